What follows belongs to an exercise in optimizing a design on an open flow for small area, a short achievable clock period and few clock cycles per item; a production flow would make more cautious choices. Where RTL was checked, it was by simulation tests only, not by an equivalence proof against the original. Runs are listed by start time; runs that overlapped did not see each other's results, and the first one shown may already differ from the original design. Not every run is shown, and edits may drop behaviour that the tests do not exercise. Only the layout flow was run in runs 2 to 4, 7 to 11, 14, 18, 33, 44 and 59; the RTL was not checked for function there. No driver is modelled on the clock port, so clocking that relies on it looks cheaper here than on a real chip. Power is estimated from default activity; no workload was simulated.

==> flow/design.v <==
module adler32(
    input clock,
    input rst_n,
    input size_valid,
    input [31:0] size,
    input data_start,
    input [7:0] data,
    output checksum_valid,
    output [31:0] checksum
);
    wire last;     
    reg sumValid;
    adler32_acc acc1(
        .clk( clock ),
        .rst_n( rst_n ),
        .data ( data ),
        .checksum( checksum ),
        .checksum_valid( checksum_valid ),
        .data_start( data_start )
    );
    size_count cnt1(
        .rst_n( rst_n ),
        .clock ( clock ),
        .size_valid( size_valid ),
        .data_start( data_start ),
        .size ( size ),
        .last ( last )    
    );
  always @( posedge clock )begin
      sumValid <= last;
  end
  assign checksum_valid = sumValid;
endmodule
module adler32_acc(
    input clk,
    input rst_n,
    input [7:0] data,
    input checksum_valid,
    input data_start,
    output [31:0] checksum
);
    reg [16:0] A;
    reg [16:0] B;
    always @( posedge clk )begin
      if( !rst_n || checksum_valid || data_start ) begin
        A <= 16'h0001;
        B <= 16'h0000;
      end
      else begin
          A = A + data;
          if(A >= 16'hFFF1)
            A = A - 16'hFFF1;
          else begin
           A = A;
	end
          B = B + A;
          if(B >= 16'hFFF1)
             B = B - 16'hFFF1;
            else 
              B = B;
    end
  end
assign checksum = {B[15:0],A[15:0]};
endmodule
module size_count(
    input rst_n,
    input clock,
    input size_valid,
    input data_start,
    input [31:0] size,
    output  last
);
wire [31:0] v_size;
wire  valid;
reg [31:0] vr_size;
reg once;
wire done;
size_set U1(
    .rst_n( rst_n ),
    .clock( clock ),
    .size_valid( size_valid ),
    .size( size ),
    .v_size( v_size )
);
valid_set U2(
    .rst_n( rst_n ),
    .clock( clock ),
    .data_start( data_start ),
    .done ( done ),
    .valid( valid )
);
always @( posedge clock )begin
      if( !rst_n )begin
        once <= 0;
	vr_size <=0;
	end
      else begin
        if( valid )begin
          if(once==0)begin
            vr_size <= v_size-1;
            once <= 1;	
          end
          if( vr_size >= 1)
          vr_size <= vr_size - 1;
        end
        else begin
          vr_size <= vr_size;
	 once <= 0;
	end
      end
end
assign last = ( vr_size  ==  1 );
assign done = last;
endmodule
module size_set(
    input rst_n,
    input clock,
    input size_valid,
    input [31:0] size,
    output reg [31:0] v_size
);
always @( posedge clock )begin
    if( !rst_n )
      v_size <= 0;
    else begin
      if( size_valid )
        v_size <= size;
      else
        v_size <= v_size;
    end
end
endmodule
module valid_set(
    input rst_n,
    input clock,
    input data_start,
    input done,
    output reg valid
);
always @( posedge clock )begin
    if( !rst_n )
      valid <= 0;
    else begin
      if( data_start )
        valid <= 1;
      else begin
      if( done )
	valid <=0;
      else
	valid <= valid;
	end
    end
end
endmodule
==> flow/run.sh <==
#!/bin/bash
# synth_recipe.tcl (not shown) runs the flow's synth.tcl, then flattens the netlist and writes it again
# the make line also repeats each setting of config.mk as NAME=value (left out here)
make -C /OpenROAD-flow-scripts/flow DESIGN_CONFIG=/design/flow/config.mk WORK_HOME=/design/flow/orfs CLKGATE_MAP_FILE= SYNTH_SCRIPT=/design/flow/synth_recipe.tcl finish
==> flow/config.mk <==
export PLATFORM = sky130hd
export DESIGN_NAME = adler32
export DESIGN_NICKNAME = adler32
export VERILOG_FILES = /design/flow/design.v
export SDC_FILE = /design/flow/constraint.sdc
export NUM_CORES = 4
export LEC_CHECK = 0
export CAP_MARGIN = 20
export CORE_MARGIN = 2
export CORE_UTILIZATION = 40
export SLEW_MARGIN = 20
==> flow/constraint.sdc <==
create_clock -name core_clock -period 7.5 [get_ports {clock}]
set_input_delay 1.5000 -clock core_clock [delete_from_list [all_inputs] [get_ports {clock}]]
set_output_delay 1.5000 -clock core_clock [all_outputs]
set_load 0.01 [all_outputs]
==> metrics.md, run 1 <==
| Metric | Value |
|---|---|
| Worst Path Required | `7.80 ns` |
| CTS Sinks | `101` |
| Worst R2R Path Depth | `23` |
| Clock-pin slew on the worst setup and hold paths | `0.08 ns` |
| Post-route ant nets | `0` |
| Root buffer cell | `clkbuf_16` |
| Worst Path Max Fanout | `5` |
| Hold Path Stages | `2` |
| Synthesis-to-layout area growth | `28.2%` |
| Multi-input logic area | `0.00503 mm^2` |
| Total number of yosys warnings | `5` |
| Antenna diode count | `0` |
| Switching pwr | `1.15 mW` |
| Internal power | `1.54 mW` |
| Slew margin rel. | `36.3%` |
| First-pass GRT wire length | `32.3 mm` |
| Fill count | `1720` |
| Setup crit start kind | `input pin` |
| Synth unique cells | `89` |
| Max frequency | `136 MHz` |
| Post-synth top area share | `27.6%` |
| Clock power frac | `17.8%` |
| FF/Latch Area | `0.00202 mm^2` |
| Sw Share | `42.7%` |
| First-pass detailed-route iteration total | `5` |
| Syn Std Cell Area | `0.00734 mm^2` |
| Io pins | `77` |
| P_leak | `3.80 nW` |
| Peak VDD IR | `196 uV` |
| Cell with the most instances after synthesis | `dfxtp_1` |
| Crit end category | `flip-flop` |
| Met2 Resource Use GR | `29.4%` |
| Worst Tran Pin Value | `0.956 ns` |
| Max cap viols | `0` |
| Final wirelength | `19.3 mm` |
| Flop pwr share | `26.1%` |
| Final setup violation count | `0` |
| Synth top cells by count | `dfxtp_1 (101), nand2_1 (69), a21oi_1 (63), nor2_1 (58), nor2b_1 (48)` |
| CP Class | `in -> reg` |
| Global placement routability congestion | `0.888` |
| Crit path DAT | `7.67 ns` |
| Biggest area consumer among synthesized cells | `dfxtp_1` |
| Hold/Removal Path Class | `reg -> reg` |
| EDFF count, synth | `0` |
| Antenna violations before repair | `0` |
| Total track usage | `19.9%` |
| Asr flop ratio synth | `0%` |
| Starting DRC count in detailed routing | `550` |
| Die span in y | `139 um` |
| CTS tree | `done` |
| CTS buffer count | `9` |
| Clock Path Buffers | `2` |
| H-tree depth | `3` |
| Status | `complete, no violations` |
| GRT met3 Usage | `2.58%` |
| Clock latency on the worst-skew pair | `0.36 ns` |
| Average instance area after synthesis | `8.09 um^2` |
| Vias in the first global route | `6471` |
| Part of the power in combinational logic | `56.1%` |
| Detailed-route wire length per cell | `15.1 um` |
| # rows | `49` |
| Fin. max-slew vios | `0` |
| Post-place instance area | `0.00884 mm^2` |
| Primary FF master, synth | `dfxtp_1` |
| Clk_skew | `0.0130 ns` |
| Die X | `139 um` |
| # port buffers | `76` |
| Vias per inst | `5.43` |
| Drt drc | `0` |
| Fin. Hold Viols | `0` |
| GRT busiest layer | `met1` |
| Grt met1 use | `29.8%` |
| Syn Inst Count | `907` |
| Tcrit/Tclk final | `98.2%` |
| DPL Wire Length | `14.3 mm` |
| Vias | `6940` |
| Largest net degree at the start of global routing | `69` |
| Count of nets after finishing | `1122` |
| Largest cells by area after synthesis | `dfxtp_1 (28%), ha_1 (5.3%), mux2i_1 (4.9%)` |
| Fraction of layout cells with a size suffix above 1 | `20.1%` |
| Sequential element share of the synthesized area | `27.6%` |
| Minimum clock period | `7.36 ns` |
| Full die area | `0.0194 mm^2` |
| Finished Cell Area | `0.00941 mm^2` |
| Core Area | `0.0180 mm^2` |
| Total grt overflow | `0` |
| Initial Utilization | `40.8%` |
| Pwr/cell area | `286 mW/mm^2` |
| Synth Register Bits | `101` |
| Total power | `2.69 mW` |
## worst paths after layout
check	slack, ns	startpoint	endpoint
worst max-delay path	0.14	data[2]	acc1.B[13]$_SDFF_PP0_
worst max register to register	1.39	acc1.A[2]$_SDFF_PP0_	acc1.B[13]$_SDFF_PP0_
worst min register to register	0.47	cnt1.vr_size[19]$_SDFFE_PN0P_	cnt1.vr_size[19]$_SDFFE_PN0P_
worst min-delay path	0.47	cnt1.vr_size[19]$_SDFFE_PN0P_	cnt1.vr_size[19]$_SDFFE_PN0P_
## worst max-delay path: stages
cell and delay, ns:
clkdlybuf4s50_1 0.47, ha_2 0.29, nor2b_2 0.16, o31a_2 0.39
o21a_1 0.19, or4b_4 0.54, nor4_4 0.30, o31ai_4 0.15
o31a_2 0.34, buf_4 0.15, nor2_2 0.10, xor2_1 0.22
ha_1 0.30, o211ai_1 0.17, o21ai_2 0.27, buf_6 0.15
o2111ai_4 0.16, a31o_4 0.27, a21oi_2 0.15, xor2_1 0.10
or4_4 0.54, and3_4 0.20, or4_1 0.47, nand2_1 0.07
## power by group through the flow
stage / registers [mW] / logic, mW / clock network, mW
6_report: 0.703 / 1.51 / 0.479
5_1_grt: 0.716 / 1.67 / 0.515
4_1_cts: 0.702 / 1.43 / 0.492
3_5_place_dp: 0.714 / 1.42 / 0
3_3_place_gp: 0.714 / 1.41 / 0
2_1_floorplan: 0.685 / 0.975 / 0
## area by class of cell
type | instances | area share [%]
Clock buffer | 9 | 2.39
Clock inverter | 7 | 0.825
Inverter | 29 | 1.16
Multi-Input combinational cell | 711 | 53.5
Sequential cell | 101 | 21.5
Tap cell | 229 | 3.05
Timing Repair Buffer | 193 | 17.6
## placed cells by master, fill, tap and decap left out, types with 6 or more instances in the layout
cell,instances
buf_4,113
dfxtp_1,101
clkdlybuf4s50_1,74
nand2_1,68
a21oi_1,59
nor2_1,55
nor2b_1,47
o21ai_0,38
xnor2_1,37
mux2i_1,36
nor3_1,31
inv_1,28
nand3_1,28
ha_1,28
xor2_1,26
and2_1,20
or3_1,13
a21o_1,12
nor4_1,12
o211ai_1,11
or4_1,9
clkbuf_16,9
o21a_1,8
a211oi_1,8
nand2b_1,7
or2_2,7
a21boi_0,7
a22oi_1,7
and3_1,6
## per-stage QoR
| step | hold slack [ns] | utilization [%] | setup WS [ns] | cells | setup TNS, ns |
|---|---|---|---|---|---|
| final | 0.474 | 52.4 | 0.137 | 1279 | 0 |
| after global routing | 0.498 | 52.4 | -0.0689 | 1279 | -0.560 |
| after CTS | 0.476 | 50.9 | 0.0216 | 1268 | 0 |
| after detailed placement | 0.463 | 49.2 | -0.372 | 1252 | -4.96 |
| after global placement | 0.457 | 49.2 | -0.289 | 1252 | -2.70 |
| after floorplan | 0.437 | - | 0.00217 | 907 | 0 |
## logic make-up after synthesis
kind of cell | share of synthesized area (%)
compound gates | 20.4
xor+xnor | 7.76
fa+ha+maj | 5.83
buf+inv | 6.74
flops | 27.6
mux | 5.22
simple gates | 26.5
## per-layer routing
layer	vias to the layer above	share of wire [%]
met4	0	1.8
met1	3228	51
met3	20	4.2
li1	3534	-
met2	158	43
met5	-	0
## state kept, by name (all words and copies together), names as in the netlist
name / flops
cnt1.once: 1
sumValid: 1
cnt1.U2.valid: 1
acc1.B: 17
cnt1.vr_size: 32
acc1.A: 17
cnt1.U1.v_size: 32
## timing repair
item | CTS | global route
endpoints found under the hold margin | 0 | 0
setup buffers | 0 | 11
gates resized for setup | 1 | 44
endpoints found under the setup margin | 6 | 17
pin swaps | 0 | 24
hold buffers | 0 | 0
cloned | 0 | 0
Testbench counts, summed over its fixed seeds: cycles 572,106, bytes 568,898.
==> inputs of run 2 (changes only) <==
==> flow/design.v (replaced) <==
module adler32(
    input clock,
    input rst_n,
    input size_valid,
    input [31:0] size,
    input data_start,
    input [7:0] data,
    output checksum_valid,
    output [31:0] checksum
);
    reg  [7:0]  d_q;       
    reg         ds_q;      
    reg         fa;        
    reg         fb;        
    reg  [31:0] held;      
    reg         held_ok;   
    reg  [31:0] cnt;       
    reg         active;    
    reg         f2;        
    reg  [15:0] A, B;
    reg         vld;
    wire f1 = active & (cnt == 32'd1);    
    wire [15:0] a_in = fa ? 16'd0 : A;
    wire [16:0] sa = a_in + d_q + fa;
    wire        ga = sa[16] | (&sa[15:4] & |sa[3:0]);    
    wire [7:0]  la = sa[7:0] + 8'd15;
    wire [15:0] b_in = fb ? 16'd0 : B;
    wire [16:0] xb = b_in + A;
    wire [16:0] yb = b_in + A + 17'd15;
    always @(posedge clock) begin
        d_q  <= f1 ? 8'd0 : data;
        ds_q <= data_start & rst_n;
        fa   <= ds_q;
        fb   <= fa;
        if (size_valid)
            held <= size;
        if (!rst_n) begin
            held_ok <= 1'b0;
            active  <= 1'b0;
            f2      <= 1'b0;
            vld     <= 1'b0;
        end else begin
            if (size_valid)
                held_ok <= 1'b1;
            if (ds_q)
                active <= held_ok;
            else if (f1)
                active <= 1'b0;
            f2  <= f1;
            vld <= f2;
        end
        cnt <= ds_q ? held : cnt - 32'd1;
        A <= ga ? {8'd0, la} : sa[15:0];
        B <= yb[16] ? yb[15:0] : xb[15:0];
    end
    assign checksum_valid = vld;
    assign checksum = {B, A};
endmodule
==> metrics.md, run 2 <==
| Metric | Value |
|---|---|
| Status | `complete, no violations` |
| Biggest area consumer among synthesized cells | `dfxtp_1` |
| EDFF count, synth | `32 (+32)` |
| Io pins | `77 (unchanged)` |
| Total track usage | `16.5% (-3.4 points)` |
| H-tree depth | `3 (unchanged)` |
| Final worst setup slack | `3.28 ns (+3.14 ns)` |
| # rows | `44 (-10%)` |
| Starting DRC count in detailed routing | `288 (-48%)` |
| Clock Path Buffers | `2 (unchanged)` |
| Syn Std Cell Area | `0.00599 mm^2 (-18%)` |
| First-pass GRT wire length | `21.2 mm (-34%)` |
| CTS Sinks | `111 (+9.9%)` |
| TNS Setup | `0 ns (unchanged)` |
| Die X | `126 um (-9.3%)` |
| Worst Path Buf+Inv | `1 (-2)` |
| Drt drc | `0 (unchanged)` |
| Most frequent cells in the layout | `dfxtp_1 (78), clkdlybuf4s50_1 (76), nand2_1 (65)` |
| Tcrit/Tclk final | `56.2% (-42 points)` |
| CTS buffer count | `9 (unchanged)` |
| FF/Latch Area | `0.00255 mm^2 (+26%)` |
| Total number of yosys warnings | `1 (-4)` |
| Synth top cells by count | `dfxtp_1 (79), nand2_1 (65), xnor2_1 (48), nor2_1 (41), o21ai_0 (38)` |
| Clock latency on the worst-skew pair | `0.35 ns (about the same)` |
| P_leak | `2.67 nW (-30%)` |
| Clock-pin slew on the worst setup and hold paths | `0.08 ns (about the same)` |
| Met3 wire length | `620 um (-24%)` |
| M1 WL | `5.97 mm (-40%)` |
| Asr flop ratio synth | `0% (unchanged)` |
| Total grt overflow | `0 (unchanged)` |
| Max cap viols | `0 (unchanged)` |
| Fin. max-slew vios | `0 (unchanged)` |
| Primary FF master, synth | `dfxtp_1` |
| Minimum clock period | `4.22 ns (-3.14 ns)` |
| Most common cell after layout, fill and taps aside | `dfxtp_1` |
| Post-place instance area | `0.00690 mm^2 (-22%)` |
| CTS tree | `done` |
| Pwr/cell area | `387 mW/mm^2 (+35%)` |
| Pre-CTS WS | `3.34 ns (+3.71 ns)` |
| Final setup violation count | `0 (unchanged)` |
| Global placement routability congestion | `0.842 (-5.1%)` |
| Detailed-route wire length per cell | `14.9 um (-1.2%)` |
| Die span in y | `126 um (-9.3%)` |
| Fin. Hold Viols | `0 (unchanged)` |
| Worst Path Max Fanout | `13 (+8)` |
| Met2 Resource Use GR | `28.5% (-0.91 points)` |
| Worst Tran Pin Value | `0.793 ns (-0.162 ns)` |
| Worst hold margin | `0.447 ns (-0.0271 ns)` |
| Placed cell count | `860 (-31%)` |
| Critical path's slowest cell | `o41ai_4` |
| Syn Inst Count | `616 (-32%)` |
| GRT met3 Usage | `4.01% (+1.4 points)` |
| Setup crit start kind | `flip-flop` |
| CP Class | `reg -> reg` |
| Fill count | `1369 (-20%)` |
| Vias in the first global route | `4353 (-33%)` |
| Final wirelength | `13.1 mm (-32%)` |
| Fraction of layout cells with a size suffix above 1 | `6.79% (-13 points)` |
| Synth unique cells | `72 (-19%)` |
| Crit path max-delay family | `simple AND/OR/NAND/NOR gates` |
| Routed length on met2 | `6.31 mm (-23%)` |
| Max frequency | `237 MHz (+75%)` |
| Synth Register Bits | `111 (+9.9%)` |
| Vias per inst | `5.19 (-4.4%)` |
| Hold-fix buffers, CTS | `0 (unchanged)` |
| Biggest regs | `cnt: 32 flops, held: 32 flops` |
| Finished Cell Area | `0.00719 mm^2 (-24%)` |
| Core Area | `0.0146 mm^2 (-19%)` |
| # port buffers | `76 (unchanged)` |
| Post-CTS sizing | `0 (-1)` |
| Crit-path max cell delay | `0.79 ns (+0.25 ns)` |
-- run 2: cell count changes after synthesis, sizes merged, moves of 13 or more --
| cell | change |
|---|---|
| nor2 | -18 |
| a21oi | -38 |
| dfxtp | -22 |
| mux2i | -33 |
| nor2b | -20 |
| nor3 | -16 |
| nand3 | -13 |
| clkbuf | -17 |
| edfxtp | +32 |
| buf | -32 |
-- run 2: report_power, final --
part           total (mW)  internal (mW)  switching [mW]  leakage [nW]
Sequential          0.881          0.755           0.126         0.974
Clock               0.473          0.234           0.238         0.139
Combinational        1.43          0.659           0.774          1.56
Total                2.79           1.65            1.14          2.67
-- run 2: worst paths after layout --
kind / from / end / slack, ns / cells past startpoint
worst max-delay path: fa$_DFF_P_ / A[3]$_DFF_P_ / 3.28 / 12
worst min-delay path: f2$_SDFF_PN0_ / vld$_SDFF_PN0_ / 0.45 / 1
worst max register to register: fa$_DFF_P_ / A[3]$_DFF_P_ / 3.28 / 12
worst min register to register: f2$_SDFF_PN0_ / vld$_SDFF_PN0_ / 0.45 / 1
-- run 2: area by class of cell --
| type | count | share of cell area, % |
|---|---|---|
| clock inverter | 7 | 0.905 |
| timing repair buffer | 77 | 10.7 |
| multi-input combinational | 471 | 45.8 |
| inverter | 17 | 0.887 |
| tap | 184 | 3.20 |
| clock buffer | 9 | 3.13 |
| sequential | 111 | 35.4 |
-- run 2: worst reg2reg max path: cells and delay by family, from the launching register on --
family | cells | cell delay (ns)
adder cells (fa/ha/maj) | 2 | 0.91
flip-flops | 1 | 0.61
AO/OA/AOI/OAI | 3 | 1.14
XOR/XNOR | 1 | 0.14
buffers and inverters | 1 | 0.22
AND/OR/NAND/NOR | 5 | 1.14
-- run 2: kinds of logic after synthesis --
group	count (synthesis)	share of synthesized area, %
xor+xnor	70	10.4
flops	111	42.4
fa+ha+maj	31	6.85
simple gates	240	21.9
buf+inv	34	2.61
compound gates	126	15.2
mux	4	0.689
==> inputs of run 3 (changes only) <==
--- a/flow/config.mk
+++ b/flow/config.mk
@@ -5,7 +5,9 @@
 export SDC_FILE = /design/flow/constraint.sdc
 export NUM_CORES = 4
 export LEC_CHECK = 0
+export ABC_CLOCK_PERIOD_IN_PS = 2500
 export CAP_MARGIN = 20
 export CORE_MARGIN = 2
 export CORE_UTILIZATION = 40
+export SETUP_SLACK_MARGIN = 4.8
 export SLEW_MARGIN = 20
==> metrics.md, run 3 <==
| Metric | Value |
|---|---|
| Syn Std Cell Area | `0.00599 mm^2 (unchanged)` |
| FF/Latch Area | `0.00259 mm^2 (+1.6%)` |
| Primary FF master, synth | `dfxtp_1` |
| Total grt overflow | `0 (unchanged)` |
| Asr flop ratio synth | `0% (unchanged)` |
| Fin. Hold Viols | `0 (unchanged)` |
| Worst R2R Path Depth | `13 (+1)` |
| Worst Path Buf+Inv | `2 (+1)` |
| P_leak | `3.18 nW (+19%)` |
| Reg2Reg Setup Slack | `4.24 ns (+0.96 ns)` |
| Worst Tran Pin Value | `0.689 ns (-0.104 ns)` |
| Total track usage | `17.6% (+1.1 points)` |
| Fill count | `1233 (-9.9%)` |
| Synth Register Bits | `111 (unchanged)` |
| Synth top cells by count | `dfxtp_1 (79), nand2_1 (65), xnor2_1 (48), nor2_1 (41), o21ai_0 (38)` |
| H-tree depth | `3 (unchanged)` |
| Minimum clock period | `3.26 ns (-0.955 ns)` |
| Post-place instance area | `0.00696 mm^2 (+0.92%)` |
| CTS buffer count | `9 (unchanged)` |
| Synthesis-to-layout area growth | `39.5%` |
| Starting DRC count in detailed routing | `250 (-13%)` |
| Fin. max-slew vios | `0 (unchanged)` |
| Core Area | `0.0146 mm^2 (unchanged)` |
| Final setup violation count | `0 (unchanged)` |
| CP Class | `reg -> reg` |
| Global placement routability congestion | `0.926 (+10%)` |
| TNS Setup | `0 ns (unchanged)` |
| Max cap viols | `0 (unchanged)` |
| Synth unique cells | `72 (unchanged)` |
| Min-delay src | `f2$_SDFF_PN0_` |
| Status | `complete, no violations` |
| First-pass GRT wire length | `22.8 mm (+7.5%)` |
| Detailed-route wire length per cell | `15.8 um (+5.7%)` |
| Mux contribution to synthesized area | `0.689% (unchanged)` |
| Hold Path End | `vld$_SDFF_PN0_` |
| Worst R2R End | `A[3]$_DFF_P_` |
| Simple-gate portion of the synthesized area | `21.9% (unchanged)` |
| Worst Path Max Fanout | `8 (-5)` |
| Post-Synth XOR/XNOR Area | `10.4% (unchanged)` |
| Clock latency on the worst-skew pair | `0.36 ns (about the same)` |
| Hold-fix buffers, CTS | `0 (unchanged)` |
| Biggest regs | `cnt: 32 flops, held: 32 flops` |
| Worst R2R Start | `fa$_DFF_P_` |
| Syn Inst Count | `616 (unchanged)` |
| Pwr/cell area | `398 mW/mm^2 (+2.9%)` |
| Most common cell after layout, fill and taps aside | `dfxtp_1` |
| Largest family of logic cells by synthesized area | `simple AND/OR/NAND/NOR gates` |
| Pre-CTS WS | `3.69 ns (+0.354 ns)` |
| CTS Sinks | `111 (unchanged)` |
| CTS tree | `done` |
| Die X | `126 um (unchanged)` |
| Die span in y | `126 um (unchanged)` |
| Most frequent cells in the layout | `dfxtp_1 (61), nand2_1 (60), clkdlybuf4s50_1 (43)` |
| Critical path's slowest cell | `or4_4` |
| Crit path max-delay family | `compound AO/OA/AOI/OAI gates` |
| Fraction of layout cells with a size suffix above 1 | `27.4% (+21 points)` |
| Clock Path Buffers | `2 (unchanged)` |
| Drt drc | `0 (unchanged)` |
| Io pins | `77 (unchanged)` |
| Finished Cell Area | `0.00836 mm^2 (+16%)` |
| Vias per inst | `5.23 (+0.87%)` |
| Slew margin rel. | `53.6%` |
| Compound-Gate Fraction of Synth Area | `15.2% (unchanged)` |
| Crit-path max cell delay | `0.53 ns (-0.26 ns)` |
| # rows | `44 (unchanged)` |
| Setup crit start kind | `flip-flop` |
| Biggest area consumer among synthesized cells | `dfxtp_1` |
| Clock-pin slew on the worst setup and hold paths | `0.08 ns (about the same)` |
| Hold Path Stages | `1 (unchanged)` |
| Adder-cell area share of the yosys netlist | `6.85% (unchanged)` |
| Final worst setup slack | `4.24 ns (+0.955 ns)` |
[run 3: routing by layer]
metal / wire (um) / vias up / global-route usage (%)
met5: 0 / - / 0
li1: - / 2440 / -
met4: 277 / 0 / 4.91
met2: 7240 / 113 / 30.2
met1: 6510 / 2273 / 22.0
met3: 585 / 18 / 4.34
[run 3: what timing repair did]
| item | in CTS | in global routing |
|---|---|---|
| cloned | 0 | 1 |
| resized for setup | 124 | 58 |
| setup buffers | 39 | 10 |
| endpoints found under the setup margin | 69 | 36 |
| pin swaps | 27 | 25 |
[run 3: how the worst max path moves through the flow]
stage / start / end / slack [ns] / cells past startpoint
after CTS: fa$_DFF_P_ / A[3]$_DFF_P_ / 4.30 / 13
after floorplan: fb$_DFF_P_ / B[3]$_DFF_P_ / 4.32 / 13
final: fa$_DFF_P_ / A[3]$_DFF_P_ / 4.24 / 13
after global placement: fa$_DFF_P_ / A[3]$_DFF_P_ / 3.81 / 12
after detailed placement: fa$_DFF_P_ / A[3]$_DFF_P_ / 3.69 / 12
after global routing: fa$_DFF_P_ / A[3]$_DFF_P_ / 4.11 / 13
[run 3: kinds of logic (layout without fill, tap and decap cells)]
group,Yosys count,in the layout
AND/OR/NAND/NOR,240,240
adder cells (fa/ha/maj),31,31
flip-flops,111,111
multiplexers,4,4
buffers and inverters,34,160
XOR/XNOR,70,70
AO/OA/AOI/OAI,126,126
[run 3: final cells by class]
class,count,share of cell area (%)
multi-input cells,471,47.5
flip-flops and latches,111,31.0
repair buffers,127,13.9
clock buffers,10,2.99
well taps,184,2.75
clock inverters,6,0.988
inverters,17,0.853
[run 3: power by group]
part | switching (mW) | internal, mW | total, mW
sequential | 0.133 | 0.764 | 0.897
combinational | 0.986 | 0.922 | 1.91
clock | 0.238 | 0.287 | 0.525
total | 1.36 | 1.97 | 3.33
==> inputs of run 4 (changes only) <==
--- a/flow/design.v
+++ b/flow/design.v
@@ -19,14 +19,24 @@
     reg         f2;        
     reg  [15:0] A, B;
     reg         vld;
-    wire f1 = active & (cnt == 32'd1);    
+    wire [31:0] zp;        
+    pfx_and #(.W(32)) u_zp(.x(~cnt), .y(zp));
+    wire [31:0] cnt_dec = cnt ^ zp;
+    wire        f1 = active & cnt[0] & ~|cnt[31:1];    
     wire [15:0] a_in = fa ? 16'd0 : A;
-    wire [16:0] sa = a_in + d_q + fa;
+    wire [16:0] sa;
+    pfx_add #(.W(16)) u_sa(.a(a_in), .b({8'd0, d_q}), .ci(fa), .s(sa));
     wire        ga = sa[16] | (&sa[15:4] & |sa[3:0]);    
     wire [7:0]  la = sa[7:0] + 8'd15;
     wire [15:0] b_in = fb ? 16'd0 : B;
-    wire [16:0] xb = b_in + A;
-    wire [16:0] yb = b_in + A + 17'd15;
+    wire [16:0] xb, yb;
+    pfx_add #(.W(16)) u_xb(.a(b_in), .b(A), .ci(1'b0), .s(xb));
+    wire [15:0] ys = {b_in[15:4] ^ A[15:4], ~(b_in[3:0] ^ A[3:0])};
+    wire [15:0] yc = {b_in[14:4] & A[14:4], b_in[3:0] | A[3:0], 1'b0};
+    wire        y16c = b_in[15] & A[15];
+    wire [16:0] ysum;
+    pfx_add #(.W(16)) u_yb(.a(ys), .b(yc), .ci(1'b0), .s(ysum));
+    wire        gb = ysum[16] | y16c;
     always @(posedge clock) begin
         d_q  <= f1 ? 8'd0 : data;
         ds_q <= data_start & rst_n;
@@ -49,10 +59,58 @@
             f2  <= f1;
             vld <= f2;
         end
-        cnt <= ds_q ? held : cnt - 32'd1;
+        cnt <= ds_q ? held : cnt_dec;
         A <= ga ? {8'd0, la} : sa[15:0];
-        B <= yb[16] ? yb[15:0] : xb[15:0];
+        B <= gb ? ysum[15:0] : xb[15:0];
     end
     assign checksum_valid = vld;
     assign checksum = {B, A};
 endmodule
+module pfx_and #(parameter W = 32) (
+    input  [W-1:0] x,
+    output [W-1:0] y
+);
+    localparam L = $clog2(W);
+    wire [W-1:0] t [0:L];
+    assign t[0] = x;
+    genvar l, i;
+    generate
+        for (l = 0; l < L; l = l + 1) begin : lv
+            for (i = 0; i < W; i = i + 1) begin : bt
+                if ((i >> l) & 1)
+                    assign t[l+1][i] = t[l][i] & t[l][((i >> l) << l) - 1];
+                else
+                    assign t[l+1][i] = t[l][i];
+            end
+        end
+    endgenerate
+    assign y = {t[L][W-2:0], 1'b1};
+endmodule
+module pfx_add #(parameter W = 16) (
+    input  [W-1:0] a,
+    input  [W-1:0] b,
+    input          ci,
+    output [W:0]   s
+);
+    localparam L = $clog2(W + 1);
+    wire [W:0] p0 = {a ^ b, 1'b0};
+    wire [W:0] g [0:L];
+    wire [W:0] p [0:L];
+    assign g[0] = {a & b, ci};
+    assign p[0] = p0;
+    genvar l, i;
+    generate
+        for (l = 0; l < L; l = l + 1) begin : lv
+            for (i = 0; i <= W; i = i + 1) begin : bt
+                if ((i >> l) & 1) begin
+                    assign g[l+1][i] = g[l][i] | (p[l][i] & g[l][((i >> l) << l) - 1]);
+                    assign p[l+1][i] = p[l][i] & p[l][((i >> l) << l) - 1];
+                end else begin
+                    assign g[l+1][i] = g[l][i];
+                    assign p[l+1][i] = p[l][i];
+                end
+            end
+        end
+    endgenerate
+    assign s = {g[L][W], p0[W:1] ^ g[L][W-1:0]};
+endmodule
==> metrics.md, run 4 <==
| Metric | Value |
|---|---|
| Asr flop ratio synth | `0% (unchanged)` |
| Most frequent cells in the layout | `dfxtp_1 (64), nand2_1 (56), inv_1 (43), clkdlybuf4s50_1 (43), ha_1 (40)` |
| Syn Inst Count | `609 (-1.1%)` |
| Total grt overflow | `0 (unchanged)` |
| Min-delay src | `f2$_SDFF_PN0_` |
| CTS Sinks | `111 (unchanged)` |
| CTS tree | `done` |
| Core Area | `0.0146 mm^2 (unchanged)` |
| Clock latency on the worst-skew pair | `0.36 ns (about the same)` |
| TNS Setup | `0 ns (unchanged)` |
| Adder-cell area share of the yosys netlist | `15.4% (+8.5 points)` |
| CTS buffer count | `9 (unchanged)` |
| Synth Register Bits | `111 (unchanged)` |
| Starting DRC count in detailed routing | `197 (-21%)` |
| Slew margin rel. | `34.7% (-19 points)` |
| Hold Path End | `vld$_SDFF_PN0_` |
| Largest cells by area after synthesis | `dfxtp_1 (26%), edfxtp_1 (16%), ha_1 (10%)` |
| First-pass GRT wire length | `22.0 mm (-3.6%)` |
| Die X | `126 um (about the same)` |
| Pre-CTS WS | `3.25 ns (-0.441 ns)` |
| Drt drc | `0 (unchanged)` |
| Final setup violation count | `0 (unchanged)` |
| Worst R2R End | `B[9]$_DFF_P_` |
| Clk_skew | `0.00750 ns` |
| Hold-fix buffers, CTS | `0 (unchanged)` |
| Primary FF master, synth | `dfxtp_1` |
| Post-place instance area | `0.00703 mm^2 (+0.95%)` |
| Synth unique cells | `55 (-24%)` |
| Status | `complete, no violations` |
| Worst setup path startpoint | `fb$_DFF_P_` |
| Worst Path Max Fanout | `6 (-2)` |
| Clock-pin slew on the worst setup and hold paths | `0.08 ns (about the same)` |
| Cell with the most instances after synthesis | `dfxtp_1` |
| Global placement routability congestion | `0.880 (-4.9%)` |
| Syn Std Cell Area | `0.00599 mm^2 (-0.10%)` |
| Final worst setup slack | `4.03 ns (-0.203 ns)` |
| P_leak | `3.41 nW (+7.5%)` |
| Biggest area consumer among synthesized cells | `dfxtp_1` |
| Fraction of layout cells with a size suffix above 1 | `21.6% (-5.8 points)` |
| Detailed-route wire length per cell | `14.2 um (-10%)` |
| Setup crit start kind | `flip-flop` |
| Synth top cells by count | `dfxtp_1 (79), nand2_1 (63), ha_1 (48), inv_1 (46), o21ai_0 (43)` |
| DPL Wire Length | `8.94 mm` |
| Tcrit/Tclk final | `46.2%` |
| Pwr/cell area | `377 mW/mm^2 (-5.4%)` |
| Minimum clock period | `3.47 ns (+0.203 ns)` |
| Reg2Reg Setup Slack | `4.03 ns (-0.20 ns)` |
| Finished Cell Area | `0.00809 mm^2 (-3.2%)` |
| Fin. Hold Viols | `0 (unchanged)` |
| Worst R2R Start | `fb$_DFF_P_` |
| Io pins | `77 (unchanged)` |
| Crit path to | `B[9]$_DFF_P_` |
| CP Class | `reg -> reg` |
| H-tree depth | `3 (unchanged)` |
| Synthesis-to-layout area growth | `35.1%` |
| Fin. max-slew vios | `0 (unchanged)` |
| Max cap viols | `0 (unchanged)` |
| Mux contribution to synthesized area | `1.50% (+0.82 points)` |
| Worst Tran Pin Value | `0.979 ns (+0.290 ns)` |
| Worst R2R Path Depth | `16 (+3)` |
| Vias per inst | `4.92 (-6.0%)` |
| Fill count | `1299 (+5.4%)` |
| Total track usage | `17.1% (-0.53 points)` |
| Hold Path Stages | `1 (unchanged)` |
| Die span in y | `126 um (about the same)` |
| # rows | `44 (unchanged)` |
| Largest family of logic cells by synthesized area | `simple AND/OR/NAND/NOR gates` |
| Most common cell after layout, fill and taps aside | `dfxtp_1` |
| Compound-Gate Fraction of Synth Area | `11.0% (-4.2 points)` |
| Post-Synth XOR/XNOR Area | `8.19% (-2.2 points)` |
| Simple-gate portion of the synthesized area | `17.6% (-4.3 points)` |
run 4: timing repair:
item	4_1_cts	5_1_grt
buffers inserted	32	11
cloned	2	0
endpoints found under the hold margin	0	0
pin swaps	30	18
setup endpoints to repair	65	32
gates resized for setup	95	44
run 4: layout make-up:
cell class	count	area (um^2)	share of cell area [%]
inverter	46	173	2.13
clock inverter	7	98.8	1.22
tap	184	230	2.85
clock buffer	9	225	2.78
timing repair buffer	120	1110	13.7
sequential	111	2580	31.8
multi-input combinational	439	3680	45.5
run 4: metal layers:
layer | track usage [%] | wire length [um] | part of all wire (%) | vias to the layer above
li1 | - | - | - | 2311
met5 | 0 | 0 | 0 | -
met3 | 4.34 | 525 | 4.0 | 20
met4 | 5.04 | 288 | 2.2 | 0
met1 | 20.2 | 5660 | 44 | 2073
met2 | 30.4 | 6510 | 50 | 99
run 4: stage by stage:
step	util, %	std cells	hold slack (ns)
after global placement	48.2	855	0.424
after detailed placement	48.2	855	0.426
after floorplan	-	609	0.327
after CTS	53.5	905	0.447
after global routing	55.4	916	0.461
final	55.4	916	0.442
run 4: critical path: stages (launching register included):
cell	delay [ns]
dfxtp_4	0.37
nand2b_4	0.16
ha_4	0.28
inv_2	0.04
ha_4	0.15
fa_2	0.37
a211oi_4	0.25
o21ba_4	0.19
a211o_1	0.15
nand3b_1	0.12
o31ai_2	0.26
inv_1	0.08
a21oi_2	0.16
fa_2	0.27
nor2b_4	0.19
buf_6	0.17
mux2i_1	0.19
run 4: cell families after synthesis:
group,after synthesis
mux,9
xor+xnor,56
flops,111
buf+inv,61
simple gates,204
fa+ha+maj,64
compound gates,104
run 4: power breakdown:
group / internal [mW] / switching [mW] / total, mW
combinational: 0.823 / 0.841 / 1.66
clock: 0.248 / 0.265 / 0.512
sequential: 0.759 / 0.114 / 0.873
==> inputs of run 5 (changes only) <==
==> flow/design.v (replaced) <==
module adler32(
    input clock,
    input rst_n,
    input size_valid,
    input [31:0] size,
    input data_start,
    input [7:0] data,
    output checksum_valid,
    output [31:0] checksum
);
    reg  [7:0]  d_q;       
    reg         ds_q;      
    reg         fa;        
    reg  [31:0] held;      
    reg         held_ok;   
    reg  [31:0] cnt;       
    reg         active;    
    reg         f2;        
    reg  [15:0] A, B;
    reg         vld;
    wire f1 = active & (cnt == 32'd1);    
    wire [15:0] a_in = fa ? 16'd0 : A;
    wire [8:0]  sl = a_in[7:0] + d_q + fa;
    wire [7:0]  ah1 = a_in[15:8] + 8'd1;
    wire        hff = &a_in[15:8];
    wire        hfe = (a_in[15:8] == 8'hFE);
    wire        lge = &sl[7:4] & |sl[3:0];                   
    wire        ga = sl[8] ? (hff | (hfe & lge)) : (hff & lge);   
    wire [7:0]  la = sl[7:0] + 8'd15;
    wire [15:0] a_nx = ga ? {8'd0, la} : {sl[8] ? ah1 : a_in[15:8], sl[7:0]};
    wire [16:0] xb = B + A;
    wire [16:0] yb = B + A + 17'd15;
    wire [15:0] b_nx = yb[16] ? yb[15:0] : xb[15:0];
    always @(posedge clock) begin
        d_q  <= f1 ? 8'd0 : data;
        ds_q <= data_start & rst_n;
        fa   <= ds_q;
        if (size_valid)
            held <= size;
        if (!rst_n) begin
            held_ok <= 1'b0;
            active  <= 1'b0;
            f2      <= 1'b0;
            vld     <= 1'b0;
        end else begin
            if (size_valid)
                held_ok <= 1'b1;
            if (ds_q)
                active <= held_ok;
            else if (f1)
                active <= 1'b0;
            f2  <= f1;
            vld <= f2;
        end
        cnt <= ds_q ? held : cnt - 32'd1;
        A <= a_nx;
        B <= fa ? 16'd0 : b_nx;
    end
    assign checksum_valid = vld;
    assign checksum = {B, A};
endmodule
==> metrics.md, run 5 <==
| Metric | Value |
|---|---|
| Fill count | `1217 (-6.3%)` |
| Starting DRC count in detailed routing | `273 (+39%)` |
| CTS buffer count | `9 (unchanged)` |
| Critical Path Stages | `13 (-3)` |
| Minimum clock period | `3.27 ns (-0.193 ns)` |
| Tcrit/Tclk final | `43.6% (-2.6 points)` |
| Worst Path Buf+Inv | `1 (-2)` |
| # rows | `43 (-2.3%)` |
| Syn Inst Count | `571 (-6.2%)` |
| Clk_skew | `0.00762 ns (+0.000127 ns)` |
| Asr flop ratio synth | `0% (unchanged)` |
| Sequence of cells on the critical path | `nor2b_4 > fa_2 > fa_2 > a21o_1 > a21o_1 > a211oi_2 > o211ai_1 > a2111oi_4 > nand3_2 > a211oi_4 > buf_6 > nand4_1 > xor2_1` |
| Count of nets after finishing | `784` |
| Max cap viols | `0 (unchanged)` |
| Die X | `122 um (-3.2%)` |
| Fraction of layout cells with a size suffix above 1 | `30.1% (+8.5 points)` |
| Final setup violation count | `0 (unchanged)` |
| Hold/Removal Path Class | `reg -> reg` |
| Reg2Reg Setup Slack | `4.23 ns (+0.19 ns)` |
| Syn Std Cell Area | `0.00559 mm^2 (-6.6%)` |
| Critical path's slowest cell | `dfxtp_4` |
| Core Area | `0.0138 mm^2 (-5.6%)` |
| Max frequency | `305 MHz` |
| CP Class | `reg -> reg` |
| Die span in y | `122 um (-3.2%)` |
| Largest cells by area after synthesis | `dfxtp_1 (28%), edfxtp_1 (17%), ha_1 (6.7%)` |
| Total grt overflow | `0 (unchanged)` |
| Worst R2R Path Depth | `13 (-3)` |
| Vias in the first global route | `4759` |
| Crit end category | `flip-flop` |
| CTS Sinks | `110 (-0.90%)` |
| Global placement routability congestion | `0.849 (-3.6%)` |
| Setup crit start kind | `flip-flop` |
| FF/Latch Area | `0.00256 mm^2 (-0.68%)` |
| # port buffers | `76` |
| Fin. Hold Viols | `0 (unchanged)` |
| Antenna violations before repair | `0` |
| Crit-path max cell delay | `0.35 ns (-0.02 ns)` |
| Clock-pin slew on the worst setup and hold paths | `0.07 ns (about the same)` |
| Total track usage | `19.1% (+2.0 points)` |
| Hold-fix buffers, CTS | `0 (unchanged)` |
| Crit path max-delay family | `compound AO/OA/AOI/OAI gates` |
| Slew margin rel. | `34.2% (-0.49 points)` |
| TNS Setup | `0 ns (unchanged)` |
| P_leak | `3.04 nW (-11%)` |
| Hold Path Stages | `1 (unchanged)` |
| Pwr/cell area | `417 mW/mm^2 (+11%)` |
| Biggest area consumer among synthesized cells | `dfxtp_1` |
| Fin. max-slew vios | `0 (unchanged)` |
| Worst Tran Pin Value | `0.987 ns (+0.00740 ns)` |
| Most frequent cells in the layout | `nand2_1 (57), dfxtp_1 (55), buf_4 (46)` |
| H-tree depth | `3 (unchanged)` |
| CTS tree | `done` |
| Primary FF master, synth | `dfxtp_1` |
| Core Util, Final | `57.3% (+1.8 points)` |
| Synth unique cells | `64 (+16%)` |
| Synthesis-to-layout area growth | `41.1%` |
| Cell with the most instances after synthesis | `dfxtp_1` |
| Status | `complete, no violations` |
| Drt drc | `0 (unchanged)` |
| Vias per inst | `5.18 (+5.3%)` |
| Most common cell after layout, fill and taps aside | `nand2_1` |
| Clock latency on the worst-skew pair | `0.35 ns (about the same)` |
| Synth Register Bits | `110 (-0.90%)` |
| Worst Path Max Fanout | `7 (+1)` |
| Synth top cells by count | `dfxtp_1 (78), nand2_1 (58), a21oi_1 (38), xnor2_1 (38), o21ai_0 (37)` |
| First-pass GRT wire length | `22.4 mm (+1.6%)` |
| Multi-input logic area | `0.00349 mm^2 (-5.2%)` |
| DPL Wire Length | `9.27 mm (+3.6%)` |
| Detailed-route wire length per cell | `15.5 um (+9.2%)` |
| Io pins | `77 (unchanged)` |
run 5: final timing paths:
kind | startpoint | to
max | A[0]$_DFF_P_ | A[6]$_DFF_P_
min | f2$_SDFF_PN0_ | vld$_SDFF_PN0_
max reg2reg | A[0]$_DFF_P_ | A[6]$_DFF_P_
min reg2reg | f2$_SDFF_PN0_ | vld$_SDFF_PN0_
run 5: through the flow:
stage	instances	hold WS, ns	setup WS [ns]	instance area (um^2)
finish	892	0.445	4.23	7890
global route	892	0.470	4.08	7890
CTS	873	0.446	4.24	7570
detailed placement	812	0.426	3.17	6620
global placement	812	0.426	3.32	6620
floorplan	571	0.329	4.18	5740
run 5: report_power, final:
group / internal, mW / total (mW) / switching (mW)
clock: 0.230 / 0.461 / 0.231
combinational: 0.923 / 1.94 / 1.02
sequential: 0.755 / 0.885 / 0.130
total: 1.91 / 3.29 / 1.38
run 5: layout make-up:
type	instances	share of cell area, %
clock buffers	9	2.85
clock inverters	7	0.698
inverters	16	0.761
multi-input cells	431	44.2
flip-flops and latches	110	32.4
well taps	180	2.85
repair buffers	139	16.2
run 5: logic make-up after synthesis:
family          share of synthesized area (%)
simple gates                             18.8
buf+inv                                  2.53
flops                                    45.1
mux                                     0.380
xor+xnor                                 9.69
compound gates                           15.7
fa+ha+maj                                7.79
run 5: repair_timing:
action                                  CTS  global route
cloned                                    1             1
setup buffers                            44            18
resized for setup                       120            42
pin swaps                                48            26
endpoints found under the setup margin   75            45
run 5: per-layer routing:
metal	GRT usage, %	routed length, um	vias up
met2	35.4	7300	97
met5	0	0	-
met1	21.5	5740	2180
met4	7.47	294	0
met3	3.53	487	19
li1	-	-	2321
Testbench counts for the RTL of run 5, summed over its fixed seeds: cycles 572,122, bytes 568,898.
==> inputs of run 6 (changes only) <==
==> flow/flow/run.sh (new file) <==
#!/bin/bash
# Standard layout, with plain buffers on the ports.
export BUFFER_PORTS_ARGS="-buffer_cell sky130_fd_sc_hd__buf_2"
bash standard.sh > standard.log 2>&1
==> flow/standard.sh (new file) <==
#!/bin/bash
# synth_recipe.tcl (not shown) runs the flow's synth.tcl, then flattens the netlist and writes it again
# the make line also repeats each setting of config.mk as NAME=value (left out here)
make -C /OpenROAD-flow-scripts/flow DESIGN_CONFIG=/design/flow/config.mk WORK_HOME=/design/flow/orfs CLKGATE_MAP_FILE= SYNTH_SCRIPT=/design/flow/synth_recipe.tcl "${@:-finish}"
removed: flow/run.sh
==> metrics.md, run 6 <==
| Metric | Value |
|---|---|
| Min-delay src | `held[22]$_DFFE_PP_` |
| Clock Power | `0.495 mW (+7.4%)` |
| Met2 Resource Use GR | `33.2% (-2.2 points)` |
| Worst Tran Pin Value | `1.02 ns (+0.0310 ns)` |
| Die span in y | `122 um (unchanged)` |
| Synthesis-to-layout area growth | `33.2%` |
| Count of nets after finishing | `771 (-1.7%)` |
| Minimum clock period | `3.24 ns (-0.0296 ns)` |
| Switching pwr | `1.36 mW (-1.5%)` |
| Synth top cells by count | `dfxtp_1 (78), nand2_1 (58), a21oi_1 (38), xnor2_1 (38), o21ai_0 (37)` |
| Vias in the first global route | `4469 (-6.1%)` |
| Worst R2R End | `A[6]$_DFF_P_` |
| Pre-CTS WS | `3.24 ns (+0.0728 ns)` |
| Part of the power in combinational logic | `57.5% (-1.6 points)` |
| TNS Setup | `0 ns (unchanged)` |
| Fin. max-slew vios | `0 (unchanged)` |
| Pwr/cell area | `433 mW/mm^2 (+3.8%)` |
| Clock power frac | `15.4% (+1.4 points)` |
| Placed cell count | `811 (-0.12%)` |
| CTS buffer count | `9 (unchanged)` |
| Tcrit/Tclk final | `43.3% (-0.39 points)` |
| Grt met1 use | `20.9% (-0.64 points)` |
| Syn Std Cell Area | `0.00559 mm^2 (unchanged)` |
| Drt drc | `0 (unchanged)` |
| # rows | `43 (unchanged)` |
| Io pins | `77 (unchanged)` |
| Crit end category | `flip-flop` |
| Total grt overflow | `0 (unchanged)` |
| Worst R2R Start | `A[0]$_DFF_P_` |
| Seq pwr | `0.874 mW (-1%)` |
| Flop pwr share | `27.1% (+0.2 points)` |
| Reg2Reg Setup Slack | `4.26 ns (+0.03 ns)` |
| Post-place instance area | `0.00623 mm^2 (-5.9%)` |
| Fin. Hold Viols | `0 (unchanged)` |
| # port buffers | `76 (unchanged)` |
| Cell with the most instances after synthesis | `dfxtp_1` |
| Most common cell after layout, fill and taps aside | `buf_2` |
| Total track usage | `18.1% (-1.0 points)` |
| GRT met3 Usage | `3.72% (+0.19 points)` |
| Fraction of layout cells with a size suffix above 1 | `36.8% (+6.7 points)` |
| Most frequent cells in the layout | `buf_2 (76), dfxtp_1 (72), nand2_1 (57)` |
| Vias per inst | `5.18 (about the same)` |
| Synth unique cells | `64 (unchanged)` |
| Total combinational power | `1.85 mW (-5%)` |
| Max cap viols | `0 (unchanged)` |
| Sw Share | `42.2% (+0.23 points)` |
| CTS Sinks | `110 (unchanged)` |
| Largest cells by area after synthesis | `dfxtp_1 (28%), edfxtp_1 (17%), ha_1 (6.7%)` |
| Cell Count, Final, Fillers Out | `879 (-1.5%)` |
| Worst Path Max Fanout | `7 (unchanged)` |
| Status | `complete, no violations` |
| Starting DRC count in detailed routing | `227 (-17%)` |
| CP Class | `reg -> reg` |
| Synth Register Bits | `110 (unchanged)` |
| Primary FF master, synth | `dfxtp_1` |
| Heaviest power group | `combinational cells` |
| Clk_skew | `0.00981 ns (+0.00218 ns)` |
| Final setup violation count | `0 (unchanged)` |
| P_leak | `2.91 nW (-4.3%)` |
| Worst hold margin | `0.448 ns (+0.00260 ns)` |
| Clock-pin slew on the worst setup and hold paths | `0.07 ns (about the same)` |
| Global placement routability congestion | `0.837 (-1.4%)` |
| Hold/Removal Path Class | `reg -> reg` |
| Biggest area consumer among synthesized cells | `dfxtp_1` |
| Clock latency on the worst-skew pair | `0.35 ns (about the same)` |
| H-tree depth | `3 (unchanged)` |
| Asr flop ratio synth | `0% (unchanged)` |
| GRT busiest layer | `met2` |
| Antenna violations before repair | `0 (unchanged)` |
| Syn Inst Count | `571 (unchanged)` |
| Detailed-route wire length per cell | `15.0 um (-3.4%)` |
## run 6: cell counts after synthesis
No cell type changed its count.
## run 6: area by class of cell
cell class,count,area [um^2]
tap,180,225
multi-input combinational,430,3480
fill,1252,6320
inverter,16,60.1
clock buffer,10,229
timing repair buffer,127,835
clock inverter,6,78.8
sequential,110,2540
## run 6: how the worst max path moves through the flow
stage                             from      endpoint  slack [ns]  depth (start not counted)
final                     A[0]$_DFF_P_  A[6]$_DFF_P_        4.26                         13
after global routing      A[0]$_DFF_P_  A[1]$_DFF_P_        4.10                         14
after CTS                 A[0]$_DFF_P_  A[6]$_DFF_P_        4.27                         13
after detailed placement    fa$_DFF_P_  A[6]$_DFF_P_        3.24                         12
after global placement      fa$_DFF_P_  A[6]$_DFF_P_        3.31                         12
after floorplan             fa$_DFF_P_  A[5]$_DFF_P_        4.18                         14
## run 6: timing repair
action	in CTS	in global routing
setup buffers	38	13
gates resized for setup	65	53
pin swaps	46	37
cloned	1	0
endpoints found under the hold margin	0	0
setup endpoints to repair	43	43
## run 6: worst max-delay path, stage by stage (launching register included)
cell	delay, ns
dfxtp_4	0.36
nor2b_4	0.12
fa_2	0.35
fa_2	0.35
a21o_1	0.16
a21o_1	0.20
a211oi_2	0.23
o211ai_1	0.18
a2111oi_4	0.30
nand3_2	0.16
a211oi_4	0.27
buf_6	0.17
nand4_1	0.11
xor2_1	0.16
## run 6: logic make-up (layout without fill, tap and decap cells)
family	Yosys count	in the layout	synth area share, %
AO/OA/AOI/OAI	133	133	15.7
AND/OR/NAND/NOR	200	201	18.8
flip-flops	110	110	45.1
buffers and inverters	32	159	2.53
adder cells (fa/ha/maj)	33	33	7.79
multiplexers	2	2	0.380
XOR/XNOR	61	61	9.69
## run 6: layer usage
layer / up-vias / wire length [um]
met1: 2136 / 5500
met2: 88 / 6950
li1: 2308 / -
met5: - / 0
met4: 0 / 264
met3: 22 / 434
==> inputs of run 7 (changes only) <==
--- a/flow/design.v
+++ b/flow/design.v
@@ -21,13 +21,12 @@
     wire f1 = active & (cnt == 32'd1);    
     wire [15:0] a_in = fa ? 16'd0 : A;
     wire [8:0]  sl = a_in[7:0] + d_q + fa;
+    wire [9:0]  tl = a_in[7:0] + d_q + 10'd15;
     wire [7:0]  ah1 = a_in[15:8] + 8'd1;
     wire        hff = &a_in[15:8];
     wire        hfe = (a_in[15:8] == 8'hFE);
-    wire        lge = &sl[7:4] & |sl[3:0];                   
-    wire        ga = sl[8] ? (hff | (hfe & lge)) : (hff & lge);   
-    wire [7:0]  la = sl[7:0] + 8'd15;
-    wire [15:0] a_nx = ga ? {8'd0, la} : {sl[8] ? ah1 : a_in[15:8], sl[7:0]};
+    wire        ga = (hff & (tl[8] | tl[9])) | (hfe & tl[9]);   
+    wire [15:0] a_nx = ga ? {8'd0, tl[7:0]} : {sl[8] ? ah1 : a_in[15:8], sl[7:0]};
     wire [16:0] xb = B + A;
     wire [16:0] yb = B + A + 17'd15;
     wire [15:0] b_nx = yb[16] ? yb[15:0] : xb[15:0];
==> flow/config.mk (replaced) <==
export PLATFORM = sky130hd
export DESIGN_NAME = adler32
export DESIGN_NICKNAME = adler32
export VERILOG_FILES = /design/flow/design.v
export SDC_FILE = /design/flow/constraint.sdc
export NUM_CORES = 4
export LEC_CHECK = 0
export CAP_MARGIN = 20
export CORE_MARGIN = 2
export CORE_UTILIZATION = 40
export SETUP_SLACK_MARGIN = 5
export SLEW_MARGIN = 20
export TNS_END_PERCENT = 100
==> metrics.md, run 7 <==
| Metric | Value |
|---|---|
| Status | `complete, no violations` |
| H-tree depth | `3 (unchanged)` |
| Simple-gate portion of the synthesized area | `17.8% (-0.98 points)` |
| RSZ-0062 raised after global routing | `yes` |
| Crit end category | `flip-flop` |
| Global placement routability congestion | `0.832 (-0.66%)` |
| Clock latency on the worst-skew pair | `0.36 ns (about the same)` |
| Post-Synth XOR/XNOR Area | `8.47% (-1.2 points)` |
| Worst hold margin | `0.437 ns (-0.0102 ns)` |
| Flop pwr share | `24.6% (-2.5 points)` |
| Synth unique cells | `74 (+16%)` |
| Clk_skew | `0.0108 ns (+0.000998 ns)` |
| Largest cells by area after synthesis | `dfxtp_1 (26%), edfxtp_1 (16%), ha_1 (8.0%)` |
| TNS Setup | `0 ns (unchanged)` |
| Sequence of cells on the critical path | `ha_4 > fa_2 > a211oi_4 > o21bai_2 > a21oi_1 > xor2_2 > buf_4 > nor4_4 > nand2_1 > or4_1 > a21oi_2` |
| Heaviest power group | `combinational cells` |
| Mux contribution to synthesized area | `2.06% (+1.7 points)` |
| P_leak | `3.42 nW (+18%)` |
| Total track usage | `18.3% (+0.24 points)` |
| CTS buffer count | `9 (unchanged)` |
| Part of the power in combinational logic | `61.1% (+3.6 points)` |
| Synth top cells by count | `dfxtp_1 (78), nand2_1 (55), xnor2_1 (40), ha_1 (39), inv_1 (35)` |
| First-pass GRT wire length | `23.7 mm` |
| # port buffers | `76 (unchanged)` |
| Critical path's slowest cell | `or4_1` |
| Vias | `5017` |
| Worst Tran Pin Value | `1.02 ns (-0.00103 ns)` |
| Synth Register Bits | `110 (unchanged)` |
| Syn Std Cell Area | `0.00607 mm^2 (+8.5%)` |
| Crit path max-delay family | `simple AND/OR/NAND/NOR gates` |
| Vias in the first global route | `4982 (+11%)` |
| CTS Sinks | `110 (unchanged)` |
| Syn Inst Count | `615 (+7.7%)` |
| Worst Path Buf+Inv | `1 (unchanged)` |
| Crit-path max cell delay | `0.55 ns (+0.19 ns)` |
| Largest family of logic cells by synthesized area | `simple AND/OR/NAND/NOR gates` |
| Cell with the most instances after synthesis | `dfxtp_1` |
| Most frequent cells in the layout | `buf_2 (75), dfxtp_1 (63), buf_4 (58)` |
| Starting DRC count in detailed routing | `338 (+49%)` |
| Most common cell after layout, fill and taps aside | `buf_2` |
| Fraction of layout cells with a size suffix above 1 | `40.0% (+3.3 points)` |
| Die span in y | `127 um (+4.0%)` |
| Detailed-route wire length per cell | `15.5 um (+3.5%)` |
| Fin. max-slew vios | `0 (unchanged)` |
| Synthesis-to-layout area growth | `36.2%` |
| Minimum clock period | `3.17 ns (-0.0713 ns)` |
| Io pins | `77 (unchanged)` |
| Peak VDD IR | `184 uV` |
| Count of nets after finishing | `852 (+11%)` |
| Clock Power | `0.515 mW (+4.0%)` |
| Tcrit/Tclk final | `42.3% (-0.95 points)` |
| Switching pwr | `1.49 mW (+9.4%)` |
| Primary FF master, synth | `dfxtp_1` |
| Clock power frac | `14.3% (-1.1 points)` |
| Hold/Removal Path Class | `reg -> reg` |
| Sw Share | `41.4% (-0.80 points)` |
| Compound-Gate Fraction of Synth Area | `15.4% (-0.35 points)` |
| Pwr/cell area | `435 mW/mm^2 (+0.53%)` |
| EDFF count, synth | `32` |
| Cell Count, Final, Fillers Out | `955 (+8.6%)` |
| Fin. Hold Viols | `0 (unchanged)` |
| Asr flop ratio synth | `0% (unchanged)` |
| Max cap viols | `0 (unchanged)` |
| Drt drc | `0 (unchanged)` |
| Clock-pin slew on the worst setup and hold paths | `0.07 ns (about the same)` |
| Critical Path Stages | `11 (-2)` |
| Post-route ant nets | `0` |
| Biggest area consumer among synthesized cells | `dfxtp_1` |
| Total combinational power | `2.20 mW (+19%)` |
| Placed cell count | `858 (+5.8%)` |
| Vias per inst | `5.25 (+1.4%)` |
[run 7: per-layer routing]
metal / GRT usage (%) / wire length, um / vias up
li1: - / - / 2507
met1: 21.7 / 6390 / 2371
met2: 32.4 / 7610 / 115
met3: 2.81 / 425 / 24
met4: 9.37 / 361 / 0
met5: 0 / 0 / -
[run 7: cell type report]
type	count	area [um^2]
clock inverters	6	92.6
well taps	188	235
clock buffers	10	229
fillers	1283	6770
inverters	35	144
repair buffers	156	1090
multi-input cells	450	3930
flip-flops and latches	110	2550
[run 7: cell families after synthesis]
family / Yosys count
DFF: 110
muxes: 12
adders and majority gates: 46
and+or+nand+nor: 198
buffers and inverters: 56
AOI/OAI and AO/OA: 136
xor gates and xnor gates: 57
[run 7: what timing repair did]
action,in CTS,in global routing
endpoints found under the setup margin,54,47
gates resized for setup,76,47
gates cloned,2,1
pin swaps,50,37
setup buffers,52,26
[run 7: worst register-to-register path: stages, from the launching register on]
cell and delay [ns]:
dfxtp_4 0.35, ha_4 0.16, fa_2 0.38, a211oi_4 0.26
o21bai_2 0.13, a21oi_1 0.27, xor2_2 0.17, buf_4 0.18
nor4_4 0.38, nand2_1 0.14, or4_1 0.55, a21oi_2 0.14
[run 7: final timing paths]
kind,slack [ns],endpoint,startpoint
hold reg to reg,0.44,vld$_SDFF_PN0_,f2$_SDFF_PN0_
hold / removal,0.44,vld$_SDFF_PN0_,f2$_SDFF_PN0_
setup / recovery,4.33,B[9]$_SDFF_PP0_,A[0]$_DFF_P_
setup reg to reg,4.33,B[9]$_SDFF_PP0_,A[0]$_DFF_P_
[run 7: through the flow]
| stage | util, % | power [mW] | area, um^2 |
|---|---|---|---|
| after detailed placement | 45.0 | 2.46 | 6760 |
| after global placement | 45.0 | 2.42 | 6760 |
| after floorplan | - | 2.11 | 6320 |
| final | 55.0 | 3.59 | 8260 |
| after global routing | 55.0 | 3.84 | 8260 |
| after CTS | 52.1 | 3.35 | 7830 |
==> inputs of run 8 (changes only) <==
--- a/flow/config.mk
+++ b/flow/config.mk
@@ -5,9 +5,9 @@
 export SDC_FILE = /design/flow/constraint.sdc
 export NUM_CORES = 4
 export LEC_CHECK = 0
+export ABC_CLOCK_PERIOD_IN_PS = 2500
 export CAP_MARGIN = 20
 export CORE_MARGIN = 2
 export CORE_UTILIZATION = 40
-export SETUP_SLACK_MARGIN = 5
+export SETUP_SLACK_MARGIN = 4.8
 export SLEW_MARGIN = 20
-export TNS_END_PERCENT = 100
==> metrics.md, run 8 <==
| Metric | Value |
|---|---|
| Clk_skew | `0.00901 ns (-0.00179 ns)` |
| Primary FF master, synth | `dfxtp_1` |
| Clock-pin slew on the worst setup and hold paths | `0.07 ns (about the same)` |
| Fill count | `1329 (+3.6%)` |
| Pwr/cell area | `426 mW/mm^2 (-2.1%)` |
| Biggest area consumer among synthesized cells | `dfxtp_1` |
| H-tree depth | `3 (unchanged)` |
| Syn Std Cell Area | `0.00607 mm^2 (unchanged)` |
| RSZ-0062 raised after global routing | `yes` |
| Post-place instance area | `0.00675 mm^2 (-0.15%)` |
| P_leak | `3.26 nW (-4.8%)` |
| Crit end category | `flip-flop` |
| Tcrit/Tclk final | `42.2% (-0.12 points)` |
| Fraction of layout cells with a size suffix above 1 | `36.2% (-3.9 points)` |
| First-pass GRT wire length | `21.6 mm (-8.8%)` |
| Final setup violation count | `0` |
| FF/Latch Area | `0.00254 mm^2 (-0.25%)` |
| Drt drc | `0 (unchanged)` |
| Critical path's slowest cell | `or4_1` |
| Biggest regs | `cnt: 32 flops, held: 32 flops` |
| Vias per inst | `5.22 (-0.60%)` |
| Post-route ant nets | `0 (unchanged)` |
| Status | `complete, no violations` |
| Total track usage | `16.6% (-1.7 points)` |
| Asr flop ratio synth | `0% (unchanged)` |
| Clock latency on the worst-skew pair | `0.36 ns (about the same)` |
| TNS Setup | `0 ns (unchanged)` |
| CTS Sinks | `110 (unchanged)` |
| Largest cells by area after synthesis | `dfxtp_1 (26%), edfxtp_1 (16%), ha_1 (8.0%)` |
| Most common cell after layout, fill and taps aside | `buf_2` |
| Worst Tran Pin Value | `0.993 ns (-0.0240 ns)` |
| Pre-CTS WS | `3.74 ns` |
| Core Util, Final | `52.9% (-2.1 points)` |
| Syn Inst Count | `615 (unchanged)` |
| Cell with the most instances after synthesis | `dfxtp_1` |
| Minimum clock period | `3.16 ns (-0.00914 ns)` |
| Root buffer cell | `clkbuf_16` |
| Setup crit start kind | `flip-flop` |
| Finished Cell Area | `0.00795 mm^2 (-3.8%)` |
| Sequence of cells on the critical path | `ha_4 > fa_2 > a21o_2 > a21oi_2 > xor2_2 > a311o_1 > nor3_4 > and2_4 > a31oi_4 > or4_1 > a21oi_2` |
| Global placement routability congestion | `0.891 (+7.1%)` |
| Die span in y | `127 um (unchanged)` |
| Peak VDD IR | `242 uV (+32%)` |
| Cell Count, Final, Fillers Out | `932 (-2.4%)` |
| EDFF count, synth | `32 (unchanged)` |
| Hold/Removal Path Class | `reg -> reg` |
| Vias | `4867 (-3.0%)` |
| Starting DRC count in detailed routing | `298 (-12%)` |
| Crit-path max cell delay | `0.55 ns (about the same)` |
| # port buffers | `76 (unchanged)` |
| Synth top cells by count | `dfxtp_1 (78), nand2_1 (55), xnor2_1 (40), ha_1 (39), inv_1 (35)` |
| Placed cell count | `858 (unchanged)` |
| Max cap viols | `0 (unchanged)` |
| Crit path max-delay family | `compound AO/OA/AOI/OAI gates` |
| Synth Register Bits | `110 (unchanged)` |
| Io pins | `77 (unchanged)` |
| Most frequent cells in the layout | `buf_2 (77), dfxtp_1 (66), nand2_1 (52)` |
| Total power | `3.39 mW (-5.8%)` |
| Detailed-route wire length per cell | `14.7 um (-5.4%)` |
| Worst hold margin | `0.447 ns (+0.00918 ns)` |
| Vias in the first global route | `4634 (-7.0%)` |
| CTS tree | `done` |
| Count of nets after finishing | `829 (-2.7%)` |
| Synth unique cells | `74 (unchanged)` |
| Multi-input logic area | `0.00381 mm^2 (-2.8%)` |
| Fin. max-slew vios | `0 (unchanged)` |
| CTS buffer count | `9 (unchanged)` |
| Worst Path Buf+Inv | `0 (-1)` |
| # rows | `45` |
| Fin. Hold Viols | `0 (unchanged)` |
| Synthesis-to-layout area growth | `31.0%` |
## run 8: cell types whose count changed in the layout (fill, tap and decap cells not counted), sizes merged
| cell | before | now |
|---|---|---|
| a31o | 5 | 4 |
| buf | 156 | 134 |
| bufinv | 2 | 1 |
| clkbuf | 10 | 9 |
| clkinv | 0 | 2 |
| clkinvlp | 2 | 1 |
| inv | 37 | 38 |
## run 8: area by class of cell
cell class,count,area share [%]
clock inverter,7,0.976
sequential,110,32.0
timing repair buffer,134,11.5
tap,188,2.96
inverter,35,1.78
multi-input combinational,449,48.0
clock buffer,9,2.83
## run 8: power by group
part	total [mW]	switching [mW]	internal, mW
clock network	0.486	0.223	0.263
registers	0.875	0.124	0.752
logic	2.02	1.07	0.951
total	3.39	1.42	1.97
## run 8: layer usage
layer / part of all wire (%) / vias to the layer above / GRT usage (%)
li1: - / 2455 / -
met1: 43 / 2275 / 20.4
met2: 50 / 111 / 28.8
met3: 4.0 / 26 / 2.68
met4: 2.7 / 0 / 7.76
met5: 0 / - / 0
## run 8: path summary, 6_finish.rpt
kind | start | to | slack, ns | cells after the start
worst max-delay path | A[0]$_DFF_P_ | B[15]$_SDFF_PP0_ | 4.34 | 11
worst min-delay path | held[20]$_DFFE_PP_ | cnt[20]$_DFF_P_ | 0.45 | 2
worst max register to register | A[0]$_DFF_P_ | B[15]$_SDFF_PP0_ | 4.34 | 11
worst min register to register | held[20]$_DFFE_PP_ | cnt[20]$_DFF_P_ | 0.45 | 2
## run 8: logic make-up after synthesis
| family | after synthesis | synth area share (%) |
|---|---|---|
| buffers and inverters | 56 | 4.35 |
| AO/OA/AOI/OAI | 136 | 15.4 |
| adder cells (fa/ha/maj) | 46 | 10.4 |
| XOR/XNOR | 57 | 8.47 |
| multiplexers | 12 | 2.06 |
| flip-flops | 110 | 41.6 |
| AND/OR/NAND/NOR | 198 | 17.8 |
## run 8: timing repair
action	CTS	global route
cloned	0	1
pin swaps	32	46
setup endpoints to repair	41	39
buffers inserted	29	28
gates resized for setup	39	58
==> inputs of run 9 (changes only) <==
==> flow/design.v: back to that of run 4 <==
--- a/flow/config.mk
+++ b/flow/config.mk
@@ -5,9 +5,10 @@
 export SDC_FILE = /design/flow/constraint.sdc
 export NUM_CORES = 4
 export LEC_CHECK = 0
-export ABC_CLOCK_PERIOD_IN_PS = 2500
 export CAP_MARGIN = 20
 export CORE_MARGIN = 2
 export CORE_UTILIZATION = 40
 export SETUP_SLACK_MARGIN = 4.8
 export SLEW_MARGIN = 20
+export SYNTH_HIERARCHICAL = 1
+export SYNTH_MINIMUM_KEEP_SIZE = 0
==> metrics.md, run 9 <==
| Metric | Value |
|---|---|
| TNS Setup | `0 ns (unchanged)` |
| P_leak | `4.05 nW (+24%)` |
| H-tree depth | `3 (unchanged)` |
| Root buffer cell | `clkbuf_16` |
| # port buffers | `76 (unchanged)` |
| Most frequent cells in the layout | `inv_1 (90), buf_2 (76), dfxtp_1 (73)` |
| Hold-fix buffers, CTS | `0` |
| Max frequency | `307 MHz` |
| M1 WL | `6.61 mm (+12%)` |
| Drt drc | `0 (unchanged)` |
| Die span in y | `135 um (+6.2%)` |
| Most common cell after layout, fill and taps aside | `inv_1` |
| Initial Utilization | `41.1%` |
| CTS Sinks | `111 (+0.91%)` |
| Fill count | `1460 (+9.9%)` |
| Fin. max-slew vios | `0 (unchanged)` |
| Sw Share | `40.4% (-1.5 points)` |
| Worst Path Buf+Inv | `2 (+2)` |
| Total track usage | `17.6% (+0.95 points)` |
| Die X | `135 um` |
| RSZ-0062 raised after global routing | `yes` |
| Io pins | `77 (unchanged)` |
| Final worst setup slack | `4.24 ns` |
| CTS buffer count | `9 (unchanged)` |
| Worst Tran Pin Value | `0.991 ns (-0.00175 ns)` |
| Core Util, Final | `54.5% (+1.6 points)` |
| Clock latency on the worst-skew pair | `0.36 ns (about the same)` |
| Total power | `4.61 mW (+36%)` |
| Antenna violations before repair | `0` |
| Crit path DAT | `3.55 ns` |
| Minimum clock period | `3.26 ns (+0.0947 ns)` |
| Total grt overflow | `0` |
| Crit path max-delay family | `compound AO/OA/AOI/OAI gates` |
| Critical Path Stages | `15 (+4)` |
| Global placement routability congestion | `0.815 (-8.5%)` |
| Cell Count, Final, Fillers Out | `1078 (+16%)` |
| Vias | `5319 (+9.3%)` |
| Average instance area after synthesis | `9.59 um^2` |
| Final setup violation count | `0 (unchanged)` |
| Clock-pin slew on the worst setup and hold paths | `0.07 ns (about the same)` |
| Internal power | `2.75 mW (+40%)` |
| Crit-path max cell delay | `0.52 ns (-0.03 ns)` |
| Status | `complete, no violations` |
| Peak VDD IR | `245 uV (+1.0%)` |
| Hold/Removal Path Class | `reg -> reg` |
| Pre-CTS WS | `4.01 ns (+0.275 ns)` |
| Max cap viols | `0 (unchanged)` |
| Worst R2R Start | `fa$_DFF_P_` |
| Syn Std Cell Area | `0.00687 mm^2 (+13%)` |
| Post-route ant nets | `0 (unchanged)` |
| Max Used Layer | `met4` |
| Count of nets after finishing | `972 (+17%)` |
| Min-delay src | `held[23]$_DFFE_PP_` |
| CP Class | `reg -> reg` |
| Worst Path Required | `7.79 ns` |
| First-pass detailed-route iteration total | `4` |
| Starting DRC count in detailed routing | `146 (-51%)` |
| Worst hold margin | `0.445 ns (-0.00147 ns)` |
| Flop pwr share | `20.5% (-5.4 points)` |
| Syn Inst Count | `716 (+16%)` |
| Full die area | `0.0182 mm^2` |
| Worst R2R Path Depth | `15 (+4)` |
| Routed length on met2 | `7.80 mm (+14%)` |
| Tcrit/Tclk final | `43.4% (+1.3 points)` |
| Pwr/cell area | `507 mW/mm^2 (+19%)` |
| # rows | `47 (+4.4%)` |
| Part of the power in combinational logic | `68.2% (+8.4 points)` |
| Met3 wire length | `523 um (-3.3%)` |
| Vias per inst | `4.93 (-5.5%)` |
| Slew margin rel. | `33.9%` |
| Fraction of layout cells with a size suffix above 1 | `34.7% (-1.4 points)` |
| Sequence of cells on the critical path | `buf_4 > nor2_4 > ha_4 > o211ai_1 > a21o_1 > nand2_2 > a21o_1 > a21o_2 > fa_1 > nand4_1 > nor4_4 > buf_4 > a21oi_4 > a211oi_2 > xor2_1` |
| Fin. Hold Viols | `0 (unchanged)` |
| Synthesis-to-layout area growth | `32.6%` |
| Vias in the first global route | `5412 (+17%)` |
| Setup crit start kind | `flip-flop` |
| CTS tree | `done` |
| Placed cell count | `1007 (+17%)` |
| DPL Wire Length | `11.1 mm` |
| Total number of yosys warnings | `9` |
| Worst setup path startpoint | `fa$_DFF_P_` |
| Largest net degree at the start of global routing | `68` |
| Hold Path Stages | `2 (unchanged)` |
| Biggest regs | `cnt: 32 flops, held: 32 flops` |
| Post-place instance area | `0.00794 mm^2 (+18%)` |
| Crit end category | `flip-flop` |
| First-pass GRT wire length | `25.4 mm (+17%)` |
| Switching pwr | `1.86 mW (+31%)` |
| Critical path's slowest cell | `fa_1` |
| Worst Path Max Fanout | `6` |
| Core Area | `0.0167 mm^2` |
| Clock power frac | `11.4% (-2.9 points)` |
| Detailed-route wire length per cell | `14.1 um (-4.1%)` |
| Clock Path Buffers | `2` |
| Antenna diode count | `0` |
| Finished Cell Area | `0.00910 mm^2 (+15%)` |
| Clk_skew | `0.00805 ns (-0.000960 ns)` |
| Final wirelength | `15.2 mm` |
[run 9: layout make-up]
type | count | area, um^2 | share of cell area (%)
clock inverter | 6 | 100 | 1.10
sequential | 111 | 2550 | 28.1
timing repair buffer | 130 | 880 | 9.66
tap | 220 | 275 | 3.02
clock buffer | 10 | 229 | 2.51
multi-input combinational | 506 | 4710 | 51.7
inverter | 95 | 359 | 3.94
[run 9: worst paths after layout]
check | slack (ns) | endpoint
max reg2reg | 4.24 | A[6]$_DFF_P_
max | 4.24 | A[6]$_DFF_P_
min | 0.45 | cnt[23]$_DFF_P_
min reg2reg | 0.45 | cnt[23]$_DFF_P_
[run 9: repair_timing]
item | in CTS | in global routing
buffers inserted | 45 | 8
gates resized for setup | 54 | 23
setup endpoints to repair | 32 | 32
gates cloned | 2 | 0
pin swaps | 33 | 13
[run 9: power groups by stage]
stage	Clock (mW)	Sequential, mW	Combinational, mW
4_1_cts	0.541	0.943	3.03
3_5_place_dp	0	0.952	2.66
5_1_grt	0.562	0.966	3.46
3_3_place_gp	0	0.947	2.58
2_1_floorplan	0	0.952	2.13
6_report	0.525	0.944	3.14
[run 9: per-layer routing]
layer	up-vias	track usage, %
li1	2701	-
met1	2489	20.7
met2	110	32.5
met3	19	3.49
met4	0	4.69
met5	-	0
[run 9: tightest hold or removal path, cell delays in order (launching register included)]
cell      delay (ns)
edfxtp_1        0.32
nand2_1         0.04
o21ai_0         0.05
==> inputs of run 10 (changes only) <==
==> flow/design.v (replaced) <==
module adler32(
    input clock,
    input rst_n,
    input size_valid,
    input [31:0] size,
    input data_start,
    input [7:0] data,
    output checksum_valid,
    output [31:0] checksum
);
    reg  [7:0]  d_q;       
    reg         ds_q;      
    reg         fa;        
    reg  [31:0] held;      
    reg         held_ok;   
    reg  [31:0] cnt;       
    reg         active;    
    reg         f2;        
    reg  [15:0] A, B;
    reg         vld;
    wire f1 = active & (cnt == 32'd1);    
    wire [15:0] a_in = fa ? 16'd0 : A;
    wire [8:0]  sl = a_in[7:0] + d_q + fa;
    wire [9:0]  tl = a_in[7:0] + d_q + 10'd15;
    wire [7:0]  ah1 = a_in[15:8] + 8'd1;
    wire        hff = &a_in[15:8];
    wire        hfe = (a_in[15:8] == 8'hFE);
    wire        ga = (hff & (tl[8] | tl[9])) | (hfe & tl[9]);   
    wire [15:0] a_nx = ga ? {8'd0, tl[7:0]} : {sl[8] ? ah1 : a_in[15:8], sl[7:0]};
    wire [16:0] xb = B + A;
    wire [16:0] yb = B + A + 17'd15;
    wire [15:0] b_nx = yb[16] ? yb[15:0] : xb[15:0];
    always @(posedge clock) begin
        d_q  <= f1 ? 8'd0 : data;
        ds_q <= data_start & rst_n;
        fa   <= ds_q;
        if (size_valid)
            held <= size;
        if (!rst_n) begin
            held_ok <= 1'b0;
            active  <= 1'b0;
            f2      <= 1'b0;
            vld     <= 1'b0;
        end else begin
            if (size_valid)
                held_ok <= 1'b1;
            if (ds_q)
                active <= held_ok;
            else if (f1)
                active <= 1'b0;
            f2  <= f1;
            vld <= f2;
        end
        cnt <= ds_q ? held : cnt - 32'd1;
        A <= a_nx;
        B <= fa ? 16'd0 : b_nx;
    end
    assign checksum_valid = vld;
    assign checksum = {B, A};
endmodule
==> flow/config.mk (replaced) <==
export PLATFORM = sky130hd
export DESIGN_NAME = adler32
export DESIGN_NICKNAME = adler32
export VERILOG_FILES = /design/flow/design.v
export SDC_FILE = /design/flow/constraint.sdc
export NUM_CORES = 4
export LEC_CHECK = 0
export ABC_AREA = 1
export CAP_MARGIN = 20
export CORE_MARGIN = 2
export CORE_UTILIZATION = 40
export SETUP_SLACK_MARGIN = 4.8
export SLEW_MARGIN = 20
==> metrics.md, run 10 <==
| Metric | Value |
|---|---|
| Hold-fix buffers, CTS | `0 (unchanged)` |
| Final worst setup slack | `4.83 ns (+0.592 ns)` |
| First-pass GRT wire length | `25.4 mm (-0.13%)` |
| Vias | `5760 (+8.3%)` |
| Peak VDD IR | `169 uV (-31%)` |
| H-tree depth | `3 (unchanged)` |
| Max frequency | `375 MHz (+22%)` |
| Worst R2R Path Depth | `15 (unchanged)` |
| CP Class | `reg -> reg` |
| Crit path max-delay family | `adder cells` |
| Average instance area after synthesis | `7.38 um^2 (-23%)` |
| Clock latency on the worst-skew pair | `0.36 ns (about the same)` |
| Crit end category | `flip-flop` |
| Crit path to | `A[0]$_DFF_P_` |
| Fin. max-slew vios | `0 (unchanged)` |
| Status | `complete, no violations` |
| Total track usage | `17.7% (+0.14 points)` |
| Antenna diode count | `0 (unchanged)` |
| RSZ-0062 raised after global routing | `yes` |
| Synthesis-to-layout area growth | `21.0%` |
| Total grt overflow | `0 (unchanged)` |
| Total power | `3.08 mW (-33%)` |
| Finished Cell Area | `0.00801 mm^2 (-12%)` |
| Worst Path Buf+Inv | `3 (+1)` |
| Worst setup path startpoint | `fa$_DFF_P_` |
| Detailed-route wire length per cell | `12.7 um (-9.6%)` |
| Crit path DAT | `2.89 ns (-0.66 ns)` |
| Largest net degree at the start of global routing | `43 (-37%)` |
| Io pins | `77 (unchanged)` |
| CTS buffer count | `9 (unchanged)` |
| Vias in the first global route | `5500 (+1.6%)` |
| Initial Utilization | `40.5% (-0.65 points)` |
| Slew margin rel. | `51.2% (+17 points)` |
| Final wirelength | `15.5 mm (+2.4%)` |
| Worst hold margin | `0.423 ns (-0.0225 ns)` |
| Fill count | `1639 (+12%)` |
| Most common cell after layout, fill and taps aside | `nand2_1` |
| CTS Sinks | `110 (-0.90%)` |
| Most frequent cells in the layout | `nand2_1 (215), inv_1 (121), nor2_1 (99)` |
| Antenna violations before repair | `0 (unchanged)` |
| Max cap viols | `0 (unchanged)` |
| Critical path's slowest cell | `dfxtp_4` |
| Count of nets after finishing | `1086 (+12%)` |
| Reg2Reg Setup Slack | `4.83 ns (+0.59 ns)` |
| Total number of yosys warnings | `1 (-8)` |
| Global placement routability congestion | `0.859 (+5.5%)` |
| Biggest regs | `cnt: 32 flops, held: 32 flops` |
| Placed cell count | `1180 (+17%)` |
| Post-place instance area | `0.00722 mm^2 (-9.0%)` |
| Sequence of cells on the critical path | `clkinvlp_4 > buf_4 > nand2_1 > ha_1 > inv_1 > ha_2 > fa_2 > nand3_2 > nand2_4 > a41oi_4 > nand2_2 > nand2_4 > o21ai_4 > nand2_1 > o21ai_0` |
| Drt drc | `0 (unchanged)` |
| Starting DRC count in detailed routing | `258 (+77%)` |
| Crit-path max cell delay | `0.38 ns (-0.14 ns)` |
| Die span in y | `133 um (-1.8%)` |
| Setup crit start kind | `flip-flop` |
| Worst Tran Pin Value | `0.727 ns (-0.264 ns)` |
| Critical Path Stages | `15 (unchanged)` |
| Core Area | `0.0163 mm^2 (-2.1%)` |
| Min-delay src | `f2$_SDFF_PN0_` |
| Final setup violation count | `0 (unchanged)` |
| Worst R2R Start | `fa$_DFF_P_` |
| Fin. Hold Viols | `0 (unchanged)` |
| DPL Wire Length | `11.4 mm (+2.3%)` |
| # rows | `47 (unchanged)` |
| TNS Setup | `0 ns (unchanged)` |
| Full die area | `0.0176 mm^2 (-3.6%)` |
| P_leak | `3.76 nW (-7.3%)` |
| Minimum clock period | `2.67 ns (-0.592 ns)` |
| Post-route ant nets | `0 (unchanged)` |
| First-pass detailed-route iteration total | `4 (unchanged)` |
| Cell Count, Final, Fillers Out | `1221 (+13%)` |
## run 10: changes by cell type in the layout (fill, tap and decap cells not counted), moves of 13 or more
cell,delta
a21oi_1,+32
xnor2_1,-30
nor2_1,+76
nand2_1,+159
nand3_1,+43
nor2b_1,-17
nor4_1,-13
ha_4,-23
mux2_4,-16
buf_4,-20
nand2_2,+14
inv_1,+31
## run 10: final cells by class
class,instances,area [um^2],share of cell area (%)
Timing Repair Buffer,97,554,6.92
Clock buffer,9,225,2.81
Tap cell,220,275,3.44
Sequential cell,110,2530,31.6
Multi-Input combinational cell,644,3830,47.9
Inverter,134,507,6.33
Clock inverter,7,81.3,1.02
## run 10: routing by layer
layer  up-vias  share of wire, %  GRT usage, %  wire length [um]
met5         -                 0             0                 0
met4         0              0.97          5.97               151
met3         8               3.1          2.07               476
met2        99                50          32.0              7720
met1      2584                46          21.9              7160
li1       3069                 -             -                 -
## run 10: how the worst min path moves through the flow
stage,slack [ns],end,depth (start not counted)
after floorplan,0.39,fa$_DFF_P_,0
after global placement,0.41,vld$_SDFF_PN0_,2
after detailed placement,0.40,vld$_SDFF_PN0_,2
after CTS,0.43,vld$_SDFF_PN0_,2
after global routing,0.45,vld$_SDFF_PN0_,2
final,0.42,vld$_SDFF_PN0_,2
## run 10: cells by family (layout without fill, tap and decap cells)
| family | Yosys count | after routing | share of synthesized area [%] |
|---|---|---|---|
| flip-flops | 110 | 110 | 38.1 |
| XOR/XNOR | 39 | 39 | 5.16 |
| adder cells (fa/ha/maj) | 46 | 46 | 9.49 |
| buffers and inverters | 148 | 247 | 8.64 |
| AO/OA/AOI/OAI | 96 | 99 | 7.68 |
| AND/OR/NAND/NOR | 458 | 460 | 30.9 |
## run 10: timing repair
item,in CTS,in global routing
hold endpoints to repair,0,0
buffers inserted,14,6
setup endpoints to repair,32,32
cloned,3,2
pin swaps,8,19
gates resized for setup,24,46
## run 10: report_power, final
part	internal (mW)	switching (mW)
clock network	0.239	0.240
logic	0.671	1.09
registers	0.737	0.106
==> inputs of run 11 (changes only) <==
--- a/flow/config.mk
+++ b/flow/config.mk
@@ -9,5 +9,5 @@
 export CAP_MARGIN = 20
 export CORE_MARGIN = 2
 export CORE_UTILIZATION = 40
-export SETUP_SLACK_MARGIN = 4.8
+export SETUP_SLACK_MARGIN = 5
 export SLEW_MARGIN = 20
==> metrics.md, run 11 <==
| Metric | Value |
|---|---|
| Status | `complete, no violations` |
| Fin. Hold Viols | `0 (unchanged)` |
| Min-delay src | `f2$_SDFF_PN0_` |
| Clock latency on the worst-skew pair | `0.35 ns (about the same)` |
| M1 WL | `7.37 mm (+2.9%)` |
| Vias | `6079 (+5.5%)` |
| Initial Utilization | `40.5% (unchanged)` |
| Full die area | `0.0176 mm^2 (unchanged)` |
| Detailed-route wire length per cell | `13.5 um (+6.2%)` |
| Grt met1 use | `22.6% (+0.64 points)` |
| Hold-fix buffers, CTS | `0 (unchanged)` |
| Final wirelength | `16.8 mm (+8.5%)` |
| Routed length on met2 | `8.49 mm (+10%)` |
| Peak VDD IR | `206 uV (+22%)` |
| Part of the power in combinational logic | `61.5% (+4.4 points)` |
| Worst Tran Pin Value | `0.748 ns (+0.0214 ns)` |
| Drt drc | `0 (unchanged)` |
| CTS Sinks | `110 (unchanged)` |
| Average instance area after synthesis | `7.38 um^2 (unchanged)` |
| Max Used Layer | `met4` |
| Post-place instance area | `0.00725 mm^2 (+0.42%)` |
| Clock power frac | `14.1% (-1.4 points)` |
| Largest net degree at the start of global routing | `43 (unchanged)` |
| H-tree depth | `3 (unchanged)` |
| RSZ-0062 raised after global routing | `yes` |
| Hold Path Stages | `2 (unchanged)` |
| Met3 wire length | `478 um (+0.42%)` |
| Total power | `3.55 mW (+15%)` |
| Reg2Reg Setup Slack | `4.80 ns (-0.04 ns)` |
| Final setup violation count | `0 (unchanged)` |
| Crit end category | `flip-flop` |
| Biggest regs | `cnt: 32 flops, held: 32 flops` |
| Io pins | `77 (unchanged)` |
| Setup crit start kind | `flip-flop` |
| Flop pwr share | `24.4% (-2.9 points)` |
| Total number of yosys warnings | `1 (unchanged)` |
| Finished Cell Area | `0.00871 mm^2 (+8.8%)` |
| DPL Wire Length | `11.6 mm (+1.7%)` |
| Worst hold margin | `0.439 ns (+0.0166 ns)` |
| Vias in the first global route | `5724 (+4.1%)` |
| Count of nets after finishing | `1112 (+2.4%)` |
| Switching pwr | `1.62 mW (+13%)` |
| Cell Count, Final, Fillers Out | `1247 (+2.1%)` |
| Hold Path End | `vld$_SDFF_PN0_` |
| Postcts setup bufs | `21 (+7)` |
| Worst R2R Start | `fa$_DFF_P_` |
| Max frequency | `370 MHz (-1.4%)` |
| Core Area | `0.0163 mm^2 (unchanged)` |
| Total grt overflow | `0 (unchanged)` |
| First-pass detailed-route iteration total | `4 (unchanged)` |
| Sequential element share of the synthesized area | `38.1%` |
| Most frequent cells in the layout | `nand2_1 (191), inv_1 (116), nor2_1 (99)` |
| GRT met3 Usage | `2.61% (+0.54 points)` |
| Final worst setup slack | `4.80 ns (-0.0371 ns)` |
| Post-route ant nets | `0 (unchanged)` |
| TNS Setup | `0 ns (unchanged)` |
| Fin. max-slew vios | `0 (unchanged)` |
| Max cap viols | `0 (unchanged)` |
| Root buffer cell | `clkbuf_16` |
| GRT busiest layer | `met2` |
| CTS buffer count | `9 (unchanged)` |
| Met2 Resource Use GR | `33.0% (+1.1 points)` |
| Placed cell count | `1180 (unchanged)` |
| Sw Share | `45.8% (-0.77 points)` |
| Crit path DAT | `2.98 ns (+0.09 ns)` |
| Global placement routability congestion | `0.840 (-2.3%)` |
| P_leak | `4.01 nW (+6.8%)` |
| # rows | `47 (unchanged)` |
| Antenna diode count | `0 (unchanged)` |
| CP Class | `reg -> reg` |
| Post-CTS sizing | `55 (+130%)` |
[run 11: cell counts after synthesis]
No cell type changed its count.
[run 11: area by class of cell]
type	instances	area [um^2]
inverters	134	509
repair buffers	122	773
flip-flops and latches	110	2540
fillers	1549	7640
clock buffers	9	225
well taps	220	275
clock inverters	7	88.8
multi-input cells	645	4300
[run 11: how the worst max path moves through the flow]
| stage | from | slack, ns | end |
|---|---|---|---|
| 2_1_floorplan | fa$_DFF_P_ | 4.93 | A[3]$_DFF_P_ |
| 3_3_place_gp | fa$_DFF_P_ | 4.13 | A[1]$_DFF_P_ |
| 3_5_place_dp | fa$_DFF_P_ | 4.01 | A[2]$_DFF_P_ |
| 4_1_cts | fa$_DFF_P_ | 4.91 | A[0]$_DFF_P_ |
| 5_1_grt | fa$_DFF_P_ | 4.68 | A[6]$_DFF_P_ |
| 6_report | fa$_DFF_P_ | 4.80 | A[6]$_DFF_P_ |
[run 11: cell families (layout without fill, tap and decap cells)]
| group | after synthesis | count (layout) | share of synthesized area (%) |
|---|---|---|---|
| AND/OR/NAND/NOR | 458 | 461 | 30.9 |
| buffers and inverters | 148 | 272 | 8.64 |
| adder cells (fa/ha/maj) | 46 | 46 | 9.49 |
| AO/OA/AOI/OAI | 96 | 99 | 7.68 |
| flip-flops | 110 | 110 | 38.1 |
| XOR/XNOR | 39 | 39 | 5.16 |
[run 11: worst max-delay path, cell delays in order, from the launching register on]
cell and delay [ns]:
dfxtp_4 0.38, clkinvlp_4 0.17, buf_6 0.15, nand2_4 0.05
ha_4 0.27, inv_4 0.04, ha_4 0.16, fa_2 0.41
nand3_2 0.09, nand2_4 0.07, a41oi_4 0.27, nand2_2 0.11
nand2_4 0.13, o21ai_2 0.14, o21ai_1 0.18
[run 11: power groups by stage]
stage	Combinational [mW]	Sequential, mW	Clock, mW
3_5_place_dp	1.61	0.847	0
4_1_cts	1.75	0.837	0.512
5_1_grt	2.41	0.882	0.535
3_3_place_gp	1.59	0.848	0
2_1_floorplan	1.23	0.846	0
6_report	2.18	0.867	0.500
==> inputs of run 12 (changes only) <==
--- a/flow/design.v
+++ b/flow/design.v
@@ -21,12 +21,13 @@
     wire f1 = active & (cnt == 32'd1);    
     wire [15:0] a_in = fa ? 16'd0 : A;
     wire [8:0]  sl = a_in[7:0] + d_q + fa;
-    wire [9:0]  tl = a_in[7:0] + d_q + 10'd15;
     wire [7:0]  ah1 = a_in[15:8] + 8'd1;
     wire        hff = &a_in[15:8];
     wire        hfe = (a_in[15:8] == 8'hFE);
-    wire        ga = (hff & (tl[8] | tl[9])) | (hfe & tl[9]);   
-    wire [15:0] a_nx = ga ? {8'd0, tl[7:0]} : {sl[8] ? ah1 : a_in[15:8], sl[7:0]};
+    wire        lge = &sl[7:4] & |sl[3:0];                   
+    wire        ga = sl[8] ? (hff | (hfe & lge)) : (hff & lge);   
+    wire [7:0]  la = sl[7:0] + 8'd15;
+    wire [15:0] a_nx = ga ? {8'd0, la} : {sl[8] ? ah1 : a_in[15:8], sl[7:0]};
     wire [16:0] xb = B + A;
     wire [16:0] yb = B + A + 17'd15;
     wire [15:0] b_nx = yb[16] ? yb[15:0] : xb[15:0];
--- a/flow/config.mk
+++ b/flow/config.mk
@@ -9,5 +9,5 @@
 export CAP_MARGIN = 20
 export CORE_MARGIN = 2
 export CORE_UTILIZATION = 40
-export SETUP_SLACK_MARGIN = 5
+export SETUP_SLACK_MARGIN = 4.8
 export SLEW_MARGIN = 20
==> metrics.md, run 12 <==
| Metric | Value |
|---|---|
| Biggest regs | `cnt: 32 flops, held: 32 flops` |
| Tcrit/Tclk final | `35.4%` |
| Clock latency on the worst-skew pair | `0.36 ns (about the same)` |
| Clock-pin slew on the worst setup and hold paths | `0.08 ns` |
| Hold Path Stages | `2 (unchanged)` |
| FF/Latch Area | `0.00254 mm^2 (-0.20%)` |
| Largest net degree at the start of global routing | `44 (+2.3%)` |
| Vias | `5708 (-6.1%)` |
| M1 WL | `7.20 mm (-2.3%)` |
| Post-CTS sizing | `14 (-75%)` |
| Asr flop ratio synth | `0%` |
| Antenna diode count | `0 (unchanged)` |
| Fin. Hold Viols | `0 (unchanged)` |
| Most frequent cells in the layout | `nand2_1 (190), inv_1 (132), nor2_1 (111)` |
| Hold/Removal Path Class | `reg -> reg` |
| CTS Sinks | `110 (unchanged)` |
| Most common cell after layout, fill and taps aside | `nand2_1` |
| Worst R2R Path Depth | `20` |
| Vias in the first global route | `5213 (-8.9%)` |
| Max frequency | `376 MHz (+1.8%)` |
| Post-route ant nets | `0 (unchanged)` |
| Placed cell count | `1165 (-1.3%)` |
| DPL Wire Length | `11.3 mm (-2.3%)` |
| Max cap viols | `0 (unchanged)` |
| Core Area | `0.0159 mm^2 (-2.5%)` |
| Worst R2R End | `A[13]$_SDFF_PP0_` |
| Worst R2R Start | `A[0]$_DFF_P_` |
| Multi-input logic area | `0.00371 mm^2 (-14%)` |
| Worst Tran Pin Value | `0.763 ns (+0.0148 ns)` |
| Postcts setup bufs | `11 (-48%)` |
| P_leak | `3.78 nW (-5.7%)` |
| Final wirelength | `15.5 mm (-8.1%)` |
| Setup crit start kind | `flip-flop` |
| Sequential element share of the synthesized area | `38.6% (+0.53 points)` |
| Syn Std Cell Area | `0.00653 mm^2` |
| Crit path DAT | `2.91 ns (-0.07 ns)` |
| Full die area | `0.0174 mm^2 (-1.3%)` |
| Global placement routability congestion | `0.870 (+3.5%)` |
| Max Used Layer | `met4` |
| Detailed-route wire length per cell | `12.9 um (-4.8%)` |
| Met3 wire length | `789 um (+65%)` |
| RSZ-0062 raised after global routing | `yes` |
| GRT met3 Usage | `4.15% (+1.5 points)` |
| First-pass detailed-route iteration total | `9 (+5)` |
| Reg2Reg Setup Slack | `4.84 ns (+0.05 ns)` |
| Final setup violation count | `0 (unchanged)` |
| Fill count | `1608 (+3.8%)` |
| Hold Path End | `vld$_SDFF_PN0_` |
| Io pins | `77 (unchanged)` |
| Fin. max-slew vios | `0 (unchanged)` |
| Cell Count, Final, Fillers Out | `1203 (-3.5%)` |
| CP Class | `reg -> reg` |
| Clock Path Buffers | `2` |
| Total number of yosys warnings | `1 (unchanged)` |
| Drt drc | `0 (unchanged)` |
| TNS Setup | `0 ns (unchanged)` |
| Hold-fix buffers, CTS | `0 (unchanged)` |
| Min-delay src | `f2$_SDFF_PN0_` |
| Total grt overflow | `0 (unchanged)` |
| CTS buffer count | `9 (unchanged)` |
| Root buffer cell | `clkbuf_16` |
| # rows | `46 (-2.1%)` |
| Met2 Resource Use GR | `30.2% (-2.8 points)` |
| Cell with the most instances after synthesis | `nand2_1` |
| GRT busiest layer | `met2` |
| Count of nets after finishing | `1059 (-4.8%)` |
| Status | `complete, no violations` |
| H-tree depth | `3 (unchanged)` |
| Average instance area after synthesis | `7.37 um^2 (-0.14%)` |
| Peak VDD IR | `225 uV (+9.1%)` |
| Initial Utilization | `40.9% (+0.46 points)` |
## run 12: worst max path at each step
stage	start	end	slack (ns)
6_report	A[0]$_DFF_P_	A[13]$_SDFF_PP0_	4.84
2_1_floorplan	fa$_DFF_P_	A[12]$_SDFF_PP0_	4.80
4_1_cts	A[0]$_DFF_P_	A[13]$_SDFF_PP0_	4.80
5_1_grt	A[0]$_DFF_P_	A[4]$_DFF_P_	4.69
3_3_place_gp	fa$_DFF_P_	A[9]$_SDFF_PP0_	4.34
3_5_place_dp	fa$_DFF_P_	A[13]$_SDFF_PP0_	4.28
## run 12: report_power, final
group / switching (mW) / internal [mW]
Combinational: 1.10 / 0.683
Sequential: 0.104 / 0.737
Clock: 0.247 / 0.271
## run 12: kinds of logic after synthesis
logic type	synth area share, %
buf+inv	9.60
fa+ha+maj	6.67
compound gates	7.30
flops	38.6
xor+xnor	5.37
simple gates	32.4
## run 12: layout make-up
type	instances	share of cell area, %
clock buffers	9	2.84
clock inverters	7	1.28
inverters	144	6.94
multi-input cells	622	46.7
flip-flops and latches	110	32.0
well taps	216	3.40
repair buffers	95	6.87
## run 12: worst max-delay path, stage by stage, from the launching register on
cell and delay, ns:
dfxtp_4 0.37, inv_4 0.06, nor2_4 0.03, fa_2 0.38, fa_2 0.42, nand2_2 0.07, nand2_2 0.05, nand2_2 0.06
nand2_2 0.06, nand2_2 0.07, nand2_2 0.06, nand2_2 0.07, nand2_2 0.06, nand2_2 0.06, nand2_2 0.08, a21oi_2 0.12
nand3_2 0.10, o21ai_4 0.14, nand2_4 0.14, inv_4 0.11, nor2_1 0.04
## run 12: per-stage QoR
step | cell area [um^2] | setup WS, ns | utilization, % | power [mW] | hold WS (ns)
global route | 7940 | 4.69 | 49.8 | 3.41 | 0.449
floorplan | 6580 | 4.80 | - | 2.09 | 0.387
finish | 7940 | 4.84 | 49.8 | 3.14 | 0.426
CTS | 7630 | 4.80 | 47.8 | 2.99 | 0.432
detailed placement | 7120 | 4.28 | 44.6 | 2.43 | 0.414
global placement | 7120 | 4.34 | 44.6 | 2.43 | 0.412
Testbench counts for the RTL of run 12, summed over its fixed seeds: cycles 572,122, bytes 568,898.
==> inputs of run 13 (changes only) <==
--- a/flow/design.v
+++ b/flow/design.v
@@ -29,8 +29,10 @@
     wire [7:0]  la = sl[7:0] + 8'd15;
     wire [15:0] a_nx = ga ? {8'd0, la} : {sl[8] ? ah1 : a_in[15:8], sl[7:0]};
     wire [16:0] xb = B + A;
-    wire [16:0] yb = B + A + 17'd15;
-    wire [15:0] b_nx = yb[16] ? yb[15:0] : xb[15:0];
+    wire        nz = |xb[3:0];
+    wire        gb = xb[16] | (&xb[15:4] & nz);
+    wire [15:0] yb = {xb[15:4] + {11'd0, nz}, xb[3:0] - 4'd1};
+    wire [15:0] b_nx = gb ? yb : xb[15:0];
     always @(posedge clock) begin
         d_q  <= f1 ? 8'd0 : data;
         ds_q <= data_start & rst_n;
==> metrics.md, run 13 <==
| Metric | Value |
|---|---|
| # rows | `45 (-2.2%)` |
| Switching pwr | `1.47 mW (+0.83%)` |
| Part of the power in combinational logic | `57.9% (+1.1 points)` |
| Met2 Resource Use GR | `32.8% (+2.6 points)` |
| Final setup violation count | `0 (unchanged)` |
| Vias in the first global route | `5265 (+1.0%)` |
| Most frequent cells in the layout | `nand2_1 (228), nor2_1 (122), inv_1 (111)` |
| DPL Wire Length | `11.1 mm (-1.5%)` |
| Core Area | `0.0153 mm^2 (-3.9%)` |
| Full die area | `0.0168 mm^2 (-3.4%)` |
| Clock latency on the worst-skew pair | `0.36 ns (about the same)` |
| Heaviest power group | `combinational cells` |
| Vias | `5580 (-2.2%)` |
| Largest family of logic cells by synthesized area | `simple AND/OR/NAND/NOR gates` |
| First-pass detailed-route iteration total | `4 (-5)` |
| Simple-gate portion of the synthesized area | `32.4% (about the same)` |
| Internal power | `1.75 mW (+3.5%)` |
| Cell Count, Final, Fillers Out | `1187 (-1.3%)` |
| Most common cell after layout, fill and taps aside | `nand2_1` |
| Compound-Gate Fraction of Synth Area | `6.66% (-0.65 points)` |
| Initial Utilization | `41.1% (+0.18 points)` |
| GRT met3 Usage | `2.39% (-1.8 points)` |
| Fill count | `1545 (-3.9%)` |
| Crit path max-delay family | `flip-flops` |
| CTS Sinks | `110 (unchanged)` |
| Worst Path Buf+Inv | `1 (-1)` |
| Clock-pin slew on the worst setup and hold paths | `0.07 ns (about the same)` |
| Core Util, Final | `49.8% (about the same)` |
| Tcrit/Tclk final | `34.2% (-1.2 points)` |
| Max frequency | `390 MHz (+3.6%)` |
| Status | `complete, no violations` |
| Total combinational power | `1.86 mW (+4%)` |
| Io pins | `77 (unchanged)` |
| Clock Power | `0.497 mW (-4.1%)` |
| Detailed-route wire length per cell | `12.5 um (-2.6%)` |
| Sequential element share of the synthesized area | `40.1% (+1.4 points)` |
| GRT busiest layer | `met2` |
| Placed cell count | `1152 (-1.1%)` |
| H-tree depth | `3 (unchanged)` |
| Hold/Removal Path Class | `reg -> reg` |
| Worst Tran Pin Value | `0.719 ns (-0.0445 ns)` |
| Total number of yosys warnings | `1 (unchanged)` |
| Global placement routability congestion | `0.875 (+0.55%)` |
| Finished Cell Area | `0.00763 mm^2 (-3.8%)` |
| Hold-fix buffers, CTS | `0 (unchanged)` |
| Peak VDD IR | `184 uV (-18%)` |
| Fin. max-slew vios | `0 (unchanged)` |
| Mux contribution to synthesized area | `0% (unchanged)` |
| CP Class | `reg -> out` |
| Total grt overflow | `0 (unchanged)` |
| Post-route ant nets | `0 (unchanged)` |
| Post-place instance area | `0.00689 mm^2 (-3.1%)` |
| Post-Synth XOR/XNOR Area | `5.13% (-0.24 points)` |
| Final worst setup slack | `4.94 ns (+0.0928 ns)` |
| TNS Setup | `0 ns (unchanged)` |
| Asr flop ratio synth | `0% (unchanged)` |
| Crit-path max cell delay | `0.50 ns (+0.08 ns)` |
| Pre-CTS WS | `4.17 ns (-0.107 ns)` |
| Critical path's slowest cell | `dfxtp_1` |
| Die X | `129 um` |
| Average instance area after synthesis | `7.19 um^2 (-2.4%)` |
| Syn Std Cell Area | `0.00630 mm^2 (-3.5%)` |
| Setup crit start kind | `flip-flop` |
| P_leak | `3.67 nW (-3.1%)` |
| Biggest regs | `cnt: 32 flops, held: 32 flops` |
| Adder-cell area share of the yosys netlist | `7.31% (+0.64 points)` |
| Flop pwr share | `26.6% (about the same)` |
| CTS buffer count | `9 (unchanged)` |
| RSZ-0062 raised after global routing | `yes` |
| Cell with the most instances after synthesis | `nand2_1` |
| Biggest area consumer among synthesized cells | `dfxtp_1` |
[run 13: changes by cell type after synthesis, sizes merged, moves of 2 or more]
cell    previous run  this run
nor4               0         6
nand4             18        14
a21oi             32        29
nand3             66        68
a31oi              7        10
clkbuf             9         6
buf                5         7
nand2            240       243
inv              143       122
nor2             124       133
or2                3         5
ha                30        32
xor2              29        24
[run 13: area by class of cell]
type | instances | area [um^2] | area share [%]
multi-input cells | 630 | 3500 | 45.8
inverters | 124 | 470 | 6.16
repair buffers | 96 | 543 | 7.11
flip-flops and latches | 110 | 2540 | 33.3
clock inverters | 5 | 42.5 | 0.557
clock buffers | 11 | 275 | 3.61
well taps | 211 | 264 | 3.46
[run 13: repair_timing]
action | in CTS | in global routing
gates resized for setup | 26 | 41
setup endpoints to repair | 32 | 32
buffers inserted | 7 | 11
pin swaps | 6 | 21
cloned | 0 | 1
[run 13: worst reg2reg max path, delay by kind of cell, from the launching register on]
family	cells	cell delay, ns
fa+ha+maj	5	1.19
compound gates	1	0.12
simple gates	9	0.75
buf+inv	2	0.09
flops	1	0.37
[run 13: worst paths after layout]
check                                         to  slack, ns  depth (start not counted)           from
worst max-delay path                 checksum[7]       4.94                          1   A[7]$_DFF_P_
worst min-delay path              vld$_SDFF_PN0_       0.41                          2  f2$_SDFF_PN0_
worst max register to register  B[10]$_SDFF_PP0_       4.94                         17   A[0]$_DFF_P_
worst min register to register    vld$_SDFF_PN0_       0.41                          2  f2$_SDFF_PN0_
[run 13: per-stage QoR]
step / hold WS, ns / total power [mW]
after floorplan: 0.390 / 2.00
after global placement: 0.406 / 2.37
after detailed placement: 0.402 / 2.38
after CTS: 0.420 / 3.00
after global routing: 0.424 / 3.52
final: 0.413 / 3.22
[run 13: per-layer routing]
metal	vias to the layer above	wire [um]
met1	2484	6830
met2	95	7240
met4	0	351
li1	2981	-
met3	20	439
met5	-	0
[run 13: cells by family after synthesis]
kind of cell / count (synthesis)
AOI/OAI and AO/OA: 73
xor gates and xnor gates: 36
adders and majority gates: 35
buffers and inverters: 137
DFF: 110
and+or+nand+nor: 485
Testbench counts for the RTL of run 13, summed over its fixed seeds: cycles 572,122, bytes 568,898.
==> inputs of run 14 (changes only) <==
--- a/flow/design.v
+++ b/flow/design.v
@@ -18,7 +18,8 @@
     reg         f2;        
     reg  [15:0] A, B;
     reg         vld;
-    wire f1 = active & (cnt == 32'd1);    
+    wire [31:0] cnt_m = ds_q ? held : cnt;
+    wire        f1 = active & (cnt_m == 32'd0);    
     wire [15:0] a_in = fa ? 16'd0 : A;
     wire [8:0]  sl = a_in[7:0] + d_q + fa;
     wire [7:0]  ah1 = a_in[15:8] + 8'd1;
@@ -54,7 +55,7 @@
             f2  <= f1;
             vld <= f2;
         end
-        cnt <= ds_q ? held : cnt - 32'd1;
+        cnt <= cnt_m - 32'd1;
         A <= a_nx;
         B <= fa ? 16'd0 : b_nx;
     end
==> metrics.md, run 14 <==
| Metric | Value |
|---|---|
| Worst Path Buf+Inv | `2 (+1)` |
| Synthesis-to-layout area growth | `21.7%` |
| Pwr/cell area | `385 mW/mm^2` |
| Worst Tran Pin Value | `0.726 ns (+0.00752 ns)` |
| Crit-path max cell delay | `0.42 ns (-0.08 ns)` |
| CTS Sinks | `110 (unchanged)` |
| FF/Latch Area | `0.00254 mm^2 (unchanged)` |
| Syn Std Cell Area | `0.00650 mm^2 (+3.2%)` |
| Fill count | `1595 (+3.2%)` |
| Detailed-route wire length per cell | `12.7 um (+1.6%)` |
| Max Used Layer | `met4` |
| CTS buffer count | `9 (unchanged)` |
| RSZ-0062 raised after global routing | `yes` |
| M1 WL | `6.98 mm (+2.2%)` |
| Clock-pin slew on the worst setup and hold paths | `0.08 ns (about the same)` |
| Status | `complete, no violations` |
| Clock latency on the worst-skew pair | `0.35 ns (about the same)` |
| H-tree depth | `3 (unchanged)` |
| Post-route ant nets | `0 (unchanged)` |
| Flop pwr share | `27.1% (+0.5 points)` |
| Total number of yosys warnings | `1 (unchanged)` |
| Most common cell after layout, fill and taps aside | `nand2_1` |
| Slew margin rel. | `51.6%` |
| Die X | `131 um (+1.5%)` |
| Asr flop ratio synth | `0% (unchanged)` |
| DPL Wire Length | `11.3 mm (+1.0%)` |
| Worst R2R Path Depth | `16 (-1)` |
| Cell with the most instances after synthesis | `nand2_1` |
| Fin. max-slew vios | `0 (unchanged)` |
| Sequential element share of the synthesized area | `38.8% (-1.2 points)` |
| Global placement routability congestion | `0.868 (-0.71%)` |
| Part of the power in combinational logic | `57.8% (about the same)` |
| Core Util, Final | `49.8% (-0.073 points)` |
| Max frequency | `375 MHz (-3.9%)` |
| Worst hold margin | `0.443 ns (+0.0305 ns)` |
| Reg2Reg Setup Slack | `4.83 ns (-0.10 ns)` |
| Met2 Resource Use GR | `30.7% (-2.1 points)` |
| Critical path's slowest cell | `fa_2` |
| Tcrit/Tclk final | `35.6% (+1.4 points)` |
| Initial Utilization | `40.9% (-0.22 points)` |
| Pre-CTS WS | `4.27 ns (+0.0954 ns)` |
| Vias | `5636 (+1.0%)` |
| Peak VDD IR | `191 uV (+4.0%)` |
| CP Class | `reg -> reg` |
| Met3 wire length | `538 um (+23%)` |
| Worst R2R End | `A[1]$_DFF_P_` |
| Internal power | `1.65 mW (-5.7%)` |
| Setup crit start kind | `flip-flop` |
| GRT busiest layer | `met2` |
| Worst R2R Start | `fa$_DFF_P_` |
| Io pins | `77 (unchanged)` |
| # rows | `46 (+2.2%)` |
| First-pass GRT wire length | `24.7 mm` |
| Hold/Removal Path Class | `reg -> reg` |
| Multi-input logic area | `0.00367 mm^2 (+5.0%)` |
| Routed length on met2 | `7.51 mm (+3.8%)` |
| Hold Path Stages | `2 (unchanged)` |
| Hold Path End | `vld$_SDFF_PN0_` |
| Average instance area after synthesis | `7.38 um^2 (+2.7%)` |
| Total power | `3.05 mW (-5.3%)` |
| Final setup violation count | `0 (unchanged)` |
| Vias in the first global route | `5269 (+0.076%)` |
| TNS Setup | `0 ns (unchanged)` |
| Biggest area consumer among synthesized cells | `dfxtp_1` |
| Crit path max-delay family | `simple AND/OR/NAND/NOR gates` |
| First-pass detailed-route iteration total | `5 (+1)` |
| Switching pwr | `1.40 mW (-4.8%)` |
| GRT met3 Usage | `2.85% (+0.46 points)` |
| P_leak | `3.83 nW (+4.5%)` |
| Biggest regs | `cnt: 32 flops, held: 32 flops` |
| Full die area | `0.0173 mm^2 (+3.1%)` |
==> run 14: worst min-delay path: cells and delay by family, from the launching register on <==
family	cells	cell delay, ns
and+or+nand+nor	1	0.06
DFF	1	0.31
buffers and inverters	1	0.03
==> run 14: cell type report <==
type                            count  area share, %
Clock inverter                      7          0.712
Multi-Input combinational cell    621           46.5
Sequential cell                   110           32.1
Clock buffer                        9           2.85
Inverter                          138           6.62
Timing Repair Buffer              101           7.80
Tap cell                          216           3.42
==> run 14: worst max-delay path by stage <==
stage / start / end / depth (start not counted)
after global routing: fa$_DFF_P_ / A[7]$_DFF_P_ / 16
after detailed placement: fa$_DFF_P_ / A[14]$_SDFF_PP0_ / 16
after floorplan: A[0]$_DFF_P_ / B[14]$_SDFF_PP0_ / 18
after CTS: A[0]$_DFF_P_ / B[15]$_SDFF_PP0_ / 17
final: fa$_DFF_P_ / A[1]$_DFF_P_ / 16
after global placement: A[0]$_DFF_P_ / B[4]$_SDFF_PP0_ / 17
==> run 14: logic make-up (layout without fill, tap and decap cells) <==
group	Yosys count	after routing	share of synthesized area [%]
muxes	2	2	0.308
adders and majority gates	34	34	6.90
DFF	110	110	38.8
AOI/OAI and AO/OA	58	58	5.30
buffers and inverters	150	255	9.28
and+or+nand+nor	480	481	33.2
xor gates and xnor gates	46	46	6.20
==> run 14: stage by stage <==
step                instances  instance area (um^2)
finish                   1202                  7910
global route             1202                  7910
CTS                      1191                  7600
detailed placement       1162                  7090
global placement         1162                  7090
floorplan                 880                  6530
==> run 14: power by group through the flow <==
stage	Sequential, mW	Combinational [mW]	Clock [mW]
finish	0.824	1.76	0.460
global route	0.840	2.00	0.495
CTS	0.822	1.56	0.474
detailed placement	0.833	1.46	0
global placement	0.831	1.45	0
floorplan	0.829	1.10	0
==> run 14: what timing repair did <==
item,4_1_cts,5_1_grt
buffers inserted,13,10
resized for setup,28,50
cloned,0,1
pin swaps,8,28
endpoints found under the setup margin,60,52
hold buffers,0,0
==> inputs of run 15 (changes only) <==
--- a/flow/design.v
+++ b/flow/design.v
@@ -18,8 +18,7 @@
     reg         f2;        
     reg  [15:0] A, B;
     reg         vld;
-    wire [31:0] cnt_m = ds_q ? held : cnt;
-    wire        f1 = active & (cnt_m == 32'd0);    
+    wire f1 = active & (cnt == 32'd1);    
     wire [15:0] a_in = fa ? 16'd0 : A;
     wire [8:0]  sl = a_in[7:0] + d_q + fa;
     wire [7:0]  ah1 = a_in[15:8] + 8'd1;
@@ -55,7 +54,7 @@
             f2  <= f1;
             vld <= f2;
         end
-        cnt <= cnt_m - 32'd1;
+        cnt <= ds_q ? held : cnt - 32'd1;
         A <= a_nx;
         B <= fa ? 16'd0 : b_nx;
     end
--- a/flow/config.mk
+++ b/flow/config.mk
@@ -5,9 +5,9 @@
 export SDC_FILE = /design/flow/constraint.sdc
 export NUM_CORES = 4
 export LEC_CHECK = 0
-export ABC_AREA = 1
 export CAP_MARGIN = 20
 export CORE_MARGIN = 2
 export CORE_UTILIZATION = 40
+export CTS_BUF_LIST = sky130_fd_sc_hd__clkbuf_4 sky130_fd_sc_hd__clkbuf_8
 export SETUP_SLACK_MARGIN = 4.8
 export SLEW_MARGIN = 20
==> metrics.md, run 15 <==
| Metric | Value |
|---|---|
| Status | `complete, no violations` |
| First-pass detailed-route iteration total | `4 (-1)` |
| Clock latency on the worst-skew pair | `0.39 ns (+0.04 ns)` |
| Part of the power in combinational logic | `62.6% (+4.8 points)` |
| Vias in the first global route | `5024 (-4.6%)` |
| Worst R2R Start | `A[0]$_DFF_P_` |
| Die X | `126 um (-4.5%)` |
| CTS buffer count | `9 (unchanged)` |
| Largest net degree at the start of global routing | `66` |
| Worst Path Buf+Inv | `3 (+1)` |
| Hold-fix buffers, CTS | `0 (unchanged)` |
| Pre-CTS WS | `3.76 ns (-0.509 ns)` |
| Total combinational power | `2.11 mW (+20%)` |
| Placed cell count | `868 (-25%)` |
| Initial Utilization | `40.8% (-0.072 points)` |
| Vias | `4974 (-12%)` |
| Total number of yosys warnings | `1 (unchanged)` |
| Syn Std Cell Area | `0.00591 mm^2 (-9.0%)` |
| RSZ-0062 raised after global routing | `yes` |
| # rows | `44 (-4.3%)` |
| Critical path's slowest cell | `or3_4` |
| Sequential element share of the synthesized area | `42.7% (+3.8 points)` |
| Hold Path Stages | `1 (-1)` |
| Clock Power | `0.401 mW (-13%)` |
| Final setup violation count | `0 (unchanged)` |
| Cell with the most instances after synthesis | `dfxtp_1` |
| CP Class | `reg -> reg` |
| First-pass GRT wire length | `23.2 mm (-6.2%)` |
| Average instance area after synthesis | `9.40 um^2 (+27%)` |
| Internal power | `1.94 mW (+17%)` |
| Worst R2R Path Depth | `13 (-3)` |
| Heaviest power group | `combinational cells` |
| Reg2Reg Setup Slack | `4.46 ns (-0.37 ns)` |
| H-tree depth | `3 (unchanged)` |
| Biggest regs | `cnt: 32 flops, held: 32 flops` |
| Drt drc | `0` |
| Synthesis-to-layout area growth | `27.8%` |
| Biggest area consumer among synthesized cells | `dfxtp_1` |
| Crit path max-delay family | `simple AND/OR/NAND/NOR gates` |
| TNS Setup | `0 ns (unchanged)` |
| Fin. max-slew vios | `0 (unchanged)` |
| Cell Count, Final, Fillers Out | `930 (-23%)` |
| Count of nets after finishing | `820` |
| Hold/Removal Path Class | `reg -> reg` |
| Full die area | `0.0158 mm^2 (-8.7%)` |
| Hold Path End | `vld$_SDFF_PN0_` |
| DPL Wire Length | `9.64 mm (-14%)` |
| Pwr/cell area | `447 mW/mm^2 (+16%)` |
| Worst hold margin | `0.446 ns (+0.00232 ns)` |
| Io pins | `77 (unchanged)` |
| Crit-path max cell delay | `0.41 ns (about the same)` |
| Seq pwr | `0.862 mW (+4.6%)` |
| Asr flop ratio synth | `0% (unchanged)` |
| Post-route ant nets | `0 (unchanged)` |
| Clock-pin slew on the worst setup and hold paths | `0.09 ns (about the same)` |
| Most common cell after layout, fill and taps aside | `buf_2` |
| Max frequency | `329 MHz (-12%)` |
| Core Util, Final | `52.2% (+2.4 points)` |
| Minimum clock period | `3.04 ns` |
| CTS Sinks | `110 (unchanged)` |
| Tcrit/Tclk final | `40.6% (+5.0 points)` |
| Switching pwr | `1.44 mW (+3.1%)` |
| Slew margin rel. | `33.9% (-18 points)` |
| Flop pwr share | `25.5% (-1.6 points)` |
| Worst R2R End | `B[0]$_SDFF_PP0_` |
| Peak VDD IR | `184 uV (-3.8%)` |
| Setup crit start kind | `flip-flop` |
| Worst Tran Pin Value | `0.992 ns (+0.266 ns)` |
| Detailed-route wire length per cell | `14.8 um (+17%)` |
| CTS tree | `done` |
| Global placement routability congestion | `0.862 (-0.76%)` |
## run 15: repair_timing
item / 4_1_cts / 5_1_grt
pin swaps: 33 / 19
setup endpoints to repair: 32 / 41
setup buffers: 36 / 9
resized for setup: 66 / 32
cloned: 1 / 0
## run 15: cell type report
cell class,count,area [um^2]
Fill cell,1319,6930
Multi-Input combinational cell,480,3720
Sequential cell,110,2540
Timing Repair Buffer,121,764
Tap cell,184,230
Clock buffer,10,131
Clock inverter,6,93.8
Inverter,19,71.3
## run 15: how the worst max path moves through the flow
stage,from,slack [ns],endpoint,cells after the start
global route,A[0]$_DFF_P_,4.34,B[0]$_SDFF_PP0_,13
floorplan,fa$_DFF_P_,4.34,A[6]$_DFF_P_,14
detailed placement,fa$_DFF_P_,3.76,A[7]$_DFF_P_,11
global placement,fa$_DFF_P_,3.88,A[7]$_DFF_P_,11
CTS,A[0]$_DFF_P_,4.51,B[0]$_SDFF_PP0_,13
finish,A[0]$_DFF_P_,4.46,B[0]$_SDFF_PP0_,13
## run 15: per-layer routing
metal / vias to the layer above / GRT usage (%) / routed length (um)
met5: - / 0 / 0
met4: 0 / 9.61 / 452
met3: 36 / 2.74 / 620
met2: 125 / 31.6 / 6880
met1: 2342 / 20.9 / 5830
li1: 2471 / - / -
## run 15: kinds of logic (layout without fill, tap and decap cells)
family	after synthesis	after routing	share of synthesized area, %
AO/OA/AOI/OAI	133	134	15.0
adder cells (fa/ha/maj)	35	35	7.79
AND/OR/NAND/NOR	242	242	21.2
buffers and inverters	40	156	2.90
multiplexers	8	8	1.42
flip-flops	110	110	42.7
XOR/XNOR	61	61	9.04
## run 15: metrics by stage
stage / power [mW] / instance area, um^2
final: 3.38 / 7550
after global routing: 3.65 / 7550
after CTS: 3.19 / 7320
after detailed placement: 2.46 / 6500
after global placement: 2.42 / 6500
after floorplan: 2.10 / 6020
Testbench counts for the RTL of run 15, summed over its fixed seeds: cycles 572,122, bytes 568,898.
==> inputs of run 16 (changes only) <==
==> flow/flow/run.sh (replaced) <==
#!/bin/bash
# Standard layout with plain buffers on the ports; synthesis is the standard
# one except that ABC maps the logic with the script in flow/abc.script.
set -o pipefail
export BUFFER_PORTS_ARGS="-buffer_cell sky130_fd_sc_hd__buf_2"
W=$PWD
cp flow/abc.script $W/abc_custom.script
{
  echo "proc abc {args} {"
  echo "  set i [lsearch -exact \$args -script]"
  echo "  if {\$i >= 0} { lset args [expr {\$i + 1}] $W/abc_custom.script }"
  echo "  yosys abc {*}\$args"
  echo "}"
  cat synth_recipe.tcl
} > $W/custom_synth.tcl
sed "s#SYNTH_SCRIPT=[^ ]*#SYNTH_SCRIPT=$W/custom_synth.tcl#" standard.sh > $W/custom_standard.sh
bash $W/custom_standard.sh > standard.log 2>&1
==> flow/flow/abc.script (new file) <==
strash
&get -n
&fraig -x
&put
scorr
dc2
strash
&get -n
&dch -f
&nf
&put
topo
stime -c
buffer -c
upsize -c
dnsize -c
==> metrics.md, run 16 <==
| Metric | Value |
|---|---|
| Crit path max-delay family | `compound AO/OA/AOI/OAI gates` |
| Critical path's slowest cell | `dfxtp_4` |
| Hold Path Stages | `1 (unchanged)` |
| Finished Cell Area | `0.00681 mm^2 (-9.9%)` |
| CTS tree | `done` |
| CTS Sinks | `110 (unchanged)` |
| RSZ-0062 raised after global routing | `yes` |
| Reg2Reg Setup Slack | `3.85 ns (-0.61 ns)` |
| Hold/Removal Path Class | `reg -> reg` |
| Crit-path max cell delay | `0.38 ns (-0.03 ns)` |
| Peak VDD IR | `156 uV (-15%)` |
| Largest net degree at the start of global routing | `58 (-12%)` |
| Status | `complete, no violations` |
| First-pass detailed-route iteration total | `7 (+3)` |
| Post-place instance area | `0.00600 mm^2 (-7.7%)` |
| Asr flop ratio synth | `0% (unchanged)` |
| Worst R2R End | `B[10]$_SDFF_PP0_` |
| Final setup violation count | `0 (unchanged)` |
| Most common cell after layout, fill and taps aside | `buf_2` |
| Worst Tran Pin Value | `0.920 ns (-0.0722 ns)` |
| Switching pwr | `1.06 mW (-27%)` |
| Flop pwr share | `33.7% (+8.2 points)` |
| TNS Setup | `0 ns (unchanged)` |
| Global placement routability congestion | `0.813 (-5.7%)` |
| Worst R2R Path Depth | `23 (+10)` |
| Placed cell count | `782 (-9.9%)` |
| Die span in y | `120 um` |
| Largest cells by area after synthesis | `dfxtp_1 (29%), edfxtp_1 (18%), ha_1 (7.5%)` |
| Vias in the first global route | `3998 (-20%)` |
| Detailed-route wire length per cell | `13.1 um (-12%)` |
| CTS buffer count | `9 (unchanged)` |
| Full die area | `0.0143 mm^2 (-9.2%)` |
| Part of the power in combinational logic | `51.8% (-11 points)` |
| Vias | `3996 (-20%)` |
| Average instance area after synthesis | `9.87 um^2 (+5.0%)` |
| Die X | `120 um (-4.7%)` |
| Worst Path Buf+Inv | `2 (-1)` |
| Fill count | `1193 (-9.6%)` |
| # rows | `42 (-4.5%)` |
| Initial Utilization | `40.7% (-0.099 points)` |
| Total power | `2.58 mW (-24%)` |
| Worst hold margin | `0.443 ns (-0.00209 ns)` |
| Clock-pin slew on the worst setup and hold paths | `0.11 ns (+0.02 ns)` |
| FF/Latch Area | `0.00254 mm^2 (-0.15%)` |
| Biggest regs | `cnt: 32 flops, held: 32 flops` |
| Fin. max-slew vios | `0 (unchanged)` |
| Multi-input logic area | `0.00304 mm^2 (-18%)` |
| Sequential element share of the synthesized area | `47.1% (+4.5 points)` |
| Hold-fix buffers, CTS | `0 (unchanged)` |
| DPL Wire Length | `7.65 mm (-21%)` |
| Slew margin rel. | `38.7% (+4.8 points)` |
| Core Util, Final | `51.8% (-0.35 points)` |
| Tcrit/Tclk final | `48.7% (+8.1 points)` |
| Worst R2R Start | `A[0]$_DFF_P_` |
| Synthesis-to-layout area growth | `27.2%` |
| Max frequency | `274 MHz (-17%)` |
| Pwr/cell area | `379 mW/mm^2 (-15%)` |
| Minimum clock period | `3.65 ns (+0.609 ns)` |
| Post-route ant nets | `0 (unchanged)` |
| Biggest area consumer among synthesized cells | `dfxtp_1` |
| Count of nets after finishing | `733 (-11%)` |
| Clock latency on the worst-skew pair | `0.39 ns (about the same)` |
| Io pins | `77 (unchanged)` |
| Internal power | `1.52 mW (-21%)` |
| Setup crit start kind | `flip-flop` |
| Cell Count, Final, Fillers Out | `835 (-10%)` |
| Pre-CTS WS | `3.54 ns (-0.213 ns)` |
| Syn Std Cell Area | `0.00535 mm^2 (-9.5%)` |
| Drt drc | `0 (unchanged)` |
| H-tree depth | `3 (unchanged)` |
| First-pass GRT wire length | `18.4 mm (-20%)` |
==> run 16: power by group through the flow <==
stage | Combinational (mW) | Sequential, mW | Clock (mW)
finish | 1.34 | 0.869 | 0.373
global route | 1.50 | 0.887 | 0.411
CTS | 1.26 | 0.863 | 0.386
detailed placement | 1.13 | 0.864 | 0
global placement | 1.09 | 0.858 | 0
floorplan | 0.860 | 0.863 | 0
==> run 16: worst max-delay path by stage <==
stage	slack (ns)	from	cells after the start	endpoint
2_1_floorplan	4.14	A[0]$_DFF_P_	23	B[11]$_SDFF_PP0_
3_3_place_gp	3.67	A[1]$_DFF_P_	19	B[14]$_SDFF_PP0_
3_5_place_dp	3.54	A[1]$_DFF_P_	20	B[13]$_SDFF_PP0_
4_1_cts	3.84	B[1]$_SDFF_PP0_	20	B[13]$_SDFF_PP0_
5_1_grt	3.62	A[0]$_DFF_P_	22	B[13]$_SDFF_PP0_
6_report	3.85	A[0]$_DFF_P_	23	B[10]$_SDFF_PP0_
==> run 16: per-layer routing <==
metal | track usage (%) | wire, um
met5 | 0 | 0
met4 | 6.84 | 232
met3 | 3.18 | 435
met2 | 26.5 | 5240
met1 | 20.6 | 5000
==> run 16: logic make-up (layout without fill, tap and decap cells) <==
logic type / Yosys count / count (layout) / synth area share, %
xor+xnor: 52 / 52 / 8.51
simple gates: 194 / 194 / 18.6
fa+ha+maj: 35 / 35 / 8.61
buf+inv: 45 / 161 / 3.44
flops: 110 / 110 / 47.1
mux: 5 / 5 / 1.01
compound gates: 101 / 102 / 12.7
==> run 16: final cells by class <==
type                            count  share of cell area, %
Clock buffer                        9                   1.82
Clock inverter                      7                   1.14
Inverter                           33                   1.93
Multi-Input combinational cell    388                   44.7
Sequential cell                   110                   37.3
Tap cell                          176                   3.24
Timing Repair Buffer              112                   9.94
==> run 16: what timing repair did <==
item	in CTS	in global routing
buffers inserted	23	13
cloned	1	0
gates resized for setup	33	37
setup endpoints to repair	39	36
pin swaps	40	28
==> inputs of run 17 (changes only) <==
==> flow/flow/abc.script (replaced) <==
strash
dch -f
amap
topo
stime -c
buffer -c
upsize -c
dnsize -c
==> metrics.md, run 17 <==
| Metric | Value |
|---|---|
| Status | `complete, no violations` |
| Die span in y | `122 um (+1.9%)` |
| Tcrit/Tclk final | `44.7% (-4.0 points)` |
| H-tree depth | `3 (unchanged)` |
| Initial Utilization | `40.5% (-0.18 points)` |
| Primary FF master, synth | `dfxtp_1` |
| CTS Sinks | `110 (unchanged)` |
| Fin. max-slew vios | `0 (unchanged)` |
| Vias in the first global route | `5178 (+30%)` |
| Hold/Removal Path Class | `reg -> reg` |
| GRT met3 Usage | `5.15% (+2.0 points)` |
| Worst R2R Path Depth | `17 (-26%)` |
| Hold-fix buffers, CTS | `0 (unchanged)` |
| Grt met1 use | `22.1% (+1.5 points)` |
| Largest net degree at the start of global routing | `49 (-16%)` |
| Full die area | `0.0149 mm^2 (+3.8%)` |
| # rows | `43 (+2.4%)` |
| Biggest regs | `cnt: 32 flops, held: 32 flops` |
| CTS buffer count | `9 (unchanged)` |
| Minimum clock period | `3.35 ns (-0.301 ns)` |
| Synthesis-to-layout area growth | `48.1%` |
| Vias | `5315 (+33%)` |
| M1 WL | `6.33 mm (+27%)` |
| Reg2Reg Setup Slack | `4.15 ns (+0.30 ns)` |
| Fill count | `1138 (-4.6%)` |
| Final setup violation count | `0 (unchanged)` |
| Syn Std Cell Area | `0.00556 mm^2 (+4.0%)` |
| Max Used Layer | `met4` |
| Routed length on met2 | `8.59 mm (+64%)` |
| Worst R2R End | `B[2]$_SDFF_PP0_` |
| First-pass detailed-route iteration total | `4 (-3)` |
| Average instance area after synthesis | `8.86 um^2 (-10%)` |
| Pwr/cell area | `338 mW/mm^2 (-11%)` |
| Worst Path Buf+Inv | `4 (+2)` |
| Pre-CTS WS | `3.97 ns (+0.432 ns)` |
| Total grt overflow | `0` |
| Critical path's slowest cell | `or3_4` |
| First-pass GRT wire length | `23.4 mm (+27%)` |
| Clk_skew | `0.0158 ns` |
| Die X | `122 um (+1.9%)` |
| EDFF count, synth | `32` |
| Crit-path max cell delay | `0.39 ns (about the same)` |
| Max cap viols | `0` |
| Detailed-route wire length per cell | `16.1 um (+23%)` |
| CTS tree | `done` |
| Io pins | `77 (unchanged)` |
| Clock-pin slew on the worst setup and hold paths | `0.12 ns (about the same)` |
| Most common cell after layout, fill and taps aside | `buf_2` |
| Slew margin rel. | `50.8% (+12 points)` |
| Drt drc | `0 (unchanged)` |
| Biggest area consumer among synthesized cells | `dfxtp_1` |
| Hold Path Stages | `1 (unchanged)` |
| Global placement routability congestion | `0.880 (+8.2%)` |
| RSZ-0062 raised after global routing | `yes` |
| Met3 wire length | `711 um (+63%)` |
| Setup crit start kind | `flip-flop` |
| GRT busiest layer | `met2` |
| Worst R2R Start | `B[0]$_SDFF_PP0_` |
| Asr flop ratio synth | `0% (unchanged)` |
| TNS Setup | `0 ns (unchanged)` |
| Final wirelength | `16.2 mm` |
| Peak VDD IR | `179 uV (+15%)` |
| DPL Wire Length | `9.01 mm (+18%)` |
| Sequential element share of the synthesized area | `45.3% (-1.8 points)` |
| Count of nets after finishing | `904 (+23%)` |
| Clock latency on the worst-skew pair | `0.41 ns (+0.02 ns)` |
| Worst Tran Pin Value | `0.733 ns (-0.187 ns)` |
| Max frequency | `299 MHz (+9.0%)` |
| Met2 Resource Use GR | `35.9% (+9.4 points)` |
| Cell with the most instances after synthesis | `dfxtp_1` |
| Largest cells by area after synthesis | `dfxtp_1 (28%), edfxtp_1 (17%), ha_1 (7.2%)` |
==> run 17: per-stage QoR <==
stage	cell area, um^2	util (%)	total power [mW]	std cells	hold WS [ns]
after global routing	8240	60.0	2.98	1010	0.478
final	8240	60.0	2.78	1010	0.451
after global placement	6280	45.8	1.87	874	0.432
after floorplan	5720	-	1.63	628	0.339
after detailed placement	6280	45.8	1.90	874	0.433
after CTS	7520	54.8	2.48	986	0.456
==> run 17: cells by family (layout without fill, tap and decap cells) <==
kind of cell,Yosys count,in the layout,synth area share (%)
xor gates and xnor gates,1,1,0.157
adders and majority gates,35,35,8.28
DFF,110,110,45.3
buffers and inverters,94,296,6.41
and+or+nand+nor,220,220,20.2
AOI/OAI and AO/OA,168,168,19.7
==> run 17: final cells by class <==
cell class / count / area (um^2) / share of cell area (%)
clock inverter: 5 / 48.8 / 0.592
inverter: 82 / 328 / 3.98
timing repair inverter: 1 / 16.3 / 0.197
timing repair buffer: 197 / 1580 / 19.1
sequential: 110 / 2540 / 30.9
clock buffer: 11 / 139 / 1.69
multi-input combinational: 424 / 3360 / 40.8
tap: 180 / 225 / 2.73
==> run 17: worst max path at each step <==
stage / start / end / cells past startpoint
after global placement: A[0]$_DFF_P_ / B[15]$_SDFF_PP0_ / 17
final: B[0]$_SDFF_PP0_ / B[2]$_SDFF_PP0_ / 17
after detailed placement: A[0]$_DFF_P_ / B[1]$_SDFF_PP0_ / 17
after CTS: B[0]$_SDFF_PP0_ / B[6]$_SDFF_PP0_ / 17
after floorplan: B[0]$_SDFF_PP0_ / B[8]$_SDFF_PP0_ / 16
after global routing: B[0]$_SDFF_PP0_ / B[2]$_SDFF_PP0_ / 17
==> run 17: power breakdown <==
group          switching (mW)  internal, mW  leakage, nW
registers               0.109         0.736        0.967
clock network           0.223         0.136       0.0992
logic                   0.865         0.715         2.52
total                    1.20          1.59         3.58
==> run 17: repair_timing <==
item,in CTS,in global routing
endpoints found under the hold margin,0,0
buffers inserted,94,24
pin swaps,21,32
resized for setup,64,135
endpoints found under the setup margin,44,51
gates cloned,2,0
==> inputs of run 18 (changes only) <==
--- a/flow/design.v
+++ b/flow/design.v
@@ -20,7 +20,8 @@
     reg         vld;
     wire f1 = active & (cnt == 32'd1);    
     wire [15:0] a_in = fa ? 16'd0 : A;
-    wire [8:0]  sl = a_in[7:0] + d_q + fa;
+    wire [8:0]  sl;
+    pfx_add #(.W(8)) u_sl(.a(a_in[7:0]), .b(d_q), .ci(fa), .s(sl));
     wire [7:0]  ah1 = a_in[15:8] + 8'd1;
     wire        hff = &a_in[15:8];
     wire        hfe = (a_in[15:8] == 8'hFE);
@@ -28,7 +29,8 @@
     wire        ga = sl[8] ? (hff | (hfe & lge)) : (hff & lge);   
     wire [7:0]  la = sl[7:0] + 8'd15;
     wire [15:0] a_nx = ga ? {8'd0, la} : {sl[8] ? ah1 : a_in[15:8], sl[7:0]};
-    wire [16:0] xb = B + A;
+    wire [16:0] xb;
+    pfx_add #(.W(16)) u_xb(.a(B), .b(A), .ci(1'b0), .s(xb));
     wire        nz = |xb[3:0];
     wire        gb = xb[16] | (&xb[15:4] & nz);
     wire [15:0] yb = {xb[15:4] + {11'd0, nz}, xb[3:0] - 4'd1};
@@ -61,3 +63,31 @@
     assign checksum_valid = vld;
     assign checksum = {B, A};
 endmodule
+module pfx_add #(parameter W = 16) (
+    input  [W-1:0] a,
+    input  [W-1:0] b,
+    input          ci,
+    output [W:0]   s
+);
+    localparam L = $clog2(W + 1);
+    wire [W:0] p0 = {a ^ b, 1'b0};
+    wire [W:0] g [0:L];
+    wire [W:0] p [0:L];
+    assign g[0] = {a & b, ci};
+    assign p[0] = p0;
+    genvar l, i;
+    generate
+        for (l = 0; l < L; l = l + 1) begin : lv
+            for (i = 0; i <= W; i = i + 1) begin : bt
+                if ((i >> l) & 1) begin
+                    assign g[l+1][i] = g[l][i] | (p[l][i] & g[l][((i >> l) << l) - 1]);
+                    assign p[l+1][i] = p[l][i] & p[l][((i >> l) << l) - 1];
+                end else begin
+                    assign g[l+1][i] = g[l][i];
+                    assign p[l+1][i] = p[l][i];
+                end
+            end
+        end
+    endgenerate
+    assign s = {g[L][W], p0[W:1] ^ g[L][W-1:0]};
+endmodule
==> flow/flow/run.sh (replaced) <==
#!/bin/bash
# Standard layout, with plain buffers on the ports.
export BUFFER_PORTS_ARGS="-buffer_cell sky130_fd_sc_hd__buf_2"
bash standard.sh > standard.log 2>&1
--- a/flow/config.mk
+++ b/flow/config.mk
@@ -5,6 +5,7 @@
 export SDC_FILE = /design/flow/constraint.sdc
 export NUM_CORES = 4
 export LEC_CHECK = 0
+export ABC_AREA = 1
 export CAP_MARGIN = 20
 export CORE_MARGIN = 2
 export CORE_UTILIZATION = 40
removed: flow/flow/abc.script
==> metrics.md, run 18 <==
| Metric | Value |
|---|---|
| Detailed-route wire length per cell | `13.4 um (-17%)` |
| Sequential element share of the synthesized area | `41.9% (-3.5 points)` |
| H-tree depth | `3 (unchanged)` |
| Io pins | `77 (unchanged)` |
| Hold-fix buffers, CTS | `0 (unchanged)` |
| Clock-pin slew on the worst setup and hold paths | `0.11 ns (about the same)` |
| Setup crit start kind | `flip-flop` |
| Met2 Resource Use GR | `32.1% (-3.8 points)` |
| Primary FF master, synth | `dfxtp_1` |
| Syn Std Cell Area | `0.00603 mm^2 (+8.3%)` |
| Slew margin rel. | `48.3% (-2.4 points)` |
| Part of the power in combinational logic | `61.5% (+4.7 points)` |
| Clk_skew | `0.0117 ns (-0.00406 ns)` |
| Max cap viols | `0 (unchanged)` |
| Die span in y | `127 um (+4.0%)` |
| Fill count | `1364 (+20%)` |
| Core Util, Final | `52.4% (-7.7 points)` |
| Routed length on met2 | `7.15 mm (-17%)` |
| Finished Cell Area | `0.00767 mm^2 (-6.9%)` |
| Flop pwr share | `27.4% (-2.9 points)` |
| Vias | `5054 (-4.9%)` |
| Largest family of logic cells by synthesized area | `simple AND/OR/NAND/NOR gates` |
| Status | `complete, no violations` |
| Largest net degree at the start of global routing | `42 (-14%)` |
| Full die area | `0.0161 mm^2 (+8.1%)` |
| Hold Path Stages | `2 (+1)` |
| GRT busiest layer | `met2` |
| M1 WL | `6.43 mm (+1.7%)` |
| Met3 wire length | `463 um (-35%)` |
| First-pass GRT wire length | `23.4 mm (+0.18%)` |
| Minimum clock period | `2.91 ns (-0.441 ns)` |
| RSZ-0062 raised after global routing | `yes` |
| Most common cell after layout, fill and taps aside | `nand2_1` |
| Average instance area after synthesis | `7.91 um^2 (-11%)` |
| Biggest area consumer among synthesized cells | `dfxtp_1` |
| Global placement routability congestion | `0.859 (-2.4%)` |
| Tcrit/Tclk final | `38.8% (-5.9 points)` |
| CTS Sinks | `110 (unchanged)` |
| Largest cells by area after synthesis | `dfxtp_1 (26%), edfxtp_1 (16%), nand2_1 (11%)` |
| GRT met3 Usage | `4.30% (-0.85 points)` |
| Total grt overflow | `0 (unchanged)` |
| TNS Setup | `0 ns (unchanged)` |
| Critical path's slowest cell | `fa_1` |
| Hold/Removal Path Class | `reg -> reg` |
| Mux contribution to synthesized area | `0% (unchanged)` |
| First-pass detailed-route iteration total | `4 (unchanged)` |
| Synthesis-to-layout area growth | `27.2%` |
| Vias in the first global route | `4977 (-3.9%)` |
| Post-Synth XOR/XNOR Area | `5.09% (+4.9 points)` |
| Die X | `127 um (+4.0%)` |
| Max Used Layer | `met4` |
| Simple-gate portion of the synthesized area | `30.0% (+9.9 points)` |
| Worst R2R Path Depth | `19 (+2)` |
| Post-place instance area | `0.00675 mm^2 (+7.5%)` |
| Asr flop ratio synth | `0% (unchanged)` |
| Worst R2R Start | `A[4]$_DFF_P_` |
| Final wirelength | `14.2 mm (-12%)` |
| Switching pwr | `1.48 mW (+23%)` |
| Sw Share | `45.8% (+2.9 points)` |
| Crit-path max cell delay | `0.46 ns (+0.07 ns)` |
| Count of nets after finishing | `959 (+6.1%)` |
| Placed cell count | `1010 (+16%)` |
| Drt drc | `0 (unchanged)` |
| Worst setup path startpoint | `A[4]$_DFF_P_` |
| Max frequency | `344 MHz (+15%)` |
| CTS tree | `done` |
| Clock power frac | `11.2% (-1.7 points)` |
| Biggest regs | `cnt: 32 flops, held: 32 flops` |
| CTS buffer count | `9 (unchanged)` |
| Total power | `3.22 mW (+16%)` |
| Cell Count, Final, Fillers Out | `1066 (+5.5%)` |
[run 18: changes by cell type after synthesis, moves of 14 or more]
| cell | before | now |
|---|---|---|
| a21oi_1 | 50 | 26 |
| inv_1 | 72 | 96 |
| nand2_1 | 61 | 169 |
| nand3_1 | 4 | 45 |
| nor2_1 | 67 | 111 |
| nor2b_1 | 20 | 0 |
| nor3_1 | 18 | 4 |
| o21ai_0 | 46 | 28 |
| o22ai_1 | 16 | 0 |
| xnor2_1 | 0 | 14 |
| xor2_1 | 1 | 21 |
[run 18: timing repair]
item / in CTS / in global routing
gates cloned: 1 / 1
endpoints found under the setup margin: 32 / 32
buffers inserted: 30 / 8
gates resized for setup: 86 / 35
pin swaps: 52 / 12
[run 18: power groups by stage]
stage          clock network (mW)  registers [mW]  logic [mW]
2_1_floorplan                   0           0.883        1.18
3_3_place_gp                    0           0.875        1.55
3_5_place_dp                    0           0.881        1.54
4_1_cts                     0.372           0.880        1.86
5_1_grt                     0.394           0.897        2.21
6_report                    0.360           0.882        1.98
[run 18: cell type report]
class / instances / area [um^2] / area share (%)
clock inverters: 6 / 67.6 / 0.881
repair buffers: 115 / 704 / 9.19
well taps: 184 / 230 / 3.00
flip-flops and latches: 110 / 2580 / 33.6
clock buffers: 10 / 131 / 1.71
multi-input cells: 535 / 3520 / 46.0
repair inverters: 1 / 16.3 / 0.212
inverters: 105 / 414 / 5.40
[run 18: critical path: cells and delay by family, from the launching register on]
| family | cells | cell delay (ns) |
|---|---|---|
| AND/OR/NAND/NOR | 11 | 0.87 |
| adder cells (fa/ha/maj) | 2 | 0.71 |
| AO/OA/AOI/OAI | 4 | 0.67 |
| flip-flops | 1 | 0.38 |
| buffers and inverters | 2 | 0.21 |
[run 18: through the flow]
step / worst slack (ns) / hold WS (ns)
finish: 4.59 / 0.438
global route: 4.39 / 0.452
CTS: 4.65 / 0.442
detailed placement: 4.28 / 0.416
global placement: 4.27 / 0.420
floorplan: 4.69 / 0.368
==> inputs of run 19 (changes only) <==
--- a/flow/design.v
+++ b/flow/design.v
@@ -20,8 +20,7 @@
     reg         vld;
     wire f1 = active & (cnt == 32'd1);    
     wire [15:0] a_in = fa ? 16'd0 : A;
-    wire [8:0]  sl;
-    pfx_add #(.W(8)) u_sl(.a(a_in[7:0]), .b(d_q), .ci(fa), .s(sl));
+    wire [8:0]  sl = a_in[7:0] + d_q + fa;
     wire [7:0]  ah1 = a_in[15:8] + 8'd1;
     wire        hff = &a_in[15:8];
     wire        hfe = (a_in[15:8] == 8'hFE);
@@ -29,8 +28,7 @@
     wire        ga = sl[8] ? (hff | (hfe & lge)) : (hff & lge);   
     wire [7:0]  la = sl[7:0] + 8'd15;
     wire [15:0] a_nx = ga ? {8'd0, la} : {sl[8] ? ah1 : a_in[15:8], sl[7:0]};
-    wire [16:0] xb;
-    pfx_add #(.W(16)) u_xb(.a(B), .b(A), .ci(1'b0), .s(xb));
+    wire [16:0] xb = B + A;
     wire        nz = |xb[3:0];
     wire        gb = xb[16] | (&xb[15:4] & nz);
     wire [15:0] yb = {xb[15:4] + {11'd0, nz}, xb[3:0] - 4'd1};
@@ -63,31 +61,3 @@
     assign checksum_valid = vld;
     assign checksum = {B, A};
 endmodule
-module pfx_add #(parameter W = 16) (
-    input  [W-1:0] a,
-    input  [W-1:0] b,
-    input          ci,
-    output [W:0]   s
-);
-    localparam L = $clog2(W + 1);
-    wire [W:0] p0 = {a ^ b, 1'b0};
-    wire [W:0] g [0:L];
-    wire [W:0] p [0:L];
-    assign g[0] = {a & b, ci};
-    assign p[0] = p0;
-    genvar l, i;
-    generate
-        for (l = 0; l < L; l = l + 1) begin : lv
-            for (i = 0; i <= W; i = i + 1) begin : bt
-                if ((i >> l) & 1) begin
-                    assign g[l+1][i] = g[l][i] | (p[l][i] & g[l][((i >> l) << l) - 1]);
-                    assign p[l+1][i] = p[l][i] & p[l][((i >> l) << l) - 1];
-                end else begin
-                    assign g[l+1][i] = g[l][i];
-                    assign p[l+1][i] = p[l][i];
-                end
-            end
-        end
-    endgenerate
-    assign s = {g[L][W], p0[W:1] ^ g[L][W-1:0]};
-endmodule
==> metrics.md, run 19 <==
| Metric | Value |
|---|---|
| Vias in the first global route | `5223 (+4.9%)` |
| Setup crit start kind | `flip-flop` |
| Die span in y | `129 um (+2.1%)` |
| Part of the power in combinational logic | `59.9% (-1.6 points)` |
| Worst hold margin | `0.418 ns (-0.0195 ns)` |
| Placed cell count | `1152 (+14%)` |
| Crit end category | `output port` |
| Critical path's slowest cell | `dfxtp_1` |
| Hold/Removal Path Class | `reg -> reg` |
| Root buffer cell | `clkbuf_8` |
| Worst Path Buf+Inv | `1 (-1)` |
| Most common cell after layout, fill and taps aside | `nand2_1` |
| CTS buffer count | `9 (unchanged)` |
| Fin. Hold Viols | `0` |
| Largest net degree at the start of global routing | `44 (+4.8%)` |
| Max frequency | `385 MHz (+12%)` |
| Clock-pin slew on the worst setup and hold paths | `0.11 ns (about the same)` |
| Max cap viols | `0 (unchanged)` |
| Minimum clock period | `2.60 ns (-0.314 ns)` |
| Status | `complete, no violations` |
| Global placement routability congestion | `0.875 (+1.8%)` |
| Vias | `5576 (+10%)` |
| RSZ-0062 raised after global routing | `no` |
| Sequential element share of the synthesized area | `40.1% (-1.8 points)` |
| Primary FF master, synth | `dfxtp_1` |
| Core Area | `0.0153 mm^2` |
| Seq pwr | `0.855 mW (-3.1%)` |
| Hold-fix buffers, CTS | `0 (unchanged)` |
| Clk_skew | `0.0101 ns (-0.00163 ns)` |
| Detailed-route wire length per cell | `12.5 um (-6.8%)` |
| Clock Power | `0.405 mW (+12%)` |
| Syn Std Cell Area | `0.00630 mm^2 (+4.5%)` |
| Finished Cell Area | `0.00757 mm^2 (-1.3%)` |
| Biggest area consumer among synthesized cells | `dfxtp_1` |
| Average instance area after synthesis | `7.19 um^2 (-9.1%)` |
| First-pass detailed-route iteration total | `4 (unchanged)` |
| Tcrit/Tclk final | `34.6% (-4.2 points)` |
| Syn Inst Count | `876` |
| Sw Share | `46.4% (+0.57 points)` |
| Worst setup path startpoint | `A[7]$_DFF_P_` |
| Final worst setup slack | `4.90 ns (+0.314 ns)` |
| Flop pwr share | `27.2% (-0.2 points)` |
| Cell Count, Final, Fillers Out | `1187 (+11%)` |
| Count of nets after finishing | `1050 (+9.5%)` |
| Final wirelength | `14.8 mm (+3.8%)` |
| Post-place instance area | `0.00689 mm^2 (+2.1%)` |
| Biggest regs | `cnt: 32 flops, held: 32 flops` |
| Clock power frac | `12.9% (+1.7 points)` |
| First-pass GRT wire length | `24.3 mm (+3.7%)` |
| Io pins | `77 (unchanged)` |
| Worst R2R Start | `A[0]$_DFF_P_` |
| Slew margin rel. | `51.6% (+3.3 points)` |
| CTS tree | `done` |
| CTS Sinks | `110 (unchanged)` |
| Total combinational power | `1.89 mW (-5%)` |
| Full die area | `0.0168 mm^2 (+4.3%)` |
| Total power | `3.15 mW (-2.4%)` |
| TNS Setup | `0 ns (unchanged)` |
| Synthesis-to-layout area growth | `20.2%` |
| Asr flop ratio synth | `0% (unchanged)` |
| Total grt overflow | `0 (unchanged)` |
| Crit-path max cell delay | `0.51 ns (+0.05 ns)` |
| H-tree depth | `3 (unchanged)` |
| Heaviest power group | `combinational cells` |
| Largest cells by area after synthesis | `dfxtp_1 (25%), edfxtp_1 (15%), nand2_1 (14%)` |
| Drt drc | `0 (unchanged)` |
| Core Util, Final | `49.4% (-2.9 points)` |
| Crit path max-delay family | `flip-flops` |
| Die X | `129 um (+2.1%)` |
| Switching pwr | `1.46 mW (-1.2%)` |
| Vias per inst | `4.70` |
-- run 19: changes by cell type in the layout (fill, tap and decap cells not counted), moves of 8 or more --
| cell | delta |
|---|---|
| nand2_2 | -15 |
| nand3_2 | -12 |
| nand4_1 | +8 |
| dfxtp_1 | +15 |
| a21oi_1 | +10 |
| inv_1 | +20 |
| dfxtp_4 | -8 |
| buf_4 | -14 |
| nand3_1 | +22 |
| nand2_1 | +82 |
| nor2_1 | +25 |
-- run 19: repair_timing --
| item | 4_1_cts | 5_1_grt |
|---|---|---|
| hold endpoints to repair | 0 | 0 |
| setup buffers | 7 | 11 |
| pin swaps | 6 | 21 |
| setup endpoints to repair | 32 | 32 |
| gates resized for setup | 26 | 48 |
| cloned | 0 | 1 |
-- run 19: cell type report --
cell class / instances / area, um^2
sequential: 110 / 2540
multi-input combinational: 630 / 3520
inverter: 124 / 474
clock inverter: 7 / 103
clock buffer: 9 / 124
tap: 211 / 264
fill: 1543 / 7740
timing repair buffer: 96 / 543
-- run 19: layer usage --
layer | vias to the layer above | track usage, % | routed length, um
li1 | 2977 | - | -
met1 | 2489 | 22.6 | 6820
met2 | 90 | 32.6 | 7140
met3 | 20 | 2.31 | 487
met4 | 0 | 7.65 | 338
met5 | - | 0 | 0
-- run 19: kinds of logic (layout without fill, tap and decap cells) --
group / after synthesis / in the layout / share of synthesized area (%)
DFF: 110 / 110 / 40.1
and+or+nand+nor: 485 / 486 / 32.4
buffers and inverters: 137 / 236 / 8.46
AOI/OAI and AO/OA: 73 / 73 / 6.66
xor gates and xnor gates: 36 / 36 / 5.13
adders and majority gates: 35 / 35 / 7.31
-- run 19: final timing paths --
kind                            slack [ns]          endpoint  depth (start not counted)
worst max-delay path                  4.90       checksum[7]                          1
worst min-delay path                  0.42    vld$_SDFF_PN0_                          2
worst max register to register        4.92  B[10]$_SDFF_PP0_                         17
worst min register to register        0.42    vld$_SDFF_PN0_                          2
Testbench counts for the RTL of run 19, summed over its fixed seeds: cycles 572,122, bytes 568,898.
==> inputs of run 20 (changes only) <==
--- a/flow/config.mk
+++ b/flow/config.mk
@@ -10,5 +10,5 @@
 export CORE_MARGIN = 2
 export CORE_UTILIZATION = 40
 export CTS_BUF_LIST = sky130_fd_sc_hd__clkbuf_4 sky130_fd_sc_hd__clkbuf_8
-export SETUP_SLACK_MARGIN = 4.8
+export SETUP_SLACK_MARGIN = 4.9
 export SLEW_MARGIN = 20
==> metrics.md, run 20 <==
| Metric | Value |
|---|---|
| Count of nets after finishing | `1059 (+0.86%)` |
| Total grt overflow | `0 (unchanged)` |
| Setup crit start kind | `flip-flop` |
| Biggest regs | `cnt: 32 flops, held: 32 flops` |
| Clock Power | `0.356 mW (-12%)` |
| Clock-pin slew on the worst setup and hold paths | `0.12 ns (about the same)` |
| Die span in y | `129 um (unchanged)` |
| Total number of yosys warnings | `1` |
| First-pass detailed-route iteration total | `4 (unchanged)` |
| Drt drc | `0 (unchanged)` |
| Flop pwr share | `26.7% (-0.5 points)` |
| Multi-input logic area | `0.00362 mm^2 (+2.7%)` |
| Clk_skew | `0.0171 ns (+0.00703 ns)` |
| Tcrit/Tclk final | `34.5% (-0.14 points)` |
| Part of the power in combinational logic | `62.2% (+2.3 points)` |
| First-pass GRT wire length | `23.5 mm (-3.3%)` |
| Vias per inst | `4.69 (-0.17%)` |
| Biggest area consumer among synthesized cells | `dfxtp_1` |
| Syn Inst Count | `876 (unchanged)` |
| Core Util, Final | `50.2% (+0.74 points)` |
| Cell Count, Final, Fillers Out | `1196 (+0.76%)` |
| Sequential element share of the synthesized area | `40.1% (unchanged)` |
| Fill count | `1573 (+1.9%)` |
| Crit-path max cell delay | `0.49 ns (-0.02 ns)` |
| P_leak | `3.68 nW` |
| Minimum clock period | `2.58 ns (-0.0108 ns)` |
| Sw Share | `47.0% (+0.62 points)` |
| Vias | `5609 (+0.59%)` |
| Worst Path Buf+Inv | `1 (unchanged)` |
| Core Area | `0.0153 mm^2 (unchanged)` |
| CTS Sinks | `110 (unchanged)` |
| Fin. Hold Viols | `0 (unchanged)` |
| Root buffer cell | `clkbuf_8` |
| RSZ-0062 raised after global routing | `yes` |
| FF/Latch Area | `0.00254 mm^2 (about the same)` |
| CTS tree | `done` |
| Full die area | `0.0168 mm^2 (unchanged)` |
| Critical path's slowest cell | `dfxtp_1` |
| Status | `complete, no violations` |
| Asr flop ratio synth | `0% (unchanged)` |
| Vias in the first global route | `5114 (-2.1%)` |
| Worst hold margin | `0.432 ns (+0.0141 ns)` |
| Synth unique cells | `38` |
| Heaviest power group | `combinational cells` |
| TNS Setup | `0 ns (unchanged)` |
| Most common cell after layout, fill and taps aside | `nand2_1` |
| Synthesis-to-layout area growth | `22.0%` |
| Detailed-route wire length per cell | `12.5 um (+0.61%)` |
| Total combinational power | `2.00 mW (+6%)` |
| Crit path max-delay family | `flip-flops` |
| Average instance area after synthesis | `7.19 um^2 (unchanged)` |
| Global placement routability congestion | `0.831 (-5.0%)` |
| Hold-fix buffers, CTS | `0 (unchanged)` |
| Max frequency | `387 MHz (+0.42%)` |
| H-tree depth | `3 (unchanged)` |
| Slew margin rel. | `52.9% (+1.3 points)` |
| Seq pwr | `0.857 mW (about the same)` |
| Syn Std Cell Area | `0.00630 mm^2 (unchanged)` |
| Final wirelength | `15.0 mm (+1.4%)` |
| CP Class | `reg -> out` |
| CTS buffer count | `9 (unchanged)` |
| Io pins | `77 (unchanged)` |
| Post-place instance area | `0.00693 mm^2 (+0.51%)` |
| Primary FF master, synth | `dfxtp_1` |
| Hold/Removal Path Class | `reg -> reg` |
| # rows | `45` |
| Final worst setup slack | `4.92 ns (+0.0108 ns)` |
| Largest cells by area after synthesis | `dfxtp_1 (25%), edfxtp_1 (15%), nand2_1 (14%)` |
| Placed cell count | `1151 (-0.087%)` |
| Switching pwr | `1.51 mW (+3.5%)` |
| Finished Cell Area | `0.00768 mm^2 (+1.5%)` |
-- run 20: cell count changes in the layout (fill, tap and decap cells not counted), sizes merged --
| cell | change |
|---|---|
| nand2 | +1 |
| bufinv | -2 |
| buf | +7 |
| inv | +1 |
| clkinv | +3 |
| clkinvlp | -1 |
-- run 20: area by class of cell --
class                   instances  share of cell area (%)
multi-input cells             631                    47.1
flip-flops and latches        110                    33.1
repair buffers                103                    7.64
inverters                     124                    6.20
well taps                     211                    3.44
clock buffers                   9                    1.61
clock inverters                 7                   0.879
repair inverters                1                  0.0651
-- run 20: path summary, 6_finish.rpt --
check / cells past startpoint / slack (ns) / end / from
max: 1 / 4.92 / checksum[3] / A[3]$_DFF_P_
min: 2 / 0.43 / vld$_SDFF_PN0_ / f2$_SDFF_PN0_
max reg2reg: 19 / 4.94 / B[14]$_SDFF_PP0_ / A[0]$_DFF_P_
min reg2reg: 2 / 0.43 / vld$_SDFF_PN0_ / f2$_SDFF_PN0_
-- run 20: routing by layer --
layer	track usage [%]	vias up	part of all wire [%]
li1	-	3004	-
met1	22.0	2505	47
met2	30.8	81	49
met3	3.55	19	3.3
met4	5.95	0	1.6
met5	0	-	0
-- run 20: tightest hold or removal path, delay by kind of cell (launching register included) --
kind                   cells  cell delay, ns
flip-flops                 1            0.31
AND/OR/NAND/NOR            1            0.05
buffers and inverters      1            0.04
-- run 20: timing repair --
item | CTS | global route
cloned | 0 | 3
endpoints found under the hold margin | 0 | 0
setup buffers | 11 | 15
resized for setup | 26 | 56
pin swaps | 8 | 31
endpoints found under the setup margin | 32 | 33
-- run 20: cells by family after synthesis --
kind of cell | count (synthesis) | share of synthesized area, %
buf+inv | 137 | 8.46
fa+ha+maj | 35 | 7.31
flops | 110 | 40.1
compound gates | 73 | 6.66
xor+xnor | 36 | 5.13
simple gates | 485 | 32.4
==> inputs of run 21 (changes only) <==
--- a/flow/config.mk
+++ b/flow/config.mk
@@ -10,5 +10,5 @@
 export CORE_MARGIN = 2
 export CORE_UTILIZATION = 40
 export CTS_BUF_LIST = sky130_fd_sc_hd__clkbuf_4 sky130_fd_sc_hd__clkbuf_8
-export SETUP_SLACK_MARGIN = 4.9
+export SETUP_SLACK_MARGIN = 4.95
 export SLEW_MARGIN = 20
==> metrics.md, run 21 <==
| Metric | Value |
|---|---|
| Clk_skew | `0.0144 ns (-0.00271 ns)` |
| Part of the power in combinational logic | `64.9% (+2.7 points)` |
| TNS Setup | `0 ns (unchanged)` |
| Biggest regs | `cnt: 32 flops, held: 32 flops` |
| Status | `complete, no violations` |
| Worst hold margin | `0.421 ns (-0.0115 ns)` |
| CTS Sinks | `110 (unchanged)` |
| Switching pwr | `1.65 mW (+9.0%)` |
| First-pass GRT wire length | `25.1 mm (+6.7%)` |
| Tcrit/Tclk final | `34.4% (-0.081 points)` |
| Synthesis-to-layout area growth | `28.9%` |
| Root buffer cell | `clkbuf_8` |
| Flop pwr share | `24.1% (-2.6 points)` |
| Post-place instance area | `0.00694 mm^2 (+0.13%)` |
| Global placement routability congestion | `0.857 (+3.2%)` |
| Die span in y | `129 um (unchanged)` |
| Worst Path Required | `7.79 ns` |
| Max frequency | `388 MHz (+0.24%)` |
| Post-synth top area share | `24.8%` |
| Vias per inst | `4.81 (+2.7%)` |
| Worst Path Buf+Inv | `2 (+1)` |
| CTS tree | `done` |
| Crit end category | `flip-flop` |
| Placed cell count | `1151 (unchanged)` |
| Minimum clock period | `2.58 ns (-0.00611 ns)` |
| Crit path max-delay family | `simple AND/OR/NAND/NOR gates` |
| Sequential element share of the synthesized area | `40.1% (unchanged)` |
| Clock-pin slew on the worst setup and hold paths | `0.11 ns (about the same)` |
| P_leak | `3.85 nW (+4.6%)` |
| Seq pwr | `0.841 mW (-2%)` |
| Sw Share | `47.2% (+0.18 points)` |
| Synth unique cells | `38 (unchanged)` |
| CP Class | `reg -> reg` |
| First-pass detailed-route iteration total | `4 (unchanged)` |
| Clock Path Buffers | `2` |
| Most common cell after layout, fill and taps aside | `nand2_1` |
| Crit-path max cell delay | `0.38 ns (-0.11 ns)` |
| Core Area | `0.0153 mm^2 (unchanged)` |
| Finished Cell Area | `0.00812 mm^2 (+5.7%)` |
| Full die area | `0.0168 mm^2 (unchanged)` |
| RSZ-0062 raised after global routing | `yes` |
| Asr flop ratio synth | `0% (unchanged)` |
| Count of nets after finishing | `1069 (+0.94%)` |
| Heaviest power group | `combinational cells` |
| H-tree depth | `3 (unchanged)` |
| Average instance area after synthesis | `7.19 um^2 (unchanged)` |
| Slew margin rel. | `51.8% (-1.1 points)` |
| Drt drc | `0 (unchanged)` |
| Final wirelength | `16.1 mm (+7.4%)` |
| Total combinational power | `2.26 mW (+13%)` |
| Final worst setup slack | `4.92 ns (+0.00611 ns)` |
| Core Util, Final | `53.0% (+2.8 points)` |
| Vias in the first global route | `5420 (+6.0%)` |
| Setup crit start kind | `flip-flop` |
| Largest cells by area after synthesis | `dfxtp_1 (25%), edfxtp_1 (15%), nand2_1 (14%)` |
| Detailed-route wire length per cell | `13.3 um (+6.5%)` |
| Io pins | `77 (unchanged)` |
| Clock Power | `0.383 mW (+7.6%)` |
| CTS buffer count | `9 (unchanged)` |
| Total number of yosys warnings | `1 (unchanged)` |
| Fin. Hold Viols | `0 (unchanged)` |
| Hold/Removal Path Class | `reg -> reg` |
| Critical path's slowest cell | `dfxtp_4` |
| Primary FF master, synth | `dfxtp_1` |
| # rows | `45 (unchanged)` |
| Syn Std Cell Area | `0.00630 mm^2 (unchanged)` |
| Total grt overflow | `0 (unchanged)` |
| Cell Count, Final, Fillers Out | `1206 (+0.84%)` |
| Syn Inst Count | `876 (unchanged)` |
| Biggest area consumer among synthesized cells | `dfxtp_1` |
| Vias | `5806 (+3.5%)` |
run 21: cell counts after synthesis:
No cell type changed its count.
run 21: repair_timing:
| action | CTS | global route |
|---|---|---|
| hold buffers | 0 | 0 |
| resized for setup | 43 | 109 |
| buffers inserted | 21 | 14 |
| endpoints found under the setup margin | 32 | 33 |
| cloned | 1 | 3 |
| pin swaps | 22 | 34 |
run 21: metal layers:
metal  wire length, um  vias to the layer above  global-route usage, %
met5                 0                        -                      0
met4               311                        0                   5.82
met3               687                       23                   3.22
met2              7970                      141                   33.4
met1              7130                     2624                   23.6
li1                  -                     3018                      -
run 21: cell families after synthesis:
family | synth area share (%)
adder cells (fa/ha/maj) | 7.31
buffers and inverters | 8.46
XOR/XNOR | 5.13
AND/OR/NAND/NOR | 32.4
flip-flops | 40.1
AO/OA/AOI/OAI | 6.66
run 21: worst paths after layout:
path / from / endpoint / slack (ns) / depth (start not counted)
max: A[0]$_DFF_P_ / B[14]$_SDFF_PP0_ / 4.92 / 19
min reg2reg: f2$_SDFF_PN0_ / vld$_SDFF_PN0_ / 0.42 / 2
max reg2reg: A[0]$_DFF_P_ / B[14]$_SDFF_PP0_ / 4.92 / 19
min: f2$_SDFF_PN0_ / vld$_SDFF_PN0_ / 0.42 / 2
run 21: cell type report:
| class | instances | area [um^2] | share of cell area (%) |
|---|---|---|---|
| Timing Repair Buffer | 112 | 731 | 9.00 |
| Clock inverter | 7 | 87.6 | 1.08 |
| Multi-Input combinational cell | 632 | 3870 | 47.7 |
| Sequential cell | 110 | 2540 | 31.3 |
| Timing Repair inverter | 1 | 16.3 | 0.200 |
| Tap cell | 211 | 264 | 3.25 |
| Inverter | 124 | 485 | 5.98 |
| Clock buffer | 9 | 124 | 1.53 |
==> inputs of run 22 (changes only) <==
--- a/flow/config.mk
+++ b/flow/config.mk
@@ -10,5 +10,5 @@
 export CORE_MARGIN = 2
 export CORE_UTILIZATION = 40
 export CTS_BUF_LIST = sky130_fd_sc_hd__clkbuf_4 sky130_fd_sc_hd__clkbuf_8
-export SETUP_SLACK_MARGIN = 4.95
+export SETUP_SLACK_MARGIN = 5
 export SLEW_MARGIN = 20
==> metrics.md, run 22 <==
| Metric | Value |
|---|---|
| Status | `complete, no violations` |
| Met2 Resource Use GR | `33.7% (+0.28 points)` |
| CTS Sinks | `110 (unchanged)` |
| Hold Path End | `cnt[29]$_DFF_P_` |
| Synthesis-to-layout area growth | `24.6%` |
| Core Area | `0.0153 mm^2 (unchanged)` |
| Average instance area after synthesis | `7.19 um^2 (unchanged)` |
| Total number of yosys warnings | `1 (unchanged)` |
| Total grt overflow | `0 (unchanged)` |
| Hold Path Stages | `2 (unchanged)` |
| Final worst setup slack | `4.95 ns (+0.0267 ns)` |
| Min-delay src | `held[29]$_DFFE_PP_` |
| Detailed-route wire length per cell | `12.7 um (-4.9%)` |
| Worst R2R Path Depth | `15 (-4)` |
| CP Class | `reg -> reg` |
| Minimum clock period | `2.55 ns (-0.0267 ns)` |
| Final wirelength | `15.2 mm (-5.6%)` |
| Die span in y | `129 um (unchanged)` |
| M1 WL | `6.79 mm (-4.8%)` |
| Hold/Removal Path Class | `reg -> reg` |
| Placed cell count | `1152 (+0.087%)` |
| GRT busiest layer | `met2` |
| Worst Path Required | `7.83 ns (+0.04 ns)` |
| Drt drc | `0 (unchanged)` |
| Setup crit start kind | `flip-flop` |
| Global placement routability congestion | `0.878 (+2.4%)` |
| Syn Inst Count | `876 (unchanged)` |
| Asr flop ratio synth | `0% (unchanged)` |
| # rows | `45 (unchanged)` |
| Slew margin rel. | `53.0% (+1.2 points)` |
| Antenna diode count | `0` |
| Finished Cell Area | `0.00785 mm^2 (-3.3%)` |
| Cell Count, Final, Fillers Out | `1197 (-0.75%)` |
| Routed length on met2 | `7.56 mm (-5.1%)` |
| Reg2Reg Setup Slack | `4.95 ns (+0.03 ns)` |
| H-tree depth | `3 (unchanged)` |
| Max frequency | `392 MHz (+1.0%)` |
| Tcrit/Tclk final | `34.0% (-0.36 points)` |
| CTS buffer count | `9 (unchanged)` |
| Worst hold margin | `0.449 ns (+0.0287 ns)` |
| Root buffer cell | `clkbuf_8` |
| Part of the power in combinational logic | `60.6% (-4.3 points)` |
| Worst R2R End | `B[8]$_SDFF_PP0_` |
| GRT met3 Usage | `4.38% (+1.2 points)` |
| TNS Setup | `0 ns (unchanged)` |
| EDFF count, synth | `32` |
| Post-place instance area | `0.00698 mm^2 (+0.63%)` |
| Grt met1 use | `22.3% (-1.3 points)` |
| Biggest area consumer among synthesized cells | `dfxtp_1` |
| Clk_skew | `0.0140 ns (-0.000410 ns)` |
| First-pass GRT wire length | `24.6 mm (-1.7%)` |
| Crit-path max cell delay | `0.59 ns (+0.21 ns)` |
| Syn Std Cell Area | `0.00630 mm^2 (unchanged)` |
| Clock-pin slew on the worst setup and hold paths | `0.11 ns (about the same)` |
| Met3 wire length | `666 um (-3.1%)` |
| Biggest regs | `cnt: 32 flops, held: 32 flops` |
| P_leak | `3.75 nW (-2.6%)` |
| Worst R2R Start | `A[0]$_DFF_P_` |
| Clock Path Buffers | `2 (unchanged)` |
| Sequential element share of the synthesized area | `40.1% (unchanged)` |
| Max Used Layer | `met4` |
| First-pass detailed-route iteration total | `5 (+1)` |
| Sw Share | `46.2% (-0.99 points)` |
| Worst Path Buf+Inv | `3 (+1)` |
| CTS tree | `done` |
| Critical path's slowest cell | `fa_2` |
| Io pins | `77 (unchanged)` |
| Flop pwr share | `26.4% (+2.3 points)` |
| Fin. Hold Viols | `0 (unchanged)` |
| Count of nets after finishing | `1060 (-0.84%)` |
| RSZ-0062 raised after global routing | `yes` |
==> run 22: cell counts after synthesis <==
Identical to the previous run, type by type.
==> run 22: power groups by stage <==
stage          registers, mW  logic, mW  clock network, mW
2_1_floorplan          0.851       1.23                  0
3_3_place_gp           0.862       1.58                  0
3_5_place_dp           0.862       1.59                  0
4_1_cts                0.851       1.76              0.437
5_1_grt                0.866       2.20              0.457
6_report               0.853       1.96              0.421
==> run 22: worst max path at each step <==
stage	start	endpoint	cells after the start	slack [ns]
floorplan	fa$_DFF_P_	A[2]$_DFF_P_	14	4.96
global placement	fa$_DFF_P_	A[7]$_DFF_P_	12	4.64
detailed placement	fa$_DFF_P_	A[3]$_DFF_P_	12	4.54
CTS	A[0]$_DFF_P_	B[10]$_SDFF_PP0_	17	4.93
global route	B[8]$_SDFF_PP0_	B[14]$_SDFF_PP0_	14	4.74
finish	A[0]$_DFF_P_	B[8]$_SDFF_PP0_	15	4.95
==> run 22: cell families after synthesis <==
kind of cell	after synthesis	share of synthesized area, %
AND/OR/NAND/NOR	485	32.4
buffers and inverters	137	8.46
flip-flops	110	40.1
AO/OA/AOI/OAI	73	6.66
XOR/XNOR	36	5.13
adder cells (fa/ha/maj)	35	7.31
==> run 22: tightest hold or removal path: stages (launching register included) <==
cell and delay, ns:
edfxtp_1 0.33, nand2_1 0.05, nand2_1 0.05
==> run 22: timing repair <==
action | 4_1_cts | 5_1_grt
gates resized for setup | 36 | 71
gates cloned | 2 | 2
hold endpoints to repair | 0 | 0
pin swaps | 17 | 28
buffers inserted | 13 | 12
setup endpoints to repair | 41 | 37
hold buffers | 0 | 0
==> run 22: cell type report <==
class | instances | area [um^2] | area share [%]
inverter | 124 | 484 | 6.17
tap | 211 | 264 | 3.36
clock buffer | 10 | 131 | 1.67
multi-input combinational | 632 | 3680 | 46.9
sequential | 110 | 2550 | 32.5
timing repair inverter | 1 | 11.3 | 0.143
timing repair buffer | 103 | 618 | 7.88
clock inverter | 6 | 104 | 1.32
==> inputs of run 23 (changes only) <==
==> flow/flow/run.sh (replaced) <==
#!/bin/bash
# Standard layout, with plain buffers on the ports.
export BUFFER_PORTS_ARGS="-buffer_cell sky130_fd_sc_hd__buf_4"
bash standard.sh > standard.log 2>&1
--- a/flow/config.mk
+++ b/flow/config.mk
@@ -10,5 +10,5 @@
 export CORE_MARGIN = 2
 export CORE_UTILIZATION = 40
 export CTS_BUF_LIST = sky130_fd_sc_hd__clkbuf_4 sky130_fd_sc_hd__clkbuf_8
-export SETUP_SLACK_MARGIN = 5
+export SETUP_SLACK_MARGIN = 4.8
 export SLEW_MARGIN = 20
==> metrics.md, run 23 <==
| Metric | Value |
|---|---|
| Vias | `5637` |
| Synthesis-to-layout area growth | `22.1%` |
| FF/Latch Area | `0.00254 mm^2 (-0.39%)` |
| RSZ-0062 raised after global routing | `yes` |
| Root buffer cell | `clkbuf_8` |
| Critical path's slowest cell | `fa_2` |
| Detailed-route wire length per cell | `12.7 um (-0.23%)` |
| CTS buffer count | `9 (unchanged)` |
| Setup crit start kind | `flip-flop` |
| Syn Std Cell Area | `0.00630 mm^2 (unchanged)` |
| Worst setup path startpoint | `A[0]$_DFF_P_` |
| First-pass GRT wire length | `24.6 mm (about the same)` |
| CTS Sinks | `110 (unchanged)` |
| Clock Path Buffers | `2 (unchanged)` |
| Sw Share | `47.1% (+0.91 points)` |
| Finished Cell Area | `0.00769 mm^2 (-2.1%)` |
| Worst Tran Pin Value | `0.632 ns` |
| Slew margin rel. | `57.4% (+4.4 points)` |
| Io pins | `77 (unchanged)` |
| Status | `complete, no violations` |
| TNS Setup | `0 ns (unchanged)` |
| Worst R2R Start | `A[0]$_DFF_P_` |
| CP Class | `reg -> reg` |
| Crit path to | `A[9]$_SDFF_PP0_` |
| # rows | `45 (unchanged)` |
| Worst Path Required | `7.77 ns (-0.06 ns)` |
| Min-delay src | `f2$_SDFF_PN0_` |
| Vias per inst | `4.76` |
| Hold/Removal Path Class | `reg -> reg` |
| Post-place instance area | `0.00708 mm^2 (+1.5%)` |
| Multi-input logic area | `0.00353 mm^2 (-4.2%)` |
| Biggest area consumer among synthesized cells | `dfxtp_1` |
| Sequential element share of the synthesized area | `40.1% (unchanged)` |
| Worst R2R Path Depth | `13 (-2)` |
| Count of nets after finishing | `1047 (-1.2%)` |
| Initial Utilization | `41.1%` |
| Part of the power in combinational logic | `61.3% (+0.7 points)` |
| Syn Inst Count | `876 (unchanged)` |
| Internal power | `1.64 mW` |
| Fin. Hold Viols | `0 (unchanged)` |
| Tcrit/Tclk final | `34.5% (+0.50 points)` |
| Clock latency on the worst-skew pair | `0.39 ns` |
| First-pass detailed-route iteration total | `4 (-1)` |
| H-tree depth | `3 (unchanged)` |
| Hold Path Stages | `2 (unchanged)` |
| Biggest regs | `cnt: 32 flops, held: 32 flops` |
| Clk_skew | `0.0181 ns (+0.00408 ns)` |
| Global placement routability congestion | `0.858 (-2.2%)` |
| Hold-fix buffers, CTS | `0 (unchanged)` |
| Die span in y | `129 um (unchanged)` |
| Crit-path max cell delay | `0.44 ns (-0.15 ns)` |
| Crit path DAT | `2.86 ns` |
| Average instance area after synthesis | `7.19 um^2 (unchanged)` |
| Asr flop ratio synth | `0% (unchanged)` |
| Reg2Reg Setup Slack | `4.91 ns (-0.04 ns)` |
| Final wirelength | `15.0 mm (-1.3%)` |
| Hold Path End | `vld$_SDFF_PN0_` |
| Antenna diode count | `0 (unchanged)` |
| Flop pwr share | `27.8% (+1.4 points)` |
| Worst R2R End | `A[9]$_SDFF_PP0_` |
| Max frequency | `386 MHz (-1.5%)` |
| Drt drc | `0 (unchanged)` |
| EDFF count, synth | `32 (unchanged)` |
| Clock-pin slew on the worst setup and hold paths | `0.11 ns (about the same)` |
| Core Area | `0.0153 mm^2 (unchanged)` |
| Total number of yosys warnings | `1 (unchanged)` |
| Total grt overflow | `0 (unchanged)` |
| CTS tree | `done` |
| Minimum clock period | `2.59 ns (+0.0379 ns)` |
| P_leak | `3.64 nW (-3.0%)` |
| Synth Register Bits | `110` |
[run 23: changes by cell type in the layout (fill, tap and decap cells not counted), sizes merged]
cell,previous run,this run
buf,103,93
bufinv,2,0
clkinv,2,5
clkinvlp,2,1
inv,125,124
nand2,246,244
[run 23: cell type report]
class	instances	share of cell area (%)
clock inverter	6	0.602
timing repair buffer	93	9.08
multi-input combinational	630	45.9
tap	211	3.43
clock buffer	10	1.71
sequential	110	33.1
inverter	124	6.20
[run 23: critical path, delay by kind of cell (launching register included)]
family | cells | cell delay, ns
simple gates | 5 | 0.56
fa+ha+maj | 2 | 0.80
compound gates | 2 | 0.28
buf+inv | 3 | 0.28
xor+xnor | 1 | 0.16
flops | 1 | 0.38
[run 23: per-layer routing]
metal  wire, um  track usage, %  vias to the layer above
met1       6860            23.6                     2552
met2       7390            32.4                       90
met5          0               0                        -
met3        535            2.93                       17
met4        200            5.82                        0
li1           -               -                     2978
[run 23: repair_timing]
action                     in CTS  in global routing
pin swaps                       8                 21
cloned                          0                  1
setup endpoints to repair      32                 32
resized for setup              31                 46
buffers inserted                9                  6
[run 23: cells by family after synthesis]
| family | Yosys count | share of synthesized area [%] |
|---|---|---|
| buffers and inverters | 137 | 8.46 |
| AO/OA/AOI/OAI | 73 | 6.66 |
| adder cells (fa/ha/maj) | 35 | 7.31 |
| flip-flops | 110 | 40.1 |
| XOR/XNOR | 36 | 5.13 |
| AND/OR/NAND/NOR | 485 | 32.4 |
[run 23: stage by stage]
stage                     worst slack, ns  std cells  hold WS (ns)
after floorplan                      4.80        876         0.390
after global placement               4.24       1152         0.404
after detailed placement             4.21       1152         0.410
after CTS                            4.80       1177         0.431
after global routing                 4.77       1184         0.444
final                                4.91       1184         0.425
[run 23: power groups by stage]
stage | clock, mW | combinational [mW] | sequential, mW
after floorplan | 0 | 1.16 | 0.845
after global placement | 0 | 1.55 | 0.862
after detailed placement | 0 | 1.56 | 0.860
after CTS | 0.348 | 1.68 | 0.850
after global routing | 0.377 | 2.14 | 0.877
final | 0.338 | 1.90 | 0.860
==> inputs of run 24 (changes only) <==
==> flow/flow/run.sh (replaced) <==
#!/bin/bash
# Standard layout, with plain buffers on the ports.
export BUFFER_PORTS_ARGS="-buffer_cell sky130_fd_sc_hd__buf_2"
bash standard.sh > standard.log 2>&1
--- a/flow/config.mk
+++ b/flow/config.mk
@@ -6,9 +6,9 @@
 export NUM_CORES = 4
 export LEC_CHECK = 0
 export ABC_AREA = 1
-export CAP_MARGIN = 20
+export CAP_MARGIN = 0
 export CORE_MARGIN = 2
 export CORE_UTILIZATION = 40
 export CTS_BUF_LIST = sky130_fd_sc_hd__clkbuf_4 sky130_fd_sc_hd__clkbuf_8
 export SETUP_SLACK_MARGIN = 4.8
-export SLEW_MARGIN = 20
+export SLEW_MARGIN = 0
==> metrics.md, run 24 <==
| Metric | Value |
|---|---|
| Clock latency on the worst-skew pair | `0.39 ns (about the same)` |
| CP Class | `reg -> out` |
| Final worst setup slack | `4.90 ns (-0.00574 ns)` |
| CTS Sinks | `110 (unchanged)` |
| Met2 Resource Use GR | `32.6% (+0.22 points)` |
| Io pins | `77 (unchanged)` |
| Asr flop ratio synth | `0% (unchanged)` |
| Worst Path Required | `6.00 ns (-1.77 ns)` |
| Die span in y | `129 um (unchanged)` |
| Vias | `5576 (-1.1%)` |
| Flop pwr share | `27.2% (-0.6 points)` |
| Synth Register Bits | `110 (unchanged)` |
| Max cap viols | `0` |
| Part of the power in combinational logic | `59.9% (-1.4 points)` |
| Synthesis-to-layout area growth | `20.2%` |
| Crit path DAT | `1.10 ns (-1.76 ns)` |
| Final wirelength | `14.8 mm (-1.3%)` |
| Grt met1 use | `22.6% (-1.0 points)` |
| Antenna diode count | `0 (unchanged)` |
| Max Used Layer | `met4` |
| Total combinational power | `1.89 mW (about the same)` |
| Heaviest power group | `combinational cells` |
| Syn Inst Count | `876 (unchanged)` |
| Cell Count, Final, Fillers Out | `1187 (+0.25%)` |
| Worst Path Buf+Inv | `1 (-2)` |
| Clock Path Buffers | `2 (unchanged)` |
| Clk_skew | `0.0101 ns (-0.00800 ns)` |
| Biggest area consumer among synthesized cells | `dfxtp_1` |
| CTS buffer count | `9 (unchanged)` |
| Total number of yosys warnings | `1 (unchanged)` |
| Count of nets after finishing | `1050 (+0.29%)` |
| Starting DRC count in detailed routing | `217` |
| First-pass GRT wire length | `24.3 mm (-1.4%)` |
| Root buffer cell | `clkbuf_8` |
| Sw Share | `46.4% (-0.73 points)` |
| Clock Power | `0.405 mW (+20%)` |
| Crit path max-delay family | `flip-flops` |
| Vias per inst | `4.70 (-1.3%)` |
| RSZ-0062 raised after global routing | `no` |
| Met3 wire length | `487 um (-9.0%)` |
| Drt drc | `0 (unchanged)` |
| Biggest regs | `cnt: 32 flops, held: 32 flops` |
| Max frequency | `385 MHz (-0.22%)` |
| Critical path's slowest cell | `dfxtp_1` |
| TNS Setup | `0 ns (unchanged)` |
| First-pass detailed-route iteration total | `4 (unchanged)` |
| Initial Utilization | `41.1% (unchanged)` |
| Core Area | `0.0153 mm^2 (unchanged)` |
| # rows | `45 (unchanged)` |
| Sequential element share of the synthesized area | `40.1% (unchanged)` |
| Slew margin rel. | `51.6% (-5.9 points)` |
| Average instance area after synthesis | `7.19 um^2 (unchanged)` |
| Crit-path max cell delay | `0.51 ns (+0.07 ns)` |
| Routed length on met2 | `7.14 mm (-3.4%)` |
| GRT busiest layer | `met2` |
| Clock-pin slew on the worst setup and hold paths | `0.11 ns (about the same)` |
| GRT met3 Usage | `2.31% (-0.62 points)` |
| Total grt overflow | `0 (unchanged)` |
| Status | `complete, no violations` |
| Detailed-route wire length per cell | `12.5 um (-1.6%)` |
| EDFF count, synth | `32 (unchanged)` |
| H-tree depth | `3 (unchanged)` |
| Internal power | `1.69 mW (+2.9%)` |
| Syn Std Cell Area | `0.00630 mm^2 (unchanged)` |
| Tcrit/Tclk final | `34.6% (+0.077 points)` |
| P_leak | `3.63 nW (-0.48%)` |
| Global placement routability congestion | `0.875 (+1.9%)` |
| Hold/Removal Path Class | `reg -> reg` |
| M1 WL | `6.82 mm (-0.60%)` |
| CTS tree | `done` |
| Seq pwr | `0.855 mW (-0.6%)` |
[run 24: cell types whose count changed in the layout (fill, tap and decap cells not counted), moves of 3 or more]
cell / previous run / this run
dfxtp_1: 67 / 70
buf_4: 93 / 19
buf_2: 0 / 76
dfxtp_2: 9 / 5
nand3_2: 4 / 1
inv_6: 1 / 4
[run 24: area by class of cell]
| type | instances | area (um^2) |
|---|---|---|
| repair buffers | 96 | 543 |
| clock buffers | 9 | 124 |
| flip-flops and latches | 110 | 2540 |
| fillers | 1543 | 7740 |
| clock inverters | 7 | 103 |
| multi-input cells | 630 | 3520 |
| inverters | 124 | 474 |
| well taps | 211 | 264 |
[run 24: worst register-to-register path, stage by stage (launching register included)]
cell and delay, ns:
dfxtp_4 0.38, ha_4 0.16, inv_2 0.05, fa_2 0.47, ha_4 0.18, inv_1 0.05
nor2_1 0.04, nand3_1 0.10, ha_2 0.23, ha_4 0.16, nand3_4 0.07, nor2_4 0.11
nand2_2 0.08, nor2_4 0.11, nand3_1 0.08, nand2_1 0.08, nand2_1 0.07, a21oi_2 0.12
[run 24: final timing paths]
kind | start | slack [ns] | end | cells after the start
setup / recovery | A[7]$_DFF_P_ | 4.90 | checksum[7] | 1
hold / removal | f2$_SDFF_PN0_ | 0.42 | vld$_SDFF_PN0_ | 2
setup reg to reg | A[0]$_DFF_P_ | 4.92 | B[10]$_SDFF_PP0_ | 17
hold reg to reg | f2$_SDFF_PN0_ | 0.42 | vld$_SDFF_PN0_ | 2
[run 24: logic make-up after synthesis]
group,share of synthesized area [%]
simple gates,32.4
buf+inv,8.46
fa+ha+maj,7.31
xor+xnor,5.13
compound gates,6.66
flops,40.1
[run 24: stage by stage]
stage | hold WS, ns | instance area, um^2
final | 0.418 | 7570
after global routing | 0.434 | 7570
after CTS | 0.427 | 7270
after detailed placement | 0.402 | 6890
after global placement | 0.406 | 6890
after floorplan | 0.390 | 6310
[run 24: what timing repair did]
item                       CTS  global route
hold buffers                 0             0
setup endpoints to repair   32            32
gates resized for setup     26            48
cloned                       0             1
pin swaps                    6            21
setup buffers                7            11
==> inputs of run 25 (changes only) <==
--- a/flow/config.mk
+++ b/flow/config.mk
@@ -6,9 +6,9 @@
 export NUM_CORES = 4
 export LEC_CHECK = 0
 export ABC_AREA = 1
-export CAP_MARGIN = 0
+export CAP_MARGIN = 20
 export CORE_MARGIN = 2
-export CORE_UTILIZATION = 40
+export CORE_UTILIZATION = 50
 export CTS_BUF_LIST = sky130_fd_sc_hd__clkbuf_4 sky130_fd_sc_hd__clkbuf_8
 export SETUP_SLACK_MARGIN = 4.8
-export SLEW_MARGIN = 0
+export SLEW_MARGIN = 20
==> metrics.md, run 25 <==
| Metric | Value |
|---|---|
| Post-place instance area | `0.00683 mm^2 (-0.89%)` |
| RSZ-0062 raised after global routing | `yes` |
| Tcrit/Tclk final | `34.6% (-0.053 points)` |
| First-pass detailed-route iteration total | `5 (+1)` |
| Clk_skew | `0.0188 ns (+0.00877 ns)` |
| Reg2Reg Setup Slack | `4.92 ns (about the same)` |
| Biggest regs | `cnt: 32 flops, held: 32 flops` |
| CP Class | `reg -> out` |
| CTS Sinks | `110 (unchanged)` |
| Clock-pin slew on the worst setup and hold paths | `0.10 ns (about the same)` |
| Synthesis-to-layout area growth | `17.8%` |
| Hold-fix buffers, CTS | `0 (unchanged)` |
| Final wirelength | `14.6 mm (-1.1%)` |
| Worst R2R Path Depth | `15 (-2)` |
| TNS Setup | `0 ns (unchanged)` |
| Minimum clock period | `2.59 ns` |
| Worst Path Buf+Inv | `1 (unchanged)` |
| Total track usage | `23.0%` |
| Average instance area after synthesis | `7.19 um^2 (unchanged)` |
| Critical path's slowest cell | `dfxtp_1` |
| First-pass GRT wire length | `24.3 mm (+0.11%)` |
| Max frequency | `386 MHz (+0.15%)` |
| Crit path to | `checksum[8]` |
| Global placement routability congestion | `0.932 (+6.6%)` |
| Drt drc | `0 (unchanged)` |
| Syn Inst Count | `876 (unchanged)` |
| Initial Utilization | `51.8% (+11 points)` |
| Io pins | `77 (unchanged)` |
| Die span in y | `116 um (-10%)` |
| Crit-path max cell delay | `0.51 ns (about the same)` |
| Worst Path Required | `6.00 ns (about the same)` |
| Biggest area consumer among synthesized cells | `dfxtp_1` |
| Critical Path Stages | `1 (unchanged)` |
| Synth Register Bits | `110 (unchanged)` |
| Final worst setup slack | `4.91 ns (+0.00398 ns)` |
| Clock Path Buffers | `2 (unchanged)` |
| Asr flop ratio synth | `0% (unchanged)` |
| Finished Cell Area | `0.00742 mm^2 (-2.0%)` |
| Vias per inst | `4.94 (+5.1%)` |
| Detailed-route wire length per cell | `12.8 um (+2.7%)` |
| Cell Count, Final, Fillers Out | `1143 (-3.7%)` |
| Core Area | `0.0122 mm^2 (-21%)` |
| H-tree depth | `3 (unchanged)` |
| Crit path max-delay family | `flip-flops` |
| CTS tree | `done` |
| Hold/Removal Path Class | `reg -> reg` |
| Starting DRC count in detailed routing | `248 (+14%)` |
| Worst setup path startpoint | `A[8]$_SDFF_PP0_` |
| Worst R2R Start | `A[0]$_DFF_P_` |
| Status | `complete, no violations` |
| Worst R2R End | `B[8]$_SDFF_PP0_` |
| Max cap viols | `0 (unchanged)` |
| EDFF count, synth | `32 (unchanged)` |
| Pwr/cell area | `419 mW/mm^2` |
| Worst hold margin | `0.420 ns (+0.00157 ns)` |
| Count of nets after finishing | `1049 (-0.095%)` |
| Total grt overflow | `0 (unchanged)` |
| Vias | `5644 (+1.2%)` |
| Total number of yosys warnings | `1 (unchanged)` |
| CTS buffer count | `9 (unchanged)` |
| Syn Std Cell Area | `0.00630 mm^2 (unchanged)` |
| # rows | `40 (-11%)` |
| Largest net degree at the start of global routing | `44` |
| Pre-CTS WS | `4.14 ns` |
| Slew margin rel. | `53.5% (+1.9 points)` |
| Worst Path Max Fanout | `3` |
| Root buffer cell | `clkbuf_8` |
| Antenna diode count | `0 (unchanged)` |
| Crit path DAT | `1.09 ns (about the same)` |
| Sequential element share of the synthesized area | `40.1% (unchanged)` |
| P_leak | `3.60 nW (-0.59%)` |
## run 25: logic make-up after synthesis
logic type	synth area share, %
buf+inv	8.46
fa+ha+maj	7.31
simple gates	32.4
xor+xnor	5.13
flops	40.1
compound gates	6.66
## run 25: cell type report
class	instances	area, um^2
fillers	1155	4740
multi-input cells	629	3500
flip-flops and latches	110	2530
repair buffers	96	534
inverters	124	468
well taps	168	210
clock buffers	10	131
clock inverters	6	45.0
## run 25: timing repair
item                                    in CTS  in global routing
pin swaps                                   11                 23
endpoints found under the hold margin        0                  0
endpoints found under the setup margin      32                 32
resized for setup                           23                 46
setup buffers                               12                  7
## run 25: metal layers
layer | GRT usage [%] | share of wire, %
met1 | 28.4 | 45
met2 | 40.5 | 49
met3 | 3.17 | 3.2
met4 | 9.29 | 2.2
met5 | 0 | 0
## run 25: worst min-delay path by stage
stage | start | end | slack (ns) | depth (start not counted)
after floorplan | f2$_SDFF_PN0_ | vld$_SDFF_PN0_ | 0.39 | 2
after global placement | f2$_SDFF_PN0_ | vld$_SDFF_PN0_ | 0.40 | 2
after detailed placement | f2$_SDFF_PN0_ | vld$_SDFF_PN0_ | 0.40 | 2
after CTS | f2$_SDFF_PN0_ | vld$_SDFF_PN0_ | 0.42 | 2
after global routing | f2$_SDFF_PN0_ | vld$_SDFF_PN0_ | 0.46 | 2
final | f2$_SDFF_PN0_ | vld$_SDFF_PN0_ | 0.42 | 2
## run 25: power breakdown
part	total (mW)	internal, mW	switching (mW)
registers	0.845	0.739	0.106
clock network	0.338	0.129	0.210
logic	1.92	0.784	1.14
total	3.11	1.65	1.45
==> inputs of run 26 (changes only) <==
--- a/flow/config.mk
+++ b/flow/config.mk
@@ -8,7 +8,7 @@
 export ABC_AREA = 1
 export CAP_MARGIN = 20
 export CORE_MARGIN = 2
-export CORE_UTILIZATION = 50
+export CORE_UTILIZATION = 60
 export CTS_BUF_LIST = sky130_fd_sc_hd__clkbuf_4 sky130_fd_sc_hd__clkbuf_8
 export SETUP_SLACK_MARGIN = 4.8
 export SLEW_MARGIN = 20
==> metrics.md, run 26 <==
| Metric | Value |
|---|---|
| Part of the power in combinational logic | `61.8% (about the same)` |
| Adder-cell area share of the yosys netlist | `7.31% (unchanged)` |
| Multi-input logic area | `0.00352 mm^2 (+0.68%)` |
| CTS tree | `done` |
| Io pins | `77 (unchanged)` |
| Clock Path Buffers | `2 (unchanged)` |
| Worst R2R End | `B[12]$_SDFF_PP0_` |
| Total combinational power | `1.94 mW (about the same)` |
| Min-delay src | `f2$_SDFF_PN0_` |
| Worst setup path startpoint | `A[6]$_DFF_P_` |
| CTS buffer count | `9 (unchanged)` |
| Largest family of logic cells by synthesized area | `simple AND/OR/NAND/NOR gates` |
| Syn Std Cell Area | `0.00630 mm^2 (unchanged)` |
| Largest net degree at the start of global routing | `44 (unchanged)` |
| Pre-CTS WS | `4.17 ns (+0.0308 ns)` |
| Worst Path Max Fanout | `6 (+3)` |
| Worst Path Required | `7.82 ns (+1.82 ns)` |
| Pwr/cell area | `423 mW/mm^2 (+0.96%)` |
| Post-Synth XOR/XNOR Area | `5.13% (unchanged)` |
| Clock Power | `0.351 mW (+4%)` |
| Antenna diode count | `0 (unchanged)` |
| FF/Latch Area | `0.00253 mm^2 (-0.15%)` |
| Root buffer cell | `clkbuf_8` |
| Max frequency | `383 MHz (-0.71%)` |
| Die span in y | `106 um (-8.4%)` |
| Cell Count, Final, Fillers Out | `1110 (-2.9%)` |
| CTS Sinks | `110 (unchanged)` |
| Internal power | `1.64 mW (-0.54%)` |
| Sw Share | `47.6% (+0.74 points)` |
| Worst hold margin | `0.420 ns (+0.000740 ns)` |
| Average instance area after synthesis | `7.19 um^2 (unchanged)` |
| Global placement routability congestion | `0.934 (+0.27%)` |
| Post-place instance area | `0.00679 mm^2 (-0.59%)` |
| TNS Setup | `0 ns (unchanged)` |
| Reg2Reg Setup Slack | `4.89 ns (-0.03 ns)` |
| Clock-pin slew on the worst setup and hold paths | `0.11 ns (about the same)` |
| Hold/Removal Path Class | `reg -> reg` |
| H-tree depth | `3 (unchanged)` |
| Worst R2R Start | `A[6]$_DFF_P_` |
| Synthesis-to-layout area growth | `17.7%` |
| CP Class | `reg -> reg` |
| Final worst setup slack | `4.89 ns (-0.0185 ns)` |
| Tcrit/Tclk final | `34.8% (+0.25 points)` |
| Clock power frac | `11.2% (+0.3 points)` |
| Detailed-route wire length per cell | `13.4 um (+4.7%)` |
| Total number of yosys warnings | `1 (unchanged)` |
| First-pass detailed-route iteration total | `8 (+3)` |
| RSZ-0062 raised after global routing | `yes` |
| Core Area | `0.0103 mm^2 (-15%)` |
| Asr flop ratio synth | `0% (unchanged)` |
| Simple-gate portion of the synthesized area | `32.4% (unchanged)` |
| Worst R2R Path Depth | `15 (unchanged)` |
| Switching pwr | `1.49 mW (+2.5%)` |
| Crit path DAT | `2.93 ns (+1.84 ns)` |
| Vias per inst | `5.24 (+6.1%)` |
| Final wirelength | `14.9 mm (+1.6%)` |
| Clk_skew | `0.00809 ns (-0.0108 ns)` |
| Status | `complete, no violations` |
| Sequential element share of the synthesized area | `40.1% (unchanged)` |
| Max cap viols | `0 (unchanged)` |
| Hold Path Stages | `2 (unchanged)` |
| Minimum clock period | `2.61 ns (+0.0185 ns)` |
| Fill count | `859 (-26%)` |
| Initial Utilization | `61.3% (+9.5 points)` |
| Starting DRC count in detailed routing | `294 (+19%)` |
| Synth Register Bits | `110 (unchanged)` |
| Drt drc | `0 (unchanged)` |
| Compound-Gate Fraction of Synth Area | `6.66% (unchanged)` |
| P_leak | `3.61 nW (+0.24%)` |
| First-pass GRT wire length | `23.2 mm (-4.5%)` |
| Total track usage | `25.7% (+2.7 points)` |
run 26: cell counts after synthesis:
Identical to the previous run, type by type.
run 26: how the worst max path moves through the flow:
stage	endpoint	slack [ns]	cells after the start
floorplan	A[2]$_DFF_P_	4.80	14
global placement	A[7]$_DFF_P_	4.32	12
detailed placement	A[8]$_SDFF_PP0_	4.17	11
CTS	B[14]$_SDFF_PP0_	4.80	19
global route	B[1]$_SDFF_PP0_	4.76	17
finish	B[12]$_SDFF_PP0_	4.89	15
run 26: layout make-up:
cell class | count | area share [%]
Multi-Input combinational cell | 630 | 47.5
Tap cell | 136 | 2.30
Timing Repair Buffer | 94 | 6.95
Inverter | 124 | 6.43
Sequential cell | 110 | 34.1
Clock inverter | 6 | 0.912
Clock buffer | 10 | 1.77
run 26: kinds of logic (layout without fill, tap and decap cells):
| logic type | Yosys count | in the layout |
|---|---|---|
| fa+ha+maj | 35 | 35 |
| flops | 110 | 110 |
| buf+inv | 137 | 234 |
| simple gates | 485 | 486 |
| xor+xnor | 36 | 36 |
| compound gates | 73 | 73 |
run 26: what timing repair did:
action | in CTS | in global routing
buffers inserted | 8 | 9
gates resized for setup | 21 | 43
setup endpoints to repair | 32 | 32
cloned | 0 | 1
endpoints found under the hold margin | 0 | 0
pin swaps | 8 | 17
run 26: worst max-delay path, stage by stage, from the launching register on:
cell and delay [ns]:
dfxtp_1 0.43, ha_2 0.34, nand2_1 0.15, inv_1 0.07, a21oi_1 0.22, nand2_1 0.12
nand2_1 0.10, nand2_2 0.12, nor2_2 0.17, nand2_1 0.10, nor2_2 0.14, nand3_4 0.15
buf_4 0.19, nand3_1 0.06, nand2_1 0.05, nor2_1 0.14
run 26: metal layers:
metal	up-vias	wire length (um)	GRT usage, %
li1	2973	-	-
met1	2643	6100	30.0
met2	174	7540	46.5
met3	26	786	4.17
met4	0	439	10.7
met5	-	0	0
==> inputs of run 27 (changes only) <==
--- a/flow/config.mk
+++ b/flow/config.mk
@@ -8,7 +8,7 @@
 export ABC_AREA = 1
 export CAP_MARGIN = 20
 export CORE_MARGIN = 2
-export CORE_UTILIZATION = 60
+export CORE_UTILIZATION = 55
 export CTS_BUF_LIST = sky130_fd_sc_hd__clkbuf_4 sky130_fd_sc_hd__clkbuf_8
 export SETUP_SLACK_MARGIN = 4.8
 export SLEW_MARGIN = 20
==> metrics.md, run 27 <==
| Metric | Value |
|---|---|
| Largest net degree at the start of global routing | `44 (unchanged)` |
| First-pass GRT wire length | `24.4 mm (+5.0%)` |
| Routed length on met2 | `7.36 mm (-2.5%)` |
| Minimum clock period | `2.61 ns (+0.000160 ns)` |
| Total number of yosys warnings | `1 (unchanged)` |
| H-tree depth | `3 (unchanged)` |
| Worst Path Max Fanout | `3 (-3)` |
| Worst R2R Path Depth | `16 (+1)` |
| Seq/total area | `34.4% (+0.25 points)` |
| Simple-gate portion of the synthesized area | `32.4% (unchanged)` |
| Status | `complete, no violations` |
| Max cap viols | `0 (unchanged)` |
| Post-place instance area | `0.00680 mm^2 (+0.13%)` |
| Pwr/cell area | `417 mW/mm^2 (-1.4%)` |
| Syn Inst Count | `876` |
| Sequential element share of the synthesized area | `40.1% (unchanged)` |
| FF/Latch Area | `0.00254 mm^2 (+0.25%)` |
| CTS tree | `done` |
| Compound-Gate Fraction of Synth Area | `6.66% (unchanged)` |
| M1 WL | `6.22 mm (+2.0%)` |
| GRT met3 Usage | `4.59% (+0.42 points)` |
| Worst Path Required | `7.78 ns (-0.04 ns)` |
| Post-Synth XOR/XNOR Area | `5.13% (unchanged)` |
| Die span in y | `111 um (+4.3%)` |
| Final wirelength | `14.6 mm (-2.0%)` |
| Multi-input logic area | `0.00347 mm^2 (-1.5%)` |
| FFs & Latches | `110 (unchanged)` |
| Met2 Resource Use GR | `43.8% (-2.7 points)` |
| Multi-In Gates | `629 (-0.16%)` |
| Non-clk buf share | `7.40% (+0.44 points)` |
| Antenna diode count | `0 (unchanged)` |
| Hold Path Stages | `2 (unchanged)` |
| Starting DRC count in detailed routing | `282 (-4.1%)` |
| Crit path DAT | `2.89 ns (-0.04 ns)` |
| Vias per inst | `5.14 (-1.9%)` |
| Clock-pin slew on the worst setup and hold paths | `0.10 ns (about the same)` |
| Final worst setup slack | `4.89 ns (-0.000160 ns)` |
| Global placement routability congestion | `0.915 (-2.1%)` |
| P_leak | `3.62 nW (+0.27%)` |
| CP Class | `reg -> reg` |
| Met3 wire length | `598 um (-24%)` |
| Root buffer cell | `clkbuf_8` |
| Fraction of area in multi-input gates | `47.0% (-0.48 points)` |
| Io pins | `77 (unchanged)` |
| GRT busiest layer | `met2` |
| Most frequent cells in the layout | `nand2_1 (226), nor2_1 (122), inv_1 (110)` |
| Synth Register Bits | `110 (unchanged)` |
| Initial Utilization | `55.9% (-5.4 points)` |
| TNS Setup | `0 ns (unchanged)` |
| RSZ-0062 raised after global routing | `yes` |
| CTS Sinks | `110 (unchanged)` |
| EDFF count, synth | `32` |
| Fin. Hold Viols | `0` |
| Clock Path Buffers | `2 (unchanged)` |
| CTS buffer count | `9 (unchanged)` |
| Adder-cell area share of the yosys netlist | `7.31% (unchanged)` |
| Clock-cell share | `2.39% (-0.29 points)` |
| Tcrit/Tclk final | `34.8% (about the same)` |
| First-pass detailed-route iteration total | `5 (-3)` |
| Peak VDD IR | `292 uV` |
| Layout clock buffers | `11 (+1)` |
| Asr flop ratio synth | `0% (unchanged)` |
| Syn Std Cell Area | `0.00630 mm^2 (unchanged)` |
| Fill count | `1028 (+20%)` |
| Area-dominant class | `multi-input combinational cells` |
| Total track usage | `24.1% (-1.6 points)` |
| Max Used Layer | `met4` |
| Max frequency | `383 MHz (about the same)` |
| Clk_skew | `0.0131 ns (+0.00500 ns)` |
| Grt met1 use | `28.6% (-1.4 points)` |
| Average instance area after synthesis | `7.19 um^2 (unchanged)` |
==> run 27: cell count changes in the layout (fill, tap and decap cells not counted), moves of 3 or more <==
cell,before,now
inv_1,113,110
inv_2,7,12
ha_4,7,3
ha_1,23,26
nand2_2,10,15
dfxtp_1,73,70
nand2_1,231,226
==> run 27: what timing repair did <==
item / CTS / global route
pin swaps: 9 / 25
buffers inserted: 7 / 13
resized for setup: 25 / 44
setup endpoints to repair: 32 / 32
==> run 27: worst max-delay path, cell delays in order (launching register included) <==
cell and delay, ns:
dfxtp_4 0.37, ha_4 0.16, inv_2 0.05, fa_2 0.47, ha_4 0.19, inv_2 0.04, nor2_1 0.03, nand3_1 0.09
ha_2 0.23, ha_4 0.16, nand3_4 0.07, nor2_4 0.11, nand2_2 0.09, o21ai_0 0.20, nand2_1 0.08, nand2_1 0.11
a21oi_2 0.06
==> run 27: through the flow <==
stage	utilization [%]	hold WS [ns]
after floorplan	-	0.390
after CTS	63.3	0.419
after global placement	60.3	0.398
after global routing	65.4	0.451
final	65.4	0.417
after detailed placement	60.3	0.397
==> run 27: path summary, 6_finish.rpt <==
path	slack [ns]	endpoint	from
min reg2reg	0.42	vld$_SDFF_PN0_	f2$_SDFF_PN0_
max	4.89	B[10]$_SDFF_PP0_	A[0]$_DFF_P_
min	0.42	vld$_SDFF_PN0_	f2$_SDFF_PN0_
max reg2reg	4.89	B[10]$_SDFF_PP0_	A[0]$_DFF_P_
==> run 27: logic make-up after synthesis <==
logic type,Yosys count
simple gates,485
xor+xnor,36
fa+ha+maj,35
buf+inv,137
compound gates,73
flops,110
==> run 27: power breakdown <==
| part | switching (mW) | total (mW) | internal [mW] |
|---|---|---|---|
| sequential | 0.0983 | 0.839 | 0.741 |
| clock | 0.201 | 0.336 | 0.134 |
| combinational | 1.15 | 1.90 | 0.750 |
==> inputs of run 28 (changes only) <==
--- a/flow/config.mk
+++ b/flow/config.mk
@@ -8,7 +8,8 @@
 export ABC_AREA = 1
 export CAP_MARGIN = 20
 export CORE_MARGIN = 2
-export CORE_UTILIZATION = 55
+export CORE_UTILIZATION = 50
 export CTS_BUF_LIST = sky130_fd_sc_hd__clkbuf_4 sky130_fd_sc_hd__clkbuf_8
+export GPL_ROUTABILITY_DRIVEN = 0
 export SETUP_SLACK_MARGIN = 4.8
 export SLEW_MARGIN = 20
==> metrics.md, run 28 <==
| Metric | Value |
|---|---|
| Status | `complete, no violations` |
| Crit path to | `B[8]$_SDFF_PP0_` |
| P_leak | `3.61 nW (-0.43%)` |
| Antenna violations before repair | `0` |
| Sequence of cells on the critical path | `ha_4 > inv_2 > fa_2 > ha_4 > inv_2 > nor2_2 > nand3_1 > ha_2 > ha_4 > nand3_4 > nor2_4 > buf_6 > xor2_1 > nand2_1 > a21oi_2` |
| Worst R2R Start | `A[0]$_DFF_P_` |
| Detailed-route wire length per cell | `12.9 um` |
| Fill count | `1131 (+10%)` |
| Final wirelength | `14.8 mm (+1.3%)` |
| CTS Sinks | `110 (unchanged)` |
| Multi-input logic area | `0.00349 mm^2 (+0.79%)` |
| CP Class | `reg -> reg` |
| Worst Path Buf+Inv | `3 (+1)` |
| Internal power | `1.62 mW (-0.39%)` |
| RSZ-0062 raised after global routing | `yes` |
| Part of the power in combinational logic | `62.0% (+0.2 points)` |
| Average instance area after synthesis | `7.19 um^2 (unchanged)` |
| Critical Path Stages | `15 (-1)` |
| Final worst setup slack | `4.90 ns (+0.00622 ns)` |
| Root buffer cell | `clkbuf_8` |
| Crit path max-delay family | `adder cells` |
| Most frequent cells in the layout | `nand2_1 (225), nor2_1 (120), inv_1 (111)` |
| Minimum clock period | `2.60 ns (-0.00622 ns)` |
| Worst Path Max Fanout | `3 (unchanged)` |
| Sequential element share of the synthesized area | `40.1% (unchanged)` |
| Adder-cell area share of the yosys netlist | `7.31% (unchanged)` |
| Max cap viols | `0 (unchanged)` |
| Compound-Gate Fraction of Synth Area | `6.66% (unchanged)` |
| Critical path's slowest cell | `fa_2` |
| First-pass GRT wire length | `24.0 mm (-1.5%)` |
| TNS Setup | `0 ns (unchanged)` |
| First-pass detailed-route iteration total | `4 (-1)` |
| Hold Path Stages | `2 (unchanged)` |
| Crit path DAT | `2.93 ns (+0.04 ns)` |
| Hold Path End | `vld$_SDFF_PN0_` |
| Post-place instance area | `0.00683 mm^2 (+0.46%)` |
| Core Util, Final | `61.3% (-4.2 points)` |
| Switching pwr | `1.46 mW (+0.76%)` |
| Fin. Hold Viols | `0 (unchanged)` |
| Syn Std Cell Area | `0.00630 mm^2 (unchanged)` |
| Worst hold margin | `0.416 ns (-0.00137 ns)` |
| Cell with the most instances after synthesis | `nand2_1` |
| Total number of yosys warnings | `1 (unchanged)` |
| Die span in y | `116 um (+4.7%)` |
| Worst setup path startpoint | `A[0]$_DFF_P_` |
| Clk_skew | `0.0107 ns (-0.00240 ns)` |
| Clock-pin slew on the worst setup and hold paths | `0.11 ns (about the same)` |
| Sw Share | `47.4% (+0.28 points)` |
| Reg2Reg Setup Slack | `4.90 ns (about the same)` |
| Starting DRC count in detailed routing | `263 (-6.7%)` |
| Pwr/cell area | `413 mW/mm^2 (-0.84%)` |
| Total track usage | `22.6% (-1.5 points)` |
| Post-Synth XOR/XNOR Area | `5.13% (unchanged)` |
| Clock Path Buffers | `2 (unchanged)` |
| Peak VDD IR | `195 uV (-33%)` |
| EDFF count, synth | `32 (unchanged)` |
| Most common cell on crit path | `ha_4` |
| Min-delay src | `f2$_SDFF_PN0_` |
| Largest net degree at the start of global routing | `44 (unchanged)` |
| Worst R2R Path Depth | `15 (-1)` |
| Worst R2R End | `B[8]$_SDFF_PP0_` |
| H-tree depth | `3 (unchanged)` |
| Initial Utilization | `51.8% (-4.1 points)` |
| Worst Path Required | `7.82 ns (+0.04 ns)` |
| Antenna diode count | `0 (unchanged)` |
| Clock power frac | `10.7% (-0.2 points)` |
| Max frequency | `384 MHz (+0.24%)` |
| Flop pwr share | `27.3% (about the same)` |
| Tcrit/Tclk final | `34.7% (-0.083 points)` |
| Syn Inst Count | `876 (unchanged)` |
| CTS tree | `done` |
-- run 28: cells by family after synthesis --
logic type | after synthesis
and+or+nand+nor | 485
adders and majority gates | 35
AOI/OAI and AO/OA | 73
DFF | 110
xor gates and xnor gates | 36
buffers and inverters | 137
-- run 28: layer usage --
layer | global-route usage (%) | up-vias | part of all wire [%]
met5 | 0 | - | 0
met4 | 8.89 | 0 | 1.7
met3 | 3.43 | 20 | 3.5
met2 | 40.8 | 119 | 50
met1 | 27.0 | 2547 | 45
li1 | - | 2980 | -
-- run 28: repair_timing --
item	4_1_cts	5_1_grt
setup endpoints to repair	32	32
cloned	0	1
setup buffers	9	10
hold endpoints to repair	0	0
gates resized for setup	27	49
hold buffers	0	0
pin swaps	7	25
-- run 28: power groups by stage --
| stage | Clock, mW | Combinational (mW) | Sequential, mW |
|---|---|---|---|
| 6_report | 0.331 | 1.91 | 0.840 |
| 5_1_grt | 0.364 | 2.14 | 0.854 |
| 4_1_cts | 0.345 | 1.68 | 0.838 |
| 3_5_place_dp | 0 | 1.53 | 0.848 |
| 3_3_place_gp | 0 | 1.52 | 0.845 |
| 2_1_floorplan | 0 | 1.16 | 0.845 |
-- run 28: final cells by class --
| cell class | count | share of cell area (%) |
|---|---|---|
| clock buffer | 9 | 1.66 |
| sequential | 110 | 34.0 |
| multi-input combinational | 630 | 46.9 |
| tap | 168 | 2.82 |
| clock inverter | 7 | 0.621 |
| timing repair buffer | 96 | 7.61 |
| inverter | 124 | 6.35 |
-- run 28: worst reg2reg max path, stage by stage, from the launching register on --
cell	delay, ns
dfxtp_2	0.37
ha_4	0.14
inv_2	0.04
fa_2	0.59
ha_4	0.16
inv_2	0.03
nor2_2	0.06
nand3_1	0.11
ha_2	0.24
ha_4	0.18
nand3_4	0.08
nor2_4	0.04
buf_6	0.12
xor2_1	0.13
nand2_1	0.07
a21oi_2	0.16
==> inputs of run 29 (changes only) <==
==> flow/flow/run.sh (replaced) <==
#!/bin/bash
# Standard layout, with plain buffers on the ports and without the full and
# half adder cells, so that adders are mapped to plain gates that timing
# repair can restructure and size.
export BUFFER_PORTS_ARGS="-buffer_cell sky130_fd_sc_hd__buf_2"
export DONT_USE_CELLS="sky130_fd_sc_hd__fa_1 sky130_fd_sc_hd__fa_2 sky130_fd_sc_hd__fa_4 sky130_fd_sc_hd__ha_1 sky130_fd_sc_hd__ha_2 sky130_fd_sc_hd__ha_4"
bash standard.sh > standard.log 2>&1
--- a/flow/config.mk
+++ b/flow/config.mk
@@ -10,6 +10,5 @@
 export CORE_MARGIN = 2
 export CORE_UTILIZATION = 50
 export CTS_BUF_LIST = sky130_fd_sc_hd__clkbuf_4 sky130_fd_sc_hd__clkbuf_8
-export GPL_ROUTABILITY_DRIVEN = 0
 export SETUP_SLACK_MARGIN = 4.8
 export SLEW_MARGIN = 20
==> metrics.md, run 29 <==
| Metric | Value |
|---|---|
| Sequence of cells on the critical path | `buf_2` |
| Total number of yosys warnings | `1 (unchanged)` |
| Reg2Reg Setup Slack | `4.92 ns (+0.02 ns)` |
| First-pass detailed-route iteration total | `5 (+1)` |
| Die span in y | `116 um (unchanged)` |
| Fraction of area in multi-input gates | `47.1% (+0.21 points)` |
| Non-clk bufs | `96 (unchanged)` |
| Worst Path Required | `6.00 ns (-1.82 ns)` |
| EDFF count, synth | `32 (unchanged)` |
| Pwr/cell area | `419 mW/mm^2 (+1.3%)` |
| Multi-input logic area | `0.00350 mm^2 (about the same)` |
| Routed length on met2 | `7.21 mm (-2.8%)` |
| Met3 wire length | `467 um (-9.5%)` |
| Post-synth top area share | `24.8%` |
| Worst R2R Start | `A[0]$_DFF_P_` |
| CTS tree | `done` |
| Average instance area after synthesis | `7.19 um^2 (unchanged)` |
| P_leak | `3.60 nW (about the same)` |
| Nonclk inv count | `124 (unchanged)` |
| Max Used Layer | `met4` |
| Tap Count | `168 (unchanged)` |
| GRT busiest layer | `met2` |
| Clock Path Buffers | `2 (unchanged)` |
| GRT met3 Usage | `3.17% (-0.26 points)` |
| Antenna diode count | `0 (unchanged)` |
| Syn Std Cell Area | `0.00630 mm^2 (unchanged)` |
| Worst Path Buf+Inv | `1 (-2)` |
| M1 WL | `6.63 mm (+0.73%)` |
| Initial Utilization | `51.8% (unchanged)` |
| Worst setup path startpoint | `A[8]$_SDFF_PP0_` |
| Worst hold margin | `0.420 ns (+0.00371 ns)` |
| Starting DRC count in detailed routing | `248 (-5.7%)` |
| Fin. Hold Viols | `0 (unchanged)` |
| Critical path's slowest cell | `dfxtp_1` |
| CTS Sinks | `110 (unchanged)` |
| Synth unique cells | `38` |
| Final wirelength | `14.6 mm (-0.90%)` |
| Clk_skew | `0.0188 ns (+0.00815 ns)` |
| Clock-pin slew on the worst setup and hold paths | `0.10 ns (about the same)` |
| Status | `complete, no violations` |
| Seq/total area | `34.2% (+0.14 points)` |
| Fill count | `1155 (+2.1%)` |
| Max cap viols | `0 (unchanged)` |
| Peak VDD IR | `228 uV (+17%)` |
| Clock-cell share | `2.38% (+0.094 points)` |
| Met2 Resource Use GR | `40.5% (-0.27 points)` |
| Worst R2R End | `B[8]$_SDFF_PP0_` |
| Non-clk buf share | `7.20% (-0.41 points)` |
| Hold-fix buffers, CTS | `0 (unchanged)` |
| Max frequency | `386 MHz (+0.48%)` |
| Minimum clock period | `2.59 ns (-0.0124 ns)` |
| RSZ-0062 raised after global routing | `yes` |
| Worst Path Max Fanout | `3 (unchanged)` |
| Crit path DAT | `1.09 ns (-1.84 ns)` |
| Final worst setup slack | `4.91 ns (+0.0124 ns)` |
| Crit path to | `checksum[8]` |
| Multi-In Gates | `629 (-0.16%)` |
| Area-dominant class | `multi-input combinational cells` |
| Total track usage | `23.0% (+0.38 points)` |
| Root buffer cell | `clkbuf_8` |
| Grt met1 use | `28.4% (+1.3 points)` |
| TNS Setup | `0 ns (unchanged)` |
| Critical Path Stages | `1 (-14)` |
| Largest net degree at the start of global routing | `44 (unchanged)` |
| Layout clock buffers | `10 (+1)` |
| Tcrit/Tclk final | `34.6% (-0.17 points)` |
| Cell with the most instances after synthesis | `nand2_1` |
| Worst R2R Path Depth | `15 (unchanged)` |
| CP Class | `reg -> out` |
| H-tree depth | `3 (unchanged)` |
| Sequential element share of the synthesized area | `40.1% (unchanged)` |
==> run 29: cell types whose count changed in the layout (fill, tap and decap cells not counted), moves of 3 or more <==
cell,delta
clkinv_1,-3
nor2_2,+3
nand2_2,-5
nand2_1,+4
inv_2,+3
dfxtp_2,-3
buf_4,+4
==> run 29: what timing repair did <==
| action | in CTS | in global routing |
|---|---|---|
| pin swaps | 11 | 23 |
| endpoints found under the setup margin | 32 | 32 |
| hold endpoints to repair | 0 | 0 |
| buffers inserted | 12 | 7 |
| gates resized for setup | 23 | 46 |
==> run 29: how the worst min path moves through the flow <==
| stage | depth (start not counted) | slack [ns] | endpoint | startpoint |
|---|---|---|---|---|
| 2_1_floorplan | 2 | 0.39 | vld$_SDFF_PN0_ | f2$_SDFF_PN0_ |
| 3_3_place_gp | 2 | 0.40 | vld$_SDFF_PN0_ | f2$_SDFF_PN0_ |
| 3_5_place_dp | 2 | 0.40 | vld$_SDFF_PN0_ | f2$_SDFF_PN0_ |
| 4_1_cts | 2 | 0.42 | vld$_SDFF_PN0_ | f2$_SDFF_PN0_ |
| 5_1_grt | 2 | 0.46 | vld$_SDFF_PN0_ | f2$_SDFF_PN0_ |
| 6_report | 2 | 0.42 | vld$_SDFF_PN0_ | f2$_SDFF_PN0_ |
==> run 29: power by group <==
group	internal, mW	switching [mW]	leakage [nW]
Sequential	0.739	0.106	0.966
Combinational	0.784	1.14	2.54
Clock	0.129	0.210	0.0967
==> run 29: per-stage QoR <==
step                util (%)  cell area [um^2]
finish                  61.0              7420
global route            61.0              7420
floorplan                  -              6310
detailed placement      56.2              6830
CTS                     59.2              7200
global placement        56.2              6830
==> run 29: cell families after synthesis <==
family | Yosys count | share of synthesized area (%)
buf+inv | 137 | 8.46
compound gates | 73 | 6.66
flops | 110 | 40.1
simple gates | 485 | 32.4
xor+xnor | 36 | 5.13
fa+ha+maj | 35 | 7.31
==> inputs of run 30 (changes only) <==
--- a/flow/config.mk
+++ b/flow/config.mk
@@ -10,5 +10,5 @@
 export CORE_MARGIN = 2
 export CORE_UTILIZATION = 50
 export CTS_BUF_LIST = sky130_fd_sc_hd__clkbuf_4 sky130_fd_sc_hd__clkbuf_8
-export SETUP_SLACK_MARGIN = 4.8
+export SETUP_SLACK_MARGIN = 5
 export SLEW_MARGIN = 20
==> metrics.md, run 30 <==
| Metric | Value |
|---|---|
| CTS Sinks | `110 (unchanged)` |
| Root buffer cell | `clkbuf_8` |
| Fraction of layout cells with a size suffix above 1 | `25.4%` |
| Area-dominant class | `multi-input combinational cells` |
| Minimum clock period | `2.63 ns (+0.0359 ns)` |
| Fill count | `1079 (-6.6%)` |
| Multi-input logic area | `0.00377 mm^2 (+7.7%)` |
| CP Class | `reg -> reg` |
| Clock-pin slew on the worst setup and hold paths | `0.10 ns (about the same)` |
| Worst setup path startpoint | `B[0]$_SDFF_PP0_` |
| CTS buffer count | `9` |
| Worst Path Required | `7.79 ns (+1.79 ns)` |
| Fin. Hold Viols | `0 (unchanged)` |
| P_leak | `3.76 nW (+4.4%)` |
| # port buffers | `76` |
| Clock Path Buffers | `2 (unchanged)` |
| Synth unique cells | `38 (unchanged)` |
| Worst hold margin | `0.420 ns (+0.000359 ns)` |
| Initial Utilization | `51.8% (unchanged)` |
| Vias in the first global route | `5469` |
| CTS tree | `done` |
| Antenna diode count | `0 (unchanged)` |
| Largest net degree at the start of global routing | `44 (unchanged)` |
| Tcrit/Tclk final | `35.0% (+0.48 points)` |
| Total number of yosys warnings | `1 (unchanged)` |
| Clk_skew | `0.0126 ns (-0.00628 ns)` |
| DPL Wire Length | `11.8 mm` |
| Hold-fix buffers, CTS | `0 (unchanged)` |
| Sequential element share of the synthesized area | `40.1% (unchanged)` |
| Final wirelength | `16.3 mm (+11%)` |
| Syn Std Cell Area | `0.00630 mm^2 (unchanged)` |
| Post-place instance area | `0.00692 mm^2 (+1.3%)` |
| Die span in y | `116 um (unchanged)` |
| Max frequency | `381 MHz (-1.4%)` |
| Post-synth top area share | `24.8% (unchanged)` |
| Clock-cell share | `2.46% (+0.085 points)` |
| Layout clock buffers | `11 (+1)` |
| EDFF count, synth | `32 (unchanged)` |
| Worst Tran Pin Value | `0.735 ns` |
| FFs & Latches | `110` |
| Detailed-route wire length per cell | `14.0 um` |
| Average instance area after synthesis | `7.19 um^2 (unchanged)` |
| Max cap viols | `0 (unchanged)` |
| Setup crit start kind | `flip-flop` |
| Cell with the most instances after synthesis | `nand2_1` |
| Min-delay src | `f2$_SDFF_PN0_` |
| Fraction of area in multi-input gates | `47.5% (+0.40 points)` |
| Starting DRC count in detailed routing | `365 (+47%)` |
| Worst R2R Start | `B[0]$_SDFF_PP0_` |
| RSZ-0062 raised after global routing | `yes` |
| Pwr/cell area | `430 mW/mm^2 (+2.6%)` |
| Seq/total area | `32.1% (-2.0 points)` |
| Multi-In Gates | `632 (+0.48%)` |
| Pre-CTS WS | `4.47 ns` |
| Non-clk buf share | `9.03% (+1.8 points)` |
| Non-clk bufs | `111 (+16%)` |
| # rows | `40` |
| Total track usage | `23.8% (+0.79 points)` |
| Worst Path Max Fanout | `8 (+5)` |
| Status | `complete, no violations` |
| H-tree depth | `3 (unchanged)` |
| Core Util, Final | `65.2% (+4.2 points)` |
| Tap Count | `168 (unchanged)` |
| Peak VDD IR | `204 uV (-10%)` |
| Biggest regs | `cnt: 32 flops, held: 32 flops` |
| TNS Setup | `0 ns (unchanged)` |
| Crit path DAT | `2.91 ns (+1.82 ns)` |
| First-pass detailed-route iteration total | `5 (unchanged)` |
| Nonclk inv count | `125 (+0.81%)` |
| Finished Cell Area | `0.00793 mm^2 (+6.8%)` |
| Final worst setup slack | `4.87 ns (-0.0359 ns)` |
-- run 30: path summary, 6_finish.rpt --
check / slack [ns] / depth (start not counted) / to
worst max-delay path: 4.87 / 18 / B[5]$_SDFF_PP0_
worst min-delay path: 0.42 / 2 / vld$_SDFF_PN0_
worst max register to register: 4.87 / 18 / B[5]$_SDFF_PP0_
worst min register to register: 0.42 / 2 / vld$_SDFF_PN0_
-- run 30: routing by layer --
| layer | GRT usage, % | vias up | wire length [um] |
|---|---|---|---|
| met5 | 0 | - | 0 |
| met4 | 11.5 | 0 | 626 |
| met3 | 3.43 | 32 | 720 |
| met2 | 41.4 | 170 | 8010 |
| met1 | 28.9 | 2687 | 6920 |
| li1 | - | 3013 | - |
-- run 30: logic make-up (layout without fill, tap and decap cells) --
| family | count (synthesis) | count (layout) | synth area share (%) |
|---|---|---|---|
| flops | 110 | 110 | 40.1 |
| fa+ha+maj | 35 | 35 | 7.31 |
| simple gates | 485 | 488 | 32.4 |
| compound gates | 73 | 73 | 6.66 |
| xor+xnor | 36 | 36 | 5.13 |
| buf+inv | 137 | 252 | 8.46 |
-- run 30: timing repair --
action | CTS | global route
pin swaps | 21 | 38
buffers inserted | 18 | 16
gates resized for setup | 41 | 72
setup endpoints to repair | 37 | 33
cloned | 2 | 2
-- run 30: worst max-delay path, stage by stage, from the launching register on --
cell and delay (ns):
dfxtp_4 0.38, ha_4 0.13, inv_2 0.04, fa_2 0.36
inv_2 0.07, nand2_2 0.07, nand2_4 0.09, nand2_4 0.06
xor2_4 0.17, buf_4 0.15, nand2_1 0.05, nor2_1 0.10
nand2_1 0.08, nor2_2 0.15, nand3_4 0.20, nand2_8 0.14
inv_4 0.06, nor2_1 0.16, nor2_1 0.07
-- run 30: where the power goes --
group          internal [mW]  switching, mW  leakage [nW]
sequential             0.742          0.103         0.970
clock                  0.163          0.200         0.103
combinational          0.901           1.30          2.69
total                   1.81           1.60          3.76
==> inputs of run 31 (changes only) <==
==> flow/flow/run.sh (replaced) <==
#!/bin/bash
# Standard layout, with two changes to how it is made:
#  - plain buffers (buf_2) on the ports;
#  - the full and half adder cells are added to the don't-use list, so that
#    synthesis maps adders to plain gates (faster after timing repair).
set -o pipefail
export BUFFER_PORTS_ARGS="-buffer_cell sky130_fd_sc_hd__buf_2"
BASE=$(make -s -C "$FLOW_HOME" DESIGN_CONFIG="$PWD/config.mk" WORK_HOME="$PWD/orfs" print-DONT_USE_CELLS 2>/dev/null | sed -n 's/^DONT_USE_CELLS: //p')
DU="$BASE sky130_fd_sc_hd__fa_1 sky130_fd_sc_hd__fa_2 sky130_fd_sc_hd__fa_4 sky130_fd_sc_hd__ha_1 sky130_fd_sc_hd__ha_2 sky130_fd_sc_hd__ha_4"
bash standard.sh "DONT_USE_CELLS=$DU" finish > standard.log 2>&1
--- a/flow/config.mk
+++ b/flow/config.mk
@@ -10,5 +10,5 @@
 export CORE_MARGIN = 2
 export CORE_UTILIZATION = 50
 export CTS_BUF_LIST = sky130_fd_sc_hd__clkbuf_4 sky130_fd_sc_hd__clkbuf_8
-export SETUP_SLACK_MARGIN = 5
+export SETUP_SLACK_MARGIN = 4.8
 export SLEW_MARGIN = 20
==> metrics.md, run 31 <==
| Metric | Value |
|---|---|
| Total grt overflow | `0` |
| Crit path DAT | `1.07 ns (-1.84 ns)` |
| Worst R2R Path Depth | `17 (-1)` |
| Worst Tran Pin Value | `0.813 ns (+0.0773 ns)` |
| Root buffer cell | `clkbuf_8` |
| Finished Cell Area | `0.00705 mm^2 (-11%)` |
| Synth unique cells | `40 (+5.3%)` |
| Pwr/cell area | `384 mW/mm^2 (-11%)` |
| Fin. Hold Viols | `0 (unchanged)` |
| Worst hold margin | `0.456 ns (+0.0361 ns)` |
| Min-delay src | `f2$_SDFF_PN0_` |
| Final wirelength | `15.7 mm (-3.4%)` |
| Worst Path Required | `6.00 ns (-1.79 ns)` |
| EDFF count, synth | `32 (unchanged)` |
| DPL Wire Length | `12.5 mm (+5.9%)` |
| Starting DRC count in detailed routing | `385 (+5.5%)` |
| Fill count | `1184 (+9.7%)` |
| Post-synth top area share | `25.0% (+0.17 points)` |
| CTS Sinks | `110 (unchanged)` |
| Die span in y | `116 um (-0.33%)` |
| CTS tree | `done` |
| Hold Path Stages | `2 (unchanged)` |
| Peak VDD IR | `163 uV (-20%)` |
| Cell with the most instances after synthesis | `nand2_1` |
| Post-place instance area | `0.00678 mm^2 (-2.0%)` |
| Total track usage | `24.4% (+0.62 points)` |
| Total number of yosys warnings | `1 (unchanged)` |
| P_leak | `3.51 nW (-6.7%)` |
| # port buffers | `76 (unchanged)` |
| Syn Std Cell Area | `0.00625 mm^2 (-0.68%)` |
| Pre-CTS WS | `4.42 ns (-0.0533 ns)` |
| Antenna diode count | `0 (unchanged)` |
| Hold/Removal Path Class | `reg -> reg` |
| Fraction of layout cells with a size suffix above 1 | `16.6% (-8.8 points)` |
| TNS Setup | `0 ns (unchanged)` |
| Setup crit start kind | `flip-flop` |
| Max frequency | `389 MHz (+2.2%)` |
| CTS buffer count | `9 (unchanged)` |
| Clock-pin slew on the worst setup and hold paths | `0.10 ns (about the same)` |
| Initial Utilization | `51.6% (-0.14 points)` |
| Critical Path Stages | `1 (-17)` |
| Tcrit/Tclk final | `34.3% (-0.74 points)` |
| Final worst setup slack | `4.93 ns (+0.0557 ns)` |
| # rows | `40 (unchanged)` |
| First-pass GRT wire length | `25.8 mm` |
| Hold Path End | `vld$_SDFF_PN0_` |
| Detailed-route wire length per cell | `13.3 um (-5.3%)` |
| Drt drc | `0` |
| RSZ-0062 raised after global routing | `no` |
| Vias in the first global route | `5694 (+4.1%)` |
| Minimum clock period | `2.57 ns (-0.0557 ns)` |
| Worst R2R Start | `A[5]$_DFF_P_` |
| Critical path's slowest cell | `dfxtp_1` |
| Max cap viols | `0 (unchanged)` |
| Worst Path Buf+Inv | `1 (-3)` |
| Biggest regs | `cnt: 32 flops, held: 32 flops` |
| H-tree depth | `3 (unchanged)` |
| Worst Path Max Fanout | `6 (-2)` |
| Sequential element share of the synthesized area | `40.3% (+0.27 points)` |
| Clk_skew | `0.0115 ns (-0.00102 ns)` |
| First-pass detailed-route iteration total | `5 (unchanged)` |
| Average instance area after synthesis | `6.71 um^2 (-6.6%)` |
| Largest net degree at the start of global routing | `54 (+23%)` |
| Status | `complete, no violations` |
| Worst R2R End | `B[8]$_SDFF_PP0_` |
| Worst setup path startpoint | `A[2]$_DFF_P_` |
| Clock Path Buffers | `2 (unchanged)` |
| Crit path to | `checksum[2]` |
| Reg2Reg Setup Slack | `5.00 ns (+0.13 ns)` |
| Crit path max-delay family | `flip-flops` |
| Crit-path max cell delay | `0.52 ns (+0.14 ns)` |
[run 31: cell count changes after synthesis, moves of 10 or more]
cell,before,now
ha_1,32,0
nand2_1,239,257
nor2_1,129,157
nand2_2,4,19
xor2_1,23,10
nor2_2,3,13
a31oi_1,10,24
[run 31: layer usage]
metal / track usage [%] / part of all wire [%]
met1: 29.1 / 42
met2: 43.7 / 50
met3: 3.29 / 4.6
met4: 11.1 / 3.9
met5: 0 / 0
[run 31: stage by stage]
stage	utilization (%)	power (mW)	std cells
after floorplan	-	1.99	932
after global placement	56.0	2.34	1164
after detailed placement	56.0	2.37	1164
after CTS	57.5	2.71	1180
after global routing	58.2	2.97	1186
final	58.2	2.71	1186
[run 31: report_power, final]
group          internal [mW]  switching (mW)  total [mW]
registers              0.733           0.131       0.863
clock network          0.137           0.193       0.331
logic                  0.505            1.01        1.52
total                   1.38            1.34        2.71
[run 31: layout make-up]
type / instances / area [um^2] / share of cell area (%)
multi-input cells: 680 / 3210 / 45.6
flip-flops and latches: 110 / 2530 / 35.8
inverters: 130 / 490 / 6.95
repair buffers: 82 / 438 / 6.21
well taps: 168 / 210 / 2.98
clock buffers: 13 / 154 / 2.18
clock inverters: 3 / 20.0 / 0.284
[run 31: logic make-up (layout without fill, tap and decap cells)]
| kind of cell | after synthesis | after routing | share of synthesized area [%] |
|---|---|---|---|
| simple gates | 567 | 567 | 39.5 |
| flops | 110 | 110 | 40.3 |
| xor+xnor | 16 | 16 | 2.24 |
| compound gates | 97 | 97 | 9.04 |
| buf+inv | 142 | 228 | 8.84 |
[run 31: repair_timing]
action                     in CTS  in global routing
setup endpoints to repair      19                 33
hold buffers                    0                  0
pin swaps                       0                  2
buffers inserted                0                  6
cloned                          0                  0
resized for setup               4                  8
==> inputs of run 32 (changes only) <==
--- a/flow/config.mk
+++ b/flow/config.mk
@@ -10,5 +10,5 @@
 export CORE_MARGIN = 2
 export CORE_UTILIZATION = 50
 export CTS_BUF_LIST = sky130_fd_sc_hd__clkbuf_4 sky130_fd_sc_hd__clkbuf_8
-export SETUP_SLACK_MARGIN = 4.8
+export SETUP_SLACK_MARGIN = 5
 export SLEW_MARGIN = 20
==> metrics.md, run 32 <==
| Metric | Value |
|---|---|
| Synth top cells by count | `nand2_1 (257), nor2_1 (157), inv_1 (117), dfxtp_1 (78), nand3_1 (73)` |
| CTS Sinks | `110 (unchanged)` |
| Clk_skew | `0.0117 ns (+0.000195 ns)` |
| Crit path max-delay family | `flip-flops` |
| Final worst setup slack | `5.05 ns (+0.123 ns)` |
| Die span in y | `116 um (unchanged)` |
| Total grt overflow | `0 (unchanged)` |
| Total power | `2.84 mW (+4.9%)` |
| Status | `complete, no violations` |
| Pre-CTS WS | `4.42 ns (unchanged)` |
| Final wirelength | `16.1 mm (+2.4%)` |
| Internal power | `1.44 mW (+4.4%)` |
| Syn Std Cell Area | `0.00625 mm^2 (unchanged)` |
| Total number of yosys warnings | `1 (unchanged)` |
| Initial Utilization | `51.6% (unchanged)` |
| Count of nets after finishing | `1061` |
| Vias per inst | `5.14` |
| Part of the power in combinational logic | `57.1% (+1.1 points)` |
| Biggest regs | `cnt: 32 flops, held: 32 flops` |
| Worst Path Max Fanout | `6 (unchanged)` |
| Crit-path max cell delay | `0.42 ns (-0.10 ns)` |
| First-pass detailed-route iteration total | `5 (unchanged)` |
| Starting DRC count in detailed routing | `321 (-17%)` |
| # port buffers | `76 (unchanged)` |
| Worst Path Buf+Inv | `1 (unchanged)` |
| Fin. Hold Viols | `0 (unchanged)` |
| Worst Path Required | `6.00 ns (about the same)` |
| EDFF count, synth | `32 (unchanged)` |
| Average instance area after synthesis | `6.71 um^2 (unchanged)` |
| Core Util, Final | `60.2% (+2.0 points)` |
| Antenna diode count | `0 (unchanged)` |
| Finished Cell Area | `0.00729 mm^2 (+3.4%)` |
| Switching pwr | `1.41 mW (+5.4%)` |
| Max cap viols | `0 (unchanged)` |
| Fin. max-slew vios | `0` |
| Total track usage | `24.6% (+0.18 points)` |
| Post-place instance area | `0.00678 mm^2 (unchanged)` |
| Detailed-route wire length per cell | `13.5 um (+2.0%)` |
| Max frequency | `408 MHz (+5.0%)` |
| Hold/Removal Path Class | `reg -> reg` |
| Crit path DAT | `0.95 ns (-0.12 ns)` |
| Cell with the most instances after synthesis | `nand2_1` |
| Tcrit/Tclk final | `32.6% (-1.6 points)` |
| Minimum clock period | `2.45 ns (-0.123 ns)` |
| Root buffer cell | `clkbuf_8` |
| Placed cell count | `1164 (unchanged)` |
| Post-synth top area share | `25.0% (unchanged)` |
| Clock-pin slew on the worst setup and hold paths | `0.10 ns (about the same)` |
| CTS buffer count | `9 (unchanged)` |
| DPL Wire Length | `12.5 mm (unchanged)` |
| Setup crit start kind | `flip-flop` |
| Cell Count, Final, Fillers Out | `1190 (+0.34%)` |
| Synth unique cells | `40 (unchanged)` |
| Io pins | `77` |
| Sequential element share of the synthesized area | `40.3% (unchanged)` |
| Clock power frac | `11.6% (-0.6 points)` |
| Peak VDD IR | `164 uV (+0.68%)` |
| P_leak | `3.56 nW (+1.4%)` |
| Clock latency on the worst-skew pair | `0.37 ns` |
| Pwr/cell area | `390 mW/mm^2 (+1.5%)` |
| Clock Path Buffers | `2 (unchanged)` |
| Critical path's slowest cell | `dfxtp_2` |
| Worst hold margin | `0.461 ns (+0.00459 ns)` |
| CTS tree | `done` |
| Vias in the first global route | `5709 (+0.26%)` |
| Drt drc | `0 (unchanged)` |
| Largest net degree at the start of global routing | `54 (unchanged)` |
| Fraction of layout cells with a size suffix above 1 | `22.1% (+5.5 points)` |
| Fill count | `1167 (-1.4%)` |
| First-pass GRT wire length | `26.0 mm (+0.56%)` |
| Sw Share | `49.5% (+0.22 points)` |
[run 32: changes by cell type in the layout (fill, tap and decap cells not counted), moves of 2 or more]
cell     before  now
inv_1       117  115
dfxtp_2       1   19
nor2_1      156  147
nor2_4        6   15
nand2_2      20   35
dfxtp_1      76   54
dfxtp_4       1    5
nand2_1     256  240
buf_4         5    8
[run 32: final cells by class]
cell class,instances,area [um^2],area share (%)
timing repair buffer,86,480,6.59
tap,168,210,2.88
sequential,110,2560,35.2
inverter,130,499,6.85
clock buffer,13,154,2.11
multi-input combinational,680,3360,46.1
clock inverter,3,20.0,0.274
[run 32: power by group through the flow]
stage	clock network, mW	logic (mW)	registers, mW
6_report	0.330	1.62	0.889
5_1_grt	0.362	1.84	0.904
4_1_cts	0.340	1.51	0.866
3_5_place_dp	0	1.49	0.875
3_3_place_gp	0	1.46	0.874
2_1_floorplan	0	1.12	0.863
[run 32: cell families (layout without fill, tap and decap cells)]
family | count (synthesis) | in the layout | synth area share, %
xor gates and xnor gates | 16 | 16 | 2.24
and+or+nand+nor | 567 | 567 | 39.5
buffers and inverters | 142 | 232 | 8.84
DFF | 110 | 110 | 40.3
AOI/OAI and AO/OA | 97 | 97 | 9.04
[run 32: what timing repair did]
item,4_1_cts,5_1_grt
gates resized for setup,18,64
endpoints found under the setup margin,42,44
hold buffers,0,0
gates cloned,0,0
pin swaps,2,4
buffers inserted,5,5
[run 32: final timing paths]
check	slack, ns	end	startpoint	cells past startpoint
worst min-delay path	0.46	vld$_SDFF_PN0_	f2$_SDFF_PN0_	2
worst max-delay path	5.05	checksum[14]	A[14]$_SDFF_PP0_	1
worst min register to register	0.46	vld$_SDFF_PN0_	f2$_SDFF_PN0_	2
worst max register to register	5.14	B[0]$_SDFF_PP0_	A[5]$_DFF_P_	17
[run 32: metal layers]
metal | up-vias | GRT usage [%] | wire length (um)
li1 | 3143 | - | -
met1 | 2756 | 29.2 | 6670
met2 | 185 | 44.1 | 8150
met3 | 34 | 3.24 | 744
met4 | 0 | 11.4 | 532
met5 | - | 0 | 0
==> inputs of run 33 (changes only) <==
--- a/flow/design.v
+++ b/flow/design.v
@@ -18,7 +18,25 @@
     reg         f2;        
     reg  [15:0] A, B;
     reg         vld;
-    wire f1 = active & (cnt == 32'd1);    
+    wire [31:0] cnt_nx;
+    wire [7:0]  zb;        
+    wire [7:0]  wz;        
+    assign wz[0] = 1'b1;
+    assign wz[1] = zb[0];
+    assign wz[2] = &zb[1:0];
+    assign wz[3] = &zb[2:0];
+    assign wz[4] = &zb[3:0];
+    assign wz[5] = wz[4] & zb[4];
+    assign wz[6] = wz[4] & (&zb[5:4]);
+    assign wz[7] = wz[4] & (&zb[6:4]);
+    genvar k;
+    generate
+        for (k = 0; k < 8; k = k + 1) begin : cb
+            cnt_blk u_b(.c(cnt[4*k+3:4*k]), .h(held[4*k+3:4*k]), .ld(ds_q),
+                        .w(wz[k]), .n(cnt_nx[4*k+3:4*k]), .z(zb[k]));
+        end
+    endgenerate
+    wire f1 = active & (cnt == 32'd1);
     wire [15:0] a_in = fa ? 16'd0 : A;
     wire [8:0]  sl = a_in[7:0] + d_q + fa;
     wire [7:0]  ah1 = a_in[15:8] + 8'd1;
@@ -54,10 +72,22 @@
             f2  <= f1;
             vld <= f2;
         end
-        cnt <= ds_q ? held : cnt - 32'd1;
+        cnt <= cnt_nx;
         A <= a_nx;
         B <= fa ? 16'd0 : b_nx;
     end
     assign checksum_valid = vld;
     assign checksum = {B, A};
 endmodule
+module cnt_blk(
+    input  [3:0] c,
+    input  [3:0] h,
+    input        ld,
+    input        w,
+    output [3:0] n,
+    output       z
+);
+    wire [3:0] t = {w & ~|c[2:0], w & ~|c[1:0], w & ~c[0], w};
+    assign n = ld ? h : c ^ t;
+    assign z = ~|c;
+endmodule
==> metrics.md, run 33 <==
| Metric | Value |
|---|---|
| Worst Path Max Fanout | `5 (-1)` |
| Count of nets after finishing | `1026 (-3.3%)` |
| Antenna diode count | `0 (unchanged)` |
| Sequential element share of the synthesized area | `41.8% (+1.4 points)` |
| Worst hold margin | `0.423 ns (-0.0379 ns)` |
| Synth top cells by count | `nand2_1 (262), nor2_1 (144), inv_1 (117), dfxtp_1 (78), nand3_1 (59)` |
| Total track usage | `23.1% (-1.5 points)` |
| Drt drc | `0 (unchanged)` |
| Core Util, Final | `59.8% (-0.42 points)` |
| Fin. Hold Viols | `0 (unchanged)` |
| # port buffers | `76 (unchanged)` |
| Root buffer cell | `clkbuf_8` |
| CTS buffer count | `9 (unchanged)` |
| Synthesis-to-layout area growth | `17.9%` |
| Die X | `114 um` |
| Io pins | `77 (unchanged)` |
| Detailed-route wire length per cell | `13.1 um (-3.1%)` |
| Biggest area consumer among synthesized cells | `dfxtp_1` |
| First-pass detailed-route iteration total | `5 (unchanged)` |
| Syn Std Cell Area | `0.00604 mm^2 (-3.4%)` |
| CTS tree | `done` |
| Starting DRC count in detailed routing | `453 (+41%)` |
| # rows | `40` |
| First-pass GRT wire length | `24.0 mm (-7.5%)` |
| Placed cell count | `1103 (-5.2%)` |
| Setup crit start kind | `flip-flop` |
| Final worst setup slack | `5.06 ns (+0.00413 ns)` |
| Status | `complete, no violations` |
| Initial Utilization | `50.7% (-0.94 points)` |
| Biggest regs | `cnt: 32 flops, held: 32 flops` |
| Vias | `5855` |
| P_leak | `3.62 nW (+1.8%)` |
| CTS Sinks | `110 (unchanged)` |
| Cell Count, Final, Fillers Out | `1134 (-4.7%)` |
| Synth unique cells | `41 (+2.5%)` |
| Total power | `2.82 mW (-0.69%)` |
| Crit path DAT | `0.94 ns (about the same)` |
| Max cap viols | `0 (unchanged)` |
| Final wirelength | `14.9 mm (-7.6%)` |
| Clock Path Buffers | `2 (unchanged)` |
| Hold/Removal Path Class | `reg -> reg` |
| DPL Wire Length | `11.2 mm (-11%)` |
| Max frequency | `409 MHz (+0.17%)` |
| Worst Tran Pin Value | `0.690 ns` |
| Crit-path max cell delay | `0.42 ns (about the same)` |
| Finished Cell Area | `0.00712 mm^2 (-2.3%)` |
| Cell with the most instances after synthesis | `nand2_1` |
| Peak VDD IR | `163 uV (-0.42%)` |
| Post-synth top area share | `25.9% (+0.89 points)` |
| EDFF count, synth | `32 (unchanged)` |
| Minimum clock period | `2.44 ns (-0.00413 ns)` |
| Tcrit/Tclk final | `32.6% (-0.055 points)` |
| Pre-CTS WS | `4.83 ns (+0.418 ns)` |
| Pwr/cell area | `396 mW/mm^2 (+1.7%)` |
| Fraction of layout cells with a size suffix above 1 | `22.3% (+0.18 points)` |
| Vias per inst | `5.16 (+0.43%)` |
| Total grt overflow | `0 (unchanged)` |
| Worst Path Required | `6.00 ns (about the same)` |
| Crit path max-delay family | `flip-flops` |
| Fin. max-slew vios | `0 (unchanged)` |
| Critical path's slowest cell | `dfxtp_2` |
| Clock-pin slew on the worst setup and hold paths | `0.10 ns (about the same)` |
| Worst Path Buf+Inv | `1 (unchanged)` |
| Die span in y | `114 um (-1.7%)` |
| Total number of yosys warnings | `1 (unchanged)` |
| Clock latency on the worst-skew pair | `0.36 ns (about the same)` |
| Largest net degree at the start of global routing | `62 (+15%)` |
| Vias in the first global route | `5265 (-7.8%)` |
| Clk_skew | `0.00966 ns (-0.00207 ns)` |
| Post-place instance area | `0.00656 mm^2 (-3.2%)` |
| Average instance area after synthesis | `6.79 um^2 (+1.2%)` |
==> run 33: final timing paths <==
path / from / to / slack, ns / cells after the start
worst max-delay path: A[2]$_DFF_P_ / checksum[2] / 5.06 / 1
worst min-delay path: f2$_SDFF_PN0_ / vld$_SDFF_PN0_ / 0.42 / 2
worst max register to register: fa$_DFF_P_ / A[7]$_DFF_P_ / 5.10 / 17
worst min register to register: f2$_SDFF_PN0_ / vld$_SDFF_PN0_ / 0.42 / 2
==> run 33: metal layers <==
layer | global-route usage, % | vias up | part of all wire [%]
met1 | 28.7 | 2643 | 43
met2 | 40.9 | 171 | 50
li1 | - | 3008 | -
met5 | 0 | - | 0
met3 | 2.92 | 33 | 4.5
met4 | 8.86 | 0 | 2.9
==> run 33: cells by family after synthesis <==
family	count (synthesis)	share of synthesized area, %
compound gates	84	8.27
flops	110	41.8
buf+inv	139	8.93
simple gates	540	38.7
xor+xnor	16	2.32
==> run 33: final cells by class <==
| cell class | count | area (um^2) |
|---|---|---|
| Clock inverter | 4 | 47.5 |
| Multi-Input combinational cell | 641 | 3150 |
| Clock buffer | 12 | 153 |
| Sequential cell | 110 | 2550 |
| Timing Repair Buffer | 93 | 551 |
| Tap cell | 147 | 184 |
| Fill cell | 1132 | 4790 |
| Inverter | 127 | 489 |
==> run 33: timing repair <==
item / CTS / global route
pin swaps: 0 / 13
gates resized for setup: 15 / 66
endpoints found under the setup margin: 41 / 41
hold buffers: 0 / 0
buffers inserted: 1 / 12
cloned: 0 / 2
==> run 33: power by group <==
| group | leakage (nW) | switching [mW] | internal (mW) |
|---|---|---|---|
| clock | 0.105 | 0.192 | 0.170 |
| combinational | 2.55 | 1.05 | 0.554 |
| sequential | 0.970 | 0.118 | 0.742 |
| total | 3.62 | 1.36 | 1.47 |
==> inputs of run 34 (changes only) <==
--- a/flow/design.v
+++ b/flow/design.v
@@ -36,7 +36,7 @@
                         .w(wz[k]), .n(cnt_nx[4*k+3:4*k]), .z(zb[k]));
         end
     endgenerate
-    wire f1 = active & (cnt == 32'd1);
+    wire f1 = active & cnt[0] & ~|cnt[3:1] & (&zb[7:1]);    
     wire [15:0] a_in = fa ? 16'd0 : A;
     wire [8:0]  sl = a_in[7:0] + d_q + fa;
     wire [7:0]  ah1 = a_in[15:8] + 8'd1;
==> flow/flow/run.sh (replaced) <==
#!/bin/bash
# Standard layout, with these changes to how it is made:
#  - plain buffers (buf_2) on the ports;
#  - the full and half adder cells are added to the don't-use list, so that
#    synthesis maps adders to plain gates (faster after timing repair);
#  - after clock tree synthesis, one more setup repair pass aims at a tighter
#    slack margin (flow/post_cts.tcl).
set -o pipefail
export BUFFER_PORTS_ARGS="-buffer_cell sky130_fd_sc_hd__buf_2"
BASE=$(make -s -C "$FLOW_HOME" DESIGN_CONFIG="$PWD/config.mk" WORK_HOME="$PWD/orfs" print-DONT_USE_CELLS 2>/dev/null | sed -n 's/^DONT_USE_CELLS: //p')
DU="$BASE sky130_fd_sc_hd__fa_1 sky130_fd_sc_hd__fa_2 sky130_fd_sc_hd__fa_4 sky130_fd_sc_hd__ha_1 sky130_fd_sc_hd__ha_2 sky130_fd_sc_hd__ha_4"
bash standard.sh "DONT_USE_CELLS=$DU" "POST_CTS_TCL=$PWD/flow/post_cts.tcl" finish > standard.log 2>&1
==> flow/flow/post_cts.tcl (new file) <==
# Extra setup repair after clock tree synthesis, aiming past the flow's margin.
repair_timing -setup -setup_margin 5.3 -repair_tns 100 -verbose
detailed_placement
check_placement -verbose
==> metrics.md, run 34 <==
| Metric | Value |
|---|---|
| Fraction of layout cells with a size suffix above 1 | `31.8% (+9.5 points)` |
| First-pass GRT wire length | `26.6 mm (+11%)` |
| Worst R2R Path Depth | `19 (+2)` |
| Fin. max-slew vios | `0 (unchanged)` |
| Tcrit/Tclk final | `31.9% (-0.72 points)` |
| Worst R2R End | `B[1]$_SDFF_PP0_` |
| Die span in y | `115 um (+1.1%)` |
| Antenna diode count | `0 (unchanged)` |
| Vias | `6181 (+5.6%)` |
| Minimum clock period | `2.39 ns (-0.0537 ns)` |
| Crit path max-delay family | `flip-flops` |
| Final setup violation count | `0` |
| Min-delay src | `f2$_SDFF_PN0_` |
| Syn Std Cell Area | `0.00618 mm^2 (+2.3%)` |
| Placed cell count | `1140 (+3.4%)` |
| Part of the power in combinational logic | `62.6% (+5.9 points)` |
| Reg2Reg Setup Slack | `5.22 ns (+0.12 ns)` |
| Starting DRC count in detailed routing | `313 (-31%)` |
| Post-synth top area share | `25.3% (-0.59 points)` |
| EDFF count, synth | `32 (unchanged)` |
| RSZ-0062 raised after global routing | `no` |
| Total grt overflow | `0 (unchanged)` |
| Fin. Hold Viols | `0 (unchanged)` |
| Internal power | `1.80 mW (+22%)` |
| Hold Path End | `vld$_SDFF_PN0_` |
| CTS Sinks | `110 (unchanged)` |
| Largest net degree at the start of global routing | `43 (-31%)` |
| Sequential element share of the synthesized area | `40.8% (-0.96 points)` |
| Peak VDD IR | `183 uV (+12%)` |
| Crit-path max cell delay | `0.38 ns (-0.04 ns)` |
| Biggest area consumer among synthesized cells | `dfxtp_1` |
| Cell Count, Final, Fillers Out | `1229 (+8.4%)` |
| # port buffers | `76 (unchanged)` |
| Total track usage | `25.6% (+2.5 points)` |
| Biggest regs | `cnt: 32 flops, held: 32 flops` |
| Clock latency on the worst-skew pair | `0.39 ns (+0.03 ns)` |
| Worst Path Max Fanout | `2 (-3)` |
| Fill count | `1028 (-9.2%)` |
| Clock power frac | `11.3% (-1.5 points)` |
| Status | `complete, no violations` |
| Hold Path Stages | `2 (unchanged)` |
| Clk_skew | `0.00943 ns (-0.000231 ns)` |
| CTS tree | `done` |
| Synthesis-to-layout area growth | `32.3%` |
| Pwr/cell area | `408 mW/mm^2 (+2.8%)` |
| Sw Share | `46.1% (-2.0 points)` |
| DPL Wire Length | `11.6 mm (+3.6%)` |
| Cell with the most instances after synthesis | `nand2_1` |
| First-pass detailed-route iteration total | `9 (+4)` |
| Synth unique cells | `41 (unchanged)` |
| Total number of yosys warnings | `1 (unchanged)` |
| Setup crit start kind | `flip-flop` |
| Vias in the first global route | `5804 (+10%)` |
| Crit path DAT | `0.89 ns (-0.05 ns)` |
| Total power | `3.33 mW (+18%)` |
| Vias per inst | `5.03 (-2.6%)` |
| Clock-pin slew on the worst setup and hold paths | `0.10 ns (about the same)` |
| Final wirelength | `16.4 mm (+10%)` |
| Switching pwr | `1.54 mW (+13%)` |
| Max frequency | `418 MHz (+2.2%)` |
| Drt drc | `0 (unchanged)` |
| P_leak | `4.09 nW (+13%)` |
| Max cap viols | `0 (unchanged)` |
| Die X | `115 um (+1.1%)` |
| Hold/Removal Path Class | `reg -> reg` |
| Count of nets after finishing | `1100 (+7.2%)` |
| Critical path's slowest cell | `dfxtp_4` |
| Detailed-route wire length per cell | `13.4 um (+1.8%)` |
| Flop pwr share | `26.0% (-4.5 points)` |
| Average instance area after synthesis | `6.78 um^2 (-0.13%)` |
| Synth top cells by count | `nand2_1 (274), nor2_1 (132), inv_1 (123), dfxtp_1 (78), nand3_1 (65)` |
## run 34: power by group through the flow
stage | combinational [mW] | clock, mW | sequential [mW]
2_1_floorplan | 1.11 | 0 | 0.857
3_3_place_gp | 1.43 | 0 | 0.868
3_5_place_dp | 1.45 | 0 | 0.871
5_1_grt | 2.29 | 0.411 | 0.884
6_report | 2.09 | 0.377 | 0.868
## run 34: layout make-up
type	count	area (um^2)	share of cell area, %
clock buffers	10	131	1.61
flip-flops and latches	110	2610	32.0
multi-input cells	656	3450	42.2
inverters	130	507	6.20
clock inverters	6	77.6	0.949
repair buffers	149	1190	14.6
well taps	168	210	2.57
## run 34: worst max path at each step
| stage | start | end | slack [ns] | cells past startpoint |
|---|---|---|---|---|
| 6_report | A[15]$_SDFF_PP0_ | checksum[15] | 5.11 | 1 |
| 2_1_floorplan | A[1]$_DFF_P_ | B[2]$_SDFF_PP0_ | 5.50 | 16 |
| 3_3_place_gp | fa$_DFF_P_ | A[3]$_DFF_P_ | 4.50 | 15 |
| 3_5_place_dp | fa$_DFF_P_ | A[3]$_DFF_P_ | 4.42 | 15 |
| 5_1_grt | fa$_DFF_P_ | A[3]$_DFF_P_ | 5.01 | 17 |
## run 34: per-stage QoR
step                area (um^2)  util, %  worst slack [ns]  hold WS (ns)
detailed placement         6680     55.4              4.42         0.405
finish                     8180     67.8              5.11         0.424
floorplan                  6180        -              5.50         0.349
global placement           6680     55.4              4.50         0.413
global route               8180     67.8              5.01         0.439
## run 34: kinds of logic after synthesis
kind of cell	after synthesis	synth area share, %
DFF	110	40.8
buffers and inverters	146	9.47
and+or+nand+nor	549	39.0
AOI/OAI and AO/OA	92	8.75
xor gates and xnor gates	14	1.98
## run 34: routing by layer
layer,GRT usage (%),share of wire [%],up-vias
li1,-,-,3190
met1,28.1,40,2808
met2,47.6,51,150
met3,5.17,5.1,33
met4,11.2,3.1,0
met5,0,0,-
Testbench counts for the RTL of run 34, summed over its fixed seeds: cycles 572,122, bytes 568,898.
==> inputs of run 35 (changes only) <==
==> flow/flow/run.sh (replaced) <==
#!/bin/bash
# Standard layout, with two changes to how it is made:
#  - plain buffers (buf_2) on the ports;
#  - the full and half adder cells are added to the don't-use list, so that
#    synthesis maps adders to plain gates (faster after timing repair).
set -o pipefail
export BUFFER_PORTS_ARGS="-buffer_cell sky130_fd_sc_hd__buf_2"
BASE=$(make -s -C "$FLOW_HOME" DESIGN_CONFIG="$PWD/config.mk" WORK_HOME="$PWD/orfs" print-DONT_USE_CELLS 2>/dev/null | sed -n 's/^DONT_USE_CELLS: //p')
DU="$BASE sky130_fd_sc_hd__fa_1 sky130_fd_sc_hd__fa_2 sky130_fd_sc_hd__fa_4 sky130_fd_sc_hd__ha_1 sky130_fd_sc_hd__ha_2 sky130_fd_sc_hd__ha_4"
bash standard.sh "DONT_USE_CELLS=$DU" finish > standard.log 2>&1
removed: flow/flow/post_cts.tcl
==> metrics.md, run 35 <==
| Metric | Value |
|---|---|
| Pre-CTS WS | `4.42 ns (unchanged)` |
| Die X | `115 um (unchanged)` |
| Drt drc | `0 (unchanged)` |
| RSZ-0062 raised after global routing | `yes` |
| Antenna diode count | `0 (unchanged)` |
| Pwr/cell area | `385 mW/mm^2 (-5.5%)` |
| Vias | `5788 (-6.4%)` |
| Worst Tran Pin Value | `0.725 ns` |
| Critical path's slowest cell | `dfxtp_1` |
| Final wirelength | `14.8 mm (-9.7%)` |
| Crit-path max cell delay | `0.41 ns (+0.03 ns)` |
| Vias in the first global route | `5233 (-9.8%)` |
| Detailed-route wire length per cell | `12.7 um (-4.9%)` |
| Io pins | `77` |
| Setup crit start kind | `flip-flop` |
| Biggest regs | `cnt: 32 flops, held: 32 flops` |
| Worst Path Buf+Inv | `1` |
| Total grt overflow | `0 (unchanged)` |
| Tcrit/Tclk final | `32.8% (+0.90 points)` |
| Most frequent cells in the layout | `nand2_1 (269), nor2_1 (125), inv_1 (121)` |
| Final setup violation count | `0 (unchanged)` |
| Fin. Hold Viols | `0 (unchanged)` |
| Status | `complete, no violations` |
| Starting DRC count in detailed routing | `265 (-15%)` |
| Finished Cell Area | `0.00712 mm^2 (-13%)` |
| Post-place instance area | `0.00668 mm^2 (unchanged)` |
| EDFF count, synth | `32 (unchanged)` |
| First-pass GRT wire length | `24.2 mm (-9.3%)` |
| Post-synth top area share | `25.3% (unchanged)` |
| Hold/Removal Path Class | `reg -> reg` |
| Syn Std Cell Area | `0.00618 mm^2 (unchanged)` |
| Biggest area consumer among synthesized cells | `dfxtp_1` |
| Primary FF master, synth | `dfxtp_1` |
| Total number of yosys warnings | `1 (unchanged)` |
| Synthesis-to-layout area growth | `15.3%` |
| Peak VDD IR | `181 uV (-1.2%)` |
| Max frequency | `407 MHz (-2.7%)` |
| CTS Sinks | `110 (unchanged)` |
| Minimum clock period | `2.46 ns (+0.0673 ns)` |
| Final worst setup slack | `5.04 ns (-0.0673 ns)` |
| Sequential element share of the synthesized area | `40.8% (unchanged)` |
| Largest net degree at the start of global routing | `43 (unchanged)` |
| Clk_skew | `0.00988 ns (+0.000451 ns)` |
| P_leak | `3.65 nW (-11%)` |
| Cell Count, Final, Fillers Out | `1167 (-5.0%)` |
| Worst Path Max Fanout | `3 (+1)` |
| Clock-pin slew on the worst setup and hold paths | `0.11 ns (about the same)` |
| Average instance area after synthesis | `6.78 um^2 (unchanged)` |
| CTS tree | `done` |
| Fin. max-slew vios | `0 (unchanged)` |
| GRT busiest layer | `met2` |
| Die span in y | `115 um (unchanged)` |
| GRT met3 Usage | `5.11% (-0.053 points)` |
| Synth top cells by count | `nand2_1 (274), nor2_1 (132), inv_1 (123), dfxtp_1 (78), nand3_1 (65)` |
| Total track usage | `23.2% (-2.4 points)` |
| DPL Wire Length | `11.6 mm (unchanged)` |
| Initial Utilization | `51.2%` |
| Max cap viols | `0 (unchanged)` |
| Crit path max-delay family | `flip-flops` |
| Met2 Resource Use GR | `42.2% (-5.4 points)` |
| Placed cell count | `1140 (unchanged)` |
| Fill count | `1158 (+13%)` |
| Count of nets after finishing | `1038 (-5.6%)` |
| Grt met1 use | `26.4% (-1.7 points)` |
| Core Util, Final | `59.1% (-8.7 points)` |
| Cell with the most instances after synthesis | `nand2_1` |
| First-pass detailed-route iteration total | `5 (-4)` |
| Crit path DAT | `0.96 ns (+0.07 ns)` |
| Fraction of layout cells with a size suffix above 1 | `19.5% (-12 points)` |
| Vias per inst | `4.96 (-1.4%)` |
| # port buffers | `76 (unchanged)` |
-- run 35: cell counts after synthesis --
No cell type changed its count.
-- run 35: through the flow --
step           hold slack (ns)  power, mW
3_3_place_gp             0.413       2.30
4_1_cts                  0.427       2.72
3_5_place_dp             0.405       2.32
6_report                 0.423       2.74
5_1_grt                  0.439       2.99
2_1_floorplan            0.349       1.96
-- run 35: final cells by class --
type / instances / area (um^2) / area share [%]
Sequential cell: 110 / 2570 / 36.1
Tap cell: 168 / 210 / 2.95
Clock inverter: 6 / 77.6 / 1.09
Timing Repair Buffer: 88 / 474 / 6.66
Inverter: 130 / 504 / 7.08
Clock buffer: 10 / 131 / 1.84
Multi-Input combinational cell: 655 / 3150 / 44.3
-- run 35: final timing paths --
path,from,cells after the start,to,slack [ns]
setup / recovery,B[12]$_SDFF_PP0_,1,checksum[28],5.04
hold / removal,f2$_SDFF_PN0_,2,vld$_SDFF_PN0_,0.42
setup reg to reg,cnt[0]$_DFF_P_,17,cnt[21]$_DFF_P_,5.18
hold reg to reg,f2$_SDFF_PN0_,2,vld$_SDFF_PN0_,0.42
-- run 35: repair_timing --
action | in CTS | in global routing
gates resized for setup | 23 | 37
setup endpoints to repair | 34 | 55
hold endpoints to repair | 0 | 0
pin swaps | 1 | 5
setup buffers | 2 | 9
-- run 35: metal layers --
layer / up-vias / wire length, um
met5: - / 0
met4: 0 / 347
met3: 24 / 624
met2: 110 / 7470
met1: 2593 / 6380
li1: 3061 / -
-- run 35: power breakdown --
| part | internal [mW] | switching (mW) |
|---|---|---|
| sequential | 0.745 | 0.126 |
| combinational | 0.513 | 0.983 |
| clock | 0.165 | 0.212 |
| total | 1.42 | 1.32 |
-- run 35: logic make-up (layout without fill, tap and decap cells) --
logic type                Yosys count  in the layout  synth area share [%]
AOI/OAI and AO/OA                  92             92                  8.75
buffers and inverters             146            234                  9.47
and+or+nand+nor                   549            549                  39.0
xor gates and xnor gates           14             14                  1.98
DFF                               110            110                  40.8
==> inputs of run 36 (changes only) <==
==> flow/flow/run.sh (replaced) <==
#!/bin/bash
# Standard layout, with these changes to how it is made:
#  - plain buffers (buf_2) on the ports;
#  - the full and half adder cells are added to the don't-use list, so that
#    synthesis maps adders to plain gates;
#  - ABC maps the logic with flow/abc.script (a delay-targeted map with area
#    recovery) instead of the flow's area script. The rest of synthesis is
#    synth_recipe.tcl unchanged.
set -o pipefail
W=$PWD
export BUFFER_PORTS_ARGS="-buffer_cell sky130_fd_sc_hd__buf_2"
BASE=$(make -s -C "$FLOW_HOME" DESIGN_CONFIG="$W/config.mk" WORK_HOME="$W/orfs" print-DONT_USE_CELLS 2>/dev/null | sed -n 's/^DONT_USE_CELLS: //p')
DU="$BASE sky130_fd_sc_hd__fa_1 sky130_fd_sc_hd__fa_2 sky130_fd_sc_hd__fa_4 sky130_fd_sc_hd__ha_1 sky130_fd_sc_hd__ha_2 sky130_fd_sc_hd__ha_4"
cp flow/abc.script "$W/abc_custom.script"
{
  echo "proc abc {args} {"
  echo "  set i [lsearch -exact \$args -script]"
  echo "  if {\$i >= 0} { lset args [expr {\$i + 1}] $W/abc_custom.script }"
  echo "  yosys abc {*}\$args"
  echo "}"
  cat synth_recipe.tcl
} > "$W/custom_synth.tcl"
sed "s#SYNTH_SCRIPT=[^ ]*#SYNTH_SCRIPT=$W/custom_synth.tcl#" standard.sh > "$W/custom_standard.sh"
bash "$W/custom_standard.sh" "DONT_USE_CELLS=$DU" finish > standard.log 2>&1
==> flow/flow/abc.script (new file) <==
strash
dch
map -D 1800
topo
stime -c
buffer -c
upsize -c
dnsize -c
==> metrics.md, run 36 <==
| Metric | Value |
|---|---|
| Pre-CTS WS | `4.08 ns (-0.336 ns)` |
| Crit path DAT | `3.08 ns (+2.12 ns)` |
| Minimum clock period | `2.79 ns (+0.332 ns)` |
| First-pass detailed-route iteration total | `5 (unchanged)` |
| Status | `complete, no violations` |
| Post-synth top area share | `28.8% (+3.5 points)` |
| Clk_skew | `0.0122 ns (+0.00231 ns)` |
| DPL Wire Length | `9.21 mm (-21%)` |
| Fraction of layout cells with a size suffix above 1 | `45.4% (+26 points)` |
| Fin. Hold Viols | `0 (unchanged)` |
| Reg2Reg Setup Slack | `4.71 ns (-0.47 ns)` |
| Critical path's slowest cell | `dfxtp_2` |
| Clock power frac | `11.9% (-1.8 points)` |
| Max cap viols | `0 (unchanged)` |
| Part of the power in combinational logic | `61.7% (+7.2 points)` |
| Antenna diode count | `0 (unchanged)` |
| CTS Sinks | `110 (unchanged)` |
| Vias | `5291 (-8.6%)` |
| P_leak | `3.44 nW (-5.6%)` |
| Total number of yosys warnings | `1 (unchanged)` |
| Final wirelength | `15.6 mm (+5.3%)` |
| Total grt overflow | `0 (unchanged)` |
| Worst Tran Pin Value | `0.707 ns (-0.0183 ns)` |
| Total combinational power | `2.05 mW (+37%)` |
| Biggest area consumer among synthesized cells | `dfxtp_1` |
| Sw Share | `44.2% (-4.0 points)` |
| Syn Std Cell Area | `0.00542 mm^2 (-12%)` |
| Synthesis-to-layout area growth | `43.7%` |
| Detailed-route wire length per cell | `16.0 um (+26%)` |
| Die span in y | `108 um (-6.1%)` |
| Cell Count, Final, Fillers Out | `973 (-17%)` |
| Switching pwr | `1.47 mW (+11%)` |
| EDFF count, synth | `32 (unchanged)` |
| Vias in the first global route | `5052 (-3.5%)` |
| Average instance area after synthesis | `8.02 um^2 (+18%)` |
| # port buffers | `76 (unchanged)` |
| Starting DRC count in detailed routing | `321 (+21%)` |
| Crit path to | `B[2]$_SDFF_PP0_` |
| Io pins | `77 (unchanged)` |
| Primary FF master, synth | `dfxtp_1` |
| Hold/Removal Path Class | `reg -> reg` |
| Fin. max-slew vios | `0 (unchanged)` |
| Seq pwr | `0.880 mW (+1%)` |
| Final worst setup slack | `4.71 ns (-0.332 ns)` |
| Final setup violation count | `0 (unchanged)` |
| Total power | `3.33 mW (+21%)` |
| Worst setup path startpoint | `A[4]$_DFF_P_` |
| Clock-pin slew on the worst setup and hold paths | `0.10 ns (about the same)` |
| Crit-path max cell delay | `0.35 ns (-0.06 ns)` |
| Placed cell count | `881 (-23%)` |
| Synth top cells by count | `nor2_1 (128), nand2_1 (95), dfxtp_1 (78), inv_1 (73), a21oi_1 (49)` |
| Cell with the most instances after synthesis | `nor2_1` |
| Internal power | `1.86 mW (+31%)` |
| H-tree depth | `3` |
| First-pass GRT wire length | `22.8 mm (-5.5%)` |
| Setup crit start kind | `flip-flop` |
| Biggest regs | `cnt: 32 flops, held: 32 flops` |
| Largest net degree at the start of global routing | `44 (+2.3%)` |
| Total track usage | `24.7% (+1.5 points)` |
| Clock Power | `0.395 mW (+5%)` |
| Vias per inst | `5.44 (+9.6%)` |
| Max frequency | `358 MHz (-12%)` |
| Drt drc | `0 (unchanged)` |
| CTS tree | `done` |
| Sequential element share of the synthesized area | `46.5% (+5.7 points)` |
| Min-delay src | `f2$_SDFF_PN0_` |
| Worst R2R End | `B[2]$_SDFF_PP0_` |
| Most frequent cells in the layout | `nor2_1 (99), nand2_1 (77), buf_2 (72)` |
| Die X | `108 um (-6.1%)` |
| Tcrit/Tclk final | `37.2% (+4.4 points)` |
| Crit end category | `flip-flop` |
-- run 36: final cells by class --
type,instances,area [um^2]
clock inverter,4,72.6
fill,780,2910
multi-input combinational,479,3430
tap,140,175
clock buffer,12,153
sequential,110,2560
inverter,76,307
timing repair buffer,151,1090
timing repair inverter,1,5.00
-- run 36: stage by stage --
stage          util [%]  hold WS (ns)  area [um^2]
2_1_floorplan         -         0.329         5420
3_5_place_dp       55.4         0.422         5930
3_3_place_gp       55.4         0.427         5930
6_report           72.8         0.450         7790
5_1_grt            72.8         0.463         7790
4_1_cts            66.8         0.445         7150
-- run 36: critical path: cells and delay by family, from the launching register on --
family	cells	cell delay (ns)
simple gates	6	1.10
flops	1	0.35
compound gates	4	0.46
buf+inv	4	0.58
xor+xnor	1	0.22
-- run 36: layer usage --
layer	track usage, %	vias up	wire, um
li1	-	2555	-
met3	3.32	51	752
met5	0	-	0
met2	46.7	189	8070
met4	10.9	0	541
met1	27.5	2496	6250
-- run 36: cells by family (layout without fill, tap and decap cells) --
kind of cell | count (synthesis) | in the layout | synth area share, %
simple gates | 316 | 317 | 26.8
mux | 1 | 1 | 0.185
flops | 110 | 110 | 46.5
xor+xnor | 36 | 36 | 6.23
buf+inv | 89 | 244 | 6.46
compound gates | 124 | 125 | 13.8
-- run 36: timing repair --
action,4_1_cts,5_1_grt
resized for setup,136,120
gates cloned,3,1
setup endpoints to repair,40,43
hold buffers,0,0
pin swaps,31,37
setup buffers,51,21
endpoints found under the hold margin,0,0
-- run 36: worst min path at each step --
stage / end / slack (ns) / cells after the start
floorplan: fa$_DFF_P_ / 0.33 / 0
global placement: vld$_SDFF_PN0_ / 0.43 / 2
detailed placement: vld$_SDFF_PN0_ / 0.42 / 2
CTS: vld$_SDFF_PN0_ / 0.45 / 2
global route: vld$_SDFF_PN0_ / 0.46 / 2
finish: vld$_SDFF_PN0_ / 0.45 / 2
==> inputs of run 37 (changes only) <==
==> flow/flow/abc.script (replaced) <==
strash
dch
map -D 1500
topo
stime -c
buffer -c
upsize -c
dnsize -c
==> metrics.md, run 37 <==
| Metric | Value |
|---|---|
| Switching pwr | `1.66 mW (+13%)` |
| Fraction of layout cells with a size suffix above 1 | `34.2% (-11 points)` |
| Vias in the first global route | `5244 (+3.8%)` |
| Crit end category | `flip-flop` |
| Clock power frac | `9.5% (-2.4 points)` |
| Worst Tran Pin Value | `0.887 ns (+0.180 ns)` |
| Total power | `3.49 mW (+4.7%)` |
| Fin. Hold Viols | `0 (unchanged)` |
| CTS tree | `done` |
| Detailed-route wire length per cell | `14.9 um (-7.3%)` |
| Critical path's slowest cell | `dfxtp_4` |
| Flop pwr share | `25.8%` |
| Max cap viols | `0 (unchanged)` |
| Crit-path max cell delay | `0.38 ns (+0.03 ns)` |
| Total number of yosys warnings | `1 (unchanged)` |
| Primary FF master, synth | `dfxtp_1` |
| Vias per inst | `5.41 (-0.49%)` |
| Drt drc | `0 (unchanged)` |
| # port buffers | `76 (unchanged)` |
| Internal power | `1.83 mW (-1.7%)` |
| Sequential element share of the synthesized area | `42.6% (-3.9 points)` |
| Placed cell count | `950 (+7.8%)` |
| Synth top cells by count | `nor2_1 (132), nand2_1 (116), inv_1 (88), dfxtp_1 (78), a21oi_1 (36)` |
| Worst Path Buf+Inv | `3 (-1)` |
| Average instance area after synthesis | `7.96 um^2 (-0.79%)` |
| Antenna diode count | `0 (unchanged)` |
| Max Used Layer | `met4` |
| Biggest regs | `cnt: 32 flops, held: 32 flops` |
| Total track usage | `22.9% (-1.8 points)` |
| Tcrit/Tclk final | `34.4% (-2.8 points)` |
| Fill count | `945 (+21%)` |
| Status | `complete, no violations` |
| Fin. max-slew vios | `0 (unchanged)` |
| Met3 wire length | `451 um (-40%)` |
| Total combinational power | `2.26 mW (+10%)` |
| Final worst setup slack | `4.92 ns (+0.206 ns)` |
| Crit path max-delay family | `compound AO/OA/AOI/OAI gates` |
| Cell with the most instances after synthesis | `nor2_1` |
| Die span in y | `113 um (+4.3%)` |
| Post-synth top area share | `26.4% (-2.4 points)` |
| Worst Path Required | `7.77 ns` |
| Io pins | `77 (unchanged)` |
| Final wirelength | `15.2 mm (-2.7%)` |
| Biggest area consumer among synthesized cells | `dfxtp_1` |
| Clock-pin slew on the worst setup and hold paths | `0.10 ns (about the same)` |
| P_leak | `3.42 nW (-0.78%)` |
| Total grt overflow | `0 (unchanged)` |
| Cell Count, Final, Fillers Out | `1022 (+5.0%)` |
| Sw Share | `47.6% (+3.4 points)` |
| Synth Register Bits | `110` |
| Routed length on met2 | `7.94 mm (-1.6%)` |
| M1 WL | `6.30 mm (+0.69%)` |
| Minimum clock period | `2.58 ns (-0.206 ns)` |
| H-tree depth | `3 (unchanged)` |
| Clock Path Buffers | `2` |
| Seq pwr | `0.899 mW (+2%)` |
| Hold/Removal Path Class | `reg -> reg` |
| Vias | `5530 (+4.5%)` |
| Clk_skew | `0.0151 ns (+0.00286 ns)` |
| Synthesis-to-layout area growth | `29.5%` |
| Syn Std Cell Area | `0.00592 mm^2 (+9.2%)` |
| Max frequency | `387 MHz (+8.0%)` |
| Largest net degree at the start of global routing | `57 (+30%)` |
| Pre-CTS WS | `4.03 ns (-0.0551 ns)` |
| First-pass detailed-route iteration total | `5 (unchanged)` |
| Setup crit start kind | `flip-flop` |
| Final setup violation count | `0 (unchanged)` |
| DPL Wire Length | `10.2 mm (+10%)` |
| First-pass GRT wire length | `23.7 mm (+3.6%)` |
| CTS Sinks | `110 (unchanged)` |
| Crit path DAT | `2.86 ns (-0.22 ns)` |
## run 37: kinds of logic (layout without fill, tap and decap cells)
logic type	count (synthesis)	count (layout)	synth area share, %
AND/OR/NAND/NOR	349	350	27.5
AO/OA/AOI/OAI	142	143	16.0
flip-flops	110	110	42.6
XOR/XNOR	33	33	6.47
buffers and inverters	110	243	7.42
## run 37: worst paths after layout
path,startpoint,to,slack (ns),depth (start not counted)
worst max-delay path,A[2]$_DFF_P_,B[5]$_SDFF_PP0_,4.92,14
worst min-delay path,f2$_SDFF_PN0_,vld$_SDFF_PN0_,0.42,2
worst max register to register,A[2]$_DFF_P_,B[5]$_SDFF_PP0_,4.92,14
worst min register to register,f2$_SDFF_PN0_,vld$_SDFF_PN0_,0.42,2
## run 37: tightest hold or removal path, delay by kind of cell, from the launching register on
family | cells | cell delay, ns
flip-flops | 1 | 0.31
buffers and inverters | 1 | 0.04
AND/OR/NAND/NOR | 1 | 0.04
## run 37: timing repair
action                                 in CTS  in global routing
cloned                                      1                  3
gates resized for setup                    78                 72
buffers inserted                           26                 26
setup endpoints to repair                  48                 39
pin swaps                                  22                 31
hold buffers                                0                  0
endpoints found under the hold margin       0                  0
## run 37: cell type report
cell class,count,area [um^2],share of cell area (%)
clock buffer,9,124,1.62
clock inverter,7,48.8,0.637
inverter,96,375,4.90
multi-input combinational,526,3500,45.7
sequential,110,2570,33.6
tap,143,179,2.33
timing repair buffer,130,857,11.2
timing repair inverter,1,8.76,0.114
## run 37: stage by stage
step,instance area [um^2],util [%]
finish,7670,66.9
global route,7670,66.9
CTS,7140,62.3
detailed placement,6410,55.9
global placement,6410,55.9
floorplan,5920,-
## run 37: metal layers
| layer | up-vias | GRT usage [%] |
|---|---|---|
| li1 | 2740 | - |
| met1 | 2619 | 27.4 |
| met4 | 0 | 11.2 |
| met3 | 35 | 2.14 |
| met2 | 136 | 41.3 |
| met5 | - | 0 |
==> inputs of run 38 (changes only) <==
==> flow/flow/run.sh (replaced) <==
#!/bin/bash
# Standard layout, with two changes to how it is made:
#  - plain buffers (buf_2) on the ports;
#  - the full and half adder cells are added to the don't-use list, so that
#    synthesis maps adders to plain gates (faster after timing repair).
set -o pipefail
export BUFFER_PORTS_ARGS="-buffer_cell sky130_fd_sc_hd__buf_2"
BASE=$(make -s -C "$FLOW_HOME" DESIGN_CONFIG="$PWD/config.mk" WORK_HOME="$PWD/orfs" print-DONT_USE_CELLS 2>/dev/null | sed -n 's/^DONT_USE_CELLS: //p')
DU="$BASE sky130_fd_sc_hd__fa_1 sky130_fd_sc_hd__fa_2 sky130_fd_sc_hd__fa_4 sky130_fd_sc_hd__ha_1 sky130_fd_sc_hd__ha_2 sky130_fd_sc_hd__ha_4"
bash standard.sh "DONT_USE_CELLS=$DU" finish > standard.log 2>&1
--- a/flow/config.mk
+++ b/flow/config.mk
@@ -10,5 +10,5 @@
 export CORE_MARGIN = 2
 export CORE_UTILIZATION = 50
 export CTS_BUF_LIST = sky130_fd_sc_hd__clkbuf_4 sky130_fd_sc_hd__clkbuf_8
-export SETUP_SLACK_MARGIN = 5
+export SETUP_SLACK_MARGIN = 4.9
 export SLEW_MARGIN = 20
removed: flow/flow/abc.script
==> metrics.md, run 38 <==
| Metric | Value |
|---|---|
| Clk_skew | `0.00782 ns (-0.00723 ns)` |
| Primary FF master, synth | `dfxtp_1` |
| Crit path DAT | `1.05 ns (-1.81 ns)` |
| Worst R2R Start | `B[7]$_SDFF_PP0_` |
| Clock-pin slew on the worst setup and hold paths | `0.10 ns (about the same)` |
| Total grt overflow | `0 (unchanged)` |
| Final wirelength | `14.8 mm (-2.9%)` |
| Antenna violations before repair | `0` |
| Total number of yosys warnings | `1 (unchanged)` |
| Min-delay src | `f2$_SDFF_PN0_` |
| Worst R2R Path Depth | `15 (+1)` |
| Antenna diode count | `0 (unchanged)` |
| Hold/Removal Path Class | `reg -> reg` |
| H-tree depth | `3 (unchanged)` |
| Minimum clock period | `2.55 ns (-0.0384 ns)` |
| Critical Path Stages | `1 (-13)` |
| Total track usage | `23.2% (+0.24 points)` |
| Post-CTS sizing | `6 (-92%)` |
| First-pass GRT wire length | `24.1 mm (+2.0%)` |
| Vias per inst | `4.96 (-8.3%)` |
| FF/Latch Area | `0.00254 mm^2 (-1.3%)` |
| DPL Wire Length | `11.6 mm (+14%)` |
| Synth top cells by count | `nand2_1 (274), nor2_1 (132), inv_1 (123), dfxtp_1 (78), nand3_1 (65)` |
| Reg2Reg Setup Slack | `5.07 ns (+0.15 ns)` |
| First-pass detailed-route iteration total | `5 (unchanged)` |
| Biggest regs | `cnt: 32 flops, held: 32 flops` |
| Crit-path max cell delay | `0.47 ns (+0.09 ns)` |
| Clock Path Buffers | `2 (unchanged)` |
| Total power | `2.72 mW (-22%)` |
| Crit path max-delay family | `flip-flops` |
| Placed cell count | `1140 (+20%)` |
| Worst Path Buf+Inv | `1 (-2)` |
| Vias in the first global route | `5224 (-0.38%)` |
| Synthesis-to-layout area growth | `13.1%` |
| Drt drc | `0 (unchanged)` |
| Cell Count, Final, Fillers Out | `1162 (+14%)` |
| Largest net degree at the start of global routing | `43 (-25%)` |
| Average instance area after synthesis | `6.78 um^2 (-15%)` |
| Die span in y | `115 um (+2.1%)` |
| Worst Tran Pin Value | `0.709 ns (-0.178 ns)` |
| Fin. max-slew vios | `0 (unchanged)` |
| Sequential element share of the synthesized area | `40.8% (-1.8 points)` |
| Tcrit/Tclk final | `33.9% (-0.51 points)` |
| Critical path's slowest cell | `dfxtp_1` |
| Worst Path Required | `6.00 ns (-1.77 ns)` |
| Cell with the most instances after synthesis | `nand2_1` |
| Biggest area consumer among synthesized cells | `dfxtp_1` |
| Hold Path Stages | `2 (unchanged)` |
| Worst R2R End | `B[4]$_SDFF_PP0_` |
| Detailed-route wire length per cell | `12.7 um (-15%)` |
| P_leak | `3.61 nW (+5.8%)` |
| # port buffers | `76 (unchanged)` |
| Fraction of layout cells with a size suffix above 1 | `17.2% (-17 points)` |
| Hold-fix buffers, CTS | `0 (unchanged)` |
| Status | `complete, no violations` |
| Fill count | `1177 (+25%)` |
| Max frequency | `393 MHz (+1.5%)` |
| CTS tree | `done` |
| Vias | `5765 (+4.2%)` |
| Io pins | `77 (unchanged)` |
| Syn Std Cell Area | `0.00618 mm^2 (+4.4%)` |
| Fin. Hold Viols | `0 (unchanged)` |
| Final setup violation count | `0 (unchanged)` |
| Synth Register Bits | `110 (unchanged)` |
| Multi-input logic area | `0.00311 mm^2 (-11%)` |
| Hold Path End | `vld$_SDFF_PN0_` |
| Max cap viols | `0 (unchanged)` |
| CTS Sinks | `110 (unchanged)` |
| Postcts setup bufs | `0 (-100%)` |
| Post-synth top area share | `25.3% (-1.1 points)` |
| Setup crit start kind | `flip-flop` |
==> run 38: cell count changes after synthesis, moves of 7 or more <==
cell	before	now
xor2_1	16	8
o21ai_1	12	4
nand3_1	35	65
nand2_1	116	274
a31oi_1	34	24
inv_1	88	123
nor3_1	5	12
nand2_2	5	13
o21ai_0	24	15
==> run 38: metrics by stage <==
step,utilization [%],area (um^2),setup WS (ns)
after global routing,58.0,6990,4.89
after global placement,55.4,6680,4.50
after CTS,57.3,6910,4.90
after floorplan,-,6180,5.50
final,58.0,6990,4.95
after detailed placement,55.4,6680,4.42
==> run 38: logic make-up after synthesis <==
| family | count (synthesis) | share of synthesized area, % |
|---|---|---|
| compound gates | 92 | 8.75 |
| flops | 110 | 40.8 |
| simple gates | 549 | 39.0 |
| xor+xnor | 14 | 1.98 |
| buf+inv | 146 | 9.47 |
==> run 38: worst min-delay path: stages, from the launching register on <==
cell and delay, ns:
dfxtp_1 0.31, nand2_1 0.05, inv_1 0.03
==> run 38: worst max path at each step <==
stage                                start               to  slack [ns]
after floorplan               A[1]$_DFF_P_  B[2]$_SDFF_PP0_        5.50
after global placement          fa$_DFF_P_     A[3]$_DFF_P_        4.50
after detailed placement        fa$_DFF_P_     A[3]$_DFF_P_        4.42
after CTS                 A[15]$_SDFF_PP0_     checksum[15]        4.90
after global routing        cnt[0]$_DFF_P_  cnt[21]$_DFF_P_        4.89
final                         A[5]$_DFF_P_      checksum[5]        4.95
==> run 38: final cells by class <==
cell class	count	share of cell area [%]
clock buffers	10	1.88
clock inverters	6	1.11
inverters	130	7.05
multi-input cells	655	44.5
flip-flops and latches	110	36.3
well taps	168	3.01
repair buffers	83	6.19
==> run 38: layer usage <==
layer / wire length [um] / global-route usage [%] / vias to the layer above
met2: 7370 / 42.1 / 120
met3: 674 / 5.11 / 24
li1: - / - / 3044
met5: 0 / 0 / -
met4: 359 / 9.00 / 0
met1: 6360 / 26.4 / 2577
==> run 38: report_power, final <==
group	internal, mW	switching (mW)
Combinational	0.504	0.976
Sequential	0.735	0.125
Clock	0.165	0.214
==> inputs of run 39 (changes only) <==
--- a/flow/config.mk
+++ b/flow/config.mk
@@ -8,7 +8,7 @@
 export ABC_AREA = 1
 export CAP_MARGIN = 20
 export CORE_MARGIN = 2
-export CORE_UTILIZATION = 50
+export CORE_UTILIZATION = 45
 export CTS_BUF_LIST = sky130_fd_sc_hd__clkbuf_4 sky130_fd_sc_hd__clkbuf_8
-export SETUP_SLACK_MARGIN = 4.9
+export SETUP_SLACK_MARGIN = 5
 export SLEW_MARGIN = 20
==> metrics.md, run 39 <==
| Metric | Value |
|---|---|
| Status | `complete, no violations` |
| Fin. max-slew vios | `0 (unchanged)` |
| Minimum clock period | `2.47 ns (-0.0747 ns)` |
| Synth Register Bits | `110 (unchanged)` |
| Synth unique cells | `41` |
| Post-place instance area | `0.00669 mm^2 (+0.15%)` |
| Crit path DAT | `0.97 ns (-0.08 ns)` |
| M1 WL | `6.61 mm (+3.9%)` |
| Worst Path Required | `6.00 ns (about the same)` |
| Finished Cell Area | `0.00723 mm^2 (+3.4%)` |
| Hold/Removal Path Class | `reg -> reg` |
| Total track usage | `20.8% (-2.4 points)` |
| Clk_skew | `0.0109 ns (+0.00309 ns)` |
| Final setup violation count | `0 (unchanged)` |
| Hold-fix buffers, CTS | `0 (unchanged)` |
| Biggest area consumer among synthesized cells | `dfxtp_1` |
| Max frequency | `405 MHz (+3.0%)` |
| Vias per inst | `4.92 (-0.83%)` |
| First-pass detailed-route iteration total | `5 (unchanged)` |
| Pre-CTS WS | `4.48 ns (+0.0634 ns)` |
| Crit path max-delay family | `flip-flops` |
| Total grt overflow | `0 (unchanged)` |
| Synthesis-to-layout area growth | `16.9%` |
| Largest net degree at the start of global routing | `57 (+33%)` |
| DPL Wire Length | `11.4 mm (-1.8%)` |
| Post-synth top area share | `25.3% (unchanged)` |
| Primary FF master, synth | `dfxtp_1` |
| Fraction of layout cells with a size suffix above 1 | `21.5% (+4.3 points)` |
| First-pass GRT wire length | `24.1 mm (-0.20%)` |
| # port buffers | `76 (unchanged)` |
| Setup crit start kind | `flip-flop` |
| Worst R2R Start | `A[10]$_SDFF_PP0_` |
| Final worst setup slack | `5.03 ns (+0.0747 ns)` |
| Worst R2R Path Depth | `16 (+1)` |
| CTS Sinks | `110 (unchanged)` |
| Min-delay src | `f2$_SDFF_PN0_` |
| Sequential element share of the synthesized area | `40.8% (unchanged)` |
| Worst Tran Pin Value | `0.689 ns (-0.0199 ns)` |
| Io pins | `77 (unchanged)` |
| Met3 wire length | `764 um (+13%)` |
| Detailed-route wire length per cell | `12.6 um (-0.67%)` |
| Die span in y | `121 um (+5.2%)` |
| P_leak | `3.67 nW (+1.7%)` |
| Max Used Layer | `met4` |
| Max cap viols | `0 (unchanged)` |
| H-tree depth | `3 (unchanged)` |
| Most common cell after layout, fill and taps aside | `nand2_1` |
| Total number of yosys warnings | `1 (unchanged)` |
| Critical path's slowest cell | `dfxtp_1` |
| Tcrit/Tclk final | `32.9% (-1.0 points)` |
| CTS tree | `done` |
| Synth top cells by count | `nand2_1 (274), nor2_1 (132), inv_1 (123), dfxtp_1 (78), nand3_1 (65)` |
| Final wirelength | `14.8 mm (+0.61%)` |
| CP Class | `reg -> out` |
| Core Util, Final | `54.1% (-3.8 points)` |
| Fin. Hold Viols | `0 (unchanged)` |
| Average instance area after synthesis | `6.78 um^2 (unchanged)` |
| Clock-pin slew on the worst setup and hold paths | `0.11 ns (about the same)` |
| Hold Path Stages | `2 (unchanged)` |
| Drt drc | `0 (unchanged)` |
| Reg2Reg Setup Slack | `5.16 ns (+0.09 ns)` |
| Worst R2R End | `B[3]$_SDFF_PP0_` |
| Worst Path Buf+Inv | `1 (unchanged)` |
| Vias | `5791 (+0.45%)` |
| Antenna violations before repair | `0 (unchanged)` |
| Vias in the first global route | `5162 (-1.2%)` |
| Crit-path max cell delay | `0.42 ns (-0.05 ns)` |
| Biggest regs | `cnt: 32 flops, held: 32 flops` |
| Clock Path Buffers | `2 (unchanged)` |
| Most frequent cells in the layout | `nand2_1 (259), inv_1 (120), nor2_1 (117)` |
| Cell with the most instances after synthesis | `nand2_1` |
## run 39: cells by family after synthesis
group,synth area share (%)
xor+xnor,1.98
flops,40.8
simple gates,39.0
buf+inv,9.47
compound gates,8.75
## run 39: worst max path at each step
stage | slack, ns | depth (start not counted) | to | from
global placement | 4.54 | 15 | A[3]$_DFF_P_ | fa$_DFF_P_
finish | 5.03 | 1 | checksum[22] | B[6]$_SDFF_PP0_
floorplan | 5.50 | 16 | B[2]$_SDFF_PP0_ | A[1]$_DFF_P_
global route | 4.95 | 18 | A[3]$_DFF_P_ | fa$_DFF_P_
CTS | 4.99 | 15 | A[3]$_DFF_P_ | fa$_DFF_P_
detailed placement | 4.48 | 15 | A[3]$_DFF_P_ | fa$_DFF_P_
## run 39: area by class of cell
| class | instances | area (um^2) |
|---|---|---|
| fill | 1422 | 6120 |
| clock inverter | 7 | 72.6 |
| timing repair buffer | 89 | 507 |
| clock buffer | 9 | 124 |
| tap | 176 | 220 |
| inverter | 130 | 499 |
| multi-input combinational | 656 | 3230 |
| sequential | 110 | 2570 |
## run 39: where the power goes
group | internal [mW] | total [mW] | switching (mW)
Sequential | 0.746 | 0.874 | 0.128
Clock | 0.131 | 0.354 | 0.224
Combinational | 0.542 | 1.55 | 1.01
## run 39: stage by stage
stage          total power, mW  cells
2_1_floorplan             1.96    911
3_3_place_gp              2.30   1148
3_5_place_dp              2.31   1148
4_1_cts                   2.68   1164
5_1_grt                   3.04   1177
6_report                  2.78   1177
## run 39: per-layer routing
layer,vias up,track usage (%)
met5,-,0
met4,0,6.54
met3,25,5.12
met2,131,36.7
met1,2574,24.8
li1,3061,-
## run 39: what timing repair did
item / in CTS / in global routing
buffers inserted: 0 / 12
cloned: 0 / 1
pin swaps: 0 / 7
resized for setup: 23 / 58
endpoints found under the setup margin: 36 / 52
==> inputs of run 40 (changes only) <==
==> flow/flow/run.sh (replaced) <==
#!/bin/bash
# Standard layout, with these changes to how it is made:
#  - plain buffers (buf_2) on the ports;
#  - the full and half adder cells are added to the don't-use list, so that
#    synthesis maps adders to plain gates;
#  - ABC maps the logic with flow/abc.script (a delay-targeted map with area
#    recovery) instead of the flow's area script. The rest of synthesis is
#    synth_recipe.tcl unchanged.
set -o pipefail
W=$PWD
export BUFFER_PORTS_ARGS="-buffer_cell sky130_fd_sc_hd__buf_2"
BASE=$(make -s -C "$FLOW_HOME" DESIGN_CONFIG="$W/config.mk" WORK_HOME="$W/orfs" print-DONT_USE_CELLS 2>/dev/null | sed -n 's/^DONT_USE_CELLS: //p')
DU="$BASE sky130_fd_sc_hd__fa_1 sky130_fd_sc_hd__fa_2 sky130_fd_sc_hd__fa_4 sky130_fd_sc_hd__ha_1 sky130_fd_sc_hd__ha_2 sky130_fd_sc_hd__ha_4"
cp flow/abc.script "$W/abc_custom.script"
{
  echo "proc abc {args} {"
  echo "  set i [lsearch -exact \$args -script]"
  echo "  if {\$i >= 0} { lset args [expr {\$i + 1}] $W/abc_custom.script }"
  echo "  yosys abc {*}\$args"
  echo "}"
  cat synth_recipe.tcl
} > "$W/custom_synth.tcl"
sed "s#SYNTH_SCRIPT=[^ ]*#SYNTH_SCRIPT=$W/custom_synth.tcl#" standard.sh > "$W/custom_standard.sh"
bash "$W/custom_standard.sh" "DONT_USE_CELLS=$DU" finish > standard.log 2>&1
==> flow/flow/abc.script (new file) <==
strash
&get -n
&dch -f
&put
dch
map -B 0.9
topo
stime -c
buffer -c
upsize -c
dnsize -c
--- a/flow/config.mk
+++ b/flow/config.mk
@@ -8,7 +8,7 @@
 export ABC_AREA = 1
 export CAP_MARGIN = 20
 export CORE_MARGIN = 2
-export CORE_UTILIZATION = 45
+export CORE_UTILIZATION = 50
 export CTS_BUF_LIST = sky130_fd_sc_hd__clkbuf_4 sky130_fd_sc_hd__clkbuf_8
 export SETUP_SLACK_MARGIN = 5
 export SLEW_MARGIN = 20
==> metrics.md, run 40 <==
| Metric | Value |
|---|---|
| First-pass detailed-route iteration total | `5 (unchanged)` |
| Worst R2R End | `B[2]$_SDFF_PP0_` |
| First-pass GRT wire length | `20.9 mm (-13%)` |
| Status | `complete, no violations` |
| Largest net degree at the start of global routing | `59 (+3.5%)` |
| Detailed-route wire length per cell | `12.1 um (-4.4%)` |
| CTS buffer count | `9` |
| Internal power | `1.34 mW (-5.4%)` |
| Minimum clock period | `2.43 ns (-0.0416 ns)` |
| Vias | `5231 (-9.7%)` |
| Synth top cells by count | `nand2_1 (203), nor2_1 (138), inv_1 (104), dfxtp_1 (78), nand3_1 (38)` |
| Flop pwr share | `35.5% (+4.0 points)` |
| Biggest area consumer among synthesized cells | `dfxtp_1` |
| Worst R2R Start | `A[7]$_DFF_P_` |
| Cell Count, Final, Fillers Out | `1045 (-11%)` |
| Core Util, Final | `60.2% (+6.1 points)` |
| Synthesis-to-layout area growth | `18.1%` |
| Reg2Reg Setup Slack | `5.13 ns (-0.03 ns)` |
| Crit path DAT | `0.93 ns (-0.04 ns)` |
| Cell with the most instances after synthesis | `nand2_1` |
| Switching pwr | `1.14 mW (-16%)` |
| Biggest regs | `cnt: 32 flops, held: 32 flops` |
| DPL Wire Length | `9.47 mm (-17%)` |
| Crit path max-delay family | `flip-flops` |
| Final wirelength | `12.6 mm (-15%)` |
| Fin. max-slew vios | `0 (unchanged)` |
| Total grt overflow | `0 (unchanged)` |
| Post-synth top area share | `26.9% (+1.7 points)` |
| Total number of yosys warnings | `1 (unchanged)` |
| Fraction of layout cells with a size suffix above 1 | `26.4% (+4.9 points)` |
| Average instance area after synthesis | `7.19 um^2 (+6.0%)` |
| # port buffers | `76 (unchanged)` |
| Critical Path Stages | `1 (unchanged)` |
| CTS tree | `done` |
| Die span in y | `112 um (-7.9%)` |
| Min-delay src | `f2$_SDFF_PN0_` |
| Primary FF master, synth | `dfxtp_1` |
| Post-place instance area | `0.00627 mm^2 (-6.2%)` |
| Total power | `2.49 mW (-11%)` |
| Worst Path Required | `6.00 ns (about the same)` |
| Sw Share | `46.0% (-2.9 points)` |
| CP Class | `reg -> out` |
| Tcrit/Tclk final | `32.4% (-0.55 points)` |
| Final worst setup slack | `5.07 ns (+0.0416 ns)` |
| Critical path's slowest cell | `dfxtp_4` |
| Clock power frac | `13.1% (+0.4 points)` |
| Sequential element share of the synthesized area | `43.5% (+2.7 points)` |
| Part of the power in combinational logic | `51.4% (-4.4 points)` |
| Synth unique cells | `45 (+9.8%)` |
| Worst setup path startpoint | `A[9]$_SDFF_PP0_` |
| Die X | `112 um` |
| Synth Register Bits | `110 (unchanged)` |
| P_leak | `3.40 nW (-7.4%)` |
| Clk_skew | `0.0113 ns (+0.000354 ns)` |
| Crit path to | `checksum[9]` |
| Hold Path Stages | `2 (unchanged)` |
| Finished Cell Area | `0.00685 mm^2 (-5.3%)` |
| Antenna violations before repair | `0 (unchanged)` |
| Worst Tran Pin Value | `0.719 ns (+0.0300 ns)` |
| Fin. Hold Viols | `0 (unchanged)` |
| Worst R2R Path Depth | `18 (+2)` |
| Max cap viols | `0 (unchanged)` |
| Slew margin rel. | `52.1%` |
| Io pins | `77 (unchanged)` |
| Total track usage | `20.2% (-0.59 points)` |
| Clock Path Buffers | `2 (unchanged)` |
| Most common cell after layout, fill and taps aside | `nand2_1` |
| Worst Path Buf+Inv | `1 (unchanged)` |
| Setup crit start kind | `flip-flop` |
| Vias in the first global route | `4862 (-5.8%)` |
| Drt drc | `0 (unchanged)` |
==> run 40: changes by cell type in the layout (fill, tap and decap cells not counted), moves of 4 or more <==
| cell | change |
|---|---|
| nand2_1 | -70 |
| nand3_1 | -27 |
| inv_1 | -18 |
| a21oi_1 | -9 |
| o21ai_1 | +7 |
| inv_2 | +5 |
| nor2_4 | +5 |
| a21o_1 | +4 |
| nand3_2 | +4 |
==> run 40: layer usage <==
| metal | share of wire, % | vias to the layer above | global-route usage [%] |
|---|---|---|---|
| li1 | - | 2743 | - |
| met1 | 45 | 2370 | 24.6 |
| met2 | 50 | 95 | 36.2 |
| met3 | 3.0 | 23 | 2.89 |
| met4 | 2.2 | 0 | 7.41 |
| met5 | 0 | - | 0 |
==> run 40: power by group through the flow <==
stage | Sequential (mW) | Clock [mW] | Combinational (mW)
floorplan | 0.864 | 0 | 0.884
global placement | 0.861 | 0 | 1.14
detailed placement | 0.864 | 0 | 1.16
CTS | 0.856 | 0.339 | 1.17
global route | 0.901 | 0.361 | 1.44
finish | 0.882 | 0.325 | 1.28
==> run 40: logic make-up (layout without fill, tap and decap cells) <==
kind of cell / Yosys count / in the layout / synth area share (%)
DFF: 110 / 110 / 43.5
and+or+nand+nor: 459 / 461 / 35.6
AOI/OAI and AO/OA: 91 / 91 / 9.18
xor gates and xnor gates: 14 / 14 / 2.50
buffers and inverters: 132 / 226 / 9.22
==> run 40: cell type report <==
class	instances	area, um^2
fillers	1037	4520
multi-input cells	566	2940
flip-flops and latches	110	2570
repair buffers	90	503
inverters	119	465
well taps	143	179
clock buffers	11	139
clock inverters	5	36.3
repair inverters	1	8.76
==> run 40: timing repair <==
action                     CTS  global route
gates resized for setup     16            73
hold buffers                 0             0
gates cloned                 1             2
buffers inserted             0            13
pin swaps                    1            12
setup endpoints to repair   39            39
==> inputs of run 41 (changes only) <==
==> flow/flow/abc.script (replaced) <==
strash
dc2
dch
map -B 0.9
topo
stime -c
buffer -c
upsize -c
dnsize -c
==> metrics.md, run 41 <==
| Metric | Value |
|---|---|
| Status | `complete, no violations` |
| Part of the power in combinational logic | `53.6% (+2.2 points)` |
| Max cap viols | `0 (unchanged)` |
| Worst R2R End | `B[4]$_SDFF_PP0_` |
| Fraction of layout cells with a size suffix above 1 | `42.2% (+16 points)` |
| Seq pwr | `0.867 mW (-2%)` |
| Biggest area consumer among synthesized cells | `dfxtp_1` |
| Total combinational power | `1.42 mW (+11%)` |
| CP Class | `reg -> reg` |
| Clock Path Buffers | `2 (unchanged)` |
| Drt drc | `0 (unchanged)` |
| Sequential element share of the synthesized area | `49.1% (+5.6 points)` |
| Worst R2R Path Depth | `22 (+4)` |
| Minimum clock period | `2.99 ns (+0.561 ns)` |
| Worst Path Max Fanout | `8` |
| Hold Path Stages | `2 (unchanged)` |
| Fin. Hold Viols | `0 (unchanged)` |
| GRT met3 Usage | `4.51% (+1.6 points)` |
| Fin. max-slew vios | `0 (unchanged)` |
| Worst Path Required | `7.77 ns (+1.77 ns)` |
| Crit path DAT | `3.26 ns (+2.33 ns)` |
| Final wirelength | `13.5 mm (+7.0%)` |
| Setup crit start kind | `flip-flop` |
| First-pass detailed-route iteration total | `9 (+4)` |
| Cell with the most instances after synthesis | `nand2_1` |
| Sw Share | `43.8% (-2.3 points)` |
| First-pass GRT wire length | `20.3 mm (-2.8%)` |
| Total power | `2.64 mW (+6.4%)` |
| Total grt overflow | `0 (unchanged)` |
| Worst R2R Start | `A[0]$_DFF_P_` |
| Switching pwr | `1.16 mW (+1.2%)` |
| Synthesis-to-layout area growth | `42.8%` |
| Average instance area after synthesis | `7.55 um^2 (+5.0%)` |
| Vias in the first global route | `4617 (-5.0%)` |
| Final worst setup slack | `4.51 ns (-0.561 ns)` |
| DPL Wire Length | `7.72 mm (-18%)` |
| Primary FF master, synth | `dfxtp_1` |
| Worst Tran Pin Value | `0.931 ns (+0.212 ns)` |
| Initial Utilization | `52.1%` |
| Synth Register Bits | `110 (unchanged)` |
| P_leak | `3.79 nW (+11%)` |
| Synth unique cells | `36 (-20%)` |
| Pre-CTS WS | `4.31 ns` |
| Heaviest power group | `combinational cells` |
| Finished Cell Area | `0.00733 mm^2 (+7.1%)` |
| Clock power frac | `13.6% (+0.5 points)` |
| Flop pwr share | `32.8% (-2.7 points)` |
| Total track usage | `22.4% (+2.3 points)` |
| Postcts setup bufs | `55 (+55)` |
| Post-place instance area | `0.00573 mm^2 (-8.7%)` |
| CTS buffer count | `9 (unchanged)` |
| Detailed-route wire length per cell | `13.8 um (+14%)` |
| Antenna violations before repair | `0 (unchanged)` |
| Hold-fix buffers, CTS | `0 (unchanged)` |
| Io pins | `77 (unchanged)` |
| Grt met1 use | `26.5% (+1.8 points)` |
| Clock Power | `0.361 mW (+11%)` |
| Synth top cells by count | `nand2_1 (195), inv_1 (95), nor2_1 (89), dfxtp_1 (78), nand3_1 (43)` |
| Clk_skew | `0.0120 ns (+0.000713 ns)` |
| Vias | `4984 (-4.7%)` |
| Tcrit/Tclk final | `39.9% (+7.5 points)` |
| Met2 Resource Use GR | `40.7% (+4.5 points)` |
| Slew margin rel. | `37.8% (-14 points)` |
| Post-synth top area share | `30.4% (+3.5 points)` |
| CTS tree | `done` |
| Internal power | `1.49 mW (+11%)` |
| Cell Count, Final, Fillers Out | `978 (-6.4%)` |
| Most common cell after layout, fill and taps aside | `nand2_1` |
| Die span in y | `105 um (-5.7%)` |
| Reg2Reg Setup Slack | `4.51 ns (-0.62 ns)` |
| Biggest regs | `cnt: 32 flops, held: 32 flops` |
run 41: how the worst min path moves through the flow:
stage	startpoint	end	slack (ns)
3_5_place_dp	held[28]$_DFFE_PP_	cnt[28]$_DFF_P_	0.43
2_1_floorplan	ds_q$_DFF_P_	fa$_DFF_P_	0.38
5_1_grt	held[28]$_DFFE_PP_	cnt[28]$_DFF_P_	0.45
3_3_place_gp	held[9]$_DFFE_PP_	cnt[9]$_DFF_P_	0.43
6_report	held[28]$_DFFE_PP_	cnt[28]$_DFF_P_	0.43
4_1_cts	held[28]$_DFFE_PP_	cnt[28]$_DFF_P_	0.44
run 41: worst max-delay path: stages (launching register included):
cell and delay (ns):
dfxtp_4 0.38, nand2_4 0.05, o21ai_2 0.15, buf_4 0.14
xor2_2 0.23, nor2_2 0.10, nand2_1 0.14, nand3_2 0.13
nor2_4 0.15, nand3_4 0.10, nor2_4 0.12, nand2_2 0.07
nor2_2 0.14, nand2_1 0.08, nor2_2 0.11, nand2_1 0.07
nor2_2 0.14, nand2_4 0.10, buf_12 0.14, nand2_8 0.12
nand3_4 0.09, nand2_2 0.07, nor2_1 0.04
run 41: cells by family (layout without fill, tap and decap cells):
| group | count (synthesis) | in the layout | share of synthesized area (%) |
|---|---|---|---|
| buffers and inverters | 109 | 273 | 8.16 |
| AOI/OAI and AO/OA | 73 | 73 | 8.58 |
| DFF | 110 | 110 | 49.1 |
| xor gates and xnor gates | 11 | 11 | 1.88 |
| and+or+nand+nor | 377 | 378 | 32.3 |
run 41: final cells by class:
cell class / instances / area, um^2
multi-input cells: 462 / 2930
flip-flops and latches: 110 / 2560
fillers: 701 / 2530
repair buffers: 158 / 1080
inverters: 98 / 380
well taps: 133 / 166
clock buffers: 12 / 146
clock inverters: 4 / 47.5
repair inverters: 1 / 8.76
run 41: metal layers:
| metal | vias to the layer above | part of all wire [%] |
|---|---|---|
| met5 | - | 0 |
| met4 | 0 | 2.7 |
| met3 | 31 | 4.4 |
| met2 | 137 | 53 |
| met1 | 2327 | 40 |
| li1 | 2489 | - |
==> inputs of run 42 (changes only) <==
==> flow/design.v (replaced) <==
module adler32(
    input clock,
    input rst_n,
    input size_valid,
    input [31:0] size,
    input data_start,
    input [7:0] data,
    output checksum_valid,
    output [31:0] checksum
);
    reg  [7:0]  d_q;       
    reg         ds_q;      
    reg         fa;        
    reg  [31:0] held;      
    reg         held_ok;   
    reg  [31:0] cnt;       
    reg         active;    
    reg         f2;        
    reg  [15:0] A, B;
    reg         vld;
    wire f1 = active & (cnt == 32'd1);    
    wire [15:0] a_in = fa ? 16'd0 : A;
    wire [8:0]  sl = a_in[7:0] + d_q + fa;
    wire [7:0]  ah1 = a_in[15:8] + 8'd1;
    wire        hff = &a_in[15:8];
    wire        hfe = (a_in[15:8] == 8'hFE);
    wire        lge = &sl[7:4] & |sl[3:0];                   
    wire        ga = sl[8] ? (hff | (hfe & lge)) : (hff & lge);   
    wire [7:0]  la = sl[7:0] + 8'd15;
    wire [15:0] a_nx = ga ? {8'd0, la} : {sl[8] ? ah1 : a_in[15:8], sl[7:0]};
    wire [16:0] xb = B + A;
    wire [16:0] yb = B + A + 17'd15;
    wire [15:0] b_nx = yb[16] ? yb[15:0] : xb[15:0];
    always @(posedge clock) begin
        d_q  <= f1 ? 8'd0 : data;
        ds_q <= data_start & rst_n;
        fa   <= ds_q;
        if (size_valid)
            held <= size;
        if (!rst_n) begin
            held_ok <= 1'b0;
            active  <= 1'b0;
            f2      <= 1'b0;
            vld     <= 1'b0;
        end else begin
            if (size_valid)
                held_ok <= 1'b1;
            if (ds_q)
                active <= held_ok;
            else if (f1)
                active <= 1'b0;
            f2  <= f1;
            vld <= f2;
        end
        cnt <= ds_q ? held : cnt - 32'd1;
        A <= a_nx;
        B <= fa ? 16'd0 : b_nx;
    end
    assign checksum_valid = vld;
    assign checksum = {B, A};
endmodule
==> flow/flow/abc.script (replaced) <==
strash
&get -n
&dch
&put
dch
map -B 0.9
topo
stime -c
buffer -c
upsize -c
dnsize -c
==> metrics.md, run 42 <==
| Metric | Value |
|---|---|
| CP Class | `reg -> out` |
| Most common cell after layout, fill and taps aside | `nand2_1` |
| Fill count | `1016 (+45%)` |
| Final wirelength | `13.1 mm (-3.1%)` |
| Fin. max-slew vios | `0 (unchanged)` |
| Adder-cell area share of the yosys netlist | `0% (unchanged)` |
| Slew margin rel. | `46.0% (+8.1 points)` |
| Post-synth top area share | `27.9% (-2.5 points)` |
| Die span in y | `110 um (+4.2%)` |
| Vias | `5199 (+4.3%)` |
| Critical Path Stages | `1 (-95%)` |
| Crit-path max cell delay | `0.43 ns (+0.05 ns)` |
| Sequence of cells on the critical path | `buf_2` |
| Status | `complete, no violations` |
| Total combinational power | `1.24 mW (-13%)` |
| Average instance area after synthesis | `7.01 um^2 (-7.1%)` |
| Synth Register Bits | `110 (unchanged)` |
| Worst Path Buf+Inv | `1 (-1)` |
| Fin. Hold Viols | `0 (unchanged)` |
| Primary FF master, synth | `dfxtp_1` |
| Postcts setup bufs | `3 (-95%)` |
| Vias in the first global route | `4650 (+0.71%)` |
| Hold Path Stages | `2 (unchanged)` |
| Heaviest power group | `combinational cells` |
| Drt drc | `0 (unchanged)` |
| First-pass GRT wire length | `20.4 mm (+0.61%)` |
| Critical path's slowest cell | `dfxtp_2` |
| Clock power frac | `14.6% (+1.0 points)` |
| Clock Path Buffers | `2 (unchanged)` |
| Worst setup path startpoint | `A[11]$_SDFF_PP0_` |
| Fraction of layout cells with a size suffix above 1 | `23.3% (-19 points)` |
| Part of the power in combinational logic | `50.7% (-2.9 points)` |
| Worst Tran Pin Value | `0.809 ns (-0.122 ns)` |
| DPL Wire Length | `9.65 mm (+25%)` |
| Mux contribution to synthesized area | `0% (unchanged)` |
| First-pass detailed-route iteration total | `5 (-4)` |
| Simple-gate portion of the synthesized area | `32.5% (+0.24 points)` |
| Max cap viols | `0 (unchanged)` |
| Internal power | `1.34 mW (-10%)` |
| CTS Sinks | `110` |
| Full die area | `0.0120 mm^2` |
| Largest family of logic cells by synthesized area | `simple AND/OR/NAND/NOR gates` |
| Total grt overflow | `0 (unchanged)` |
| Biggest area consumer among synthesized cells | `dfxtp_1` |
| Hold-fix buffers, CTS | `0 (unchanged)` |
| Clock Power | `0.358 mW (about the same)` |
| Synth unique cells | `36 (unchanged)` |
| CTS buffer count | `9 (unchanged)` |
| Tcrit/Tclk final | `32.8% (-7.1 points)` |
| Sw Share | `45.5% (+1.8 points)` |
| Clk_skew | `0.00857 ns (-0.00341 ns)` |
| Antenna violations before repair | `0 (unchanged)` |
| Seq pwr | `0.850 mW (-2%)` |
| Crit path DAT | `0.96 ns (-2.30 ns)` |
| Worst R2R Path Depth | `18 (-18%)` |
| Synth top cells by count | `nand2_1 (218), inv_1 (122), nor2_1 (118), dfxtp_1 (78), nand3_1 (50)` |
| Sequential element share of the synthesized area | `45.1% (-4.0 points)` |
| Asr flop ratio synth | `0%` |
| Total track usage | `21.7% (-0.71 points)` |
| Worst Path Required | `6.00 ns (-1.77 ns)` |
| Post-Synth XOR/XNOR Area | `2.33% (+0.45 points)` |
| Initial Utilization | `51.3% (-0.72 points)` |
| Detailed-route wire length per cell | `12.7 um (-8.1%)` |
| Synthesis-to-layout area growth | `19.9%` |
| Flop pwr share | `34.7% (+1.9 points)` |
| Worst Path Max Fanout | `7 (-1)` |
| P_leak | `3.42 nW (-9.7%)` |
| Setup crit start kind | `flip-flop` |
| Compound-Gate Fraction of Synth Area | `10.3% (+1.7 points)` |
| Worst R2R End | `B[7]$_SDFF_PP0_` |
| CTS tree | `done` |
==> run 42: cell types whose count changed after synthesis, sizes merged, moves of 5 or more <==
cell    before  now
nor2        99  123
xor2         8   14
o21ai       10   35
a21o         7    1
o21bai       0    5
nand2      204  222
a21oi       19   39
inv         98  130
a31oi       28   20
nand3       45   54
==> run 42: cells by family after synthesis <==
kind of cell           count (synthesis)
AND/OR/NAND/NOR                      427
AO/OA/AOI/OAI                        104
buffers and inverters                142
flip-flops                           110
XOR/XNOR                              14
==> run 42: final cells by class <==
type	instances	area (um^2)	area share (%)
inverters	130	498	7.43
well taps	140	175	2.61
clock inverters	6	60.1	0.897
flip-flops and latches	110	2560	38.2
multi-input cells	546	2790	41.7
clock buffers	10	138	2.05
repair buffers	89	478	7.13
==> run 42: how the worst min path moves through the flow <==
stage	endpoint	start	slack (ns)
global route	vld$_SDFF_PN0_	f2$_SDFF_PN0_	0.44
detailed placement	vld$_SDFF_PN0_	f2$_SDFF_PN0_	0.40
finish	vld$_SDFF_PN0_	f2$_SDFF_PN0_	0.41
global placement	vld$_SDFF_PN0_	f2$_SDFF_PN0_	0.40
floorplan	fa$_DFF_P_	ds_q$_DFF_P_	0.37
CTS	vld$_SDFF_PN0_	f2$_SDFF_PN0_	0.41
==> run 42: per-layer routing <==
metal	wire length (um)	part of all wire (%)	up-vias	GRT usage, %
met3	380	2.9	22	3.14
met2	6680	51	115	40.2
li1	-	-	2707	-
met5	0	0	-	0
met4	273	2.1	0	7.32
met1	5740	44	2355	25.6
==> run 42: through the flow <==
stage               instance area (um^2)  utilization (%)  worst slack [ns]  power (mW)  instances
floorplan                           5590                -              5.29        1.64        797
global placement                    6090             55.9              4.40        1.91       1001
detailed placement                  6090             55.9              4.34        1.93       1001
CTS                                 6380             58.6              5.00        2.31       1021
global route                        6700             61.5              4.96        2.63       1031
finish                              6700             61.5              5.04        2.45       1031
==> run 42: worst min-delay path: cells and delay by family, from the launching register on <==
kind	cells	cell delay, ns
simple gates	1	0.05
buf+inv	1	0.03
flops	1	0.31
Testbench counts for the RTL of run 42, summed over its fixed seeds: cycles 572,122, bytes 568,898.
==> inputs of run 43 (changes only) <==
--- a/flow/design.v
+++ b/flow/design.v
@@ -18,7 +18,25 @@
     reg         f2;        
     reg  [15:0] A, B;
     reg         vld;
-    wire f1 = active & (cnt == 32'd1);    
+    wire [31:0] cnt_nx;
+    wire [7:0]  zb;        
+    wire [7:0]  wz;        
+    assign wz[0] = 1'b1;
+    assign wz[1] = zb[0];
+    assign wz[2] = &zb[1:0];
+    assign wz[3] = &zb[2:0];
+    assign wz[4] = &zb[3:0];
+    assign wz[5] = wz[4] & zb[4];
+    assign wz[6] = wz[4] & (&zb[5:4]);
+    assign wz[7] = wz[4] & (&zb[6:4]);
+    genvar k;
+    generate
+        for (k = 0; k < 8; k = k + 1) begin : cb
+            cnt_blk u_b(.c(cnt[4*k+3:4*k]), .h(held[4*k+3:4*k]), .ld(ds_q),
+                        .w(wz[k]), .n(cnt_nx[4*k+3:4*k]), .z(zb[k]));
+        end
+    endgenerate
+    wire f1 = active & cnt[0] & ~|cnt[3:1] & (&zb[7:1]);    
     wire [15:0] a_in = fa ? 16'd0 : A;
     wire [8:0]  sl = a_in[7:0] + d_q + fa;
     wire [7:0]  ah1 = a_in[15:8] + 8'd1;
@@ -29,8 +47,10 @@
     wire [7:0]  la = sl[7:0] + 8'd15;
     wire [15:0] a_nx = ga ? {8'd0, la} : {sl[8] ? ah1 : a_in[15:8], sl[7:0]};
     wire [16:0] xb = B + A;
-    wire [16:0] yb = B + A + 17'd15;
-    wire [15:0] b_nx = yb[16] ? yb[15:0] : xb[15:0];
+    wire        nz = |xb[3:0];
+    wire        gb = xb[16] | (&xb[15:4] & nz);
+    wire [15:0] yb = {xb[15:4] + {11'd0, nz}, xb[3:0] - 4'd1};
+    wire [15:0] b_nx = gb ? yb : xb[15:0];
     always @(posedge clock) begin
         d_q  <= f1 ? 8'd0 : data;
         ds_q <= data_start & rst_n;
@@ -52,10 +72,22 @@
             f2  <= f1;
             vld <= f2;
         end
-        cnt <= ds_q ? held : cnt - 32'd1;
+        cnt <= cnt_nx;
         A <= a_nx;
         B <= fa ? 16'd0 : b_nx;
     end
     assign checksum_valid = vld;
     assign checksum = {B, A};
 endmodule
+module cnt_blk(
+    input  [3:0] c,
+    input  [3:0] h,
+    input        ld,
+    input        w,
+    output [3:0] n,
+    output       z
+);
+    wire [3:0] t = {w & ~|c[2:0], w & ~|c[1:0], w & ~c[0], w};
+    assign n = ld ? h : c ^ t;
+    assign z = ~|c;
+endmodule
==> metrics.md, run 43 <==
| Metric | Value |
|---|---|
| Crit path max-delay family | `flip-flops` |
| Total power | `2.47 mW (+0.71%)` |
| Max frequency | `408 MHz` |
| Most frequent cells in the layout | `nand2_1 (227), nor2_1 (137), inv_1 (112)` |
| Die span in y | `111 um (+0.71%)` |
| Biggest regs | `cnt: 32 flops, held: 32 flops` |
| Slew margin rel. | `42.6% (-3.4 points)` |
| Asr flop ratio synth | `0% (unchanged)` |
| Post-route ant nets | `0` |
| P_leak | `3.46 nW (+1.1%)` |
| Full die area | `0.0122 mm^2 (+1.4%)` |
| Synth Register Bits | `110 (unchanged)` |
| Synthesis-to-layout area growth | `18.7%` |
| Final wirelength | `12.7 mm (-2.8%)` |
| Clock Path Buffers | `2 (unchanged)` |
| Final worst setup slack | `5.05 ns (+0.00862 ns)` |
| Setup crit start kind | `flip-flop` |
| Minimum clock period | `2.45 ns` |
| Final setup violation count | `0` |
| Worst Path Required | `6.00 ns (about the same)` |
| Drt drc | `0 (unchanged)` |
| Antenna violations before repair | `0 (unchanged)` |
| EDFF count, synth | `32` |
| CTS buffer count | `9 (unchanged)` |
| Root buffer cell | `clkbuf_8` |
| Post-place instance area | `0.00614 mm^2 (+0.92%)` |
| Hold Path Stages | `2 (unchanged)` |
| Largest net degree at the start of global routing | `56` |
| # rows | `38` |
| Post-synth top area share | `27.5% (-0.41 points)` |
| Worst R2R Path Depth | `17 (-1)` |
| Worst Path Max Fanout | `4 (-3)` |
| Cell Count, Final, Fillers Out | `1060 (+2.8%)` |
| Status | `complete, no violations` |
| Largest cells by area after synthesis | `dfxtp_1 (28%), edfxtp_1 (17%), nand2_1 (16%)` |
| Clock latency on the worst-skew pair | `0.37 ns` |
| TNS Setup | `0 ns` |
| Core Util, Final | `61.6% (about the same)` |
| Peak VDD IR | `289 uV` |
| Detailed-route wire length per cell | `12.0 um (-5.4%)` |
| Sequential element share of the synthesized area | `44.5% (-0.66 points)` |
| Initial Utilization | `51.9% (+0.53 points)` |
| First-pass detailed-route iteration total | `5 (unchanged)` |
| FF/Latch Area | `0.00255 mm^2 (about the same)` |
| Count of nets after finishing | `959` |
| Worst Path Buf+Inv | `1 (unchanged)` |
| Crit end category | `output port` |
| Clk_skew | `0.0138 ns (+0.00525 ns)` |
| Worst hold margin | `0.419 ns` |
| Max cap viols | `0 (unchanged)` |
| Fraction of layout cells with a size suffix above 1 | `20.7% (-2.7 points)` |
| Die X | `111 um` |
| DPL Wire Length | `9.33 mm (-3.3%)` |
| CP Class | `reg -> out` |
| Io pins | `77` |
| Vias per inst | `5.03` |
| Fin. Hold Viols | `0 (unchanged)` |
| Cell with the most instances after synthesis | `nand2_1` |
| CTS Sinks | `110 (unchanged)` |
| Critical path's slowest cell | `dfxtp_1` |
| Hold/Removal Path Class | `reg -> reg` |
| Vias | `5328 (+2.5%)` |
| Finished Cell Area | `0.00673 mm^2 (+0.50%)` |
| Total track usage | `19.9% (-1.9 points)` |
| Primary FF master, synth | `dfxtp_1` |
| Starting DRC count in detailed routing | `274` |
| Vias in the first global route | `4883 (+5.0%)` |
| Pwr/cell area | `367 mW/mm^2` |
| Core Area | `0.0109 mm^2` |
| Syn Inst Count | `827` |
| Global placement routability congestion | `0.877` |
| CTS tree | `done` |
| # port buffers | `76` |
| Pre-CTS WS | `4.63 ns (+0.287 ns)` |
| Synth unique cells | `39 (+8.3%)` |
| Critical Path Stages | `1 (unchanged)` |
| Most common cell after layout, fill and taps aside | `nand2_1` |
| H-tree depth | `3` |
| Placed cell count | `1030 (+2.9%)` |
| Clock-pin slew on the worst setup and hold paths | `0.09 ns` |
| Crit path DAT | `0.95 ns (about the same)` |
| Fin. max-slew vios | `0 (unchanged)` |
| Multi-input logic area | `0.00283 mm^2 (+1.4%)` |
| Antenna diode count | `0` |
| Biggest area consumer among synthesized cells | `dfxtp_1` |
| First-pass GRT wire length | `20.4 mm (+0.24%)` |
| Worst Tran Pin Value | `0.860 ns (+0.0506 ns)` |
| Sequence of cells on the critical path | `buf_2` |
| Tcrit/Tclk final | `32.7% (-0.11 points)` |
| Syn Std Cell Area | `0.00567 mm^2` |
| Synth top cells by count | `nand2_1 (242), nor2_1 (150), inv_1 (113), dfxtp_1 (78), nand3_1 (40)` |
| Total number of yosys warnings | `1` |
| Fill count | `1010 (-0.59%)` |
| RSZ-0062 raised after global routing | `yes` |
| Total grt overflow | `0 (unchanged)` |
| Crit-path max cell delay | `0.42 ns (about the same)` |
| Average instance area after synthesis | `6.86 um^2 (-2.2%)` |
-- run 43: cell families after synthesis --
| kind of cell | share of synthesized area [%] |
|---|---|
| AND/OR/NAND/NOR | 34.9 |
| flip-flops | 44.5 |
| buffers and inverters | 9.60 |
| XOR/XNOR | 1.24 |
| AO/OA/AOI/OAI | 9.77 |
-- run 43: layout make-up --
class                   count  share of cell area, %
clock buffers              13                   2.47
clock inverters             3                  0.650
inverters                 123                   7.08
multi-input cells         583                   42.1
flip-flops and latches    110                   37.9
well taps                 140                   2.60
repair buffers             87                   7.06
repair inverters            1                  0.130
-- run 43: power by group --
part           switching [mW]  internal, mW
Clock                   0.195         0.181
Combinational           0.785         0.452
Sequential              0.113         0.742
Total                    1.09          1.38
-- run 43: path summary, 6_finish.rpt --
check / start / to / slack, ns
worst max-delay path: A[15]$_SDFF_PP0_ / checksum[15] / 5.05
worst min-delay path: f2$_SDFF_PN0_ / vld$_SDFF_PN0_ / 0.42
worst max register to register: A[2]$_DFF_P_ / B[2]$_SDFF_PP0_ / 5.14
worst min register to register: f2$_SDFF_PN0_ / vld$_SDFF_PN0_ / 0.42
-- run 43: repair_timing --
item	in CTS	in global routing
pin swaps	0	15
endpoints found under the setup margin	44	43
hold buffers	0	0
gates resized for setup	18	58
buffers inserted	0	11
gates cloned	0	3
-- run 43: layer usage --
metal | track usage (%) | up-vias | part of all wire, %
met5 | 0 | - | 0
met4 | 7.33 | 0 | 1.8
met3 | 3.13 | 20 | 3.6
met2 | 35.3 | 111 | 50
met1 | 24.3 | 2390 | 45
li1 | - | 2807 | -
Testbench counts for the RTL of run 43, summed over its fixed seeds: cycles 572,122, bytes 568,898.
==> inputs of run 44 (changes only) <==
--- a/flow/design.v
+++ b/flow/design.v
@@ -47,10 +47,8 @@
     wire [7:0]  la = sl[7:0] + 8'd15;
     wire [15:0] a_nx = ga ? {8'd0, la} : {sl[8] ? ah1 : a_in[15:8], sl[7:0]};
     wire [16:0] xb = B + A;
-    wire        nz = |xb[3:0];
-    wire        gb = xb[16] | (&xb[15:4] & nz);
-    wire [15:0] yb = {xb[15:4] + {11'd0, nz}, xb[3:0] - 4'd1};
-    wire [15:0] b_nx = gb ? yb : xb[15:0];
+    wire [16:0] yb = B + A + 17'd15;
+    wire [15:0] b_nx = yb[16] ? yb[15:0] : xb[15:0];
     always @(posedge clock) begin
         d_q  <= f1 ? 8'd0 : data;
         ds_q <= data_start & rst_n;
==> metrics.md, run 44 <==
| Metric | Value |
|---|---|
| Status | `complete, no violations` |
| Total grt overflow | `0 (unchanged)` |
| First-pass detailed-route iteration total | `7 (+2)` |
| Tcrit/Tclk final | `33.1% (+0.44 points)` |
| Flop pwr share | `33.9% (-0.8 points)` |
| Worst R2R End | `B[1]$_SDFF_PP0_` |
| Clock latency on the worst-skew pair | `0.39 ns (+0.02 ns)` |
| CP Class | `reg -> out` |
| Sequence of cells on the critical path | `buf_2` |
| Count of nets after finishing | `946 (-1.4%)` |
| Starting DRC count in detailed routing | `350 (+28%)` |
| Most frequent cells in the layout | `nand2_1 (192), inv_1 (122), nor2_1 (117)` |
| Crit path max-delay family | `flip-flops` |
| # rows | `38 (unchanged)` |
| Worst Path Max Fanout | `6 (+2)` |
| Multi-In Gates | `555 (-4.8%)` |
| Worst setup path startpoint | `A[13]$_SDFF_PP0_` |
| Tap Count | `140 (unchanged)` |
| Core Area | `0.0109 mm^2 (-0.44%)` |
| Biggest regs | `cnt: 32 flops, held: 32 flops` |
| TNS Setup | `0 ns (unchanged)` |
| Fin. max-slew vios | `0 (unchanged)` |
| CTS buffer count | `9 (unchanged)` |
| Largest cells by area after synthesis | `dfxtp_1 (28%), edfxtp_1 (17%), nand2_1 (15%)` |
| Drt drc | `0 (unchanged)` |
| FFs & Latches | `110 (unchanged)` |
| Clock-cell share | `3.33% (+0.21 points)` |
| Reg2Reg Setup Slack | `5.11 ns (-0.03 ns)` |
| Biggest area consumer among synthesized cells | `dfxtp_1` |
| Synth Register Bits | `110 (unchanged)` |
| # port buffers | `76 (unchanged)` |
| DPL Wire Length | `9.68 mm (+3.7%)` |
| Worst Tran Pin Value | `0.702 ns (-0.158 ns)` |
| RSZ-0062 raised after global routing | `no` |
| Cell with the most instances after synthesis | `nand2_1` |
| Part of the power in combinational logic | `49.8% (-0.3 points)` |
| Pre-CTS WS | `4.58 ns (-0.0444 ns)` |
| Post-place instance area | `0.00611 mm^2 (-0.53%)` |
| Post-route ant nets | `0 (unchanged)` |
| Multi-input logic area | `0.00294 mm^2 (+3.9%)` |
| Sw Share | `45.8% (+1.5 points)` |
| Area-dominant class | `multi-input combinational cells` |
| Clock Path Buffers | `2 (unchanged)` |
| Fin. Hold Viols | `0 (unchanged)` |
| Layout clock buffers | `10 (-3)` |
| FF/Latch Area | `0.00256 mm^2 (+0.25%)` |
| Die span in y | `110 um (-0.44%)` |
| Crit path DAT | `0.98 ns (+0.03 ns)` |
| Full die area | `0.0121 mm^2 (-0.88%)` |
| Cell Count, Final, Fillers Out | `1047 (-1.2%)` |
| Root buffer cell | `clkbuf_8` |
| CTS Sinks | `110 (unchanged)` |
| Syn Std Cell Area | `0.00562 mm^2 (-0.90%)` |
| Finished Cell Area | `0.00695 mm^2 (+3.3%)` |
| Post-synth top area share | `27.8% (+0.25 points)` |
| Die X | `110 um (-0.44%)` |
| Peak VDD IR | `277 uV (-4.2%)` |
| Hold/Removal Path Class | `reg -> reg` |
| Global placement routability congestion | `0.836 (-4.7%)` |
| Largest net degree at the start of global routing | `59 (+5.4%)` |
| Clk_skew | `0.0136 ns (-0.000189 ns)` |
| Worst Path Required | `6.00 ns (about the same)` |
| Critical path's slowest cell | `dfxtp_2` |
| Fill count | `985 (-2.5%)` |
| Fraction of layout cells with a size suffix above 1 | `25.2% (+4.6 points)` |
| Primary FF master, synth | `dfxtp_1` |
| Worst hold margin | `0.429 ns (+0.00996 ns)` |
| Placed cell count | `1007 (-2.2%)` |
| Io pins | `77 (unchanged)` |
| Synth top cells by count | `nand2_1 (220), nor2_1 (132), inv_1 (125), dfxtp_1 (78), nand3_1 (37)` |
| Seq/total area | `36.8% (-1.1 points)` |
## run 44: cell count changes after synthesis, moves of 4 or more
cell	change
inv_1	+12
inv_2	-8
nand2_1	-22
nor2_1	-18
nor2_2	+5
o21ai_0	+10
o21ai_1	-11
xnor2_1	-4
xor2_1	+6
## run 44: repair_timing
action                                  in CTS  in global routing
resized for setup                           21                102
pin swaps                                    1                 27
setup buffers                                0                 21
hold buffers                                 0                  0
gates cloned                                 2                  1
hold endpoints to repair                     0                  0
endpoints found under the setup margin      43                 46
## run 44: power groups by stage
| stage | clock network (mW) | registers [mW] | logic, mW |
|---|---|---|---|
| 2_1_floorplan | 0 | 0.847 | 0.747 |
| 3_3_place_gp | 0 | 0.845 | 1.02 |
| 3_5_place_dp | 0 | 0.847 | 1.04 |
| 4_1_cts | 0.417 | 0.839 | 1.05 |
| 5_1_grt | 0.438 | 0.867 | 1.41 |
| 6_report | 0.410 | 0.852 | 1.25 |
## run 44: worst min-delay path by stage
stage,startpoint,endpoint,cells past startpoint
2_1_floorplan,ds_q$_DFF_P_,fa$_DFF_P_,0
3_3_place_gp,f2$_SDFF_PN0_,vld$_SDFF_PN0_,2
3_5_place_dp,f2$_SDFF_PN0_,vld$_SDFF_PN0_,2
4_1_cts,f2$_SDFF_PN0_,vld$_SDFF_PN0_,2
5_1_grt,f2$_SDFF_PN0_,vld$_SDFF_PN0_,2
6_report,f2$_SDFF_PN0_,vld$_SDFF_PN0_,2
## run 44: kinds of logic after synthesis
| logic type | count (synthesis) | share of synthesized area, % |
|---|---|---|
| AND/OR/NAND/NOR | 446 | 33.7 |
| buffers and inverters | 140 | 9.75 |
| flip-flops | 110 | 44.9 |
| AO/OA/AOI/OAI | 95 | 9.51 |
| XOR/XNOR | 12 | 2.14 |
## run 44: metal layers
metal | track usage [%] | routed length, um | up-vias
met1 | 26.4 | 5650 | 2376
met2 | 41.1 | 7050 | 147
met4 | 8.41 | 243 | 0
met5 | 0 | 0 | -
li1 | - | - | 2735
met3 | 3.82 | 710 | 18
==> inputs of run 45 (changes only) <==
--- a/flow/design.v
+++ b/flow/design.v
@@ -47,8 +47,10 @@
     wire [7:0]  la = sl[7:0] + 8'd15;
     wire [15:0] a_nx = ga ? {8'd0, la} : {sl[8] ? ah1 : a_in[15:8], sl[7:0]};
     wire [16:0] xb = B + A;
-    wire [16:0] yb = B + A + 17'd15;
-    wire [15:0] b_nx = yb[16] ? yb[15:0] : xb[15:0];
+    wire        nz = |xb[3:0];
+    wire        gb = xb[16] | (&xb[15:4] & nz);
+    wire [15:0] yb = {xb[15:4] + {11'd0, nz}, xb[3:0] - 4'd1};
+    wire [15:0] b_nx = gb ? yb : xb[15:0];
     always @(posedge clock) begin
         d_q  <= f1 ? 8'd0 : data;
         ds_q <= data_start & rst_n;
==> flow/flow/abc.script (replaced) <==
strash
&get -n
&dch
&put
dch
map -B 0.9
topo
stime -c
==> metrics.md, run 45 <==
| Metric | Value |
|---|---|
| Status | `complete, no violations` |
| Worst hold margin | `0.455 ns (+0.0258 ns)` |
| Clk_skew | `0.0138 ns (+0.000130 ns)` |
| Core Area | `0.0108 mm^2 (-0.87%)` |
| FF/Latch Area | `0.00256 mm^2 (about the same)` |
| Die span in y | `109 um (-0.90%)` |
| Minimum clock period | `2.48 ns` |
| TNS Setup | `0 ns (unchanged)` |
| Flop pwr share | `34.4% (+0.5 points)` |
| Clock Path Buffers | `2 (unchanged)` |
| Worst Path Max Fanout | `3 (-3)` |
| Total combinational power | `1.25 mW (about the same)` |
| Sw Share | `44.7% (-1.1 points)` |
| Largest family of logic cells by synthesized area | `simple AND/OR/NAND/NOR gates` |
| Fin. max-slew vios | `0 (unchanged)` |
| Fraction of layout cells with a size suffix above 1 | `24.0% (-1.2 points)` |
| Drt drc | `0 (unchanged)` |
| RSZ-0062 raised after global routing | `yes` |
| Post-Synth XOR/XNOR Area | `1.27% (-0.87 points)` |
| CP Class | `reg -> out` |
| Crit path DAT | `0.98 ns (about the same)` |
| Crit path max-delay family | `flip-flops` |
| Root buffer cell | `clkbuf_8` |
| DPL Wire Length | `9.24 mm (-4.5%)` |
| Hold/Removal Path Class | `reg -> reg` |
| Full die area | `0.0119 mm^2 (-1.8%)` |
| Peak VDD IR | `287 uV (+3.4%)` |
| Largest net degree at the start of global routing | `56 (-5.1%)` |
| Synth Register Bits | `110 (unchanged)` |
| Most frequent cells in the layout | `nand2_1 (221), nor2_1 (132), clkinv_1 (111)` |
| Fin. Hold Viols | `0 (unchanged)` |
| Critical path's slowest cell | `dfxtp_2` |
| Clock latency on the worst-skew pair | `0.39 ns (about the same)` |
| Heaviest power group | `combinational cells` |
| CTS Sinks | `110 (unchanged)` |
| Syn Std Cell Area | `0.00552 mm^2 (-1.9%)` |
| Pre-CTS WS | `4.40 ns (-0.182 ns)` |
| Starting DRC count in detailed routing | `209 (-40%)` |
| # port buffers | `76 (unchanged)` |
| Global placement routability congestion | `0.812 (-2.9%)` |
| Compound-Gate Fraction of Synth Area | `9.96% (+0.45 points)` |
| Pwr/cell area | `363 mW/mm^2` |
| Post-synth top area share | `28.3% (+0.53 points)` |
| Part of the power in combinational logic | `50.4% (+0.6 points)` |
| Io pins | `77 (unchanged)` |
| Post-route ant nets | `0 (unchanged)` |
| Biggest regs | `cnt: 32 flops, held: 32 flops` |
| CTS buffer count | `9 (unchanged)` |
| Multi-input logic area | `0.00281 mm^2 (-4.5%)` |
| Seq pwr | `0.855 mW (about the same)` |
| Synth top cells by count | `nand2_1 (247), nor2_1 (155), clkinv_1 (123), dfxtp_1 (78), nand3_1 (41)` |
| Mux contribution to synthesized area | `0% (unchanged)` |
| Antenna diode count | `0` |
| Total grt overflow | `0 (unchanged)` |
| Vias in the first global route | `4900` |
| Worst Path Required | `6.00 ns (about the same)` |
| Adder-cell area share of the yosys netlist | `0% (unchanged)` |
| Primary FF master, synth | `dfxtp_1` |
| Tcrit/Tclk final | `33.1% (about the same)` |
| Worst Tran Pin Value | `0.693 ns (-0.00834 ns)` |
| Count of nets after finishing | `976 (+3.2%)` |
| Cell Count, Final, Fillers Out | `1077 (+2.9%)` |
| Post-place instance area | `0.00609 mm^2 (-0.33%)` |
| Simple-gate portion of the synthesized area | `34.7% (+0.94 points)` |
| Cell with the most instances after synthesis | `nand2_1` |
| Finished Cell Area | `0.00685 mm^2 (-1.4%)` |
| Biggest area consumer among synthesized cells | `dfxtp_1` |
| # rows | `38 (unchanged)` |
| EDFF count, synth | `32` |
| First-pass detailed-route iteration total | `4 (-3)` |
| Fill count | `972 (-1.3%)` |
-- run 45: cell count changes after synthesis, sizes merged, moves of 4 or more --
| cell | previous run | this run |
|---|---|---|
| buf | 6 | 0 |
| clkbuf | 7 | 0 |
| clkinv | 0 | 123 |
| inv | 127 | 0 |
| nand2 | 227 | 247 |
| nor2 | 142 | 155 |
| xnor2 | 0 | 4 |
| xor2 | 12 | 4 |
-- run 45: logic make-up after synthesis --
group / Yosys count
AO/OA/AOI/OAI: 97
XOR/XNOR: 8
buffers and inverters: 123
flip-flops: 110
AND/OR/NAND/NOR: 476
-- run 45: area by class of cell --
class	instances	share of cell area (%)
timing repair inverter	1	0.128
sequential	110	37.3
multi-input combinational	582	41.0
tap	140	2.56
inverter	123	6.96
clock buffer	10	1.92
timing repair buffer	105	8.91
clock inverter	6	1.17
-- run 45: repair_timing --
action / 4_1_cts / 5_1_grt
hold buffers: 0 / 0
pin swaps: 5 / 33
gates cloned: 1 / 1
setup buffers: 8 / 20
endpoints found under the setup margin: 46 / 44
gates resized for setup: 30 / 85
-- run 45: worst paths after layout --
| path | from | end | slack [ns] | depth (start not counted) |
|---|---|---|---|---|
| max | A[3]$_DFF_P_ | checksum[3] | 5.02 | 2 |
| min | f2$_SDFF_PN0_ | vld$_SDFF_PN0_ | 0.46 | 2 |
| max reg2reg | A[1]$_DFF_P_ | B[9]$_SDFF_PP0_ | 5.12 | 17 |
| min reg2reg | f2$_SDFF_PN0_ | vld$_SDFF_PN0_ | 0.46 | 2 |
-- run 45: layer usage --
metal  global-route usage [%]  up-vias  part of all wire, %
met1                     25.3     2448                   43
met2                     40.0      121                   51
met5                        0        -                    0
li1                         -     2847                    -
met3                     5.02       20                  4.7
met4                     8.24        0                  1.9
Testbench counts for the RTL of run 45, summed over its fixed seeds: cycles 572,122, bytes 568,898.
==> inputs of run 46 (changes only) <==
==> flow/flow/abc.script (replaced) <==
strash
&get -n
&dc2
&dch
&put
dch
map -B 0.9
topo
stime -c
buffer -c
upsize -c
dnsize -c
==> metrics.md, run 46 <==
| Metric | Value |
|---|---|
| Hold-fix buffers, CTS | `0 (unchanged)` |
| Count of nets after finishing | `899 (-7.9%)` |
| Cell with the most instances after synthesis | `nand2_1` |
| Total power | `2.36 mW` |
| Worst R2R End | `B[14]$_SDFF_PP0_` |
| Hold Path End | `vld$_SDFF_PN0_` |
| Crit path DAT | `0.97 ns (about the same)` |
| Post-synth top area share | `28.5% (+0.21 points)` |
| CP Class | `reg -> out` |
| Worst R2R Start | `A[0]$_DFF_P_` |
| TNS Setup | `0 ns (unchanged)` |
| Fraction of layout cells with a size suffix above 1 | `24.3% (+0.29 points)` |
| Largest net degree at the start of global routing | `45 (-20%)` |
| # rows | `38 (unchanged)` |
| Reg2Reg Setup Slack | `5.13 ns (about the same)` |
| CTS tree | `done` |
| # port buffers | `76 (unchanged)` |
| Post-place instance area | `0.00596 mm^2 (-2.2%)` |
| Root buffer cell | `clkbuf_8` |
| Min-delay src | `f2$_SDFF_PN0_` |
| Biggest area consumer among synthesized cells | `dfxtp_1` |
| Total grt overflow | `0 (unchanged)` |
| Global placement routability congestion | `0.824 (+1.5%)` |
| Antenna diode count | `0 (unchanged)` |
| Hold/Removal Path Class | `reg -> reg` |
| DPL Wire Length | `8.51 mm (-7.9%)` |
| Critical Path Stages | `1 (-1)` |
| Post-route ant nets | `0 (unchanged)` |
| Worst setup path startpoint | `A[13]$_SDFF_PP0_` |
| Worst Tran Pin Value | `0.698 ns (+0.00495 ns)` |
| Drt drc | `0 (unchanged)` |
| Worst Path Max Fanout | `6 (+3)` |
| Core Area | `0.0107 mm^2 (-0.44%)` |
| Clock latency on the worst-skew pair | `0.39 ns (about the same)` |
| Clk_skew | `0.0170 ns (+0.00327 ns)` |
| Clock Path Buffers | `2 (unchanged)` |
| CTS buffer count | `9 (unchanged)` |
| CTS Sinks | `110 (unchanged)` |
| First-pass detailed-route iteration total | `4 (unchanged)` |
| Pwr/cell area | `356 mW/mm^2 (-1.7%)` |
| Crit path to | `checksum[13]` |
| Full die area | `0.0118 mm^2 (-0.72%)` |
| Primary FF master, synth | `dfxtp_1` |
| Fin. Hold Viols | `0 (unchanged)` |
| Worst Path Required | `6.00 ns (about the same)` |
| Slew margin rel. | `53.4%` |
| Biggest regs | `cnt: 32 flops, held: 32 flops` |
| Synth Register Bits | `110 (unchanged)` |
| Tcrit/Tclk final | `33.0% (-0.11 points)` |
| Pre-CTS WS | `4.53 ns (+0.128 ns)` |
| Max cap viols | `0` |
| Fin. max-slew vios | `0 (unchanged)` |
| Critical path's slowest cell | `dfxtp_2` |
| EDFF count, synth | `32 (unchanged)` |
| Finished Cell Area | `0.00661 mm^2 (-3.5%)` |
| Synth top cells by count | `nand2_1 (199), nor2_1 (124), inv_1 (104), dfxtp_1 (78), nand3_1 (39)` |
| Worst R2R Path Depth | `16 (-1)` |
| Status | `complete, no violations` |
| Die span in y | `109 um (-0.36%)` |
| Starting DRC count in detailed routing | `365 (+75%)` |
| Fill count | `998 (+2.7%)` |
| RSZ-0062 raised after global routing | `yes` |
| Io pins | `77 (unchanged)` |
| Crit path max-delay family | `flip-flops` |
| Hold Path Stages | `2 (unchanged)` |
| Total number of yosys warnings | `1` |
| Most frequent cells in the layout | `nand2_1 (184), nor2_1 (110), inv_1 (103)` |
| Vias in the first global route | `4314 (-12%)` |
| Minimum clock period | `2.47 ns (-0.00849 ns)` |
| Peak VDD IR | `240 uV (-16%)` |
| Syn Std Cell Area | `0.00547 mm^2 (-0.75%)` |
==> run 46: cell count changes in the layout (fill, tap and decap cells not counted), moves of 5 or more <==
| cell | previous run | this run |
|---|---|---|
| a21oi_1 | 26 | 35 |
| buf_4 | 28 | 18 |
| clkinv_1 | 111 | 0 |
| dfxtp_2 | 19 | 14 |
| inv_1 | 0 | 103 |
| inv_2 | 9 | 1 |
| nand2_1 | 221 | 184 |
| nand4_1 | 13 | 8 |
| nor2_1 | 132 | 110 |
| o21ai_0 | 30 | 22 |
==> run 46: area by class of cell <==
class / instances / area [um^2] / area share (%)
timing repair buffer: 96 / 526 / 7.95
tap: 140 / 175 / 2.65
multi-input combinational: 532 / 2700 / 40.9
sequential: 110 / 2570 / 38.8
clock inverter: 6 / 93.8 / 1.42
clock buffer: 10 / 131 / 1.99
inverter: 105 / 407 / 6.15
timing repair inverter: 1 / 8.76 / 0.133
==> run 46: cell families after synthesis <==
group           after synthesis  synth area share (%)
compound gates               94                  9.78
xor+xnor                      8                  1.28
buf+inv                     119                  8.66
flops                       110                  46.1
simple gates                427                  34.2
==> run 46: report_power, final <==
group,internal (mW),leakage [nW],switching (mW)
sequential,0.748,0.972,0.113
clock,0.194,0.110,0.209
combinational,0.404,2.25,0.688
==> run 46: layer usage <==
metal / wire length [um] / part of all wire [%] / track usage (%) / vias up
li1: - / - / - / 2635
met1: 5510 / 45 / 24.7 / 2257
met2: 6210 / 50 / 35.3 / 85
met3: 345 / 2.8 / 2.99 / 21
met4: 252 / 2.0 / 8.88 / 0
met5: 0 / 0 / 0 / -
==> run 46: through the flow <==
stage	instances	hold slack, ns	util (%)
2_1_floorplan	758	0.349	-
3_3_place_gp	961	0.398	55.4
3_5_place_dp	961	0.404	55.4
4_1_cts	979	0.403	58.1
5_1_grt	1000	0.426	61.5
6_report	1000	0.401	61.5
==> run 46: what timing repair did <==
item / 4_1_cts / 5_1_grt
resized for setup: 17 / 69
setup buffers: 1 / 18
endpoints found under the setup margin: 42 / 43
pin swaps: 2 / 26
gates cloned: 1 / 3
==> inputs of run 47 (changes only) <==
==> flow/design.v (replaced) <==
module adler32(
    input clock,
    input rst_n,
    input size_valid,
    input [31:0] size,
    input data_start,
    input [7:0] data,
    output checksum_valid,
    output [31:0] checksum
);
    reg  [7:0]  d_q;       
    reg         ds_q;      
    reg         fa;        
    reg  [31:0] held;      
    reg         held_ok;   
    reg  [31:0] cnt;       
    reg         active;    
    reg         f2;        
    reg  [15:0] A, B;
    reg         vld;
    wire f1 = active & (cnt == 32'd1);    
    wire [15:0] a_in = fa ? 16'd0 : A;
    wire [8:0]  sl = a_in[7:0] + d_q + fa;
    wire [7:0]  ah1 = a_in[15:8] + 8'd1;
    wire        hff = &a_in[15:8];
    wire        hfe = (a_in[15:8] == 8'hFE);
    wire        lge = &sl[7:4] & |sl[3:0];                   
    wire        ga = sl[8] ? (hff | (hfe & lge)) : (hff & lge);   
    wire [7:0]  la = sl[7:0] + 8'd15;
    wire [15:0] a_nx = ga ? {8'd0, la} : {sl[8] ? ah1 : a_in[15:8], sl[7:0]};
    wire [16:0] xb = B + A;
    wire [16:0] yb = B + A + 17'd15;
    wire [15:0] b_nx = yb[16] ? yb[15:0] : xb[15:0];
    always @(posedge clock) begin
        d_q  <= f1 ? 8'd0 : data;
        ds_q <= data_start & rst_n;
        fa   <= ds_q;
        if (size_valid)
            held <= size;
        if (!rst_n) begin
            held_ok <= 1'b0;
            active  <= 1'b0;
            f2      <= 1'b0;
            vld     <= 1'b0;
        end else begin
            if (size_valid)
                held_ok <= 1'b1;
            if (ds_q)
                active <= held_ok;
            else if (f1)
                active <= 1'b0;
            f2  <= f1;
            vld <= f2;
        end
        cnt <= ds_q ? held : cnt - 32'd1;
        A <= a_nx;
        B <= fa ? 16'd0 : b_nx;
    end
    assign checksum_valid = vld;
    assign checksum = {B, A};
endmodule
==> metrics.md, run 47 <==
| Metric | Value |
|---|---|
| Synthesis-to-layout area growth | `27.2%` |
| Finished Cell Area | `0.00738 mm^2 (+12%)` |
| Post-synth top area share | `26.9% (-1.6 points)` |
| Clock latency on the worst-skew pair | `0.37 ns (-0.02 ns)` |
| Cell Count, Final, Fillers Out | `1076 (+7.6%)` |
| Crit path DAT | `1.01 ns (+0.04 ns)` |
| Synth top cells by count | `nand2_1 (197), nor2_1 (121), inv_1 (106), dfxtp_1 (78), nand3_1 (49)` |
| Fin. Hold Viols | `0 (unchanged)` |
| Synth Register Bits | `110 (unchanged)` |
| Clk_skew | `0.0108 ns (-0.00621 ns)` |
| EDFF count, synth | `32 (unchanged)` |
| Min-delay src | `held[1]$_DFFE_PP_` |
| Crit path max-delay family | `flip-flops` |
| Die span in y | `112 um (+2.9%)` |
| Slew margin rel. | `40.1% (-13 points)` |
| Core Area | `0.0114 mm^2 (+5.8%)` |
| Status | `complete, no violations` |
| Largest net degree at the start of global routing | `60 (+33%)` |
| Biggest regs | `cnt: 32 flops, held: 32 flops` |
| Critical path's slowest cell | `dfxtp_4` |
| Worst Path Max Fanout | `3 (-3)` |
| Cell with the most instances after synthesis | `nand2_1` |
| Drt drc | `0 (unchanged)` |
| Total number of yosys warnings | `1 (unchanged)` |
| Most frequent cells in the layout | `nand2_1 (164), inv_1 (102), nor2_1 (101)` |
| Crit end category | `output port` |
| Biggest area consumer among synthesized cells | `dfxtp_1` |
| Worst R2R Path Depth | `19 (+3)` |
| Hold Path End | `cnt[1]$_DFF_P_` |
| CP Class | `reg -> out` |
| TNS Setup | `0 ns (unchanged)` |
| Fill count | `1016 (+1.8%)` |
| # port buffers | `76 (unchanged)` |
| Worst Tran Pin Value | `0.897 ns (+0.199 ns)` |
| CTS Sinks | `110 (unchanged)` |
| RSZ-0062 raised after global routing | `yes` |
| Count of nets after finishing | `972 (+8.1%)` |
| Peak VDD IR | `310 uV (+29%)` |
| Full die area | `0.0125 mm^2 (+5.8%)` |
| Hold-fix buffers, CTS | `0 (unchanged)` |
| Vias in the first global route | `4991 (+16%)` |
| Worst R2R Start | `A[1]$_DFF_P_` |
| CTS buffer count | `9 (unchanged)` |
| Post-place instance area | `0.00629 mm^2 (+5.7%)` |
| CTS tree | `done` |
| Global placement routability congestion | `0.854 (+3.7%)` |
| Primary FF master, synth | `dfxtp_1` |
| Io pins | `77 (unchanged)` |
| Post-route ant nets | `0 (unchanged)` |
| # rows | `39 (+2.6%)` |
| Worst Path Required | `6.00 ns (about the same)` |
| Clock Path Buffers | `2 (unchanged)` |
| DPL Wire Length | `9.56 mm (+12%)` |
| Minimum clock period | `2.51 ns (+0.0355 ns)` |
| Most common cell after layout, fill and taps aside | `nand2_1` |
| Pre-CTS WS | `4.48 ns (-0.0461 ns)` |
| Max cap viols | `0 (unchanged)` |
| Die X | `112 um` |
| Syn Std Cell Area | `0.00580 mm^2 (+6.0%)` |
| Pwr/cell area | `381 mW/mm^2 (+7.0%)` |
| Antenna diode count | `0 (unchanged)` |
| Placed cell count | `1015 (+5.6%)` |
| Starting DRC count in detailed routing | `281 (-23%)` |
| Worst R2R End | `B[6]$_SDFF_PP0_` |
| Core Util, Final | `64.9% (+3.4 points)` |
| Total grt overflow | `0 (unchanged)` |
| Hold/Removal Path Class | `reg -> reg` |
| Worst hold margin | `0.448 ns (+0.0468 ns)` |
| Root buffer cell | `clkbuf_8` |
| Reg2Reg Setup Slack | `5.07 ns (-0.06 ns)` |
| Tcrit/Tclk final | `33.5% (+0.47 points)` |
[run 47: cell count changes after synthesis, sizes merged, moves of 4 or more]
cell | previous run | this run
nor4 | 4 | 8
nand3b | 6 | 0
o21ai | 26 | 32
a31oi | 20 | 24
inv | 105 | 117
nand3 | 45 | 59
nor2 | 132 | 138
nand2 | 209 | 227
[run 47: worst max path at each step]
stage / end / slack [ns] / cells past startpoint
finish: checksum[3] / 4.99 / 2
global route: B[6]$_SDFF_PP0_ / 4.84 / 18
CTS: checksum[13] / 5.00 / 1
detailed placement: A[1]$_DFF_P_ / 4.48 / 15
global placement: A[1]$_DFF_P_ / 4.59 / 15
floorplan: B[8]$_SDFF_PP0_ / 5.23 / 20
[run 47: what timing repair did]
action                                 4_1_cts  5_1_grt
gates cloned                                 2        2
resized for setup                           33      132
pin swaps                                    9       47
endpoints found under the hold margin        0        0
setup endpoints to repair                   48       46
buffers inserted                             9       32
[run 47: power breakdown]
part	total [mW]	leakage, nW	switching (mW)	internal (mW)
registers	0.885	0.971	0.134	0.750
logic	1.58	2.58	0.976	0.602
clock network	0.352	0.0933	0.195	0.157
[run 47: layer usage]
| metal | up-vias | wire, um | global-route usage (%) |
|---|---|---|---|
| li1 | 2851 | - | - |
| met1 | 2416 | 5820 | 25.8 |
| met2 | 121 | 7070 | 38.9 |
| met3 | 26 | 486 | 3.32 |
| met4 | 0 | 310 | 7.33 |
| met5 | - | 0 | 0 |
[run 47: cell type report]
cell class | count | area, um^2 | area share, %
inverters | 118 | 463 | 6.27
clock inverters | 6 | 62.6 | 0.847
repair buffers | 118 | 703 | 9.53
well taps | 143 | 179 | 2.42
repair inverters | 1 | 8.76 | 0.119
clock buffers | 10 | 131 | 1.78
flip-flops and latches | 110 | 2570 | 34.8
multi-input cells | 570 | 3270 | 44.3
[run 47: logic make-up after synthesis]
logic type                synth area share [%]
and+or+nand+nor                           36.4
buffers and inverters                     8.99
DFF                                       43.5
AOI/OAI and AO/OA                         9.94
xor gates and xnor gates                  1.21
Testbench counts for the RTL of run 47, summed over its fixed seeds: cycles 572,122, bytes 568,898.
==> inputs of run 48 (changes only) <==
--- a/flow/design.v
+++ b/flow/design.v
@@ -18,7 +18,25 @@
     reg         f2;        
     reg  [15:0] A, B;
     reg         vld;
-    wire f1 = active & (cnt == 32'd1);    
+    wire [31:0] cnt_nx;
+    wire [7:0]  zb;        
+    wire [7:0]  wz;        
+    assign wz[0] = 1'b1;
+    assign wz[1] = zb[0];
+    assign wz[2] = &zb[1:0];
+    assign wz[3] = &zb[2:0];
+    assign wz[4] = &zb[3:0];
+    assign wz[5] = wz[4] & zb[4];
+    assign wz[6] = wz[4] & (&zb[5:4]);
+    assign wz[7] = wz[4] & (&zb[6:4]);
+    genvar k;
+    generate
+        for (k = 0; k < 8; k = k + 1) begin : cb
+            cnt_blk u_b(.c(cnt[4*k+3:4*k]), .h(held[4*k+3:4*k]), .ld(ds_q),
+                        .w(wz[k]), .n(cnt_nx[4*k+3:4*k]), .z(zb[k]));
+        end
+    endgenerate
+    wire f1 = active & cnt[0] & ~|cnt[3:1] & (&zb[7:1]);    
     wire [15:0] a_in = fa ? 16'd0 : A;
     wire [8:0]  sl = a_in[7:0] + d_q + fa;
     wire [7:0]  ah1 = a_in[15:8] + 8'd1;
@@ -29,8 +47,10 @@
     wire [7:0]  la = sl[7:0] + 8'd15;
     wire [15:0] a_nx = ga ? {8'd0, la} : {sl[8] ? ah1 : a_in[15:8], sl[7:0]};
     wire [16:0] xb = B + A;
-    wire [16:0] yb = B + A + 17'd15;
-    wire [15:0] b_nx = yb[16] ? yb[15:0] : xb[15:0];
+    wire        nz = |xb[3:0];
+    wire        gb = xb[16] | (&xb[15:4] & nz);
+    wire [15:0] yb = {xb[15:4] + {11'd0, nz}, xb[3:0] - 4'd1};
+    wire [15:0] b_nx = gb ? yb : xb[15:0];
     always @(posedge clock) begin
         d_q  <= f1 ? 8'd0 : data;
         ds_q <= data_start & rst_n;
@@ -52,10 +72,22 @@
             f2  <= f1;
             vld <= f2;
         end
-        cnt <= ds_q ? held : cnt - 32'd1;
+        cnt <= cnt_nx;
         A <= a_nx;
         B <= fa ? 16'd0 : b_nx;
     end
     assign checksum_valid = vld;
     assign checksum = {B, A};
 endmodule
+module cnt_blk(
+    input  [3:0] c,
+    input  [3:0] h,
+    input        ld,
+    input        w,
+    output [3:0] n,
+    output       z
+);
+    wire [3:0] t = {w & ~|c[2:0], w & ~|c[1:0], w & ~c[0], w};
+    assign n = ld ? h : c ^ t;
+    assign z = ~|c;
+endmodule
==> flow/flow/abc.script (replaced) <==
strash
&get -n
&dc2
&dch
&put
map -B 0.9
topo
stime -c
buffer -c
upsize -c
dnsize -c
==> metrics.md, run 48 <==
| Metric | Value |
|---|---|
| Sw Share | `43.3% (-3.1 points)` |
| Finished Cell Area | `0.00660 mm^2 (-11%)` |
| Crit path DAT | `0.95 ns (-0.06 ns)` |
| Count of nets after finishing | `906 (-6.8%)` |
| Clock power frac | `15.9% (+3.4 points)` |
| Cell Count, Final, Fillers Out | `1007 (-6.4%)` |
| Max cap viols | `0 (unchanged)` |
| Initial Utilization | `50.7%` |
| Post-synth top area share | `28.6% (+1.7 points)` |
| Root buffer cell | `clkbuf_8` |
| RSZ-0062 raised after global routing | `yes` |
| Minimum clock period | `2.45 ns (-0.0577 ns)` |
| Most frequent cells in the layout | `nand2_1 (188), nor2_1 (107), inv_1 (103)` |
| Fin. Hold Viols | `0 (unchanged)` |
| Crit end category | `output port` |
| Antenna diode count | `0 (unchanged)` |
| Synth top cells by count | `nand2_1 (206), nor2_1 (118), inv_1 (105), dfxtp_1 (78), a21oi_1 (42)` |
| Vias in the first global route | `4424 (-11%)` |
| Most common cell after layout, fill and taps aside | `nand2_1` |
| Clk_skew | `0.0127 ns (+0.00188 ns)` |
| Post-place instance area | `0.00593 mm^2 (-5.8%)` |
| DPL Wire Length | `8.52 mm (-11%)` |
| Flop pwr share | `37.1% (+5.7 points)` |
| Pre-CTS WS | `4.32 ns (-0.167 ns)` |
| Die X | `108 um (-3.0%)` |
| Global placement routability congestion | `0.801 (-6.3%)` |
| Io pins | `77 (unchanged)` |
| Core Area | `0.0107 mm^2 (-5.5%)` |
| Biggest area consumer among synthesized cells | `dfxtp_1` |
| Full die area | `0.0118 mm^2 (-5.8%)` |
| Tcrit/Tclk final | `32.7% (-0.77 points)` |
| Post-route ant nets | `0 (unchanged)` |
| Worst Path Required | `6.00 ns (about the same)` |
| Syn Std Cell Area | `0.00545 mm^2 (-6.1%)` |
| Placed cell count | `965 (-4.9%)` |
| FF/Latch Area | `0.00256 mm^2 (-0.34%)` |
| Clock Path Buffers | `2 (unchanged)` |
| Core Util, Final | `61.4% (-3.6 points)` |
| Die span in y | `108 um (-3.0%)` |
| Hold/Removal Path Class | `reg -> reg` |
| Total grt overflow | `0 (unchanged)` |
| Cell with the most instances after synthesis | `nand2_1` |
| Worst hold margin | `0.424 ns (-0.0240 ns)` |
| Total number of yosys warnings | `1 (unchanged)` |
| Peak VDD IR | `203 uV (-34%)` |
| Crit path max-delay family | `flip-flops` |
| CP Class | `reg -> out` |
| Pwr/cell area | `349 mW/mm^2 (-8.4%)` |
| Critical path's slowest cell | `dfxtp_2` |
| # port buffers | `76 (unchanged)` |
| Multi-input logic area | `0.00268 mm^2 (-18%)` |
| Drt drc | `0 (unchanged)` |
| Synth Register Bits | `110 (unchanged)` |
| TNS Setup | `0 ns (unchanged)` |
| Worst R2R Path Depth | `16 (-3)` |
| CTS tree | `done` |
| Worst Path Max Fanout | `6 (+3)` |
| Status | `complete, no violations` |
| Vias | `5054` |
| Hold-fix buffers, CTS | `0 (unchanged)` |
| # rows | `38 (-2.6%)` |
| Worst Tran Pin Value | `0.694 ns (-0.203 ns)` |
| Clock latency on the worst-skew pair | `0.38 ns (about the same)` |
| CTS Sinks | `110 (unchanged)` |
| CTS buffer count | `9 (unchanged)` |
| Switching pwr | `0.997 mW (-24%)` |
| Synthesis-to-layout area growth | `21.0%` |
| Fill count | `1047 (+3.1%)` |
| Internal power | `1.31 mW (-13%)` |
| Largest net degree at the start of global routing | `61 (+1.7%)` |
| Starting DRC count in detailed routing | `245 (-13%)` |
## run 48: cell types whose count changed after synthesis, sizes merged, moves of 7 or more
cell    delta
o21ai     -11
nand3     -14
a21oi      +7
nor2      -10
nand3b     +7
inv       -11
nand2     -15
## run 48: repair_timing
| item | CTS | global route |
|---|---|---|
| pin swaps | 8 | 29 |
| cloned | 1 | 3 |
| endpoints found under the setup margin | 41 | 43 |
| setup buffers | 2 | 20 |
| endpoints found under the hold margin | 0 | 0 |
| resized for setup | 22 | 64 |
## run 48: power by group through the flow
stage	clock network (mW)	registers, mW	logic, mW
after floorplan	0	0.856	0.703
after global placement	0	0.848	0.934
after detailed placement	0	0.853	0.951
after CTS	0.377	0.844	0.961
after global routing	0.401	0.872	1.24
final	0.366	0.854	1.08
## run 48: cell type report
type | instances | share of cell area [%]
clock buffers | 10 | 2.09
clock inverters | 6 | 1.02
inverters | 107 | 6.28
multi-input cells | 534 | 40.7
flip-flops and latches | 110 | 38.8
well taps | 140 | 2.66
repair buffers | 99 | 8.35
repair inverters | 1 | 0.133
## run 48: routing by layer
metal	vias to the layer above	track usage, %	part of all wire, %
li1	2642	-	-
met3	11	3.13	3.1
met1	2309	25.5	44
met2	92	36.3	52
met5	-	0	0
met4	0	6.04	1.1
## run 48: cell families (layout without fill, tap and decap cells)
kind of cell	count (synthesis)	in the layout	share of synthesized area, %
compound gates	92	92	9.20
xor+xnor	10	10	1.61
buf+inv	120	223	8.93
flops	110	110	46.3
simple gates	429	432	34.0
## run 48: final timing paths
kind	slack, ns	end	startpoint
worst min register to register	0.42	vld$_SDFF_PN0_	f2$_SDFF_PN0_
worst min-delay path	0.42	vld$_SDFF_PN0_	f2$_SDFF_PN0_
worst max-delay path	5.05	checksum[13]	A[13]$_SDFF_PP0_
worst max register to register	5.14	A[3]$_DFF_P_	fa$_DFF_P_
Testbench counts for the RTL of run 48, summed over its fixed seeds: cycles 572,122, bytes 568,898.
==> inputs of run 49 (changes only) <==
--- a/flow/config.mk
+++ b/flow/config.mk
@@ -10,5 +10,7 @@
 export CORE_MARGIN = 2
 export CORE_UTILIZATION = 50
 export CTS_BUF_LIST = sky130_fd_sc_hd__clkbuf_4 sky130_fd_sc_hd__clkbuf_8
+export CTS_CLUSTER_DIAMETER = 80
+export CTS_CLUSTER_SIZE = 30
 export SETUP_SLACK_MARGIN = 5
 export SLEW_MARGIN = 20
==> metrics.md, run 49 <==
| Metric | Value |
|---|---|
| Status | `complete, no violations` |
| Min-delay src | `f2$_SDFF_PN0_` |
| Drt drc | `0 (unchanged)` |
| M1 WL | `5.26 mm (unchanged)` |
| Cell with the most instances after synthesis | `nand2_1` |
| Io pins | `77 (unchanged)` |
| Hold/Removal Path Class | `reg -> reg` |
| CTS tree | `done` |
| Worst R2R End | `A[3]$_DFF_P_` |
| Max Used Layer | `met4` |
| # rows | `38 (unchanged)` |
| Clock latency on the worst-skew pair | `0.38 ns (about the same)` |
| Largest cells by area after synthesis | `dfxtp_1 (29%), edfxtp_1 (18%), nand2_1 (14%)` |
| Tcrit/Tclk final | `32.7% (unchanged)` |
| Post-synth top area share | `28.6% (unchanged)` |
| Initial Utilization | `50.7% (unchanged)` |
| Routed length on met2 | `6.18 mm (unchanged)` |
| Crit end category | `output port` |
| TNS Setup | `0 ns (unchanged)` |
| Total number of yosys warnings | `1 (unchanged)` |
| Full die area | `0.0118 mm^2 (unchanged)` |
| Global placement routability congestion | `0.801 (unchanged)` |
| Core Area | `0.0107 mm^2 (unchanged)` |
| Antenna diode count | `0 (unchanged)` |
| Post-route ant nets | `0 (unchanged)` |
| Synthesis-to-layout area growth | `21.0% (unchanged)` |
| Largest net degree at the start of global routing | `61 (unchanged)` |
| # port buffers | `76 (unchanged)` |
| Syn Std Cell Area | `0.00545 mm^2 (unchanged)` |
| Vias per inst | `5.02` |
| Biggest area consumer among synthesized cells | `dfxtp_1` |
| Synth top cells by count | `nand2_1 (206), nor2_1 (118), inv_1 (105), dfxtp_1 (78), a21oi_1 (42)` |
| Total grt overflow | `0 (unchanged)` |
| Max cap viols | `0 (unchanged)` |
| Critical path's slowest cell | `dfxtp_2` |
| Most common cell after layout, fill and taps aside | `nand2_1` |
| Vias | `5054 (unchanged)` |
| Fin. Hold Viols | `0 (unchanged)` |
| EDFF count, synth | `32` |
| Reg2Reg Setup Slack | `5.14 ns (about the same)` |
| Clock Path Buffers | `2 (unchanged)` |
| Synth Register Bits | `110 (unchanged)` |
| Peak VDD IR | `203 uV (unchanged)` |
| Worst hold margin | `0.424 ns (unchanged)` |
| H-tree depth | `3` |
| Worst Path Buf+Inv | `1` |
| Minimum clock period | `2.45 ns (unchanged)` |
| Worst R2R Path Depth | `16 (unchanged)` |
| Crit path max-delay family | `flip-flops` |
| Starting DRC count in detailed routing | `245 (unchanged)` |
| Die X | `108 um (unchanged)` |
| Core Util, Final | `61.4% (unchanged)` |
| Crit path DAT | `0.95 ns (about the same)` |
| Root buffer cell | `clkbuf_8` |
| Clock-pin slew on the worst setup and hold paths | `0.10 ns` |
| Worst Path Max Fanout | `6 (unchanged)` |
| Worst R2R Start | `fa$_DFF_P_` |
| Die span in y | `108 um (unchanged)` |
| Worst Path Required | `6.00 ns (about the same)` |
| RSZ-0062 raised after global routing | `yes` |
| Clk_skew | `0.0127 ns (unchanged)` |
| CP Class | `reg -> out` |
| CTS Sinks | `110 (unchanged)` |
| Slew margin rel. | `53.8%` |
| Vias in the first global route | `4424 (unchanged)` |
| Count of nets after finishing | `906 (unchanged)` |
| Pwr/cell area | `349 mW/mm^2 (unchanged)` |
| Worst Tran Pin Value | `0.694 ns (unchanged)` |
| Worst setup path startpoint | `A[13]$_SDFF_PP0_` |
| Most frequent cells in the layout | `nand2_1 (188), nor2_1 (107), inv_1 (103)` |
| CTS buffer count | `9 (unchanged)` |
==> run 49: repair_timing <==
item | 4_1_cts | 5_1_grt
hold buffers | 0 | 0
gates resized for setup | 22 | 64
hold endpoints to repair | 0 | 0
buffers inserted | 2 | 20
endpoints found under the setup margin | 41 | 43
pin swaps | 8 | 29
cloned | 1 | 3
==> run 49: cells by family (layout without fill, tap and decap cells) <==
logic type / after synthesis / after routing / synth area share, %
and+or+nand+nor: 429 / 432 / 34.0
buffers and inverters: 120 / 223 / 8.93
DFF: 110 / 110 / 46.3
AOI/OAI and AO/OA: 92 / 92 / 9.20
xor gates and xnor gates: 10 / 10 / 1.61
==> run 49: metal layers <==
metal,vias up,global-route usage [%]
met5,-,0
met4,0,6.04
met3,11,3.13
met2,92,36.3
met1,2309,25.5
li1,2642,-
==> run 49: area by class of cell <==
class,instances,area [um^2]
clock buffers,10,138
clock inverters,6,67.6
fillers,1047,4150
inverters,107,414
multi-input cells,534,2680
flip-flops and latches,110,2560
well taps,140,175
repair buffers,99,551
repair inverters,1,8.76
==> run 49: power by group <==
part	switching, mW	internal [mW]	leakage, nW
Sequential	0.109	0.745	0.970
Combinational	0.687	0.396	2.25
Clock	0.200	0.165	0.101
Total	0.997	1.31	3.32
==> run 49: worst max-delay path by stage <==
stage	end	slack, ns
after floorplan	B[6]$_SDFF_PP0_	5.32
after global placement	A[2]$_DFF_P_	4.42
after detailed placement	A[3]$_DFF_P_	4.32
after CTS	checksum[10]	5.00
after global routing	A[3]$_DFF_P_	4.91
final	checksum[13]	5.05
==> run 49: stage by stage <==
| step | instance area [um^2] | std cells | power [mW] | setup slack, ns |
|---|---|---|---|---|
| detailed placement | 5930 | 965 | 1.80 | 4.32 |
| global route | 6600 | 1007 | 2.51 | 4.91 |
| floorplan | 5450 | 761 | 1.56 | 5.32 |
| finish | 6600 | 1007 | 2.30 | 5.05 |
| global placement | 5930 | 965 | 1.78 | 4.42 |
| CTS | 6230 | 984 | 2.18 | 5.00 |
==> inputs of run 50 (changes only) <==
--- a/flow/flow/run.sh
+++ b/flow/flow/run.sh
@@ -1,6 +1,6 @@
 #!/bin/bash
 # Standard layout, with these changes to how it is made:
-#  - plain buffers (buf_2) on the ports;
+#  - plain buffers (buf_1) on the ports;
 #  - the full and half adder cells are added to the don't-use list, so that
 #    synthesis maps adders to plain gates;
 #  - ABC maps the logic with flow/abc.script (a delay-targeted map with area
@@ -8,7 +8,7 @@
 #    synth_recipe.tcl unchanged.
 set -o pipefail
 W=$PWD
-export BUFFER_PORTS_ARGS="-buffer_cell sky130_fd_sc_hd__buf_2"
+export BUFFER_PORTS_ARGS="-buffer_cell sky130_fd_sc_hd__buf_1"
 BASE=$(make -s -C "$FLOW_HOME" DESIGN_CONFIG="$W/config.mk" WORK_HOME="$W/orfs" print-DONT_USE_CELLS 2>/dev/null | sed -n 's/^DONT_USE_CELLS: //p')
 DU="$BASE sky130_fd_sc_hd__fa_1 sky130_fd_sc_hd__fa_2 sky130_fd_sc_hd__fa_4 sky130_fd_sc_hd__ha_1 sky130_fd_sc_hd__ha_2 sky130_fd_sc_hd__ha_4"
 cp flow/abc.script "$W/abc_custom.script"
--- a/flow/config.mk
+++ b/flow/config.mk
@@ -10,7 +10,5 @@
 export CORE_MARGIN = 2
 export CORE_UTILIZATION = 50
 export CTS_BUF_LIST = sky130_fd_sc_hd__clkbuf_4 sky130_fd_sc_hd__clkbuf_8
-export CTS_CLUSTER_DIAMETER = 80
-export CTS_CLUSTER_SIZE = 30
 export SETUP_SLACK_MARGIN = 5
 export SLEW_MARGIN = 20
==> metrics.md, run 50 <==
| Metric | Value |
|---|---|
| Status | `complete, no violations` |
| Vias in the first global route | `4399 (-0.57%)` |
| Sequential element share of the synthesized area | `46.3%` |
| Most frequent cells in the layout | `nand2_1 (187), nor2_1 (108), inv_1 (103)` |
| Synth top cells by count | `nand2_1 (206), nor2_1 (118), inv_1 (105), dfxtp_1 (78), a21oi_1 (42)` |
| Hold/Removal Path Class | `reg -> reg` |
| Antenna diode count | `0 (unchanged)` |
| Clock-pin slew on the worst setup and hold paths | `0.10 ns (about the same)` |
| Post-route ant nets | `0 (unchanged)` |
| Clk_skew | `0.00972 ns (-0.00297 ns)` |
| Max cap viols | `0 (unchanged)` |
| Crit-path max cell delay | `0.38 ns` |
| Primary FF master, synth | `dfxtp_1` |
| Detailed-route wire length per cell | `12.0 um` |
| Syn Std Cell Area | `0.00545 mm^2 (unchanged)` |
| Largest cells by area after synthesis | `dfxtp_1 (29%), edfxtp_1 (18%), nand2_1 (14%)` |
| Core Area | `0.0107 mm^2 (unchanged)` |
| Worst Path Required | `6.00 ns (about the same)` |
| Worst Path Max Fanout | `4 (-2)` |
| Total grt overflow | `0 (unchanged)` |
| Crit end category | `output port` |
| Setup crit start kind | `flip-flop` |
| CP Class | `reg -> out` |
| Finished Cell Area | `0.00656 mm^2 (-0.53%)` |
| Most common cell after layout, fill and taps aside | `nand2_1` |
| Peak VDD IR | `210 uV (+3.4%)` |
| Total track usage | `20.3%` |
| EDFF count, synth | `32 (unchanged)` |
| Average instance area after synthesis | `7.16 um^2` |
| Initial Utilization | `50.7% (unchanged)` |
| Pre-CTS WS | `4.30 ns (-0.0151 ns)` |
| Clock Path Buffers | `2 (unchanged)` |
| RSZ-0062 raised after global routing | `yes` |
| Total number of yosys warnings | `1 (unchanged)` |
| Largest net degree at the start of global routing | `46 (-25%)` |
| First-pass GRT wire length | `19.2 mm` |
| Syn Inst Count | `761` |
| Minimum clock period | `2.51 ns (+0.0610 ns)` |
| Pwr/cell area | `348 mW/mm^2 (-0.26%)` |
| TNS Setup | `0 ns (unchanged)` |
| # port buffers | `76 (unchanged)` |
| Drt drc | `0 (unchanged)` |
| Critical path's slowest cell | `dfxtp_4` |
| Biggest regs | `cnt: 32 flops, held: 32 flops` |
| Count of nets after finishing | `911 (+0.55%)` |
| First-pass detailed-route iteration total | `5` |
| Fin. Hold Viols | `0 (unchanged)` |
| CTS tree | `done` |
| Fin. max-slew vios | `0` |
| Worst Path Buf+Inv | `2 (+1)` |
| Biggest area consumer among synthesized cells | `dfxtp_1` |
| Io pins | `77 (unchanged)` |
| Post-place instance area | `0.00584 mm^2 (-1.6%)` |
| CTS Sinks | `110 (unchanged)` |
| Final wirelength | `12.1 mm` |
| Post-synth top area share | `28.6% (unchanged)` |
| Cell with the most instances after synthesis | `nand2_1` |
| Die span in y | `108 um (unchanged)` |
| Die X | `108 um (unchanged)` |
| Starting DRC count in detailed routing | `255 (+4.1%)` |
| DPL Wire Length | `8.55 mm` |
| Tcrit/Tclk final | `33.5% (+0.81 points)` |
| CTS buffer count | `9 (unchanged)` |
| Fraction of layout cells with a size suffix above 1 | `16.5%` |
| Max frequency | `398 MHz` |
| Final worst setup slack | `4.99 ns (-0.0610 ns)` |
| P_leak | `3.12 nW` |
| Vias | `5013 (-0.81%)` |
| Crit path max-delay family | `flip-flops` |
| Worst Tran Pin Value | `0.786 ns (+0.0923 ns)` |
| H-tree depth | `3 (unchanged)` |
| Full die area | `0.0118 mm^2 (unchanged)` |
| Antenna violations before repair | `0` |
| Synthesis-to-layout area growth | `20.3%` |
| Global placement routability congestion | `0.840 (+4.9%)` |
| Sequence of cells on the critical path | `buf_4 > buf_1` |
| Synth Register Bits | `110 (unchanged)` |
| Vias per inst | `4.95 (-1.3%)` |
| Synth unique cells | `37` |
| Root buffer cell | `clkbuf_8` |
| Asr flop ratio synth | `0%` |
| # rows | `38 (unchanged)` |
| Crit path DAT | `1.01 ns (+0.06 ns)` |
| Final setup violation count | `0` |
| Slew margin rel. | `47.6% (-6.2 points)` |
| Clock latency on the worst-skew pair | `0.37 ns (about the same)` |
run 50: cell counts after synthesis:
Identical to the previous run, type by type.
run 50: power breakdown:
group | leakage (nW) | internal (mW) | switching, mW
Clock | 0.0855 | 0.123 | 0.198
Sequential | 0.972 | 0.747 | 0.118
Combinational | 2.07 | 0.400 | 0.700
Total | 3.12 | 1.27 | 1.02
run 50: what timing repair did:
item,4_1_cts,5_1_grt
endpoints found under the setup margin,40,47
resized for setup,20,77
pin swaps,6,31
gates cloned,1,3
buffers inserted,2,25
hold buffers,0,0
run 50: kinds of logic after synthesis:
logic type	share of synthesized area, %
xor gates and xnor gates	1.61
and+or+nand+nor	34.0
buffers and inverters	8.93
DFF	46.3
AOI/OAI and AO/OA	9.20
run 50: routing by layer:
layer | global-route usage [%] | vias to the layer above | routed length [um]
met3 | 3.32 | 9 | 348
li1 | - | 2661 | -
met2 | 36.3 | 72 | 6270
met5 | 0 | - | 0
met1 | 25.3 | 2271 | 5370
met4 | 5.77 | 0 | 131
run 50: stage by stage:
step                util [%]  hold WS [ns]  power [mW]  std cells
floorplan                  -         0.390        1.56        761
global placement        54.3         0.396        1.76        965
detailed placement      54.3         0.416        1.79        965
CTS                     56.7         0.433        2.11        984
global route            61.1         0.452        2.48       1012
finish                  61.1         0.424        2.29       1012
run 50: cell type report:
| type | instances | area, um^2 |
|---|---|---|
| clock buffers | 10 | 131 |
| fillers | 1031 | 4190 |
| clock inverters | 6 | 38.8 |
| repair buffers | 104 | 504 |
| inverters | 107 | 414 |
| flip-flops and latches | 110 | 2570 |
| repair inverters | 1 | 8.76 |
| multi-input cells | 534 | 2720 |
| well taps | 140 | 175 |
run 50: final timing paths:
kind	from	to	slack (ns)	cells after the start
setup / recovery	A[0]$_DFF_P_	checksum[0]	4.99	2
hold / removal	f2$_SDFF_PN0_	vld$_SDFF_PN0_	0.42	2
setup reg to reg	A[3]$_DFF_P_	B[8]$_SDFF_PP0_	5.15	17
hold reg to reg	f2$_SDFF_PN0_	vld$_SDFF_PN0_	0.42	2
==> inputs of run 51 (changes only) <==
--- a/flow/flow/run.sh
+++ b/flow/flow/run.sh
@@ -1,6 +1,6 @@
 #!/bin/bash
 # Standard layout, with these changes to how it is made:
-#  - plain buffers (buf_1) on the ports;
+#  - plain buffers (buf_2) on the ports;
 #  - the full and half adder cells are added to the don't-use list, so that
 #    synthesis maps adders to plain gates;
 #  - ABC maps the logic with flow/abc.script (a delay-targeted map with area
@@ -8,7 +8,7 @@
 #    synth_recipe.tcl unchanged.
 set -o pipefail
 W=$PWD
-export BUFFER_PORTS_ARGS="-buffer_cell sky130_fd_sc_hd__buf_1"
+export BUFFER_PORTS_ARGS="-buffer_cell sky130_fd_sc_hd__buf_2"
 BASE=$(make -s -C "$FLOW_HOME" DESIGN_CONFIG="$W/config.mk" WORK_HOME="$W/orfs" print-DONT_USE_CELLS 2>/dev/null | sed -n 's/^DONT_USE_CELLS: //p')
 DU="$BASE sky130_fd_sc_hd__fa_1 sky130_fd_sc_hd__fa_2 sky130_fd_sc_hd__fa_4 sky130_fd_sc_hd__ha_1 sky130_fd_sc_hd__ha_2 sky130_fd_sc_hd__ha_4"
 cp flow/abc.script "$W/abc_custom.script"
==> flow/flow/abc.script (replaced) <==
strash
&get -n
&dc2
&dch
&put
map -B 0.9 -a
topo
stime -c
buffer -c
upsize -c
dnsize -c
==> metrics.md, run 51 <==
| Metric | Value |
|---|---|
| Post-route ant nets | `0 (unchanged)` |
| Clk_skew | `0.00916 ns (-0.000562 ns)` |
| Final wirelength | `13.5 mm (+11%)` |
| Pwr/cell area | `356 mW/mm^2 (+2.1%)` |
| Cell with the most instances after synthesis | `nor2_1` |
| Max frequency | `343 MHz (-14%)` |
| CTS buffer count | `9 (unchanged)` |
| Clock Path Buffers | `2 (unchanged)` |
| Tcrit/Tclk final | `38.9% (+5.4 points)` |
| Hold Path Stages | `2 (unchanged)` |
| Routed length on met2 | `6.91 mm (+10%)` |
| Largest net degree at the start of global routing | `55 (+20%)` |
| # rows | `37 (-2.6%)` |
| EDFF count, synth | `32 (unchanged)` |
| Final setup violation count | `0 (unchanged)` |
| Worst setup path startpoint | `A[0]$_DFF_P_` |
| Crit path to | `B[7]$_SDFF_PP0_` |
| Biggest area consumer among synthesized cells | `dfxtp_1` |
| Full die area | `0.0112 mm^2 (-5.0%)` |
| Peak VDD IR | `265 uV (+26%)` |
| Slew margin rel. | `40.2% (-7.4 points)` |
| Synth Register Bits | `110 (unchanged)` |
| Worst Tran Pin Value | `0.895 ns (+0.109 ns)` |
| Most common cell after layout, fill and taps aside | `nor2_1` |
| Worst R2R End | `B[7]$_SDFF_PP0_` |
| First-pass GRT wire length | `20.4 mm (+6.6%)` |
| GRT busiest layer | `met2` |
| Worst Path Max Fanout | `5 (+1)` |
| Vias | `4921 (-1.8%)` |
| Crit-path max cell delay | `0.36 ns (-0.02 ns)` |
| Status | `complete, no violations` |
| Minimum clock period | `2.92 ns (+0.406 ns)` |
| CTS Sinks | `110 (unchanged)` |
| Fin. Hold Viols | `0 (unchanged)` |
| Crit end category | `flip-flop` |
| Starting DRC count in detailed routing | `254 (-0.39%)` |
| Critical path's slowest cell | `dfxtp_4` |
| Worst R2R Start | `A[0]$_DFF_P_` |
| Total number of yosys warnings | `1 (unchanged)` |
| Vias in the first global route | `4730 (+7.5%)` |
| Core Area | `0.0102 mm^2 (-5.2%)` |
| Fin. max-slew vios | `0 (unchanged)` |
| Worst R2R Path Depth | `21 (+4)` |
| TNS Setup | `0 ns (unchanged)` |
| Setup crit start kind | `flip-flop` |
| P_leak | `3.26 nW (+4.2%)` |
| Critical Path Stages | `21 (+19)` |
| Total track usage | `22.5% (+2.2 points)` |
| Max Used Layer | `met4` |
| # port buffers | `76 (unchanged)` |
| Met3 wire length | `510 um (+47%)` |
| Min-delay src | `f2$_SDFF_PN0_` |
| H-tree depth | `3 (unchanged)` |
| Sequential element share of the synthesized area | `48.8% (+2.5 points)` |
| Detailed-route wire length per cell | `14.0 um (+17%)` |
| Post-synth top area share | `30.2% (+1.6 points)` |
| Clock-pin slew on the worst setup and hold paths | `0.10 ns (about the same)` |
| Io pins | `77 (unchanged)` |
| Final worst setup slack | `4.58 ns (-0.406 ns)` |
| Antenna diode count | `0 (unchanged)` |
| Most frequent cells in the layout | `nor2_1 (103), buf_2 (75), inv_1 (70), buf_4 (70), nand2_1 (65)` |
| Syn Inst Count | `650 (-15%)` |
| Die X | `106 um (-2.5%)` |
| Average instance area after synthesis | `7.95 um^2 (+11%)` |
| Max cap viols | `0 (unchanged)` |
| Synthesis-to-layout area growth | `43.1%` |
| Root buffer cell | `clkbuf_8` |
| M1 WL | `5.56 mm (+3.4%)` |
| DPL Wire Length | `7.89 mm (-7.7%)` |
| Sequence of cells on the critical path | `inv_2 > nor2_4 > maj3_4 > nand2_4 > nand2_4 > nand3_4 > nand2_4 > nand4_1 > nand2_2 > xor2_4 > nor3_4 > nand2_2 > nor3_4 > nand2_2 > nand2_4 > buf_4 > buf_6 > nand2_4 > nor3_4 > o21ai_1 > nor2_1` |
| Asr flop ratio synth | `0% (unchanged)` |
run 51: cell types whose count changed in the layout (fill, tap and decap cells not counted), sizes merged, moves of 4 or more:
| cell | previous run | this run |
|---|---|---|
| a21oi | 42 | 56 |
| o21ai | 21 | 25 |
| nand3 | 45 | 11 |
| nand2 | 215 | 97 |
| buf | 102 | 172 |
| inv | 106 | 89 |
| xor2 | 8 | 19 |
| nor2 | 128 | 134 |
| nor3 | 14 | 24 |
| xnor2 | 2 | 10 |
| nand3b | 7 | 2 |
run 51: per-stage QoR:
step / util (%) / area (um^2) / total power, mW / std cells / hold WS (ns)
after global routing: 72.6 / 7400 / 2.80 / 964 / 0.438
final: 72.6 / 7400 / 2.63 / 964 / 0.418
after global placement: 56.0 / 5710 / 1.78 / 851 / 0.405
after floorplan: - / 5200 / 1.56 / 650 / 0.385
after CTS: 64.9 / 6610 / 2.27 / 931 / 0.426
after detailed placement: 56.1 / 5710 / 1.80 / 851 / 0.411
run 51: cells by family after synthesis:
| logic type | count (synthesis) | synth area share (%) |
|---|---|---|
| and+or+nand+nor | 293 | 25.9 |
| adders and majority gates | 1 | 0.266 |
| DFF | 110 | 48.8 |
| AOI/OAI and AO/OA | 117 | 12.8 |
| buffers and inverters | 100 | 7.31 |
| xor gates and xnor gates | 29 | 4.91 |
run 51: layout make-up:
type | count | area (um^2)
Tap cell | 136 | 170
Sequential cell | 110 | 2550
Clock inverter | 6 | 35.0
Inverter | 89 | 348
Timing Repair Buffer | 172 | 1230
Clock buffer | 10 | 138
Timing Repair inverter | 1 | 5.00
Multi-Input combinational cell | 440 | 2920
Fill cell | 754 | 2790
run 51: where the power goes:
part           total, mW  internal (mW)  switching (mW)
Clock              0.329          0.129           0.201
Sequential         0.861          0.745           0.115
Combinational       1.44          0.600           0.841
run 51: repair_timing:
action                                  CTS  global route
pin swaps                                26            49
resized for setup                        67           130
buffers inserted                         63            33
endpoints found under the setup margin   37            50
cloned                                    1             0
==> inputs of run 52 (changes only) <==
==> flow/flow/abc.script (replaced) <==
strash
&get -n
&dc2
&dch -f
&put
map -B 0.9
topo
stime -c
buffer -c
upsize -c
dnsize -c
==> metrics.md, run 52 <==
| Metric | Value |
|---|---|
| Slew margin rel. | `53.7% (+13 points)` |
| P_leak | `3.26 nW (+0.24%)` |
| Post-route ant nets | `0 (unchanged)` |
| Routed length on met2 | `6.14 mm (-11%)` |
| Crit end category | `output port` |
| Sw Share | `44.0% (+0.073 points)` |
| Sequence of cells on the critical path | `buf_4 > buf_2` |
| Post-synth top area share | `28.6% (-1.6 points)` |
| Clock Power | `0.318 mW (-3%)` |
| Largest net degree at the start of global routing | `48 (-13%)` |
| Total number of yosys warnings | `1 (unchanged)` |
| TNS Setup | `0 ns (unchanged)` |
| Worst setup path startpoint | `A[0]$_DFF_P_` |
| Clock Path Buffers | `2 (unchanged)` |
| # rows | `38 (+2.7%)` |
| Status | `complete, no violations` |
| Starting DRC count in detailed routing | `276 (+8.7%)` |
| Io pins | `77 (unchanged)` |
| Setup crit start kind | `flip-flop` |
| EDFF count, synth | `32 (unchanged)` |
| Clock power frac | `14.0% (+1.5 points)` |
| Synthesis-to-layout area growth | `19.0%` |
| Biggest area consumer among synthesized cells | `dfxtp_1` |
| Post-place instance area | `0.00596 mm^2 (+4.4%)` |
| Worst R2R Path Depth | `18 (-14%)` |
| GRT busiest layer | `met2` |
| Fin. Hold Viols | `0 (unchanged)` |
| Finished Cell Area | `0.00650 mm^2 (-12%)` |
| Worst Tran Pin Value | `0.695 ns (-0.200 ns)` |
| Average instance area after synthesis | `7.18 um^2 (-9.7%)` |
| DPL Wire Length | `8.69 mm (+10%)` |
| Heaviest power group | `combinational cells` |
| Tcrit/Tclk final | `33.4% (-5.5 points)` |
| Critical path's slowest cell | `dfxtp_4` |
| Total combinational power | `1.10 mW (-24%)` |
| Met3 wire length | `407 um (-20%)` |
| Worst R2R Start | `cnt[0]$_DFF_P_` |
| Sequential element share of the synthesized area | `46.1% (-2.7 points)` |
| H-tree depth | `3 (unchanged)` |
| Final wirelength | `12.1 mm (-11%)` |
| Flop pwr share | `37.7% (+5.0 points)` |
| Detailed-route wire length per cell | `12.1 um (-14%)` |
| Final setup violation count | `0 (unchanged)` |
| Part of the power in combinational logic | `48.3% (-6.5 points)` |
| Worst R2R End | `cnt[30]$_DFF_P_` |
| Most frequent cells in the layout | `nand2_1 (190), inv_1 (102), nor2_1 (102)` |
| Internal power | `1.27 mW (-14%)` |
| Most common cell after layout, fill and taps aside | `nand2_1` |
| Antenna diode count | `0 (unchanged)` |
| Cell with the most instances after synthesis | `nand2_1` |
| Full die area | `0.0118 mm^2 (+5.5%)` |
| Die X | `109 um (+2.7%)` |
| Seq pwr | `0.857 mW (-0.5%)` |
| # port buffers | `76 (unchanged)` |
| Syn Inst Count | `761 (+17%)` |
| Vias | `4980 (+1.2%)` |
| CTS Sinks | `110 (unchanged)` |
| Crit-path max cell delay | `0.36 ns (about the same)` |
| Minimum clock period | `2.51 ns (-0.412 ns)` |
| Crit path to | `checksum[0]` |
| Pwr/cell area | `349 mW/mm^2 (-1.8%)` |
| Clock-pin slew on the worst setup and hold paths | `0.09 ns (about the same)` |
| Max frequency | `399 MHz (+16%)` |
| Post-CTS sizing | `14 (-79%)` |
| M1 WL | `5.36 mm (-3.5%)` |
| First-pass GRT wire length | `18.8 mm (-8.0%)` |
| Total track usage | `20.2% (-2.3 points)` |
| Peak VDD IR | `228 uV (-14%)` |
| Clk_skew | `0.00732 ns (-0.00184 ns)` |
| Postcts setup bufs | `1 (-98%)` |
| Switching pwr | `1.00 mW (-14%)` |
==> run 52: cell count changes after synthesis, moves of 10 or more <==
| cell | change |
|---|---|
| nand2_1 | +116 |
| inv_2 | -10 |
| a21oi_1 | -21 |
| inv_1 | +26 |
| nand3_1 | +32 |
==> run 52: area by class of cell <==
| type | count | area (um^2) |
|---|---|---|
| Timing Repair Buffer | 93 | 508 |
| Fill cell | 1035 | 4240 |
| Clock inverter | 5 | 26.3 |
| Clock buffer | 11 | 139 |
| Tap cell | 140 | 175 |
| Multi-Input combinational cell | 536 | 2700 |
| Inverter | 104 | 398 |
| Sequential cell | 110 | 2560 |
==> run 52: per-stage QoR <==
stage | std cells | worst slack (ns) | hold WS, ns | total power [mW]
floorplan | 761 | 5.30 | 0.329 | 1.57
global placement | 965 | 4.49 | 0.396 | 1.79
detailed placement | 965 | 4.41 | 0.413 | 1.82
CTS | 983 | 5.00 | 0.426 | 2.15
global route | 999 | 4.94 | 0.455 | 2.46
finish | 999 | 4.99 | 0.423 | 2.27
==> run 52: cell families after synthesis <==
kind of cell / after synthesis / share of synthesized area, %
and+or+nand+nor: 427 / 33.9
DFF: 110 / 46.1
buffers and inverters: 117 / 8.40
AOI/OAI and AO/OA: 96 / 9.82
xor gates and xnor gates: 11 / 1.76
==> run 52: how the worst min path moves through the flow <==
stage | endpoint | cells after the start | startpoint | slack (ns)
finish | vld$_SDFF_PN0_ | 2 | f2$_SDFF_PN0_ | 0.42
global route | vld$_SDFF_PN0_ | 2 | f2$_SDFF_PN0_ | 0.45
CTS | vld$_SDFF_PN0_ | 2 | f2$_SDFF_PN0_ | 0.43
detailed placement | vld$_SDFF_PN0_ | 2 | f2$_SDFF_PN0_ | 0.41
global placement | vld$_SDFF_PN0_ | 2 | f2$_SDFF_PN0_ | 0.40
floorplan | fa$_DFF_P_ | 0 | ds_q$_DFF_P_ | 0.33
==> run 52: worst max-delay path: cells and delay by family (launching register included) <==
family,cells,cell delay (ns)
flops,1,0.36
buf+inv,2,0.27
==> inputs of run 53 (changes only) <==
--- a/flow/flow/run.sh
+++ b/flow/flow/run.sh
@@ -5,7 +5,9 @@
 #    synthesis maps adders to plain gates;
 #  - ABC maps the logic with flow/abc.script (a delay-targeted map with area
 #    recovery) instead of the flow's area script. The rest of synthesis is
-#    synth_recipe.tcl unchanged.
+#    synth_recipe.tcl unchanged;
+#  - after global routing, cells off the critical paths are downsized
+#    (RECOVER_POWER).
 set -o pipefail
 W=$PWD
 export BUFFER_PORTS_ARGS="-buffer_cell sky130_fd_sc_hd__buf_2"
@@ -21,4 +23,4 @@
   cat synth_recipe.tcl
 } > "$W/custom_synth.tcl"
 sed "s#SYNTH_SCRIPT=[^ ]*#SYNTH_SCRIPT=$W/custom_synth.tcl#" standard.sh > "$W/custom_standard.sh"
-bash "$W/custom_standard.sh" "DONT_USE_CELLS=$DU" finish > standard.log 2>&1
+bash "$W/custom_standard.sh" "DONT_USE_CELLS=$DU" "RECOVER_POWER=100" finish > standard.log 2>&1
==> flow/flow/abc.script (replaced) <==
strash
&get -n
&dc2
&dch
&put
map -B 0.9
topo
stime -c
buffer -c
upsize -c
dnsize -c
==> metrics.md, run 53 <==
| Metric | Value |
|---|---|
| Status | `complete, but fails checks` |
| Layout violations | `capacitance limit, slew limit` |
| Crit path to | `A[11]$_SDFF_PP0_` |
| H-tree depth | `3 (unchanged)` |
| Detailed-route wire length per cell | `12.0 um (-0.63%)` |
| Slew margin rel. | `-57.0% (-110 points)` |
| # rows | `38 (unchanged)` |
| TNS Setup | `0 ns (unchanged)` |
| Largest net degree at the start of global routing | `61 (+27%)` |
| Synthesis-to-layout area growth | `17.6%` |
| Hold Path Stages | `2 (unchanged)` |
| CTS Sinks | `110 (unchanged)` |
| Pwr/cell area | `350 mW/mm^2 (+0.21%)` |
| # port buffers | `76 (unchanged)` |
| Biggest regs | `cnt: 32 flops, held: 32 flops` |
| Syn Inst Count | `761 (unchanged)` |
| Total power | `2.24 mW (-1.2%)` |
| EDFF count, synth | `32 (unchanged)` |
| Count of nets after finishing | `906` |
| Post-synth top area share | `28.6% (+0.079 points)` |
| Antenna diode count | `0 (unchanged)` |
| Fin. Hold Viols | `0 (unchanged)` |
| Biggest area consumer among synthesized cells | `dfxtp_1` |
| Pre-CTS WS | `4.32 ns (-0.0891 ns)` |
| Total number of yosys warnings | `1 (unchanged)` |
| Clock Path Buffers | `2 (unchanged)` |
| Setup crit start kind | `flip-flop` |
| Post-route ant nets | `0 (unchanged)` |
| Starting DRC count in detailed routing | `283 (+2.5%)` |
| Minimum clock period | `3.39 ns (+0.887 ns)` |
| Total track usage | `20.4% (+0.20 points)` |
| Sequential element share of the synthesized area | `46.3% (+0.13 points)` |
| RSZ-0062 raised after global routing | `yes` |
| Final wirelength | `12.1 mm (+0.17%)` |
| Core Area | `0.0107 mm^2` |
| Hold Path End | `vld$_SDFF_PN0_` |
| Final worst setup slack | `4.11 ns (-0.887 ns)` |
| First-pass GRT wire length | `19.2 mm (+2.3%)` |
| Full die area | `0.0118 mm^2 (-0.27%)` |
| Placed cell count | `965 (unchanged)` |
| Cell with the most instances after synthesis | `nand2_1` |
| Die span in y | `108 um` |
| DPL Wire Length | `8.52 mm (-2.0%)` |
| Worst R2R End | `A[11]$_SDFF_PP0_` |
| Syn Std Cell Area | `0.00545 mm^2` |
| Min-delay src | `f2$_SDFF_PN0_` |
| Max cap viols | `2` |
| Worst R2R Start | `fa$_DFF_P_` |
| CTS tree | `done` |
| Fin. max-slew vios | `95` |
| Max frequency | `295 MHz (-26%)` |
| Tcrit/Tclk final | `45.2% (+12 points)` |
| Average instance area after synthesis | `7.16 um^2 (-0.27%)` |
| Worst setup path startpoint | `fa$_DFF_P_` |
| Most common cell after layout, fill and taps aside | `nand2_1` |
| Clock-pin slew on the worst setup and hold paths | `0.10 ns (about the same)` |
| Io pins | `77 (unchanged)` |
| Worst R2R Path Depth | `15 (-3)` |
| Worst Path Required | `7.78 ns` |
| Clk_skew | `0.0101 ns (+0.00279 ns)` |
| Root buffer cell | `clkbuf_8` |
| Crit end category | `flip-flop` |
| Worst Tran Pin Value | `2.35 ns (+1.66 ns)` |
| Most frequent cells in the layout | `nand2_1 (198), nor2_1 (110), inv_1 (103)` |
| Cell Count, Final, Fillers Out | `1007 (+0.80%)` |
| Die X | `108 um (-0.13%)` |
| Peak VDD IR | `195 uV (-15%)` |
| P_leak | `3.22 nW (-1.3%)` |
| First-pass detailed-route iteration total | `5` |
| Final setup violation count | `0 (unchanged)` |
| Vias | `5074 (+1.9%)` |
-- run 53: cell families (layout without fill, tap and decap cells) --
| family | Yosys count | after routing | synth area share [%] |
|---|---|---|---|
| xor gates and xnor gates | 10 | 10 | 1.61 |
| AOI/OAI and AO/OA | 92 | 92 | 9.20 |
| DFF | 110 | 110 | 46.3 |
| and+or+nand+nor | 429 | 432 | 34.0 |
| buffers and inverters | 120 | 223 | 8.93 |
-- run 53: stage by stage --
stage	hold slack, ns	utilization [%]	instance area (um^2)
2_1_floorplan	0.390	-	5450
3_3_place_gp	0.395	55.2	5930
3_5_place_dp	0.405	55.2	5930
4_1_cts	0.428	58.0	6230
5_1_grt	0.475	59.7	6410
6_report	0.423	59.7	6410
-- run 53: worst max-delay path: stages, from the launching register on --
cell        delay (ns)
dfxtp_1           0.55
clkinvlp_2        0.55
nand3_1           0.23
nand2_1           0.10
o21ai_0           0.34
nand3_1           0.12
nand2_1           0.12
xor2_1            0.19
nand2_1           0.09
nor2_1            0.17
nand2_1           0.13
nor2_2            0.11
nand2_1           0.11
nand2_1           0.24
clkbuf_1          0.18
nor2_1            0.06
-- run 53: final cells by class --
cell class | instances | area, um^2
flip-flops and latches | 110 | 2530
repair inverters | 1 | 8.76
inverters | 107 | 403
fillers | 1075 | 4330
clock inverters | 6 | 67.6
repair buffers | 99 | 518
well taps | 140 | 175
multi-input cells | 534 | 2570
clock buffers | 10 | 138
-- run 53: per-layer routing --
layer | wire (um) | part of all wire [%] | GRT usage [%]
met5 | 0 | 0 | 0
met1 | 5330 | 44 | 25.5
met4 | 141 | 1.2 | 6.04
met2 | 6200 | 51 | 36.3
met3 | 406 | 3.4 | 3.13
-- run 53: repair_timing --
action | in CTS | in global routing
resized for setup | 22 | 64
cloned | 1 | 3
pin swaps | 8 | 29
endpoints found under the setup margin | 41 | 43
buffers inserted | 2 | 20
-- run 53: power breakdown --
group	leakage [nW]	internal, mW	switching (mW)
Combinational	2.16	0.374	0.657
Sequential	0.966	0.734	0.111
Clock	0.101	0.166	0.202
Total	3.22	1.27	0.970
==> inputs of run 54 (changes only) <==
--- a/flow/flow/run.sh
+++ b/flow/flow/run.sh
@@ -5,9 +5,7 @@
 #    synthesis maps adders to plain gates;
 #  - ABC maps the logic with flow/abc.script (a delay-targeted map with area
 #    recovery) instead of the flow's area script. The rest of synthesis is
-#    synth_recipe.tcl unchanged;
-#  - after global routing, cells off the critical paths are downsized
-#    (RECOVER_POWER).
+#    synth_recipe.tcl unchanged.
 set -o pipefail
 W=$PWD
 export BUFFER_PORTS_ARGS="-buffer_cell sky130_fd_sc_hd__buf_2"
@@ -23,4 +21,4 @@
   cat synth_recipe.tcl
 } > "$W/custom_synth.tcl"
 sed "s#SYNTH_SCRIPT=[^ ]*#SYNTH_SCRIPT=$W/custom_synth.tcl#" standard.sh > "$W/custom_standard.sh"
-bash "$W/custom_standard.sh" "DONT_USE_CELLS=$DU" "RECOVER_POWER=100" finish > standard.log 2>&1
+bash "$W/custom_standard.sh" "DONT_USE_CELLS=$DU" "POST_GLOBAL_ROUTE_TCL=$W/flow/post_grt.tcl" finish > standard.log 2>&1
==> flow/flow/post_grt.tcl (new file) <==
# Downsize cells whose paths keep at least the flow's setup margin of slack.
global_route -start_incremental
repair_timing -recover_power 100 -slack_margin 5.0 -verbose
global_route -end_incremental
==> metrics.md, run 54 <==
| Metric | Value |
|---|---|
| Status | `complete, but fails checks` |
| Layout violations | `capacitance limit, slew limit` |
| FF/Latch Area | `0.00253 mm^2 (unchanged)` |
| Seq/total area | `39.4% (about the same)` |
| Worst Tran Pin Value | `2.35 ns (-0.00837 ns)` |
| Fin. max-slew vios | `95 (unchanged)` |
| Hold Path Stages | `2 (unchanged)` |
| Min-delay src | `f2$_SDFF_PN0_` |
| Critical path's slowest cell | `dfxtp_1` |
| Biggest regs | `cnt: 32 flops, held: 32 flops` |
| P_leak | `3.22 nW (about the same)` |
| Fraction of area in multi-input gates | `40.2% (about the same)` |
| Compound-Gate Fraction of Synth Area | `9.20% (unchanged)` |
| Flop pwr share | `37.7% (about the same)` |
| Total track usage | `20.4% (unchanged)` |
| Worst Path Required | `7.78 ns (about the same)` |
| TNS Setup | `0 ns (unchanged)` |
| Hold Path End | `vld$_SDFF_PN0_` |
| Average instance area after synthesis | `7.16 um^2 (unchanged)` |
| Tcrit/Tclk final | `45.2% (about the same)` |
| Area-dominant class | `multi-input combinational cells` |
| Final worst setup slack | `4.11 ns (+0.000640 ns)` |
| Count of nets after finishing | `906 (unchanged)` |
| First-pass detailed-route iteration total | `5 (unchanged)` |
| Adder-cell area share of the yosys netlist | `0% (unchanged)` |
| Cell Count, Final, Fillers Out | `1007 (unchanged)` |
| Worst R2R End | `A[5]$_DFF_P_` |
| Most frequent cells in the layout | `nand2_1 (197), nor2_1 (111), inv_1 (103)` |
| Detailed-route wire length per cell | `12.0 um (-0.16%)` |
| Layout clock buffers | `10 (unchanged)` |
| Cell with the most instances after synthesis | `nand2_1` |
| Die X | `108 um (unchanged)` |
| Internal power | `1.27 mW (about the same)` |
| Core Area | `0.0107 mm^2 (unchanged)` |
| Fill count | `1073 (-0.19%)` |
| Starting DRC count in detailed routing | `282 (-0.35%)` |
| Max cap viols | `2 (unchanged)` |
| EDFF count, synth | `32 (unchanged)` |
| Syn Inst Count | `761 (unchanged)` |
| Non-clk bufs | `99 (unchanged)` |
| First-pass GRT wire length | `19.2 mm (unchanged)` |
| Setup crit start kind | `flip-flop` |
| Total power | `2.24 mW (about the same)` |
| Antenna diode count | `0 (unchanged)` |
| Vias | `5089 (+0.30%)` |
| # rows | `38 (unchanged)` |
| Crit-path max cell delay | `0.55 ns (about the same)` |
| Slew margin rel. | `-56.4% (+0.56 points)` |
| Syn Std Cell Area | `0.00545 mm^2 (unchanged)` |
| CTS Sinks | `110 (unchanged)` |
| H-tree depth | `3 (unchanged)` |
| Pwr/cell area | `350 mW/mm^2 (about the same)` |
| Peak VDD IR | `195 uV (about the same)` |
| Non-clk buf share | `8.07% (about the same)` |
| Multi-input logic area | `0.00258 mm^2 (+0.15%)` |
| Postcts setup bufs | `2 (unchanged)` |
| DPL Wire Length | `8.52 mm (unchanged)` |
| Largest net degree at the start of global routing | `61 (unchanged)` |
| Root buffer cell | `clkbuf_8` |
| Clock Path Buffers | `2 (unchanged)` |
| Post-synth top area share | `28.6% (unchanged)` |
| Worst R2R Path Depth | `14 (-1)` |
| Simple-gate portion of the synthesized area | `34.0% (unchanged)` |
| Crit path max-delay family | `simple AND/OR/NAND/NOR gates` |
| Largest family of logic cells by synthesized area | `simple AND/OR/NAND/NOR gates` |
| Pre-CTS WS | `4.32 ns (unchanged)` |
| Final setup violation count | `0 (unchanged)` |
| Clock power frac | `16.4% (about the same)` |
| Minimum clock period | `3.39 ns (-0.000640 ns)` |
| Die span in y | `108 um (unchanged)` |
| Most common cell on crit path | `nand2_1` |
-- run 54: worst max-delay path by stage --
stage                startpoint               to  slack [ns]  cells past startpoint
4_1_cts        A[10]$_SDFF_PP0_     checksum[10]        5.00                      1
3_5_place_dp         fa$_DFF_P_     A[3]$_DFF_P_        4.32                     16
2_1_floorplan      A[0]$_DFF_P_  B[6]$_SDFF_PP0_        5.32                     18
3_3_place_gp         fa$_DFF_P_     A[2]$_DFF_P_        4.42                     16
6_report             fa$_DFF_P_     A[5]$_DFF_P_        4.11                     14
-- run 54: worst reg2reg max path, cell delays in order (launching register included) --
cell and delay [ns]:
dfxtp_1 0.55, clkinvlp_2 0.56, nand3_1 0.24, nand2_1 0.10, o21ai_0 0.34, nand3_1 0.12
nand2_1 0.12, xor2_1 0.19, nand2_1 0.09, nor2_1 0.19, nand2_2 0.09, o21ai_0 0.39
nand3_1 0.18, nand2_1 0.11, inv_1 0.04
-- run 54: through the flow --
stage	cell area [um^2]	utilization, %	hold slack, ns
floorplan	5450	-	0.390
detailed placement	5930	55.2	0.405
finish	6410	59.7	0.424
CTS	6230	58.0	0.428
global placement	5930	55.2	0.395
-- run 54: layer usage --
layer | part of all wire (%) | wire length, um | track usage (%)
met1 | 44 | 5330 | 25.5
met2 | 51 | 6200 | 36.3
met3 | 3.4 | 414 | 3.13
met4 | 0.89 | 107 | 6.04
met5 | 0 | 0 | 0
-- run 54: logic make-up (layout without fill, tap and decap cells) --
| group | count (synthesis) | in the layout |
|---|---|---|
| AOI/OAI and AO/OA | 92 | 92 |
| xor gates and xnor gates | 10 | 10 |
| DFF | 110 | 110 |
| and+or+nand+nor | 429 | 432 |
| buffers and inverters | 120 | 223 |
-- run 54: power by group through the flow --
stage	Sequential, mW	Combinational, mW	Clock (mW)
after floorplan	0.856	0.703	0
after global placement	0.848	0.934	0
after detailed placement	0.853	0.951	0
after CTS	0.844	0.961	0.377
final	0.845	1.03	0.367
==> inputs of run 55 (changes only) <==
==> flow/flow/post_grt.tcl (replaced) <==
# Downsize cells whose paths keep at least the flow's setup margin of slack.
global_route -start_incremental
repair_timing -recover_power 100 -setup_margin 5.0 -verbose
global_route -end_incremental
==> metrics.md, run 55 <==
| Metric | Value |
|---|---|
| Status | `complete, but fails checks` |
| Layout violations | `capacitance limit, slew limit` |
| Most frequent cells in the layout | `nand2_1 (197), nor2_1 (111), inv_1 (103)` |
| Setup crit start kind | `flip-flop` |
| CTS Sinks | `110 (unchanged)` |
| Post-synth top area share | `28.6% (unchanged)` |
| Postcts setup bufs | `2 (unchanged)` |
| Largest family of logic cells by synthesized area | `simple AND/OR/NAND/NOR gates` |
| Vias | `5089 (unchanged)` |
| Most common cell after layout, fill and taps aside | `nand2_1` |
| Syn Inst Count | `761 (unchanged)` |
| Count of nets after finishing | `906 (unchanged)` |
| Max frequency | `295 MHz` |
| Primary FF master, synth | `dfxtp_1` |
| Antenna diode count | `0 (unchanged)` |
| Adder-cell area share of the yosys netlist | `0% (unchanged)` |
| Pre-CTS WS | `4.32 ns (unchanged)` |
| Largest net degree at the start of global routing | `61 (unchanged)` |
| DPL Wire Length | `8.52 mm (unchanged)` |
| Core Area | `0.0107 mm^2 (unchanged)` |
| Simple-gate portion of the synthesized area | `34.0% (unchanged)` |
| Syn Std Cell Area | `0.00545 mm^2 (unchanged)` |
| Fin. Hold Viols | `0` |
| Worst Path Required | `7.78 ns (about the same)` |
| Total track usage | `20.4% (unchanged)` |
| TNS Setup | `0 ns (unchanged)` |
| # port buffers | `76` |
| P_leak | `3.22 nW (unchanged)` |
| Multi-input logic area | `0.00258 mm^2 (unchanged)` |
| Root buffer cell | `clkbuf_8` |
| Slew margin rel. | `-56.4% (unchanged)` |
| Fill count | `1073 (unchanged)` |
| Cell with the most instances after synthesis | `nand2_1` |
| Tcrit/Tclk final | `45.2% (unchanged)` |
| Final worst setup slack | `4.11 ns (unchanged)` |
| Biggest regs | `cnt: 32 flops, held: 32 flops` |
| EDFF count, synth | `32 (unchanged)` |
| CP Class | `reg -> reg` |
| # rows | `38 (unchanged)` |
| Worst Tran Pin Value | `2.35 ns (unchanged)` |
| Detailed-route wire length per cell | `12.0 um (unchanged)` |
| Clk_skew | `0.0101 ns` |
| Die X | `108 um (unchanged)` |
| Synthesis-to-layout area growth | `17.7%` |
| CTS buffer count | `9` |
| First-pass GRT wire length | `19.2 mm (unchanged)` |
| Clock latency on the worst-skew pair | `0.37 ns` |
| H-tree depth | `3 (unchanged)` |
| Final wirelength | `12.1 mm` |
| Post-CTS sizing | `22` |
| Starting DRC count in detailed routing | `282 (unchanged)` |
| First-pass detailed-route iteration total | `5 (unchanged)` |
| Clock Path Buffers | `2 (unchanged)` |
| Pwr/cell area | `350 mW/mm^2 (unchanged)` |
| Post-route ant nets | `0` |
| Hold-fix buffers, CTS | `0` |
| Minimum clock period | `3.39 ns (unchanged)` |
| Die span in y | `108 um (unchanged)` |
| Synth top cells by count | `nand2_1 (206), nor2_1 (118), inv_1 (105), dfxtp_1 (78), a21oi_1 (42)` |
| Final setup violation count | `0 (unchanged)` |
| FF/Latch Area | `0.00253 mm^2 (unchanged)` |
| Total number of yosys warnings | `1` |
| Worst hold margin | `0.424 ns (unchanged)` |
| Max cap viols | `2 (unchanged)` |
| Fin. max-slew vios | `95 (unchanged)` |
| Peak VDD IR | `195 uV (unchanged)` |
| Full die area | `0.0118 mm^2` |
| Compound-Gate Fraction of Synth Area | `9.20% (unchanged)` |
| Average instance area after synthesis | `7.16 um^2 (unchanged)` |
| Io pins | `77` |
| Drt drc | `0` |
==> run 55: cell counts after synthesis <==
Identical to the previous run, type by type.
==> run 55: power breakdown <==
part / total, mW / internal [mW] / switching (mW) / leakage [nW]
sequential: 0.845 / 0.734 / 0.111 / 0.966
clock: 0.367 / 0.166 / 0.202 / 0.101
combinational: 1.03 / 0.374 / 0.657 / 2.16
total: 2.24 / 1.27 / 0.969 / 3.22
==> run 55: final cells by class <==
class	count	area share (%)
Clock buffer	10	2.15
Clock inverter	6	1.05
Inverter	107	6.28
Multi-Input combinational cell	534	40.2
Sequential cell	110	39.4
Tap cell	140	2.73
Timing Repair Buffer	99	8.07
Timing Repair inverter	1	0.137
==> run 55: metal layers <==
layer / wire length, um / share of wire, % / track usage (%)
met5: 0 / 0 / 0
met2: 6200 / 51 / 36.3
met4: 107 / 0.89 / 6.04
met1: 5330 / 44 / 25.5
met3: 414 / 3.4 / 3.13
==> run 55: per-stage QoR <==
step	cell area (um^2)	instances	power [mW]	util [%]
after floorplan	5450	761	1.56	-
after global placement	5930	965	1.78	55.2
after detailed placement	5930	965	1.80	55.2
after CTS	6230	984	2.18	58.0
final	6410	1007	2.24	59.7
==> run 55: worst max-delay path, stage by stage, from the launching register on <==
cell	delay (ns)
dfxtp_1	0.55
clkinvlp_2	0.55
nand3_1	0.24
nand2_1	0.10
o21ai_0	0.34
nand3_1	0.12
nand2_1	0.12
xor2_1	0.19
nand2_1	0.09
nor2_1	0.19
nand2_2	0.09
o21ai_0	0.39
nand3_1	0.18
nand2_1	0.11
inv_1	0.04
==> run 55: path summary, 6_finish.rpt <==
kind                                     from             end  slack, ns  cells after the start
worst max-delay path               fa$_DFF_P_    A[5]$_DFF_P_       4.11                     14
worst min-delay path            f2$_SDFF_PN0_  vld$_SDFF_PN0_       0.42                      2
worst max register to register     fa$_DFF_P_    A[5]$_DFF_P_       4.11                     14
worst min register to register  f2$_SDFF_PN0_  vld$_SDFF_PN0_       0.42                      2
==> inputs of run 56 (changes only) <==
--- a/flow/flow/run.sh
+++ b/flow/flow/run.sh
@@ -21,4 +21,4 @@
   cat synth_recipe.tcl
 } > "$W/custom_synth.tcl"
 sed "s#SYNTH_SCRIPT=[^ ]*#SYNTH_SCRIPT=$W/custom_synth.tcl#" standard.sh > "$W/custom_standard.sh"
-bash "$W/custom_standard.sh" "DONT_USE_CELLS=$DU" "POST_GLOBAL_ROUTE_TCL=$W/flow/post_grt.tcl" finish > standard.log 2>&1
+bash "$W/custom_standard.sh" "DONT_USE_CELLS=$DU" finish > standard.log 2>&1
--- a/flow/config.mk
+++ b/flow/config.mk
@@ -8,7 +8,7 @@
 export ABC_AREA = 1
 export CAP_MARGIN = 20
 export CORE_MARGIN = 2
-export CORE_UTILIZATION = 50
+export CORE_UTILIZATION = 45
 export CTS_BUF_LIST = sky130_fd_sc_hd__clkbuf_4 sky130_fd_sc_hd__clkbuf_8
 export SETUP_SLACK_MARGIN = 5
 export SLEW_MARGIN = 20
removed: flow/flow/post_grt.tcl
==> metrics.md, run 56 <==
| Metric | Value |
|---|---|
| Core Area | `0.0119 mm^2 (+11%)` |
| Worst Path Required | `6.00 ns (-1.78 ns)` |
| Crit path max-delay family | `flip-flops` |
| Most frequent cells in the layout | `nand2_1 (190), nor2_1 (106), inv_1 (104)` |
| CTS buffer count | `9 (unchanged)` |
| Die X | `114 um (+5.2%)` |
| Syn Std Cell Area | `0.00545 mm^2 (unchanged)` |
| CP Class | `reg -> out` |
| First-pass GRT wire length | `19.1 mm (-0.75%)` |
| Most common cell after layout, fill and taps aside | `nand2_1` |
| DPL Wire Length | `8.79 mm (+3.3%)` |
| Synth Register Bits | `110` |
| Total track usage | `18.4% (-2.0 points)` |
| Setup crit start kind | `flip-flop` |
| Synth top cells by count | `nand2_1 (206), nor2_1 (118), inv_1 (105), dfxtp_1 (78), a21oi_1 (42)` |
| Count of nets after finishing | `906 (unchanged)` |
| TNS Setup | `0 ns (unchanged)` |
| Synthesis-to-layout area growth | `21.3%` |
| CTS Sinks | `110 (unchanged)` |
| Root buffer cell | `clkbuf_8` |
| Slew margin rel. | `53.7% (+110 points)` |
| Postcts setup bufs | `1 (-1)` |
| Post-CTS sizing | `22 (unchanged)` |
| Clock Path Buffers | `2 (unchanged)` |
| Antenna diode count | `0 (unchanged)` |
| Max cap viols | `0 (-2)` |
| Minimum clock period | `2.46 ns (-0.929 ns)` |
| Critical path's slowest cell | `dfxtp_2` |
| First-pass detailed-route iteration total | `5 (unchanged)` |
| Fraction of layout cells with a size suffix above 1 | `24.1%` |
| Sequence of cells on the critical path | `buf_2` |
| Peak VDD IR | `148 uV (-24%)` |
| Post-route ant nets | `0 (unchanged)` |
| Post-synth top area share | `28.6% (unchanged)` |
| Tcrit/Tclk final | `32.8% (-12 points)` |
| Drt drc | `0 (unchanged)` |
| Pwr/cell area | `348 mW/mm^2 (-0.60%)` |
| Sequential element share of the synthesized area | `46.3%` |
| Status | `complete, no violations` |
| EDFF count, synth | `32 (unchanged)` |
| Die span in y | `114 um (+5.2%)` |
| Largest net degree at the start of global routing | `61 (unchanged)` |
| Core Util, Final | `55.5% (-4.2 points)` |
| Starting DRC count in detailed routing | `225 (-20%)` |
| Vias | `4981 (-2.1%)` |
| Syn Inst Count | `761 (unchanged)` |
| Hold-fix buffers, CTS | `0 (unchanged)` |
| # rows | `40 (+5.3%)` |
| Worst Tran Pin Value | `0.695 ns (-1.65 ns)` |
| Final wirelength | `12.2 mm (+1.2%)` |
| Worst Path Buf+Inv | `1 (-1)` |
| Crit path DAT | `0.96 ns` |
| Primary FF master, synth | `dfxtp_1` |
| Vias per inst | `4.91` |
| # port buffers | `76 (unchanged)` |
| Placed cell count | `972 (+0.73%)` |
| Biggest regs | `cnt: 32 flops, held: 32 flops` |
| Cell with the most instances after synthesis | `nand2_1` |
| Max frequency | `406 MHz (+38%)` |
| Io pins | `77 (unchanged)` |
| Fin. Hold Viols | `0 (unchanged)` |
| Average instance area after synthesis | `7.16 um^2 (unchanged)` |
| Clock latency on the worst-skew pair | `0.39 ns (+0.02 ns)` |
| H-tree depth | `3 (unchanged)` |
| Final setup violation count | `0 (unchanged)` |
| Clk_skew | `0.0109 ns (+0.000786 ns)` |
| Fin. max-slew vios | `0 (-100%)` |
| Worst hold margin | `0.431 ns (+0.00706 ns)` |
| P_leak | `3.33 nW (+3.2%)` |
| Detailed-route wire length per cell | `12.0 um (+0.52%)` |
| Crit-path max cell delay | `0.42 ns (-0.13 ns)` |
==> run 56: cell types whose count changed in the layout (fill, tap and decap cells not counted), sizes merged <==
cell    previous run  this run
clkbuf            33        12
inv              108       107
clkinv             3         4
nand2            215       214
buf               76        99
bufinv             1         0
==> run 56: path summary, 6_finish.rpt <==
kind	cells after the start	start	endpoint	slack, ns
min	2	f2$_SDFF_PN0_	vld$_SDFF_PN0_	0.43
min reg2reg	2	f2$_SDFF_PN0_	vld$_SDFF_PN0_	0.43
max reg2reg	18	cnt[0]$_DFF_P_	cnt[31]$_DFF_P_	5.11
max	1	A[6]$_DFF_P_	checksum[6]	5.04
==> run 56: layout make-up <==
type | instances | area (um^2)
clock buffers | 11 | 145
multi-input cells | 533 | 2690
well taps | 147 | 184
clock inverters | 5 | 43.8
fillers | 1156 | 5300
flip-flops and latches | 110 | 2570
inverters | 107 | 414
repair inverters | 1 | 8.76
repair buffers | 100 | 556
==> run 56: where the power goes <==
group          switching (mW)  internal, mW  total (mW)  leakage [nW]
sequential              0.120         0.749       0.870         0.971
combinational           0.692         0.392        1.08          2.26
clock                   0.207         0.137       0.344        0.0911
total                    1.02          1.28        2.30          3.33
==> run 56: cells by family (layout without fill, tap and decap cells) <==
logic type      after synthesis  count (layout)  synth area share (%)
simple gates                429             431                  34.0
buf+inv                     120             224                  8.93
flops                       110             110                  46.3
compound gates               92              92                  9.20
xor+xnor                     10              10                  1.61
==> run 56: routing by layer <==
layer / vias to the layer above / routed length [um] / global-route usage [%]
met5: - / 0 / 0
met4: 0 / 354 / 7.72
met3: 21 / 423 / 3.18
met2: 98 / 5970 / 33.0
met1: 2215 / 5460 / 21.7
li1: 2647 / - / -
==> run 56: per-stage QoR <==
stage               setup WS (ns)  area (um^2)  total power [mW]
floorplan                    5.32         5450              1.56
global placement             4.39         5940              1.80
detailed placement           4.27         5940              1.82
CTS                          4.98         6190              2.18
global route                 4.92         6610              2.49
finish                       5.04         6610              2.30
==> inputs of run 57 (changes only) <==
--- a/flow/config.mk
+++ b/flow/config.mk
@@ -8,7 +8,7 @@
 export ABC_AREA = 1
 export CAP_MARGIN = 20
 export CORE_MARGIN = 2
-export CORE_UTILIZATION = 45
+export CORE_UTILIZATION = 55
 export CTS_BUF_LIST = sky130_fd_sc_hd__clkbuf_4 sky130_fd_sc_hd__clkbuf_8
 export SETUP_SLACK_MARGIN = 5
 export SLEW_MARGIN = 20
==> metrics.md, run 57 <==
| Metric | Value |
|---|---|
| Clock Path Buffers | `2 (unchanged)` |
| Most frequent cells in the layout | `nand2_1 (188), nor2_1 (105), inv_1 (104)` |
| Die X | `104 um (-9.2%)` |
| Fin. max-slew vios | `0 (unchanged)` |
| EDFF count, synth | `32 (unchanged)` |
| Drt drc | `0 (unchanged)` |
| Fin. Hold Viols | `0 (unchanged)` |
| First-pass GRT wire length | `19.5 mm (+2.2%)` |
| Status | `complete, no violations` |
| Clock power frac | `15.5% (+0.5 points)` |
| # port buffers | `76 (unchanged)` |
| Primary FF master, synth | `dfxtp_1` |
| Most common cell after layout, fill and taps aside | `nand2_1` |
| Crit path max-delay family | `flip-flops` |
| Io pins | `77 (unchanged)` |
| Post-route ant nets | `0 (unchanged)` |
| FF/Latch Area | `0.00255 mm^2 (-0.44%)` |
| Count of nets after finishing | `907 (+0.11%)` |
| Fill count | `855 (-26%)` |
| GRT busiest layer | `met2` |
| Switching pwr | `1.02 mW (+0.40%)` |
| P_leak | `3.33 nW (+0.11%)` |
| Hold Path End | `vld$_SDFF_PN0_` |
| Biggest regs | `cnt: 32 flops, held: 32 flops` |
| Clock latency on the worst-skew pair | `0.37 ns (-0.02 ns)` |
| Reg2Reg Setup Slack | `5.11 ns (about the same)` |
| Worst R2R Path Depth | `15 (-3)` |
| Grt met1 use | `26.0% (+4.3 points)` |
| M1 WL | `5.14 mm (-5.8%)` |
| Largest net degree at the start of global routing | `61 (unchanged)` |
| Post-synth top area share | `28.6% (unchanged)` |
| Hold-fix buffers, CTS | `0 (unchanged)` |
| Critical path's slowest cell | `dfxtp_1` |
| Sequence of cells on the critical path | `buf_2` |
| CTS Sinks | `110 (unchanged)` |
| DPL Wire Length | `8.49 mm (-3.4%)` |
| Worst Path Buf+Inv | `1 (unchanged)` |
| Internal power | `1.31 mW (+2.4%)` |
| Total track usage | `21.9% (+3.5 points)` |
| Core Area | `0.00968 mm^2 (-19%)` |
| First-pass detailed-route iteration total | `5 (unchanged)` |
| Clk_skew | `0.0114 ns (+0.000524 ns)` |
| Worst Path Required | `6.00 ns (about the same)` |
| Sequential element share of the synthesized area | `46.3% (unchanged)` |
| Vias | `5097 (+2.3%)` |
| Final setup violation count | `0 (unchanged)` |
| Sw Share | `43.9% (-0.48 points)` |
| Setup crit start kind | `flip-flop` |
| TNS Setup | `0 ns (unchanged)` |
| Slew margin rel. | `54.3% (+0.59 points)` |
| Met2 Resource Use GR | `40.5% (+7.5 points)` |
| Syn Std Cell Area | `0.00545 mm^2 (unchanged)` |
| Synthesis-to-layout area growth | `22.3%` |
| Vias per inst | `5.09 (+3.7%)` |
| Pwr/cell area | `350 mW/mm^2 (+0.66%)` |
| Core Util, Final | `68.8% (+13 points)` |
| Crit path DAT | `0.95 ns (about the same)` |
| Tcrit/Tclk final | `32.7% (-0.17 points)` |
| CP Class | `reg -> out` |
| Met3 wire length | `629 um (+49%)` |
| Antenna diode count | `0 (unchanged)` |
| GRT met3 Usage | `4.22% (+1.0 points)` |
| Min-delay src | `f2$_SDFF_PN0_` |
| Detailed-route wire length per cell | `12.2 um (+1.1%)` |
| Part of the power in combinational logic | `47.9% (+0.7 points)` |
| Max cap viols | `0 (unchanged)` |
| Synth Register Bits | `110 (unchanged)` |
| Routed length on met2 | `6.25 mm (+4.8%)` |
| Cell with the most instances after synthesis | `nand2_1` |
| Flop pwr share | `36.6% (-1.2 points)` |
| Max frequency | `408 MHz (+0.52%)` |
run 57: cell types whose count changed in the layout (fill, tap and decap cells not counted), sizes merged:
cell    previous run  this run
buf               99       101
clkbuf            12        10
clkinv             4         2
bufinv             0         1
inv              107       108
nand2            214       215
run 57: timing repair:
action / in CTS / in global routing
pin swaps: 5 / 23
gates cloned: 0 / 3
hold endpoints to repair: 0 / 0
setup buffers: 5 / 19
endpoints found under the setup margin: 41 / 43
resized for setup: 20 / 76
run 57: final cells by class:
class | instances | share of cell area (%)
Sequential cell | 110 | 38.3
Inverter | 107 | 6.14
Timing Repair Buffer | 101 | 8.90
Clock inverter | 6 | 1.01
Tap cell | 133 | 2.50
Clock buffer | 10 | 1.97
Multi-Input combinational cell | 534 | 41.2
run 57: power groups by stage:
stage / logic (mW) / clock network (mW) / registers (mW)
finish: 1.12 / 0.362 / 0.855
global route: 1.26 / 0.395 / 0.872
CTS: 0.965 / 0.373 / 0.843
detailed placement: 0.953 / 0 / 0.853
global placement: 0.930 / 0 / 0.847
floorplan: 0.703 / 0 / 0.856
run 57: worst max path at each step:
stage                startpoint          endpoint  cells past startpoint
6_report       A[11]$_SDFF_PP0_      checksum[11]                      1
4_1_cts            A[7]$_DFF_P_       checksum[7]                      1
3_3_place_gp         fa$_DFF_P_      A[3]$_DFF_P_                     16
3_5_place_dp         fa$_DFF_P_      A[2]$_DFF_P_                     16
2_1_floorplan      A[0]$_DFF_P_   B[6]$_SDFF_PP0_                     18
5_1_grt              fa$_DFF_P_  A[14]$_SDFF_PP0_                     15
run 57: kinds of logic after synthesis:
family	synth area share, %
DFF	46.3
and+or+nand+nor	34.0
xor gates and xnor gates	1.61
buffers and inverters	8.93
AOI/OAI and AO/OA	9.20
run 57: per-stage QoR:
step / instance area [um^2] / cells / worst slack, ns
after CTS: 6230 / 979 / 5.00
after floorplan: 5450 / 761 / 5.32
after global placement: 5920 / 958 / 4.46
final: 6670 / 1001 / 5.05
after global routing: 6670 / 1001 / 4.92
after detailed placement: 5920 / 958 / 4.32
==> inputs of run 58 (changes only) <==
==> flow/flow/run.sh (replaced) <==
#!/bin/bash
# The standard layout (standard.sh) with three changes to how it is made:
#  - the ports get plain buf_2 buffers (BUFFER_PORTS_ARGS) instead of the
#    delay cells that buffer_ports picks by default;
#  - the full and half adder cells are added to the don't-use list, so that
#    synthesis leaves adders as plain gates for ABC, which can then
#    restructure them for speed;
#  - ABC maps the logic with flow/abc.script (&dc2 and &dch restructuring,
#    then a delay-biased map) in place of the flow's area script. The rest of
#    synthesis is synth_recipe.tcl unchanged, so the registers are the same.
# Make's output goes to standard.log; each step's tools log under orfs/logs.
set -o pipefail
W=$PWD
export BUFFER_PORTS_ARGS="-buffer_cell sky130_fd_sc_hd__buf_2"
make -C "$FLOW_HOME" DESIGN_CONFIG="$W/config.mk" WORK_HOME="$W/orfs" print-DONT_USE_CELLS > dont_use_query.log 2>&1
BASE=$(sed -n 's/^DONT_USE_CELLS: //p' dont_use_query.log)
DU="$BASE sky130_fd_sc_hd__fa_1 sky130_fd_sc_hd__fa_2 sky130_fd_sc_hd__fa_4 sky130_fd_sc_hd__ha_1 sky130_fd_sc_hd__ha_2 sky130_fd_sc_hd__ha_4"
cp flow/abc.script "$W/abc_custom.script"
{
  echo "proc abc {args} {"
  echo "  set i [lsearch -exact \$args -script]"
  echo "  if {\$i >= 0} { lset args [expr {\$i + 1}] $W/abc_custom.script }"
  echo "  yosys abc {*}\$args"
  echo "}"
  cat synth_recipe.tcl
} > "$W/custom_synth.tcl"
sed "s#SYNTH_SCRIPT=[^ ]*#SYNTH_SCRIPT=$W/custom_synth.tcl#" standard.sh > "$W/custom_standard.sh"
bash "$W/custom_standard.sh" "DONT_USE_CELLS=$DU" finish > standard.log 2>&1
--- a/flow/config.mk
+++ b/flow/config.mk
@@ -8,7 +8,7 @@
 export ABC_AREA = 1
 export CAP_MARGIN = 20
 export CORE_MARGIN = 2
-export CORE_UTILIZATION = 55
+export CORE_UTILIZATION = 50
 export CTS_BUF_LIST = sky130_fd_sc_hd__clkbuf_4 sky130_fd_sc_hd__clkbuf_8
 export SETUP_SLACK_MARGIN = 5
 export SLEW_MARGIN = 20
==> metrics.md, run 58 <==
| Metric | Value |
|---|---|
| Largest cells by area after synthesis | `dfxtp_1 (29%), edfxtp_1 (18%), nand2_1 (14%)` |
| Crit end category | `output port` |
| Drt drc | `0 (unchanged)` |
| Core Area | `0.0107 mm^2 (+11%)` |
| Sequence of cells on the critical path | `buf_2` |
| Syn Std Cell Area | `0.00545 mm^2 (unchanged)` |
| Vias per inst | `5.02 (-1.4%)` |
| Total track usage | `20.4% (-1.5 points)` |
| Worst setup path startpoint | `A[13]$_SDFF_PP0_` |
| Max frequency | `408 MHz (about the same)` |
| EDFF count, synth | `32 (unchanged)` |
| P_leak | `3.32 nW (-0.37%)` |
| Crit path to | `checksum[13]` |
| Tcrit/Tclk final | `32.7% (about the same)` |
| Largest family of logic cells by synthesized area | `simple AND/OR/NAND/NOR gates` |
| Mux contribution to synthesized area | `0% (unchanged)` |
| Post-synth top area share | `28.6% (unchanged)` |
| Finished Cell Area | `0.00660 mm^2 (-1.1%)` |
| Cell Count, Final, Fillers Out | `1007 (+0.60%)` |
| Compound-Gate Fraction of Synth Area | `9.20% (unchanged)` |
| Worst Path Required | `6.00 ns (about the same)` |
| Core Util, Final | `61.4% (-7.5 points)` |
| # port buffers | `76 (unchanged)` |
| Part of the power in combinational logic | `47.1% (-0.8 points)` |
| Sw Share | `43.3% (-0.63 points)` |
| Status | `complete, no violations` |
| Clock latency on the worst-skew pair | `0.38 ns (about the same)` |
| Worst R2R Path Depth | `16 (+1)` |
| Critical Path Stages | `1 (unchanged)` |
| Clock Path Buffers | `2 (unchanged)` |
| Hold Path End | `vld$_SDFF_PN0_` |
| First-pass detailed-route iteration total | `5 (unchanged)` |
| Slew margin rel. | `53.8% (-0.53 points)` |
| Pre-CTS WS | `4.32 ns (-0.00685 ns)` |
| Die X | `108 um (+4.7%)` |
| Fin. max-slew vios | `0 (unchanged)` |
| Synth Register Bits | `110 (unchanged)` |
| Adder-cell area share of the yosys netlist | `0% (unchanged)` |
| Placed cell count | `965 (+0.73%)` |
| Clock power frac | `15.9% (+0.4 points)` |
| Count of nets after finishing | `906 (-0.11%)` |
| Synthesis-to-layout area growth | `21.0%` |
| Most frequent cells in the layout | `nand2_1 (188), nor2_1 (107), inv_1 (103)` |
| Simple-gate portion of the synthesized area | `34.0% (unchanged)` |
| Final setup violation count | `0 (unchanged)` |
| Critical path's slowest cell | `dfxtp_2` |
| Vias | `5054 (-0.84%)` |
| CP Class | `reg -> out` |
| Sequential element share of the synthesized area | `46.3% (unchanged)` |
| CTS Sinks | `110 (unchanged)` |
| Setup crit start kind | `flip-flop` |
| Primary FF master, synth | `dfxtp_1` |
| Post-place instance area | `0.00593 mm^2 (+0.15%)` |
| Crit path DAT | `0.95 ns (about the same)` |
| Minimum clock period | `2.45 ns` |
| Internal power | `1.31 mW (-0.17%)` |
| Crit path max-delay family | `flip-flops` |
| Detailed-route wire length per cell | `11.9 um (-2.5%)` |
| Fill count | `1047 (+22%)` |
| Fin. Hold Viols | `0 (unchanged)` |
| TNS Setup | `0 ns (unchanged)` |
| Initial Utilization | `50.7%` |
| Reg2Reg Setup Slack | `5.14 ns (+0.03 ns)` |
| Peak VDD IR | `203 uV` |
| Io pins | `77 (unchanged)` |
| Pwr/cell area | `349 mW/mm^2 (-0.21%)` |
| First-pass GRT wire length | `19.2 mm (-1.5%)` |
| Most common cell after layout, fill and taps aside | `nand2_1` |
| Max cap viols | `0 (unchanged)` |
| Min-delay src | `f2$_SDFF_PN0_` |
| DPL Wire Length | `8.52 mm (+0.28%)` |
==> run 58: what timing repair did <==
action	CTS	global route
pin swaps	8	29
hold buffers	0	0
cloned	1	3
resized for setup	22	64
endpoints found under the hold margin	0	0
endpoints found under the setup margin	41	43
setup buffers	2	20
==> run 58: worst min-delay path, cell delays in order, from the launching register on <==
cell     delay (ns)
dfxtp_1        0.31
nand2_1        0.05
inv_1          0.03
==> run 58: cell type report <==
| cell class | count | area [um^2] | area share, % |
|---|---|---|---|
| multi-input combinational | 534 | 2680 | 40.7 |
| clock inverter | 6 | 67.6 | 1.02 |
| timing repair inverter | 1 | 8.76 | 0.133 |
| inverter | 107 | 414 | 6.28 |
| timing repair buffer | 99 | 551 | 8.35 |
| tap | 140 | 175 | 2.66 |
| clock buffer | 10 | 138 | 2.09 |
| sequential | 110 | 2560 | 38.8 |
==> run 58: power groups by stage <==
stage                     Clock, mW  Sequential [mW]  Combinational, mW
after floorplan                   0            0.856              0.703
after global placement            0            0.848              0.934
after detailed placement          0            0.853              0.951
after CTS                     0.377            0.844              0.961
after global routing          0.401            0.872               1.24
final                         0.366            0.854               1.08
==> run 58: cells by family (layout without fill, tap and decap cells) <==
family,after synthesis,after routing
AND/OR/NAND/NOR,429,432
buffers and inverters,120,223
flip-flops,110,110
AO/OA/AOI/OAI,92,92
XOR/XNOR,10,10
==> run 58: routing by layer <==
| metal | wire, um | GRT usage, % | up-vias |
|---|---|---|---|
| met5 | 0 | 0 | - |
| met4 | 135 | 6.04 | 0 |
| met3 | 367 | 3.13 | 11 |
| met2 | 6180 | 36.3 | 92 |
| met1 | 5260 | 25.5 | 2309 |
| li1 | - | - | 2642 |
==> inputs of run 59 (changes only) <==
--- a/flow/design.v
+++ b/flow/design.v
@@ -37,15 +37,16 @@
         end
     endgenerate
     wire f1 = active & cnt[0] & ~|cnt[3:1] & (&zb[7:1]);    
-    wire [15:0] a_in = fa ? 16'd0 : A;
-    wire [8:0]  sl = a_in[7:0] + d_q + fa;
-    wire [7:0]  ah1 = a_in[15:8] + 8'd1;
-    wire        hff = &a_in[15:8];
-    wire        hfe = (a_in[15:8] == 8'hFE);
+    wire [7:0]  a_lo = fa ? 8'd0 : A[7:0];
+    wire [8:0]  sl = a_lo + d_q + fa;
+    wire [7:0]  ah1 = A[15:8] + 8'd1;
+    wire        hff = &A[15:8];
+    wire        hfe = (A[15:8] == 8'hFE);
     wire        lge = &sl[7:4] & |sl[3:0];                   
-    wire        ga = sl[8] ? (hff | (hfe & lge)) : (hff & lge);   
+    wire        ga = ~fa & (sl[8] ? (hff | (hfe & lge)) : (hff & lge));   
     wire [7:0]  la = sl[7:0] + 8'd15;
-    wire [15:0] a_nx = ga ? {8'd0, la} : {sl[8] ? ah1 : a_in[15:8], sl[7:0]};
+    wire [7:0]  a_hi = fa ? {7'd0, sl[8]} : (sl[8] ? ah1 : A[15:8]);
+    wire [15:0] a_nx = ga ? {8'd0, la} : {a_hi, sl[7:0]};
     wire [16:0] xb = B + A;
     wire        nz = |xb[3:0];
     wire        gb = xb[16] | (&xb[15:4] & nz);
==> metrics.md, run 59 <==
| Metric | Value |
|---|---|
| First-pass detailed-route iteration total | `5 (unchanged)` |
| RSZ-0062 raised after global routing | `no` |
| CTS Sinks | `110 (unchanged)` |
| Cell Count, Final, Fillers Out | `996 (-1.1%)` |
| Worst Path Required | `6.00 ns (about the same)` |
| Primary FF master, synth | `dfxtp_1` |
| Max frequency | `409 MHz (+0.36%)` |
| Minimum clock period | `2.44 ns (-0.00870 ns)` |
| Fin. Hold Viols | `0 (unchanged)` |
| Syn Std Cell Area | `0.00552 mm^2 (+1.2%)` |
| Die X | `109 um (+0.59%)` |
| Asr flop ratio synth | `0%` |
| Core Area | `0.0108 mm^2 (+0.44%)` |
| Critical path's slowest cell | `dfxtp_1` |
| Setup crit start kind | `flip-flop` |
| Io pins | `77 (unchanged)` |
| EDFF count, synth | `32 (unchanged)` |
| Final setup violation count | `0 (unchanged)` |
| Full die area | `0.0119 mm^2` |
| Clock Path Buffers | `2 (unchanged)` |
| Total power | `2.33 mW` |
| Fin. max-slew vios | `0 (unchanged)` |
| Synth Register Bits | `110 (unchanged)` |
| Crit path DAT | `0.94 ns (about the same)` |
| Tcrit/Tclk final | `32.6% (-0.12 points)` |
| Multi-input logic area | `0.00284 mm^2 (+5.7%)` |
| Largest cells by area after synthesis | `dfxtp_1 (28%), edfxtp_1 (17%), nand2_1 (13%)` |
| Vias per inst | `5.01 (-0.18%)` |
| CP Class | `reg -> out` |
| Min-delay src | `f2$_SDFF_PN0_` |
| CTS buffer count | `9` |
| Initial Utilization | `51.1% (+0.39 points)` |
| Placed cell count | `951 (-1.5%)` |
| Clock latency on the worst-skew pair | `0.37 ns (about the same)` |
| Crit end category | `output port` |
| H-tree depth | `3` |
| Synthesis-to-layout area growth | `23.0%` |
| Most frequent cells in the layout | `nand2_1 (177), inv_1 (96), nor2_1 (90)` |
| Worst setup path startpoint | `B[1]$_SDFF_PP0_` |
| Detailed-route wire length per cell | `11.9 um (+0.39%)` |
| Sequential element share of the synthesized area | `45.7% (-0.56 points)` |
| Peak VDD IR | `256 uV (+26%)` |
| First-pass GRT wire length | `18.8 mm (-2.0%)` |
| Root buffer cell | `clkbuf_8` |
| Vias in the first global route | `4370` |
| Post-synth top area share | `28.3% (-0.34 points)` |
| # rows | `38` |
| TNS Setup | `0 ns (unchanged)` |
| Clk_skew | `0.00900 ns` |
| Vias | `4990 (-1.3%)` |
| Count of nets after finishing | `895 (-1.2%)` |
| Drt drc | `0 (unchanged)` |
| DPL Wire Length | `8.49 mm (-0.31%)` |
| Fill count | `948 (-9.5%)` |
| Max cap viols | `0 (unchanged)` |
| FF/Latch Area | `0.00257 mm^2 (+0.39%)` |
| Total track usage | `20.1% (-0.31 points)` |
| # port buffers | `76 (unchanged)` |
| Status | `complete, no violations` |
| P_leak | `3.36 nW (+1.2%)` |
| Most common cell after layout, fill and taps aside | `nand2_1` |
| Die span in y | `109 um` |
| Worst Path Max Fanout | `4` |
| Post-route ant nets | `0` |
| Sequence of cells on the critical path | `buf_2` |
| Slew margin rel. | `54.6% (+0.85 points)` |
| Core Util, Final | `62.9% (+1.5 points)` |
| Hold-fix buffers, CTS | `0 (unchanged)` |
| Pwr/cell area | `343 mW/mm^2 (-1.8%)` |
| Worst hold margin | `0.423 ns` |
| Crit path max-delay family | `flip-flops` |
-- run 59: cell count changes in the layout (fill, tap and decap cells not counted), moves of 7 or more --
cell,before,now
nand2_2,22,30
nand3_1,35,26
inv_1,103,96
nor2_1,107,90
nand2_1,188,177
-- run 59: kinds of logic after synthesis --
| family | Yosys count | share of synthesized area [%] |
|---|---|---|
| and+or+nand+nor | 417 | 34.5 |
| xor gates and xnor gates | 8 | 1.41 |
| DFF | 110 | 45.7 |
| buffers and inverters | 111 | 8.00 |
| AOI/OAI and AO/OA | 100 | 10.4 |
-- run 59: through the flow --
step / worst slack [ns] / area, um^2
floorplan: 5.31 / 5520
global placement: 4.74 / 6010
detailed placement: 4.61 / 6010
CTS: 5.00 / 6310
global route: 4.90 / 6790
finish: 5.06 / 6790
-- run 59: repair_timing --
| item | in CTS | in global routing |
|---|---|---|
| gates cloned | 1 | 2 |
| resized for setup | 24 | 84 |
| endpoints found under the setup margin | 46 | 47 |
| setup buffers | 2 | 24 |
| pin swaps | 4 | 31 |
-- run 59: where the power goes --
group,total (mW),leakage [nW],switching [mW],internal [mW]
clock,0.397,0.115,0.195,0.202
combinational,1.08,2.27,0.660,0.421
sequential,0.850,0.972,0.113,0.738
-- run 59: routing by layer --
metal  routed length, um  GRT usage, %
met5                   0             0
met4                 199          9.07
met3                 344          2.69
met2                6040          35.9
met1                5270          23.9
-- run 59: final cells by class --
type                       instances  area share [%]
inverter                          99            5.66
sequential                       110            37.8
multi-input combinational        527            41.8
clock inverter                     5            1.20
timing repair inverter             1           0.129
clock buffer                      11            2.14
tap                              140            2.58
timing repair buffer             103            8.65
-- run 59: path summary, 6_finish.rpt --
kind / slack (ns) / cells past startpoint / endpoint
min reg2reg: 0.42 / 2 / vld$_SDFF_PN0_
min: 0.42 / 2 / vld$_SDFF_PN0_
max reg2reg: 5.15 / 17 / B[14]$_SDFF_PP0_
max: 5.06 / 1 / checksum[17]
==> inputs of run 60 (changes only) <==
--- a/flow/design.v
+++ b/flow/design.v
@@ -37,16 +37,15 @@
         end
     endgenerate
     wire f1 = active & cnt[0] & ~|cnt[3:1] & (&zb[7:1]);    
-    wire [7:0]  a_lo = fa ? 8'd0 : A[7:0];
-    wire [8:0]  sl = a_lo + d_q + fa;
-    wire [7:0]  ah1 = A[15:8] + 8'd1;
-    wire        hff = &A[15:8];
-    wire        hfe = (A[15:8] == 8'hFE);
+    wire [15:0] a_in = fa ? 16'd0 : A;
+    wire [8:0]  sl = a_in[7:0] + d_q + fa;
+    wire [7:0]  ah1 = a_in[15:8] + 8'd1;
+    wire        hff = &a_in[15:8];
+    wire        hfe = (a_in[15:8] == 8'hFE);
     wire        lge = &sl[7:4] & |sl[3:0];                   
-    wire        ga = ~fa & (sl[8] ? (hff | (hfe & lge)) : (hff & lge));   
+    wire        ga = sl[8] ? (hff | (hfe & lge)) : (hff & lge);   
     wire [7:0]  la = sl[7:0] + 8'd15;
-    wire [7:0]  a_hi = fa ? {7'd0, sl[8]} : (sl[8] ? ah1 : A[15:8]);
-    wire [15:0] a_nx = ga ? {8'd0, la} : {a_hi, sl[7:0]};
+    wire [15:0] a_nx = ga ? {8'd0, la} : {sl[8] ? ah1 : a_in[15:8], sl[7:0]};
     wire [16:0] xb = B + A;
     wire        nz = |xb[3:0];
     wire        gb = xb[16] | (&xb[15:4] & nz);
--- a/flow/flow/run.sh
+++ b/flow/flow/run.sh
@@ -25,4 +25,4 @@
   cat synth_recipe.tcl
 } > "$W/custom_synth.tcl"
 sed "s#SYNTH_SCRIPT=[^ ]*#SYNTH_SCRIPT=$W/custom_synth.tcl#" standard.sh > "$W/custom_standard.sh"
-bash "$W/custom_standard.sh" "DONT_USE_CELLS=$DU" finish > standard.log 2>&1
+bash "$W/custom_standard.sh" "DONT_USE_CELLS=$DU" "POST_CTS_TCL=$W/flow/post_cts.tcl" finish > standard.log 2>&1
==> flow/flow/post_cts.tcl (new file) <==
repair_timing -setup -setup_margin 5.1 -repair_tns 100 -verbose
detailed_placement
check_placement -verbose
==> metrics.md, run 60 <==
| Metric | Value |
|---|---|
| Synth Register Bits | `110 (unchanged)` |
| Max cap viols | `0 (unchanged)` |
| Reg2Reg Setup Slack | `5.11 ns (-0.04 ns)` |
| Sequence of cells on the critical path | `buf_2` |
| Clock power frac | `15.8% (-1.3 points)` |
| Pwr/cell area | `349 mW/mm^2 (+1.6%)` |
| Tcrit/Tclk final | `32.1% (-0.42 points)` |
| Clk_skew | `0.0122 ns (+0.00317 ns)` |
| Largest cells by area after synthesis | `dfxtp_1 (29%), edfxtp_1 (18%), nand2_1 (14%)` |
| Total power | `2.33 mW (about the same)` |
| Flop pwr share | `36.8% (+0.3 points)` |
| First-pass detailed-route iteration total | `5 (unchanged)` |
| Synthesis-to-layout area growth | `22.4%` |
| Status | `complete, no violations` |
| Die X | `108 um (-0.58%)` |
| Drt drc | `0 (unchanged)` |
| Crit end category | `output port` |
| Total combinational power | `1.10 mW (about the same)` |
| Detailed-route wire length per cell | `12.2 um (+2.0%)` |
| Peak VDD IR | `205 uV (-20%)` |
| Critical path's slowest cell | `dfxtp_2` |
| Io pins | `77 (unchanged)` |
| Slew margin rel. | `53.3% (-1.3 points)` |
| Most frequent cells in the layout | `nand2_1 (191), nor2_1 (109), inv_1 (104)` |
| First-pass GRT wire length | `19.9 mm (+6.0%)` |
| Worst Path Required | `6.00 ns (about the same)` |
| Clock Power | `0.368 mW (-7.3%)` |
| Part of the power in combinational logic | `47.4% (+1.0 points)` |
| CP Class | `reg -> out` |
| Crit path DAT | `0.91 ns (-0.03 ns)` |
| Vias per inst | `5.04 (+0.51%)` |
| Total track usage | `21.3% (+1.2 points)` |
| Max frequency | `415 MHz (+1.3%)` |
| CTS Sinks | `110 (unchanged)` |
| Hold Path Stages | `2 (unchanged)` |
| Syn Std Cell Area | `0.00545 mm^2 (-1.2%)` |
| Final wirelength | `12.3 mm` |
| Primary FF master, synth | `dfxtp_1` |
| Worst R2R Path Depth | `18 (+1)` |
| Fill count | `1042 (+9.9%)` |
| Worst R2R End | `cnt[31]$_DFF_P_` |
| Asr flop ratio synth | `0% (unchanged)` |
| DPL Wire Length | `8.52 mm (+0.31%)` |
| Seq pwr | `0.858 mW (+0.9%)` |
| Vias | `5106 (+2.3%)` |
| Fin. max-slew vios | `0 (unchanged)` |
| Core Area | `0.0107 mm^2 (-0.44%)` |
| Heaviest power group | `combinational cells` |
| Initial Utilization | `50.7% (-0.39 points)` |
| P_leak | `3.36 nW (+0.19%)` |
| Worst Path Max Fanout | `5 (+1)` |
| Internal power | `1.33 mW (-1.9%)` |
| # rows | `38 (unchanged)` |
| Crit path max-delay family | `flip-flops` |
| Count of nets after finishing | `913 (+2.0%)` |
| Hold Path End | `vld$_SDFF_PN0_` |
| Sw Share | `42.7% (+1.1 points)` |
| Post-route ant nets | `0 (unchanged)` |
| Final setup violation count | `0 (unchanged)` |
| Clock latency on the worst-skew pair | `0.38 ns (about the same)` |
| Setup crit start kind | `flip-flop` |
| Fin. Hold Viols | `0 (unchanged)` |
| Vias in the first global route | `4579 (+4.8%)` |
| Switching pwr | `0.993 mW (+2.7%)` |
| Min-delay src | `f2$_SDFF_PN0_` |
| Most common cell after layout, fill and taps aside | `nand2_1` |
| TNS Setup | `0 ns (unchanged)` |
| Die span in y | `108 um (-0.58%)` |
| EDFF count, synth | `32 (unchanged)` |
| # port buffers | `76 (unchanged)` |
| RSZ-0062 raised after global routing | `yes` |
-- run 60: changes by cell type after synthesis, moves of 4 or more --
cell,before,now
nand2_2,14,5
inv_1,98,105
nor2_2,5,9
nor2_1,102,118
nand3_1,34,40
nor2_4,6,1
nand2_1,198,206
-- run 60: how the worst max path moves through the flow --
stage                                 from               to  slack [ns]  cells past startpoint
after global routing        cnt[1]$_DFF_P_  cnt[31]$_DFF_P_        4.90                     18
after floorplan               A[0]$_DFF_P_  B[6]$_SDFF_PP0_        5.32                     18
final                     A[10]$_SDFF_PP0_     checksum[10]        5.09                      1
after global placement          fa$_DFF_P_     A[2]$_DFF_P_        4.42                     16
after detailed placement        fa$_DFF_P_     A[3]$_DFF_P_        4.32                     16
-- run 60: area by class of cell --
class / count / area (um^2) / area share [%]
Timing Repair inverter: 1 / 8.76 / 0.131
Timing Repair Buffer: 106 / 649 / 9.73
Sequential cell: 110 / 2580 / 38.7
Clock buffer: 10 / 138 / 2.06
Tap cell: 140 / 175 / 2.62
Inverter: 107 / 414 / 6.20
Clock inverter: 6 / 67.6 / 1.01
Multi-Input combinational cell: 534 / 2640 / 39.6
-- run 60: through the flow --
step	instance area (um^2)	worst slack [ns]	hold WS (ns)	instances	utilization, %
2_1_floorplan	5450	5.32	0.390	761	-
3_3_place_gp	5930	4.42	0.395	965	55.2
5_1_grt	6680	4.90	0.472	1014	62.1
3_5_place_dp	5930	4.32	0.405	965	55.2
6_report	6680	5.09	0.421	1014	62.1
-- run 60: cells by family (layout without fill, tap and decap cells) --
kind of cell	after synthesis	count (layout)	share of synthesized area, %
compound gates	92	92	9.20
xor+xnor	10	10	1.61
buf+inv	120	230	8.93
simple gates	429	432	34.0
flops	110	110	46.3
-- run 60: routing by layer --
| metal | up-vias | track usage (%) | share of wire (%) |
|---|---|---|---|
| met5 | - | 0 | 0 |
| met2 | 113 | 37.8 | 51 |
| met1 | 2323 | 26.3 | 43 |
| met4 | 0 | 7.05 | 1.4 |
| li1 | 2655 | - | - |
| met3 | 15 | 3.38 | 3.7 |
Testbench counts for the RTL of run 60, summed over its fixed seeds: cycles 572,122, bytes 568,898.
==> inputs of run 61 (changes only) <==
--- a/flow/flow/run.sh
+++ b/flow/flow/run.sh
@@ -25,4 +25,4 @@
   cat synth_recipe.tcl
 } > "$W/custom_synth.tcl"
 sed "s#SYNTH_SCRIPT=[^ ]*#SYNTH_SCRIPT=$W/custom_synth.tcl#" standard.sh > "$W/custom_standard.sh"
-bash "$W/custom_standard.sh" "DONT_USE_CELLS=$DU" "POST_CTS_TCL=$W/flow/post_cts.tcl" finish > standard.log 2>&1
+bash "$W/custom_standard.sh" "DONT_USE_CELLS=$DU" finish > standard.log 2>&1
--- a/flow/config.mk
+++ b/flow/config.mk
@@ -9,6 +9,6 @@
 export CAP_MARGIN = 20
 export CORE_MARGIN = 2
 export CORE_UTILIZATION = 50
-export CTS_BUF_LIST = sky130_fd_sc_hd__clkbuf_4 sky130_fd_sc_hd__clkbuf_8
+export CTS_BUF_LIST = sky130_fd_sc_hd__clkbuf_8 sky130_fd_sc_hd__clkbuf_16
 export SETUP_SLACK_MARGIN = 5
 export SLEW_MARGIN = 20
removed: flow/flow/post_cts.tcl
==> metrics.md, run 61 <==
| Metric | Value |
|---|---|
| Met2 Resource Use GR | `36.3% (-1.5 points)` |
| Most common cell after layout, fill and taps aside | `nand2_1` |
| CTS Sinks | `110 (unchanged)` |
| Worst R2R End | `A[3]$_DFF_P_` |
| Pwr/cell area | `349 mW/mm^2 (+0.15%)` |
| Critical path's slowest cell | `dfxtp_2` |
| Status | `complete, no violations` |
| Fin. max-slew vios | `0 (unchanged)` |
| Peak VDD IR | `203 uV (-0.73%)` |
| Post-route ant nets | `0 (unchanged)` |
| Count of nets after finishing | `906 (-0.77%)` |
| Switching pwr | `0.997 mW (+0.33%)` |
| Clock power frac | `15.9% (about the same)` |
| Compound-Gate Fraction of Synth Area | `9.20% (unchanged)` |
| GRT busiest layer | `met2` |
| Reg2Reg Setup Slack | `5.14 ns (+0.03 ns)` |
| Max cap viols | `0 (unchanged)` |
| Total track usage | `20.4% (-0.87 points)` |
| Grt met1 use | `25.5% (-0.76 points)` |
| Clock latency on the worst-skew pair | `0.38 ns (about the same)` |
| GRT met3 Usage | `3.13% (-0.24 points)` |
| TNS Setup | `0 ns (unchanged)` |
| Hold Path End | `vld$_SDFF_PN0_` |
| Final setup violation count | `0 (unchanged)` |
| DPL Wire Length | `8.52 mm (unchanged)` |
| Setup crit start kind | `flip-flop` |
| Vias | `5054 (-1.0%)` |
| Drt drc | `0 (unchanged)` |
| Flop pwr share | `37.1% (+0.3 points)` |
| Io pins | `77 (unchanged)` |
| Synth Register Bits | `110 (unchanged)` |
| Max frequency | `408 MHz (-1.6%)` |
| Largest family of logic cells by synthesized area | `simple AND/OR/NAND/NOR gates` |
| First-pass GRT wire length | `19.2 mm (-3.7%)` |
| Asr flop ratio synth | `0% (unchanged)` |
| Worst Path Max Fanout | `6 (+1)` |
| Sequence of cells on the critical path | `buf_2` |
| Final wirelength | `11.9 mm (-3.1%)` |
| Fin. Hold Viols | `0 (unchanged)` |
| # rows | `38 (unchanged)` |
| Sw Share | `43.3% (+0.60 points)` |
| Worst R2R Path Depth | `16 (-2)` |
| Final worst setup slack | `5.05 ns (-0.0401 ns)` |
| Clk_skew | `0.0127 ns (+0.000530 ns)` |
| # port buffers | `76 (unchanged)` |
| Simple-gate portion of the synthesized area | `34.0% (unchanged)` |
| Cell Count, Final, Fillers Out | `1007 (-0.69%)` |
| P_leak | `3.32 nW (-1.4%)` |
| Core Util, Final | `61.4% (-0.75 points)` |
| EDFF count, synth | `32 (unchanged)` |
| Slew margin rel. | `53.8% (+0.46 points)` |
| Vias in the first global route | `4424 (-3.4%)` |
| Adder-cell area share of the yosys netlist | `0% (unchanged)` |
| Pre-CTS WS | `4.32 ns (unchanged)` |
| RSZ-0062 raised after global routing | `yes` |
| Total power | `2.30 mW (-1.1%)` |
| CP Class | `reg -> out` |
| Largest cells by area after synthesis | `dfxtp_1 (29%), edfxtp_1 (18%), nand2_1 (14%)` |
| Finished Cell Area | `0.00660 mm^2 (-1.2%)` |
| Die span in y | `108 um (unchanged)` |
| Post-place instance area | `0.00593 mm^2 (unchanged)` |
| Hold Path Stages | `2 (unchanged)` |
| Post-Synth XOR/XNOR Area | `1.61% (unchanged)` |
| First-pass detailed-route iteration total | `5 (unchanged)` |
| Tcrit/Tclk final | `32.7% (+0.53 points)` |
| Vias per inst | `5.02 (-0.33%)` |
| Initial Utilization | `50.7% (unchanged)` |
| Worst Path Required | `6.00 ns (about the same)` |
| Min-delay src | `f2$_SDFF_PN0_` |
| Mux contribution to synthesized area | `0% (unchanged)` |
| Core Area | `0.0107 mm^2 (unchanged)` |
## run 61: how the worst max path moves through the flow
stage / to / slack [ns] / cells after the start
final: checksum[13] / 5.05 / 1
after global routing: A[3]$_DFF_P_ / 4.91 / 16
after CTS: checksum[10] / 5.00 / 1
after detailed placement: A[3]$_DFF_P_ / 4.32 / 16
after global placement: A[2]$_DFF_P_ / 4.42 / 16
after floorplan: B[6]$_SDFF_PP0_ / 5.32 / 18
## run 61: what timing repair did
item                       4_1_cts  5_1_grt
pin swaps                        8       29
setup endpoints to repair       41       43
setup buffers                    2       20
hold buffers                     0        0
gates resized for setup         22       64
gates cloned                     1        3
## run 61: worst min-delay path: stages, from the launching register on
cell     delay [ns]
dfxtp_1        0.31
nand2_1        0.05
inv_1          0.03
## run 61: cells by family (layout without fill, tap and decap cells)
logic type,Yosys count,count (layout)
and+or+nand+nor,429,432
buffers and inverters,120,223
DFF,110,110
AOI/OAI and AO/OA,92,92
xor gates and xnor gates,10,10
## run 61: power by group through the flow
| stage | Combinational [mW] | Sequential [mW] | Clock (mW) |
|---|---|---|---|
| floorplan | 0.703 | 0.856 | 0 |
| global placement | 0.934 | 0.848 | 0 |
| detailed placement | 0.951 | 0.853 | 0 |
| CTS | 0.961 | 0.844 | 0.377 |
| global route | 1.24 | 0.872 | 0.401 |
| finish | 1.08 | 0.854 | 0.366 |
## run 61: layer usage
layer	routed length, um	vias up
met5	0	-
met4	135	0
met3	367	11
met2	6180	92
met1	5260	2309
li1	-	2642
## run 61: final cells by class
type	count	area [um^2]
inverter	107	414
clock inverter	6	67.6
timing repair buffer	99	551
multi-input combinational	534	2680
timing repair inverter	1	8.76
clock buffer	10	138
tap	140	175
fill	1047	4150
sequential	110	2560

-- static timing again, ports no longer ideal --
Ports are ideal in the flow. The routed layouts listed here were re-timed in OpenROAD.
Step 1: set_driving_cell puts a clkbuf_16 on clock and a buf_2 on each other input, an assumption about the parent block.
Step 2 also shifts input and output timing later by t, the mid clock arrival at the registers, as if the neighbouring blocks saw the same clock.
Three values: no drivers, after step 1, after step 2; two values: the first two.
run | t (ns) | slack for setup (ns) | hold WS [ns] | worst data-port slew with drivers (ns) | pins driven straight from the clock port
run 1 | 0.397 | 0.137 / 0.148 / -0.248 | 0.474 / 0.474 / 0.474 | 0.03 | 1
run 2 | 0.392 | 3.282 / 3.282 / 3.282 | 0.447 / 0.447 / 0.447 | 0.03 | 1
run 3 | 0.397 | 4.237 / 4.237 / 4.237 | 0.445 / 0.445 / 0.445 | 0.03 | 1
run 4 | 0.395 | 4.034 / 4.034 / 4.034 | 0.442 / 0.442 / 0.442 | 0.04 | 1
run 5 | 0.388 | 4.226 / 4.226 / 4.226 | 0.445 / 0.445 / 0.445 | 0.03 | 1
run 6 | 0.390 | 4.256 / 4.256 / 4.256 | 0.448 / 0.448 / 0.448 | 0.03 | 1
run 7 | 0.391 | 4.327 / 4.327 / 4.327 | 0.437 / 0.437 / 0.437 | 0.04 | 1
run 8 | 0.391 | 4.336 / 4.336 / 4.336 | 0.447 / 0.447 / 0.447 | 0.04 | 1
run 9 | 0.393 | 4.242 / 4.242 / 4.242 | 0.445 / 0.445 / 0.445 | 0.03 | 1
run 10 | 0.391 | 4.833 / 4.833 / 4.833 | 0.423 / 0.423 / 0.423 | 0.03 | 1
run 11 | 0.390 | 4.796 / 4.796 / 4.796 | 0.439 / 0.439 / 0.439 | 0.04 | 1
run 12 | 0.401 | 4.843 / 4.843 / 4.843 | 0.426 / 0.426 / 0.426 | 0.03 | 1
run 13 | 0.397 | 4.936 / 4.896 / 4.937 | 0.413 / 0.413 / 0.413 | 0.03 | 1
run 14 | 0.388 | 4.832 / 4.832 / 4.832 | 0.443 / 0.443 / 0.443 | 0.04 | 1
run 15 | 0.420 | 4.458 / 4.458 / 4.458 | 0.446 / 0.446 / 0.446 | 0.03 | 1
run 16 | 0.412 | 3.849 / 3.849 / 3.849 | 0.443 / 0.443 / 0.443 | 0.03 | 1
run 17 | 0.434 | 4.150 / 4.150 / 4.150 | 0.451 / 0.451 / 0.451 | 0.03 | 1
run 18 | 0.417 | 4.591 / 4.591 / 4.591 | 0.438 / 0.438 / 0.438 | 0.03 | 1
run 19 | 0.420 | 4.905 / 4.869 / 4.922 | 0.418 / 0.418 / 0.418 | 0.03 | 1
run 20 | 0.423 | 4.915 / 4.883 / 4.944 | 0.432 / 0.432 / 0.432 | 0.04 | 1
run 21 | 0.413 | 4.922 / 4.897 / 4.922 | 0.421 / 0.421 / 0.421 | 0.03 | 1
run 22 | 0.423 | 4.948 / 4.948 / 4.948 | 0.449 / 0.449 / 0.449 | 0.03 | 1
run 23 | 0.410 | 4.910 / 4.909 / 4.910 | 0.425 / 0.425 / 0.425 | 0.03 | 1
run 24 | 0.420 | 4.905 / 4.869 / 4.922 | 0.418 / 0.418 / 0.418 | 0.03 | 1
run 25 | 0.421 | 4.909 / 4.875 / 4.924 | 0.420 / 0.420 / 0.420 | 0.03 | 1
run 26 | 0.415 | 4.890 / 4.889 / 4.890 | 0.420 / 0.420 / 0.420 | 0.03 | 1
run 27 | 0.411 | 4.890 / 4.890 / 4.890 | 0.417 / 0.417 / 0.417 | 0.03 | 1
run 28 | 0.419 | 4.896 / 4.896 / 4.896 | 0.416 / 0.416 / 0.416 | 0.03 | 1
run 29 | 0.421 | 4.909 / 4.875 / 4.924 | 0.420 / 0.420 / 0.420 | 0.03 | 1
run 30 | 0.415 | 4.873 / 4.873 / 4.873 | 0.420 / 0.420 / 0.420 | 0.03 | 1
run 31 | 0.396 | 4.928 / 4.894 / 5.000 | 0.456 / 0.456 / 0.456 | 0.03 | 1
run 32 | 0.395 | 5.052 / 5.018 / 5.056 | 0.461 / 0.461 / 0.461 | 0.03 | 1
run 33 | 0.392 | 5.056 / 5.023 / 5.073 | 0.423 / 0.423 / 0.423 | 0.03 | 1
run 34 | 0.426 | 5.110 / 5.070 / 5.061 | 0.424 / 0.424 / 0.424 | 0.03 | 1
run 35 | 0.424 | 5.042 / 5.005 / 5.050 | 0.423 / 0.423 / 0.423 | 0.03 | 1
run 36 | 0.398 | 4.710 / 4.710 / 4.710 | 0.450 / 0.450 / 0.450 | 0.03 | 1
run 37 | 0.404 | 4.916 / 4.916 / 4.916 | 0.420 / 0.420 / 0.420 | 0.03 | 1
run 38 | 0.424 | 4.955 / 4.917 / 5.057 | 0.424 / 0.424 / 0.424 | 0.03 | 1
run 39 | 0.421 | 5.029 / 4.996 / 5.076 | 0.423 / 0.423 / 0.423 | 0.03 | 1
run 40 | 0.395 | 5.071 / 5.037 / 5.053 | 0.423 / 0.423 / 0.423 | 0.03 | 1
run 41 | 0.396 | 4.510 / 4.510 / 4.510 | 0.431 / 0.431 / 0.431 | 0.04 | 1
run 42 | 0.394 | 5.041 / 5.008 / 5.067 | 0.411 / 0.411 / 0.411 | 0.04 | 1
run 43 | 0.402 | 5.050 / 5.016 / 5.066 | 0.419 / 0.419 / 0.419 | 0.03 | 1
run 44 | 0.412 | 5.017 / 4.984 / 5.064 | 0.429 / 0.429 / 0.429 | 0.03 | 1
run 45 | 0.420 | 5.018 / 4.985 / 5.071 | 0.455 / 0.455 / 0.455 | 0.03 | 1
run 46 | 0.416 | 5.027 / 4.994 / 5.058 | 0.401 / 0.401 / 0.401 | 0.03 | 1
run 47 | 0.395 | 4.991 / 4.958 / 5.062 | 0.448 / 0.448 / 0.448 | 0.03 | 1
run 48 | 0.402 | 5.049 / 5.017 / 5.072 | 0.424 / 0.424 / 0.424 | 0.03 | 1
run 49 | 0.402 | 5.049 / 5.017 / 5.072 | 0.424 / 0.424 / 0.424 | 0.03 | 1
run 50 | 0.402 | 4.988 / 4.956 / 5.014 | 0.424 / 0.424 / 0.424 | 0.03 | 1
run 51 | 0.405 | 4.582 / 4.582 / 4.582 | 0.418 / 0.418 / 0.418 | 0.04 | 1
run 52 | 0.403 | 4.994 / 4.959 / 5.069 | 0.423 / 0.423 / 0.423 | 0.03 | 1
run 53 | 0.401 | 4.107 / 4.107 / 4.107 | 0.423 / 0.423 / 0.423 | 0.03 | 1
run 54 | 0.402 | 4.108 / 4.108 / 4.108 | 0.424 / 0.424 / 0.424 | 0.03 | 1
run 55 | 0.402 | 4.108 / 4.108 / 4.108 | 0.424 / 0.424 / 0.424 | 0.03 | 1
run 56 | 0.411 | 5.037 / 5.007 / 5.071 | 0.431 / 0.431 / 0.431 | 0.03 | 1
run 57 | 0.400 | 5.050 / 5.019 / 5.075 | 0.417 / 0.417 / 0.417 | 0.03 | 1
run 58 | 0.402 | 5.049 / 5.017 / 5.072 | 0.424 / 0.424 / 0.424 | 0.03 | 1
run 59 | 0.400 | 5.058 / 5.024 / 5.079 | 0.423 / 0.423 / 0.423 | 0.03 | 1
run 60 | 0.405 | 5.089 / 5.057 / 5.067 | 0.421 / 0.421 / 0.421 | 0.03 | 1
run 61 | 0.402 | 5.049 / 5.017 / 5.072 | 0.424 / 0.424 / 0.424 | 0.03 | 1
Met with ideal ports but missed after step 2: setup timing in run 1. For run 1, which loses most, drivers alone change the setup slack by +0.011 ns; drivers and shift together by -0.385 ns.
